This is an optimization exercise on Yosys and OpenROAD, whose aim is small area, not a production implementation.
RTL that was checked went through simulation tests only; none was proved equivalent to the original.
Order is by start time. A run may have started before the one above it ended, and the first run may already hold edits.
Not every run is shown, and edits may drop behaviour that the tests do not exercise.
No functional check of the RTL was part of runs 4 and 5.

===== flow/config.mk =====
export PLATFORM = sky130hd
export DESIGN_NAME = FM_demodulator
export DESIGN_NICKNAME = FM_demodulator
export VERILOG_FILES = /design/flow/design.v
export SDC_FILE = /design/flow/constraint.sdc
export NUM_CORES = 4
export LEC_CHECK = 0
export ABC_AREA = 1
export CAP_MARGIN = 20
export CORE_MARGIN = 2
export CORE_UTILIZATION = 40
export SLEW_MARGIN = 20

===== flow/constraint.sdc =====
create_clock -name core_clock -period 25.0 [get_ports {clk}]
set_input_delay 5.0000 -clock core_clock [delete_from_list [all_inputs] [get_ports {clk}]]
set_output_delay 5.0000 -clock core_clock [all_outputs]
set_load 0.01 [all_outputs]

===== flow/design.v =====
`timescale 1 ns / 1 ns
module FM_demodulator
          (
           clk,
           reset,
           clk_enable,
           inp_I,
           inp_Q,
           out_fm
          );
  input   clk;
  input   reset;
  input   clk_enable;
  input   signed [38:0] inp_I;
  input   signed [38:0] inp_Q;
  output  [12:0] out_fm;
  reg [38:0] I1;
  reg [38:0] Q1;
  reg [36:8] I2;
  reg [36:7] Q2;
  reg [12:0] out_r;
  always @(posedge clk or posedge reset)
    if (reset) begin
      I1 <= 39'd0;
      Q1 <= 39'd0;
      I2 <= 29'd0;
      Q2 <= 30'd0;
    end else if (clk_enable) begin
      I1 <= inp_I;
      Q1 <= inp_Q;
      I2 <= I1[36:8];
      Q2 <= Q1[36:7];
    end
  wire [29:0] dQ = inp_Q[36:7] - Q2;
  wire [28:0] dI = inp_I[36:8] - I2;
  wire a_one0;
  wire a_two0;
  wire a_neg0;
  wire a_p0_0;
  wire a_p0_1;
  wire a_p0_2;
  wire a_p0_3;
  wire a_p0_4;
  wire a_p0_5;
  wire a_p0_6;
  wire a_p0_7;
  wire a_p0_8;
  wire a_p0_9;
  wire a_p0_10;
  wire a_p0_11;
  wire a_p0_12;
  wire a_p0_13;
  wire a_p0_14;
  wire a_p0_15;
  wire a_p0_16;
  wire a_p0_17;
  wire a_p0_18;
  wire a_p0_19;
  wire a_p0_20;
  wire a_p0_21;
  wire a_p0_22;
  wire a_p0_23;
  wire a_p0_24;
  wire a_p0_25;
  wire a_p0_26;
  wire a_p0_27;
  wire a_p0_28;
  wire a_p0_29;
  wire a_p0_30;
  wire a_one1;
  wire a_two1;
  wire a_neg1;
  wire a_p1_0;
  wire a_p1_1;
  wire a_p1_2;
  wire a_p1_3;
  wire a_p1_4;
  wire a_p1_5;
  wire a_p1_6;
  wire a_p1_7;
  wire a_p1_8;
  wire a_p1_9;
  wire a_p1_10;
  wire a_p1_11;
  wire a_p1_12;
  wire a_p1_13;
  wire a_p1_14;
  wire a_p1_15;
  wire a_p1_16;
  wire a_p1_17;
  wire a_p1_18;
  wire a_p1_19;
  wire a_p1_20;
  wire a_p1_21;
  wire a_p1_22;
  wire a_p1_23;
  wire a_p1_24;
  wire a_p1_25;
  wire a_p1_26;
  wire a_p1_27;
  wire a_p1_28;
  wire a_p1_29;
  wire a_p1_30;
  wire a_one2;
  wire a_two2;
  wire a_neg2;
  wire a_p2_0;
  wire a_p2_1;
  wire a_p2_2;
  wire a_p2_3;
  wire a_p2_4;
  wire a_p2_5;
  wire a_p2_6;
  wire a_p2_7;
  wire a_p2_8;
  wire a_p2_9;
  wire a_p2_10;
  wire a_p2_11;
  wire a_p2_12;
  wire a_p2_13;
  wire a_p2_14;
  wire a_p2_15;
  wire a_p2_16;
  wire a_p2_17;
  wire a_p2_18;
  wire a_p2_19;
  wire a_p2_20;
  wire a_p2_21;
  wire a_p2_22;
  wire a_p2_23;
  wire a_p2_24;
  wire a_p2_25;
  wire a_p2_26;
  wire a_p2_27;
  wire a_p2_28;
  wire a_p2_29;
  wire a_p2_30;
  wire a_one3;
  wire a_two3;
  wire a_neg3;
  wire a_p3_0;
  wire a_p3_1;
  wire a_p3_2;
  wire a_p3_3;
  wire a_p3_4;
  wire a_p3_5;
  wire a_p3_6;
  wire a_p3_7;
  wire a_p3_8;
  wire a_p3_9;
  wire a_p3_10;
  wire a_p3_11;
  wire a_p3_12;
  wire a_p3_13;
  wire a_p3_14;
  wire a_p3_15;
  wire a_p3_16;
  wire a_p3_17;
  wire a_p3_18;
  wire a_p3_19;
  wire a_p3_20;
  wire a_p3_21;
  wire a_p3_22;
  wire a_p3_23;
  wire a_p3_24;
  wire a_p3_25;
  wire a_p3_26;
  wire a_p3_27;
  wire a_p3_28;
  wire a_p3_29;
  wire a_p3_30;
  wire a_one4;
  wire a_two4;
  wire a_neg4;
  wire a_p4_0;
  wire a_p4_1;
  wire a_p4_2;
  wire a_p4_3;
  wire a_p4_4;
  wire a_p4_5;
  wire a_p4_6;
  wire a_p4_7;
  wire a_p4_8;
  wire a_p4_9;
  wire a_p4_10;
  wire a_p4_11;
  wire a_p4_12;
  wire a_p4_13;
  wire a_p4_14;
  wire a_p4_15;
  wire a_p4_16;
  wire a_p4_17;
  wire a_p4_18;
  wire a_p4_19;
  wire a_p4_20;
  wire a_p4_21;
  wire a_p4_22;
  wire a_p4_23;
  wire a_p4_24;
  wire a_p4_25;
  wire a_p4_26;
  wire a_p4_27;
  wire a_p4_28;
  wire a_p4_29;
  wire a_p4_30;
  wire a_one5;
  wire a_two5;
  wire a_neg5;
  wire a_p5_0;
  wire a_p5_1;
  wire a_p5_2;
  wire a_p5_3;
  wire a_p5_4;
  wire a_p5_5;
  wire a_p5_6;
  wire a_p5_7;
  wire a_p5_8;
  wire a_p5_9;
  wire a_p5_10;
  wire a_p5_11;
  wire a_p5_12;
  wire a_p5_13;
  wire a_p5_14;
  wire a_p5_15;
  wire a_p5_16;
  wire a_p5_17;
  wire a_p5_18;
  wire a_p5_19;
  wire a_p5_20;
  wire a_p5_21;
  wire a_p5_22;
  wire a_p5_23;
  wire a_p5_24;
  wire a_p5_25;
  wire a_p5_26;
  wire a_p5_27;
  wire a_p5_28;
  wire a_p5_29;
  wire a_p5_30;
  wire a_one6;
  wire a_two6;
  wire a_neg6;
  wire a_p6_0;
  wire a_p6_1;
  wire a_p6_2;
  wire a_p6_3;
  wire a_p6_4;
  wire a_p6_5;
  wire a_p6_6;
  wire a_p6_7;
  wire a_p6_8;
  wire a_p6_9;
  wire a_p6_10;
  wire a_p6_11;
  wire a_p6_12;
  wire a_p6_13;
  wire a_p6_14;
  wire a_p6_15;
  wire a_p6_16;
  wire a_p6_17;
  wire a_p6_18;
  wire a_p6_19;
  wire a_p6_20;
  wire a_p6_21;
  wire a_p6_22;
  wire a_p6_23;
  wire a_p6_24;
  wire a_p6_25;
  wire a_p6_26;
  wire a_p6_27;
  wire a_p6_28;
  wire a_p6_29;
  wire a_p6_30;
  wire a_one7;
  wire a_two7;
  wire a_neg7;
  wire a_p7_0;
  wire a_p7_1;
  wire a_p7_2;
  wire a_p7_3;
  wire a_p7_4;
  wire a_p7_5;
  wire a_p7_6;
  wire a_p7_7;
  wire a_p7_8;
  wire a_p7_9;
  wire a_p7_10;
  wire a_p7_11;
  wire a_p7_12;
  wire a_p7_13;
  wire a_p7_14;
  wire a_p7_15;
  wire a_p7_16;
  wire a_p7_17;
  wire a_p7_18;
  wire a_p7_19;
  wire a_p7_20;
  wire a_p7_21;
  wire a_p7_22;
  wire a_p7_23;
  wire a_p7_24;
  wire a_p7_25;
  wire a_p7_26;
  wire a_p7_27;
  wire a_p7_28;
  wire a_p7_29;
  wire a_p7_30;
  wire a_one8;
  wire a_two8;
  wire a_neg8;
  wire a_p8_0;
  wire a_p8_1;
  wire a_p8_2;
  wire a_p8_3;
  wire a_p8_4;
  wire a_p8_5;
  wire a_p8_6;
  wire a_p8_7;
  wire a_p8_8;
  wire a_p8_9;
  wire a_p8_10;
  wire a_p8_11;
  wire a_p8_12;
  wire a_p8_13;
  wire a_p8_14;
  wire a_p8_15;
  wire a_p8_16;
  wire a_p8_17;
  wire a_p8_18;
  wire a_p8_19;
  wire a_p8_20;
  wire a_p8_21;
  wire a_p8_22;
  wire a_p8_23;
  wire a_p8_24;
  wire a_p8_25;
  wire a_p8_26;
  wire a_p8_27;
  wire a_p8_28;
  wire a_p8_29;
  wire a_p8_30;
  wire a_one9;
  wire a_two9;
  wire a_neg9;
  wire a_p9_0;
  wire a_p9_1;
  wire a_p9_2;
  wire a_p9_3;
  wire a_p9_4;
  wire a_p9_5;
  wire a_p9_6;
  wire a_p9_7;
  wire a_p9_8;
  wire a_p9_9;
  wire a_p9_10;
  wire a_p9_11;
  wire a_p9_12;
  wire a_p9_13;
  wire a_p9_14;
  wire a_p9_15;
  wire a_p9_16;
  wire a_p9_17;
  wire a_p9_18;
  wire a_p9_19;
  wire a_p9_20;
  wire a_p9_21;
  wire a_p9_22;
  wire a_p9_23;
  wire a_p9_24;
  wire a_p9_25;
  wire a_p9_26;
  wire a_p9_27;
  wire a_p9_28;
  wire a_p9_29;
  wire a_p9_30;
  wire a_one10;
  wire a_two10;
  wire a_neg10;
  wire a_p10_0;
  wire a_p10_1;
  wire a_p10_2;
  wire a_p10_3;
  wire a_p10_4;
  wire a_p10_5;
  wire a_p10_6;
  wire a_p10_7;
  wire a_p10_8;
  wire a_p10_9;
  wire a_p10_10;
  wire a_p10_11;
  wire a_p10_12;
  wire a_p10_13;
  wire a_p10_14;
  wire a_p10_15;
  wire a_p10_16;
  wire a_p10_17;
  wire a_p10_18;
  wire a_p10_19;
  wire a_p10_20;
  wire a_p10_21;
  wire a_p10_22;
  wire a_p10_23;
  wire a_p10_24;
  wire a_p10_25;
  wire a_p10_26;
  wire a_p10_27;
  wire a_p10_28;
  wire a_p10_29;
  wire a_p10_30;
  wire a_one11;
  wire a_two11;
  wire a_neg11;
  wire a_p11_0;
  wire a_p11_1;
  wire a_p11_2;
  wire a_p11_3;
  wire a_p11_4;
  wire a_p11_5;
  wire a_p11_6;
  wire a_p11_7;
  wire a_p11_8;
  wire a_p11_9;
  wire a_p11_10;
  wire a_p11_11;
  wire a_p11_12;
  wire a_p11_13;
  wire a_p11_14;
  wire a_p11_15;
  wire a_p11_16;
  wire a_p11_17;
  wire a_p11_18;
  wire a_p11_19;
  wire a_p11_20;
  wire a_p11_21;
  wire a_p11_22;
  wire a_p11_23;
  wire a_p11_24;
  wire a_p11_25;
  wire a_p11_26;
  wire a_p11_27;
  wire a_p11_28;
  wire a_p11_29;
  wire a_p11_30;
  wire a_one12;
  wire a_two12;
  wire a_neg12;
  wire a_p12_0;
  wire a_p12_1;
  wire a_p12_2;
  wire a_p12_3;
  wire a_p12_4;
  wire a_p12_5;
  wire a_p12_6;
  wire a_p12_7;
  wire a_p12_8;
  wire a_p12_9;
  wire a_p12_10;
  wire a_p12_11;
  wire a_p12_12;
  wire a_p12_13;
  wire a_p12_14;
  wire a_p12_15;
  wire a_p12_16;
  wire a_p12_17;
  wire a_p12_18;
  wire a_p12_19;
  wire a_p12_20;
  wire a_p12_21;
  wire a_p12_22;
  wire a_p12_23;
  wire a_p12_24;
  wire a_p12_25;
  wire a_p12_26;
  wire a_p12_27;
  wire a_p12_28;
  wire a_p12_29;
  wire a_p12_30;
  wire a_one13;
  wire a_two13;
  wire a_neg13;
  wire a_p13_0;
  wire a_p13_1;
  wire a_p13_2;
  wire a_p13_3;
  wire a_p13_4;
  wire a_p13_5;
  wire a_p13_6;
  wire a_p13_7;
  wire a_p13_8;
  wire a_p13_9;
  wire a_p13_10;
  wire a_p13_11;
  wire a_p13_12;
  wire a_p13_13;
  wire a_p13_14;
  wire a_p13_15;
  wire a_p13_16;
  wire a_p13_17;
  wire a_p13_18;
  wire a_p13_19;
  wire a_p13_20;
  wire a_p13_21;
  wire a_p13_22;
  wire a_p13_23;
  wire a_p13_24;
  wire a_p13_25;
  wire a_p13_26;
  wire a_p13_27;
  wire a_p13_28;
  wire a_p13_29;
  wire a_p13_30;
  wire a_one14;
  wire a_two14;
  wire a_neg14;
  wire a_p14_0;
  wire a_p14_1;
  wire a_p14_2;
  wire a_p14_3;
  wire a_p14_4;
  wire a_p14_5;
  wire a_p14_6;
  wire a_p14_7;
  wire a_p14_8;
  wire a_p14_9;
  wire a_p14_10;
  wire a_p14_11;
  wire a_p14_12;
  wire a_p14_13;
  wire a_p14_14;
  wire a_p14_15;
  wire a_p14_16;
  wire a_p14_17;
  wire a_p14_18;
  wire a_p14_19;
  wire a_p14_20;
  wire a_p14_21;
  wire a_p14_22;
  wire a_p14_23;
  wire a_p14_24;
  wire a_p14_25;
  wire a_p14_26;
  wire a_p14_27;
  wire a_p14_28;
  wire a_p14_29;
  wire a_p14_30;
  wire a_one15;
  wire a_two15;
  wire a_neg15;
  wire a_p15_0;
  wire a_p15_1;
  wire a_p15_2;
  wire a_p15_3;
  wire a_p15_4;
  wire a_p15_5;
  wire a_p15_6;
  wire a_p15_7;
  wire a_p15_8;
  wire a_p15_9;
  wire a_p15_10;
  wire a_p15_11;
  wire a_p15_12;
  wire a_p15_13;
  wire a_p15_14;
  wire a_p15_15;
  wire a_p15_16;
  wire a_p15_17;
  wire a_p15_18;
  wire a_p15_19;
  wire a_p15_20;
  wire a_p15_21;
  wire a_p15_22;
  wire a_p15_23;
  wire a_p15_24;
  wire a_p15_25;
  wire a_p15_26;
  wire a_p15_27;
  wire a_p15_28;
  wire a_p15_29;
  wire a_p15_30;
  wire a_one16;
  wire a_two16;
  wire a_neg16;
  wire a_p16_0;
  wire a_p16_1;
  wire a_p16_2;
  wire a_p16_3;
  wire a_p16_4;
  wire a_p16_5;
  wire a_p16_6;
  wire a_p16_7;
  wire a_p16_8;
  wire a_p16_9;
  wire a_p16_10;
  wire a_p16_11;
  wire a_p16_12;
  wire a_p16_13;
  wire a_p16_14;
  wire a_p16_15;
  wire a_p16_16;
  wire a_p16_17;
  wire a_p16_18;
  wire a_p16_19;
  wire a_p16_20;
  wire a_p16_21;
  wire a_p16_22;
  wire a_p16_23;
  wire a_p16_24;
  wire a_p16_25;
  wire a_p16_26;
  wire a_p16_27;
  wire a_p16_28;
  wire a_p16_29;
  wire a_p16_30;
  wire a_one17;
  wire a_two17;
  wire a_neg17;
  wire a_p17_0;
  wire a_p17_1;
  wire a_p17_2;
  wire a_p17_3;
  wire a_p17_4;
  wire a_p17_5;
  wire a_p17_6;
  wire a_p17_7;
  wire a_p17_8;
  wire a_p17_9;
  wire a_p17_10;
  wire a_p17_11;
  wire a_p17_12;
  wire a_p17_13;
  wire a_p17_14;
  wire a_p17_15;
  wire a_p17_16;
  wire a_p17_17;
  wire a_p17_18;
  wire a_p17_19;
  wire a_p17_20;
  wire a_p17_21;
  wire a_p17_22;
  wire a_p17_23;
  wire a_p17_24;
  wire a_p17_25;
  wire a_p17_26;
  wire a_p17_27;
  wire a_p17_28;
  wire a_p17_29;
  wire a_p17_30;
  wire a_one18;
  wire a_two18;
  wire a_neg18;
  wire a_p18_0;
  wire a_p18_1;
  wire a_p18_2;
  wire a_p18_3;
  wire a_p18_4;
  wire a_p18_5;
  wire a_p18_6;
  wire a_p18_7;
  wire a_p18_8;
  wire a_p18_9;
  wire a_p18_10;
  wire a_p18_11;
  wire a_p18_12;
  wire a_p18_13;
  wire a_p18_14;
  wire a_p18_15;
  wire a_p18_16;
  wire a_p18_17;
  wire a_p18_18;
  wire a_p18_19;
  wire a_p18_20;
  wire a_p18_21;
  wire a_p18_22;
  wire a_p18_23;
  wire a_p18_24;
  wire a_p18_25;
  wire a_p18_26;
  wire a_p18_27;
  wire a_p18_28;
  wire a_p18_29;
  wire a_one19;
  wire a_two19;
  wire a_neg19;
  wire a_p19_0;
  wire a_p19_1;
  wire a_p19_2;
  wire a_p19_3;
  wire a_p19_4;
  wire a_p19_5;
  wire a_p19_6;
  wire a_p19_7;
  wire a_p19_8;
  wire a_p19_9;
  wire a_p19_10;
  wire a_p19_11;
  wire a_p19_12;
  wire a_p19_13;
  wire a_p19_14;
  wire a_p19_15;
  wire a_p19_16;
  wire a_p19_17;
  wire a_p19_18;
  wire a_p19_19;
  wire a_p19_20;
  wire a_p19_21;
  wire a_p19_22;
  wire a_p19_23;
  wire a_p19_24;
  wire a_p19_25;
  wire a_p19_26;
  wire a_p19_27;
  wire b_one0;
  wire b_two0;
  wire b_neg0;
  wire b_p0_0;
  wire b_p0_1;
  wire b_p0_2;
  wire b_p0_3;
  wire b_p0_4;
  wire b_p0_5;
  wire b_p0_6;
  wire b_p0_7;
  wire b_p0_8;
  wire b_p0_9;
  wire b_p0_10;
  wire b_p0_11;
  wire b_p0_12;
  wire b_p0_13;
  wire b_p0_14;
  wire b_p0_15;
  wire b_p0_16;
  wire b_p0_17;
  wire b_p0_18;
  wire b_p0_19;
  wire b_p0_20;
  wire b_p0_21;
  wire b_p0_22;
  wire b_p0_23;
  wire b_p0_24;
  wire b_p0_25;
  wire b_p0_26;
  wire b_p0_27;
  wire b_p0_28;
  wire b_p0_29;
  wire b_one1;
  wire b_two1;
  wire b_neg1;
  wire b_p1_0;
  wire b_p1_1;
  wire b_p1_2;
  wire b_p1_3;
  wire b_p1_4;
  wire b_p1_5;
  wire b_p1_6;
  wire b_p1_7;
  wire b_p1_8;
  wire b_p1_9;
  wire b_p1_10;
  wire b_p1_11;
  wire b_p1_12;
  wire b_p1_13;
  wire b_p1_14;
  wire b_p1_15;
  wire b_p1_16;
  wire b_p1_17;
  wire b_p1_18;
  wire b_p1_19;
  wire b_p1_20;
  wire b_p1_21;
  wire b_p1_22;
  wire b_p1_23;
  wire b_p1_24;
  wire b_p1_25;
  wire b_p1_26;
  wire b_p1_27;
  wire b_p1_28;
  wire b_p1_29;
  wire b_one2;
  wire b_two2;
  wire b_neg2;
  wire b_p2_0;
  wire b_p2_1;
  wire b_p2_2;
  wire b_p2_3;
  wire b_p2_4;
  wire b_p2_5;
  wire b_p2_6;
  wire b_p2_7;
  wire b_p2_8;
  wire b_p2_9;
  wire b_p2_10;
  wire b_p2_11;
  wire b_p2_12;
  wire b_p2_13;
  wire b_p2_14;
  wire b_p2_15;
  wire b_p2_16;
  wire b_p2_17;
  wire b_p2_18;
  wire b_p2_19;
  wire b_p2_20;
  wire b_p2_21;
  wire b_p2_22;
  wire b_p2_23;
  wire b_p2_24;
  wire b_p2_25;
  wire b_p2_26;
  wire b_p2_27;
  wire b_p2_28;
  wire b_p2_29;
  wire b_one3;
  wire b_two3;
  wire b_neg3;
  wire b_p3_0;
  wire b_p3_1;
  wire b_p3_2;
  wire b_p3_3;
  wire b_p3_4;
  wire b_p3_5;
  wire b_p3_6;
  wire b_p3_7;
  wire b_p3_8;
  wire b_p3_9;
  wire b_p3_10;
  wire b_p3_11;
  wire b_p3_12;
  wire b_p3_13;
  wire b_p3_14;
  wire b_p3_15;
  wire b_p3_16;
  wire b_p3_17;
  wire b_p3_18;
  wire b_p3_19;
  wire b_p3_20;
  wire b_p3_21;
  wire b_p3_22;
  wire b_p3_23;
  wire b_p3_24;
  wire b_p3_25;
  wire b_p3_26;
  wire b_p3_27;
  wire b_p3_28;
  wire b_p3_29;
  wire b_one4;
  wire b_two4;
  wire b_neg4;
  wire b_p4_0;
  wire b_p4_1;
  wire b_p4_2;
  wire b_p4_3;
  wire b_p4_4;
  wire b_p4_5;
  wire b_p4_6;
  wire b_p4_7;
  wire b_p4_8;
  wire b_p4_9;
  wire b_p4_10;
  wire b_p4_11;
  wire b_p4_12;
  wire b_p4_13;
  wire b_p4_14;
  wire b_p4_15;
  wire b_p4_16;
  wire b_p4_17;
  wire b_p4_18;
  wire b_p4_19;
  wire b_p4_20;
  wire b_p4_21;
  wire b_p4_22;
  wire b_p4_23;
  wire b_p4_24;
  wire b_p4_25;
  wire b_p4_26;
  wire b_p4_27;
  wire b_p4_28;
  wire b_p4_29;
  wire b_one5;
  wire b_two5;
  wire b_neg5;
  wire b_p5_0;
  wire b_p5_1;
  wire b_p5_2;
  wire b_p5_3;
  wire b_p5_4;
  wire b_p5_5;
  wire b_p5_6;
  wire b_p5_7;
  wire b_p5_8;
  wire b_p5_9;
  wire b_p5_10;
  wire b_p5_11;
  wire b_p5_12;
  wire b_p5_13;
  wire b_p5_14;
  wire b_p5_15;
  wire b_p5_16;
  wire b_p5_17;
  wire b_p5_18;
  wire b_p5_19;
  wire b_p5_20;
  wire b_p5_21;
  wire b_p5_22;
  wire b_p5_23;
  wire b_p5_24;
  wire b_p5_25;
  wire b_p5_26;
  wire b_p5_27;
  wire b_p5_28;
  wire b_p5_29;
  wire b_one6;
  wire b_two6;
  wire b_neg6;
  wire b_p6_0;
  wire b_p6_1;
  wire b_p6_2;
  wire b_p6_3;
  wire b_p6_4;
  wire b_p6_5;
  wire b_p6_6;
  wire b_p6_7;
  wire b_p6_8;
  wire b_p6_9;
  wire b_p6_10;
  wire b_p6_11;
  wire b_p6_12;
  wire b_p6_13;
  wire b_p6_14;
  wire b_p6_15;
  wire b_p6_16;
  wire b_p6_17;
  wire b_p6_18;
  wire b_p6_19;
  wire b_p6_20;
  wire b_p6_21;
  wire b_p6_22;
  wire b_p6_23;
  wire b_p6_24;
  wire b_p6_25;
  wire b_p6_26;
  wire b_p6_27;
  wire b_p6_28;
  wire b_p6_29;
  wire b_one7;
  wire b_two7;
  wire b_neg7;
  wire b_p7_0;
  wire b_p7_1;
  wire b_p7_2;
  wire b_p7_3;
  wire b_p7_4;
  wire b_p7_5;
  wire b_p7_6;
  wire b_p7_7;
  wire b_p7_8;
  wire b_p7_9;
  wire b_p7_10;
  wire b_p7_11;
  wire b_p7_12;
  wire b_p7_13;
  wire b_p7_14;
  wire b_p7_15;
  wire b_p7_16;
  wire b_p7_17;
  wire b_p7_18;
  wire b_p7_19;
  wire b_p7_20;
  wire b_p7_21;
  wire b_p7_22;
  wire b_p7_23;
  wire b_p7_24;
  wire b_p7_25;
  wire b_p7_26;
  wire b_p7_27;
  wire b_p7_28;
  wire b_p7_29;
  wire b_one8;
  wire b_two8;
  wire b_neg8;
  wire b_p8_0;
  wire b_p8_1;
  wire b_p8_2;
  wire b_p8_3;
  wire b_p8_4;
  wire b_p8_5;
  wire b_p8_6;
  wire b_p8_7;
  wire b_p8_8;
  wire b_p8_9;
  wire b_p8_10;
  wire b_p8_11;
  wire b_p8_12;
  wire b_p8_13;
  wire b_p8_14;
  wire b_p8_15;
  wire b_p8_16;
  wire b_p8_17;
  wire b_p8_18;
  wire b_p8_19;
  wire b_p8_20;
  wire b_p8_21;
  wire b_p8_22;
  wire b_p8_23;
  wire b_p8_24;
  wire b_p8_25;
  wire b_p8_26;
  wire b_p8_27;
  wire b_p8_28;
  wire b_p8_29;
  wire b_one9;
  wire b_two9;
  wire b_neg9;
  wire b_p9_0;
  wire b_p9_1;
  wire b_p9_2;
  wire b_p9_3;
  wire b_p9_4;
  wire b_p9_5;
  wire b_p9_6;
  wire b_p9_7;
  wire b_p9_8;
  wire b_p9_9;
  wire b_p9_10;
  wire b_p9_11;
  wire b_p9_12;
  wire b_p9_13;
  wire b_p9_14;
  wire b_p9_15;
  wire b_p9_16;
  wire b_p9_17;
  wire b_p9_18;
  wire b_p9_19;
  wire b_p9_20;
  wire b_p9_21;
  wire b_p9_22;
  wire b_p9_23;
  wire b_p9_24;
  wire b_p9_25;
  wire b_p9_26;
  wire b_p9_27;
  wire b_p9_28;
  wire b_p9_29;
  wire b_one10;
  wire b_two10;
  wire b_neg10;
  wire b_p10_0;
  wire b_p10_1;
  wire b_p10_2;
  wire b_p10_3;
  wire b_p10_4;
  wire b_p10_5;
  wire b_p10_6;
  wire b_p10_7;
  wire b_p10_8;
  wire b_p10_9;
  wire b_p10_10;
  wire b_p10_11;
  wire b_p10_12;
  wire b_p10_13;
  wire b_p10_14;
  wire b_p10_15;
  wire b_p10_16;
  wire b_p10_17;
  wire b_p10_18;
  wire b_p10_19;
  wire b_p10_20;
  wire b_p10_21;
  wire b_p10_22;
  wire b_p10_23;
  wire b_p10_24;
  wire b_p10_25;
  wire b_p10_26;
  wire b_p10_27;
  wire b_p10_28;
  wire b_p10_29;
  wire b_one11;
  wire b_two11;
  wire b_neg11;
  wire b_p11_0;
  wire b_p11_1;
  wire b_p11_2;
  wire b_p11_3;
  wire b_p11_4;
  wire b_p11_5;
  wire b_p11_6;
  wire b_p11_7;
  wire b_p11_8;
  wire b_p11_9;
  wire b_p11_10;
  wire b_p11_11;
  wire b_p11_12;
  wire b_p11_13;
  wire b_p11_14;
  wire b_p11_15;
  wire b_p11_16;
  wire b_p11_17;
  wire b_p11_18;
  wire b_p11_19;
  wire b_p11_20;
  wire b_p11_21;
  wire b_p11_22;
  wire b_p11_23;
  wire b_p11_24;
  wire b_p11_25;
  wire b_p11_26;
  wire b_p11_27;
  wire b_p11_28;
  wire b_p11_29;
  wire b_one12;
  wire b_two12;
  wire b_neg12;
  wire b_p12_0;
  wire b_p12_1;
  wire b_p12_2;
  wire b_p12_3;
  wire b_p12_4;
  wire b_p12_5;
  wire b_p12_6;
  wire b_p12_7;
  wire b_p12_8;
  wire b_p12_9;
  wire b_p12_10;
  wire b_p12_11;
  wire b_p12_12;
  wire b_p12_13;
  wire b_p12_14;
  wire b_p12_15;
  wire b_p12_16;
  wire b_p12_17;
  wire b_p12_18;
  wire b_p12_19;
  wire b_p12_20;
  wire b_p12_21;
  wire b_p12_22;
  wire b_p12_23;
  wire b_p12_24;
  wire b_p12_25;
  wire b_p12_26;
  wire b_p12_27;
  wire b_p12_28;
  wire b_p12_29;
  wire b_one13;
  wire b_two13;
  wire b_neg13;
  wire b_p13_0;
  wire b_p13_1;
  wire b_p13_2;
  wire b_p13_3;
  wire b_p13_4;
  wire b_p13_5;
  wire b_p13_6;
  wire b_p13_7;
  wire b_p13_8;
  wire b_p13_9;
  wire b_p13_10;
  wire b_p13_11;
  wire b_p13_12;
  wire b_p13_13;
  wire b_p13_14;
  wire b_p13_15;
  wire b_p13_16;
  wire b_p13_17;
  wire b_p13_18;
  wire b_p13_19;
  wire b_p13_20;
  wire b_p13_21;
  wire b_p13_22;
  wire b_p13_23;
  wire b_p13_24;
  wire b_p13_25;
  wire b_p13_26;
  wire b_p13_27;
  wire b_p13_28;
  wire b_p13_29;
  wire b_one14;
  wire b_two14;
  wire b_neg14;
  wire b_p14_0;
  wire b_p14_1;
  wire b_p14_2;
  wire b_p14_3;
  wire b_p14_4;
  wire b_p14_5;
  wire b_p14_6;
  wire b_p14_7;
  wire b_p14_8;
  wire b_p14_9;
  wire b_p14_10;
  wire b_p14_11;
  wire b_p14_12;
  wire b_p14_13;
  wire b_p14_14;
  wire b_p14_15;
  wire b_p14_16;
  wire b_p14_17;
  wire b_p14_18;
  wire b_p14_19;
  wire b_p14_20;
  wire b_p14_21;
  wire b_p14_22;
  wire b_p14_23;
  wire b_p14_24;
  wire b_p14_25;
  wire b_p14_26;
  wire b_p14_27;
  wire b_p14_28;
  wire b_p14_29;
  wire b_one15;
  wire b_two15;
  wire b_neg15;
  wire b_p15_0;
  wire b_p15_1;
  wire b_p15_2;
  wire b_p15_3;
  wire b_p15_4;
  wire b_p15_5;
  wire b_p15_6;
  wire b_p15_7;
  wire b_p15_8;
  wire b_p15_9;
  wire b_p15_10;
  wire b_p15_11;
  wire b_p15_12;
  wire b_p15_13;
  wire b_p15_14;
  wire b_p15_15;
  wire b_p15_16;
  wire b_p15_17;
  wire b_p15_18;
  wire b_p15_19;
  wire b_p15_20;
  wire b_p15_21;
  wire b_p15_22;
  wire b_p15_23;
  wire b_p15_24;
  wire b_p15_25;
  wire b_p15_26;
  wire b_p15_27;
  wire b_p15_28;
  wire b_p15_29;
  wire b_one16;
  wire b_two16;
  wire b_neg16;
  wire b_p16_0;
  wire b_p16_1;
  wire b_p16_2;
  wire b_p16_3;
  wire b_p16_4;
  wire b_p16_5;
  wire b_p16_6;
  wire b_p16_7;
  wire b_p16_8;
  wire b_p16_9;
  wire b_p16_10;
  wire b_p16_11;
  wire b_p16_12;
  wire b_p16_13;
  wire b_p16_14;
  wire b_p16_15;
  wire b_p16_16;
  wire b_p16_17;
  wire b_p16_18;
  wire b_p16_19;
  wire b_p16_20;
  wire b_p16_21;
  wire b_p16_22;
  wire b_p16_23;
  wire b_p16_24;
  wire b_p16_25;
  wire b_p16_26;
  wire b_p16_27;
  wire b_p16_28;
  wire b_p16_29;
  wire b_one17;
  wire b_two17;
  wire b_neg17;
  wire b_p17_0;
  wire b_p17_1;
  wire b_p17_2;
  wire b_p17_3;
  wire b_p17_4;
  wire b_p17_5;
  wire b_p17_6;
  wire b_p17_7;
  wire b_p17_8;
  wire b_p17_9;
  wire b_p17_10;
  wire b_p17_11;
  wire b_p17_12;
  wire b_p17_13;
  wire b_p17_14;
  wire b_p17_15;
  wire b_p17_16;
  wire b_p17_17;
  wire b_p17_18;
  wire b_p17_19;
  wire b_p17_20;
  wire b_p17_21;
  wire b_p17_22;
  wire b_p17_23;
  wire b_p17_24;
  wire b_p17_25;
  wire b_p17_26;
  wire b_p17_27;
  wire b_p17_28;
  wire b_p17_29;
  wire b_one18;
  wire b_two18;
  wire b_neg18;
  wire b_p18_0;
  wire b_p18_1;
  wire b_p18_2;
  wire b_p18_3;
  wire b_p18_4;
  wire b_p18_5;
  wire b_p18_6;
  wire b_p18_7;
  wire b_p18_8;
  wire b_p18_9;
  wire b_p18_10;
  wire b_p18_11;
  wire b_p18_12;
  wire b_p18_13;
  wire b_p18_14;
  wire b_p18_15;
  wire b_p18_16;
  wire b_p18_17;
  wire b_p18_18;
  wire b_p18_19;
  wire b_p18_20;
  wire b_p18_21;
  wire b_p18_22;
  wire b_p18_23;
  wire b_p18_24;
  wire b_p18_25;
  wire b_p18_26;
  wire b_p18_27;
  wire b_p18_28;
  wire b_one19;
  wire b_two19;
  wire b_neg19;
  wire b_p19_0;
  wire b_p19_1;
  wire b_p19_2;
  wire b_p19_3;
  wire b_p19_4;
  wire b_p19_5;
  wire b_p19_6;
  wire b_p19_7;
  wire b_p19_8;
  wire b_p19_9;
  wire b_p19_10;
  wire b_p19_11;
  wire b_p19_12;
  wire b_p19_13;
  wire b_p19_14;
  wire b_p19_15;
  wire b_p19_16;
  wire b_p19_17;
  wire b_p19_18;
  wire b_p19_19;
  wire b_p19_20;
  wire b_p19_21;
  wire b_p19_22;
  wire b_p19_23;
  wire b_p19_24;
  wire b_p19_25;
  wire b_p19_26;
  wire x3;
  wire s1;
  wire c2;
  wire x6;
  wire s4;
  wire c5;
  wire x9;
  wire s7;
  wire c8;
  wire x12;
  wire s10;
  wire c11;
  wire x15;
  wire s13;
  wire c14;
  wire x18;
  wire s16;
  wire c17;
  wire x21;
  wire s19;
  wire c20;
  wire x24;
  wire s22;
  wire c23;
  wire x27;
  wire s25;
  wire c26;
  wire x30;
  wire s28;
  wire c29;
  wire x33;
  wire s31;
  wire c32;
  wire x36;
  wire s34;
  wire c35;
  wire x39;
  wire s37;
  wire c38;
  wire x42;
  wire s40;
  wire c41;
  wire x45;
  wire s43;
  wire c44;
  wire x48;
  wire s46;
  wire c47;
  wire x51;
  wire s49;
  wire c50;
  wire x54;
  wire s52;
  wire c53;
  wire x57;
  wire s55;
  wire c56;
  wire x60;
  wire s58;
  wire c59;
  wire x63;
  wire s61;
  wire c62;
  wire x66;
  wire s64;
  wire c65;
  wire x69;
  wire s67;
  wire c68;
  wire x72;
  wire s70;
  wire c71;
  wire x75;
  wire s73;
  wire c74;
  wire x78;
  wire s76;
  wire c77;
  wire x81;
  wire s79;
  wire c80;
  wire x84;
  wire s82;
  wire c83;
  wire x87;
  wire s85;
  wire c86;
  wire x90;
  wire s88;
  wire c89;
  wire x93;
  wire s91;
  wire c92;
  wire x96;
  wire s94;
  wire c95;
  wire x99;
  wire s97;
  wire c98;
  wire x102;
  wire s100;
  wire c101;
  wire x105;
  wire s103;
  wire c104;
  wire x108;
  wire s106;
  wire c107;
  wire x111;
  wire s109;
  wire c110;
  wire x114;
  wire s112;
  wire c113;
  wire x117;
  wire s115;
  wire c116;
  wire x120;
  wire s118;
  wire c119;
  wire x123;
  wire s121;
  wire c122;
  wire x126;
  wire s124;
  wire c125;
  wire x129;
  wire s127;
  wire c128;
  wire x132;
  wire s130;
  wire c131;
  wire x135;
  wire s133;
  wire c134;
  wire x138;
  wire s136;
  wire c137;
  wire x141;
  wire s139;
  wire c140;
  wire x144;
  wire s142;
  wire c143;
  wire x147;
  wire s145;
  wire c146;
  wire x150;
  wire s148;
  wire c149;
  wire x153;
  wire s151;
  wire c152;
  wire x156;
  wire s154;
  wire c155;
  wire x159;
  wire s157;
  wire c158;
  wire x162;
  wire s160;
  wire c161;
  wire x165;
  wire s163;
  wire c164;
  wire x168;
  wire s166;
  wire c167;
  wire x171;
  wire s169;
  wire c170;
  wire x174;
  wire s172;
  wire c173;
  wire x177;
  wire s175;
  wire c176;
  wire x180;
  wire s178;
  wire c179;
  wire x183;
  wire s181;
  wire c182;
  wire x186;
  wire s184;
  wire c185;
  wire x189;
  wire s187;
  wire c188;
  wire x192;
  wire s190;
  wire c191;
  wire x195;
  wire s193;
  wire c194;
  wire x198;
  wire s196;
  wire c197;
  wire x201;
  wire s199;
  wire c200;
  wire x204;
  wire s202;
  wire c203;
  wire x207;
  wire s205;
  wire c206;
  wire x210;
  wire s208;
  wire c209;
  wire x213;
  wire s211;
  wire c212;
  wire x216;
  wire s214;
  wire c215;
  wire x219;
  wire s217;
  wire c218;
  wire x222;
  wire s220;
  wire c221;
  wire x225;
  wire s223;
  wire c224;
  wire x228;
  wire s226;
  wire c227;
  wire x231;
  wire s229;
  wire c230;
  wire x234;
  wire s232;
  wire c233;
  wire x237;
  wire s235;
  wire c236;
  wire x240;
  wire s238;
  wire c239;
  wire x243;
  wire s241;
  wire c242;
  wire x246;
  wire s244;
  wire c245;
  wire x249;
  wire s247;
  wire c248;
  wire x252;
  wire s250;
  wire c251;
  wire x255;
  wire s253;
  wire c254;
  wire x258;
  wire s256;
  wire c257;
  wire x261;
  wire s259;
  wire c260;
  wire x264;
  wire s262;
  wire c263;
  wire x267;
  wire s265;
  wire c266;
  wire x270;
  wire s268;
  wire c269;
  wire x273;
  wire s271;
  wire c272;
  wire x276;
  wire s274;
  wire c275;
  wire x279;
  wire s277;
  wire c278;
  wire x282;
  wire s280;
  wire c281;
  wire x285;
  wire s283;
  wire c284;
  wire x288;
  wire s286;
  wire c287;
  wire x291;
  wire s289;
  wire c290;
  wire x294;
  wire s292;
  wire c293;
  wire x297;
  wire s295;
  wire c296;
  wire x300;
  wire s298;
  wire c299;
  wire x303;
  wire s301;
  wire c302;
  wire x306;
  wire s304;
  wire c305;
  wire x309;
  wire s307;
  wire c308;
  wire x312;
  wire s310;
  wire c311;
  wire x315;
  wire s313;
  wire c314;
  wire x318;
  wire s316;
  wire c317;
  wire x321;
  wire s319;
  wire c320;
  wire x324;
  wire s322;
  wire c323;
  wire x327;
  wire s325;
  wire c326;
  wire x330;
  wire s328;
  wire c329;
  wire x333;
  wire s331;
  wire c332;
  wire x336;
  wire s334;
  wire c335;
  wire x339;
  wire s337;
  wire c338;
  wire x342;
  wire s340;
  wire c341;
  wire x345;
  wire s343;
  wire c344;
  wire x348;
  wire s346;
  wire c347;
  wire x351;
  wire s349;
  wire c350;
  wire x354;
  wire s352;
  wire c353;
  wire x357;
  wire s355;
  wire c356;
  wire x360;
  wire s358;
  wire c359;
  wire x363;
  wire s361;
  wire c362;
  wire x366;
  wire s364;
  wire c365;
  wire x369;
  wire s367;
  wire c368;
  wire x372;
  wire s370;
  wire c371;
  wire x375;
  wire s373;
  wire c374;
  wire x378;
  wire s376;
  wire c377;
  wire x381;
  wire s379;
  wire c380;
  wire x384;
  wire s382;
  wire c383;
  wire x387;
  wire s385;
  wire c386;
  wire x390;
  wire s388;
  wire c389;
  wire x393;
  wire s391;
  wire c392;
  wire x396;
  wire s394;
  wire c395;
  wire x399;
  wire s397;
  wire c398;
  wire x402;
  wire s400;
  wire c401;
  wire x405;
  wire s403;
  wire c404;
  wire x408;
  wire s406;
  wire c407;
  wire x411;
  wire s409;
  wire c410;
  wire x414;
  wire s412;
  wire c413;
  wire x417;
  wire s415;
  wire c416;
  wire x420;
  wire s418;
  wire c419;
  wire x423;
  wire s421;
  wire c422;
  wire x426;
  wire s424;
  wire c425;
  wire x429;
  wire s427;
  wire c428;
  wire x432;
  wire s430;
  wire c431;
  wire x435;
  wire s433;
  wire c434;
  wire x438;
  wire s436;
  wire c437;
  wire x441;
  wire s439;
  wire c440;
  wire x444;
  wire s442;
  wire c443;
  wire x447;
  wire s445;
  wire c446;
  wire x450;
  wire s448;
  wire c449;
  wire x453;
  wire s451;
  wire c452;
  wire x456;
  wire s454;
  wire c455;
  wire x459;
  wire s457;
  wire c458;
  wire x462;
  wire s460;
  wire c461;
  wire x465;
  wire s463;
  wire c464;
  wire x468;
  wire s466;
  wire c467;
  wire x471;
  wire s469;
  wire c470;
  wire x474;
  wire s472;
  wire c473;
  wire x477;
  wire s475;
  wire c476;
  wire x480;
  wire s478;
  wire c479;
  wire x483;
  wire s481;
  wire c482;
  wire x486;
  wire s484;
  wire c485;
  wire x489;
  wire s487;
  wire c488;
  wire x492;
  wire s490;
  wire c491;
  wire x495;
  wire s493;
  wire c494;
  wire x498;
  wire s496;
  wire c497;
  wire x501;
  wire s499;
  wire c500;
  wire x504;
  wire s502;
  wire c503;
  wire x507;
  wire s505;
  wire c506;
  wire x510;
  wire s508;
  wire c509;
  wire x513;
  wire s511;
  wire c512;
  wire x516;
  wire s514;
  wire c515;
  wire x519;
  wire s517;
  wire c518;
  wire x522;
  wire s520;
  wire c521;
  wire x525;
  wire s523;
  wire c524;
  wire x528;
  wire s526;
  wire c527;
  wire x531;
  wire s529;
  wire c530;
  wire x534;
  wire s532;
  wire c533;
  wire x537;
  wire s535;
  wire c536;
  wire x540;
  wire s538;
  wire c539;
  wire x543;
  wire s541;
  wire c542;
  wire x546;
  wire s544;
  wire c545;
  wire x549;
  wire s547;
  wire c548;
  wire x552;
  wire s550;
  wire c551;
  wire x555;
  wire s553;
  wire c554;
  wire x558;
  wire s556;
  wire c557;
  wire x561;
  wire s559;
  wire c560;
  wire x564;
  wire s562;
  wire c563;
  wire x567;
  wire s565;
  wire c566;
  wire x570;
  wire s568;
  wire c569;
  wire x573;
  wire s571;
  wire c572;
  wire x576;
  wire s574;
  wire c575;
  wire x579;
  wire s577;
  wire c578;
  wire x582;
  wire s580;
  wire c581;
  wire x585;
  wire s583;
  wire c584;
  wire x588;
  wire s586;
  wire c587;
  wire x591;
  wire s589;
  wire c590;
  wire x594;
  wire s592;
  wire c593;
  wire x597;
  wire s595;
  wire c596;
  wire x600;
  wire s598;
  wire c599;
  wire x603;
  wire s601;
  wire c602;
  wire x606;
  wire s604;
  wire c605;
  wire x609;
  wire s607;
  wire c608;
  wire x612;
  wire s610;
  wire c611;
  wire x615;
  wire s613;
  wire c614;
  wire x618;
  wire s616;
  wire c617;
  wire x621;
  wire s619;
  wire c620;
  wire x624;
  wire s622;
  wire c623;
  wire x627;
  wire s625;
  wire c626;
  wire x630;
  wire s628;
  wire c629;
  wire x633;
  wire s631;
  wire c632;
  wire x636;
  wire s634;
  wire c635;
  wire x639;
  wire s637;
  wire c638;
  wire x642;
  wire s640;
  wire c641;
  wire x645;
  wire s643;
  wire c644;
  wire x648;
  wire s646;
  wire c647;
  wire x651;
  wire s649;
  wire c650;
  wire x654;
  wire s652;
  wire c653;
  wire x657;
  wire s655;
  wire c656;
  wire x660;
  wire s658;
  wire c659;
  wire x663;
  wire s661;
  wire c662;
  wire x666;
  wire s664;
  wire c665;
  wire x669;
  wire s667;
  wire c668;
  wire x672;
  wire s670;
  wire c671;
  wire x675;
  wire s673;
  wire c674;
  wire x678;
  wire s676;
  wire c677;
  wire x681;
  wire s679;
  wire c680;
  wire x684;
  wire s682;
  wire c683;
  wire x687;
  wire s685;
  wire c686;
  wire x690;
  wire s688;
  wire c689;
  wire x693;
  wire s691;
  wire c692;
  wire x696;
  wire s694;
  wire c695;
  wire x699;
  wire s697;
  wire c698;
  wire x702;
  wire s700;
  wire c701;
  wire x705;
  wire s703;
  wire c704;
  wire x708;
  wire s706;
  wire c707;
  wire x711;
  wire s709;
  wire c710;
  wire x714;
  wire s712;
  wire c713;
  wire x717;
  wire s715;
  wire c716;
  wire x720;
  wire s718;
  wire c719;
  wire x723;
  wire s721;
  wire c722;
  wire x726;
  wire s724;
  wire c725;
  wire x729;
  wire s727;
  wire c728;
  wire x732;
  wire s730;
  wire c731;
  wire x735;
  wire s733;
  wire c734;
  wire x738;
  wire s736;
  wire c737;
  wire x741;
  wire s739;
  wire c740;
  wire x744;
  wire s742;
  wire c743;
  wire x747;
  wire s745;
  wire c746;
  wire x750;
  wire s748;
  wire c749;
  wire x753;
  wire s751;
  wire c752;
  wire x756;
  wire s754;
  wire c755;
  wire x759;
  wire s757;
  wire c758;
  wire x762;
  wire s760;
  wire c761;
  wire x765;
  wire s763;
  wire c764;
  wire x768;
  wire s766;
  wire c767;
  wire x771;
  wire s769;
  wire c770;
  wire x774;
  wire s772;
  wire c773;
  wire x777;
  wire s775;
  wire c776;
  wire x780;
  wire s778;
  wire c779;
  wire x783;
  wire s781;
  wire c782;
  wire x786;
  wire s784;
  wire c785;
  wire x789;
  wire s787;
  wire c788;
  wire x792;
  wire s790;
  wire c791;
  wire x795;
  wire s793;
  wire c794;
  wire x798;
  wire s796;
  wire c797;
  wire x801;
  wire s799;
  wire c800;
  wire x804;
  wire s802;
  wire c803;
  wire x807;
  wire s805;
  wire c806;
  wire x810;
  wire s808;
  wire c809;
  wire x813;
  wire s811;
  wire c812;
  wire x816;
  wire s814;
  wire c815;
  wire x819;
  wire s817;
  wire c818;
  wire x822;
  wire s820;
  wire c821;
  wire x825;
  wire s823;
  wire c824;
  wire x828;
  wire s826;
  wire c827;
  wire x831;
  wire s829;
  wire c830;
  wire x834;
  wire s832;
  wire c833;
  wire x837;
  wire s835;
  wire c836;
  wire x840;
  wire s838;
  wire c839;
  wire x843;
  wire s841;
  wire c842;
  wire x846;
  wire s844;
  wire c845;
  wire x849;
  wire s847;
  wire c848;
  wire x852;
  wire s850;
  wire c851;
  wire x855;
  wire s853;
  wire c854;
  wire x858;
  wire s856;
  wire c857;
  wire x861;
  wire s859;
  wire c860;
  wire x864;
  wire s862;
  wire c863;
  wire x867;
  wire s865;
  wire c866;
  wire x870;
  wire s868;
  wire c869;
  wire x873;
  wire s871;
  wire c872;
  wire x876;
  wire s874;
  wire c875;
  wire x879;
  wire s877;
  wire c878;
  wire x882;
  wire s880;
  wire c881;
  wire x885;
  wire s883;
  wire c884;
  wire x888;
  wire s886;
  wire c887;
  wire x891;
  wire s889;
  wire c890;
  wire x894;
  wire s892;
  wire c893;
  wire x897;
  wire s895;
  wire c896;
  wire x900;
  wire s898;
  wire c899;
  wire c901;
  wire c902;
  wire c903;
  wire c904;
  wire c905;
  wire c906;
  wire c907;
  wire c908;
  wire c909;
  wire c910;
  wire c911;
  wire c912;
  wire c913;
  wire c914;
  wire c915;
  wire c916;
  wire c917;
  wire c918;
  wire c919;
  wire c920;
  wire c921;
  wire c922;
  wire c923;
  wire c924;
  wire c925;
  wire c926;
  wire c927;
  wire c928;
  wire c929;
  wire c930;
  wire c931;
  wire c932;
  wire c933;
  wire c934;
  wire c935;
  wire c936;
  wire x939;
  wire s937;
  wire c938;
  wire x942;
  wire s940;
  wire c941;
  wire x945;
  wire s943;
  wire c944;
  wire x948;
  wire s946;
  wire c947;
  wire x951;
  wire s949;
  wire c950;
  wire x954;
  wire s952;
  wire c953;
  wire x957;
  wire s955;
  wire c956;
  wire x960;
  wire s958;
  wire c959;
  wire x963;
  wire s961;
  wire c962;
  wire x966;
  wire s964;
  wire c965;
  wire x969;
  wire s967;
  wire c968;
  wire x972;
  wire s970;
  wire c971;
  wire x975;
  wire s973;
  wire c974;
  wire x978;
  wire s976;
  wire c977;
  wire x981;
  wire s979;
  wire c980;
  wire x984;
  wire s982;
  wire c983;
  wire x987;
  wire s985;
  wire c986;
  wire x990;
  wire s988;
  wire c989;
  wire x993;
  wire s991;
  wire c992;
  wire x996;
  wire s994;
  wire c995;
  wire x999;
  wire s997;
  wire c998;
  wire x1002;
  wire s1000;
  wire c1001;
  wire x1005;
  wire s1003;
  wire c1004;
  wire x1008;
  wire s1006;
  wire c1007;
  wire x1011;
  wire s1009;
  wire c1010;
  wire x1014;
  wire s1012;
  wire c1013;
  wire x1017;
  wire s1015;
  wire c1016;
  wire x1020;
  wire s1018;
  wire c1019;
  wire x1023;
  wire s1021;
  wire c1022;
  wire x1026;
  wire s1024;
  wire c1025;
  wire x1029;
  wire s1027;
  wire c1028;
  wire x1032;
  wire s1030;
  wire c1031;
  wire x1035;
  wire s1033;
  wire c1034;
  wire x1038;
  wire s1036;
  wire c1037;
  wire x1041;
  wire s1039;
  wire c1040;
  wire x1044;
  wire s1042;
  wire c1043;
  wire x1047;
  wire s1045;
  wire c1046;
  wire x1050;
  wire s1048;
  wire c1049;
  wire x1053;
  wire s1051;
  wire c1052;
  wire x1056;
  wire s1054;
  wire c1055;
  wire x1059;
  wire s1057;
  wire c1058;
  wire x1062;
  wire s1060;
  wire c1061;
  wire x1065;
  wire s1063;
  wire c1064;
  wire x1068;
  wire s1066;
  wire c1067;
  wire x1071;
  wire s1069;
  wire c1070;
  wire x1074;
  wire s1072;
  wire c1073;
  wire x1077;
  wire s1075;
  wire c1076;
  wire x1080;
  wire s1078;
  wire c1079;
  wire x1083;
  wire s1081;
  wire c1082;
  wire x1086;
  wire s1084;
  wire c1085;
  wire x1089;
  wire s1087;
  wire c1088;
  wire x1092;
  wire s1090;
  wire c1091;
  wire x1095;
  wire s1093;
  wire c1094;
  wire x1098;
  wire s1096;
  wire c1097;
  wire x1101;
  wire s1099;
  wire c1100;
  wire x1104;
  wire s1102;
  wire c1103;
  wire x1107;
  wire s1105;
  wire c1106;
  wire x1110;
  wire s1108;
  wire c1109;
  wire x1113;
  wire s1111;
  wire c1112;
  wire x1116;
  wire s1114;
  wire c1115;
  wire x1119;
  wire s1117;
  wire c1118;
  wire x1122;
  wire s1120;
  wire c1121;
  wire x1125;
  wire s1123;
  wire c1124;
  wire x1128;
  wire s1126;
  wire c1127;
  wire x1131;
  wire s1129;
  wire c1130;
  wire x1134;
  wire s1132;
  wire c1133;
  wire x1137;
  wire s1135;
  wire c1136;
  wire x1140;
  wire s1138;
  wire c1139;
  wire x1143;
  wire s1141;
  wire c1142;
  wire x1146;
  wire s1144;
  wire c1145;
  wire x1149;
  wire s1147;
  wire c1148;
  wire x1152;
  wire s1150;
  wire c1151;
  wire x1155;
  wire s1153;
  wire c1154;
  wire x1158;
  wire s1156;
  wire c1157;
  wire x1161;
  wire s1159;
  wire c1160;
  wire x1164;
  wire s1162;
  wire c1163;
  wire x1167;
  wire s1165;
  wire c1166;
  wire x1170;
  wire s1168;
  wire c1169;
  wire x1173;
  wire s1171;
  wire c1172;
  wire x1176;
  wire s1174;
  wire c1175;
  wire x1179;
  wire s1177;
  wire c1178;
  wire x1182;
  wire s1180;
  wire c1181;
  wire x1185;
  wire s1183;
  wire c1184;
  wire x1188;
  wire s1186;
  wire c1187;
  wire x1191;
  wire s1189;
  wire c1190;
  wire x1194;
  wire s1192;
  wire c1193;
  wire x1197;
  wire s1195;
  wire c1196;
  wire x1200;
  wire s1198;
  wire c1199;
  wire x1203;
  wire s1201;
  wire c1202;
  wire x1206;
  wire s1204;
  wire c1205;
  wire x1209;
  wire s1207;
  wire c1208;
  wire x1212;
  wire s1210;
  wire c1211;
  wire x1215;
  wire s1213;
  wire c1214;
  wire x1218;
  wire s1216;
  wire c1217;
  wire x1221;
  wire s1219;
  wire c1220;
  wire x1224;
  wire s1222;
  wire c1223;
  wire x1227;
  wire s1225;
  wire c1226;
  wire x1230;
  wire s1228;
  wire c1229;
  wire x1233;
  wire s1231;
  wire c1232;
  wire x1236;
  wire s1234;
  wire c1235;
  wire x1239;
  wire s1237;
  wire c1238;
  wire x1242;
  wire s1240;
  wire c1241;
  wire x1245;
  wire s1243;
  wire c1244;
  wire x1248;
  wire s1246;
  wire c1247;
  wire x1251;
  wire s1249;
  wire c1250;
  wire x1254;
  wire s1252;
  wire c1253;
  wire x1257;
  wire s1255;
  wire c1256;
  wire x1260;
  wire s1258;
  wire c1259;
  wire x1263;
  wire s1261;
  wire c1262;
  wire x1266;
  wire s1264;
  wire c1265;
  wire x1269;
  wire s1267;
  wire c1268;
  wire x1272;
  wire s1270;
  wire c1271;
  wire x1275;
  wire s1273;
  wire c1274;
  wire x1278;
  wire s1276;
  wire c1277;
  wire x1281;
  wire s1279;
  wire c1280;
  wire x1284;
  wire s1282;
  wire c1283;
  wire x1287;
  wire s1285;
  wire c1286;
  wire x1290;
  wire s1288;
  wire c1289;
  wire x1293;
  wire s1291;
  wire c1292;
  wire x1296;
  wire s1294;
  wire c1295;
  wire x1299;
  wire s1297;
  wire c1298;
  wire x1302;
  wire s1300;
  wire c1301;
  wire x1305;
  wire s1303;
  wire c1304;
  wire x1308;
  wire s1306;
  wire c1307;
  wire x1311;
  wire s1309;
  wire c1310;
  wire x1314;
  wire s1312;
  wire c1313;
  wire x1317;
  wire s1315;
  wire c1316;
  wire x1320;
  wire s1318;
  wire c1319;
  wire x1323;
  wire s1321;
  wire c1322;
  wire x1326;
  wire s1324;
  wire c1325;
  wire x1329;
  wire s1327;
  wire c1328;
  wire x1332;
  wire s1330;
  wire c1331;
  wire x1335;
  wire s1333;
  wire c1334;
  wire x1338;
  wire s1336;
  wire c1337;
  wire x1341;
  wire s1339;
  wire c1340;
  wire x1344;
  wire s1342;
  wire c1343;
  wire x1347;
  wire s1345;
  wire c1346;
  wire x1350;
  wire s1348;
  wire c1349;
  wire x1353;
  wire s1351;
  wire c1352;
  wire x1356;
  wire s1354;
  wire c1355;
  wire x1359;
  wire s1357;
  wire c1358;
  wire x1362;
  wire s1360;
  wire c1361;
  wire x1365;
  wire s1363;
  wire c1364;
  wire x1368;
  wire s1366;
  wire c1367;
  wire x1371;
  wire s1369;
  wire c1370;
  wire x1374;
  wire s1372;
  wire c1373;
  wire x1377;
  wire s1375;
  wire c1376;
  wire x1380;
  wire s1378;
  wire c1379;
  wire x1383;
  wire s1381;
  wire c1382;
  wire x1386;
  wire s1384;
  wire c1385;
  wire x1389;
  wire s1387;
  wire c1388;
  wire x1392;
  wire s1390;
  wire c1391;
  wire x1395;
  wire s1393;
  wire c1394;
  wire x1398;
  wire s1396;
  wire c1397;
  wire x1401;
  wire s1399;
  wire c1400;
  wire x1404;
  wire s1402;
  wire c1403;
  wire x1407;
  wire s1405;
  wire c1406;
  wire x1410;
  wire s1408;
  wire c1409;
  wire x1413;
  wire s1411;
  wire c1412;
  wire x1416;
  wire s1414;
  wire c1415;
  wire x1419;
  wire s1417;
  wire c1418;
  wire x1422;
  wire s1420;
  wire c1421;
  wire x1425;
  wire s1423;
  wire c1424;
  wire x1428;
  wire s1426;
  wire c1427;
  wire x1431;
  wire s1429;
  wire c1430;
  wire x1434;
  wire s1432;
  wire c1433;
  wire x1437;
  wire s1435;
  wire c1436;
  wire x1440;
  wire s1438;
  wire c1439;
  wire x1443;
  wire s1441;
  wire c1442;
  wire x1446;
  wire s1444;
  wire c1445;
  wire x1449;
  wire s1447;
  wire c1448;
  wire x1452;
  wire s1450;
  wire c1451;
  wire x1455;
  wire s1453;
  wire c1454;
  wire x1458;
  wire s1456;
  wire c1457;
  wire x1461;
  wire s1459;
  wire c1460;
  wire x1464;
  wire s1462;
  wire c1463;
  wire x1467;
  wire s1465;
  wire c1466;
  wire x1470;
  wire s1468;
  wire c1469;
  wire x1473;
  wire s1471;
  wire c1472;
  wire x1476;
  wire s1474;
  wire c1475;
  wire x1479;
  wire s1477;
  wire c1478;
  wire x1482;
  wire s1480;
  wire c1481;
  wire x1485;
  wire s1483;
  wire c1484;
  wire x1488;
  wire s1486;
  wire c1487;
  wire x1491;
  wire s1489;
  wire c1490;
  wire x1494;
  wire s1492;
  wire c1493;
  wire x1497;
  wire s1495;
  wire c1496;
  wire x1500;
  wire s1498;
  wire c1499;
  wire x1503;
  wire s1501;
  wire c1502;
  wire x1506;
  wire s1504;
  wire c1505;
  wire x1509;
  wire s1507;
  wire c1508;
  wire x1512;
  wire s1510;
  wire c1511;
  wire x1515;
  wire s1513;
  wire c1514;
  wire x1518;
  wire s1516;
  wire c1517;
  wire x1521;
  wire s1519;
  wire c1520;
  wire x1524;
  wire s1522;
  wire c1523;
  wire x1527;
  wire s1525;
  wire c1526;
  wire x1530;
  wire s1528;
  wire c1529;
  wire x1533;
  wire s1531;
  wire c1532;
  wire x1536;
  wire s1534;
  wire c1535;
  wire x1539;
  wire s1537;
  wire c1538;
  wire x1542;
  wire s1540;
  wire c1541;
  wire x1545;
  wire s1543;
  wire c1544;
  wire x1548;
  wire s1546;
  wire c1547;
  wire x1551;
  wire s1549;
  wire c1550;
  wire x1554;
  wire s1552;
  wire c1553;
  wire x1557;
  wire s1555;
  wire c1556;
  wire x1560;
  wire s1558;
  wire c1559;
  wire x1563;
  wire s1561;
  wire c1562;
  wire x1566;
  wire s1564;
  wire c1565;
  wire x1569;
  wire s1567;
  wire c1568;
  wire x1572;
  wire s1570;
  wire c1571;
  wire x1575;
  wire s1573;
  wire c1574;
  wire x1578;
  wire s1576;
  wire c1577;
  wire x1581;
  wire s1579;
  wire c1580;
  wire x1584;
  wire s1582;
  wire c1583;
  wire x1587;
  wire s1585;
  wire c1586;
  wire x1590;
  wire s1588;
  wire c1589;
  wire x1593;
  wire s1591;
  wire c1592;
  wire x1596;
  wire s1594;
  wire c1595;
  wire x1599;
  wire s1597;
  wire c1598;
  wire x1602;
  wire s1600;
  wire c1601;
  wire x1605;
  wire s1603;
  wire c1604;
  wire x1608;
  wire s1606;
  wire c1607;
  wire x1611;
  wire s1609;
  wire c1610;
  wire x1614;
  wire s1612;
  wire c1613;
  wire x1617;
  wire s1615;
  wire c1616;
  wire x1620;
  wire s1618;
  wire c1619;
  wire x1623;
  wire s1621;
  wire c1622;
  wire x1626;
  wire s1624;
  wire c1625;
  wire x1629;
  wire s1627;
  wire c1628;
  wire x1632;
  wire s1630;
  wire c1631;
  wire x1635;
  wire s1633;
  wire c1634;
  wire x1638;
  wire s1636;
  wire c1637;
  wire x1641;
  wire s1639;
  wire c1640;
  wire x1644;
  wire s1642;
  wire c1643;
  wire x1647;
  wire s1645;
  wire c1646;
  wire x1650;
  wire s1648;
  wire c1649;
  wire x1653;
  wire s1651;
  wire c1652;
  wire x1656;
  wire s1654;
  wire c1655;
  wire x1659;
  wire s1657;
  wire c1658;
  wire x1662;
  wire s1660;
  wire c1661;
  wire x1665;
  wire s1663;
  wire c1664;
  wire x1668;
  wire s1666;
  wire c1667;
  wire x1671;
  wire s1669;
  wire c1670;
  wire x1674;
  wire s1672;
  wire c1673;
  wire x1677;
  wire s1675;
  wire c1676;
  wire x1680;
  wire s1678;
  wire c1679;
  wire x1683;
  wire s1681;
  wire c1682;
  wire x1686;
  wire s1684;
  wire c1685;
  wire x1689;
  wire s1687;
  wire c1688;
  wire x1692;
  wire s1690;
  wire c1691;
  wire x1695;
  wire s1693;
  wire c1694;
  wire x1698;
  wire s1696;
  wire c1697;
  wire x1701;
  wire s1699;
  wire c1700;
  wire x1704;
  wire s1702;
  wire c1703;
  wire x1707;
  wire s1705;
  wire c1706;
  wire x1710;
  wire s1708;
  wire c1709;
  wire x1713;
  wire s1711;
  wire c1712;
  wire x1716;
  wire s1714;
  wire c1715;
  wire x1719;
  wire s1717;
  wire c1718;
  wire x1722;
  wire s1720;
  wire c1721;
  wire x1725;
  wire s1723;
  wire c1724;
  wire x1728;
  wire s1726;
  wire c1727;
  wire x1731;
  wire s1729;
  wire c1730;
  wire x1734;
  wire s1732;
  wire c1733;
  wire x1737;
  wire s1735;
  wire c1736;
  wire x1740;
  wire s1738;
  wire c1739;
  wire x1743;
  wire s1741;
  wire c1742;
  wire x1746;
  wire s1744;
  wire c1745;
  wire x1749;
  wire s1747;
  wire c1748;
  wire x1752;
  wire s1750;
  wire c1751;
  wire x1755;
  wire s1753;
  wire c1754;
  wire x1758;
  wire s1756;
  wire c1757;
  wire x1761;
  wire s1759;
  wire c1760;
  wire x1764;
  wire s1762;
  wire c1763;
  wire x1767;
  wire s1765;
  wire c1766;
  wire x1770;
  wire s1768;
  wire c1769;
  wire x1773;
  wire s1771;
  wire c1772;
  wire x1776;
  wire s1774;
  wire c1775;
  wire x1779;
  wire s1777;
  wire c1778;
  wire x1782;
  wire s1780;
  wire c1781;
  wire x1785;
  wire s1783;
  wire c1784;
  wire c1786;
  wire c1787;
  wire c1788;
  wire c1789;
  wire c1790;
  wire c1791;
  wire c1792;
  wire c1793;
  wire c1794;
  wire c1795;
  wire c1796;
  wire c1797;
  wire c1798;
  wire c1799;
  wire c1800;
  wire c1801;
  wire c1802;
  wire c1803;
  wire c1804;
  wire c1805;
  wire c1806;
  wire c1807;
  wire c1808;
  wire c1809;
  wire c1810;
  wire c1811;
  wire c1812;
  wire c1813;
  wire c1814;
  wire c1815;
  wire c1816;
  wire c1817;
  wire c1818;
  wire c1819;
  wire c1820;
  wire x1823;
  wire s1821;
  wire c1822;
  wire x1826;
  wire s1824;
  wire c1825;
  wire x1829;
  wire s1827;
  wire c1828;
  wire x1832;
  wire s1830;
  wire c1831;
  wire x1835;
  wire s1833;
  wire c1834;
  wire x1838;
  wire s1836;
  wire c1837;
  wire x1841;
  wire s1839;
  wire c1840;
  wire x1844;
  wire s1842;
  wire c1843;
  wire x1847;
  wire s1845;
  wire c1846;
  wire x1850;
  wire s1848;
  wire c1849;
  wire x1853;
  wire s1851;
  wire c1852;
  wire x1856;
  wire s1854;
  wire c1855;
  wire x1859;
  wire s1857;
  wire c1858;
  wire x1862;
  wire s1860;
  wire c1861;
  wire x1865;
  wire s1863;
  wire c1864;
  wire x1868;
  wire s1866;
  wire c1867;
  wire x1871;
  wire s1869;
  wire c1870;
  wire x1874;
  wire s1872;
  wire c1873;
  wire x1877;
  wire s1875;
  wire c1876;
  wire x1880;
  wire s1878;
  wire c1879;
  wire x1883;
  wire s1881;
  wire c1882;
  wire x1886;
  wire s1884;
  wire c1885;
  wire x1889;
  wire s1887;
  wire c1888;
  wire x1892;
  wire s1890;
  wire c1891;
  wire x1895;
  wire s1893;
  wire c1894;
  wire x1898;
  wire s1896;
  wire c1897;
  wire x1901;
  wire s1899;
  wire c1900;
  wire x1904;
  wire s1902;
  wire c1903;
  wire x1907;
  wire s1905;
  wire c1906;
  wire x1910;
  wire s1908;
  wire c1909;
  wire x1913;
  wire s1911;
  wire c1912;
  wire x1916;
  wire s1914;
  wire c1915;
  wire x1919;
  wire s1917;
  wire c1918;
  wire x1922;
  wire s1920;
  wire c1921;
  wire x1925;
  wire s1923;
  wire c1924;
  wire x1928;
  wire s1926;
  wire c1927;
  wire x1931;
  wire s1929;
  wire c1930;
  wire x1934;
  wire s1932;
  wire c1933;
  wire x1937;
  wire s1935;
  wire c1936;
  wire x1940;
  wire s1938;
  wire c1939;
  wire x1943;
  wire s1941;
  wire c1942;
  wire x1946;
  wire s1944;
  wire c1945;
  wire x1949;
  wire s1947;
  wire c1948;
  wire x1952;
  wire s1950;
  wire c1951;
  wire x1955;
  wire s1953;
  wire c1954;
  wire x1958;
  wire s1956;
  wire c1957;
  wire x1961;
  wire s1959;
  wire c1960;
  wire x1964;
  wire s1962;
  wire c1963;
  wire x1967;
  wire s1965;
  wire c1966;
  wire x1970;
  wire s1968;
  wire c1969;
  wire x1973;
  wire s1971;
  wire c1972;
  wire x1976;
  wire s1974;
  wire c1975;
  wire x1979;
  wire s1977;
  wire c1978;
  wire x1982;
  wire s1980;
  wire c1981;
  wire x1985;
  wire s1983;
  wire c1984;
  wire x1988;
  wire s1986;
  wire c1987;
  wire x1991;
  wire s1989;
  wire c1990;
  wire x1994;
  wire s1992;
  wire c1993;
  wire x1997;
  wire s1995;
  wire c1996;
  wire x2000;
  wire s1998;
  wire c1999;
  wire x2003;
  wire s2001;
  wire c2002;
  wire x2006;
  wire s2004;
  wire c2005;
  wire x2009;
  wire s2007;
  wire c2008;
  wire x2012;
  wire s2010;
  wire c2011;
  wire x2015;
  wire s2013;
  wire c2014;
  wire x2018;
  wire s2016;
  wire c2017;
  wire x2021;
  wire s2019;
  wire c2020;
  wire x2024;
  wire s2022;
  wire c2023;
  wire x2027;
  wire s2025;
  wire c2026;
  wire x2030;
  wire s2028;
  wire c2029;
  wire x2033;
  wire s2031;
  wire c2032;
  wire x2036;
  wire s2034;
  wire c2035;
  wire x2039;
  wire s2037;
  wire c2038;
  wire x2042;
  wire s2040;
  wire c2041;
  wire x2045;
  wire s2043;
  wire c2044;
  wire x2048;
  wire s2046;
  wire c2047;
  wire x2051;
  wire s2049;
  wire c2050;
  wire x2054;
  wire s2052;
  wire c2053;
  wire x2057;
  wire s2055;
  wire c2056;
  wire x2060;
  wire s2058;
  wire c2059;
  wire x2063;
  wire s2061;
  wire c2062;
  wire x2066;
  wire s2064;
  wire c2065;
  wire x2069;
  wire s2067;
  wire c2068;
  wire x2072;
  wire s2070;
  wire c2071;
  wire x2075;
  wire s2073;
  wire c2074;
  wire x2078;
  wire s2076;
  wire c2077;
  wire x2081;
  wire s2079;
  wire c2080;
  wire x2084;
  wire s2082;
  wire c2083;
  wire x2087;
  wire s2085;
  wire c2086;
  wire x2090;
  wire s2088;
  wire c2089;
  wire x2093;
  wire s2091;
  wire c2092;
  wire x2096;
  wire s2094;
  wire c2095;
  wire x2099;
  wire s2097;
  wire c2098;
  wire x2102;
  wire s2100;
  wire c2101;
  wire x2105;
  wire s2103;
  wire c2104;
  wire x2108;
  wire s2106;
  wire c2107;
  wire x2111;
  wire s2109;
  wire c2110;
  wire x2114;
  wire s2112;
  wire c2113;
  wire x2117;
  wire s2115;
  wire c2116;
  wire x2120;
  wire s2118;
  wire c2119;
  wire x2123;
  wire s2121;
  wire c2122;
  wire x2126;
  wire s2124;
  wire c2125;
  wire x2129;
  wire s2127;
  wire c2128;
  wire x2132;
  wire s2130;
  wire c2131;
  wire x2135;
  wire s2133;
  wire c2134;
  wire x2138;
  wire s2136;
  wire c2137;
  wire x2141;
  wire s2139;
  wire c2140;
  wire x2144;
  wire s2142;
  wire c2143;
  wire x2147;
  wire s2145;
  wire c2146;
  wire x2150;
  wire s2148;
  wire c2149;
  wire x2153;
  wire s2151;
  wire c2152;
  wire x2156;
  wire s2154;
  wire c2155;
  wire x2159;
  wire s2157;
  wire c2158;
  wire x2162;
  wire s2160;
  wire c2161;
  wire x2165;
  wire s2163;
  wire c2164;
  wire x2168;
  wire s2166;
  wire c2167;
  wire x2171;
  wire s2169;
  wire c2170;
  wire x2174;
  wire s2172;
  wire c2173;
  wire x2177;
  wire s2175;
  wire c2176;
  wire x2180;
  wire s2178;
  wire c2179;
  wire x2183;
  wire s2181;
  wire c2182;
  wire x2186;
  wire s2184;
  wire c2185;
  wire x2189;
  wire s2187;
  wire c2188;
  wire x2192;
  wire s2190;
  wire c2191;
  wire x2195;
  wire s2193;
  wire c2194;
  wire x2198;
  wire s2196;
  wire c2197;
  wire x2201;
  wire s2199;
  wire c2200;
  wire x2204;
  wire s2202;
  wire c2203;
  wire x2207;
  wire s2205;
  wire c2206;
  wire x2210;
  wire s2208;
  wire c2209;
  wire x2213;
  wire s2211;
  wire c2212;
  wire x2216;
  wire s2214;
  wire c2215;
  wire x2219;
  wire s2217;
  wire c2218;
  wire x2222;
  wire s2220;
  wire c2221;
  wire x2225;
  wire s2223;
  wire c2224;
  wire x2228;
  wire s2226;
  wire c2227;
  wire x2231;
  wire s2229;
  wire c2230;
  wire x2234;
  wire s2232;
  wire c2233;
  wire x2237;
  wire s2235;
  wire c2236;
  wire x2240;
  wire s2238;
  wire c2239;
  wire x2243;
  wire s2241;
  wire c2242;
  wire x2246;
  wire s2244;
  wire c2245;
  wire x2249;
  wire s2247;
  wire c2248;
  wire x2252;
  wire s2250;
  wire c2251;
  wire x2255;
  wire s2253;
  wire c2254;
  wire x2258;
  wire s2256;
  wire c2257;
  wire x2261;
  wire s2259;
  wire c2260;
  wire x2264;
  wire s2262;
  wire c2263;
  wire x2267;
  wire s2265;
  wire c2266;
  wire x2270;
  wire s2268;
  wire c2269;
  wire x2273;
  wire s2271;
  wire c2272;
  wire x2276;
  wire s2274;
  wire c2275;
  wire x2279;
  wire s2277;
  wire c2278;
  wire x2282;
  wire s2280;
  wire c2281;
  wire x2285;
  wire s2283;
  wire c2284;
  wire x2288;
  wire s2286;
  wire c2287;
  wire x2291;
  wire s2289;
  wire c2290;
  wire x2294;
  wire s2292;
  wire c2293;
  wire x2297;
  wire s2295;
  wire c2296;
  wire x2300;
  wire s2298;
  wire c2299;
  wire x2303;
  wire s2301;
  wire c2302;
  wire x2306;
  wire s2304;
  wire c2305;
  wire x2309;
  wire s2307;
  wire c2308;
  wire x2312;
  wire s2310;
  wire c2311;
  wire x2315;
  wire s2313;
  wire c2314;
  wire x2318;
  wire s2316;
  wire c2317;
  wire x2321;
  wire s2319;
  wire c2320;
  wire x2324;
  wire s2322;
  wire c2323;
  wire x2327;
  wire s2325;
  wire c2326;
  wire x2330;
  wire s2328;
  wire c2329;
  wire x2333;
  wire s2331;
  wire c2332;
  wire x2336;
  wire s2334;
  wire c2335;
  wire x2339;
  wire s2337;
  wire c2338;
  wire x2342;
  wire s2340;
  wire c2341;
  wire x2345;
  wire s2343;
  wire c2344;
  wire x2348;
  wire s2346;
  wire c2347;
  wire x2351;
  wire s2349;
  wire c2350;
  wire x2354;
  wire s2352;
  wire c2353;
  wire x2357;
  wire s2355;
  wire c2356;
  wire x2360;
  wire s2358;
  wire c2359;
  wire x2363;
  wire s2361;
  wire c2362;
  wire x2366;
  wire s2364;
  wire c2365;
  wire x2369;
  wire s2367;
  wire c2368;
  wire x2372;
  wire s2370;
  wire c2371;
  wire x2375;
  wire s2373;
  wire c2374;
  wire x2378;
  wire s2376;
  wire c2377;
  wire x2381;
  wire s2379;
  wire c2380;
  wire x2384;
  wire s2382;
  wire c2383;
  wire x2387;
  wire s2385;
  wire c2386;
  wire x2390;
  wire s2388;
  wire c2389;
  wire x2393;
  wire s2391;
  wire c2392;
  wire x2396;
  wire s2394;
  wire c2395;
  wire x2399;
  wire s2397;
  wire c2398;
  wire x2402;
  wire s2400;
  wire c2401;
  wire x2405;
  wire s2403;
  wire c2404;
  wire x2408;
  wire s2406;
  wire c2407;
  wire x2411;
  wire s2409;
  wire c2410;
  wire x2414;
  wire s2412;
  wire c2413;
  wire x2417;
  wire s2415;
  wire c2416;
  wire x2420;
  wire s2418;
  wire c2419;
  wire x2423;
  wire s2421;
  wire c2422;
  wire x2426;
  wire s2424;
  wire c2425;
  wire x2429;
  wire s2427;
  wire c2428;
  wire x2432;
  wire s2430;
  wire c2431;
  wire x2435;
  wire s2433;
  wire c2434;
  wire x2438;
  wire s2436;
  wire c2437;
  wire x2441;
  wire s2439;
  wire c2440;
  wire x2444;
  wire s2442;
  wire c2443;
  wire x2447;
  wire s2445;
  wire c2446;
  wire x2450;
  wire s2448;
  wire c2449;
  wire x2453;
  wire s2451;
  wire c2452;
  wire x2456;
  wire s2454;
  wire c2455;
  wire x2459;
  wire s2457;
  wire c2458;
  wire x2462;
  wire s2460;
  wire c2461;
  wire x2465;
  wire s2463;
  wire c2464;
  wire x2468;
  wire s2466;
  wire c2467;
  wire x2471;
  wire s2469;
  wire c2470;
  wire x2474;
  wire s2472;
  wire c2473;
  wire x2477;
  wire s2475;
  wire c2476;
  wire x2480;
  wire s2478;
  wire c2479;
  wire x2483;
  wire s2481;
  wire c2482;
  wire x2486;
  wire s2484;
  wire c2485;
  wire x2489;
  wire s2487;
  wire c2488;
  wire x2492;
  wire s2490;
  wire c2491;
  wire x2495;
  wire s2493;
  wire c2494;
  wire x2498;
  wire s2496;
  wire c2497;
  wire x2501;
  wire s2499;
  wire c2500;
  wire x2504;
  wire s2502;
  wire c2503;
  wire x2507;
  wire s2505;
  wire c2506;
  wire x2510;
  wire s2508;
  wire c2509;
  wire x2513;
  wire s2511;
  wire c2512;
  wire x2516;
  wire s2514;
  wire c2515;
  wire x2519;
  wire s2517;
  wire c2518;
  wire x2522;
  wire s2520;
  wire c2521;
  wire x2525;
  wire s2523;
  wire c2524;
  wire x2528;
  wire s2526;
  wire c2527;
  wire x2531;
  wire s2529;
  wire c2530;
  wire x2534;
  wire s2532;
  wire c2533;
  wire x2537;
  wire s2535;
  wire c2536;
  wire x2540;
  wire s2538;
  wire c2539;
  wire x2543;
  wire s2541;
  wire c2542;
  wire x2546;
  wire s2544;
  wire c2545;
  wire x2549;
  wire s2547;
  wire c2548;
  wire x2552;
  wire s2550;
  wire c2551;
  wire x2555;
  wire s2553;
  wire c2554;
  wire x2558;
  wire s2556;
  wire c2557;
  wire x2561;
  wire s2559;
  wire c2560;
  wire x2564;
  wire s2562;
  wire c2563;
  wire x2567;
  wire s2565;
  wire c2566;
  wire x2570;
  wire s2568;
  wire c2569;
  wire x2573;
  wire s2571;
  wire c2572;
  wire x2576;
  wire s2574;
  wire c2575;
  wire x2579;
  wire s2577;
  wire c2578;
  wire x2582;
  wire s2580;
  wire c2581;
  wire x2585;
  wire s2583;
  wire c2584;
  wire x2588;
  wire s2586;
  wire c2587;
  wire x2591;
  wire s2589;
  wire c2590;
  wire x2594;
  wire s2592;
  wire c2593;
  wire x2597;
  wire s2595;
  wire c2596;
  wire x2600;
  wire s2598;
  wire c2599;
  wire x2603;
  wire s2601;
  wire c2602;
  wire x2606;
  wire s2604;
  wire c2605;
  wire x2609;
  wire s2607;
  wire c2608;
  wire x2612;
  wire s2610;
  wire c2611;
  wire x2615;
  wire s2613;
  wire c2614;
  wire x2618;
  wire s2616;
  wire c2617;
  wire x2621;
  wire s2619;
  wire c2620;
  wire x2624;
  wire s2622;
  wire c2623;
  wire x2627;
  wire s2625;
  wire c2626;
  wire x2630;
  wire s2628;
  wire c2629;
  wire x2633;
  wire s2631;
  wire c2632;
  wire x2636;
  wire s2634;
  wire c2635;
  wire x2639;
  wire s2637;
  wire c2638;
  wire x2642;
  wire s2640;
  wire c2641;
  wire x2645;
  wire s2643;
  wire c2644;
  wire x2648;
  wire s2646;
  wire c2647;
  wire x2651;
  wire s2649;
  wire c2650;
  wire x2654;
  wire s2652;
  wire c2653;
  wire x2657;
  wire s2655;
  wire c2656;
  wire x2660;
  wire s2658;
  wire c2659;
  wire x2663;
  wire s2661;
  wire c2662;
  wire x2666;
  wire s2664;
  wire c2665;
  wire x2669;
  wire s2667;
  wire c2668;
  wire x2672;
  wire s2670;
  wire c2671;
  wire x2675;
  wire s2673;
  wire c2674;
  wire x2678;
  wire s2676;
  wire c2677;
  wire x2681;
  wire s2679;
  wire c2680;
  wire x2684;
  wire s2682;
  wire c2683;
  wire x2687;
  wire s2685;
  wire c2686;
  wire x2690;
  wire s2688;
  wire c2689;
  wire x2693;
  wire s2691;
  wire c2692;
  wire x2696;
  wire s2694;
  wire c2695;
  wire x2699;
  wire s2697;
  wire c2698;
  wire x2702;
  wire s2700;
  wire c2701;
  wire x2705;
  wire s2703;
  wire c2704;
  wire x2708;
  wire s2706;
  wire c2707;
  wire x2711;
  wire s2709;
  wire c2710;
  wire x2714;
  wire s2712;
  wire c2713;
  wire x2717;
  wire s2715;
  wire c2716;
  wire x2720;
  wire s2718;
  wire c2719;
  wire x2723;
  wire s2721;
  wire c2722;
  wire x2726;
  wire s2724;
  wire c2725;
  wire x2729;
  wire s2727;
  wire c2728;
  wire x2732;
  wire s2730;
  wire c2731;
  wire x2735;
  wire s2733;
  wire c2734;
  wire x2738;
  wire s2736;
  wire c2737;
  wire x2741;
  wire s2739;
  wire c2740;
  wire x2744;
  wire s2742;
  wire c2743;
  wire x2747;
  wire s2745;
  wire c2746;
  wire x2750;
  wire s2748;
  wire c2749;
  wire x2753;
  wire s2751;
  wire c2752;
  wire x2756;
  wire s2754;
  wire c2755;
  wire x2759;
  wire s2757;
  wire c2758;
  wire x2762;
  wire s2760;
  wire c2761;
  wire x2765;
  wire s2763;
  wire c2764;
  wire x2768;
  wire s2766;
  wire c2767;
  wire x2771;
  wire s2769;
  wire c2770;
  wire x2774;
  wire s2772;
  wire c2773;
  wire x2777;
  wire s2775;
  wire c2776;
  wire x2780;
  wire s2778;
  wire c2779;
  wire x2783;
  wire s2781;
  wire c2782;
  wire x2786;
  wire s2784;
  wire c2785;
  wire x2789;
  wire s2787;
  wire c2788;
  wire x2792;
  wire s2790;
  wire c2791;
  wire x2795;
  wire s2793;
  wire c2794;
  wire x2798;
  wire s2796;
  wire c2797;
  wire x2801;
  wire s2799;
  wire c2800;
  wire x2804;
  wire s2802;
  wire c2803;
  wire x2807;
  wire s2805;
  wire c2806;
  wire x2810;
  wire s2808;
  wire c2809;
  wire x2813;
  wire s2811;
  wire c2812;
  wire x2816;
  wire s2814;
  wire c2815;
  wire x2819;
  wire s2817;
  wire c2818;
  wire x2822;
  wire s2820;
  wire c2821;
  wire x2825;
  wire s2823;
  wire c2824;
  wire x2828;
  wire s2826;
  wire c2827;
  wire x2831;
  wire s2829;
  wire c2830;
  wire x2834;
  wire s2832;
  wire c2833;
  wire x2837;
  wire s2835;
  wire c2836;
  wire x2840;
  wire s2838;
  wire c2839;
  wire x2843;
  wire s2841;
  wire c2842;
  wire x2846;
  wire s2844;
  wire c2845;
  wire x2849;
  wire s2847;
  wire c2848;
  wire x2852;
  wire s2850;
  wire c2851;
  wire x2855;
  wire s2853;
  wire c2854;
  wire x2858;
  wire s2856;
  wire c2857;
  wire x2861;
  wire s2859;
  wire c2860;
  wire x2864;
  wire s2862;
  wire c2863;
  wire x2867;
  wire s2865;
  wire c2866;
  wire x2870;
  wire s2868;
  wire c2869;
  wire x2873;
  wire s2871;
  wire c2872;
  wire x2876;
  wire s2874;
  wire c2875;
  wire x2879;
  wire s2877;
  wire c2878;
  wire x2882;
  wire s2880;
  wire c2881;
  wire x2885;
  wire s2883;
  wire c2884;
  wire x2888;
  wire s2886;
  wire c2887;
  wire x2891;
  wire s2889;
  wire c2890;
  wire x2894;
  wire s2892;
  wire c2893;
  wire x2897;
  wire s2895;
  wire c2896;
  wire x2900;
  wire s2898;
  wire c2899;
  wire x2903;
  wire s2901;
  wire c2902;
  wire x2906;
  wire s2904;
  wire c2905;
  wire x2909;
  wire s2907;
  wire c2908;
  wire x2912;
  wire s2910;
  wire c2911;
  wire x2915;
  wire s2913;
  wire c2914;
  wire x2918;
  wire s2916;
  wire c2917;
  wire x2921;
  wire s2919;
  wire c2920;
  wire x2924;
  wire s2922;
  wire c2923;
  wire x2927;
  wire s2925;
  wire c2926;
  wire x2930;
  wire s2928;
  wire c2929;
  wire x2933;
  wire s2931;
  wire c2932;
  wire x2936;
  wire s2934;
  wire c2935;
  wire x2939;
  wire s2937;
  wire c2938;
  wire x2942;
  wire s2940;
  wire c2941;
  wire x2945;
  wire s2943;
  wire c2944;
  wire x2948;
  wire s2946;
  wire c2947;
  wire x2951;
  wire s2949;
  wire c2950;
  wire x2954;
  wire s2952;
  wire c2953;
  wire x2957;
  wire s2955;
  wire c2956;
  wire x2960;
  wire s2958;
  wire c2959;
  wire x2963;
  wire s2961;
  wire c2962;
  wire x2966;
  wire s2964;
  wire c2965;
  wire x2969;
  wire s2967;
  wire c2968;
  wire x2972;
  wire s2970;
  wire c2971;
  wire x2975;
  wire s2973;
  wire c2974;
  wire x2978;
  wire s2976;
  wire c2977;
  wire x2981;
  wire s2979;
  wire c2980;
  wire x2984;
  wire s2982;
  wire c2983;
  wire x2987;
  wire s2985;
  wire c2986;
  wire x2990;
  wire s2988;
  wire c2989;
  wire x2993;
  wire s2991;
  wire c2992;
  wire x2996;
  wire s2994;
  wire c2995;
  wire x2999;
  wire s2997;
  wire c2998;
  wire x3002;
  wire s3000;
  wire c3001;
  wire x3005;
  wire s3003;
  wire c3004;
  wire x3008;
  wire s3006;
  wire c3007;
  wire x3011;
  wire s3009;
  wire c3010;
  wire x3014;
  wire s3012;
  wire c3013;
  wire x3017;
  wire s3015;
  wire c3016;
  wire x3020;
  wire s3018;
  wire c3019;
  wire x3023;
  wire s3021;
  wire c3022;
  wire x3026;
  wire s3024;
  wire c3025;
  wire x3029;
  wire s3027;
  wire c3028;
  wire x3032;
  wire s3030;
  wire c3031;
  wire x3035;
  wire s3033;
  wire c3034;
  wire x3038;
  wire s3036;
  wire c3037;
  wire x3041;
  wire s3039;
  wire c3040;
  wire x3044;
  wire s3042;
  wire c3043;
  wire x3047;
  wire s3045;
  wire c3046;
  wire x3050;
  wire s3048;
  wire c3049;
  wire x3053;
  wire s3051;
  wire c3052;
  wire x3056;
  wire s3054;
  wire c3055;
  wire x3059;
  wire s3057;
  wire c3058;
  wire x3062;
  wire s3060;
  wire c3061;
  wire x3065;
  wire s3063;
  wire c3064;
  wire x3068;
  wire s3066;
  wire c3067;
  wire x3071;
  wire s3069;
  wire c3070;
  wire x3074;
  wire s3072;
  wire c3073;
  wire x3077;
  wire s3075;
  wire c3076;
  wire x3080;
  wire s3078;
  wire c3079;
  wire x3083;
  wire s3081;
  wire c3082;
  wire x3086;
  wire s3084;
  wire c3085;
  wire x3089;
  wire s3087;
  wire c3088;
  wire x3092;
  wire s3090;
  wire c3091;
  wire x3095;
  wire s3093;
  wire c3094;
  wire x3098;
  wire s3096;
  wire c3097;
  wire x3101;
  wire s3099;
  wire c3100;
  wire x3104;
  wire s3102;
  wire c3103;
  wire x3107;
  wire s3105;
  wire c3106;
  wire x3110;
  wire s3108;
  wire c3109;
  wire x3113;
  wire s3111;
  wire c3112;
  wire x3116;
  wire s3114;
  wire c3115;
  wire x3119;
  wire s3117;
  wire c3118;
  wire x3122;
  wire s3120;
  wire c3121;
  wire x3125;
  wire s3123;
  wire c3124;
  wire x3128;
  wire s3126;
  wire c3127;
  wire x3131;
  wire s3129;
  wire c3130;
  wire x3134;
  wire s3132;
  wire c3133;
  wire x3137;
  wire s3135;
  wire c3136;
  wire x3140;
  wire s3138;
  wire c3139;
  wire x3143;
  wire s3141;
  wire c3142;
  wire x3146;
  wire s3144;
  wire c3145;
  wire x3149;
  wire s3147;
  wire c3148;
  wire x3152;
  wire s3150;
  wire c3151;
  wire x3155;
  wire s3153;
  wire c3154;
  wire x3158;
  wire s3156;
  wire c3157;
  wire x3161;
  wire s3159;
  wire c3160;
  wire x3164;
  wire s3162;
  wire c3163;
  wire x3167;
  wire s3165;
  wire c3166;
  wire x3170;
  wire s3168;
  wire c3169;
  wire x3173;
  wire s3171;
  wire c3172;
  wire x3176;
  wire s3174;
  wire c3175;
  wire x3179;
  wire s3177;
  wire c3178;
  wire x3182;
  wire s3180;
  wire c3181;
  wire x3185;
  wire s3183;
  wire c3184;
  wire x3188;
  wire s3186;
  wire c3187;
  wire x3191;
  wire s3189;
  wire c3190;
  wire x3194;
  wire s3192;
  wire c3193;
  wire x3197;
  wire s3195;
  wire c3196;
  wire x3200;
  wire s3198;
  wire c3199;
  wire x3203;
  wire s3201;
  wire c3202;
  wire x3206;
  wire s3204;
  wire c3205;
  wire x3209;
  wire s3207;
  wire c3208;
  wire x3212;
  wire s3210;
  wire c3211;
  wire x3215;
  wire s3213;
  wire c3214;
  wire x3218;
  wire s3216;
  wire c3217;
  wire x3221;
  wire s3219;
  wire c3220;
  wire x3224;
  wire s3222;
  wire c3223;
  wire x3227;
  wire s3225;
  wire c3226;
  wire x3230;
  wire s3228;
  wire c3229;
  wire x3233;
  wire s3231;
  wire c3232;
  wire x3236;
  wire s3234;
  wire c3235;
  wire x3239;
  wire s3237;
  wire c3238;
  wire x3242;
  wire s3240;
  wire c3241;
  wire x3245;
  wire s3243;
  wire c3244;
  wire x3248;
  wire s3246;
  wire c3247;
  wire x3251;
  wire s3249;
  wire c3250;
  wire x3254;
  wire s3252;
  wire c3253;
  wire x3257;
  wire s3255;
  wire c3256;
  wire x3260;
  wire s3258;
  wire c3259;
  wire x3263;
  wire s3261;
  wire c3262;
  wire x3266;
  wire s3264;
  wire c3265;
  wire x3269;
  wire s3267;
  wire c3268;
  wire x3272;
  wire s3270;
  wire c3271;
  wire x3275;
  wire s3273;
  wire c3274;
  wire x3278;
  wire s3276;
  wire c3277;
  wire x3281;
  wire s3279;
  wire c3280;
  wire x3284;
  wire s3282;
  wire c3283;
  wire x3287;
  wire s3285;
  wire c3286;
  wire x3290;
  wire s3288;
  wire c3289;
  wire x3293;
  wire s3291;
  wire c3292;
  wire x3296;
  wire s3294;
  wire c3295;
  wire x3299;
  wire s3297;
  wire c3298;
  wire x3302;
  wire s3300;
  wire c3301;
  wire x3305;
  wire s3303;
  wire c3304;
  wire x3308;
  wire s3306;
  wire c3307;
  wire x3311;
  wire s3309;
  wire c3310;
  wire x3314;
  wire s3312;
  wire c3313;
  wire x3317;
  wire s3315;
  wire c3316;
  wire x3320;
  wire s3318;
  wire c3319;
  wire x3323;
  wire s3321;
  wire c3322;
  wire x3326;
  wire s3324;
  wire c3325;
  wire x3329;
  wire s3327;
  wire c3328;
  wire x3332;
  wire s3330;
  wire c3331;
  wire x3335;
  wire s3333;
  wire c3334;
  wire x3338;
  wire s3336;
  wire c3337;
  wire x3341;
  wire s3339;
  wire c3340;
  wire x3344;
  wire s3342;
  wire c3343;
  wire x3347;
  wire s3345;
  wire c3346;
  wire x3350;
  wire s3348;
  wire c3349;
  wire x3353;
  wire s3351;
  wire c3352;
  wire x3356;
  wire s3354;
  wire c3355;
  wire x3359;
  wire s3357;
  wire c3358;
  wire x3362;
  wire s3360;
  wire c3361;
  wire x3365;
  wire s3363;
  wire c3364;
  wire x3368;
  wire s3366;
  wire c3367;
  wire x3371;
  wire s3369;
  wire c3370;
  wire x3374;
  wire s3372;
  wire c3373;
  wire x3377;
  wire s3375;
  wire c3376;
  wire x3380;
  wire s3378;
  wire c3379;
  wire x3383;
  wire s3381;
  wire c3382;
  wire x3386;
  wire s3384;
  wire c3385;
  wire x3389;
  wire s3387;
  wire c3388;
  wire x3392;
  wire s3390;
  wire c3391;
  wire x3395;
  wire s3393;
  wire c3394;
  wire x3398;
  wire s3396;
  wire c3397;
  wire x3401;
  wire s3399;
  wire c3400;
  wire x3404;
  wire s3402;
  wire c3403;
  wire x3407;
  wire s3405;
  wire c3406;
  wire x3410;
  wire s3408;
  wire c3409;
  wire x3413;
  wire s3411;
  wire c3412;
  wire x3416;
  wire s3414;
  wire c3415;
  wire x3419;
  wire s3417;
  wire c3418;
  wire x3422;
  wire s3420;
  wire c3421;
  wire x3425;
  wire s3423;
  wire c3424;
  wire x3428;
  wire s3426;
  wire c3427;
  wire x3431;
  wire s3429;
  wire c3430;
  wire x3434;
  wire s3432;
  wire c3433;
  wire x3437;
  wire s3435;
  wire c3436;
  wire x3440;
  wire s3438;
  wire c3439;
  wire x3443;
  wire s3441;
  wire c3442;
  wire x3446;
  wire s3444;
  wire c3445;
  wire x3449;
  wire s3447;
  wire c3448;
  wire x3452;
  wire s3450;
  wire c3451;
  wire x3455;
  wire s3453;
  wire c3454;
  wire x3458;
  wire s3456;
  wire c3457;
  wire x3461;
  wire s3459;
  wire c3460;
  wire x3464;
  wire s3462;
  wire c3463;
  wire x3467;
  wire s3465;
  wire c3466;
  wire x3470;
  wire s3468;
  wire c3469;
  wire x3473;
  wire s3471;
  wire c3472;
  wire x3476;
  wire s3474;
  wire c3475;
  wire x3479;
  wire s3477;
  wire c3478;
  wire x3482;
  wire s3480;
  wire c3481;
  wire x3485;
  wire s3483;
  wire c3484;
  wire x3488;
  wire s3486;
  wire c3487;
  wire x3491;
  wire s3489;
  wire c3490;
  wire x3494;
  wire s3492;
  wire c3493;
  wire x3497;
  wire s3495;
  wire c3496;
  wire x3500;
  wire s3498;
  wire c3499;
  wire x3503;
  wire s3501;
  wire c3502;
  wire x3506;
  wire s3504;
  wire c3505;
  wire x3509;
  wire s3507;
  wire c3508;
  wire x3512;
  wire s3510;
  wire c3511;
  wire x3515;
  wire s3513;
  wire c3514;
  wire x3518;
  wire s3516;
  wire c3517;
  wire s3519;
  wire c3520;
  wire x3523;
  wire s3521;
  wire c3522;
  wire s3524;
  wire c3525;
  wire x3528;
  wire s3526;
  wire c3527;
  wire s3529;
  wire c3530;
  wire x3533;
  wire s3531;
  wire c3532;
  wire s3534;
  wire c3535;
  wire x3538;
  wire s3536;
  wire c3537;
  wire s3539;
  wire c3540;
  wire x3543;
  wire s3541;
  wire c3542;
  wire s3544;
  wire c3545;
  wire x3548;
  wire s3546;
  wire c3547;
  wire s3549;
  wire c3550;
  wire x3553;
  wire s3551;
  wire c3552;
  wire s3554;
  wire c3555;
  wire x3558;
  wire s3556;
  wire c3557;
  wire s3559;
  wire c3560;
  wire x3563;
  wire s3561;
  wire c3562;
  wire s3564;
  wire c3565;
  wire x3568;
  wire s3566;
  wire c3567;
  wire s3569;
  wire c3570;
  wire x3573;
  wire s3571;
  wire c3572;
  wire s3574;
  wire c3575;
  wire x3578;
  wire s3576;
  wire c3577;
  wire s3579;
  wire c3580;
  wire x3583;
  wire s3581;
  wire c3582;
  wire s3584;
  wire c3585;
  wire x3588;
  wire s3586;
  wire c3587;
  assign a_one0 = I1[0] ^ 1'b0;
  assign a_two0 = (I1[1] & ~I1[0] & ~1'b0) | (~I1[1] & I1[0] & 1'b0);
  assign a_neg0 = I1[1];
  assign a_p0_0 = ((a_one0 & dQ[0]) | (a_two0 & 1'b0)) ^ a_neg0;
  assign a_p0_1 = ((a_one0 & dQ[1]) | (a_two0 & dQ[0])) ^ a_neg0;
  assign a_p0_2 = ((a_one0 & dQ[2]) | (a_two0 & dQ[1])) ^ a_neg0;
  assign a_p0_3 = ((a_one0 & dQ[3]) | (a_two0 & dQ[2])) ^ a_neg0;
  assign a_p0_4 = ((a_one0 & dQ[4]) | (a_two0 & dQ[3])) ^ a_neg0;
  assign a_p0_5 = ((a_one0 & dQ[5]) | (a_two0 & dQ[4])) ^ a_neg0;
  assign a_p0_6 = ((a_one0 & dQ[6]) | (a_two0 & dQ[5])) ^ a_neg0;
  assign a_p0_7 = ((a_one0 & dQ[7]) | (a_two0 & dQ[6])) ^ a_neg0;
  assign a_p0_8 = ((a_one0 & dQ[8]) | (a_two0 & dQ[7])) ^ a_neg0;
  assign a_p0_9 = ((a_one0 & dQ[9]) | (a_two0 & dQ[8])) ^ a_neg0;
  assign a_p0_10 = ((a_one0 & dQ[10]) | (a_two0 & dQ[9])) ^ a_neg0;
  assign a_p0_11 = ((a_one0 & dQ[11]) | (a_two0 & dQ[10])) ^ a_neg0;
  assign a_p0_12 = ((a_one0 & dQ[12]) | (a_two0 & dQ[11])) ^ a_neg0;
  assign a_p0_13 = ((a_one0 & dQ[13]) | (a_two0 & dQ[12])) ^ a_neg0;
  assign a_p0_14 = ((a_one0 & dQ[14]) | (a_two0 & dQ[13])) ^ a_neg0;
  assign a_p0_15 = ((a_one0 & dQ[15]) | (a_two0 & dQ[14])) ^ a_neg0;
  assign a_p0_16 = ((a_one0 & dQ[16]) | (a_two0 & dQ[15])) ^ a_neg0;
  assign a_p0_17 = ((a_one0 & dQ[17]) | (a_two0 & dQ[16])) ^ a_neg0;
  assign a_p0_18 = ((a_one0 & dQ[18]) | (a_two0 & dQ[17])) ^ a_neg0;
  assign a_p0_19 = ((a_one0 & dQ[19]) | (a_two0 & dQ[18])) ^ a_neg0;
  assign a_p0_20 = ((a_one0 & dQ[20]) | (a_two0 & dQ[19])) ^ a_neg0;
  assign a_p0_21 = ((a_one0 & dQ[21]) | (a_two0 & dQ[20])) ^ a_neg0;
  assign a_p0_22 = ((a_one0 & dQ[22]) | (a_two0 & dQ[21])) ^ a_neg0;
  assign a_p0_23 = ((a_one0 & dQ[23]) | (a_two0 & dQ[22])) ^ a_neg0;
  assign a_p0_24 = ((a_one0 & dQ[24]) | (a_two0 & dQ[23])) ^ a_neg0;
  assign a_p0_25 = ((a_one0 & dQ[25]) | (a_two0 & dQ[24])) ^ a_neg0;
  assign a_p0_26 = ((a_one0 & dQ[26]) | (a_two0 & dQ[25])) ^ a_neg0;
  assign a_p0_27 = ((a_one0 & dQ[27]) | (a_two0 & dQ[26])) ^ a_neg0;
  assign a_p0_28 = ((a_one0 & dQ[28]) | (a_two0 & dQ[27])) ^ a_neg0;
  assign a_p0_29 = ((a_one0 & dQ[29]) | (a_two0 & dQ[28])) ^ a_neg0;
  assign a_p0_30 = ~(((a_one0 & dQ[29]) | (a_two0 & dQ[29])) ^ a_neg0);
  assign a_one1 = I1[2] ^ I1[1];
  assign a_two1 = (I1[3] & ~I1[2] & ~I1[1]) | (~I1[3] & I1[2] & I1[1]);
  assign a_neg1 = I1[3];
  assign a_p1_0 = ((a_one1 & dQ[0]) | (a_two1 & 1'b0)) ^ a_neg1;
  assign a_p1_1 = ((a_one1 & dQ[1]) | (a_two1 & dQ[0])) ^ a_neg1;
  assign a_p1_2 = ((a_one1 & dQ[2]) | (a_two1 & dQ[1])) ^ a_neg1;
  assign a_p1_3 = ((a_one1 & dQ[3]) | (a_two1 & dQ[2])) ^ a_neg1;
  assign a_p1_4 = ((a_one1 & dQ[4]) | (a_two1 & dQ[3])) ^ a_neg1;
  assign a_p1_5 = ((a_one1 & dQ[5]) | (a_two1 & dQ[4])) ^ a_neg1;
  assign a_p1_6 = ((a_one1 & dQ[6]) | (a_two1 & dQ[5])) ^ a_neg1;
  assign a_p1_7 = ((a_one1 & dQ[7]) | (a_two1 & dQ[6])) ^ a_neg1;
  assign a_p1_8 = ((a_one1 & dQ[8]) | (a_two1 & dQ[7])) ^ a_neg1;
  assign a_p1_9 = ((a_one1 & dQ[9]) | (a_two1 & dQ[8])) ^ a_neg1;
  assign a_p1_10 = ((a_one1 & dQ[10]) | (a_two1 & dQ[9])) ^ a_neg1;
  assign a_p1_11 = ((a_one1 & dQ[11]) | (a_two1 & dQ[10])) ^ a_neg1;
  assign a_p1_12 = ((a_one1 & dQ[12]) | (a_two1 & dQ[11])) ^ a_neg1;
  assign a_p1_13 = ((a_one1 & dQ[13]) | (a_two1 & dQ[12])) ^ a_neg1;
  assign a_p1_14 = ((a_one1 & dQ[14]) | (a_two1 & dQ[13])) ^ a_neg1;
  assign a_p1_15 = ((a_one1 & dQ[15]) | (a_two1 & dQ[14])) ^ a_neg1;
  assign a_p1_16 = ((a_one1 & dQ[16]) | (a_two1 & dQ[15])) ^ a_neg1;
  assign a_p1_17 = ((a_one1 & dQ[17]) | (a_two1 & dQ[16])) ^ a_neg1;
  assign a_p1_18 = ((a_one1 & dQ[18]) | (a_two1 & dQ[17])) ^ a_neg1;
  assign a_p1_19 = ((a_one1 & dQ[19]) | (a_two1 & dQ[18])) ^ a_neg1;
  assign a_p1_20 = ((a_one1 & dQ[20]) | (a_two1 & dQ[19])) ^ a_neg1;
  assign a_p1_21 = ((a_one1 & dQ[21]) | (a_two1 & dQ[20])) ^ a_neg1;
  assign a_p1_22 = ((a_one1 & dQ[22]) | (a_two1 & dQ[21])) ^ a_neg1;
  assign a_p1_23 = ((a_one1 & dQ[23]) | (a_two1 & dQ[22])) ^ a_neg1;
  assign a_p1_24 = ((a_one1 & dQ[24]) | (a_two1 & dQ[23])) ^ a_neg1;
  assign a_p1_25 = ((a_one1 & dQ[25]) | (a_two1 & dQ[24])) ^ a_neg1;
  assign a_p1_26 = ((a_one1 & dQ[26]) | (a_two1 & dQ[25])) ^ a_neg1;
  assign a_p1_27 = ((a_one1 & dQ[27]) | (a_two1 & dQ[26])) ^ a_neg1;
  assign a_p1_28 = ((a_one1 & dQ[28]) | (a_two1 & dQ[27])) ^ a_neg1;
  assign a_p1_29 = ((a_one1 & dQ[29]) | (a_two1 & dQ[28])) ^ a_neg1;
  assign a_p1_30 = ~(((a_one1 & dQ[29]) | (a_two1 & dQ[29])) ^ a_neg1);
  assign a_one2 = I1[4] ^ I1[3];
  assign a_two2 = (I1[5] & ~I1[4] & ~I1[3]) | (~I1[5] & I1[4] & I1[3]);
  assign a_neg2 = I1[5];
  assign a_p2_0 = ((a_one2 & dQ[0]) | (a_two2 & 1'b0)) ^ a_neg2;
  assign a_p2_1 = ((a_one2 & dQ[1]) | (a_two2 & dQ[0])) ^ a_neg2;
  assign a_p2_2 = ((a_one2 & dQ[2]) | (a_two2 & dQ[1])) ^ a_neg2;
  assign a_p2_3 = ((a_one2 & dQ[3]) | (a_two2 & dQ[2])) ^ a_neg2;
  assign a_p2_4 = ((a_one2 & dQ[4]) | (a_two2 & dQ[3])) ^ a_neg2;
  assign a_p2_5 = ((a_one2 & dQ[5]) | (a_two2 & dQ[4])) ^ a_neg2;
  assign a_p2_6 = ((a_one2 & dQ[6]) | (a_two2 & dQ[5])) ^ a_neg2;
  assign a_p2_7 = ((a_one2 & dQ[7]) | (a_two2 & dQ[6])) ^ a_neg2;
  assign a_p2_8 = ((a_one2 & dQ[8]) | (a_two2 & dQ[7])) ^ a_neg2;
  assign a_p2_9 = ((a_one2 & dQ[9]) | (a_two2 & dQ[8])) ^ a_neg2;
  assign a_p2_10 = ((a_one2 & dQ[10]) | (a_two2 & dQ[9])) ^ a_neg2;
  assign a_p2_11 = ((a_one2 & dQ[11]) | (a_two2 & dQ[10])) ^ a_neg2;
  assign a_p2_12 = ((a_one2 & dQ[12]) | (a_two2 & dQ[11])) ^ a_neg2;
  assign a_p2_13 = ((a_one2 & dQ[13]) | (a_two2 & dQ[12])) ^ a_neg2;
  assign a_p2_14 = ((a_one2 & dQ[14]) | (a_two2 & dQ[13])) ^ a_neg2;
  assign a_p2_15 = ((a_one2 & dQ[15]) | (a_two2 & dQ[14])) ^ a_neg2;
  assign a_p2_16 = ((a_one2 & dQ[16]) | (a_two2 & dQ[15])) ^ a_neg2;
  assign a_p2_17 = ((a_one2 & dQ[17]) | (a_two2 & dQ[16])) ^ a_neg2;
  assign a_p2_18 = ((a_one2 & dQ[18]) | (a_two2 & dQ[17])) ^ a_neg2;
  assign a_p2_19 = ((a_one2 & dQ[19]) | (a_two2 & dQ[18])) ^ a_neg2;
  assign a_p2_20 = ((a_one2 & dQ[20]) | (a_two2 & dQ[19])) ^ a_neg2;
  assign a_p2_21 = ((a_one2 & dQ[21]) | (a_two2 & dQ[20])) ^ a_neg2;
  assign a_p2_22 = ((a_one2 & dQ[22]) | (a_two2 & dQ[21])) ^ a_neg2;
  assign a_p2_23 = ((a_one2 & dQ[23]) | (a_two2 & dQ[22])) ^ a_neg2;
  assign a_p2_24 = ((a_one2 & dQ[24]) | (a_two2 & dQ[23])) ^ a_neg2;
  assign a_p2_25 = ((a_one2 & dQ[25]) | (a_two2 & dQ[24])) ^ a_neg2;
  assign a_p2_26 = ((a_one2 & dQ[26]) | (a_two2 & dQ[25])) ^ a_neg2;
  assign a_p2_27 = ((a_one2 & dQ[27]) | (a_two2 & dQ[26])) ^ a_neg2;
  assign a_p2_28 = ((a_one2 & dQ[28]) | (a_two2 & dQ[27])) ^ a_neg2;
  assign a_p2_29 = ((a_one2 & dQ[29]) | (a_two2 & dQ[28])) ^ a_neg2;
  assign a_p2_30 = ~(((a_one2 & dQ[29]) | (a_two2 & dQ[29])) ^ a_neg2);
  assign a_one3 = I1[6] ^ I1[5];
  assign a_two3 = (I1[7] & ~I1[6] & ~I1[5]) | (~I1[7] & I1[6] & I1[5]);
  assign a_neg3 = I1[7];
  assign a_p3_0 = ((a_one3 & dQ[0]) | (a_two3 & 1'b0)) ^ a_neg3;
  assign a_p3_1 = ((a_one3 & dQ[1]) | (a_two3 & dQ[0])) ^ a_neg3;
  assign a_p3_2 = ((a_one3 & dQ[2]) | (a_two3 & dQ[1])) ^ a_neg3;
  assign a_p3_3 = ((a_one3 & dQ[3]) | (a_two3 & dQ[2])) ^ a_neg3;
  assign a_p3_4 = ((a_one3 & dQ[4]) | (a_two3 & dQ[3])) ^ a_neg3;
  assign a_p3_5 = ((a_one3 & dQ[5]) | (a_two3 & dQ[4])) ^ a_neg3;
  assign a_p3_6 = ((a_one3 & dQ[6]) | (a_two3 & dQ[5])) ^ a_neg3;
  assign a_p3_7 = ((a_one3 & dQ[7]) | (a_two3 & dQ[6])) ^ a_neg3;
  assign a_p3_8 = ((a_one3 & dQ[8]) | (a_two3 & dQ[7])) ^ a_neg3;
  assign a_p3_9 = ((a_one3 & dQ[9]) | (a_two3 & dQ[8])) ^ a_neg3;
  assign a_p3_10 = ((a_one3 & dQ[10]) | (a_two3 & dQ[9])) ^ a_neg3;
  assign a_p3_11 = ((a_one3 & dQ[11]) | (a_two3 & dQ[10])) ^ a_neg3;
  assign a_p3_12 = ((a_one3 & dQ[12]) | (a_two3 & dQ[11])) ^ a_neg3;
  assign a_p3_13 = ((a_one3 & dQ[13]) | (a_two3 & dQ[12])) ^ a_neg3;
  assign a_p3_14 = ((a_one3 & dQ[14]) | (a_two3 & dQ[13])) ^ a_neg3;
  assign a_p3_15 = ((a_one3 & dQ[15]) | (a_two3 & dQ[14])) ^ a_neg3;
  assign a_p3_16 = ((a_one3 & dQ[16]) | (a_two3 & dQ[15])) ^ a_neg3;
  assign a_p3_17 = ((a_one3 & dQ[17]) | (a_two3 & dQ[16])) ^ a_neg3;
  assign a_p3_18 = ((a_one3 & dQ[18]) | (a_two3 & dQ[17])) ^ a_neg3;
  assign a_p3_19 = ((a_one3 & dQ[19]) | (a_two3 & dQ[18])) ^ a_neg3;
  assign a_p3_20 = ((a_one3 & dQ[20]) | (a_two3 & dQ[19])) ^ a_neg3;
  assign a_p3_21 = ((a_one3 & dQ[21]) | (a_two3 & dQ[20])) ^ a_neg3;
  assign a_p3_22 = ((a_one3 & dQ[22]) | (a_two3 & dQ[21])) ^ a_neg3;
  assign a_p3_23 = ((a_one3 & dQ[23]) | (a_two3 & dQ[22])) ^ a_neg3;
  assign a_p3_24 = ((a_one3 & dQ[24]) | (a_two3 & dQ[23])) ^ a_neg3;
  assign a_p3_25 = ((a_one3 & dQ[25]) | (a_two3 & dQ[24])) ^ a_neg3;
  assign a_p3_26 = ((a_one3 & dQ[26]) | (a_two3 & dQ[25])) ^ a_neg3;
  assign a_p3_27 = ((a_one3 & dQ[27]) | (a_two3 & dQ[26])) ^ a_neg3;
  assign a_p3_28 = ((a_one3 & dQ[28]) | (a_two3 & dQ[27])) ^ a_neg3;
  assign a_p3_29 = ((a_one3 & dQ[29]) | (a_two3 & dQ[28])) ^ a_neg3;
  assign a_p3_30 = ~(((a_one3 & dQ[29]) | (a_two3 & dQ[29])) ^ a_neg3);
  assign a_one4 = I1[8] ^ I1[7];
  assign a_two4 = (I1[9] & ~I1[8] & ~I1[7]) | (~I1[9] & I1[8] & I1[7]);
  assign a_neg4 = I1[9];
  assign a_p4_0 = ((a_one4 & dQ[0]) | (a_two4 & 1'b0)) ^ a_neg4;
  assign a_p4_1 = ((a_one4 & dQ[1]) | (a_two4 & dQ[0])) ^ a_neg4;
  assign a_p4_2 = ((a_one4 & dQ[2]) | (a_two4 & dQ[1])) ^ a_neg4;
  assign a_p4_3 = ((a_one4 & dQ[3]) | (a_two4 & dQ[2])) ^ a_neg4;
  assign a_p4_4 = ((a_one4 & dQ[4]) | (a_two4 & dQ[3])) ^ a_neg4;
  assign a_p4_5 = ((a_one4 & dQ[5]) | (a_two4 & dQ[4])) ^ a_neg4;
  assign a_p4_6 = ((a_one4 & dQ[6]) | (a_two4 & dQ[5])) ^ a_neg4;
  assign a_p4_7 = ((a_one4 & dQ[7]) | (a_two4 & dQ[6])) ^ a_neg4;
  assign a_p4_8 = ((a_one4 & dQ[8]) | (a_two4 & dQ[7])) ^ a_neg4;
  assign a_p4_9 = ((a_one4 & dQ[9]) | (a_two4 & dQ[8])) ^ a_neg4;
  assign a_p4_10 = ((a_one4 & dQ[10]) | (a_two4 & dQ[9])) ^ a_neg4;
  assign a_p4_11 = ((a_one4 & dQ[11]) | (a_two4 & dQ[10])) ^ a_neg4;
  assign a_p4_12 = ((a_one4 & dQ[12]) | (a_two4 & dQ[11])) ^ a_neg4;
  assign a_p4_13 = ((a_one4 & dQ[13]) | (a_two4 & dQ[12])) ^ a_neg4;
  assign a_p4_14 = ((a_one4 & dQ[14]) | (a_two4 & dQ[13])) ^ a_neg4;
  assign a_p4_15 = ((a_one4 & dQ[15]) | (a_two4 & dQ[14])) ^ a_neg4;
  assign a_p4_16 = ((a_one4 & dQ[16]) | (a_two4 & dQ[15])) ^ a_neg4;
  assign a_p4_17 = ((a_one4 & dQ[17]) | (a_two4 & dQ[16])) ^ a_neg4;
  assign a_p4_18 = ((a_one4 & dQ[18]) | (a_two4 & dQ[17])) ^ a_neg4;
  assign a_p4_19 = ((a_one4 & dQ[19]) | (a_two4 & dQ[18])) ^ a_neg4;
  assign a_p4_20 = ((a_one4 & dQ[20]) | (a_two4 & dQ[19])) ^ a_neg4;
  assign a_p4_21 = ((a_one4 & dQ[21]) | (a_two4 & dQ[20])) ^ a_neg4;
  assign a_p4_22 = ((a_one4 & dQ[22]) | (a_two4 & dQ[21])) ^ a_neg4;
  assign a_p4_23 = ((a_one4 & dQ[23]) | (a_two4 & dQ[22])) ^ a_neg4;
  assign a_p4_24 = ((a_one4 & dQ[24]) | (a_two4 & dQ[23])) ^ a_neg4;
  assign a_p4_25 = ((a_one4 & dQ[25]) | (a_two4 & dQ[24])) ^ a_neg4;
  assign a_p4_26 = ((a_one4 & dQ[26]) | (a_two4 & dQ[25])) ^ a_neg4;
  assign a_p4_27 = ((a_one4 & dQ[27]) | (a_two4 & dQ[26])) ^ a_neg4;
  assign a_p4_28 = ((a_one4 & dQ[28]) | (a_two4 & dQ[27])) ^ a_neg4;
  assign a_p4_29 = ((a_one4 & dQ[29]) | (a_two4 & dQ[28])) ^ a_neg4;
  assign a_p4_30 = ~(((a_one4 & dQ[29]) | (a_two4 & dQ[29])) ^ a_neg4);
  assign a_one5 = I1[10] ^ I1[9];
  assign a_two5 = (I1[11] & ~I1[10] & ~I1[9]) | (~I1[11] & I1[10] & I1[9]);
  assign a_neg5 = I1[11];
  assign a_p5_0 = ((a_one5 & dQ[0]) | (a_two5 & 1'b0)) ^ a_neg5;
  assign a_p5_1 = ((a_one5 & dQ[1]) | (a_two5 & dQ[0])) ^ a_neg5;
  assign a_p5_2 = ((a_one5 & dQ[2]) | (a_two5 & dQ[1])) ^ a_neg5;
  assign a_p5_3 = ((a_one5 & dQ[3]) | (a_two5 & dQ[2])) ^ a_neg5;
  assign a_p5_4 = ((a_one5 & dQ[4]) | (a_two5 & dQ[3])) ^ a_neg5;
  assign a_p5_5 = ((a_one5 & dQ[5]) | (a_two5 & dQ[4])) ^ a_neg5;
  assign a_p5_6 = ((a_one5 & dQ[6]) | (a_two5 & dQ[5])) ^ a_neg5;
  assign a_p5_7 = ((a_one5 & dQ[7]) | (a_two5 & dQ[6])) ^ a_neg5;
  assign a_p5_8 = ((a_one5 & dQ[8]) | (a_two5 & dQ[7])) ^ a_neg5;
  assign a_p5_9 = ((a_one5 & dQ[9]) | (a_two5 & dQ[8])) ^ a_neg5;
  assign a_p5_10 = ((a_one5 & dQ[10]) | (a_two5 & dQ[9])) ^ a_neg5;
  assign a_p5_11 = ((a_one5 & dQ[11]) | (a_two5 & dQ[10])) ^ a_neg5;
  assign a_p5_12 = ((a_one5 & dQ[12]) | (a_two5 & dQ[11])) ^ a_neg5;
  assign a_p5_13 = ((a_one5 & dQ[13]) | (a_two5 & dQ[12])) ^ a_neg5;
  assign a_p5_14 = ((a_one5 & dQ[14]) | (a_two5 & dQ[13])) ^ a_neg5;
  assign a_p5_15 = ((a_one5 & dQ[15]) | (a_two5 & dQ[14])) ^ a_neg5;
  assign a_p5_16 = ((a_one5 & dQ[16]) | (a_two5 & dQ[15])) ^ a_neg5;
  assign a_p5_17 = ((a_one5 & dQ[17]) | (a_two5 & dQ[16])) ^ a_neg5;
  assign a_p5_18 = ((a_one5 & dQ[18]) | (a_two5 & dQ[17])) ^ a_neg5;
  assign a_p5_19 = ((a_one5 & dQ[19]) | (a_two5 & dQ[18])) ^ a_neg5;
  assign a_p5_20 = ((a_one5 & dQ[20]) | (a_two5 & dQ[19])) ^ a_neg5;
  assign a_p5_21 = ((a_one5 & dQ[21]) | (a_two5 & dQ[20])) ^ a_neg5;
  assign a_p5_22 = ((a_one5 & dQ[22]) | (a_two5 & dQ[21])) ^ a_neg5;
  assign a_p5_23 = ((a_one5 & dQ[23]) | (a_two5 & dQ[22])) ^ a_neg5;
  assign a_p5_24 = ((a_one5 & dQ[24]) | (a_two5 & dQ[23])) ^ a_neg5;
  assign a_p5_25 = ((a_one5 & dQ[25]) | (a_two5 & dQ[24])) ^ a_neg5;
  assign a_p5_26 = ((a_one5 & dQ[26]) | (a_two5 & dQ[25])) ^ a_neg5;
  assign a_p5_27 = ((a_one5 & dQ[27]) | (a_two5 & dQ[26])) ^ a_neg5;
  assign a_p5_28 = ((a_one5 & dQ[28]) | (a_two5 & dQ[27])) ^ a_neg5;
  assign a_p5_29 = ((a_one5 & dQ[29]) | (a_two5 & dQ[28])) ^ a_neg5;
  assign a_p5_30 = ~(((a_one5 & dQ[29]) | (a_two5 & dQ[29])) ^ a_neg5);
  assign a_one6 = I1[12] ^ I1[11];
  assign a_two6 = (I1[13] & ~I1[12] & ~I1[11]) | (~I1[13] & I1[12] & I1[11]);
  assign a_neg6 = I1[13];
  assign a_p6_0 = ((a_one6 & dQ[0]) | (a_two6 & 1'b0)) ^ a_neg6;
  assign a_p6_1 = ((a_one6 & dQ[1]) | (a_two6 & dQ[0])) ^ a_neg6;
  assign a_p6_2 = ((a_one6 & dQ[2]) | (a_two6 & dQ[1])) ^ a_neg6;
  assign a_p6_3 = ((a_one6 & dQ[3]) | (a_two6 & dQ[2])) ^ a_neg6;
  assign a_p6_4 = ((a_one6 & dQ[4]) | (a_two6 & dQ[3])) ^ a_neg6;
  assign a_p6_5 = ((a_one6 & dQ[5]) | (a_two6 & dQ[4])) ^ a_neg6;
  assign a_p6_6 = ((a_one6 & dQ[6]) | (a_two6 & dQ[5])) ^ a_neg6;
  assign a_p6_7 = ((a_one6 & dQ[7]) | (a_two6 & dQ[6])) ^ a_neg6;
  assign a_p6_8 = ((a_one6 & dQ[8]) | (a_two6 & dQ[7])) ^ a_neg6;
  assign a_p6_9 = ((a_one6 & dQ[9]) | (a_two6 & dQ[8])) ^ a_neg6;
  assign a_p6_10 = ((a_one6 & dQ[10]) | (a_two6 & dQ[9])) ^ a_neg6;
  assign a_p6_11 = ((a_one6 & dQ[11]) | (a_two6 & dQ[10])) ^ a_neg6;
  assign a_p6_12 = ((a_one6 & dQ[12]) | (a_two6 & dQ[11])) ^ a_neg6;
  assign a_p6_13 = ((a_one6 & dQ[13]) | (a_two6 & dQ[12])) ^ a_neg6;
  assign a_p6_14 = ((a_one6 & dQ[14]) | (a_two6 & dQ[13])) ^ a_neg6;
  assign a_p6_15 = ((a_one6 & dQ[15]) | (a_two6 & dQ[14])) ^ a_neg6;
  assign a_p6_16 = ((a_one6 & dQ[16]) | (a_two6 & dQ[15])) ^ a_neg6;
  assign a_p6_17 = ((a_one6 & dQ[17]) | (a_two6 & dQ[16])) ^ a_neg6;
  assign a_p6_18 = ((a_one6 & dQ[18]) | (a_two6 & dQ[17])) ^ a_neg6;
  assign a_p6_19 = ((a_one6 & dQ[19]) | (a_two6 & dQ[18])) ^ a_neg6;
  assign a_p6_20 = ((a_one6 & dQ[20]) | (a_two6 & dQ[19])) ^ a_neg6;
  assign a_p6_21 = ((a_one6 & dQ[21]) | (a_two6 & dQ[20])) ^ a_neg6;
  assign a_p6_22 = ((a_one6 & dQ[22]) | (a_two6 & dQ[21])) ^ a_neg6;
  assign a_p6_23 = ((a_one6 & dQ[23]) | (a_two6 & dQ[22])) ^ a_neg6;
  assign a_p6_24 = ((a_one6 & dQ[24]) | (a_two6 & dQ[23])) ^ a_neg6;
  assign a_p6_25 = ((a_one6 & dQ[25]) | (a_two6 & dQ[24])) ^ a_neg6;
  assign a_p6_26 = ((a_one6 & dQ[26]) | (a_two6 & dQ[25])) ^ a_neg6;
  assign a_p6_27 = ((a_one6 & dQ[27]) | (a_two6 & dQ[26])) ^ a_neg6;
  assign a_p6_28 = ((a_one6 & dQ[28]) | (a_two6 & dQ[27])) ^ a_neg6;
  assign a_p6_29 = ((a_one6 & dQ[29]) | (a_two6 & dQ[28])) ^ a_neg6;
  assign a_p6_30 = ~(((a_one6 & dQ[29]) | (a_two6 & dQ[29])) ^ a_neg6);
  assign a_one7 = I1[14] ^ I1[13];
  assign a_two7 = (I1[15] & ~I1[14] & ~I1[13]) | (~I1[15] & I1[14] & I1[13]);
  assign a_neg7 = I1[15];
  assign a_p7_0 = ((a_one7 & dQ[0]) | (a_two7 & 1'b0)) ^ a_neg7;
  assign a_p7_1 = ((a_one7 & dQ[1]) | (a_two7 & dQ[0])) ^ a_neg7;
  assign a_p7_2 = ((a_one7 & dQ[2]) | (a_two7 & dQ[1])) ^ a_neg7;
  assign a_p7_3 = ((a_one7 & dQ[3]) | (a_two7 & dQ[2])) ^ a_neg7;
  assign a_p7_4 = ((a_one7 & dQ[4]) | (a_two7 & dQ[3])) ^ a_neg7;
  assign a_p7_5 = ((a_one7 & dQ[5]) | (a_two7 & dQ[4])) ^ a_neg7;
  assign a_p7_6 = ((a_one7 & dQ[6]) | (a_two7 & dQ[5])) ^ a_neg7;
  assign a_p7_7 = ((a_one7 & dQ[7]) | (a_two7 & dQ[6])) ^ a_neg7;
  assign a_p7_8 = ((a_one7 & dQ[8]) | (a_two7 & dQ[7])) ^ a_neg7;
  assign a_p7_9 = ((a_one7 & dQ[9]) | (a_two7 & dQ[8])) ^ a_neg7;
  assign a_p7_10 = ((a_one7 & dQ[10]) | (a_two7 & dQ[9])) ^ a_neg7;
  assign a_p7_11 = ((a_one7 & dQ[11]) | (a_two7 & dQ[10])) ^ a_neg7;
  assign a_p7_12 = ((a_one7 & dQ[12]) | (a_two7 & dQ[11])) ^ a_neg7;
  assign a_p7_13 = ((a_one7 & dQ[13]) | (a_two7 & dQ[12])) ^ a_neg7;
  assign a_p7_14 = ((a_one7 & dQ[14]) | (a_two7 & dQ[13])) ^ a_neg7;
  assign a_p7_15 = ((a_one7 & dQ[15]) | (a_two7 & dQ[14])) ^ a_neg7;
  assign a_p7_16 = ((a_one7 & dQ[16]) | (a_two7 & dQ[15])) ^ a_neg7;
  assign a_p7_17 = ((a_one7 & dQ[17]) | (a_two7 & dQ[16])) ^ a_neg7;
  assign a_p7_18 = ((a_one7 & dQ[18]) | (a_two7 & dQ[17])) ^ a_neg7;
  assign a_p7_19 = ((a_one7 & dQ[19]) | (a_two7 & dQ[18])) ^ a_neg7;
  assign a_p7_20 = ((a_one7 & dQ[20]) | (a_two7 & dQ[19])) ^ a_neg7;
  assign a_p7_21 = ((a_one7 & dQ[21]) | (a_two7 & dQ[20])) ^ a_neg7;
  assign a_p7_22 = ((a_one7 & dQ[22]) | (a_two7 & dQ[21])) ^ a_neg7;
  assign a_p7_23 = ((a_one7 & dQ[23]) | (a_two7 & dQ[22])) ^ a_neg7;
  assign a_p7_24 = ((a_one7 & dQ[24]) | (a_two7 & dQ[23])) ^ a_neg7;
  assign a_p7_25 = ((a_one7 & dQ[25]) | (a_two7 & dQ[24])) ^ a_neg7;
  assign a_p7_26 = ((a_one7 & dQ[26]) | (a_two7 & dQ[25])) ^ a_neg7;
  assign a_p7_27 = ((a_one7 & dQ[27]) | (a_two7 & dQ[26])) ^ a_neg7;
  assign a_p7_28 = ((a_one7 & dQ[28]) | (a_two7 & dQ[27])) ^ a_neg7;
  assign a_p7_29 = ((a_one7 & dQ[29]) | (a_two7 & dQ[28])) ^ a_neg7;
  assign a_p7_30 = ~(((a_one7 & dQ[29]) | (a_two7 & dQ[29])) ^ a_neg7);
  assign a_one8 = I1[16] ^ I1[15];
  assign a_two8 = (I1[17] & ~I1[16] & ~I1[15]) | (~I1[17] & I1[16] & I1[15]);
  assign a_neg8 = I1[17];
  assign a_p8_0 = ((a_one8 & dQ[0]) | (a_two8 & 1'b0)) ^ a_neg8;
  assign a_p8_1 = ((a_one8 & dQ[1]) | (a_two8 & dQ[0])) ^ a_neg8;
  assign a_p8_2 = ((a_one8 & dQ[2]) | (a_two8 & dQ[1])) ^ a_neg8;
  assign a_p8_3 = ((a_one8 & dQ[3]) | (a_two8 & dQ[2])) ^ a_neg8;
  assign a_p8_4 = ((a_one8 & dQ[4]) | (a_two8 & dQ[3])) ^ a_neg8;
  assign a_p8_5 = ((a_one8 & dQ[5]) | (a_two8 & dQ[4])) ^ a_neg8;
  assign a_p8_6 = ((a_one8 & dQ[6]) | (a_two8 & dQ[5])) ^ a_neg8;
  assign a_p8_7 = ((a_one8 & dQ[7]) | (a_two8 & dQ[6])) ^ a_neg8;
  assign a_p8_8 = ((a_one8 & dQ[8]) | (a_two8 & dQ[7])) ^ a_neg8;
  assign a_p8_9 = ((a_one8 & dQ[9]) | (a_two8 & dQ[8])) ^ a_neg8;
  assign a_p8_10 = ((a_one8 & dQ[10]) | (a_two8 & dQ[9])) ^ a_neg8;
  assign a_p8_11 = ((a_one8 & dQ[11]) | (a_two8 & dQ[10])) ^ a_neg8;
  assign a_p8_12 = ((a_one8 & dQ[12]) | (a_two8 & dQ[11])) ^ a_neg8;
  assign a_p8_13 = ((a_one8 & dQ[13]) | (a_two8 & dQ[12])) ^ a_neg8;
  assign a_p8_14 = ((a_one8 & dQ[14]) | (a_two8 & dQ[13])) ^ a_neg8;
  assign a_p8_15 = ((a_one8 & dQ[15]) | (a_two8 & dQ[14])) ^ a_neg8;
  assign a_p8_16 = ((a_one8 & dQ[16]) | (a_two8 & dQ[15])) ^ a_neg8;
  assign a_p8_17 = ((a_one8 & dQ[17]) | (a_two8 & dQ[16])) ^ a_neg8;
  assign a_p8_18 = ((a_one8 & dQ[18]) | (a_two8 & dQ[17])) ^ a_neg8;
  assign a_p8_19 = ((a_one8 & dQ[19]) | (a_two8 & dQ[18])) ^ a_neg8;
  assign a_p8_20 = ((a_one8 & dQ[20]) | (a_two8 & dQ[19])) ^ a_neg8;
  assign a_p8_21 = ((a_one8 & dQ[21]) | (a_two8 & dQ[20])) ^ a_neg8;
  assign a_p8_22 = ((a_one8 & dQ[22]) | (a_two8 & dQ[21])) ^ a_neg8;
  assign a_p8_23 = ((a_one8 & dQ[23]) | (a_two8 & dQ[22])) ^ a_neg8;
  assign a_p8_24 = ((a_one8 & dQ[24]) | (a_two8 & dQ[23])) ^ a_neg8;
  assign a_p8_25 = ((a_one8 & dQ[25]) | (a_two8 & dQ[24])) ^ a_neg8;
  assign a_p8_26 = ((a_one8 & dQ[26]) | (a_two8 & dQ[25])) ^ a_neg8;
  assign a_p8_27 = ((a_one8 & dQ[27]) | (a_two8 & dQ[26])) ^ a_neg8;
  assign a_p8_28 = ((a_one8 & dQ[28]) | (a_two8 & dQ[27])) ^ a_neg8;
  assign a_p8_29 = ((a_one8 & dQ[29]) | (a_two8 & dQ[28])) ^ a_neg8;
  assign a_p8_30 = ~(((a_one8 & dQ[29]) | (a_two8 & dQ[29])) ^ a_neg8);
  assign a_one9 = I1[18] ^ I1[17];
  assign a_two9 = (I1[19] & ~I1[18] & ~I1[17]) | (~I1[19] & I1[18] & I1[17]);
  assign a_neg9 = I1[19];
  assign a_p9_0 = ((a_one9 & dQ[0]) | (a_two9 & 1'b0)) ^ a_neg9;
  assign a_p9_1 = ((a_one9 & dQ[1]) | (a_two9 & dQ[0])) ^ a_neg9;
  assign a_p9_2 = ((a_one9 & dQ[2]) | (a_two9 & dQ[1])) ^ a_neg9;
  assign a_p9_3 = ((a_one9 & dQ[3]) | (a_two9 & dQ[2])) ^ a_neg9;
  assign a_p9_4 = ((a_one9 & dQ[4]) | (a_two9 & dQ[3])) ^ a_neg9;
  assign a_p9_5 = ((a_one9 & dQ[5]) | (a_two9 & dQ[4])) ^ a_neg9;
  assign a_p9_6 = ((a_one9 & dQ[6]) | (a_two9 & dQ[5])) ^ a_neg9;
  assign a_p9_7 = ((a_one9 & dQ[7]) | (a_two9 & dQ[6])) ^ a_neg9;
  assign a_p9_8 = ((a_one9 & dQ[8]) | (a_two9 & dQ[7])) ^ a_neg9;
  assign a_p9_9 = ((a_one9 & dQ[9]) | (a_two9 & dQ[8])) ^ a_neg9;
  assign a_p9_10 = ((a_one9 & dQ[10]) | (a_two9 & dQ[9])) ^ a_neg9;
  assign a_p9_11 = ((a_one9 & dQ[11]) | (a_two9 & dQ[10])) ^ a_neg9;
  assign a_p9_12 = ((a_one9 & dQ[12]) | (a_two9 & dQ[11])) ^ a_neg9;
  assign a_p9_13 = ((a_one9 & dQ[13]) | (a_two9 & dQ[12])) ^ a_neg9;
  assign a_p9_14 = ((a_one9 & dQ[14]) | (a_two9 & dQ[13])) ^ a_neg9;
  assign a_p9_15 = ((a_one9 & dQ[15]) | (a_two9 & dQ[14])) ^ a_neg9;
  assign a_p9_16 = ((a_one9 & dQ[16]) | (a_two9 & dQ[15])) ^ a_neg9;
  assign a_p9_17 = ((a_one9 & dQ[17]) | (a_two9 & dQ[16])) ^ a_neg9;
  assign a_p9_18 = ((a_one9 & dQ[18]) | (a_two9 & dQ[17])) ^ a_neg9;
  assign a_p9_19 = ((a_one9 & dQ[19]) | (a_two9 & dQ[18])) ^ a_neg9;
  assign a_p9_20 = ((a_one9 & dQ[20]) | (a_two9 & dQ[19])) ^ a_neg9;
  assign a_p9_21 = ((a_one9 & dQ[21]) | (a_two9 & dQ[20])) ^ a_neg9;
  assign a_p9_22 = ((a_one9 & dQ[22]) | (a_two9 & dQ[21])) ^ a_neg9;
  assign a_p9_23 = ((a_one9 & dQ[23]) | (a_two9 & dQ[22])) ^ a_neg9;
  assign a_p9_24 = ((a_one9 & dQ[24]) | (a_two9 & dQ[23])) ^ a_neg9;
  assign a_p9_25 = ((a_one9 & dQ[25]) | (a_two9 & dQ[24])) ^ a_neg9;
  assign a_p9_26 = ((a_one9 & dQ[26]) | (a_two9 & dQ[25])) ^ a_neg9;
  assign a_p9_27 = ((a_one9 & dQ[27]) | (a_two9 & dQ[26])) ^ a_neg9;
  assign a_p9_28 = ((a_one9 & dQ[28]) | (a_two9 & dQ[27])) ^ a_neg9;
  assign a_p9_29 = ((a_one9 & dQ[29]) | (a_two9 & dQ[28])) ^ a_neg9;
  assign a_p9_30 = ~(((a_one9 & dQ[29]) | (a_two9 & dQ[29])) ^ a_neg9);
  assign a_one10 = I1[20] ^ I1[19];
  assign a_two10 = (I1[21] & ~I1[20] & ~I1[19]) | (~I1[21] & I1[20] & I1[19]);
  assign a_neg10 = I1[21];
  assign a_p10_0 = ((a_one10 & dQ[0]) | (a_two10 & 1'b0)) ^ a_neg10;
  assign a_p10_1 = ((a_one10 & dQ[1]) | (a_two10 & dQ[0])) ^ a_neg10;
  assign a_p10_2 = ((a_one10 & dQ[2]) | (a_two10 & dQ[1])) ^ a_neg10;
  assign a_p10_3 = ((a_one10 & dQ[3]) | (a_two10 & dQ[2])) ^ a_neg10;
  assign a_p10_4 = ((a_one10 & dQ[4]) | (a_two10 & dQ[3])) ^ a_neg10;
  assign a_p10_5 = ((a_one10 & dQ[5]) | (a_two10 & dQ[4])) ^ a_neg10;
  assign a_p10_6 = ((a_one10 & dQ[6]) | (a_two10 & dQ[5])) ^ a_neg10;
  assign a_p10_7 = ((a_one10 & dQ[7]) | (a_two10 & dQ[6])) ^ a_neg10;
  assign a_p10_8 = ((a_one10 & dQ[8]) | (a_two10 & dQ[7])) ^ a_neg10;
  assign a_p10_9 = ((a_one10 & dQ[9]) | (a_two10 & dQ[8])) ^ a_neg10;
  assign a_p10_10 = ((a_one10 & dQ[10]) | (a_two10 & dQ[9])) ^ a_neg10;
  assign a_p10_11 = ((a_one10 & dQ[11]) | (a_two10 & dQ[10])) ^ a_neg10;
  assign a_p10_12 = ((a_one10 & dQ[12]) | (a_two10 & dQ[11])) ^ a_neg10;
  assign a_p10_13 = ((a_one10 & dQ[13]) | (a_two10 & dQ[12])) ^ a_neg10;
  assign a_p10_14 = ((a_one10 & dQ[14]) | (a_two10 & dQ[13])) ^ a_neg10;
  assign a_p10_15 = ((a_one10 & dQ[15]) | (a_two10 & dQ[14])) ^ a_neg10;
  assign a_p10_16 = ((a_one10 & dQ[16]) | (a_two10 & dQ[15])) ^ a_neg10;
  assign a_p10_17 = ((a_one10 & dQ[17]) | (a_two10 & dQ[16])) ^ a_neg10;
  assign a_p10_18 = ((a_one10 & dQ[18]) | (a_two10 & dQ[17])) ^ a_neg10;
  assign a_p10_19 = ((a_one10 & dQ[19]) | (a_two10 & dQ[18])) ^ a_neg10;
  assign a_p10_20 = ((a_one10 & dQ[20]) | (a_two10 & dQ[19])) ^ a_neg10;
  assign a_p10_21 = ((a_one10 & dQ[21]) | (a_two10 & dQ[20])) ^ a_neg10;
  assign a_p10_22 = ((a_one10 & dQ[22]) | (a_two10 & dQ[21])) ^ a_neg10;
  assign a_p10_23 = ((a_one10 & dQ[23]) | (a_two10 & dQ[22])) ^ a_neg10;
  assign a_p10_24 = ((a_one10 & dQ[24]) | (a_two10 & dQ[23])) ^ a_neg10;
  assign a_p10_25 = ((a_one10 & dQ[25]) | (a_two10 & dQ[24])) ^ a_neg10;
  assign a_p10_26 = ((a_one10 & dQ[26]) | (a_two10 & dQ[25])) ^ a_neg10;
  assign a_p10_27 = ((a_one10 & dQ[27]) | (a_two10 & dQ[26])) ^ a_neg10;
  assign a_p10_28 = ((a_one10 & dQ[28]) | (a_two10 & dQ[27])) ^ a_neg10;
  assign a_p10_29 = ((a_one10 & dQ[29]) | (a_two10 & dQ[28])) ^ a_neg10;
  assign a_p10_30 = ~(((a_one10 & dQ[29]) | (a_two10 & dQ[29])) ^ a_neg10);
  assign a_one11 = I1[22] ^ I1[21];
  assign a_two11 = (I1[23] & ~I1[22] & ~I1[21]) | (~I1[23] & I1[22] & I1[21]);
  assign a_neg11 = I1[23];
  assign a_p11_0 = ((a_one11 & dQ[0]) | (a_two11 & 1'b0)) ^ a_neg11;
  assign a_p11_1 = ((a_one11 & dQ[1]) | (a_two11 & dQ[0])) ^ a_neg11;
  assign a_p11_2 = ((a_one11 & dQ[2]) | (a_two11 & dQ[1])) ^ a_neg11;
  assign a_p11_3 = ((a_one11 & dQ[3]) | (a_two11 & dQ[2])) ^ a_neg11;
  assign a_p11_4 = ((a_one11 & dQ[4]) | (a_two11 & dQ[3])) ^ a_neg11;
  assign a_p11_5 = ((a_one11 & dQ[5]) | (a_two11 & dQ[4])) ^ a_neg11;
  assign a_p11_6 = ((a_one11 & dQ[6]) | (a_two11 & dQ[5])) ^ a_neg11;
  assign a_p11_7 = ((a_one11 & dQ[7]) | (a_two11 & dQ[6])) ^ a_neg11;
  assign a_p11_8 = ((a_one11 & dQ[8]) | (a_two11 & dQ[7])) ^ a_neg11;
  assign a_p11_9 = ((a_one11 & dQ[9]) | (a_two11 & dQ[8])) ^ a_neg11;
  assign a_p11_10 = ((a_one11 & dQ[10]) | (a_two11 & dQ[9])) ^ a_neg11;
  assign a_p11_11 = ((a_one11 & dQ[11]) | (a_two11 & dQ[10])) ^ a_neg11;
  assign a_p11_12 = ((a_one11 & dQ[12]) | (a_two11 & dQ[11])) ^ a_neg11;
  assign a_p11_13 = ((a_one11 & dQ[13]) | (a_two11 & dQ[12])) ^ a_neg11;
  assign a_p11_14 = ((a_one11 & dQ[14]) | (a_two11 & dQ[13])) ^ a_neg11;
  assign a_p11_15 = ((a_one11 & dQ[15]) | (a_two11 & dQ[14])) ^ a_neg11;
  assign a_p11_16 = ((a_one11 & dQ[16]) | (a_two11 & dQ[15])) ^ a_neg11;
  assign a_p11_17 = ((a_one11 & dQ[17]) | (a_two11 & dQ[16])) ^ a_neg11;
  assign a_p11_18 = ((a_one11 & dQ[18]) | (a_two11 & dQ[17])) ^ a_neg11;
  assign a_p11_19 = ((a_one11 & dQ[19]) | (a_two11 & dQ[18])) ^ a_neg11;
  assign a_p11_20 = ((a_one11 & dQ[20]) | (a_two11 & dQ[19])) ^ a_neg11;
  assign a_p11_21 = ((a_one11 & dQ[21]) | (a_two11 & dQ[20])) ^ a_neg11;
  assign a_p11_22 = ((a_one11 & dQ[22]) | (a_two11 & dQ[21])) ^ a_neg11;
  assign a_p11_23 = ((a_one11 & dQ[23]) | (a_two11 & dQ[22])) ^ a_neg11;
  assign a_p11_24 = ((a_one11 & dQ[24]) | (a_two11 & dQ[23])) ^ a_neg11;
  assign a_p11_25 = ((a_one11 & dQ[25]) | (a_two11 & dQ[24])) ^ a_neg11;
  assign a_p11_26 = ((a_one11 & dQ[26]) | (a_two11 & dQ[25])) ^ a_neg11;
  assign a_p11_27 = ((a_one11 & dQ[27]) | (a_two11 & dQ[26])) ^ a_neg11;
  assign a_p11_28 = ((a_one11 & dQ[28]) | (a_two11 & dQ[27])) ^ a_neg11;
  assign a_p11_29 = ((a_one11 & dQ[29]) | (a_two11 & dQ[28])) ^ a_neg11;
  assign a_p11_30 = ~(((a_one11 & dQ[29]) | (a_two11 & dQ[29])) ^ a_neg11);
  assign a_one12 = I1[24] ^ I1[23];
  assign a_two12 = (I1[25] & ~I1[24] & ~I1[23]) | (~I1[25] & I1[24] & I1[23]);
  assign a_neg12 = I1[25];
  assign a_p12_0 = ((a_one12 & dQ[0]) | (a_two12 & 1'b0)) ^ a_neg12;
  assign a_p12_1 = ((a_one12 & dQ[1]) | (a_two12 & dQ[0])) ^ a_neg12;
  assign a_p12_2 = ((a_one12 & dQ[2]) | (a_two12 & dQ[1])) ^ a_neg12;
  assign a_p12_3 = ((a_one12 & dQ[3]) | (a_two12 & dQ[2])) ^ a_neg12;
  assign a_p12_4 = ((a_one12 & dQ[4]) | (a_two12 & dQ[3])) ^ a_neg12;
  assign a_p12_5 = ((a_one12 & dQ[5]) | (a_two12 & dQ[4])) ^ a_neg12;
  assign a_p12_6 = ((a_one12 & dQ[6]) | (a_two12 & dQ[5])) ^ a_neg12;
  assign a_p12_7 = ((a_one12 & dQ[7]) | (a_two12 & dQ[6])) ^ a_neg12;
  assign a_p12_8 = ((a_one12 & dQ[8]) | (a_two12 & dQ[7])) ^ a_neg12;
  assign a_p12_9 = ((a_one12 & dQ[9]) | (a_two12 & dQ[8])) ^ a_neg12;
  assign a_p12_10 = ((a_one12 & dQ[10]) | (a_two12 & dQ[9])) ^ a_neg12;
  assign a_p12_11 = ((a_one12 & dQ[11]) | (a_two12 & dQ[10])) ^ a_neg12;
  assign a_p12_12 = ((a_one12 & dQ[12]) | (a_two12 & dQ[11])) ^ a_neg12;
  assign a_p12_13 = ((a_one12 & dQ[13]) | (a_two12 & dQ[12])) ^ a_neg12;
  assign a_p12_14 = ((a_one12 & dQ[14]) | (a_two12 & dQ[13])) ^ a_neg12;
  assign a_p12_15 = ((a_one12 & dQ[15]) | (a_two12 & dQ[14])) ^ a_neg12;
  assign a_p12_16 = ((a_one12 & dQ[16]) | (a_two12 & dQ[15])) ^ a_neg12;
  assign a_p12_17 = ((a_one12 & dQ[17]) | (a_two12 & dQ[16])) ^ a_neg12;
  assign a_p12_18 = ((a_one12 & dQ[18]) | (a_two12 & dQ[17])) ^ a_neg12;
  assign a_p12_19 = ((a_one12 & dQ[19]) | (a_two12 & dQ[18])) ^ a_neg12;
  assign a_p12_20 = ((a_one12 & dQ[20]) | (a_two12 & dQ[19])) ^ a_neg12;
  assign a_p12_21 = ((a_one12 & dQ[21]) | (a_two12 & dQ[20])) ^ a_neg12;
  assign a_p12_22 = ((a_one12 & dQ[22]) | (a_two12 & dQ[21])) ^ a_neg12;
  assign a_p12_23 = ((a_one12 & dQ[23]) | (a_two12 & dQ[22])) ^ a_neg12;
  assign a_p12_24 = ((a_one12 & dQ[24]) | (a_two12 & dQ[23])) ^ a_neg12;
  assign a_p12_25 = ((a_one12 & dQ[25]) | (a_two12 & dQ[24])) ^ a_neg12;
  assign a_p12_26 = ((a_one12 & dQ[26]) | (a_two12 & dQ[25])) ^ a_neg12;
  assign a_p12_27 = ((a_one12 & dQ[27]) | (a_two12 & dQ[26])) ^ a_neg12;
  assign a_p12_28 = ((a_one12 & dQ[28]) | (a_two12 & dQ[27])) ^ a_neg12;
  assign a_p12_29 = ((a_one12 & dQ[29]) | (a_two12 & dQ[28])) ^ a_neg12;
  assign a_p12_30 = ~(((a_one12 & dQ[29]) | (a_two12 & dQ[29])) ^ a_neg12);
  assign a_one13 = I1[26] ^ I1[25];
  assign a_two13 = (I1[27] & ~I1[26] & ~I1[25]) | (~I1[27] & I1[26] & I1[25]);
  assign a_neg13 = I1[27];
  assign a_p13_0 = ((a_one13 & dQ[0]) | (a_two13 & 1'b0)) ^ a_neg13;
  assign a_p13_1 = ((a_one13 & dQ[1]) | (a_two13 & dQ[0])) ^ a_neg13;
  assign a_p13_2 = ((a_one13 & dQ[2]) | (a_two13 & dQ[1])) ^ a_neg13;
  assign a_p13_3 = ((a_one13 & dQ[3]) | (a_two13 & dQ[2])) ^ a_neg13;
  assign a_p13_4 = ((a_one13 & dQ[4]) | (a_two13 & dQ[3])) ^ a_neg13;
  assign a_p13_5 = ((a_one13 & dQ[5]) | (a_two13 & dQ[4])) ^ a_neg13;
  assign a_p13_6 = ((a_one13 & dQ[6]) | (a_two13 & dQ[5])) ^ a_neg13;
  assign a_p13_7 = ((a_one13 & dQ[7]) | (a_two13 & dQ[6])) ^ a_neg13;
  assign a_p13_8 = ((a_one13 & dQ[8]) | (a_two13 & dQ[7])) ^ a_neg13;
  assign a_p13_9 = ((a_one13 & dQ[9]) | (a_two13 & dQ[8])) ^ a_neg13;
  assign a_p13_10 = ((a_one13 & dQ[10]) | (a_two13 & dQ[9])) ^ a_neg13;
  assign a_p13_11 = ((a_one13 & dQ[11]) | (a_two13 & dQ[10])) ^ a_neg13;
  assign a_p13_12 = ((a_one13 & dQ[12]) | (a_two13 & dQ[11])) ^ a_neg13;
  assign a_p13_13 = ((a_one13 & dQ[13]) | (a_two13 & dQ[12])) ^ a_neg13;
  assign a_p13_14 = ((a_one13 & dQ[14]) | (a_two13 & dQ[13])) ^ a_neg13;
  assign a_p13_15 = ((a_one13 & dQ[15]) | (a_two13 & dQ[14])) ^ a_neg13;
  assign a_p13_16 = ((a_one13 & dQ[16]) | (a_two13 & dQ[15])) ^ a_neg13;
  assign a_p13_17 = ((a_one13 & dQ[17]) | (a_two13 & dQ[16])) ^ a_neg13;
  assign a_p13_18 = ((a_one13 & dQ[18]) | (a_two13 & dQ[17])) ^ a_neg13;
  assign a_p13_19 = ((a_one13 & dQ[19]) | (a_two13 & dQ[18])) ^ a_neg13;
  assign a_p13_20 = ((a_one13 & dQ[20]) | (a_two13 & dQ[19])) ^ a_neg13;
  assign a_p13_21 = ((a_one13 & dQ[21]) | (a_two13 & dQ[20])) ^ a_neg13;
  assign a_p13_22 = ((a_one13 & dQ[22]) | (a_two13 & dQ[21])) ^ a_neg13;
  assign a_p13_23 = ((a_one13 & dQ[23]) | (a_two13 & dQ[22])) ^ a_neg13;
  assign a_p13_24 = ((a_one13 & dQ[24]) | (a_two13 & dQ[23])) ^ a_neg13;
  assign a_p13_25 = ((a_one13 & dQ[25]) | (a_two13 & dQ[24])) ^ a_neg13;
  assign a_p13_26 = ((a_one13 & dQ[26]) | (a_two13 & dQ[25])) ^ a_neg13;
  assign a_p13_27 = ((a_one13 & dQ[27]) | (a_two13 & dQ[26])) ^ a_neg13;
  assign a_p13_28 = ((a_one13 & dQ[28]) | (a_two13 & dQ[27])) ^ a_neg13;
  assign a_p13_29 = ((a_one13 & dQ[29]) | (a_two13 & dQ[28])) ^ a_neg13;
  assign a_p13_30 = ~(((a_one13 & dQ[29]) | (a_two13 & dQ[29])) ^ a_neg13);
  assign a_one14 = I1[28] ^ I1[27];
  assign a_two14 = (I1[29] & ~I1[28] & ~I1[27]) | (~I1[29] & I1[28] & I1[27]);
  assign a_neg14 = I1[29];
  assign a_p14_0 = ((a_one14 & dQ[0]) | (a_two14 & 1'b0)) ^ a_neg14;
  assign a_p14_1 = ((a_one14 & dQ[1]) | (a_two14 & dQ[0])) ^ a_neg14;
  assign a_p14_2 = ((a_one14 & dQ[2]) | (a_two14 & dQ[1])) ^ a_neg14;
  assign a_p14_3 = ((a_one14 & dQ[3]) | (a_two14 & dQ[2])) ^ a_neg14;
  assign a_p14_4 = ((a_one14 & dQ[4]) | (a_two14 & dQ[3])) ^ a_neg14;
  assign a_p14_5 = ((a_one14 & dQ[5]) | (a_two14 & dQ[4])) ^ a_neg14;
  assign a_p14_6 = ((a_one14 & dQ[6]) | (a_two14 & dQ[5])) ^ a_neg14;
  assign a_p14_7 = ((a_one14 & dQ[7]) | (a_two14 & dQ[6])) ^ a_neg14;
  assign a_p14_8 = ((a_one14 & dQ[8]) | (a_two14 & dQ[7])) ^ a_neg14;
  assign a_p14_9 = ((a_one14 & dQ[9]) | (a_two14 & dQ[8])) ^ a_neg14;
  assign a_p14_10 = ((a_one14 & dQ[10]) | (a_two14 & dQ[9])) ^ a_neg14;
  assign a_p14_11 = ((a_one14 & dQ[11]) | (a_two14 & dQ[10])) ^ a_neg14;
  assign a_p14_12 = ((a_one14 & dQ[12]) | (a_two14 & dQ[11])) ^ a_neg14;
  assign a_p14_13 = ((a_one14 & dQ[13]) | (a_two14 & dQ[12])) ^ a_neg14;
  assign a_p14_14 = ((a_one14 & dQ[14]) | (a_two14 & dQ[13])) ^ a_neg14;
  assign a_p14_15 = ((a_one14 & dQ[15]) | (a_two14 & dQ[14])) ^ a_neg14;
  assign a_p14_16 = ((a_one14 & dQ[16]) | (a_two14 & dQ[15])) ^ a_neg14;
  assign a_p14_17 = ((a_one14 & dQ[17]) | (a_two14 & dQ[16])) ^ a_neg14;
  assign a_p14_18 = ((a_one14 & dQ[18]) | (a_two14 & dQ[17])) ^ a_neg14;
  assign a_p14_19 = ((a_one14 & dQ[19]) | (a_two14 & dQ[18])) ^ a_neg14;
  assign a_p14_20 = ((a_one14 & dQ[20]) | (a_two14 & dQ[19])) ^ a_neg14;
  assign a_p14_21 = ((a_one14 & dQ[21]) | (a_two14 & dQ[20])) ^ a_neg14;
  assign a_p14_22 = ((a_one14 & dQ[22]) | (a_two14 & dQ[21])) ^ a_neg14;
  assign a_p14_23 = ((a_one14 & dQ[23]) | (a_two14 & dQ[22])) ^ a_neg14;
  assign a_p14_24 = ((a_one14 & dQ[24]) | (a_two14 & dQ[23])) ^ a_neg14;
  assign a_p14_25 = ((a_one14 & dQ[25]) | (a_two14 & dQ[24])) ^ a_neg14;
  assign a_p14_26 = ((a_one14 & dQ[26]) | (a_two14 & dQ[25])) ^ a_neg14;
  assign a_p14_27 = ((a_one14 & dQ[27]) | (a_two14 & dQ[26])) ^ a_neg14;
  assign a_p14_28 = ((a_one14 & dQ[28]) | (a_two14 & dQ[27])) ^ a_neg14;
  assign a_p14_29 = ((a_one14 & dQ[29]) | (a_two14 & dQ[28])) ^ a_neg14;
  assign a_p14_30 = ~(((a_one14 & dQ[29]) | (a_two14 & dQ[29])) ^ a_neg14);
  assign a_one15 = I1[30] ^ I1[29];
  assign a_two15 = (I1[31] & ~I1[30] & ~I1[29]) | (~I1[31] & I1[30] & I1[29]);
  assign a_neg15 = I1[31];
  assign a_p15_0 = ((a_one15 & dQ[0]) | (a_two15 & 1'b0)) ^ a_neg15;
  assign a_p15_1 = ((a_one15 & dQ[1]) | (a_two15 & dQ[0])) ^ a_neg15;
  assign a_p15_2 = ((a_one15 & dQ[2]) | (a_two15 & dQ[1])) ^ a_neg15;
  assign a_p15_3 = ((a_one15 & dQ[3]) | (a_two15 & dQ[2])) ^ a_neg15;
  assign a_p15_4 = ((a_one15 & dQ[4]) | (a_two15 & dQ[3])) ^ a_neg15;
  assign a_p15_5 = ((a_one15 & dQ[5]) | (a_two15 & dQ[4])) ^ a_neg15;
  assign a_p15_6 = ((a_one15 & dQ[6]) | (a_two15 & dQ[5])) ^ a_neg15;
  assign a_p15_7 = ((a_one15 & dQ[7]) | (a_two15 & dQ[6])) ^ a_neg15;
  assign a_p15_8 = ((a_one15 & dQ[8]) | (a_two15 & dQ[7])) ^ a_neg15;
  assign a_p15_9 = ((a_one15 & dQ[9]) | (a_two15 & dQ[8])) ^ a_neg15;
  assign a_p15_10 = ((a_one15 & dQ[10]) | (a_two15 & dQ[9])) ^ a_neg15;
  assign a_p15_11 = ((a_one15 & dQ[11]) | (a_two15 & dQ[10])) ^ a_neg15;
  assign a_p15_12 = ((a_one15 & dQ[12]) | (a_two15 & dQ[11])) ^ a_neg15;
  assign a_p15_13 = ((a_one15 & dQ[13]) | (a_two15 & dQ[12])) ^ a_neg15;
  assign a_p15_14 = ((a_one15 & dQ[14]) | (a_two15 & dQ[13])) ^ a_neg15;
  assign a_p15_15 = ((a_one15 & dQ[15]) | (a_two15 & dQ[14])) ^ a_neg15;
  assign a_p15_16 = ((a_one15 & dQ[16]) | (a_two15 & dQ[15])) ^ a_neg15;
  assign a_p15_17 = ((a_one15 & dQ[17]) | (a_two15 & dQ[16])) ^ a_neg15;
  assign a_p15_18 = ((a_one15 & dQ[18]) | (a_two15 & dQ[17])) ^ a_neg15;
  assign a_p15_19 = ((a_one15 & dQ[19]) | (a_two15 & dQ[18])) ^ a_neg15;
  assign a_p15_20 = ((a_one15 & dQ[20]) | (a_two15 & dQ[19])) ^ a_neg15;
  assign a_p15_21 = ((a_one15 & dQ[21]) | (a_two15 & dQ[20])) ^ a_neg15;
  assign a_p15_22 = ((a_one15 & dQ[22]) | (a_two15 & dQ[21])) ^ a_neg15;
  assign a_p15_23 = ((a_one15 & dQ[23]) | (a_two15 & dQ[22])) ^ a_neg15;
  assign a_p15_24 = ((a_one15 & dQ[24]) | (a_two15 & dQ[23])) ^ a_neg15;
  assign a_p15_25 = ((a_one15 & dQ[25]) | (a_two15 & dQ[24])) ^ a_neg15;
  assign a_p15_26 = ((a_one15 & dQ[26]) | (a_two15 & dQ[25])) ^ a_neg15;
  assign a_p15_27 = ((a_one15 & dQ[27]) | (a_two15 & dQ[26])) ^ a_neg15;
  assign a_p15_28 = ((a_one15 & dQ[28]) | (a_two15 & dQ[27])) ^ a_neg15;
  assign a_p15_29 = ((a_one15 & dQ[29]) | (a_two15 & dQ[28])) ^ a_neg15;
  assign a_p15_30 = ~(((a_one15 & dQ[29]) | (a_two15 & dQ[29])) ^ a_neg15);
  assign a_one16 = I1[32] ^ I1[31];
  assign a_two16 = (I1[33] & ~I1[32] & ~I1[31]) | (~I1[33] & I1[32] & I1[31]);
  assign a_neg16 = I1[33];
  assign a_p16_0 = ((a_one16 & dQ[0]) | (a_two16 & 1'b0)) ^ a_neg16;
  assign a_p16_1 = ((a_one16 & dQ[1]) | (a_two16 & dQ[0])) ^ a_neg16;
  assign a_p16_2 = ((a_one16 & dQ[2]) | (a_two16 & dQ[1])) ^ a_neg16;
  assign a_p16_3 = ((a_one16 & dQ[3]) | (a_two16 & dQ[2])) ^ a_neg16;
  assign a_p16_4 = ((a_one16 & dQ[4]) | (a_two16 & dQ[3])) ^ a_neg16;
  assign a_p16_5 = ((a_one16 & dQ[5]) | (a_two16 & dQ[4])) ^ a_neg16;
  assign a_p16_6 = ((a_one16 & dQ[6]) | (a_two16 & dQ[5])) ^ a_neg16;
  assign a_p16_7 = ((a_one16 & dQ[7]) | (a_two16 & dQ[6])) ^ a_neg16;
  assign a_p16_8 = ((a_one16 & dQ[8]) | (a_two16 & dQ[7])) ^ a_neg16;
  assign a_p16_9 = ((a_one16 & dQ[9]) | (a_two16 & dQ[8])) ^ a_neg16;
  assign a_p16_10 = ((a_one16 & dQ[10]) | (a_two16 & dQ[9])) ^ a_neg16;
  assign a_p16_11 = ((a_one16 & dQ[11]) | (a_two16 & dQ[10])) ^ a_neg16;
  assign a_p16_12 = ((a_one16 & dQ[12]) | (a_two16 & dQ[11])) ^ a_neg16;
  assign a_p16_13 = ((a_one16 & dQ[13]) | (a_two16 & dQ[12])) ^ a_neg16;
  assign a_p16_14 = ((a_one16 & dQ[14]) | (a_two16 & dQ[13])) ^ a_neg16;
  assign a_p16_15 = ((a_one16 & dQ[15]) | (a_two16 & dQ[14])) ^ a_neg16;
  assign a_p16_16 = ((a_one16 & dQ[16]) | (a_two16 & dQ[15])) ^ a_neg16;
  assign a_p16_17 = ((a_one16 & dQ[17]) | (a_two16 & dQ[16])) ^ a_neg16;
  assign a_p16_18 = ((a_one16 & dQ[18]) | (a_two16 & dQ[17])) ^ a_neg16;
  assign a_p16_19 = ((a_one16 & dQ[19]) | (a_two16 & dQ[18])) ^ a_neg16;
  assign a_p16_20 = ((a_one16 & dQ[20]) | (a_two16 & dQ[19])) ^ a_neg16;
  assign a_p16_21 = ((a_one16 & dQ[21]) | (a_two16 & dQ[20])) ^ a_neg16;
  assign a_p16_22 = ((a_one16 & dQ[22]) | (a_two16 & dQ[21])) ^ a_neg16;
  assign a_p16_23 = ((a_one16 & dQ[23]) | (a_two16 & dQ[22])) ^ a_neg16;
  assign a_p16_24 = ((a_one16 & dQ[24]) | (a_two16 & dQ[23])) ^ a_neg16;
  assign a_p16_25 = ((a_one16 & dQ[25]) | (a_two16 & dQ[24])) ^ a_neg16;
  assign a_p16_26 = ((a_one16 & dQ[26]) | (a_two16 & dQ[25])) ^ a_neg16;
  assign a_p16_27 = ((a_one16 & dQ[27]) | (a_two16 & dQ[26])) ^ a_neg16;
  assign a_p16_28 = ((a_one16 & dQ[28]) | (a_two16 & dQ[27])) ^ a_neg16;
  assign a_p16_29 = ((a_one16 & dQ[29]) | (a_two16 & dQ[28])) ^ a_neg16;
  assign a_p16_30 = ~(((a_one16 & dQ[29]) | (a_two16 & dQ[29])) ^ a_neg16);
  assign a_one17 = I1[34] ^ I1[33];
  assign a_two17 = (I1[35] & ~I1[34] & ~I1[33]) | (~I1[35] & I1[34] & I1[33]);
  assign a_neg17 = I1[35];
  assign a_p17_0 = ((a_one17 & dQ[0]) | (a_two17 & 1'b0)) ^ a_neg17;
  assign a_p17_1 = ((a_one17 & dQ[1]) | (a_two17 & dQ[0])) ^ a_neg17;
  assign a_p17_2 = ((a_one17 & dQ[2]) | (a_two17 & dQ[1])) ^ a_neg17;
  assign a_p17_3 = ((a_one17 & dQ[3]) | (a_two17 & dQ[2])) ^ a_neg17;
  assign a_p17_4 = ((a_one17 & dQ[4]) | (a_two17 & dQ[3])) ^ a_neg17;
  assign a_p17_5 = ((a_one17 & dQ[5]) | (a_two17 & dQ[4])) ^ a_neg17;
  assign a_p17_6 = ((a_one17 & dQ[6]) | (a_two17 & dQ[5])) ^ a_neg17;
  assign a_p17_7 = ((a_one17 & dQ[7]) | (a_two17 & dQ[6])) ^ a_neg17;
  assign a_p17_8 = ((a_one17 & dQ[8]) | (a_two17 & dQ[7])) ^ a_neg17;
  assign a_p17_9 = ((a_one17 & dQ[9]) | (a_two17 & dQ[8])) ^ a_neg17;
  assign a_p17_10 = ((a_one17 & dQ[10]) | (a_two17 & dQ[9])) ^ a_neg17;
  assign a_p17_11 = ((a_one17 & dQ[11]) | (a_two17 & dQ[10])) ^ a_neg17;
  assign a_p17_12 = ((a_one17 & dQ[12]) | (a_two17 & dQ[11])) ^ a_neg17;
  assign a_p17_13 = ((a_one17 & dQ[13]) | (a_two17 & dQ[12])) ^ a_neg17;
  assign a_p17_14 = ((a_one17 & dQ[14]) | (a_two17 & dQ[13])) ^ a_neg17;
  assign a_p17_15 = ((a_one17 & dQ[15]) | (a_two17 & dQ[14])) ^ a_neg17;
  assign a_p17_16 = ((a_one17 & dQ[16]) | (a_two17 & dQ[15])) ^ a_neg17;
  assign a_p17_17 = ((a_one17 & dQ[17]) | (a_two17 & dQ[16])) ^ a_neg17;
  assign a_p17_18 = ((a_one17 & dQ[18]) | (a_two17 & dQ[17])) ^ a_neg17;
  assign a_p17_19 = ((a_one17 & dQ[19]) | (a_two17 & dQ[18])) ^ a_neg17;
  assign a_p17_20 = ((a_one17 & dQ[20]) | (a_two17 & dQ[19])) ^ a_neg17;
  assign a_p17_21 = ((a_one17 & dQ[21]) | (a_two17 & dQ[20])) ^ a_neg17;
  assign a_p17_22 = ((a_one17 & dQ[22]) | (a_two17 & dQ[21])) ^ a_neg17;
  assign a_p17_23 = ((a_one17 & dQ[23]) | (a_two17 & dQ[22])) ^ a_neg17;
  assign a_p17_24 = ((a_one17 & dQ[24]) | (a_two17 & dQ[23])) ^ a_neg17;
  assign a_p17_25 = ((a_one17 & dQ[25]) | (a_two17 & dQ[24])) ^ a_neg17;
  assign a_p17_26 = ((a_one17 & dQ[26]) | (a_two17 & dQ[25])) ^ a_neg17;
  assign a_p17_27 = ((a_one17 & dQ[27]) | (a_two17 & dQ[26])) ^ a_neg17;
  assign a_p17_28 = ((a_one17 & dQ[28]) | (a_two17 & dQ[27])) ^ a_neg17;
  assign a_p17_29 = ((a_one17 & dQ[29]) | (a_two17 & dQ[28])) ^ a_neg17;
  assign a_p17_30 = ~(((a_one17 & dQ[29]) | (a_two17 & dQ[29])) ^ a_neg17);
  assign a_one18 = I1[36] ^ I1[35];
  assign a_two18 = (I1[37] & ~I1[36] & ~I1[35]) | (~I1[37] & I1[36] & I1[35]);
  assign a_neg18 = I1[37];
  assign a_p18_0 = ((a_one18 & dQ[0]) | (a_two18 & 1'b0)) ^ a_neg18;
  assign a_p18_1 = ((a_one18 & dQ[1]) | (a_two18 & dQ[0])) ^ a_neg18;
  assign a_p18_2 = ((a_one18 & dQ[2]) | (a_two18 & dQ[1])) ^ a_neg18;
  assign a_p18_3 = ((a_one18 & dQ[3]) | (a_two18 & dQ[2])) ^ a_neg18;
  assign a_p18_4 = ((a_one18 & dQ[4]) | (a_two18 & dQ[3])) ^ a_neg18;
  assign a_p18_5 = ((a_one18 & dQ[5]) | (a_two18 & dQ[4])) ^ a_neg18;
  assign a_p18_6 = ((a_one18 & dQ[6]) | (a_two18 & dQ[5])) ^ a_neg18;
  assign a_p18_7 = ((a_one18 & dQ[7]) | (a_two18 & dQ[6])) ^ a_neg18;
  assign a_p18_8 = ((a_one18 & dQ[8]) | (a_two18 & dQ[7])) ^ a_neg18;
  assign a_p18_9 = ((a_one18 & dQ[9]) | (a_two18 & dQ[8])) ^ a_neg18;
  assign a_p18_10 = ((a_one18 & dQ[10]) | (a_two18 & dQ[9])) ^ a_neg18;
  assign a_p18_11 = ((a_one18 & dQ[11]) | (a_two18 & dQ[10])) ^ a_neg18;
  assign a_p18_12 = ((a_one18 & dQ[12]) | (a_two18 & dQ[11])) ^ a_neg18;
  assign a_p18_13 = ((a_one18 & dQ[13]) | (a_two18 & dQ[12])) ^ a_neg18;
  assign a_p18_14 = ((a_one18 & dQ[14]) | (a_two18 & dQ[13])) ^ a_neg18;
  assign a_p18_15 = ((a_one18 & dQ[15]) | (a_two18 & dQ[14])) ^ a_neg18;
  assign a_p18_16 = ((a_one18 & dQ[16]) | (a_two18 & dQ[15])) ^ a_neg18;
  assign a_p18_17 = ((a_one18 & dQ[17]) | (a_two18 & dQ[16])) ^ a_neg18;
  assign a_p18_18 = ((a_one18 & dQ[18]) | (a_two18 & dQ[17])) ^ a_neg18;
  assign a_p18_19 = ((a_one18 & dQ[19]) | (a_two18 & dQ[18])) ^ a_neg18;
  assign a_p18_20 = ((a_one18 & dQ[20]) | (a_two18 & dQ[19])) ^ a_neg18;
  assign a_p18_21 = ((a_one18 & dQ[21]) | (a_two18 & dQ[20])) ^ a_neg18;
  assign a_p18_22 = ((a_one18 & dQ[22]) | (a_two18 & dQ[21])) ^ a_neg18;
  assign a_p18_23 = ((a_one18 & dQ[23]) | (a_two18 & dQ[22])) ^ a_neg18;
  assign a_p18_24 = ((a_one18 & dQ[24]) | (a_two18 & dQ[23])) ^ a_neg18;
  assign a_p18_25 = ((a_one18 & dQ[25]) | (a_two18 & dQ[24])) ^ a_neg18;
  assign a_p18_26 = ((a_one18 & dQ[26]) | (a_two18 & dQ[25])) ^ a_neg18;
  assign a_p18_27 = ((a_one18 & dQ[27]) | (a_two18 & dQ[26])) ^ a_neg18;
  assign a_p18_28 = ((a_one18 & dQ[28]) | (a_two18 & dQ[27])) ^ a_neg18;
  assign a_p18_29 = ((a_one18 & dQ[29]) | (a_two18 & dQ[28])) ^ a_neg18;
  assign a_one19 = I1[38] ^ I1[37];
  assign a_two19 = (I1[38] & ~I1[38] & ~I1[37]) | (~I1[38] & I1[38] & I1[37]);
  assign a_neg19 = I1[38];
  assign a_p19_0 = ((a_one19 & dQ[0]) | (a_two19 & 1'b0)) ^ a_neg19;
  assign a_p19_1 = ((a_one19 & dQ[1]) | (a_two19 & dQ[0])) ^ a_neg19;
  assign a_p19_2 = ((a_one19 & dQ[2]) | (a_two19 & dQ[1])) ^ a_neg19;
  assign a_p19_3 = ((a_one19 & dQ[3]) | (a_two19 & dQ[2])) ^ a_neg19;
  assign a_p19_4 = ((a_one19 & dQ[4]) | (a_two19 & dQ[3])) ^ a_neg19;
  assign a_p19_5 = ((a_one19 & dQ[5]) | (a_two19 & dQ[4])) ^ a_neg19;
  assign a_p19_6 = ((a_one19 & dQ[6]) | (a_two19 & dQ[5])) ^ a_neg19;
  assign a_p19_7 = ((a_one19 & dQ[7]) | (a_two19 & dQ[6])) ^ a_neg19;
  assign a_p19_8 = ((a_one19 & dQ[8]) | (a_two19 & dQ[7])) ^ a_neg19;
  assign a_p19_9 = ((a_one19 & dQ[9]) | (a_two19 & dQ[8])) ^ a_neg19;
  assign a_p19_10 = ((a_one19 & dQ[10]) | (a_two19 & dQ[9])) ^ a_neg19;
  assign a_p19_11 = ((a_one19 & dQ[11]) | (a_two19 & dQ[10])) ^ a_neg19;
  assign a_p19_12 = ((a_one19 & dQ[12]) | (a_two19 & dQ[11])) ^ a_neg19;
  assign a_p19_13 = ((a_one19 & dQ[13]) | (a_two19 & dQ[12])) ^ a_neg19;
  assign a_p19_14 = ((a_one19 & dQ[14]) | (a_two19 & dQ[13])) ^ a_neg19;
  assign a_p19_15 = ((a_one19 & dQ[15]) | (a_two19 & dQ[14])) ^ a_neg19;
  assign a_p19_16 = ((a_one19 & dQ[16]) | (a_two19 & dQ[15])) ^ a_neg19;
  assign a_p19_17 = ((a_one19 & dQ[17]) | (a_two19 & dQ[16])) ^ a_neg19;
  assign a_p19_18 = ((a_one19 & dQ[18]) | (a_two19 & dQ[17])) ^ a_neg19;
  assign a_p19_19 = ((a_one19 & dQ[19]) | (a_two19 & dQ[18])) ^ a_neg19;
  assign a_p19_20 = ((a_one19 & dQ[20]) | (a_two19 & dQ[19])) ^ a_neg19;
  assign a_p19_21 = ((a_one19 & dQ[21]) | (a_two19 & dQ[20])) ^ a_neg19;
  assign a_p19_22 = ((a_one19 & dQ[22]) | (a_two19 & dQ[21])) ^ a_neg19;
  assign a_p19_23 = ((a_one19 & dQ[23]) | (a_two19 & dQ[22])) ^ a_neg19;
  assign a_p19_24 = ((a_one19 & dQ[24]) | (a_two19 & dQ[23])) ^ a_neg19;
  assign a_p19_25 = ((a_one19 & dQ[25]) | (a_two19 & dQ[24])) ^ a_neg19;
  assign a_p19_26 = ((a_one19 & dQ[26]) | (a_two19 & dQ[25])) ^ a_neg19;
  assign a_p19_27 = ((a_one19 & dQ[27]) | (a_two19 & dQ[26])) ^ a_neg19;
  assign b_one0 = Q1[0] ^ 1'b0;
  assign b_two0 = (Q1[1] & ~Q1[0] & ~1'b0) | (~Q1[1] & Q1[0] & 1'b0);
  assign b_neg0 = ~Q1[1];
  assign b_p0_0 = ((b_one0 & dI[0]) | (b_two0 & 1'b0)) ^ b_neg0;
  assign b_p0_1 = ((b_one0 & dI[1]) | (b_two0 & dI[0])) ^ b_neg0;
  assign b_p0_2 = ((b_one0 & dI[2]) | (b_two0 & dI[1])) ^ b_neg0;
  assign b_p0_3 = ((b_one0 & dI[3]) | (b_two0 & dI[2])) ^ b_neg0;
  assign b_p0_4 = ((b_one0 & dI[4]) | (b_two0 & dI[3])) ^ b_neg0;
  assign b_p0_5 = ((b_one0 & dI[5]) | (b_two0 & dI[4])) ^ b_neg0;
  assign b_p0_6 = ((b_one0 & dI[6]) | (b_two0 & dI[5])) ^ b_neg0;
  assign b_p0_7 = ((b_one0 & dI[7]) | (b_two0 & dI[6])) ^ b_neg0;
  assign b_p0_8 = ((b_one0 & dI[8]) | (b_two0 & dI[7])) ^ b_neg0;
  assign b_p0_9 = ((b_one0 & dI[9]) | (b_two0 & dI[8])) ^ b_neg0;
  assign b_p0_10 = ((b_one0 & dI[10]) | (b_two0 & dI[9])) ^ b_neg0;
  assign b_p0_11 = ((b_one0 & dI[11]) | (b_two0 & dI[10])) ^ b_neg0;
  assign b_p0_12 = ((b_one0 & dI[12]) | (b_two0 & dI[11])) ^ b_neg0;
  assign b_p0_13 = ((b_one0 & dI[13]) | (b_two0 & dI[12])) ^ b_neg0;
  assign b_p0_14 = ((b_one0 & dI[14]) | (b_two0 & dI[13])) ^ b_neg0;
  assign b_p0_15 = ((b_one0 & dI[15]) | (b_two0 & dI[14])) ^ b_neg0;
  assign b_p0_16 = ((b_one0 & dI[16]) | (b_two0 & dI[15])) ^ b_neg0;
  assign b_p0_17 = ((b_one0 & dI[17]) | (b_two0 & dI[16])) ^ b_neg0;
  assign b_p0_18 = ((b_one0 & dI[18]) | (b_two0 & dI[17])) ^ b_neg0;
  assign b_p0_19 = ((b_one0 & dI[19]) | (b_two0 & dI[18])) ^ b_neg0;
  assign b_p0_20 = ((b_one0 & dI[20]) | (b_two0 & dI[19])) ^ b_neg0;
  assign b_p0_21 = ((b_one0 & dI[21]) | (b_two0 & dI[20])) ^ b_neg0;
  assign b_p0_22 = ((b_one0 & dI[22]) | (b_two0 & dI[21])) ^ b_neg0;
  assign b_p0_23 = ((b_one0 & dI[23]) | (b_two0 & dI[22])) ^ b_neg0;
  assign b_p0_24 = ((b_one0 & dI[24]) | (b_two0 & dI[23])) ^ b_neg0;
  assign b_p0_25 = ((b_one0 & dI[25]) | (b_two0 & dI[24])) ^ b_neg0;
  assign b_p0_26 = ((b_one0 & dI[26]) | (b_two0 & dI[25])) ^ b_neg0;
  assign b_p0_27 = ((b_one0 & dI[27]) | (b_two0 & dI[26])) ^ b_neg0;
  assign b_p0_28 = ((b_one0 & dI[28]) | (b_two0 & dI[27])) ^ b_neg0;
  assign b_p0_29 = ~(((b_one0 & dI[28]) | (b_two0 & dI[28])) ^ b_neg0);
  assign b_one1 = Q1[2] ^ Q1[1];
  assign b_two1 = (Q1[3] & ~Q1[2] & ~Q1[1]) | (~Q1[3] & Q1[2] & Q1[1]);
  assign b_neg1 = ~Q1[3];
  assign b_p1_0 = ((b_one1 & dI[0]) | (b_two1 & 1'b0)) ^ b_neg1;
  assign b_p1_1 = ((b_one1 & dI[1]) | (b_two1 & dI[0])) ^ b_neg1;
  assign b_p1_2 = ((b_one1 & dI[2]) | (b_two1 & dI[1])) ^ b_neg1;
  assign b_p1_3 = ((b_one1 & dI[3]) | (b_two1 & dI[2])) ^ b_neg1;
  assign b_p1_4 = ((b_one1 & dI[4]) | (b_two1 & dI[3])) ^ b_neg1;
  assign b_p1_5 = ((b_one1 & dI[5]) | (b_two1 & dI[4])) ^ b_neg1;
  assign b_p1_6 = ((b_one1 & dI[6]) | (b_two1 & dI[5])) ^ b_neg1;
  assign b_p1_7 = ((b_one1 & dI[7]) | (b_two1 & dI[6])) ^ b_neg1;
  assign b_p1_8 = ((b_one1 & dI[8]) | (b_two1 & dI[7])) ^ b_neg1;
  assign b_p1_9 = ((b_one1 & dI[9]) | (b_two1 & dI[8])) ^ b_neg1;
  assign b_p1_10 = ((b_one1 & dI[10]) | (b_two1 & dI[9])) ^ b_neg1;
  assign b_p1_11 = ((b_one1 & dI[11]) | (b_two1 & dI[10])) ^ b_neg1;
  assign b_p1_12 = ((b_one1 & dI[12]) | (b_two1 & dI[11])) ^ b_neg1;
  assign b_p1_13 = ((b_one1 & dI[13]) | (b_two1 & dI[12])) ^ b_neg1;
  assign b_p1_14 = ((b_one1 & dI[14]) | (b_two1 & dI[13])) ^ b_neg1;
  assign b_p1_15 = ((b_one1 & dI[15]) | (b_two1 & dI[14])) ^ b_neg1;
  assign b_p1_16 = ((b_one1 & dI[16]) | (b_two1 & dI[15])) ^ b_neg1;
  assign b_p1_17 = ((b_one1 & dI[17]) | (b_two1 & dI[16])) ^ b_neg1;
  assign b_p1_18 = ((b_one1 & dI[18]) | (b_two1 & dI[17])) ^ b_neg1;
  assign b_p1_19 = ((b_one1 & dI[19]) | (b_two1 & dI[18])) ^ b_neg1;
  assign b_p1_20 = ((b_one1 & dI[20]) | (b_two1 & dI[19])) ^ b_neg1;
  assign b_p1_21 = ((b_one1 & dI[21]) | (b_two1 & dI[20])) ^ b_neg1;
  assign b_p1_22 = ((b_one1 & dI[22]) | (b_two1 & dI[21])) ^ b_neg1;
  assign b_p1_23 = ((b_one1 & dI[23]) | (b_two1 & dI[22])) ^ b_neg1;
  assign b_p1_24 = ((b_one1 & dI[24]) | (b_two1 & dI[23])) ^ b_neg1;
  assign b_p1_25 = ((b_one1 & dI[25]) | (b_two1 & dI[24])) ^ b_neg1;
  assign b_p1_26 = ((b_one1 & dI[26]) | (b_two1 & dI[25])) ^ b_neg1;
  assign b_p1_27 = ((b_one1 & dI[27]) | (b_two1 & dI[26])) ^ b_neg1;
  assign b_p1_28 = ((b_one1 & dI[28]) | (b_two1 & dI[27])) ^ b_neg1;
  assign b_p1_29 = ~(((b_one1 & dI[28]) | (b_two1 & dI[28])) ^ b_neg1);
  assign b_one2 = Q1[4] ^ Q1[3];
  assign b_two2 = (Q1[5] & ~Q1[4] & ~Q1[3]) | (~Q1[5] & Q1[4] & Q1[3]);
  assign b_neg2 = ~Q1[5];
  assign b_p2_0 = ((b_one2 & dI[0]) | (b_two2 & 1'b0)) ^ b_neg2;
  assign b_p2_1 = ((b_one2 & dI[1]) | (b_two2 & dI[0])) ^ b_neg2;
  assign b_p2_2 = ((b_one2 & dI[2]) | (b_two2 & dI[1])) ^ b_neg2;
  assign b_p2_3 = ((b_one2 & dI[3]) | (b_two2 & dI[2])) ^ b_neg2;
  assign b_p2_4 = ((b_one2 & dI[4]) | (b_two2 & dI[3])) ^ b_neg2;
  assign b_p2_5 = ((b_one2 & dI[5]) | (b_two2 & dI[4])) ^ b_neg2;
  assign b_p2_6 = ((b_one2 & dI[6]) | (b_two2 & dI[5])) ^ b_neg2;
  assign b_p2_7 = ((b_one2 & dI[7]) | (b_two2 & dI[6])) ^ b_neg2;
  assign b_p2_8 = ((b_one2 & dI[8]) | (b_two2 & dI[7])) ^ b_neg2;
  assign b_p2_9 = ((b_one2 & dI[9]) | (b_two2 & dI[8])) ^ b_neg2;
  assign b_p2_10 = ((b_one2 & dI[10]) | (b_two2 & dI[9])) ^ b_neg2;
  assign b_p2_11 = ((b_one2 & dI[11]) | (b_two2 & dI[10])) ^ b_neg2;
  assign b_p2_12 = ((b_one2 & dI[12]) | (b_two2 & dI[11])) ^ b_neg2;
  assign b_p2_13 = ((b_one2 & dI[13]) | (b_two2 & dI[12])) ^ b_neg2;
  assign b_p2_14 = ((b_one2 & dI[14]) | (b_two2 & dI[13])) ^ b_neg2;
  assign b_p2_15 = ((b_one2 & dI[15]) | (b_two2 & dI[14])) ^ b_neg2;
  assign b_p2_16 = ((b_one2 & dI[16]) | (b_two2 & dI[15])) ^ b_neg2;
  assign b_p2_17 = ((b_one2 & dI[17]) | (b_two2 & dI[16])) ^ b_neg2;
  assign b_p2_18 = ((b_one2 & dI[18]) | (b_two2 & dI[17])) ^ b_neg2;
  assign b_p2_19 = ((b_one2 & dI[19]) | (b_two2 & dI[18])) ^ b_neg2;
  assign b_p2_20 = ((b_one2 & dI[20]) | (b_two2 & dI[19])) ^ b_neg2;
  assign b_p2_21 = ((b_one2 & dI[21]) | (b_two2 & dI[20])) ^ b_neg2;
  assign b_p2_22 = ((b_one2 & dI[22]) | (b_two2 & dI[21])) ^ b_neg2;
  assign b_p2_23 = ((b_one2 & dI[23]) | (b_two2 & dI[22])) ^ b_neg2;
  assign b_p2_24 = ((b_one2 & dI[24]) | (b_two2 & dI[23])) ^ b_neg2;
  assign b_p2_25 = ((b_one2 & dI[25]) | (b_two2 & dI[24])) ^ b_neg2;
  assign b_p2_26 = ((b_one2 & dI[26]) | (b_two2 & dI[25])) ^ b_neg2;
  assign b_p2_27 = ((b_one2 & dI[27]) | (b_two2 & dI[26])) ^ b_neg2;
  assign b_p2_28 = ((b_one2 & dI[28]) | (b_two2 & dI[27])) ^ b_neg2;
  assign b_p2_29 = ~(((b_one2 & dI[28]) | (b_two2 & dI[28])) ^ b_neg2);
  assign b_one3 = Q1[6] ^ Q1[5];
  assign b_two3 = (Q1[7] & ~Q1[6] & ~Q1[5]) | (~Q1[7] & Q1[6] & Q1[5]);
  assign b_neg3 = ~Q1[7];
  assign b_p3_0 = ((b_one3 & dI[0]) | (b_two3 & 1'b0)) ^ b_neg3;
  assign b_p3_1 = ((b_one3 & dI[1]) | (b_two3 & dI[0])) ^ b_neg3;
  assign b_p3_2 = ((b_one3 & dI[2]) | (b_two3 & dI[1])) ^ b_neg3;
  assign b_p3_3 = ((b_one3 & dI[3]) | (b_two3 & dI[2])) ^ b_neg3;
  assign b_p3_4 = ((b_one3 & dI[4]) | (b_two3 & dI[3])) ^ b_neg3;
  assign b_p3_5 = ((b_one3 & dI[5]) | (b_two3 & dI[4])) ^ b_neg3;
  assign b_p3_6 = ((b_one3 & dI[6]) | (b_two3 & dI[5])) ^ b_neg3;
  assign b_p3_7 = ((b_one3 & dI[7]) | (b_two3 & dI[6])) ^ b_neg3;
  assign b_p3_8 = ((b_one3 & dI[8]) | (b_two3 & dI[7])) ^ b_neg3;
  assign b_p3_9 = ((b_one3 & dI[9]) | (b_two3 & dI[8])) ^ b_neg3;
  assign b_p3_10 = ((b_one3 & dI[10]) | (b_two3 & dI[9])) ^ b_neg3;
  assign b_p3_11 = ((b_one3 & dI[11]) | (b_two3 & dI[10])) ^ b_neg3;
  assign b_p3_12 = ((b_one3 & dI[12]) | (b_two3 & dI[11])) ^ b_neg3;
  assign b_p3_13 = ((b_one3 & dI[13]) | (b_two3 & dI[12])) ^ b_neg3;
  assign b_p3_14 = ((b_one3 & dI[14]) | (b_two3 & dI[13])) ^ b_neg3;
  assign b_p3_15 = ((b_one3 & dI[15]) | (b_two3 & dI[14])) ^ b_neg3;
  assign b_p3_16 = ((b_one3 & dI[16]) | (b_two3 & dI[15])) ^ b_neg3;
  assign b_p3_17 = ((b_one3 & dI[17]) | (b_two3 & dI[16])) ^ b_neg3;
  assign b_p3_18 = ((b_one3 & dI[18]) | (b_two3 & dI[17])) ^ b_neg3;
  assign b_p3_19 = ((b_one3 & dI[19]) | (b_two3 & dI[18])) ^ b_neg3;
  assign b_p3_20 = ((b_one3 & dI[20]) | (b_two3 & dI[19])) ^ b_neg3;
  assign b_p3_21 = ((b_one3 & dI[21]) | (b_two3 & dI[20])) ^ b_neg3;
  assign b_p3_22 = ((b_one3 & dI[22]) | (b_two3 & dI[21])) ^ b_neg3;
  assign b_p3_23 = ((b_one3 & dI[23]) | (b_two3 & dI[22])) ^ b_neg3;
  assign b_p3_24 = ((b_one3 & dI[24]) | (b_two3 & dI[23])) ^ b_neg3;
  assign b_p3_25 = ((b_one3 & dI[25]) | (b_two3 & dI[24])) ^ b_neg3;
  assign b_p3_26 = ((b_one3 & dI[26]) | (b_two3 & dI[25])) ^ b_neg3;
  assign b_p3_27 = ((b_one3 & dI[27]) | (b_two3 & dI[26])) ^ b_neg3;
  assign b_p3_28 = ((b_one3 & dI[28]) | (b_two3 & dI[27])) ^ b_neg3;
  assign b_p3_29 = ~(((b_one3 & dI[28]) | (b_two3 & dI[28])) ^ b_neg3);
  assign b_one4 = Q1[8] ^ Q1[7];
  assign b_two4 = (Q1[9] & ~Q1[8] & ~Q1[7]) | (~Q1[9] & Q1[8] & Q1[7]);
  assign b_neg4 = ~Q1[9];
  assign b_p4_0 = ((b_one4 & dI[0]) | (b_two4 & 1'b0)) ^ b_neg4;
  assign b_p4_1 = ((b_one4 & dI[1]) | (b_two4 & dI[0])) ^ b_neg4;
  assign b_p4_2 = ((b_one4 & dI[2]) | (b_two4 & dI[1])) ^ b_neg4;
  assign b_p4_3 = ((b_one4 & dI[3]) | (b_two4 & dI[2])) ^ b_neg4;
  assign b_p4_4 = ((b_one4 & dI[4]) | (b_two4 & dI[3])) ^ b_neg4;
  assign b_p4_5 = ((b_one4 & dI[5]) | (b_two4 & dI[4])) ^ b_neg4;
  assign b_p4_6 = ((b_one4 & dI[6]) | (b_two4 & dI[5])) ^ b_neg4;
  assign b_p4_7 = ((b_one4 & dI[7]) | (b_two4 & dI[6])) ^ b_neg4;
  assign b_p4_8 = ((b_one4 & dI[8]) | (b_two4 & dI[7])) ^ b_neg4;
  assign b_p4_9 = ((b_one4 & dI[9]) | (b_two4 & dI[8])) ^ b_neg4;
  assign b_p4_10 = ((b_one4 & dI[10]) | (b_two4 & dI[9])) ^ b_neg4;
  assign b_p4_11 = ((b_one4 & dI[11]) | (b_two4 & dI[10])) ^ b_neg4;
  assign b_p4_12 = ((b_one4 & dI[12]) | (b_two4 & dI[11])) ^ b_neg4;
  assign b_p4_13 = ((b_one4 & dI[13]) | (b_two4 & dI[12])) ^ b_neg4;
  assign b_p4_14 = ((b_one4 & dI[14]) | (b_two4 & dI[13])) ^ b_neg4;
  assign b_p4_15 = ((b_one4 & dI[15]) | (b_two4 & dI[14])) ^ b_neg4;
  assign b_p4_16 = ((b_one4 & dI[16]) | (b_two4 & dI[15])) ^ b_neg4;
  assign b_p4_17 = ((b_one4 & dI[17]) | (b_two4 & dI[16])) ^ b_neg4;
  assign b_p4_18 = ((b_one4 & dI[18]) | (b_two4 & dI[17])) ^ b_neg4;
  assign b_p4_19 = ((b_one4 & dI[19]) | (b_two4 & dI[18])) ^ b_neg4;
  assign b_p4_20 = ((b_one4 & dI[20]) | (b_two4 & dI[19])) ^ b_neg4;
  assign b_p4_21 = ((b_one4 & dI[21]) | (b_two4 & dI[20])) ^ b_neg4;
  assign b_p4_22 = ((b_one4 & dI[22]) | (b_two4 & dI[21])) ^ b_neg4;
  assign b_p4_23 = ((b_one4 & dI[23]) | (b_two4 & dI[22])) ^ b_neg4;
  assign b_p4_24 = ((b_one4 & dI[24]) | (b_two4 & dI[23])) ^ b_neg4;
  assign b_p4_25 = ((b_one4 & dI[25]) | (b_two4 & dI[24])) ^ b_neg4;
  assign b_p4_26 = ((b_one4 & dI[26]) | (b_two4 & dI[25])) ^ b_neg4;
  assign b_p4_27 = ((b_one4 & dI[27]) | (b_two4 & dI[26])) ^ b_neg4;
  assign b_p4_28 = ((b_one4 & dI[28]) | (b_two4 & dI[27])) ^ b_neg4;
  assign b_p4_29 = ~(((b_one4 & dI[28]) | (b_two4 & dI[28])) ^ b_neg4);
  assign b_one5 = Q1[10] ^ Q1[9];
  assign b_two5 = (Q1[11] & ~Q1[10] & ~Q1[9]) | (~Q1[11] & Q1[10] & Q1[9]);
  assign b_neg5 = ~Q1[11];
  assign b_p5_0 = ((b_one5 & dI[0]) | (b_two5 & 1'b0)) ^ b_neg5;
  assign b_p5_1 = ((b_one5 & dI[1]) | (b_two5 & dI[0])) ^ b_neg5;
  assign b_p5_2 = ((b_one5 & dI[2]) | (b_two5 & dI[1])) ^ b_neg5;
  assign b_p5_3 = ((b_one5 & dI[3]) | (b_two5 & dI[2])) ^ b_neg5;
  assign b_p5_4 = ((b_one5 & dI[4]) | (b_two5 & dI[3])) ^ b_neg5;
  assign b_p5_5 = ((b_one5 & dI[5]) | (b_two5 & dI[4])) ^ b_neg5;
  assign b_p5_6 = ((b_one5 & dI[6]) | (b_two5 & dI[5])) ^ b_neg5;
  assign b_p5_7 = ((b_one5 & dI[7]) | (b_two5 & dI[6])) ^ b_neg5;
  assign b_p5_8 = ((b_one5 & dI[8]) | (b_two5 & dI[7])) ^ b_neg5;
  assign b_p5_9 = ((b_one5 & dI[9]) | (b_two5 & dI[8])) ^ b_neg5;
  assign b_p5_10 = ((b_one5 & dI[10]) | (b_two5 & dI[9])) ^ b_neg5;
  assign b_p5_11 = ((b_one5 & dI[11]) | (b_two5 & dI[10])) ^ b_neg5;
  assign b_p5_12 = ((b_one5 & dI[12]) | (b_two5 & dI[11])) ^ b_neg5;
  assign b_p5_13 = ((b_one5 & dI[13]) | (b_two5 & dI[12])) ^ b_neg5;
  assign b_p5_14 = ((b_one5 & dI[14]) | (b_two5 & dI[13])) ^ b_neg5;
  assign b_p5_15 = ((b_one5 & dI[15]) | (b_two5 & dI[14])) ^ b_neg5;
  assign b_p5_16 = ((b_one5 & dI[16]) | (b_two5 & dI[15])) ^ b_neg5;
  assign b_p5_17 = ((b_one5 & dI[17]) | (b_two5 & dI[16])) ^ b_neg5;
  assign b_p5_18 = ((b_one5 & dI[18]) | (b_two5 & dI[17])) ^ b_neg5;
  assign b_p5_19 = ((b_one5 & dI[19]) | (b_two5 & dI[18])) ^ b_neg5;
  assign b_p5_20 = ((b_one5 & dI[20]) | (b_two5 & dI[19])) ^ b_neg5;
  assign b_p5_21 = ((b_one5 & dI[21]) | (b_two5 & dI[20])) ^ b_neg5;
  assign b_p5_22 = ((b_one5 & dI[22]) | (b_two5 & dI[21])) ^ b_neg5;
  assign b_p5_23 = ((b_one5 & dI[23]) | (b_two5 & dI[22])) ^ b_neg5;
  assign b_p5_24 = ((b_one5 & dI[24]) | (b_two5 & dI[23])) ^ b_neg5;
  assign b_p5_25 = ((b_one5 & dI[25]) | (b_two5 & dI[24])) ^ b_neg5;
  assign b_p5_26 = ((b_one5 & dI[26]) | (b_two5 & dI[25])) ^ b_neg5;
  assign b_p5_27 = ((b_one5 & dI[27]) | (b_two5 & dI[26])) ^ b_neg5;
  assign b_p5_28 = ((b_one5 & dI[28]) | (b_two5 & dI[27])) ^ b_neg5;
  assign b_p5_29 = ~(((b_one5 & dI[28]) | (b_two5 & dI[28])) ^ b_neg5);
  assign b_one6 = Q1[12] ^ Q1[11];
  assign b_two6 = (Q1[13] & ~Q1[12] & ~Q1[11]) | (~Q1[13] & Q1[12] & Q1[11]);
  assign b_neg6 = ~Q1[13];
  assign b_p6_0 = ((b_one6 & dI[0]) | (b_two6 & 1'b0)) ^ b_neg6;
  assign b_p6_1 = ((b_one6 & dI[1]) | (b_two6 & dI[0])) ^ b_neg6;
  assign b_p6_2 = ((b_one6 & dI[2]) | (b_two6 & dI[1])) ^ b_neg6;
  assign b_p6_3 = ((b_one6 & dI[3]) | (b_two6 & dI[2])) ^ b_neg6;
  assign b_p6_4 = ((b_one6 & dI[4]) | (b_two6 & dI[3])) ^ b_neg6;
  assign b_p6_5 = ((b_one6 & dI[5]) | (b_two6 & dI[4])) ^ b_neg6;
  assign b_p6_6 = ((b_one6 & dI[6]) | (b_two6 & dI[5])) ^ b_neg6;
  assign b_p6_7 = ((b_one6 & dI[7]) | (b_two6 & dI[6])) ^ b_neg6;
  assign b_p6_8 = ((b_one6 & dI[8]) | (b_two6 & dI[7])) ^ b_neg6;
  assign b_p6_9 = ((b_one6 & dI[9]) | (b_two6 & dI[8])) ^ b_neg6;
  assign b_p6_10 = ((b_one6 & dI[10]) | (b_two6 & dI[9])) ^ b_neg6;
  assign b_p6_11 = ((b_one6 & dI[11]) | (b_two6 & dI[10])) ^ b_neg6;
  assign b_p6_12 = ((b_one6 & dI[12]) | (b_two6 & dI[11])) ^ b_neg6;
  assign b_p6_13 = ((b_one6 & dI[13]) | (b_two6 & dI[12])) ^ b_neg6;
  assign b_p6_14 = ((b_one6 & dI[14]) | (b_two6 & dI[13])) ^ b_neg6;
  assign b_p6_15 = ((b_one6 & dI[15]) | (b_two6 & dI[14])) ^ b_neg6;
  assign b_p6_16 = ((b_one6 & dI[16]) | (b_two6 & dI[15])) ^ b_neg6;
  assign b_p6_17 = ((b_one6 & dI[17]) | (b_two6 & dI[16])) ^ b_neg6;
  assign b_p6_18 = ((b_one6 & dI[18]) | (b_two6 & dI[17])) ^ b_neg6;
  assign b_p6_19 = ((b_one6 & dI[19]) | (b_two6 & dI[18])) ^ b_neg6;
  assign b_p6_20 = ((b_one6 & dI[20]) | (b_two6 & dI[19])) ^ b_neg6;
  assign b_p6_21 = ((b_one6 & dI[21]) | (b_two6 & dI[20])) ^ b_neg6;
  assign b_p6_22 = ((b_one6 & dI[22]) | (b_two6 & dI[21])) ^ b_neg6;
  assign b_p6_23 = ((b_one6 & dI[23]) | (b_two6 & dI[22])) ^ b_neg6;
  assign b_p6_24 = ((b_one6 & dI[24]) | (b_two6 & dI[23])) ^ b_neg6;
  assign b_p6_25 = ((b_one6 & dI[25]) | (b_two6 & dI[24])) ^ b_neg6;
  assign b_p6_26 = ((b_one6 & dI[26]) | (b_two6 & dI[25])) ^ b_neg6;
  assign b_p6_27 = ((b_one6 & dI[27]) | (b_two6 & dI[26])) ^ b_neg6;
  assign b_p6_28 = ((b_one6 & dI[28]) | (b_two6 & dI[27])) ^ b_neg6;
  assign b_p6_29 = ~(((b_one6 & dI[28]) | (b_two6 & dI[28])) ^ b_neg6);
  assign b_one7 = Q1[14] ^ Q1[13];
  assign b_two7 = (Q1[15] & ~Q1[14] & ~Q1[13]) | (~Q1[15] & Q1[14] & Q1[13]);
  assign b_neg7 = ~Q1[15];
  assign b_p7_0 = ((b_one7 & dI[0]) | (b_two7 & 1'b0)) ^ b_neg7;
  assign b_p7_1 = ((b_one7 & dI[1]) | (b_two7 & dI[0])) ^ b_neg7;
  assign b_p7_2 = ((b_one7 & dI[2]) | (b_two7 & dI[1])) ^ b_neg7;
  assign b_p7_3 = ((b_one7 & dI[3]) | (b_two7 & dI[2])) ^ b_neg7;
  assign b_p7_4 = ((b_one7 & dI[4]) | (b_two7 & dI[3])) ^ b_neg7;
  assign b_p7_5 = ((b_one7 & dI[5]) | (b_two7 & dI[4])) ^ b_neg7;
  assign b_p7_6 = ((b_one7 & dI[6]) | (b_two7 & dI[5])) ^ b_neg7;
  assign b_p7_7 = ((b_one7 & dI[7]) | (b_two7 & dI[6])) ^ b_neg7;
  assign b_p7_8 = ((b_one7 & dI[8]) | (b_two7 & dI[7])) ^ b_neg7;
  assign b_p7_9 = ((b_one7 & dI[9]) | (b_two7 & dI[8])) ^ b_neg7;
  assign b_p7_10 = ((b_one7 & dI[10]) | (b_two7 & dI[9])) ^ b_neg7;
  assign b_p7_11 = ((b_one7 & dI[11]) | (b_two7 & dI[10])) ^ b_neg7;
  assign b_p7_12 = ((b_one7 & dI[12]) | (b_two7 & dI[11])) ^ b_neg7;
  assign b_p7_13 = ((b_one7 & dI[13]) | (b_two7 & dI[12])) ^ b_neg7;
  assign b_p7_14 = ((b_one7 & dI[14]) | (b_two7 & dI[13])) ^ b_neg7;
  assign b_p7_15 = ((b_one7 & dI[15]) | (b_two7 & dI[14])) ^ b_neg7;
  assign b_p7_16 = ((b_one7 & dI[16]) | (b_two7 & dI[15])) ^ b_neg7;
  assign b_p7_17 = ((b_one7 & dI[17]) | (b_two7 & dI[16])) ^ b_neg7;
  assign b_p7_18 = ((b_one7 & dI[18]) | (b_two7 & dI[17])) ^ b_neg7;
  assign b_p7_19 = ((b_one7 & dI[19]) | (b_two7 & dI[18])) ^ b_neg7;
  assign b_p7_20 = ((b_one7 & dI[20]) | (b_two7 & dI[19])) ^ b_neg7;
  assign b_p7_21 = ((b_one7 & dI[21]) | (b_two7 & dI[20])) ^ b_neg7;
  assign b_p7_22 = ((b_one7 & dI[22]) | (b_two7 & dI[21])) ^ b_neg7;
  assign b_p7_23 = ((b_one7 & dI[23]) | (b_two7 & dI[22])) ^ b_neg7;
  assign b_p7_24 = ((b_one7 & dI[24]) | (b_two7 & dI[23])) ^ b_neg7;
  assign b_p7_25 = ((b_one7 & dI[25]) | (b_two7 & dI[24])) ^ b_neg7;
  assign b_p7_26 = ((b_one7 & dI[26]) | (b_two7 & dI[25])) ^ b_neg7;
  assign b_p7_27 = ((b_one7 & dI[27]) | (b_two7 & dI[26])) ^ b_neg7;
  assign b_p7_28 = ((b_one7 & dI[28]) | (b_two7 & dI[27])) ^ b_neg7;
  assign b_p7_29 = ~(((b_one7 & dI[28]) | (b_two7 & dI[28])) ^ b_neg7);
  assign b_one8 = Q1[16] ^ Q1[15];
  assign b_two8 = (Q1[17] & ~Q1[16] & ~Q1[15]) | (~Q1[17] & Q1[16] & Q1[15]);
  assign b_neg8 = ~Q1[17];
  assign b_p8_0 = ((b_one8 & dI[0]) | (b_two8 & 1'b0)) ^ b_neg8;
  assign b_p8_1 = ((b_one8 & dI[1]) | (b_two8 & dI[0])) ^ b_neg8;
  assign b_p8_2 = ((b_one8 & dI[2]) | (b_two8 & dI[1])) ^ b_neg8;
  assign b_p8_3 = ((b_one8 & dI[3]) | (b_two8 & dI[2])) ^ b_neg8;
  assign b_p8_4 = ((b_one8 & dI[4]) | (b_two8 & dI[3])) ^ b_neg8;
  assign b_p8_5 = ((b_one8 & dI[5]) | (b_two8 & dI[4])) ^ b_neg8;
  assign b_p8_6 = ((b_one8 & dI[6]) | (b_two8 & dI[5])) ^ b_neg8;
  assign b_p8_7 = ((b_one8 & dI[7]) | (b_two8 & dI[6])) ^ b_neg8;
  assign b_p8_8 = ((b_one8 & dI[8]) | (b_two8 & dI[7])) ^ b_neg8;
  assign b_p8_9 = ((b_one8 & dI[9]) | (b_two8 & dI[8])) ^ b_neg8;
  assign b_p8_10 = ((b_one8 & dI[10]) | (b_two8 & dI[9])) ^ b_neg8;
  assign b_p8_11 = ((b_one8 & dI[11]) | (b_two8 & dI[10])) ^ b_neg8;
  assign b_p8_12 = ((b_one8 & dI[12]) | (b_two8 & dI[11])) ^ b_neg8;
  assign b_p8_13 = ((b_one8 & dI[13]) | (b_two8 & dI[12])) ^ b_neg8;
  assign b_p8_14 = ((b_one8 & dI[14]) | (b_two8 & dI[13])) ^ b_neg8;
  assign b_p8_15 = ((b_one8 & dI[15]) | (b_two8 & dI[14])) ^ b_neg8;
  assign b_p8_16 = ((b_one8 & dI[16]) | (b_two8 & dI[15])) ^ b_neg8;
  assign b_p8_17 = ((b_one8 & dI[17]) | (b_two8 & dI[16])) ^ b_neg8;
  assign b_p8_18 = ((b_one8 & dI[18]) | (b_two8 & dI[17])) ^ b_neg8;
  assign b_p8_19 = ((b_one8 & dI[19]) | (b_two8 & dI[18])) ^ b_neg8;
  assign b_p8_20 = ((b_one8 & dI[20]) | (b_two8 & dI[19])) ^ b_neg8;
  assign b_p8_21 = ((b_one8 & dI[21]) | (b_two8 & dI[20])) ^ b_neg8;
  assign b_p8_22 = ((b_one8 & dI[22]) | (b_two8 & dI[21])) ^ b_neg8;
  assign b_p8_23 = ((b_one8 & dI[23]) | (b_two8 & dI[22])) ^ b_neg8;
  assign b_p8_24 = ((b_one8 & dI[24]) | (b_two8 & dI[23])) ^ b_neg8;
  assign b_p8_25 = ((b_one8 & dI[25]) | (b_two8 & dI[24])) ^ b_neg8;
  assign b_p8_26 = ((b_one8 & dI[26]) | (b_two8 & dI[25])) ^ b_neg8;
  assign b_p8_27 = ((b_one8 & dI[27]) | (b_two8 & dI[26])) ^ b_neg8;
  assign b_p8_28 = ((b_one8 & dI[28]) | (b_two8 & dI[27])) ^ b_neg8;
  assign b_p8_29 = ~(((b_one8 & dI[28]) | (b_two8 & dI[28])) ^ b_neg8);
  assign b_one9 = Q1[18] ^ Q1[17];
  assign b_two9 = (Q1[19] & ~Q1[18] & ~Q1[17]) | (~Q1[19] & Q1[18] & Q1[17]);
  assign b_neg9 = ~Q1[19];
  assign b_p9_0 = ((b_one9 & dI[0]) | (b_two9 & 1'b0)) ^ b_neg9;
  assign b_p9_1 = ((b_one9 & dI[1]) | (b_two9 & dI[0])) ^ b_neg9;
  assign b_p9_2 = ((b_one9 & dI[2]) | (b_two9 & dI[1])) ^ b_neg9;
  assign b_p9_3 = ((b_one9 & dI[3]) | (b_two9 & dI[2])) ^ b_neg9;
  assign b_p9_4 = ((b_one9 & dI[4]) | (b_two9 & dI[3])) ^ b_neg9;
  assign b_p9_5 = ((b_one9 & dI[5]) | (b_two9 & dI[4])) ^ b_neg9;
  assign b_p9_6 = ((b_one9 & dI[6]) | (b_two9 & dI[5])) ^ b_neg9;
  assign b_p9_7 = ((b_one9 & dI[7]) | (b_two9 & dI[6])) ^ b_neg9;
  assign b_p9_8 = ((b_one9 & dI[8]) | (b_two9 & dI[7])) ^ b_neg9;
  assign b_p9_9 = ((b_one9 & dI[9]) | (b_two9 & dI[8])) ^ b_neg9;
  assign b_p9_10 = ((b_one9 & dI[10]) | (b_two9 & dI[9])) ^ b_neg9;
  assign b_p9_11 = ((b_one9 & dI[11]) | (b_two9 & dI[10])) ^ b_neg9;
  assign b_p9_12 = ((b_one9 & dI[12]) | (b_two9 & dI[11])) ^ b_neg9;
  assign b_p9_13 = ((b_one9 & dI[13]) | (b_two9 & dI[12])) ^ b_neg9;
  assign b_p9_14 = ((b_one9 & dI[14]) | (b_two9 & dI[13])) ^ b_neg9;
  assign b_p9_15 = ((b_one9 & dI[15]) | (b_two9 & dI[14])) ^ b_neg9;
  assign b_p9_16 = ((b_one9 & dI[16]) | (b_two9 & dI[15])) ^ b_neg9;
  assign b_p9_17 = ((b_one9 & dI[17]) | (b_two9 & dI[16])) ^ b_neg9;
  assign b_p9_18 = ((b_one9 & dI[18]) | (b_two9 & dI[17])) ^ b_neg9;
  assign b_p9_19 = ((b_one9 & dI[19]) | (b_two9 & dI[18])) ^ b_neg9;
  assign b_p9_20 = ((b_one9 & dI[20]) | (b_two9 & dI[19])) ^ b_neg9;
  assign b_p9_21 = ((b_one9 & dI[21]) | (b_two9 & dI[20])) ^ b_neg9;
  assign b_p9_22 = ((b_one9 & dI[22]) | (b_two9 & dI[21])) ^ b_neg9;
  assign b_p9_23 = ((b_one9 & dI[23]) | (b_two9 & dI[22])) ^ b_neg9;
  assign b_p9_24 = ((b_one9 & dI[24]) | (b_two9 & dI[23])) ^ b_neg9;
  assign b_p9_25 = ((b_one9 & dI[25]) | (b_two9 & dI[24])) ^ b_neg9;
  assign b_p9_26 = ((b_one9 & dI[26]) | (b_two9 & dI[25])) ^ b_neg9;
  assign b_p9_27 = ((b_one9 & dI[27]) | (b_two9 & dI[26])) ^ b_neg9;
  assign b_p9_28 = ((b_one9 & dI[28]) | (b_two9 & dI[27])) ^ b_neg9;
  assign b_p9_29 = ~(((b_one9 & dI[28]) | (b_two9 & dI[28])) ^ b_neg9);
  assign b_one10 = Q1[20] ^ Q1[19];
  assign b_two10 = (Q1[21] & ~Q1[20] & ~Q1[19]) | (~Q1[21] & Q1[20] & Q1[19]);
  assign b_neg10 = ~Q1[21];
  assign b_p10_0 = ((b_one10 & dI[0]) | (b_two10 & 1'b0)) ^ b_neg10;
  assign b_p10_1 = ((b_one10 & dI[1]) | (b_two10 & dI[0])) ^ b_neg10;
  assign b_p10_2 = ((b_one10 & dI[2]) | (b_two10 & dI[1])) ^ b_neg10;
  assign b_p10_3 = ((b_one10 & dI[3]) | (b_two10 & dI[2])) ^ b_neg10;
  assign b_p10_4 = ((b_one10 & dI[4]) | (b_two10 & dI[3])) ^ b_neg10;
  assign b_p10_5 = ((b_one10 & dI[5]) | (b_two10 & dI[4])) ^ b_neg10;
  assign b_p10_6 = ((b_one10 & dI[6]) | (b_two10 & dI[5])) ^ b_neg10;
  assign b_p10_7 = ((b_one10 & dI[7]) | (b_two10 & dI[6])) ^ b_neg10;
  assign b_p10_8 = ((b_one10 & dI[8]) | (b_two10 & dI[7])) ^ b_neg10;
  assign b_p10_9 = ((b_one10 & dI[9]) | (b_two10 & dI[8])) ^ b_neg10;
  assign b_p10_10 = ((b_one10 & dI[10]) | (b_two10 & dI[9])) ^ b_neg10;
  assign b_p10_11 = ((b_one10 & dI[11]) | (b_two10 & dI[10])) ^ b_neg10;
  assign b_p10_12 = ((b_one10 & dI[12]) | (b_two10 & dI[11])) ^ b_neg10;
  assign b_p10_13 = ((b_one10 & dI[13]) | (b_two10 & dI[12])) ^ b_neg10;
  assign b_p10_14 = ((b_one10 & dI[14]) | (b_two10 & dI[13])) ^ b_neg10;
  assign b_p10_15 = ((b_one10 & dI[15]) | (b_two10 & dI[14])) ^ b_neg10;
  assign b_p10_16 = ((b_one10 & dI[16]) | (b_two10 & dI[15])) ^ b_neg10;
  assign b_p10_17 = ((b_one10 & dI[17]) | (b_two10 & dI[16])) ^ b_neg10;
  assign b_p10_18 = ((b_one10 & dI[18]) | (b_two10 & dI[17])) ^ b_neg10;
  assign b_p10_19 = ((b_one10 & dI[19]) | (b_two10 & dI[18])) ^ b_neg10;
  assign b_p10_20 = ((b_one10 & dI[20]) | (b_two10 & dI[19])) ^ b_neg10;
  assign b_p10_21 = ((b_one10 & dI[21]) | (b_two10 & dI[20])) ^ b_neg10;
  assign b_p10_22 = ((b_one10 & dI[22]) | (b_two10 & dI[21])) ^ b_neg10;
  assign b_p10_23 = ((b_one10 & dI[23]) | (b_two10 & dI[22])) ^ b_neg10;
  assign b_p10_24 = ((b_one10 & dI[24]) | (b_two10 & dI[23])) ^ b_neg10;
  assign b_p10_25 = ((b_one10 & dI[25]) | (b_two10 & dI[24])) ^ b_neg10;
  assign b_p10_26 = ((b_one10 & dI[26]) | (b_two10 & dI[25])) ^ b_neg10;
  assign b_p10_27 = ((b_one10 & dI[27]) | (b_two10 & dI[26])) ^ b_neg10;
  assign b_p10_28 = ((b_one10 & dI[28]) | (b_two10 & dI[27])) ^ b_neg10;
  assign b_p10_29 = ~(((b_one10 & dI[28]) | (b_two10 & dI[28])) ^ b_neg10);
  assign b_one11 = Q1[22] ^ Q1[21];
  assign b_two11 = (Q1[23] & ~Q1[22] & ~Q1[21]) | (~Q1[23] & Q1[22] & Q1[21]);
  assign b_neg11 = ~Q1[23];
  assign b_p11_0 = ((b_one11 & dI[0]) | (b_two11 & 1'b0)) ^ b_neg11;
  assign b_p11_1 = ((b_one11 & dI[1]) | (b_two11 & dI[0])) ^ b_neg11;
  assign b_p11_2 = ((b_one11 & dI[2]) | (b_two11 & dI[1])) ^ b_neg11;
  assign b_p11_3 = ((b_one11 & dI[3]) | (b_two11 & dI[2])) ^ b_neg11;
  assign b_p11_4 = ((b_one11 & dI[4]) | (b_two11 & dI[3])) ^ b_neg11;
  assign b_p11_5 = ((b_one11 & dI[5]) | (b_two11 & dI[4])) ^ b_neg11;
  assign b_p11_6 = ((b_one11 & dI[6]) | (b_two11 & dI[5])) ^ b_neg11;
  assign b_p11_7 = ((b_one11 & dI[7]) | (b_two11 & dI[6])) ^ b_neg11;
  assign b_p11_8 = ((b_one11 & dI[8]) | (b_two11 & dI[7])) ^ b_neg11;
  assign b_p11_9 = ((b_one11 & dI[9]) | (b_two11 & dI[8])) ^ b_neg11;
  assign b_p11_10 = ((b_one11 & dI[10]) | (b_two11 & dI[9])) ^ b_neg11;
  assign b_p11_11 = ((b_one11 & dI[11]) | (b_two11 & dI[10])) ^ b_neg11;
  assign b_p11_12 = ((b_one11 & dI[12]) | (b_two11 & dI[11])) ^ b_neg11;
  assign b_p11_13 = ((b_one11 & dI[13]) | (b_two11 & dI[12])) ^ b_neg11;
  assign b_p11_14 = ((b_one11 & dI[14]) | (b_two11 & dI[13])) ^ b_neg11;
  assign b_p11_15 = ((b_one11 & dI[15]) | (b_two11 & dI[14])) ^ b_neg11;
  assign b_p11_16 = ((b_one11 & dI[16]) | (b_two11 & dI[15])) ^ b_neg11;
  assign b_p11_17 = ((b_one11 & dI[17]) | (b_two11 & dI[16])) ^ b_neg11;
  assign b_p11_18 = ((b_one11 & dI[18]) | (b_two11 & dI[17])) ^ b_neg11;
  assign b_p11_19 = ((b_one11 & dI[19]) | (b_two11 & dI[18])) ^ b_neg11;
  assign b_p11_20 = ((b_one11 & dI[20]) | (b_two11 & dI[19])) ^ b_neg11;
  assign b_p11_21 = ((b_one11 & dI[21]) | (b_two11 & dI[20])) ^ b_neg11;
  assign b_p11_22 = ((b_one11 & dI[22]) | (b_two11 & dI[21])) ^ b_neg11;
  assign b_p11_23 = ((b_one11 & dI[23]) | (b_two11 & dI[22])) ^ b_neg11;
  assign b_p11_24 = ((b_one11 & dI[24]) | (b_two11 & dI[23])) ^ b_neg11;
  assign b_p11_25 = ((b_one11 & dI[25]) | (b_two11 & dI[24])) ^ b_neg11;
  assign b_p11_26 = ((b_one11 & dI[26]) | (b_two11 & dI[25])) ^ b_neg11;
  assign b_p11_27 = ((b_one11 & dI[27]) | (b_two11 & dI[26])) ^ b_neg11;
  assign b_p11_28 = ((b_one11 & dI[28]) | (b_two11 & dI[27])) ^ b_neg11;
  assign b_p11_29 = ~(((b_one11 & dI[28]) | (b_two11 & dI[28])) ^ b_neg11);
  assign b_one12 = Q1[24] ^ Q1[23];
  assign b_two12 = (Q1[25] & ~Q1[24] & ~Q1[23]) | (~Q1[25] & Q1[24] & Q1[23]);
  assign b_neg12 = ~Q1[25];
  assign b_p12_0 = ((b_one12 & dI[0]) | (b_two12 & 1'b0)) ^ b_neg12;
  assign b_p12_1 = ((b_one12 & dI[1]) | (b_two12 & dI[0])) ^ b_neg12;
  assign b_p12_2 = ((b_one12 & dI[2]) | (b_two12 & dI[1])) ^ b_neg12;
  assign b_p12_3 = ((b_one12 & dI[3]) | (b_two12 & dI[2])) ^ b_neg12;
  assign b_p12_4 = ((b_one12 & dI[4]) | (b_two12 & dI[3])) ^ b_neg12;
  assign b_p12_5 = ((b_one12 & dI[5]) | (b_two12 & dI[4])) ^ b_neg12;
  assign b_p12_6 = ((b_one12 & dI[6]) | (b_two12 & dI[5])) ^ b_neg12;
  assign b_p12_7 = ((b_one12 & dI[7]) | (b_two12 & dI[6])) ^ b_neg12;
  assign b_p12_8 = ((b_one12 & dI[8]) | (b_two12 & dI[7])) ^ b_neg12;
  assign b_p12_9 = ((b_one12 & dI[9]) | (b_two12 & dI[8])) ^ b_neg12;
  assign b_p12_10 = ((b_one12 & dI[10]) | (b_two12 & dI[9])) ^ b_neg12;
  assign b_p12_11 = ((b_one12 & dI[11]) | (b_two12 & dI[10])) ^ b_neg12;
  assign b_p12_12 = ((b_one12 & dI[12]) | (b_two12 & dI[11])) ^ b_neg12;
  assign b_p12_13 = ((b_one12 & dI[13]) | (b_two12 & dI[12])) ^ b_neg12;
  assign b_p12_14 = ((b_one12 & dI[14]) | (b_two12 & dI[13])) ^ b_neg12;
  assign b_p12_15 = ((b_one12 & dI[15]) | (b_two12 & dI[14])) ^ b_neg12;
  assign b_p12_16 = ((b_one12 & dI[16]) | (b_two12 & dI[15])) ^ b_neg12;
  assign b_p12_17 = ((b_one12 & dI[17]) | (b_two12 & dI[16])) ^ b_neg12;
  assign b_p12_18 = ((b_one12 & dI[18]) | (b_two12 & dI[17])) ^ b_neg12;
  assign b_p12_19 = ((b_one12 & dI[19]) | (b_two12 & dI[18])) ^ b_neg12;
  assign b_p12_20 = ((b_one12 & dI[20]) | (b_two12 & dI[19])) ^ b_neg12;
  assign b_p12_21 = ((b_one12 & dI[21]) | (b_two12 & dI[20])) ^ b_neg12;
  assign b_p12_22 = ((b_one12 & dI[22]) | (b_two12 & dI[21])) ^ b_neg12;
  assign b_p12_23 = ((b_one12 & dI[23]) | (b_two12 & dI[22])) ^ b_neg12;
  assign b_p12_24 = ((b_one12 & dI[24]) | (b_two12 & dI[23])) ^ b_neg12;
  assign b_p12_25 = ((b_one12 & dI[25]) | (b_two12 & dI[24])) ^ b_neg12;
  assign b_p12_26 = ((b_one12 & dI[26]) | (b_two12 & dI[25])) ^ b_neg12;
  assign b_p12_27 = ((b_one12 & dI[27]) | (b_two12 & dI[26])) ^ b_neg12;
  assign b_p12_28 = ((b_one12 & dI[28]) | (b_two12 & dI[27])) ^ b_neg12;
  assign b_p12_29 = ~(((b_one12 & dI[28]) | (b_two12 & dI[28])) ^ b_neg12);
  assign b_one13 = Q1[26] ^ Q1[25];
  assign b_two13 = (Q1[27] & ~Q1[26] & ~Q1[25]) | (~Q1[27] & Q1[26] & Q1[25]);
  assign b_neg13 = ~Q1[27];
  assign b_p13_0 = ((b_one13 & dI[0]) | (b_two13 & 1'b0)) ^ b_neg13;
  assign b_p13_1 = ((b_one13 & dI[1]) | (b_two13 & dI[0])) ^ b_neg13;
  assign b_p13_2 = ((b_one13 & dI[2]) | (b_two13 & dI[1])) ^ b_neg13;
  assign b_p13_3 = ((b_one13 & dI[3]) | (b_two13 & dI[2])) ^ b_neg13;
  assign b_p13_4 = ((b_one13 & dI[4]) | (b_two13 & dI[3])) ^ b_neg13;
  assign b_p13_5 = ((b_one13 & dI[5]) | (b_two13 & dI[4])) ^ b_neg13;
  assign b_p13_6 = ((b_one13 & dI[6]) | (b_two13 & dI[5])) ^ b_neg13;
  assign b_p13_7 = ((b_one13 & dI[7]) | (b_two13 & dI[6])) ^ b_neg13;
  assign b_p13_8 = ((b_one13 & dI[8]) | (b_two13 & dI[7])) ^ b_neg13;
  assign b_p13_9 = ((b_one13 & dI[9]) | (b_two13 & dI[8])) ^ b_neg13;
  assign b_p13_10 = ((b_one13 & dI[10]) | (b_two13 & dI[9])) ^ b_neg13;
  assign b_p13_11 = ((b_one13 & dI[11]) | (b_two13 & dI[10])) ^ b_neg13;
  assign b_p13_12 = ((b_one13 & dI[12]) | (b_two13 & dI[11])) ^ b_neg13;
  assign b_p13_13 = ((b_one13 & dI[13]) | (b_two13 & dI[12])) ^ b_neg13;
  assign b_p13_14 = ((b_one13 & dI[14]) | (b_two13 & dI[13])) ^ b_neg13;
  assign b_p13_15 = ((b_one13 & dI[15]) | (b_two13 & dI[14])) ^ b_neg13;
  assign b_p13_16 = ((b_one13 & dI[16]) | (b_two13 & dI[15])) ^ b_neg13;
  assign b_p13_17 = ((b_one13 & dI[17]) | (b_two13 & dI[16])) ^ b_neg13;
  assign b_p13_18 = ((b_one13 & dI[18]) | (b_two13 & dI[17])) ^ b_neg13;
  assign b_p13_19 = ((b_one13 & dI[19]) | (b_two13 & dI[18])) ^ b_neg13;
  assign b_p13_20 = ((b_one13 & dI[20]) | (b_two13 & dI[19])) ^ b_neg13;
  assign b_p13_21 = ((b_one13 & dI[21]) | (b_two13 & dI[20])) ^ b_neg13;
  assign b_p13_22 = ((b_one13 & dI[22]) | (b_two13 & dI[21])) ^ b_neg13;
  assign b_p13_23 = ((b_one13 & dI[23]) | (b_two13 & dI[22])) ^ b_neg13;
  assign b_p13_24 = ((b_one13 & dI[24]) | (b_two13 & dI[23])) ^ b_neg13;
  assign b_p13_25 = ((b_one13 & dI[25]) | (b_two13 & dI[24])) ^ b_neg13;
  assign b_p13_26 = ((b_one13 & dI[26]) | (b_two13 & dI[25])) ^ b_neg13;
  assign b_p13_27 = ((b_one13 & dI[27]) | (b_two13 & dI[26])) ^ b_neg13;
  assign b_p13_28 = ((b_one13 & dI[28]) | (b_two13 & dI[27])) ^ b_neg13;
  assign b_p13_29 = ~(((b_one13 & dI[28]) | (b_two13 & dI[28])) ^ b_neg13);
  assign b_one14 = Q1[28] ^ Q1[27];
  assign b_two14 = (Q1[29] & ~Q1[28] & ~Q1[27]) | (~Q1[29] & Q1[28] & Q1[27]);
  assign b_neg14 = ~Q1[29];
  assign b_p14_0 = ((b_one14 & dI[0]) | (b_two14 & 1'b0)) ^ b_neg14;
  assign b_p14_1 = ((b_one14 & dI[1]) | (b_two14 & dI[0])) ^ b_neg14;
  assign b_p14_2 = ((b_one14 & dI[2]) | (b_two14 & dI[1])) ^ b_neg14;
  assign b_p14_3 = ((b_one14 & dI[3]) | (b_two14 & dI[2])) ^ b_neg14;
  assign b_p14_4 = ((b_one14 & dI[4]) | (b_two14 & dI[3])) ^ b_neg14;
  assign b_p14_5 = ((b_one14 & dI[5]) | (b_two14 & dI[4])) ^ b_neg14;
  assign b_p14_6 = ((b_one14 & dI[6]) | (b_two14 & dI[5])) ^ b_neg14;
  assign b_p14_7 = ((b_one14 & dI[7]) | (b_two14 & dI[6])) ^ b_neg14;
  assign b_p14_8 = ((b_one14 & dI[8]) | (b_two14 & dI[7])) ^ b_neg14;
  assign b_p14_9 = ((b_one14 & dI[9]) | (b_two14 & dI[8])) ^ b_neg14;
  assign b_p14_10 = ((b_one14 & dI[10]) | (b_two14 & dI[9])) ^ b_neg14;
  assign b_p14_11 = ((b_one14 & dI[11]) | (b_two14 & dI[10])) ^ b_neg14;
  assign b_p14_12 = ((b_one14 & dI[12]) | (b_two14 & dI[11])) ^ b_neg14;
  assign b_p14_13 = ((b_one14 & dI[13]) | (b_two14 & dI[12])) ^ b_neg14;
  assign b_p14_14 = ((b_one14 & dI[14]) | (b_two14 & dI[13])) ^ b_neg14;
  assign b_p14_15 = ((b_one14 & dI[15]) | (b_two14 & dI[14])) ^ b_neg14;
  assign b_p14_16 = ((b_one14 & dI[16]) | (b_two14 & dI[15])) ^ b_neg14;
  assign b_p14_17 = ((b_one14 & dI[17]) | (b_two14 & dI[16])) ^ b_neg14;
  assign b_p14_18 = ((b_one14 & dI[18]) | (b_two14 & dI[17])) ^ b_neg14;
  assign b_p14_19 = ((b_one14 & dI[19]) | (b_two14 & dI[18])) ^ b_neg14;
  assign b_p14_20 = ((b_one14 & dI[20]) | (b_two14 & dI[19])) ^ b_neg14;
  assign b_p14_21 = ((b_one14 & dI[21]) | (b_two14 & dI[20])) ^ b_neg14;
  assign b_p14_22 = ((b_one14 & dI[22]) | (b_two14 & dI[21])) ^ b_neg14;
  assign b_p14_23 = ((b_one14 & dI[23]) | (b_two14 & dI[22])) ^ b_neg14;
  assign b_p14_24 = ((b_one14 & dI[24]) | (b_two14 & dI[23])) ^ b_neg14;
  assign b_p14_25 = ((b_one14 & dI[25]) | (b_two14 & dI[24])) ^ b_neg14;
  assign b_p14_26 = ((b_one14 & dI[26]) | (b_two14 & dI[25])) ^ b_neg14;
  assign b_p14_27 = ((b_one14 & dI[27]) | (b_two14 & dI[26])) ^ b_neg14;
  assign b_p14_28 = ((b_one14 & dI[28]) | (b_two14 & dI[27])) ^ b_neg14;
  assign b_p14_29 = ~(((b_one14 & dI[28]) | (b_two14 & dI[28])) ^ b_neg14);
  assign b_one15 = Q1[30] ^ Q1[29];
  assign b_two15 = (Q1[31] & ~Q1[30] & ~Q1[29]) | (~Q1[31] & Q1[30] & Q1[29]);
  assign b_neg15 = ~Q1[31];
  assign b_p15_0 = ((b_one15 & dI[0]) | (b_two15 & 1'b0)) ^ b_neg15;
  assign b_p15_1 = ((b_one15 & dI[1]) | (b_two15 & dI[0])) ^ b_neg15;
  assign b_p15_2 = ((b_one15 & dI[2]) | (b_two15 & dI[1])) ^ b_neg15;
  assign b_p15_3 = ((b_one15 & dI[3]) | (b_two15 & dI[2])) ^ b_neg15;
  assign b_p15_4 = ((b_one15 & dI[4]) | (b_two15 & dI[3])) ^ b_neg15;
  assign b_p15_5 = ((b_one15 & dI[5]) | (b_two15 & dI[4])) ^ b_neg15;
  assign b_p15_6 = ((b_one15 & dI[6]) | (b_two15 & dI[5])) ^ b_neg15;
  assign b_p15_7 = ((b_one15 & dI[7]) | (b_two15 & dI[6])) ^ b_neg15;
  assign b_p15_8 = ((b_one15 & dI[8]) | (b_two15 & dI[7])) ^ b_neg15;
  assign b_p15_9 = ((b_one15 & dI[9]) | (b_two15 & dI[8])) ^ b_neg15;
  assign b_p15_10 = ((b_one15 & dI[10]) | (b_two15 & dI[9])) ^ b_neg15;
  assign b_p15_11 = ((b_one15 & dI[11]) | (b_two15 & dI[10])) ^ b_neg15;
  assign b_p15_12 = ((b_one15 & dI[12]) | (b_two15 & dI[11])) ^ b_neg15;
  assign b_p15_13 = ((b_one15 & dI[13]) | (b_two15 & dI[12])) ^ b_neg15;
  assign b_p15_14 = ((b_one15 & dI[14]) | (b_two15 & dI[13])) ^ b_neg15;
  assign b_p15_15 = ((b_one15 & dI[15]) | (b_two15 & dI[14])) ^ b_neg15;
  assign b_p15_16 = ((b_one15 & dI[16]) | (b_two15 & dI[15])) ^ b_neg15;
  assign b_p15_17 = ((b_one15 & dI[17]) | (b_two15 & dI[16])) ^ b_neg15;
  assign b_p15_18 = ((b_one15 & dI[18]) | (b_two15 & dI[17])) ^ b_neg15;
  assign b_p15_19 = ((b_one15 & dI[19]) | (b_two15 & dI[18])) ^ b_neg15;
  assign b_p15_20 = ((b_one15 & dI[20]) | (b_two15 & dI[19])) ^ b_neg15;
  assign b_p15_21 = ((b_one15 & dI[21]) | (b_two15 & dI[20])) ^ b_neg15;
  assign b_p15_22 = ((b_one15 & dI[22]) | (b_two15 & dI[21])) ^ b_neg15;
  assign b_p15_23 = ((b_one15 & dI[23]) | (b_two15 & dI[22])) ^ b_neg15;
  assign b_p15_24 = ((b_one15 & dI[24]) | (b_two15 & dI[23])) ^ b_neg15;
  assign b_p15_25 = ((b_one15 & dI[25]) | (b_two15 & dI[24])) ^ b_neg15;
  assign b_p15_26 = ((b_one15 & dI[26]) | (b_two15 & dI[25])) ^ b_neg15;
  assign b_p15_27 = ((b_one15 & dI[27]) | (b_two15 & dI[26])) ^ b_neg15;
  assign b_p15_28 = ((b_one15 & dI[28]) | (b_two15 & dI[27])) ^ b_neg15;
  assign b_p15_29 = ~(((b_one15 & dI[28]) | (b_two15 & dI[28])) ^ b_neg15);
  assign b_one16 = Q1[32] ^ Q1[31];
  assign b_two16 = (Q1[33] & ~Q1[32] & ~Q1[31]) | (~Q1[33] & Q1[32] & Q1[31]);
  assign b_neg16 = ~Q1[33];
  assign b_p16_0 = ((b_one16 & dI[0]) | (b_two16 & 1'b0)) ^ b_neg16;
  assign b_p16_1 = ((b_one16 & dI[1]) | (b_two16 & dI[0])) ^ b_neg16;
  assign b_p16_2 = ((b_one16 & dI[2]) | (b_two16 & dI[1])) ^ b_neg16;
  assign b_p16_3 = ((b_one16 & dI[3]) | (b_two16 & dI[2])) ^ b_neg16;
  assign b_p16_4 = ((b_one16 & dI[4]) | (b_two16 & dI[3])) ^ b_neg16;
  assign b_p16_5 = ((b_one16 & dI[5]) | (b_two16 & dI[4])) ^ b_neg16;
  assign b_p16_6 = ((b_one16 & dI[6]) | (b_two16 & dI[5])) ^ b_neg16;
  assign b_p16_7 = ((b_one16 & dI[7]) | (b_two16 & dI[6])) ^ b_neg16;
  assign b_p16_8 = ((b_one16 & dI[8]) | (b_two16 & dI[7])) ^ b_neg16;
  assign b_p16_9 = ((b_one16 & dI[9]) | (b_two16 & dI[8])) ^ b_neg16;
  assign b_p16_10 = ((b_one16 & dI[10]) | (b_two16 & dI[9])) ^ b_neg16;
  assign b_p16_11 = ((b_one16 & dI[11]) | (b_two16 & dI[10])) ^ b_neg16;
  assign b_p16_12 = ((b_one16 & dI[12]) | (b_two16 & dI[11])) ^ b_neg16;
  assign b_p16_13 = ((b_one16 & dI[13]) | (b_two16 & dI[12])) ^ b_neg16;
  assign b_p16_14 = ((b_one16 & dI[14]) | (b_two16 & dI[13])) ^ b_neg16;
  assign b_p16_15 = ((b_one16 & dI[15]) | (b_two16 & dI[14])) ^ b_neg16;
  assign b_p16_16 = ((b_one16 & dI[16]) | (b_two16 & dI[15])) ^ b_neg16;
  assign b_p16_17 = ((b_one16 & dI[17]) | (b_two16 & dI[16])) ^ b_neg16;
  assign b_p16_18 = ((b_one16 & dI[18]) | (b_two16 & dI[17])) ^ b_neg16;
  assign b_p16_19 = ((b_one16 & dI[19]) | (b_two16 & dI[18])) ^ b_neg16;
  assign b_p16_20 = ((b_one16 & dI[20]) | (b_two16 & dI[19])) ^ b_neg16;
  assign b_p16_21 = ((b_one16 & dI[21]) | (b_two16 & dI[20])) ^ b_neg16;
  assign b_p16_22 = ((b_one16 & dI[22]) | (b_two16 & dI[21])) ^ b_neg16;
  assign b_p16_23 = ((b_one16 & dI[23]) | (b_two16 & dI[22])) ^ b_neg16;
  assign b_p16_24 = ((b_one16 & dI[24]) | (b_two16 & dI[23])) ^ b_neg16;
  assign b_p16_25 = ((b_one16 & dI[25]) | (b_two16 & dI[24])) ^ b_neg16;
  assign b_p16_26 = ((b_one16 & dI[26]) | (b_two16 & dI[25])) ^ b_neg16;
  assign b_p16_27 = ((b_one16 & dI[27]) | (b_two16 & dI[26])) ^ b_neg16;
  assign b_p16_28 = ((b_one16 & dI[28]) | (b_two16 & dI[27])) ^ b_neg16;
  assign b_p16_29 = ~(((b_one16 & dI[28]) | (b_two16 & dI[28])) ^ b_neg16);
  assign b_one17 = Q1[34] ^ Q1[33];
  assign b_two17 = (Q1[35] & ~Q1[34] & ~Q1[33]) | (~Q1[35] & Q1[34] & Q1[33]);
  assign b_neg17 = ~Q1[35];
  assign b_p17_0 = ((b_one17 & dI[0]) | (b_two17 & 1'b0)) ^ b_neg17;
  assign b_p17_1 = ((b_one17 & dI[1]) | (b_two17 & dI[0])) ^ b_neg17;
  assign b_p17_2 = ((b_one17 & dI[2]) | (b_two17 & dI[1])) ^ b_neg17;
  assign b_p17_3 = ((b_one17 & dI[3]) | (b_two17 & dI[2])) ^ b_neg17;
  assign b_p17_4 = ((b_one17 & dI[4]) | (b_two17 & dI[3])) ^ b_neg17;
  assign b_p17_5 = ((b_one17 & dI[5]) | (b_two17 & dI[4])) ^ b_neg17;
  assign b_p17_6 = ((b_one17 & dI[6]) | (b_two17 & dI[5])) ^ b_neg17;
  assign b_p17_7 = ((b_one17 & dI[7]) | (b_two17 & dI[6])) ^ b_neg17;
  assign b_p17_8 = ((b_one17 & dI[8]) | (b_two17 & dI[7])) ^ b_neg17;
  assign b_p17_9 = ((b_one17 & dI[9]) | (b_two17 & dI[8])) ^ b_neg17;
  assign b_p17_10 = ((b_one17 & dI[10]) | (b_two17 & dI[9])) ^ b_neg17;
  assign b_p17_11 = ((b_one17 & dI[11]) | (b_two17 & dI[10])) ^ b_neg17;
  assign b_p17_12 = ((b_one17 & dI[12]) | (b_two17 & dI[11])) ^ b_neg17;
  assign b_p17_13 = ((b_one17 & dI[13]) | (b_two17 & dI[12])) ^ b_neg17;
  assign b_p17_14 = ((b_one17 & dI[14]) | (b_two17 & dI[13])) ^ b_neg17;
  assign b_p17_15 = ((b_one17 & dI[15]) | (b_two17 & dI[14])) ^ b_neg17;
  assign b_p17_16 = ((b_one17 & dI[16]) | (b_two17 & dI[15])) ^ b_neg17;
  assign b_p17_17 = ((b_one17 & dI[17]) | (b_two17 & dI[16])) ^ b_neg17;
  assign b_p17_18 = ((b_one17 & dI[18]) | (b_two17 & dI[17])) ^ b_neg17;
  assign b_p17_19 = ((b_one17 & dI[19]) | (b_two17 & dI[18])) ^ b_neg17;
  assign b_p17_20 = ((b_one17 & dI[20]) | (b_two17 & dI[19])) ^ b_neg17;
  assign b_p17_21 = ((b_one17 & dI[21]) | (b_two17 & dI[20])) ^ b_neg17;
  assign b_p17_22 = ((b_one17 & dI[22]) | (b_two17 & dI[21])) ^ b_neg17;
  assign b_p17_23 = ((b_one17 & dI[23]) | (b_two17 & dI[22])) ^ b_neg17;
  assign b_p17_24 = ((b_one17 & dI[24]) | (b_two17 & dI[23])) ^ b_neg17;
  assign b_p17_25 = ((b_one17 & dI[25]) | (b_two17 & dI[24])) ^ b_neg17;
  assign b_p17_26 = ((b_one17 & dI[26]) | (b_two17 & dI[25])) ^ b_neg17;
  assign b_p17_27 = ((b_one17 & dI[27]) | (b_two17 & dI[26])) ^ b_neg17;
  assign b_p17_28 = ((b_one17 & dI[28]) | (b_two17 & dI[27])) ^ b_neg17;
  assign b_p17_29 = ~(((b_one17 & dI[28]) | (b_two17 & dI[28])) ^ b_neg17);
  assign b_one18 = Q1[36] ^ Q1[35];
  assign b_two18 = (Q1[37] & ~Q1[36] & ~Q1[35]) | (~Q1[37] & Q1[36] & Q1[35]);
  assign b_neg18 = ~Q1[37];
  assign b_p18_0 = ((b_one18 & dI[0]) | (b_two18 & 1'b0)) ^ b_neg18;
  assign b_p18_1 = ((b_one18 & dI[1]) | (b_two18 & dI[0])) ^ b_neg18;
  assign b_p18_2 = ((b_one18 & dI[2]) | (b_two18 & dI[1])) ^ b_neg18;
  assign b_p18_3 = ((b_one18 & dI[3]) | (b_two18 & dI[2])) ^ b_neg18;
  assign b_p18_4 = ((b_one18 & dI[4]) | (b_two18 & dI[3])) ^ b_neg18;
  assign b_p18_5 = ((b_one18 & dI[5]) | (b_two18 & dI[4])) ^ b_neg18;
  assign b_p18_6 = ((b_one18 & dI[6]) | (b_two18 & dI[5])) ^ b_neg18;
  assign b_p18_7 = ((b_one18 & dI[7]) | (b_two18 & dI[6])) ^ b_neg18;
  assign b_p18_8 = ((b_one18 & dI[8]) | (b_two18 & dI[7])) ^ b_neg18;
  assign b_p18_9 = ((b_one18 & dI[9]) | (b_two18 & dI[8])) ^ b_neg18;
  assign b_p18_10 = ((b_one18 & dI[10]) | (b_two18 & dI[9])) ^ b_neg18;
  assign b_p18_11 = ((b_one18 & dI[11]) | (b_two18 & dI[10])) ^ b_neg18;
  assign b_p18_12 = ((b_one18 & dI[12]) | (b_two18 & dI[11])) ^ b_neg18;
  assign b_p18_13 = ((b_one18 & dI[13]) | (b_two18 & dI[12])) ^ b_neg18;
  assign b_p18_14 = ((b_one18 & dI[14]) | (b_two18 & dI[13])) ^ b_neg18;
  assign b_p18_15 = ((b_one18 & dI[15]) | (b_two18 & dI[14])) ^ b_neg18;
  assign b_p18_16 = ((b_one18 & dI[16]) | (b_two18 & dI[15])) ^ b_neg18;
  assign b_p18_17 = ((b_one18 & dI[17]) | (b_two18 & dI[16])) ^ b_neg18;
  assign b_p18_18 = ((b_one18 & dI[18]) | (b_two18 & dI[17])) ^ b_neg18;
  assign b_p18_19 = ((b_one18 & dI[19]) | (b_two18 & dI[18])) ^ b_neg18;
  assign b_p18_20 = ((b_one18 & dI[20]) | (b_two18 & dI[19])) ^ b_neg18;
  assign b_p18_21 = ((b_one18 & dI[21]) | (b_two18 & dI[20])) ^ b_neg18;
  assign b_p18_22 = ((b_one18 & dI[22]) | (b_two18 & dI[21])) ^ b_neg18;
  assign b_p18_23 = ((b_one18 & dI[23]) | (b_two18 & dI[22])) ^ b_neg18;
  assign b_p18_24 = ((b_one18 & dI[24]) | (b_two18 & dI[23])) ^ b_neg18;
  assign b_p18_25 = ((b_one18 & dI[25]) | (b_two18 & dI[24])) ^ b_neg18;
  assign b_p18_26 = ((b_one18 & dI[26]) | (b_two18 & dI[25])) ^ b_neg18;
  assign b_p18_27 = ((b_one18 & dI[27]) | (b_two18 & dI[26])) ^ b_neg18;
  assign b_p18_28 = ((b_one18 & dI[28]) | (b_two18 & dI[27])) ^ b_neg18;
  assign b_one19 = Q1[38] ^ Q1[37];
  assign b_two19 = (Q1[38] & ~Q1[38] & ~Q1[37]) | (~Q1[38] & Q1[38] & Q1[37]);
  assign b_neg19 = ~Q1[38];
  assign b_p19_0 = ((b_one19 & dI[0]) | (b_two19 & 1'b0)) ^ b_neg19;
  assign b_p19_1 = ((b_one19 & dI[1]) | (b_two19 & dI[0])) ^ b_neg19;
  assign b_p19_2 = ((b_one19 & dI[2]) | (b_two19 & dI[1])) ^ b_neg19;
  assign b_p19_3 = ((b_one19 & dI[3]) | (b_two19 & dI[2])) ^ b_neg19;
  assign b_p19_4 = ((b_one19 & dI[4]) | (b_two19 & dI[3])) ^ b_neg19;
  assign b_p19_5 = ((b_one19 & dI[5]) | (b_two19 & dI[4])) ^ b_neg19;
  assign b_p19_6 = ((b_one19 & dI[6]) | (b_two19 & dI[5])) ^ b_neg19;
  assign b_p19_7 = ((b_one19 & dI[7]) | (b_two19 & dI[6])) ^ b_neg19;
  assign b_p19_8 = ((b_one19 & dI[8]) | (b_two19 & dI[7])) ^ b_neg19;
  assign b_p19_9 = ((b_one19 & dI[9]) | (b_two19 & dI[8])) ^ b_neg19;
  assign b_p19_10 = ((b_one19 & dI[10]) | (b_two19 & dI[9])) ^ b_neg19;
  assign b_p19_11 = ((b_one19 & dI[11]) | (b_two19 & dI[10])) ^ b_neg19;
  assign b_p19_12 = ((b_one19 & dI[12]) | (b_two19 & dI[11])) ^ b_neg19;
  assign b_p19_13 = ((b_one19 & dI[13]) | (b_two19 & dI[12])) ^ b_neg19;
  assign b_p19_14 = ((b_one19 & dI[14]) | (b_two19 & dI[13])) ^ b_neg19;
  assign b_p19_15 = ((b_one19 & dI[15]) | (b_two19 & dI[14])) ^ b_neg19;
  assign b_p19_16 = ((b_one19 & dI[16]) | (b_two19 & dI[15])) ^ b_neg19;
  assign b_p19_17 = ((b_one19 & dI[17]) | (b_two19 & dI[16])) ^ b_neg19;
  assign b_p19_18 = ((b_one19 & dI[18]) | (b_two19 & dI[17])) ^ b_neg19;
  assign b_p19_19 = ((b_one19 & dI[19]) | (b_two19 & dI[18])) ^ b_neg19;
  assign b_p19_20 = ((b_one19 & dI[20]) | (b_two19 & dI[19])) ^ b_neg19;
  assign b_p19_21 = ((b_one19 & dI[21]) | (b_two19 & dI[20])) ^ b_neg19;
  assign b_p19_22 = ((b_one19 & dI[22]) | (b_two19 & dI[21])) ^ b_neg19;
  assign b_p19_23 = ((b_one19 & dI[23]) | (b_two19 & dI[22])) ^ b_neg19;
  assign b_p19_24 = ((b_one19 & dI[24]) | (b_two19 & dI[23])) ^ b_neg19;
  assign b_p19_25 = ((b_one19 & dI[25]) | (b_two19 & dI[24])) ^ b_neg19;
  assign b_p19_26 = ((b_one19 & dI[26]) | (b_two19 & dI[25])) ^ b_neg19;
  assign x3 = a_neg1 ^ a_p0_2;
  assign s1 = x3 ^ a_p1_0;
  assign c2 = (a_neg1 & a_p0_2) | (x3 & a_p1_0);
  assign x6 = a_p0_3 ^ a_p1_1;
  assign s4 = x6 ^ c2;
  assign c5 = (a_p0_3 & a_p1_1) | (x6 & c2);
  assign x9 = a_neg2 ^ a_p0_4;
  assign s7 = x9 ^ a_p1_2;
  assign c8 = (a_neg2 & a_p0_4) | (x9 & a_p1_2);
  assign x12 = a_p2_0 ^ s7;
  assign s10 = x12 ^ c5;
  assign c11 = (a_p2_0 & s7) | (x12 & c5);
  assign x15 = a_p0_5 ^ a_p1_3;
  assign s13 = x15 ^ a_p2_1;
  assign c14 = (a_p0_5 & a_p1_3) | (x15 & a_p2_1);
  assign x18 = c8 ^ s13;
  assign s16 = x18 ^ c11;
  assign c17 = (c8 & s13) | (x18 & c11);
  assign x21 = a_neg3 ^ a_p0_6;
  assign s19 = x21 ^ a_p1_4;
  assign c20 = (a_neg3 & a_p0_6) | (x21 & a_p1_4);
  assign x24 = a_p2_2 ^ a_p3_0;
  assign s22 = x24 ^ c14;
  assign c23 = (a_p2_2 & a_p3_0) | (x24 & c14);
  assign x27 = s19 ^ s22;
  assign s25 = x27 ^ c17;
  assign c26 = (s19 & s22) | (x27 & c17);
  assign x30 = a_p0_7 ^ a_p1_5;
  assign s28 = x30 ^ a_p2_3;
  assign c29 = (a_p0_7 & a_p1_5) | (x30 & a_p2_3);
  assign x33 = a_p3_1 ^ c20;
  assign s31 = x33 ^ s28;
  assign c32 = (a_p3_1 & c20) | (x33 & s28);
  assign x36 = c23 ^ s31;
  assign s34 = x36 ^ c26;
  assign c35 = (c23 & s31) | (x36 & c26);
  assign x39 = a_neg4 ^ a_p0_8;
  assign s37 = x39 ^ a_p1_6;
  assign c38 = (a_neg4 & a_p0_8) | (x39 & a_p1_6);
  assign x42 = a_p2_4 ^ a_p3_2;
  assign s40 = x42 ^ a_p4_0;
  assign c41 = (a_p2_4 & a_p3_2) | (x42 & a_p4_0);
  assign x45 = c29 ^ s37;
  assign s43 = x45 ^ s40;
  assign c44 = (c29 & s37) | (x45 & s40);
  assign x48 = c32 ^ s43;
  assign s46 = x48 ^ c35;
  assign c47 = (c32 & s43) | (x48 & c35);
  assign x51 = a_p0_9 ^ a_p1_7;
  assign s49 = x51 ^ a_p2_5;
  assign c50 = (a_p0_9 & a_p1_7) | (x51 & a_p2_5);
  assign x54 = a_p3_3 ^ a_p4_1;
  assign s52 = x54 ^ c38;
  assign c53 = (a_p3_3 & a_p4_1) | (x54 & c38);
  assign x57 = c41 ^ s49;
  assign s55 = x57 ^ c44;
  assign c56 = (c41 & s49) | (x57 & c44);
  assign x60 = s52 ^ s55;
  assign s58 = x60 ^ c47;
  assign c59 = (s52 & s55) | (x60 & c47);
  assign x63 = a_neg5 ^ a_p0_10;
  assign s61 = x63 ^ a_p1_8;
  assign c62 = (a_neg5 & a_p0_10) | (x63 & a_p1_8);
  assign x66 = a_p2_6 ^ a_p3_4;
  assign s64 = x66 ^ a_p4_2;
  assign c65 = (a_p2_6 & a_p3_4) | (x66 & a_p4_2);
  assign x69 = a_p5_0 ^ c50;
  assign s67 = x69 ^ s61;
  assign c68 = (a_p5_0 & c50) | (x69 & s61);
  assign x72 = s64 ^ c53;
  assign s70 = x72 ^ s67;
  assign c71 = (s64 & c53) | (x72 & s67);
  assign x75 = c56 ^ s70;
  assign s73 = x75 ^ c59;
  assign c74 = (c56 & s70) | (x75 & c59);
  assign x78 = a_p0_11 ^ a_p1_9;
  assign s76 = x78 ^ a_p2_7;
  assign c77 = (a_p0_11 & a_p1_9) | (x78 & a_p2_7);
  assign x81 = a_p3_5 ^ a_p4_3;
  assign s79 = x81 ^ a_p5_1;
  assign c80 = (a_p3_5 & a_p4_3) | (x81 & a_p5_1);
  assign x84 = c62 ^ c65;
  assign s82 = x84 ^ s76;
  assign c83 = (c62 & c65) | (x84 & s76);
  assign x87 = s79 ^ c68;
  assign s85 = x87 ^ s82;
  assign c86 = (s79 & c68) | (x87 & s82);
  assign x90 = c71 ^ s85;
  assign s88 = x90 ^ c74;
  assign c89 = (c71 & s85) | (x90 & c74);
  assign x93 = a_neg6 ^ a_p0_12;
  assign s91 = x93 ^ a_p1_10;
  assign c92 = (a_neg6 & a_p0_12) | (x93 & a_p1_10);
  assign x96 = a_p2_8 ^ a_p3_6;
  assign s94 = x96 ^ a_p4_4;
  assign c95 = (a_p2_8 & a_p3_6) | (x96 & a_p4_4);
  assign x99 = a_p5_2 ^ a_p6_0;
  assign s97 = x99 ^ c77;
  assign c98 = (a_p5_2 & a_p6_0) | (x99 & c77);
  assign x102 = c80 ^ s91;
  assign s100 = x102 ^ s94;
  assign c101 = (c80 & s91) | (x102 & s94);
  assign x105 = c83 ^ s97;
  assign s103 = x105 ^ s100;
  assign c104 = (c83 & s97) | (x105 & s100);
  assign x108 = c86 ^ s103;
  assign s106 = x108 ^ c89;
  assign c107 = (c86 & s103) | (x108 & c89);
  assign x111 = a_p0_13 ^ a_p1_11;
  assign s109 = x111 ^ a_p2_9;
  assign c110 = (a_p0_13 & a_p1_11) | (x111 & a_p2_9);
  assign x114 = a_p3_7 ^ a_p4_5;
  assign s112 = x114 ^ a_p5_3;
  assign c113 = (a_p3_7 & a_p4_5) | (x114 & a_p5_3);
  assign x117 = a_p6_1 ^ c92;
  assign s115 = x117 ^ c95;
  assign c116 = (a_p6_1 & c92) | (x117 & c95);
  assign x120 = s109 ^ s112;
  assign s118 = x120 ^ c98;
  assign c119 = (s109 & s112) | (x120 & c98);
  assign x123 = c101 ^ s115;
  assign s121 = x123 ^ s118;
  assign c122 = (c101 & s115) | (x123 & s118);
  assign x126 = c104 ^ s121;
  assign s124 = x126 ^ c107;
  assign c125 = (c104 & s121) | (x126 & c107);
  assign x129 = a_neg7 ^ a_p0_14;
  assign s127 = x129 ^ a_p1_12;
  assign c128 = (a_neg7 & a_p0_14) | (x129 & a_p1_12);
  assign x132 = a_p2_10 ^ a_p3_8;
  assign s130 = x132 ^ a_p4_6;
  assign c131 = (a_p2_10 & a_p3_8) | (x132 & a_p4_6);
  assign x135 = a_p5_4 ^ a_p6_2;
  assign s133 = x135 ^ a_p7_0;
  assign c134 = (a_p5_4 & a_p6_2) | (x135 & a_p7_0);
  assign x138 = c110 ^ c113;
  assign s136 = x138 ^ s127;
  assign c137 = (c110 & c113) | (x138 & s127);
  assign x141 = s130 ^ s133;
  assign s139 = x141 ^ c116;
  assign c140 = (s130 & s133) | (x141 & c116);
  assign x144 = s136 ^ c119;
  assign s142 = x144 ^ s139;
  assign c143 = (s136 & c119) | (x144 & s139);
  assign x147 = c122 ^ s142;
  assign s145 = x147 ^ c125;
  assign c146 = (c122 & s142) | (x147 & c125);
  assign x150 = a_p0_15 ^ a_p1_13;
  assign s148 = x150 ^ a_p2_11;
  assign c149 = (a_p0_15 & a_p1_13) | (x150 & a_p2_11);
  assign x153 = a_p3_9 ^ a_p4_7;
  assign s151 = x153 ^ a_p5_5;
  assign c152 = (a_p3_9 & a_p4_7) | (x153 & a_p5_5);
  assign x156 = a_p6_3 ^ a_p7_1;
  assign s154 = x156 ^ c128;
  assign c155 = (a_p6_3 & a_p7_1) | (x156 & c128);
  assign x159 = c131 ^ c134;
  assign s157 = x159 ^ s148;
  assign c158 = (c131 & c134) | (x159 & s148);
  assign x162 = s151 ^ c137;
  assign s160 = x162 ^ s154;
  assign c161 = (s151 & c137) | (x162 & s154);
  assign x165 = s157 ^ c140;
  assign s163 = x165 ^ s160;
  assign c164 = (s157 & c140) | (x165 & s160);
  assign x168 = c143 ^ s163;
  assign s166 = x168 ^ c146;
  assign c167 = (c143 & s163) | (x168 & c146);
  assign x171 = a_neg8 ^ a_p0_16;
  assign s169 = x171 ^ a_p1_14;
  assign c170 = (a_neg8 & a_p0_16) | (x171 & a_p1_14);
  assign x174 = a_p2_12 ^ a_p3_10;
  assign s172 = x174 ^ a_p4_8;
  assign c173 = (a_p2_12 & a_p3_10) | (x174 & a_p4_8);
  assign x177 = a_p5_6 ^ a_p6_4;
  assign s175 = x177 ^ a_p7_2;
  assign c176 = (a_p5_6 & a_p6_4) | (x177 & a_p7_2);
  assign x180 = a_p8_0 ^ c149;
  assign s178 = x180 ^ c152;
  assign c179 = (a_p8_0 & c149) | (x180 & c152);
  assign x183 = s169 ^ s172;
  assign s181 = x183 ^ s175;
  assign c182 = (s169 & s172) | (x183 & s175);
  assign x186 = c155 ^ c158;
  assign s184 = x186 ^ s178;
  assign c185 = (c155 & c158) | (x186 & s178);
  assign x189 = s181 ^ c161;
  assign s187 = x189 ^ s184;
  assign c188 = (s181 & c161) | (x189 & s184);
  assign x192 = c164 ^ s187;
  assign s190 = x192 ^ c167;
  assign c191 = (c164 & s187) | (x192 & c167);
  assign x195 = a_p0_17 ^ a_p1_15;
  assign s193 = x195 ^ a_p2_13;
  assign c194 = (a_p0_17 & a_p1_15) | (x195 & a_p2_13);
  assign x198 = a_p3_11 ^ a_p4_9;
  assign s196 = x198 ^ a_p5_7;
  assign c197 = (a_p3_11 & a_p4_9) | (x198 & a_p5_7);
  assign x201 = a_p6_5 ^ a_p7_3;
  assign s199 = x201 ^ a_p8_1;
  assign c200 = (a_p6_5 & a_p7_3) | (x201 & a_p8_1);
  assign x204 = c170 ^ c173;
  assign s202 = x204 ^ c176;
  assign c203 = (c170 & c173) | (x204 & c176);
  assign x207 = s193 ^ s196;
  assign s205 = x207 ^ s199;
  assign c206 = (s193 & s196) | (x207 & s199);
  assign x210 = c179 ^ c182;
  assign s208 = x210 ^ s202;
  assign c209 = (c179 & c182) | (x210 & s202);
  assign x213 = s205 ^ c185;
  assign s211 = x213 ^ s208;
  assign c212 = (s205 & c185) | (x213 & s208);
  assign x216 = c188 ^ s211;
  assign s214 = x216 ^ c191;
  assign c215 = (c188 & s211) | (x216 & c191);
  assign x219 = a_neg9 ^ a_p0_18;
  assign s217 = x219 ^ a_p1_16;
  assign c218 = (a_neg9 & a_p0_18) | (x219 & a_p1_16);
  assign x222 = a_p2_14 ^ a_p3_12;
  assign s220 = x222 ^ a_p4_10;
  assign c221 = (a_p2_14 & a_p3_12) | (x222 & a_p4_10);
  assign x225 = a_p5_8 ^ a_p6_6;
  assign s223 = x225 ^ a_p7_4;
  assign c224 = (a_p5_8 & a_p6_6) | (x225 & a_p7_4);
  assign x228 = a_p8_2 ^ a_p9_0;
  assign s226 = x228 ^ c194;
  assign c227 = (a_p8_2 & a_p9_0) | (x228 & c194);
  assign x231 = c197 ^ c200;
  assign s229 = x231 ^ s217;
  assign c230 = (c197 & c200) | (x231 & s217);
  assign x234 = s220 ^ s223;
  assign s232 = x234 ^ c203;
  assign c233 = (s220 & s223) | (x234 & c203);
  assign x237 = c206 ^ s226;
  assign s235 = x237 ^ s229;
  assign c236 = (c206 & s226) | (x237 & s229);
  assign x240 = c209 ^ s232;
  assign s238 = x240 ^ s235;
  assign c239 = (c209 & s232) | (x240 & s235);
  assign x243 = c212 ^ s238;
  assign s241 = x243 ^ c215;
  assign c242 = (c212 & s238) | (x243 & c215);
  assign x246 = a_p0_19 ^ a_p1_17;
  assign s244 = x246 ^ a_p2_15;
  assign c245 = (a_p0_19 & a_p1_17) | (x246 & a_p2_15);
  assign x249 = a_p3_13 ^ a_p4_11;
  assign s247 = x249 ^ a_p5_9;
  assign c248 = (a_p3_13 & a_p4_11) | (x249 & a_p5_9);
  assign x252 = a_p6_7 ^ a_p7_5;
  assign s250 = x252 ^ a_p8_3;
  assign c251 = (a_p6_7 & a_p7_5) | (x252 & a_p8_3);
  assign x255 = a_p9_1 ^ c218;
  assign s253 = x255 ^ c221;
  assign c254 = (a_p9_1 & c218) | (x255 & c221);
  assign x258 = c224 ^ s244;
  assign s256 = x258 ^ s247;
  assign c257 = (c224 & s244) | (x258 & s247);
  assign x261 = s250 ^ c227;
  assign s259 = x261 ^ c230;
  assign c260 = (s250 & c227) | (x261 & c230);
  assign x264 = s253 ^ s256;
  assign s262 = x264 ^ c233;
  assign c263 = (s253 & s256) | (x264 & c233);
  assign x267 = s259 ^ c236;
  assign s265 = x267 ^ s262;
  assign c266 = (s259 & c236) | (x267 & s262);
  assign x270 = c239 ^ s265;
  assign s268 = x270 ^ c242;
  assign c269 = (c239 & s265) | (x270 & c242);
  assign x273 = a_neg10 ^ a_p0_20;
  assign s271 = x273 ^ a_p1_18;
  assign c272 = (a_neg10 & a_p0_20) | (x273 & a_p1_18);
  assign x276 = a_p2_16 ^ a_p3_14;
  assign s274 = x276 ^ a_p4_12;
  assign c275 = (a_p2_16 & a_p3_14) | (x276 & a_p4_12);
  assign x279 = a_p5_10 ^ a_p6_8;
  assign s277 = x279 ^ a_p7_6;
  assign c278 = (a_p5_10 & a_p6_8) | (x279 & a_p7_6);
  assign x282 = a_p8_4 ^ a_p9_2;
  assign s280 = x282 ^ a_p10_0;
  assign c281 = (a_p8_4 & a_p9_2) | (x282 & a_p10_0);
  assign x285 = c245 ^ c248;
  assign s283 = x285 ^ c251;
  assign c284 = (c245 & c248) | (x285 & c251);
  assign x288 = s271 ^ s274;
  assign s286 = x288 ^ s277;
  assign c287 = (s271 & s274) | (x288 & s277);
  assign x291 = s280 ^ c254;
  assign s289 = x291 ^ c257;
  assign c290 = (s280 & c254) | (x291 & c257);
  assign x294 = s283 ^ s286;
  assign s292 = x294 ^ c260;
  assign c293 = (s283 & s286) | (x294 & c260);
  assign x297 = s289 ^ c263;
  assign s295 = x297 ^ s292;
  assign c296 = (s289 & c263) | (x297 & s292);
  assign x300 = c266 ^ s295;
  assign s298 = x300 ^ c269;
  assign c299 = (c266 & s295) | (x300 & c269);
  assign x303 = a_p0_21 ^ a_p1_19;
  assign s301 = x303 ^ a_p2_17;
  assign c302 = (a_p0_21 & a_p1_19) | (x303 & a_p2_17);
  assign x306 = a_p3_15 ^ a_p4_13;
  assign s304 = x306 ^ a_p5_11;
  assign c305 = (a_p3_15 & a_p4_13) | (x306 & a_p5_11);
  assign x309 = a_p6_9 ^ a_p7_7;
  assign s307 = x309 ^ a_p8_5;
  assign c308 = (a_p6_9 & a_p7_7) | (x309 & a_p8_5);
  assign x312 = a_p9_3 ^ a_p10_1;
  assign s310 = x312 ^ c272;
  assign c311 = (a_p9_3 & a_p10_1) | (x312 & c272);
  assign x315 = c275 ^ c278;
  assign s313 = x315 ^ c281;
  assign c314 = (c275 & c278) | (x315 & c281);
  assign x318 = s301 ^ s304;
  assign s316 = x318 ^ s307;
  assign c317 = (s301 & s304) | (x318 & s307);
  assign x321 = c284 ^ c287;
  assign s319 = x321 ^ s310;
  assign c320 = (c284 & c287) | (x321 & s310);
  assign x324 = s313 ^ s316;
  assign s322 = x324 ^ c290;
  assign c323 = (s313 & s316) | (x324 & c290);
  assign x327 = s319 ^ c293;
  assign s325 = x327 ^ s322;
  assign c326 = (s319 & c293) | (x327 & s322);
  assign x330 = c296 ^ s325;
  assign s328 = x330 ^ c299;
  assign c329 = (c296 & s325) | (x330 & c299);
  assign x333 = a_neg11 ^ a_p0_22;
  assign s331 = x333 ^ a_p1_20;
  assign c332 = (a_neg11 & a_p0_22) | (x333 & a_p1_20);
  assign x336 = a_p2_18 ^ a_p3_16;
  assign s334 = x336 ^ a_p4_14;
  assign c335 = (a_p2_18 & a_p3_16) | (x336 & a_p4_14);
  assign x339 = a_p5_12 ^ a_p6_10;
  assign s337 = x339 ^ a_p7_8;
  assign c338 = (a_p5_12 & a_p6_10) | (x339 & a_p7_8);
  assign x342 = a_p8_6 ^ a_p9_4;
  assign s340 = x342 ^ a_p10_2;
  assign c341 = (a_p8_6 & a_p9_4) | (x342 & a_p10_2);
  assign x345 = a_p11_0 ^ c302;
  assign s343 = x345 ^ c305;
  assign c344 = (a_p11_0 & c302) | (x345 & c305);
  assign x348 = c308 ^ s331;
  assign s346 = x348 ^ s334;
  assign c347 = (c308 & s331) | (x348 & s334);
  assign x351 = s337 ^ s340;
  assign s349 = x351 ^ c311;
  assign c350 = (s337 & s340) | (x351 & c311);
  assign x354 = c314 ^ c317;
  assign s352 = x354 ^ s343;
  assign c353 = (c314 & c317) | (x354 & s343);
  assign x357 = s346 ^ c320;
  assign s355 = x357 ^ s349;
  assign c356 = (s346 & c320) | (x357 & s349);
  assign x360 = s352 ^ c323;
  assign s358 = x360 ^ s355;
  assign c359 = (s352 & c323) | (x360 & s355);
  assign x363 = c326 ^ s358;
  assign s361 = x363 ^ c329;
  assign c362 = (c326 & s358) | (x363 & c329);
  assign x366 = a_p0_23 ^ a_p1_21;
  assign s364 = x366 ^ a_p2_19;
  assign c365 = (a_p0_23 & a_p1_21) | (x366 & a_p2_19);
  assign x369 = a_p3_17 ^ a_p4_15;
  assign s367 = x369 ^ a_p5_13;
  assign c368 = (a_p3_17 & a_p4_15) | (x369 & a_p5_13);
  assign x372 = a_p6_11 ^ a_p7_9;
  assign s370 = x372 ^ a_p8_7;
  assign c371 = (a_p6_11 & a_p7_9) | (x372 & a_p8_7);
  assign x375 = a_p9_5 ^ a_p10_3;
  assign s373 = x375 ^ a_p11_1;
  assign c374 = (a_p9_5 & a_p10_3) | (x375 & a_p11_1);
  assign x378 = c332 ^ c335;
  assign s376 = x378 ^ c338;
  assign c377 = (c332 & c335) | (x378 & c338);
  assign x381 = c341 ^ s364;
  assign s379 = x381 ^ s367;
  assign c380 = (c341 & s364) | (x381 & s367);
  assign x384 = s370 ^ s373;
  assign s382 = x384 ^ c344;
  assign c383 = (s370 & s373) | (x384 & c344);
  assign x387 = c347 ^ s376;
  assign s385 = x387 ^ s379;
  assign c386 = (c347 & s376) | (x387 & s379);
  assign x390 = c350 ^ c353;
  assign s388 = x390 ^ s382;
  assign c389 = (c350 & c353) | (x390 & s382);
  assign x393 = s385 ^ c356;
  assign s391 = x393 ^ s388;
  assign c392 = (s385 & c356) | (x393 & s388);
  assign x396 = c359 ^ s391;
  assign s394 = x396 ^ c362;
  assign c395 = (c359 & s391) | (x396 & c362);
  assign x399 = a_neg12 ^ a_p0_24;
  assign s397 = x399 ^ a_p1_22;
  assign c398 = (a_neg12 & a_p0_24) | (x399 & a_p1_22);
  assign x402 = a_p2_20 ^ a_p3_18;
  assign s400 = x402 ^ a_p4_16;
  assign c401 = (a_p2_20 & a_p3_18) | (x402 & a_p4_16);
  assign x405 = a_p5_14 ^ a_p6_12;
  assign s403 = x405 ^ a_p7_10;
  assign c404 = (a_p5_14 & a_p6_12) | (x405 & a_p7_10);
  assign x408 = a_p8_8 ^ a_p9_6;
  assign s406 = x408 ^ a_p10_4;
  assign c407 = (a_p8_8 & a_p9_6) | (x408 & a_p10_4);
  assign x411 = a_p11_2 ^ a_p12_0;
  assign s409 = x411 ^ c365;
  assign c410 = (a_p11_2 & a_p12_0) | (x411 & c365);
  assign x414 = c368 ^ c371;
  assign s412 = x414 ^ c374;
  assign c413 = (c368 & c371) | (x414 & c374);
  assign x417 = s397 ^ s400;
  assign s415 = x417 ^ s403;
  assign c416 = (s397 & s400) | (x417 & s403);
  assign x420 = s406 ^ c377;
  assign s418 = x420 ^ c380;
  assign c419 = (s406 & c377) | (x420 & c380);
  assign x423 = s409 ^ s412;
  assign s421 = x423 ^ s415;
  assign c422 = (s409 & s412) | (x423 & s415);
  assign x426 = c383 ^ s418;
  assign s424 = x426 ^ c386;
  assign c425 = (c383 & s418) | (x426 & c386);
  assign x429 = s421 ^ c389;
  assign s427 = x429 ^ s424;
  assign c428 = (s421 & c389) | (x429 & s424);
  assign x432 = c392 ^ s427;
  assign s430 = x432 ^ c395;
  assign c431 = (c392 & s427) | (x432 & c395);
  assign x435 = a_p0_25 ^ a_p1_23;
  assign s433 = x435 ^ a_p2_21;
  assign c434 = (a_p0_25 & a_p1_23) | (x435 & a_p2_21);
  assign x438 = a_p3_19 ^ a_p4_17;
  assign s436 = x438 ^ a_p5_15;
  assign c437 = (a_p3_19 & a_p4_17) | (x438 & a_p5_15);
  assign x441 = a_p6_13 ^ a_p7_11;
  assign s439 = x441 ^ a_p8_9;
  assign c440 = (a_p6_13 & a_p7_11) | (x441 & a_p8_9);
  assign x444 = a_p9_7 ^ a_p10_5;
  assign s442 = x444 ^ a_p11_3;
  assign c443 = (a_p9_7 & a_p10_5) | (x444 & a_p11_3);
  assign x447 = a_p12_1 ^ c398;
  assign s445 = x447 ^ c401;
  assign c446 = (a_p12_1 & c398) | (x447 & c401);
  assign x450 = c404 ^ c407;
  assign s448 = x450 ^ s433;
  assign c449 = (c404 & c407) | (x450 & s433);
  assign x453 = s436 ^ s439;
  assign s451 = x453 ^ s442;
  assign c452 = (s436 & s439) | (x453 & s442);
  assign x456 = c410 ^ c413;
  assign s454 = x456 ^ c416;
  assign c455 = (c410 & c413) | (x456 & c416);
  assign x459 = s445 ^ s448;
  assign s457 = x459 ^ s451;
  assign c458 = (s445 & s448) | (x459 & s451);
  assign x462 = c419 ^ s454;
  assign s460 = x462 ^ c422;
  assign c461 = (c419 & s454) | (x462 & c422);
  assign x465 = s457 ^ c425;
  assign s463 = x465 ^ s460;
  assign c464 = (s457 & c425) | (x465 & s460);
  assign x468 = c428 ^ s463;
  assign s466 = x468 ^ c431;
  assign c467 = (c428 & s463) | (x468 & c431);
  assign x471 = a_neg13 ^ a_p0_26;
  assign s469 = x471 ^ a_p1_24;
  assign c470 = (a_neg13 & a_p0_26) | (x471 & a_p1_24);
  assign x474 = a_p2_22 ^ a_p3_20;
  assign s472 = x474 ^ a_p4_18;
  assign c473 = (a_p2_22 & a_p3_20) | (x474 & a_p4_18);
  assign x477 = a_p5_16 ^ a_p6_14;
  assign s475 = x477 ^ a_p7_12;
  assign c476 = (a_p5_16 & a_p6_14) | (x477 & a_p7_12);
  assign x480 = a_p8_10 ^ a_p9_8;
  assign s478 = x480 ^ a_p10_6;
  assign c479 = (a_p8_10 & a_p9_8) | (x480 & a_p10_6);
  assign x483 = a_p11_4 ^ a_p12_2;
  assign s481 = x483 ^ a_p13_0;
  assign c482 = (a_p11_4 & a_p12_2) | (x483 & a_p13_0);
  assign x486 = c434 ^ c437;
  assign s484 = x486 ^ c440;
  assign c485 = (c434 & c437) | (x486 & c440);
  assign x489 = c443 ^ s469;
  assign s487 = x489 ^ s472;
  assign c488 = (c443 & s469) | (x489 & s472);
  assign x492 = s475 ^ s478;
  assign s490 = x492 ^ s481;
  assign c491 = (s475 & s478) | (x492 & s481);
  assign x495 = c446 ^ c449;
  assign s493 = x495 ^ c452;
  assign c494 = (c446 & c449) | (x495 & c452);
  assign x498 = s484 ^ s487;
  assign s496 = x498 ^ s490;
  assign c497 = (s484 & s487) | (x498 & s490);
  assign x501 = c455 ^ s493;
  assign s499 = x501 ^ c458;
  assign c500 = (c455 & s493) | (x501 & c458);
  assign x504 = s496 ^ c461;
  assign s502 = x504 ^ s499;
  assign c503 = (s496 & c461) | (x504 & s499);
  assign x507 = c464 ^ s502;
  assign s505 = x507 ^ c467;
  assign c506 = (c464 & s502) | (x507 & c467);
  assign x510 = a_p0_27 ^ a_p1_25;
  assign s508 = x510 ^ a_p2_23;
  assign c509 = (a_p0_27 & a_p1_25) | (x510 & a_p2_23);
  assign x513 = a_p3_21 ^ a_p4_19;
  assign s511 = x513 ^ a_p5_17;
  assign c512 = (a_p3_21 & a_p4_19) | (x513 & a_p5_17);
  assign x516 = a_p6_15 ^ a_p7_13;
  assign s514 = x516 ^ a_p8_11;
  assign c515 = (a_p6_15 & a_p7_13) | (x516 & a_p8_11);
  assign x519 = a_p9_9 ^ a_p10_7;
  assign s517 = x519 ^ a_p11_5;
  assign c518 = (a_p9_9 & a_p10_7) | (x519 & a_p11_5);
  assign x522 = a_p12_3 ^ a_p13_1;
  assign s520 = x522 ^ c470;
  assign c521 = (a_p12_3 & a_p13_1) | (x522 & c470);
  assign x525 = c473 ^ c476;
  assign s523 = x525 ^ c479;
  assign c524 = (c473 & c476) | (x525 & c479);
  assign x528 = c482 ^ s508;
  assign s526 = x528 ^ s511;
  assign c527 = (c482 & s508) | (x528 & s511);
  assign x531 = s514 ^ s517;
  assign s529 = x531 ^ c485;
  assign c530 = (s514 & s517) | (x531 & c485);
  assign x534 = c488 ^ c491;
  assign s532 = x534 ^ s520;
  assign c533 = (c488 & c491) | (x534 & s520);
  assign x537 = s523 ^ s526;
  assign s535 = x537 ^ c494;
  assign c536 = (s523 & s526) | (x537 & c494);
  assign x540 = s529 ^ s532;
  assign s538 = x540 ^ c497;
  assign c539 = (s529 & s532) | (x540 & c497);
  assign x543 = s535 ^ c500;
  assign s541 = x543 ^ s538;
  assign c542 = (s535 & c500) | (x543 & s538);
  assign x546 = c503 ^ s541;
  assign s544 = x546 ^ c506;
  assign c545 = (c503 & s541) | (x546 & c506);
  assign x549 = a_neg14 ^ a_p0_28;
  assign s547 = x549 ^ a_p1_26;
  assign c548 = (a_neg14 & a_p0_28) | (x549 & a_p1_26);
  assign x552 = a_p2_24 ^ a_p3_22;
  assign s550 = x552 ^ a_p4_20;
  assign c551 = (a_p2_24 & a_p3_22) | (x552 & a_p4_20);
  assign x555 = a_p5_18 ^ a_p6_16;
  assign s553 = x555 ^ a_p7_14;
  assign c554 = (a_p5_18 & a_p6_16) | (x555 & a_p7_14);
  assign x558 = a_p8_12 ^ a_p9_10;
  assign s556 = x558 ^ a_p10_8;
  assign c557 = (a_p8_12 & a_p9_10) | (x558 & a_p10_8);
  assign x561 = a_p11_6 ^ a_p12_4;
  assign s559 = x561 ^ a_p13_2;
  assign c560 = (a_p11_6 & a_p12_4) | (x561 & a_p13_2);
  assign x564 = a_p14_0 ^ c509;
  assign s562 = x564 ^ c512;
  assign c563 = (a_p14_0 & c509) | (x564 & c512);
  assign x567 = c515 ^ c518;
  assign s565 = x567 ^ s547;
  assign c566 = (c515 & c518) | (x567 & s547);
  assign x570 = s550 ^ s553;
  assign s568 = x570 ^ s556;
  assign c569 = (s550 & s553) | (x570 & s556);
  assign x573 = s559 ^ c521;
  assign s571 = x573 ^ c524;
  assign c572 = (s559 & c521) | (x573 & c524);
  assign x576 = c527 ^ s562;
  assign s574 = x576 ^ s565;
  assign c575 = (c527 & s562) | (x576 & s565);
  assign x579 = s568 ^ c530;
  assign s577 = x579 ^ c533;
  assign c578 = (s568 & c530) | (x579 & c533);
  assign x582 = s571 ^ s574;
  assign s580 = x582 ^ c536;
  assign c581 = (s571 & s574) | (x582 & c536);
  assign x585 = s577 ^ c539;
  assign s583 = x585 ^ s580;
  assign c584 = (s577 & c539) | (x585 & s580);
  assign x588 = c542 ^ s583;
  assign s586 = x588 ^ c545;
  assign c587 = (c542 & s583) | (x588 & c545);
  assign x591 = a_p0_29 ^ a_p1_27;
  assign s589 = x591 ^ a_p2_25;
  assign c590 = (a_p0_29 & a_p1_27) | (x591 & a_p2_25);
  assign x594 = a_p3_23 ^ a_p4_21;
  assign s592 = x594 ^ a_p5_19;
  assign c593 = (a_p3_23 & a_p4_21) | (x594 & a_p5_19);
  assign x597 = a_p6_17 ^ a_p7_15;
  assign s595 = x597 ^ a_p8_13;
  assign c596 = (a_p6_17 & a_p7_15) | (x597 & a_p8_13);
  assign x600 = a_p9_11 ^ a_p10_9;
  assign s598 = x600 ^ a_p11_7;
  assign c599 = (a_p9_11 & a_p10_9) | (x600 & a_p11_7);
  assign x603 = a_p12_5 ^ a_p13_3;
  assign s601 = x603 ^ a_p14_1;
  assign c602 = (a_p12_5 & a_p13_3) | (x603 & a_p14_1);
  assign x606 = c548 ^ c551;
  assign s604 = x606 ^ c554;
  assign c605 = (c548 & c551) | (x606 & c554);
  assign x609 = c557 ^ c560;
  assign s607 = x609 ^ s589;
  assign c608 = (c557 & c560) | (x609 & s589);
  assign x612 = s592 ^ s595;
  assign s610 = x612 ^ s598;
  assign c611 = (s592 & s595) | (x612 & s598);
  assign x615 = s601 ^ c563;
  assign s613 = x615 ^ c566;
  assign c614 = (s601 & c563) | (x615 & c566);
  assign x618 = c569 ^ s604;
  assign s616 = x618 ^ s607;
  assign c617 = (c569 & s604) | (x618 & s607);
  assign x621 = s610 ^ c572;
  assign s619 = x621 ^ s613;
  assign c620 = (s610 & c572) | (x621 & s613);
  assign x624 = c575 ^ s616;
  assign s622 = x624 ^ c578;
  assign c623 = (c575 & s616) | (x624 & c578);
  assign x627 = s619 ^ c581;
  assign s625 = x627 ^ s622;
  assign c626 = (s619 & c581) | (x627 & s622);
  assign x630 = c584 ^ s625;
  assign s628 = x630 ^ c587;
  assign c629 = (c584 & s625) | (x630 & c587);
  assign x633 = 1'b1 ^ a_neg15;
  assign s631 = x633 ^ a_p0_30;
  assign c632 = (1'b1 & a_neg15) | (x633 & a_p0_30);
  assign x636 = a_p1_28 ^ a_p2_26;
  assign s634 = x636 ^ a_p3_24;
  assign c635 = (a_p1_28 & a_p2_26) | (x636 & a_p3_24);
  assign x639 = a_p4_22 ^ a_p5_20;
  assign s637 = x639 ^ a_p6_18;
  assign c638 = (a_p4_22 & a_p5_20) | (x639 & a_p6_18);
  assign x642 = a_p7_16 ^ a_p8_14;
  assign s640 = x642 ^ a_p9_12;
  assign c641 = (a_p7_16 & a_p8_14) | (x642 & a_p9_12);
  assign x645 = a_p10_10 ^ a_p11_8;
  assign s643 = x645 ^ a_p12_6;
  assign c644 = (a_p10_10 & a_p11_8) | (x645 & a_p12_6);
  assign x648 = a_p13_4 ^ a_p14_2;
  assign s646 = x648 ^ a_p15_0;
  assign c647 = (a_p13_4 & a_p14_2) | (x648 & a_p15_0);
  assign x651 = c590 ^ c593;
  assign s649 = x651 ^ c596;
  assign c650 = (c590 & c593) | (x651 & c596);
  assign x654 = c599 ^ c602;
  assign s652 = x654 ^ s631;
  assign c653 = (c599 & c602) | (x654 & s631);
  assign x657 = s634 ^ s637;
  assign s655 = x657 ^ s640;
  assign c656 = (s634 & s637) | (x657 & s640);
  assign x660 = s643 ^ s646;
  assign s658 = x660 ^ c605;
  assign c659 = (s643 & s646) | (x660 & c605);
  assign x663 = c608 ^ c611;
  assign s661 = x663 ^ s649;
  assign c662 = (c608 & c611) | (x663 & s649);
  assign x666 = s652 ^ s655;
  assign s664 = x666 ^ c614;
  assign c665 = (s652 & s655) | (x666 & c614);
  assign x669 = s658 ^ s661;
  assign s667 = x669 ^ c617;
  assign c668 = (s658 & s661) | (x669 & c617);
  assign x672 = c620 ^ s664;
  assign s670 = x672 ^ s667;
  assign c671 = (c620 & s664) | (x672 & s667);
  assign x675 = c623 ^ s670;
  assign s673 = x675 ^ c626;
  assign c674 = (c623 & s670) | (x675 & c626);
  assign x678 = 1'b1 ^ a_p1_29;
  assign s676 = x678 ^ a_p2_27;
  assign c677 = (1'b1 & a_p1_29) | (x678 & a_p2_27);
  assign x681 = a_p3_25 ^ a_p4_23;
  assign s679 = x681 ^ a_p5_21;
  assign c680 = (a_p3_25 & a_p4_23) | (x681 & a_p5_21);
  assign x684 = a_p6_19 ^ a_p7_17;
  assign s682 = x684 ^ a_p8_15;
  assign c683 = (a_p6_19 & a_p7_17) | (x684 & a_p8_15);
  assign x687 = a_p9_13 ^ a_p10_11;
  assign s685 = x687 ^ a_p11_9;
  assign c686 = (a_p9_13 & a_p10_11) | (x687 & a_p11_9);
  assign x690 = a_p12_7 ^ a_p13_5;
  assign s688 = x690 ^ a_p14_3;
  assign c689 = (a_p12_7 & a_p13_5) | (x690 & a_p14_3);
  assign x693 = a_p15_1 ^ c632;
  assign s691 = x693 ^ c635;
  assign c692 = (a_p15_1 & c632) | (x693 & c635);
  assign x696 = c638 ^ c641;
  assign s694 = x696 ^ c644;
  assign c695 = (c638 & c641) | (x696 & c644);
  assign x699 = c647 ^ s676;
  assign s697 = x699 ^ s679;
  assign c698 = (c647 & s676) | (x699 & s679);
  assign x702 = s682 ^ s685;
  assign s700 = x702 ^ s688;
  assign c701 = (s682 & s685) | (x702 & s688);
  assign x705 = c650 ^ c653;
  assign s703 = x705 ^ c656;
  assign c704 = (c650 & c653) | (x705 & c656);
  assign x708 = s691 ^ s694;
  assign s706 = x708 ^ s697;
  assign c707 = (s691 & s694) | (x708 & s697);
  assign x711 = s700 ^ c659;
  assign s709 = x711 ^ c662;
  assign c710 = (s700 & c659) | (x711 & c662);
  assign x714 = s703 ^ s706;
  assign s712 = x714 ^ c665;
  assign c713 = (s703 & s706) | (x714 & c665);
  assign x717 = s709 ^ c668;
  assign s715 = x717 ^ s712;
  assign c716 = (s709 & c668) | (x717 & s712);
  assign x720 = c671 ^ s715;
  assign s718 = x720 ^ c674;
  assign c719 = (c671 & s715) | (x720 & c674);
  assign x723 = a_neg16 ^ a_p1_30;
  assign s721 = x723 ^ a_p2_28;
  assign c722 = (a_neg16 & a_p1_30) | (x723 & a_p2_28);
  assign x726 = a_p3_26 ^ a_p4_24;
  assign s724 = x726 ^ a_p5_22;
  assign c725 = (a_p3_26 & a_p4_24) | (x726 & a_p5_22);
  assign x729 = a_p6_20 ^ a_p7_18;
  assign s727 = x729 ^ a_p8_16;
  assign c728 = (a_p6_20 & a_p7_18) | (x729 & a_p8_16);
  assign x732 = a_p9_14 ^ a_p10_12;
  assign s730 = x732 ^ a_p11_10;
  assign c731 = (a_p9_14 & a_p10_12) | (x732 & a_p11_10);
  assign x735 = a_p12_8 ^ a_p13_6;
  assign s733 = x735 ^ a_p14_4;
  assign c734 = (a_p12_8 & a_p13_6) | (x735 & a_p14_4);
  assign x738 = a_p15_2 ^ a_p16_0;
  assign s736 = x738 ^ c677;
  assign c737 = (a_p15_2 & a_p16_0) | (x738 & c677);
  assign x741 = c680 ^ c683;
  assign s739 = x741 ^ c686;
  assign c740 = (c680 & c683) | (x741 & c686);
  assign x744 = c689 ^ s721;
  assign s742 = x744 ^ s724;
  assign c743 = (c689 & s721) | (x744 & s724);
  assign x747 = s727 ^ s730;
  assign s745 = x747 ^ s733;
  assign c746 = (s727 & s730) | (x747 & s733);
  assign x750 = c692 ^ c695;
  assign s748 = x750 ^ c698;
  assign c749 = (c692 & c695) | (x750 & c698);
  assign x753 = c701 ^ s736;
  assign s751 = x753 ^ s739;
  assign c752 = (c701 & s736) | (x753 & s739);
  assign x756 = s742 ^ s745;
  assign s754 = x756 ^ c704;
  assign c755 = (s742 & s745) | (x756 & c704);
  assign x759 = s748 ^ s751;
  assign s757 = x759 ^ c707;
  assign c758 = (s748 & s751) | (x759 & c707);
  assign x762 = c710 ^ s754;
  assign s760 = x762 ^ s757;
  assign c761 = (c710 & s754) | (x762 & s757);
  assign x765 = c713 ^ s760;
  assign s763 = x765 ^ c716;
  assign c764 = (c713 & s760) | (x765 & c716);
  assign x768 = 1'b1 ^ a_p2_29;
  assign s766 = x768 ^ a_p3_27;
  assign c767 = (1'b1 & a_p2_29) | (x768 & a_p3_27);
  assign x771 = a_p4_25 ^ a_p5_23;
  assign s769 = x771 ^ a_p6_21;
  assign c770 = (a_p4_25 & a_p5_23) | (x771 & a_p6_21);
  assign x774 = a_p7_19 ^ a_p8_17;
  assign s772 = x774 ^ a_p9_15;
  assign c773 = (a_p7_19 & a_p8_17) | (x774 & a_p9_15);
  assign x777 = a_p10_13 ^ a_p11_11;
  assign s775 = x777 ^ a_p12_9;
  assign c776 = (a_p10_13 & a_p11_11) | (x777 & a_p12_9);
  assign x780 = a_p13_7 ^ a_p14_5;
  assign s778 = x780 ^ a_p15_3;
  assign c779 = (a_p13_7 & a_p14_5) | (x780 & a_p15_3);
  assign x783 = a_p16_1 ^ c722;
  assign s781 = x783 ^ c725;
  assign c782 = (a_p16_1 & c722) | (x783 & c725);
  assign x786 = c728 ^ c731;
  assign s784 = x786 ^ c734;
  assign c785 = (c728 & c731) | (x786 & c734);
  assign x789 = s766 ^ s769;
  assign s787 = x789 ^ s772;
  assign c788 = (s766 & s769) | (x789 & s772);
  assign x792 = s775 ^ s778;
  assign s790 = x792 ^ c737;
  assign c791 = (s775 & s778) | (x792 & c737);
  assign x795 = c740 ^ c743;
  assign s793 = x795 ^ c746;
  assign c794 = (c740 & c743) | (x795 & c746);
  assign x798 = s781 ^ s784;
  assign s796 = x798 ^ s787;
  assign c797 = (s781 & s784) | (x798 & s787);
  assign x801 = c749 ^ c752;
  assign s799 = x801 ^ s790;
  assign c800 = (c749 & c752) | (x801 & s790);
  assign x804 = s793 ^ s796;
  assign s802 = x804 ^ c755;
  assign c803 = (s793 & s796) | (x804 & c755);
  assign x807 = s799 ^ c758;
  assign s805 = x807 ^ s802;
  assign c806 = (s799 & c758) | (x807 & s802);
  assign x810 = c761 ^ s805;
  assign s808 = x810 ^ c764;
  assign c809 = (c761 & s805) | (x810 & c764);
  assign x813 = a_neg17 ^ a_p2_30;
  assign s811 = x813 ^ a_p3_28;
  assign c812 = (a_neg17 & a_p2_30) | (x813 & a_p3_28);
  assign x816 = a_p4_26 ^ a_p5_24;
  assign s814 = x816 ^ a_p6_22;
  assign c815 = (a_p4_26 & a_p5_24) | (x816 & a_p6_22);
  assign x819 = a_p7_20 ^ a_p8_18;
  assign s817 = x819 ^ a_p9_16;
  assign c818 = (a_p7_20 & a_p8_18) | (x819 & a_p9_16);
  assign x822 = a_p10_14 ^ a_p11_12;
  assign s820 = x822 ^ a_p12_10;
  assign c821 = (a_p10_14 & a_p11_12) | (x822 & a_p12_10);
  assign x825 = a_p13_8 ^ a_p14_6;
  assign s823 = x825 ^ a_p15_4;
  assign c824 = (a_p13_8 & a_p14_6) | (x825 & a_p15_4);
  assign x828 = a_p16_2 ^ a_p17_0;
  assign s826 = x828 ^ c767;
  assign c827 = (a_p16_2 & a_p17_0) | (x828 & c767);
  assign x831 = c770 ^ c773;
  assign s829 = x831 ^ c776;
  assign c830 = (c770 & c773) | (x831 & c776);
  assign x834 = c779 ^ s811;
  assign s832 = x834 ^ s814;
  assign c833 = (c779 & s811) | (x834 & s814);
  assign x837 = s817 ^ s820;
  assign s835 = x837 ^ s823;
  assign c836 = (s817 & s820) | (x837 & s823);
  assign x840 = c782 ^ c785;
  assign s838 = x840 ^ c788;
  assign c839 = (c782 & c785) | (x840 & c788);
  assign x843 = s826 ^ s829;
  assign s841 = x843 ^ s832;
  assign c842 = (s826 & s829) | (x843 & s832);
  assign x846 = s835 ^ c791;
  assign s844 = x846 ^ c794;
  assign c845 = (s835 & c791) | (x846 & c794);
  assign x849 = s838 ^ c797;
  assign s847 = x849 ^ s841;
  assign c848 = (s838 & c797) | (x849 & s841);
  assign x852 = c800 ^ s844;
  assign s850 = x852 ^ s847;
  assign c851 = (c800 & s844) | (x852 & s847);
  assign x855 = c803 ^ s850;
  assign s853 = x855 ^ c806;
  assign c854 = (c803 & s850) | (x855 & c806);
  assign x858 = 1'b1 ^ a_p3_29;
  assign s856 = x858 ^ a_p4_27;
  assign c857 = (1'b1 & a_p3_29) | (x858 & a_p4_27);
  assign x861 = a_p5_25 ^ a_p6_23;
  assign s859 = x861 ^ a_p7_21;
  assign c860 = (a_p5_25 & a_p6_23) | (x861 & a_p7_21);
  assign x864 = a_p8_19 ^ a_p9_17;
  assign s862 = x864 ^ a_p10_15;
  assign c863 = (a_p8_19 & a_p9_17) | (x864 & a_p10_15);
  assign x867 = a_p11_13 ^ a_p12_11;
  assign s865 = x867 ^ a_p13_9;
  assign c866 = (a_p11_13 & a_p12_11) | (x867 & a_p13_9);
  assign x870 = a_p14_7 ^ a_p15_5;
  assign s868 = x870 ^ a_p16_3;
  assign c869 = (a_p14_7 & a_p15_5) | (x870 & a_p16_3);
  assign x873 = a_p17_1 ^ c812;
  assign s871 = x873 ^ c815;
  assign c872 = (a_p17_1 & c812) | (x873 & c815);
  assign x876 = c818 ^ c821;
  assign s874 = x876 ^ c824;
  assign c875 = (c818 & c821) | (x876 & c824);
  assign x879 = s856 ^ s859;
  assign s877 = x879 ^ s862;
  assign c878 = (s856 & s859) | (x879 & s862);
  assign x882 = s865 ^ s868;
  assign s880 = x882 ^ c827;
  assign c881 = (s865 & s868) | (x882 & c827);
  assign x885 = c830 ^ c833;
  assign s883 = x885 ^ c836;
  assign c884 = (c830 & c833) | (x885 & c836);
  assign x888 = s871 ^ s874;
  assign s886 = x888 ^ s877;
  assign c887 = (s871 & s874) | (x888 & s877);
  assign x891 = c839 ^ s880;
  assign s889 = x891 ^ s883;
  assign c890 = (c839 & s880) | (x891 & s883);
  assign x894 = c842 ^ s886;
  assign s892 = x894 ^ c845;
  assign c893 = (c842 & s886) | (x894 & c845);
  assign x897 = s889 ^ c848;
  assign s895 = x897 ^ s892;
  assign c896 = (s889 & c848) | (x897 & s892);
  assign x900 = c851 ^ s895;
  assign s898 = x900 ^ c854;
  assign c899 = (c851 & s895) | (x900 & c854);
  assign c901 = a_neg0 & a_p0_0;
  assign c902 = a_p0_1 & c901;
  assign c903 = s1 & c902;
  assign c904 = s4 & c903;
  assign c905 = s10 & c904;
  assign c906 = s16 & c905;
  assign c907 = s25 & c906;
  assign c908 = s34 & c907;
  assign c909 = s46 & c908;
  assign c910 = s58 & c909;
  assign c911 = s73 & c910;
  assign c912 = s88 & c911;
  assign c913 = s106 & c912;
  assign c914 = s124 & c913;
  assign c915 = s145 & c914;
  assign c916 = s166 & c915;
  assign c917 = s190 & c916;
  assign c918 = s214 & c917;
  assign c919 = s241 & c918;
  assign c920 = s268 & c919;
  assign c921 = s298 & c920;
  assign c922 = s328 & c921;
  assign c923 = s361 & c922;
  assign c924 = s394 & c923;
  assign c925 = s430 & c924;
  assign c926 = s466 & c925;
  assign c927 = s505 & c926;
  assign c928 = s544 & c927;
  assign c929 = s586 & c928;
  assign c930 = s628 & c929;
  assign c931 = (s673 & c629) | (s673 & c930) | (c629 & c930);
  assign c932 = s718 & c931;
  assign c933 = (s763 & c719) | (s763 & c932) | (c719 & c932);
  assign c934 = s808 & c933;
  assign c935 = (s853 & c809) | (s853 & c934) | (c809 & c934);
  assign c936 = s898 & c935;
  assign x939 = 1'b1 ^ b_neg1;
  assign s937 = x939 ^ b_p0_2;
  assign c938 = (1'b1 & b_neg1) | (x939 & b_p0_2);
  assign x942 = 1'b1 ^ b_p0_3;
  assign s940 = x942 ^ b_p1_1;
  assign c941 = (1'b1 & b_p0_3) | (x942 & b_p1_1);
  assign x945 = 1'b1 ^ b_neg2;
  assign s943 = x945 ^ b_p0_4;
  assign c944 = (1'b1 & b_neg2) | (x945 & b_p0_4);
  assign x948 = b_p1_2 ^ b_p2_0;
  assign s946 = x948 ^ c941;
  assign c947 = (b_p1_2 & b_p2_0) | (x948 & c941);
  assign x951 = 1'b1 ^ b_p0_5;
  assign s949 = x951 ^ b_p1_3;
  assign c950 = (1'b1 & b_p0_5) | (x951 & b_p1_3);
  assign x954 = b_p2_1 ^ c944;
  assign s952 = x954 ^ s949;
  assign c953 = (b_p2_1 & c944) | (x954 & s949);
  assign x957 = 1'b1 ^ b_neg3;
  assign s955 = x957 ^ b_p0_6;
  assign c956 = (1'b1 & b_neg3) | (x957 & b_p0_6);
  assign x960 = b_p1_4 ^ b_p2_2;
  assign s958 = x960 ^ b_p3_0;
  assign c959 = (b_p1_4 & b_p2_2) | (x960 & b_p3_0);
  assign x963 = c950 ^ s955;
  assign s961 = x963 ^ s958;
  assign c962 = (c950 & s955) | (x963 & s958);
  assign x966 = 1'b1 ^ b_p0_7;
  assign s964 = x966 ^ b_p1_5;
  assign c965 = (1'b1 & b_p0_7) | (x966 & b_p1_5);
  assign x969 = b_p2_3 ^ b_p3_1;
  assign s967 = x969 ^ c956;
  assign c968 = (b_p2_3 & b_p3_1) | (x969 & c956);
  assign x972 = c959 ^ s964;
  assign s970 = x972 ^ c962;
  assign c971 = (c959 & s964) | (x972 & c962);
  assign x975 = 1'b1 ^ b_neg4;
  assign s973 = x975 ^ b_p0_8;
  assign c974 = (1'b1 & b_neg4) | (x975 & b_p0_8);
  assign x978 = b_p1_6 ^ b_p2_4;
  assign s976 = x978 ^ b_p3_2;
  assign c977 = (b_p1_6 & b_p2_4) | (x978 & b_p3_2);
  assign x981 = b_p4_0 ^ c965;
  assign s979 = x981 ^ s973;
  assign c980 = (b_p4_0 & c965) | (x981 & s973);
  assign x984 = s976 ^ c968;
  assign s982 = x984 ^ s979;
  assign c983 = (s976 & c968) | (x984 & s979);
  assign x987 = 1'b1 ^ b_p0_9;
  assign s985 = x987 ^ b_p1_7;
  assign c986 = (1'b1 & b_p0_9) | (x987 & b_p1_7);
  assign x990 = b_p2_5 ^ b_p3_3;
  assign s988 = x990 ^ b_p4_1;
  assign c989 = (b_p2_5 & b_p3_3) | (x990 & b_p4_1);
  assign x993 = c974 ^ c977;
  assign s991 = x993 ^ s985;
  assign c992 = (c974 & c977) | (x993 & s985);
  assign x996 = s988 ^ c980;
  assign s994 = x996 ^ s991;
  assign c995 = (s988 & c980) | (x996 & s991);
  assign x999 = 1'b1 ^ b_neg5;
  assign s997 = x999 ^ b_p0_10;
  assign c998 = (1'b1 & b_neg5) | (x999 & b_p0_10);
  assign x1002 = b_p1_8 ^ b_p2_6;
  assign s1000 = x1002 ^ b_p3_4;
  assign c1001 = (b_p1_8 & b_p2_6) | (x1002 & b_p3_4);
  assign x1005 = b_p4_2 ^ b_p5_0;
  assign s1003 = x1005 ^ c986;
  assign c1004 = (b_p4_2 & b_p5_0) | (x1005 & c986);
  assign x1008 = c989 ^ s997;
  assign s1006 = x1008 ^ s1000;
  assign c1007 = (c989 & s997) | (x1008 & s1000);
  assign x1011 = c992 ^ s1003;
  assign s1009 = x1011 ^ s1006;
  assign c1010 = (c992 & s1003) | (x1011 & s1006);
  assign x1014 = 1'b1 ^ b_p0_11;
  assign s1012 = x1014 ^ b_p1_9;
  assign c1013 = (1'b1 & b_p0_11) | (x1014 & b_p1_9);
  assign x1017 = b_p2_7 ^ b_p3_5;
  assign s1015 = x1017 ^ b_p4_3;
  assign c1016 = (b_p2_7 & b_p3_5) | (x1017 & b_p4_3);
  assign x1020 = b_p5_1 ^ c998;
  assign s1018 = x1020 ^ c1001;
  assign c1019 = (b_p5_1 & c998) | (x1020 & c1001);
  assign x1023 = s1012 ^ s1015;
  assign s1021 = x1023 ^ c1004;
  assign c1022 = (s1012 & s1015) | (x1023 & c1004);
  assign x1026 = c1007 ^ s1018;
  assign s1024 = x1026 ^ s1021;
  assign c1025 = (c1007 & s1018) | (x1026 & s1021);
  assign x1029 = 1'b1 ^ b_neg6;
  assign s1027 = x1029 ^ b_p0_12;
  assign c1028 = (1'b1 & b_neg6) | (x1029 & b_p0_12);
  assign x1032 = b_p1_10 ^ b_p2_8;
  assign s1030 = x1032 ^ b_p3_6;
  assign c1031 = (b_p1_10 & b_p2_8) | (x1032 & b_p3_6);
  assign x1035 = b_p4_4 ^ b_p5_2;
  assign s1033 = x1035 ^ b_p6_0;
  assign c1034 = (b_p4_4 & b_p5_2) | (x1035 & b_p6_0);
  assign x1038 = c1013 ^ c1016;
  assign s1036 = x1038 ^ s1027;
  assign c1037 = (c1013 & c1016) | (x1038 & s1027);
  assign x1041 = s1030 ^ s1033;
  assign s1039 = x1041 ^ c1019;
  assign c1040 = (s1030 & s1033) | (x1041 & c1019);
  assign x1044 = s1036 ^ c1022;
  assign s1042 = x1044 ^ s1039;
  assign c1043 = (s1036 & c1022) | (x1044 & s1039);
  assign x1047 = 1'b1 ^ b_p0_13;
  assign s1045 = x1047 ^ b_p1_11;
  assign c1046 = (1'b1 & b_p0_13) | (x1047 & b_p1_11);
  assign x1050 = b_p2_9 ^ b_p3_7;
  assign s1048 = x1050 ^ b_p4_5;
  assign c1049 = (b_p2_9 & b_p3_7) | (x1050 & b_p4_5);
  assign x1053 = b_p5_3 ^ b_p6_1;
  assign s1051 = x1053 ^ c1028;
  assign c1052 = (b_p5_3 & b_p6_1) | (x1053 & c1028);
  assign x1056 = c1031 ^ c1034;
  assign s1054 = x1056 ^ s1045;
  assign c1055 = (c1031 & c1034) | (x1056 & s1045);
  assign x1059 = s1048 ^ c1037;
  assign s1057 = x1059 ^ s1051;
  assign c1058 = (s1048 & c1037) | (x1059 & s1051);
  assign x1062 = s1054 ^ c1040;
  assign s1060 = x1062 ^ s1057;
  assign c1061 = (s1054 & c1040) | (x1062 & s1057);
  assign x1065 = 1'b1 ^ b_neg7;
  assign s1063 = x1065 ^ b_p0_14;
  assign c1064 = (1'b1 & b_neg7) | (x1065 & b_p0_14);
  assign x1068 = b_p1_12 ^ b_p2_10;
  assign s1066 = x1068 ^ b_p3_8;
  assign c1067 = (b_p1_12 & b_p2_10) | (x1068 & b_p3_8);
  assign x1071 = b_p4_6 ^ b_p5_4;
  assign s1069 = x1071 ^ b_p6_2;
  assign c1070 = (b_p4_6 & b_p5_4) | (x1071 & b_p6_2);
  assign x1074 = b_p7_0 ^ c1046;
  assign s1072 = x1074 ^ c1049;
  assign c1073 = (b_p7_0 & c1046) | (x1074 & c1049);
  assign x1077 = s1063 ^ s1066;
  assign s1075 = x1077 ^ s1069;
  assign c1076 = (s1063 & s1066) | (x1077 & s1069);
  assign x1080 = c1052 ^ c1055;
  assign s1078 = x1080 ^ s1072;
  assign c1079 = (c1052 & c1055) | (x1080 & s1072);
  assign x1083 = s1075 ^ c1058;
  assign s1081 = x1083 ^ s1078;
  assign c1082 = (s1075 & c1058) | (x1083 & s1078);
  assign x1086 = 1'b1 ^ b_p0_15;
  assign s1084 = x1086 ^ b_p1_13;
  assign c1085 = (1'b1 & b_p0_15) | (x1086 & b_p1_13);
  assign x1089 = b_p2_11 ^ b_p3_9;
  assign s1087 = x1089 ^ b_p4_7;
  assign c1088 = (b_p2_11 & b_p3_9) | (x1089 & b_p4_7);
  assign x1092 = b_p5_5 ^ b_p6_3;
  assign s1090 = x1092 ^ b_p7_1;
  assign c1091 = (b_p5_5 & b_p6_3) | (x1092 & b_p7_1);
  assign x1095 = c1064 ^ c1067;
  assign s1093 = x1095 ^ c1070;
  assign c1094 = (c1064 & c1067) | (x1095 & c1070);
  assign x1098 = s1084 ^ s1087;
  assign s1096 = x1098 ^ s1090;
  assign c1097 = (s1084 & s1087) | (x1098 & s1090);
  assign x1101 = c1073 ^ c1076;
  assign s1099 = x1101 ^ s1093;
  assign c1100 = (c1073 & c1076) | (x1101 & s1093);
  assign x1104 = s1096 ^ c1079;
  assign s1102 = x1104 ^ s1099;
  assign c1103 = (s1096 & c1079) | (x1104 & s1099);
  assign x1107 = 1'b1 ^ b_neg8;
  assign s1105 = x1107 ^ b_p0_16;
  assign c1106 = (1'b1 & b_neg8) | (x1107 & b_p0_16);
  assign x1110 = b_p1_14 ^ b_p2_12;
  assign s1108 = x1110 ^ b_p3_10;
  assign c1109 = (b_p1_14 & b_p2_12) | (x1110 & b_p3_10);
  assign x1113 = b_p4_8 ^ b_p5_6;
  assign s1111 = x1113 ^ b_p6_4;
  assign c1112 = (b_p4_8 & b_p5_6) | (x1113 & b_p6_4);
  assign x1116 = b_p7_2 ^ b_p8_0;
  assign s1114 = x1116 ^ c1085;
  assign c1115 = (b_p7_2 & b_p8_0) | (x1116 & c1085);
  assign x1119 = c1088 ^ c1091;
  assign s1117 = x1119 ^ s1105;
  assign c1118 = (c1088 & c1091) | (x1119 & s1105);
  assign x1122 = s1108 ^ s1111;
  assign s1120 = x1122 ^ c1094;
  assign c1121 = (s1108 & s1111) | (x1122 & c1094);
  assign x1125 = c1097 ^ s1114;
  assign s1123 = x1125 ^ s1117;
  assign c1124 = (c1097 & s1114) | (x1125 & s1117);
  assign x1128 = c1100 ^ s1120;
  assign s1126 = x1128 ^ s1123;
  assign c1127 = (c1100 & s1120) | (x1128 & s1123);
  assign x1131 = 1'b1 ^ b_p0_17;
  assign s1129 = x1131 ^ b_p1_15;
  assign c1130 = (1'b1 & b_p0_17) | (x1131 & b_p1_15);
  assign x1134 = b_p2_13 ^ b_p3_11;
  assign s1132 = x1134 ^ b_p4_9;
  assign c1133 = (b_p2_13 & b_p3_11) | (x1134 & b_p4_9);
  assign x1137 = b_p5_7 ^ b_p6_5;
  assign s1135 = x1137 ^ b_p7_3;
  assign c1136 = (b_p5_7 & b_p6_5) | (x1137 & b_p7_3);
  assign x1140 = b_p8_1 ^ c1106;
  assign s1138 = x1140 ^ c1109;
  assign c1139 = (b_p8_1 & c1106) | (x1140 & c1109);
  assign x1143 = c1112 ^ s1129;
  assign s1141 = x1143 ^ s1132;
  assign c1142 = (c1112 & s1129) | (x1143 & s1132);
  assign x1146 = s1135 ^ c1115;
  assign s1144 = x1146 ^ c1118;
  assign c1145 = (s1135 & c1115) | (x1146 & c1118);
  assign x1149 = s1138 ^ s1141;
  assign s1147 = x1149 ^ c1121;
  assign c1148 = (s1138 & s1141) | (x1149 & c1121);
  assign x1152 = s1144 ^ c1124;
  assign s1150 = x1152 ^ s1147;
  assign c1151 = (s1144 & c1124) | (x1152 & s1147);
  assign x1155 = 1'b1 ^ b_neg9;
  assign s1153 = x1155 ^ b_p0_18;
  assign c1154 = (1'b1 & b_neg9) | (x1155 & b_p0_18);
  assign x1158 = b_p1_16 ^ b_p2_14;
  assign s1156 = x1158 ^ b_p3_12;
  assign c1157 = (b_p1_16 & b_p2_14) | (x1158 & b_p3_12);
  assign x1161 = b_p4_10 ^ b_p5_8;
  assign s1159 = x1161 ^ b_p6_6;
  assign c1160 = (b_p4_10 & b_p5_8) | (x1161 & b_p6_6);
  assign x1164 = b_p7_4 ^ b_p8_2;
  assign s1162 = x1164 ^ b_p9_0;
  assign c1163 = (b_p7_4 & b_p8_2) | (x1164 & b_p9_0);
  assign x1167 = c1130 ^ c1133;
  assign s1165 = x1167 ^ c1136;
  assign c1166 = (c1130 & c1133) | (x1167 & c1136);
  assign x1170 = s1153 ^ s1156;
  assign s1168 = x1170 ^ s1159;
  assign c1169 = (s1153 & s1156) | (x1170 & s1159);
  assign x1173 = s1162 ^ c1139;
  assign s1171 = x1173 ^ c1142;
  assign c1172 = (s1162 & c1139) | (x1173 & c1142);
  assign x1176 = s1165 ^ s1168;
  assign s1174 = x1176 ^ c1145;
  assign c1175 = (s1165 & s1168) | (x1176 & c1145);
  assign x1179 = s1171 ^ c1148;
  assign s1177 = x1179 ^ s1174;
  assign c1178 = (s1171 & c1148) | (x1179 & s1174);
  assign x1182 = 1'b1 ^ b_p0_19;
  assign s1180 = x1182 ^ b_p1_17;
  assign c1181 = (1'b1 & b_p0_19) | (x1182 & b_p1_17);
  assign x1185 = b_p2_15 ^ b_p3_13;
  assign s1183 = x1185 ^ b_p4_11;
  assign c1184 = (b_p2_15 & b_p3_13) | (x1185 & b_p4_11);
  assign x1188 = b_p5_9 ^ b_p6_7;
  assign s1186 = x1188 ^ b_p7_5;
  assign c1187 = (b_p5_9 & b_p6_7) | (x1188 & b_p7_5);
  assign x1191 = b_p8_3 ^ b_p9_1;
  assign s1189 = x1191 ^ c1154;
  assign c1190 = (b_p8_3 & b_p9_1) | (x1191 & c1154);
  assign x1194 = c1157 ^ c1160;
  assign s1192 = x1194 ^ c1163;
  assign c1193 = (c1157 & c1160) | (x1194 & c1163);
  assign x1197 = s1180 ^ s1183;
  assign s1195 = x1197 ^ s1186;
  assign c1196 = (s1180 & s1183) | (x1197 & s1186);
  assign x1200 = c1166 ^ c1169;
  assign s1198 = x1200 ^ s1189;
  assign c1199 = (c1166 & c1169) | (x1200 & s1189);
  assign x1203 = s1192 ^ s1195;
  assign s1201 = x1203 ^ c1172;
  assign c1202 = (s1192 & s1195) | (x1203 & c1172);
  assign x1206 = s1198 ^ c1175;
  assign s1204 = x1206 ^ s1201;
  assign c1205 = (s1198 & c1175) | (x1206 & s1201);
  assign x1209 = 1'b1 ^ b_neg10;
  assign s1207 = x1209 ^ b_p0_20;
  assign c1208 = (1'b1 & b_neg10) | (x1209 & b_p0_20);
  assign x1212 = b_p1_18 ^ b_p2_16;
  assign s1210 = x1212 ^ b_p3_14;
  assign c1211 = (b_p1_18 & b_p2_16) | (x1212 & b_p3_14);
  assign x1215 = b_p4_12 ^ b_p5_10;
  assign s1213 = x1215 ^ b_p6_8;
  assign c1214 = (b_p4_12 & b_p5_10) | (x1215 & b_p6_8);
  assign x1218 = b_p7_6 ^ b_p8_4;
  assign s1216 = x1218 ^ b_p9_2;
  assign c1217 = (b_p7_6 & b_p8_4) | (x1218 & b_p9_2);
  assign x1221 = b_p10_0 ^ c1181;
  assign s1219 = x1221 ^ c1184;
  assign c1220 = (b_p10_0 & c1181) | (x1221 & c1184);
  assign x1224 = c1187 ^ s1207;
  assign s1222 = x1224 ^ s1210;
  assign c1223 = (c1187 & s1207) | (x1224 & s1210);
  assign x1227 = s1213 ^ s1216;
  assign s1225 = x1227 ^ c1190;
  assign c1226 = (s1213 & s1216) | (x1227 & c1190);
  assign x1230 = c1193 ^ c1196;
  assign s1228 = x1230 ^ s1219;
  assign c1229 = (c1193 & c1196) | (x1230 & s1219);
  assign x1233 = s1222 ^ c1199;
  assign s1231 = x1233 ^ s1225;
  assign c1232 = (s1222 & c1199) | (x1233 & s1225);
  assign x1236 = s1228 ^ c1202;
  assign s1234 = x1236 ^ s1231;
  assign c1235 = (s1228 & c1202) | (x1236 & s1231);
  assign x1239 = 1'b1 ^ b_p0_21;
  assign s1237 = x1239 ^ b_p1_19;
  assign c1238 = (1'b1 & b_p0_21) | (x1239 & b_p1_19);
  assign x1242 = b_p2_17 ^ b_p3_15;
  assign s1240 = x1242 ^ b_p4_13;
  assign c1241 = (b_p2_17 & b_p3_15) | (x1242 & b_p4_13);
  assign x1245 = b_p5_11 ^ b_p6_9;
  assign s1243 = x1245 ^ b_p7_7;
  assign c1244 = (b_p5_11 & b_p6_9) | (x1245 & b_p7_7);
  assign x1248 = b_p8_5 ^ b_p9_3;
  assign s1246 = x1248 ^ b_p10_1;
  assign c1247 = (b_p8_5 & b_p9_3) | (x1248 & b_p10_1);
  assign x1251 = c1208 ^ c1211;
  assign s1249 = x1251 ^ c1214;
  assign c1250 = (c1208 & c1211) | (x1251 & c1214);
  assign x1254 = c1217 ^ s1237;
  assign s1252 = x1254 ^ s1240;
  assign c1253 = (c1217 & s1237) | (x1254 & s1240);
  assign x1257 = s1243 ^ s1246;
  assign s1255 = x1257 ^ c1220;
  assign c1256 = (s1243 & s1246) | (x1257 & c1220);
  assign x1260 = c1223 ^ s1249;
  assign s1258 = x1260 ^ s1252;
  assign c1259 = (c1223 & s1249) | (x1260 & s1252);
  assign x1263 = c1226 ^ c1229;
  assign s1261 = x1263 ^ s1255;
  assign c1262 = (c1226 & c1229) | (x1263 & s1255);
  assign x1266 = s1258 ^ c1232;
  assign s1264 = x1266 ^ s1261;
  assign c1265 = (s1258 & c1232) | (x1266 & s1261);
  assign x1269 = 1'b1 ^ b_neg11;
  assign s1267 = x1269 ^ b_p0_22;
  assign c1268 = (1'b1 & b_neg11) | (x1269 & b_p0_22);
  assign x1272 = b_p1_20 ^ b_p2_18;
  assign s1270 = x1272 ^ b_p3_16;
  assign c1271 = (b_p1_20 & b_p2_18) | (x1272 & b_p3_16);
  assign x1275 = b_p4_14 ^ b_p5_12;
  assign s1273 = x1275 ^ b_p6_10;
  assign c1274 = (b_p4_14 & b_p5_12) | (x1275 & b_p6_10);
  assign x1278 = b_p7_8 ^ b_p8_6;
  assign s1276 = x1278 ^ b_p9_4;
  assign c1277 = (b_p7_8 & b_p8_6) | (x1278 & b_p9_4);
  assign x1281 = b_p10_2 ^ b_p11_0;
  assign s1279 = x1281 ^ c1238;
  assign c1280 = (b_p10_2 & b_p11_0) | (x1281 & c1238);
  assign x1284 = c1241 ^ c1244;
  assign s1282 = x1284 ^ c1247;
  assign c1283 = (c1241 & c1244) | (x1284 & c1247);
  assign x1287 = s1267 ^ s1270;
  assign s1285 = x1287 ^ s1273;
  assign c1286 = (s1267 & s1270) | (x1287 & s1273);
  assign x1290 = s1276 ^ c1250;
  assign s1288 = x1290 ^ c1253;
  assign c1289 = (s1276 & c1250) | (x1290 & c1253);
  assign x1293 = s1279 ^ s1282;
  assign s1291 = x1293 ^ s1285;
  assign c1292 = (s1279 & s1282) | (x1293 & s1285);
  assign x1296 = c1256 ^ s1288;
  assign s1294 = x1296 ^ c1259;
  assign c1295 = (c1256 & s1288) | (x1296 & c1259);
  assign x1299 = s1291 ^ c1262;
  assign s1297 = x1299 ^ s1294;
  assign c1298 = (s1291 & c1262) | (x1299 & s1294);
  assign x1302 = 1'b1 ^ b_p0_23;
  assign s1300 = x1302 ^ b_p1_21;
  assign c1301 = (1'b1 & b_p0_23) | (x1302 & b_p1_21);
  assign x1305 = b_p2_19 ^ b_p3_17;
  assign s1303 = x1305 ^ b_p4_15;
  assign c1304 = (b_p2_19 & b_p3_17) | (x1305 & b_p4_15);
  assign x1308 = b_p5_13 ^ b_p6_11;
  assign s1306 = x1308 ^ b_p7_9;
  assign c1307 = (b_p5_13 & b_p6_11) | (x1308 & b_p7_9);
  assign x1311 = b_p8_7 ^ b_p9_5;
  assign s1309 = x1311 ^ b_p10_3;
  assign c1310 = (b_p8_7 & b_p9_5) | (x1311 & b_p10_3);
  assign x1314 = b_p11_1 ^ c1268;
  assign s1312 = x1314 ^ c1271;
  assign c1313 = (b_p11_1 & c1268) | (x1314 & c1271);
  assign x1317 = c1274 ^ c1277;
  assign s1315 = x1317 ^ s1300;
  assign c1316 = (c1274 & c1277) | (x1317 & s1300);
  assign x1320 = s1303 ^ s1306;
  assign s1318 = x1320 ^ s1309;
  assign c1319 = (s1303 & s1306) | (x1320 & s1309);
  assign x1323 = c1280 ^ c1283;
  assign s1321 = x1323 ^ c1286;
  assign c1322 = (c1280 & c1283) | (x1323 & c1286);
  assign x1326 = s1312 ^ s1315;
  assign s1324 = x1326 ^ s1318;
  assign c1325 = (s1312 & s1315) | (x1326 & s1318);
  assign x1329 = c1289 ^ s1321;
  assign s1327 = x1329 ^ c1292;
  assign c1328 = (c1289 & s1321) | (x1329 & c1292);
  assign x1332 = s1324 ^ c1295;
  assign s1330 = x1332 ^ s1327;
  assign c1331 = (s1324 & c1295) | (x1332 & s1327);
  assign x1335 = 1'b1 ^ b_neg12;
  assign s1333 = x1335 ^ b_p0_24;
  assign c1334 = (1'b1 & b_neg12) | (x1335 & b_p0_24);
  assign x1338 = b_p1_22 ^ b_p2_20;
  assign s1336 = x1338 ^ b_p3_18;
  assign c1337 = (b_p1_22 & b_p2_20) | (x1338 & b_p3_18);
  assign x1341 = b_p4_16 ^ b_p5_14;
  assign s1339 = x1341 ^ b_p6_12;
  assign c1340 = (b_p4_16 & b_p5_14) | (x1341 & b_p6_12);
  assign x1344 = b_p7_10 ^ b_p8_8;
  assign s1342 = x1344 ^ b_p9_6;
  assign c1343 = (b_p7_10 & b_p8_8) | (x1344 & b_p9_6);
  assign x1347 = b_p10_4 ^ b_p11_2;
  assign s1345 = x1347 ^ b_p12_0;
  assign c1346 = (b_p10_4 & b_p11_2) | (x1347 & b_p12_0);
  assign x1350 = c1301 ^ c1304;
  assign s1348 = x1350 ^ c1307;
  assign c1349 = (c1301 & c1304) | (x1350 & c1307);
  assign x1353 = c1310 ^ s1333;
  assign s1351 = x1353 ^ s1336;
  assign c1352 = (c1310 & s1333) | (x1353 & s1336);
  assign x1356 = s1339 ^ s1342;
  assign s1354 = x1356 ^ s1345;
  assign c1355 = (s1339 & s1342) | (x1356 & s1345);
  assign x1359 = c1313 ^ c1316;
  assign s1357 = x1359 ^ c1319;
  assign c1358 = (c1313 & c1316) | (x1359 & c1319);
  assign x1362 = s1348 ^ s1351;
  assign s1360 = x1362 ^ s1354;
  assign c1361 = (s1348 & s1351) | (x1362 & s1354);
  assign x1365 = c1322 ^ s1357;
  assign s1363 = x1365 ^ c1325;
  assign c1364 = (c1322 & s1357) | (x1365 & c1325);
  assign x1368 = s1360 ^ c1328;
  assign s1366 = x1368 ^ s1363;
  assign c1367 = (s1360 & c1328) | (x1368 & s1363);
  assign x1371 = 1'b1 ^ b_p0_25;
  assign s1369 = x1371 ^ b_p1_23;
  assign c1370 = (1'b1 & b_p0_25) | (x1371 & b_p1_23);
  assign x1374 = b_p2_21 ^ b_p3_19;
  assign s1372 = x1374 ^ b_p4_17;
  assign c1373 = (b_p2_21 & b_p3_19) | (x1374 & b_p4_17);
  assign x1377 = b_p5_15 ^ b_p6_13;
  assign s1375 = x1377 ^ b_p7_11;
  assign c1376 = (b_p5_15 & b_p6_13) | (x1377 & b_p7_11);
  assign x1380 = b_p8_9 ^ b_p9_7;
  assign s1378 = x1380 ^ b_p10_5;
  assign c1379 = (b_p8_9 & b_p9_7) | (x1380 & b_p10_5);
  assign x1383 = b_p11_3 ^ b_p12_1;
  assign s1381 = x1383 ^ c1334;
  assign c1382 = (b_p11_3 & b_p12_1) | (x1383 & c1334);
  assign x1386 = c1337 ^ c1340;
  assign s1384 = x1386 ^ c1343;
  assign c1385 = (c1337 & c1340) | (x1386 & c1343);
  assign x1389 = c1346 ^ s1369;
  assign s1387 = x1389 ^ s1372;
  assign c1388 = (c1346 & s1369) | (x1389 & s1372);
  assign x1392 = s1375 ^ s1378;
  assign s1390 = x1392 ^ c1349;
  assign c1391 = (s1375 & s1378) | (x1392 & c1349);
  assign x1395 = c1352 ^ c1355;
  assign s1393 = x1395 ^ s1381;
  assign c1394 = (c1352 & c1355) | (x1395 & s1381);
  assign x1398 = s1384 ^ s1387;
  assign s1396 = x1398 ^ c1358;
  assign c1397 = (s1384 & s1387) | (x1398 & c1358);
  assign x1401 = s1390 ^ s1393;
  assign s1399 = x1401 ^ c1361;
  assign c1400 = (s1390 & s1393) | (x1401 & c1361);
  assign x1404 = s1396 ^ c1364;
  assign s1402 = x1404 ^ s1399;
  assign c1403 = (s1396 & c1364) | (x1404 & s1399);
  assign x1407 = 1'b1 ^ b_neg13;
  assign s1405 = x1407 ^ b_p0_26;
  assign c1406 = (1'b1 & b_neg13) | (x1407 & b_p0_26);
  assign x1410 = b_p1_24 ^ b_p2_22;
  assign s1408 = x1410 ^ b_p3_20;
  assign c1409 = (b_p1_24 & b_p2_22) | (x1410 & b_p3_20);
  assign x1413 = b_p4_18 ^ b_p5_16;
  assign s1411 = x1413 ^ b_p6_14;
  assign c1412 = (b_p4_18 & b_p5_16) | (x1413 & b_p6_14);
  assign x1416 = b_p7_12 ^ b_p8_10;
  assign s1414 = x1416 ^ b_p9_8;
  assign c1415 = (b_p7_12 & b_p8_10) | (x1416 & b_p9_8);
  assign x1419 = b_p10_6 ^ b_p11_4;
  assign s1417 = x1419 ^ b_p12_2;
  assign c1418 = (b_p10_6 & b_p11_4) | (x1419 & b_p12_2);
  assign x1422 = b_p13_0 ^ c1370;
  assign s1420 = x1422 ^ c1373;
  assign c1421 = (b_p13_0 & c1370) | (x1422 & c1373);
  assign x1425 = c1376 ^ c1379;
  assign s1423 = x1425 ^ s1405;
  assign c1424 = (c1376 & c1379) | (x1425 & s1405);
  assign x1428 = s1408 ^ s1411;
  assign s1426 = x1428 ^ s1414;
  assign c1427 = (s1408 & s1411) | (x1428 & s1414);
  assign x1431 = s1417 ^ c1382;
  assign s1429 = x1431 ^ c1385;
  assign c1430 = (s1417 & c1382) | (x1431 & c1385);
  assign x1434 = c1388 ^ s1420;
  assign s1432 = x1434 ^ s1423;
  assign c1433 = (c1388 & s1420) | (x1434 & s1423);
  assign x1437 = s1426 ^ c1391;
  assign s1435 = x1437 ^ c1394;
  assign c1436 = (s1426 & c1391) | (x1437 & c1394);
  assign x1440 = s1429 ^ s1432;
  assign s1438 = x1440 ^ c1397;
  assign c1439 = (s1429 & s1432) | (x1440 & c1397);
  assign x1443 = s1435 ^ c1400;
  assign s1441 = x1443 ^ s1438;
  assign c1442 = (s1435 & c1400) | (x1443 & s1438);
  assign x1446 = 1'b1 ^ b_p0_27;
  assign s1444 = x1446 ^ b_p1_25;
  assign c1445 = (1'b1 & b_p0_27) | (x1446 & b_p1_25);
  assign x1449 = b_p2_23 ^ b_p3_21;
  assign s1447 = x1449 ^ b_p4_19;
  assign c1448 = (b_p2_23 & b_p3_21) | (x1449 & b_p4_19);
  assign x1452 = b_p5_17 ^ b_p6_15;
  assign s1450 = x1452 ^ b_p7_13;
  assign c1451 = (b_p5_17 & b_p6_15) | (x1452 & b_p7_13);
  assign x1455 = b_p8_11 ^ b_p9_9;
  assign s1453 = x1455 ^ b_p10_7;
  assign c1454 = (b_p8_11 & b_p9_9) | (x1455 & b_p10_7);
  assign x1458 = b_p11_5 ^ b_p12_3;
  assign s1456 = x1458 ^ b_p13_1;
  assign c1457 = (b_p11_5 & b_p12_3) | (x1458 & b_p13_1);
  assign x1461 = c1406 ^ c1409;
  assign s1459 = x1461 ^ c1412;
  assign c1460 = (c1406 & c1409) | (x1461 & c1412);
  assign x1464 = c1415 ^ c1418;
  assign s1462 = x1464 ^ s1444;
  assign c1463 = (c1415 & c1418) | (x1464 & s1444);
  assign x1467 = s1447 ^ s1450;
  assign s1465 = x1467 ^ s1453;
  assign c1466 = (s1447 & s1450) | (x1467 & s1453);
  assign x1470 = s1456 ^ c1421;
  assign s1468 = x1470 ^ c1424;
  assign c1469 = (s1456 & c1421) | (x1470 & c1424);
  assign x1473 = c1427 ^ s1459;
  assign s1471 = x1473 ^ s1462;
  assign c1472 = (c1427 & s1459) | (x1473 & s1462);
  assign x1476 = s1465 ^ c1430;
  assign s1474 = x1476 ^ s1468;
  assign c1475 = (s1465 & c1430) | (x1476 & s1468);
  assign x1479 = c1433 ^ s1471;
  assign s1477 = x1479 ^ c1436;
  assign c1478 = (c1433 & s1471) | (x1479 & c1436);
  assign x1482 = s1474 ^ c1439;
  assign s1480 = x1482 ^ s1477;
  assign c1481 = (s1474 & c1439) | (x1482 & s1477);
  assign x1485 = 1'b1 ^ b_neg14;
  assign s1483 = x1485 ^ b_p0_28;
  assign c1484 = (1'b1 & b_neg14) | (x1485 & b_p0_28);
  assign x1488 = b_p1_26 ^ b_p2_24;
  assign s1486 = x1488 ^ b_p3_22;
  assign c1487 = (b_p1_26 & b_p2_24) | (x1488 & b_p3_22);
  assign x1491 = b_p4_20 ^ b_p5_18;
  assign s1489 = x1491 ^ b_p6_16;
  assign c1490 = (b_p4_20 & b_p5_18) | (x1491 & b_p6_16);
  assign x1494 = b_p7_14 ^ b_p8_12;
  assign s1492 = x1494 ^ b_p9_10;
  assign c1493 = (b_p7_14 & b_p8_12) | (x1494 & b_p9_10);
  assign x1497 = b_p10_8 ^ b_p11_6;
  assign s1495 = x1497 ^ b_p12_4;
  assign c1496 = (b_p10_8 & b_p11_6) | (x1497 & b_p12_4);
  assign x1500 = b_p13_2 ^ b_p14_0;
  assign s1498 = x1500 ^ c1445;
  assign c1499 = (b_p13_2 & b_p14_0) | (x1500 & c1445);
  assign x1503 = c1448 ^ c1451;
  assign s1501 = x1503 ^ c1454;
  assign c1502 = (c1448 & c1451) | (x1503 & c1454);
  assign x1506 = c1457 ^ s1483;
  assign s1504 = x1506 ^ s1486;
  assign c1505 = (c1457 & s1483) | (x1506 & s1486);
  assign x1509 = s1489 ^ s1492;
  assign s1507 = x1509 ^ s1495;
  assign c1508 = (s1489 & s1492) | (x1509 & s1495);
  assign x1512 = c1460 ^ c1463;
  assign s1510 = x1512 ^ c1466;
  assign c1511 = (c1460 & c1463) | (x1512 & c1466);
  assign x1515 = s1498 ^ s1501;
  assign s1513 = x1515 ^ s1504;
  assign c1514 = (s1498 & s1501) | (x1515 & s1504);
  assign x1518 = s1507 ^ c1469;
  assign s1516 = x1518 ^ s1510;
  assign c1517 = (s1507 & c1469) | (x1518 & s1510);
  assign x1521 = c1472 ^ s1513;
  assign s1519 = x1521 ^ c1475;
  assign c1520 = (c1472 & s1513) | (x1521 & c1475);
  assign x1524 = s1516 ^ c1478;
  assign s1522 = x1524 ^ s1519;
  assign c1523 = (s1516 & c1478) | (x1524 & s1519);
  assign x1527 = b_p0_29 ^ b_p1_27;
  assign s1525 = x1527 ^ b_p2_25;
  assign c1526 = (b_p0_29 & b_p1_27) | (x1527 & b_p2_25);
  assign x1530 = b_p3_23 ^ b_p4_21;
  assign s1528 = x1530 ^ b_p5_19;
  assign c1529 = (b_p3_23 & b_p4_21) | (x1530 & b_p5_19);
  assign x1533 = b_p6_17 ^ b_p7_15;
  assign s1531 = x1533 ^ b_p8_13;
  assign c1532 = (b_p6_17 & b_p7_15) | (x1533 & b_p8_13);
  assign x1536 = b_p9_11 ^ b_p10_9;
  assign s1534 = x1536 ^ b_p11_7;
  assign c1535 = (b_p9_11 & b_p10_9) | (x1536 & b_p11_7);
  assign x1539 = b_p12_5 ^ b_p13_3;
  assign s1537 = x1539 ^ b_p14_1;
  assign c1538 = (b_p12_5 & b_p13_3) | (x1539 & b_p14_1);
  assign x1542 = c1484 ^ c1487;
  assign s1540 = x1542 ^ c1490;
  assign c1541 = (c1484 & c1487) | (x1542 & c1490);
  assign x1545 = c1493 ^ c1496;
  assign s1543 = x1545 ^ s1525;
  assign c1544 = (c1493 & c1496) | (x1545 & s1525);
  assign x1548 = s1528 ^ s1531;
  assign s1546 = x1548 ^ s1534;
  assign c1547 = (s1528 & s1531) | (x1548 & s1534);
  assign x1551 = s1537 ^ c1499;
  assign s1549 = x1551 ^ c1502;
  assign c1550 = (s1537 & c1499) | (x1551 & c1502);
  assign x1554 = c1505 ^ c1508;
  assign s1552 = x1554 ^ s1540;
  assign c1553 = (c1505 & c1508) | (x1554 & s1540);
  assign x1557 = s1543 ^ s1546;
  assign s1555 = x1557 ^ c1511;
  assign c1556 = (s1543 & s1546) | (x1557 & c1511);
  assign x1560 = s1549 ^ s1552;
  assign s1558 = x1560 ^ c1514;
  assign c1559 = (s1549 & s1552) | (x1560 & c1514);
  assign x1563 = c1517 ^ s1555;
  assign s1561 = x1563 ^ s1558;
  assign c1562 = (c1517 & s1555) | (x1563 & s1558);
  assign x1566 = c1520 ^ s1561;
  assign s1564 = x1566 ^ c1523;
  assign c1565 = (c1520 & s1561) | (x1566 & c1523);
  assign x1569 = 1'b1 ^ b_neg15;
  assign s1567 = x1569 ^ b_p1_28;
  assign c1568 = (1'b1 & b_neg15) | (x1569 & b_p1_28);
  assign x1572 = b_p2_26 ^ b_p3_24;
  assign s1570 = x1572 ^ b_p4_22;
  assign c1571 = (b_p2_26 & b_p3_24) | (x1572 & b_p4_22);
  assign x1575 = b_p5_20 ^ b_p6_18;
  assign s1573 = x1575 ^ b_p7_16;
  assign c1574 = (b_p5_20 & b_p6_18) | (x1575 & b_p7_16);
  assign x1578 = b_p8_14 ^ b_p9_12;
  assign s1576 = x1578 ^ b_p10_10;
  assign c1577 = (b_p8_14 & b_p9_12) | (x1578 & b_p10_10);
  assign x1581 = b_p11_8 ^ b_p12_6;
  assign s1579 = x1581 ^ b_p13_4;
  assign c1580 = (b_p11_8 & b_p12_6) | (x1581 & b_p13_4);
  assign x1584 = b_p14_2 ^ b_p15_0;
  assign s1582 = x1584 ^ c1526;
  assign c1583 = (b_p14_2 & b_p15_0) | (x1584 & c1526);
  assign x1587 = c1529 ^ c1532;
  assign s1585 = x1587 ^ c1535;
  assign c1586 = (c1529 & c1532) | (x1587 & c1535);
  assign x1590 = c1538 ^ s1567;
  assign s1588 = x1590 ^ s1570;
  assign c1589 = (c1538 & s1567) | (x1590 & s1570);
  assign x1593 = s1573 ^ s1576;
  assign s1591 = x1593 ^ s1579;
  assign c1592 = (s1573 & s1576) | (x1593 & s1579);
  assign x1596 = c1541 ^ c1544;
  assign s1594 = x1596 ^ c1547;
  assign c1595 = (c1541 & c1544) | (x1596 & c1547);
  assign x1599 = s1582 ^ s1585;
  assign s1597 = x1599 ^ s1588;
  assign c1598 = (s1582 & s1585) | (x1599 & s1588);
  assign x1602 = s1591 ^ c1550;
  assign s1600 = x1602 ^ c1553;
  assign c1601 = (s1591 & c1550) | (x1602 & c1553);
  assign x1605 = s1594 ^ s1597;
  assign s1603 = x1605 ^ c1556;
  assign c1604 = (s1594 & s1597) | (x1605 & c1556);
  assign x1608 = s1600 ^ c1559;
  assign s1606 = x1608 ^ s1603;
  assign c1607 = (s1600 & c1559) | (x1608 & s1603);
  assign x1611 = c1562 ^ s1606;
  assign s1609 = x1611 ^ c1565;
  assign c1610 = (c1562 & s1606) | (x1611 & c1565);
  assign x1614 = b_p1_29 ^ b_p2_27;
  assign s1612 = x1614 ^ b_p3_25;
  assign c1613 = (b_p1_29 & b_p2_27) | (x1614 & b_p3_25);
  assign x1617 = b_p4_23 ^ b_p5_21;
  assign s1615 = x1617 ^ b_p6_19;
  assign c1616 = (b_p4_23 & b_p5_21) | (x1617 & b_p6_19);
  assign x1620 = b_p7_17 ^ b_p8_15;
  assign s1618 = x1620 ^ b_p9_13;
  assign c1619 = (b_p7_17 & b_p8_15) | (x1620 & b_p9_13);
  assign x1623 = b_p10_11 ^ b_p11_9;
  assign s1621 = x1623 ^ b_p12_7;
  assign c1622 = (b_p10_11 & b_p11_9) | (x1623 & b_p12_7);
  assign x1626 = b_p13_5 ^ b_p14_3;
  assign s1624 = x1626 ^ b_p15_1;
  assign c1625 = (b_p13_5 & b_p14_3) | (x1626 & b_p15_1);
  assign x1629 = c1568 ^ c1571;
  assign s1627 = x1629 ^ c1574;
  assign c1628 = (c1568 & c1571) | (x1629 & c1574);
  assign x1632 = c1577 ^ c1580;
  assign s1630 = x1632 ^ s1612;
  assign c1631 = (c1577 & c1580) | (x1632 & s1612);
  assign x1635 = s1615 ^ s1618;
  assign s1633 = x1635 ^ s1621;
  assign c1634 = (s1615 & s1618) | (x1635 & s1621);
  assign x1638 = s1624 ^ c1583;
  assign s1636 = x1638 ^ c1586;
  assign c1637 = (s1624 & c1583) | (x1638 & c1586);
  assign x1641 = c1589 ^ c1592;
  assign s1639 = x1641 ^ s1627;
  assign c1640 = (c1589 & c1592) | (x1641 & s1627);
  assign x1644 = s1630 ^ s1633;
  assign s1642 = x1644 ^ c1595;
  assign c1643 = (s1630 & s1633) | (x1644 & c1595);
  assign x1647 = s1636 ^ s1639;
  assign s1645 = x1647 ^ c1598;
  assign c1646 = (s1636 & s1639) | (x1647 & c1598);
  assign x1650 = c1601 ^ s1642;
  assign s1648 = x1650 ^ s1645;
  assign c1649 = (c1601 & s1642) | (x1650 & s1645);
  assign x1653 = c1604 ^ s1648;
  assign s1651 = x1653 ^ c1607;
  assign c1652 = (c1604 & s1648) | (x1653 & c1607);
  assign x1656 = 1'b1 ^ b_neg16;
  assign s1654 = x1656 ^ b_p2_28;
  assign c1655 = (1'b1 & b_neg16) | (x1656 & b_p2_28);
  assign x1659 = b_p3_26 ^ b_p4_24;
  assign s1657 = x1659 ^ b_p5_22;
  assign c1658 = (b_p3_26 & b_p4_24) | (x1659 & b_p5_22);
  assign x1662 = b_p6_20 ^ b_p7_18;
  assign s1660 = x1662 ^ b_p8_16;
  assign c1661 = (b_p6_20 & b_p7_18) | (x1662 & b_p8_16);
  assign x1665 = b_p9_14 ^ b_p10_12;
  assign s1663 = x1665 ^ b_p11_10;
  assign c1664 = (b_p9_14 & b_p10_12) | (x1665 & b_p11_10);
  assign x1668 = b_p12_8 ^ b_p13_6;
  assign s1666 = x1668 ^ b_p14_4;
  assign c1667 = (b_p12_8 & b_p13_6) | (x1668 & b_p14_4);
  assign x1671 = b_p15_2 ^ b_p16_0;
  assign s1669 = x1671 ^ c1613;
  assign c1670 = (b_p15_2 & b_p16_0) | (x1671 & c1613);
  assign x1674 = c1616 ^ c1619;
  assign s1672 = x1674 ^ c1622;
  assign c1673 = (c1616 & c1619) | (x1674 & c1622);
  assign x1677 = c1625 ^ s1654;
  assign s1675 = x1677 ^ s1657;
  assign c1676 = (c1625 & s1654) | (x1677 & s1657);
  assign x1680 = s1660 ^ s1663;
  assign s1678 = x1680 ^ s1666;
  assign c1679 = (s1660 & s1663) | (x1680 & s1666);
  assign x1683 = c1628 ^ c1631;
  assign s1681 = x1683 ^ c1634;
  assign c1682 = (c1628 & c1631) | (x1683 & c1634);
  assign x1686 = s1669 ^ s1672;
  assign s1684 = x1686 ^ s1675;
  assign c1685 = (s1669 & s1672) | (x1686 & s1675);
  assign x1689 = s1678 ^ c1637;
  assign s1687 = x1689 ^ c1640;
  assign c1688 = (s1678 & c1637) | (x1689 & c1640);
  assign x1692 = s1681 ^ s1684;
  assign s1690 = x1692 ^ c1643;
  assign c1691 = (s1681 & s1684) | (x1692 & c1643);
  assign x1695 = s1687 ^ c1646;
  assign s1693 = x1695 ^ s1690;
  assign c1694 = (s1687 & c1646) | (x1695 & s1690);
  assign x1698 = c1649 ^ s1693;
  assign s1696 = x1698 ^ c1652;
  assign c1697 = (c1649 & s1693) | (x1698 & c1652);
  assign x1701 = b_p2_29 ^ b_p3_27;
  assign s1699 = x1701 ^ b_p4_25;
  assign c1700 = (b_p2_29 & b_p3_27) | (x1701 & b_p4_25);
  assign x1704 = b_p5_23 ^ b_p6_21;
  assign s1702 = x1704 ^ b_p7_19;
  assign c1703 = (b_p5_23 & b_p6_21) | (x1704 & b_p7_19);
  assign x1707 = b_p8_17 ^ b_p9_15;
  assign s1705 = x1707 ^ b_p10_13;
  assign c1706 = (b_p8_17 & b_p9_15) | (x1707 & b_p10_13);
  assign x1710 = b_p11_11 ^ b_p12_9;
  assign s1708 = x1710 ^ b_p13_7;
  assign c1709 = (b_p11_11 & b_p12_9) | (x1710 & b_p13_7);
  assign x1713 = b_p14_5 ^ b_p15_3;
  assign s1711 = x1713 ^ b_p16_1;
  assign c1712 = (b_p14_5 & b_p15_3) | (x1713 & b_p16_1);
  assign x1716 = c1655 ^ c1658;
  assign s1714 = x1716 ^ c1661;
  assign c1715 = (c1655 & c1658) | (x1716 & c1661);
  assign x1719 = c1664 ^ c1667;
  assign s1717 = x1719 ^ s1699;
  assign c1718 = (c1664 & c1667) | (x1719 & s1699);
  assign x1722 = s1702 ^ s1705;
  assign s1720 = x1722 ^ s1708;
  assign c1721 = (s1702 & s1705) | (x1722 & s1708);
  assign x1725 = s1711 ^ c1670;
  assign s1723 = x1725 ^ c1673;
  assign c1724 = (s1711 & c1670) | (x1725 & c1673);
  assign x1728 = c1676 ^ c1679;
  assign s1726 = x1728 ^ s1714;
  assign c1727 = (c1676 & c1679) | (x1728 & s1714);
  assign x1731 = s1717 ^ s1720;
  assign s1729 = x1731 ^ c1682;
  assign c1730 = (s1717 & s1720) | (x1731 & c1682);
  assign x1734 = s1723 ^ s1726;
  assign s1732 = x1734 ^ c1685;
  assign c1733 = (s1723 & s1726) | (x1734 & c1685);
  assign x1737 = c1688 ^ s1729;
  assign s1735 = x1737 ^ s1732;
  assign c1736 = (c1688 & s1729) | (x1737 & s1732);
  assign x1740 = c1691 ^ s1735;
  assign s1738 = x1740 ^ c1694;
  assign c1739 = (c1691 & s1735) | (x1740 & c1694);
  assign x1743 = 1'b1 ^ b_neg17;
  assign s1741 = x1743 ^ b_p3_28;
  assign c1742 = (1'b1 & b_neg17) | (x1743 & b_p3_28);
  assign x1746 = b_p4_26 ^ b_p5_24;
  assign s1744 = x1746 ^ b_p6_22;
  assign c1745 = (b_p4_26 & b_p5_24) | (x1746 & b_p6_22);
  assign x1749 = b_p7_20 ^ b_p8_18;
  assign s1747 = x1749 ^ b_p9_16;
  assign c1748 = (b_p7_20 & b_p8_18) | (x1749 & b_p9_16);
  assign x1752 = b_p10_14 ^ b_p11_12;
  assign s1750 = x1752 ^ b_p12_10;
  assign c1751 = (b_p10_14 & b_p11_12) | (x1752 & b_p12_10);
  assign x1755 = b_p13_8 ^ b_p14_6;
  assign s1753 = x1755 ^ b_p15_4;
  assign c1754 = (b_p13_8 & b_p14_6) | (x1755 & b_p15_4);
  assign x1758 = b_p16_2 ^ b_p17_0;
  assign s1756 = x1758 ^ c1700;
  assign c1757 = (b_p16_2 & b_p17_0) | (x1758 & c1700);
  assign x1761 = c1703 ^ c1706;
  assign s1759 = x1761 ^ c1709;
  assign c1760 = (c1703 & c1706) | (x1761 & c1709);
  assign x1764 = c1712 ^ s1741;
  assign s1762 = x1764 ^ s1744;
  assign c1763 = (c1712 & s1741) | (x1764 & s1744);
  assign x1767 = s1747 ^ s1750;
  assign s1765 = x1767 ^ s1753;
  assign c1766 = (s1747 & s1750) | (x1767 & s1753);
  assign x1770 = c1715 ^ c1718;
  assign s1768 = x1770 ^ c1721;
  assign c1769 = (c1715 & c1718) | (x1770 & c1721);
  assign x1773 = s1756 ^ s1759;
  assign s1771 = x1773 ^ s1762;
  assign c1772 = (s1756 & s1759) | (x1773 & s1762);
  assign x1776 = s1765 ^ c1724;
  assign s1774 = x1776 ^ c1727;
  assign c1775 = (s1765 & c1724) | (x1776 & c1727);
  assign x1779 = s1768 ^ s1771;
  assign s1777 = x1779 ^ c1730;
  assign c1778 = (s1768 & s1771) | (x1779 & c1730);
  assign x1782 = s1774 ^ c1733;
  assign s1780 = x1782 ^ s1777;
  assign c1781 = (s1774 & c1733) | (x1782 & s1777);
  assign x1785 = c1736 ^ s1780;
  assign s1783 = x1785 ^ c1739;
  assign c1784 = (c1736 & s1780) | (x1785 & c1739);
  assign c1786 = (1'b1 & b_neg0) | (1'b1 & b_p0_0) | (b_neg0 & b_p0_0);
  assign c1787 = (1'b1 & b_p0_1) | (1'b1 & c1786) | (b_p0_1 & c1786);
  assign c1788 = (b_p1_0 & s937) | (b_p1_0 & c1787) | (s937 & c1787);
  assign c1789 = (c938 & s940) | (c938 & c1788) | (s940 & c1788);
  assign c1790 = (s943 & s946) | (s943 & c1789) | (s946 & c1789);
  assign c1791 = (c947 & s952) | (c947 & c1790) | (s952 & c1790);
  assign c1792 = (c953 & s961) | (c953 & c1791) | (s961 & c1791);
  assign c1793 = (s967 & s970) | (s967 & c1792) | (s970 & c1792);
  assign c1794 = (c971 & s982) | (c971 & c1793) | (s982 & c1793);
  assign c1795 = (c983 & s994) | (c983 & c1794) | (s994 & c1794);
  assign c1796 = (c995 & s1009) | (c995 & c1795) | (s1009 & c1795);
  assign c1797 = (c1010 & s1024) | (c1010 & c1796) | (s1024 & c1796);
  assign c1798 = (c1025 & s1042) | (c1025 & c1797) | (s1042 & c1797);
  assign c1799 = (c1043 & s1060) | (c1043 & c1798) | (s1060 & c1798);
  assign c1800 = (c1061 & s1081) | (c1061 & c1799) | (s1081 & c1799);
  assign c1801 = (c1082 & s1102) | (c1082 & c1800) | (s1102 & c1800);
  assign c1802 = (c1103 & s1126) | (c1103 & c1801) | (s1126 & c1801);
  assign c1803 = (c1127 & s1150) | (c1127 & c1802) | (s1150 & c1802);
  assign c1804 = (c1151 & s1177) | (c1151 & c1803) | (s1177 & c1803);
  assign c1805 = (c1178 & s1204) | (c1178 & c1804) | (s1204 & c1804);
  assign c1806 = (c1205 & s1234) | (c1205 & c1805) | (s1234 & c1805);
  assign c1807 = (c1235 & s1264) | (c1235 & c1806) | (s1264 & c1806);
  assign c1808 = (c1265 & s1297) | (c1265 & c1807) | (s1297 & c1807);
  assign c1809 = (c1298 & s1330) | (c1298 & c1808) | (s1330 & c1808);
  assign c1810 = (c1331 & s1366) | (c1331 & c1809) | (s1366 & c1809);
  assign c1811 = (c1367 & s1402) | (c1367 & c1810) | (s1402 & c1810);
  assign c1812 = (c1403 & s1441) | (c1403 & c1811) | (s1441 & c1811);
  assign c1813 = (c1442 & s1480) | (c1442 & c1812) | (s1480 & c1812);
  assign c1814 = (c1481 & s1522) | (c1481 & c1813) | (s1522 & c1813);
  assign c1815 = s1564 & c1814;
  assign c1816 = s1609 & c1815;
  assign c1817 = (s1651 & c1610) | (s1651 & c1816) | (c1610 & c1816);
  assign c1818 = s1696 & c1817;
  assign c1819 = (s1738 & c1697) | (s1738 & c1818) | (c1697 & c1818);
  assign c1820 = s1783 & c1819;
  assign x1823 = 1'b1 ^ a_neg18;
  assign s1821 = x1823 ^ a_p3_30;
  assign c1822 = (1'b1 & a_neg18) | (x1823 & a_p3_30);
  assign x1826 = a_p4_28 ^ a_p5_26;
  assign s1824 = x1826 ^ a_p6_24;
  assign c1825 = (a_p4_28 & a_p5_26) | (x1826 & a_p6_24);
  assign x1829 = a_p7_22 ^ a_p8_20;
  assign s1827 = x1829 ^ a_p9_18;
  assign c1828 = (a_p7_22 & a_p8_20) | (x1829 & a_p9_18);
  assign x1832 = a_p10_16 ^ a_p11_14;
  assign s1830 = x1832 ^ a_p12_12;
  assign c1831 = (a_p10_16 & a_p11_14) | (x1832 & a_p12_12);
  assign x1835 = a_p13_10 ^ a_p14_8;
  assign s1833 = x1835 ^ a_p15_6;
  assign c1834 = (a_p13_10 & a_p14_8) | (x1835 & a_p15_6);
  assign x1838 = a_p16_4 ^ a_p17_2;
  assign s1836 = x1838 ^ a_p18_0;
  assign c1837 = (a_p16_4 & a_p17_2) | (x1838 & a_p18_0);
  assign x1841 = b_p3_29 ^ b_p4_27;
  assign s1839 = x1841 ^ b_p5_25;
  assign c1840 = (b_p3_29 & b_p4_27) | (x1841 & b_p5_25);
  assign x1844 = b_p6_23 ^ b_p7_21;
  assign s1842 = x1844 ^ b_p8_19;
  assign c1843 = (b_p6_23 & b_p7_21) | (x1844 & b_p8_19);
  assign x1847 = b_p9_17 ^ b_p10_15;
  assign s1845 = x1847 ^ b_p11_13;
  assign c1846 = (b_p9_17 & b_p10_15) | (x1847 & b_p11_13);
  assign x1850 = b_p12_11 ^ b_p13_9;
  assign s1848 = x1850 ^ b_p14_7;
  assign c1849 = (b_p12_11 & b_p13_9) | (x1850 & b_p14_7);
  assign x1853 = b_p15_5 ^ b_p16_3;
  assign s1851 = x1853 ^ b_p17_1;
  assign c1852 = (b_p15_5 & b_p16_3) | (x1853 & b_p17_1);
  assign x1856 = c857 ^ c860;
  assign s1854 = x1856 ^ c863;
  assign c1855 = (c857 & c860) | (x1856 & c863);
  assign x1859 = c866 ^ c869;
  assign s1857 = x1859 ^ c1742;
  assign c1858 = (c866 & c869) | (x1859 & c1742);
  assign x1862 = c1745 ^ c1748;
  assign s1860 = x1862 ^ c1751;
  assign c1861 = (c1745 & c1748) | (x1862 & c1751);
  assign x1865 = c1754 ^ s1821;
  assign s1863 = x1865 ^ s1824;
  assign c1864 = (c1754 & s1821) | (x1865 & s1824);
  assign x1868 = s1827 ^ s1830;
  assign s1866 = x1868 ^ s1833;
  assign c1867 = (s1827 & s1830) | (x1868 & s1833);
  assign x1871 = s1836 ^ s1839;
  assign s1869 = x1871 ^ s1842;
  assign c1870 = (s1836 & s1839) | (x1871 & s1842);
  assign x1874 = s1845 ^ s1848;
  assign s1872 = x1874 ^ s1851;
  assign c1873 = (s1845 & s1848) | (x1874 & s1851);
  assign x1877 = c872 ^ c875;
  assign s1875 = x1877 ^ c1757;
  assign c1876 = (c872 & c875) | (x1877 & c1757);
  assign x1880 = c1760 ^ c878;
  assign s1878 = x1880 ^ c1763;
  assign c1879 = (c1760 & c878) | (x1880 & c1763);
  assign x1883 = c1766 ^ s1854;
  assign s1881 = x1883 ^ s1857;
  assign c1882 = (c1766 & s1854) | (x1883 & s1857);
  assign x1886 = s1860 ^ s1863;
  assign s1884 = x1886 ^ s1866;
  assign c1885 = (s1860 & s1863) | (x1886 & s1866);
  assign x1889 = s1869 ^ s1872;
  assign s1887 = x1889 ^ c881;
  assign c1888 = (s1869 & s1872) | (x1889 & c881);
  assign x1892 = c884 ^ c1769;
  assign s1890 = x1892 ^ s1875;
  assign c1891 = (c884 & c1769) | (x1892 & s1875);
  assign x1895 = s1878 ^ s1881;
  assign s1893 = x1895 ^ c887;
  assign c1894 = (s1878 & s1881) | (x1895 & c887);
  assign x1898 = c1772 ^ s1884;
  assign s1896 = x1898 ^ s1887;
  assign c1897 = (c1772 & s1884) | (x1898 & s1887);
  assign x1901 = c1775 ^ c890;
  assign s1899 = x1901 ^ s1890;
  assign c1900 = (c1775 & c890) | (x1901 & s1890);
  assign x1904 = s1893 ^ c893;
  assign s1902 = x1904 ^ c1778;
  assign c1903 = (s1893 & c893) | (x1904 & c1778);
  assign x1907 = s1896 ^ s1899;
  assign s1905 = x1907 ^ c896;
  assign c1906 = (s1896 & s1899) | (x1907 & c896);
  assign x1910 = c1781 ^ s1902;
  assign s1908 = x1910 ^ s1905;
  assign c1909 = (c1781 & s1902) | (x1910 & s1905);
  assign x1913 = c899 ^ c1784;
  assign s1911 = x1913 ^ s1908;
  assign c1912 = (c899 & c1784) | (x1913 & s1908);
  assign x1916 = b_neg18 ^ a_p4_29;
  assign s1914 = x1916 ^ a_p5_27;
  assign c1915 = (b_neg18 & a_p4_29) | (x1916 & a_p5_27);
  assign x1919 = a_p6_25 ^ a_p7_23;
  assign s1917 = x1919 ^ a_p8_21;
  assign c1918 = (a_p6_25 & a_p7_23) | (x1919 & a_p8_21);
  assign x1922 = a_p9_19 ^ a_p10_17;
  assign s1920 = x1922 ^ a_p11_15;
  assign c1921 = (a_p9_19 & a_p10_17) | (x1922 & a_p11_15);
  assign x1925 = a_p12_13 ^ a_p13_11;
  assign s1923 = x1925 ^ a_p14_9;
  assign c1924 = (a_p12_13 & a_p13_11) | (x1925 & a_p14_9);
  assign x1928 = a_p15_7 ^ a_p16_5;
  assign s1926 = x1928 ^ a_p17_3;
  assign c1927 = (a_p15_7 & a_p16_5) | (x1928 & a_p17_3);
  assign x1931 = a_p18_1 ^ b_p4_28;
  assign s1929 = x1931 ^ b_p5_26;
  assign c1930 = (a_p18_1 & b_p4_28) | (x1931 & b_p5_26);
  assign x1934 = b_p6_24 ^ b_p7_22;
  assign s1932 = x1934 ^ b_p8_20;
  assign c1933 = (b_p6_24 & b_p7_22) | (x1934 & b_p8_20);
  assign x1937 = b_p9_18 ^ b_p10_16;
  assign s1935 = x1937 ^ b_p11_14;
  assign c1936 = (b_p9_18 & b_p10_16) | (x1937 & b_p11_14);
  assign x1940 = b_p12_12 ^ b_p13_10;
  assign s1938 = x1940 ^ b_p14_8;
  assign c1939 = (b_p12_12 & b_p13_10) | (x1940 & b_p14_8);
  assign x1943 = b_p15_6 ^ b_p16_4;
  assign s1941 = x1943 ^ b_p17_2;
  assign c1942 = (b_p15_6 & b_p16_4) | (x1943 & b_p17_2);
  assign x1946 = b_p18_0 ^ c1822;
  assign s1944 = x1946 ^ c1825;
  assign c1945 = (b_p18_0 & c1822) | (x1946 & c1825);
  assign x1949 = c1828 ^ c1831;
  assign s1947 = x1949 ^ c1834;
  assign c1948 = (c1828 & c1831) | (x1949 & c1834);
  assign x1952 = c1837 ^ c1840;
  assign s1950 = x1952 ^ c1843;
  assign c1951 = (c1837 & c1840) | (x1952 & c1843);
  assign x1955 = c1846 ^ c1849;
  assign s1953 = x1955 ^ c1852;
  assign c1954 = (c1846 & c1849) | (x1955 & c1852);
  assign x1958 = s1914 ^ s1917;
  assign s1956 = x1958 ^ s1920;
  assign c1957 = (s1914 & s1917) | (x1958 & s1920);
  assign x1961 = s1923 ^ s1926;
  assign s1959 = x1961 ^ s1929;
  assign c1960 = (s1923 & s1926) | (x1961 & s1929);
  assign x1964 = s1932 ^ s1935;
  assign s1962 = x1964 ^ s1938;
  assign c1963 = (s1932 & s1935) | (x1964 & s1938);
  assign x1967 = s1941 ^ c1855;
  assign s1965 = x1967 ^ c1858;
  assign c1966 = (s1941 & c1855) | (x1967 & c1858);
  assign x1970 = c1861 ^ c1864;
  assign s1968 = x1970 ^ c1867;
  assign c1969 = (c1861 & c1864) | (x1970 & c1867);
  assign x1973 = c1870 ^ c1873;
  assign s1971 = x1973 ^ s1944;
  assign c1972 = (c1870 & c1873) | (x1973 & s1944);
  assign x1976 = s1947 ^ s1950;
  assign s1974 = x1976 ^ s1953;
  assign c1975 = (s1947 & s1950) | (x1976 & s1953);
  assign x1979 = s1956 ^ s1959;
  assign s1977 = x1979 ^ s1962;
  assign c1978 = (s1956 & s1959) | (x1979 & s1962);
  assign x1982 = c1876 ^ c1879;
  assign s1980 = x1982 ^ c1882;
  assign c1981 = (c1876 & c1879) | (x1982 & c1882);
  assign x1985 = s1965 ^ s1968;
  assign s1983 = x1985 ^ s1971;
  assign c1984 = (s1965 & s1968) | (x1985 & s1971);
  assign x1988 = s1974 ^ c1885;
  assign s1986 = x1988 ^ s1977;
  assign c1987 = (s1974 & c1885) | (x1988 & s1977);
  assign x1991 = c1888 ^ c1891;
  assign s1989 = x1991 ^ s1980;
  assign c1990 = (c1888 & c1891) | (x1991 & s1980);
  assign x1994 = c1894 ^ s1983;
  assign s1992 = x1994 ^ s1986;
  assign c1993 = (c1894 & s1983) | (x1994 & s1986);
  assign x1997 = c1897 ^ c1900;
  assign s1995 = x1997 ^ s1989;
  assign c1996 = (c1897 & c1900) | (x1997 & s1989);
  assign x2000 = s1992 ^ c1903;
  assign s1998 = x2000 ^ s1995;
  assign c1999 = (s1992 & c1903) | (x2000 & s1995);
  assign x2003 = c1906 ^ s1998;
  assign s2001 = x2003 ^ c1909;
  assign c2002 = (c1906 & s1998) | (x2003 & c1909);
  assign x2006 = 1'b1 ^ a_neg19;
  assign s2004 = x2006 ^ a_p4_30;
  assign c2005 = (1'b1 & a_neg19) | (x2006 & a_p4_30);
  assign x2009 = a_p5_28 ^ a_p6_26;
  assign s2007 = x2009 ^ a_p7_24;
  assign c2008 = (a_p5_28 & a_p6_26) | (x2009 & a_p7_24);
  assign x2012 = a_p8_22 ^ a_p9_20;
  assign s2010 = x2012 ^ a_p10_18;
  assign c2011 = (a_p8_22 & a_p9_20) | (x2012 & a_p10_18);
  assign x2015 = a_p11_16 ^ a_p12_14;
  assign s2013 = x2015 ^ a_p13_12;
  assign c2014 = (a_p11_16 & a_p12_14) | (x2015 & a_p13_12);
  assign x2018 = a_p14_10 ^ a_p15_8;
  assign s2016 = x2018 ^ a_p16_6;
  assign c2017 = (a_p14_10 & a_p15_8) | (x2018 & a_p16_6);
  assign x2021 = a_p17_4 ^ a_p18_2;
  assign s2019 = x2021 ^ a_p19_0;
  assign c2020 = (a_p17_4 & a_p18_2) | (x2021 & a_p19_0);
  assign x2024 = b_p4_29 ^ b_p5_27;
  assign s2022 = x2024 ^ b_p6_25;
  assign c2023 = (b_p4_29 & b_p5_27) | (x2024 & b_p6_25);
  assign x2027 = b_p7_23 ^ b_p8_21;
  assign s2025 = x2027 ^ b_p9_19;
  assign c2026 = (b_p7_23 & b_p8_21) | (x2027 & b_p9_19);
  assign x2030 = b_p10_17 ^ b_p11_15;
  assign s2028 = x2030 ^ b_p12_13;
  assign c2029 = (b_p10_17 & b_p11_15) | (x2030 & b_p12_13);
  assign x2033 = b_p13_11 ^ b_p14_9;
  assign s2031 = x2033 ^ b_p15_7;
  assign c2032 = (b_p13_11 & b_p14_9) | (x2033 & b_p15_7);
  assign x2036 = b_p16_5 ^ b_p17_3;
  assign s2034 = x2036 ^ b_p18_1;
  assign c2035 = (b_p16_5 & b_p17_3) | (x2036 & b_p18_1);
  assign x2039 = c1915 ^ c1918;
  assign s2037 = x2039 ^ c1921;
  assign c2038 = (c1915 & c1918) | (x2039 & c1921);
  assign x2042 = c1924 ^ c1927;
  assign s2040 = x2042 ^ c1930;
  assign c2041 = (c1924 & c1927) | (x2042 & c1930);
  assign x2045 = c1933 ^ c1936;
  assign s2043 = x2045 ^ c1939;
  assign c2044 = (c1933 & c1936) | (x2045 & c1939);
  assign x2048 = c1942 ^ s2004;
  assign s2046 = x2048 ^ s2007;
  assign c2047 = (c1942 & s2004) | (x2048 & s2007);
  assign x2051 = s2010 ^ s2013;
  assign s2049 = x2051 ^ s2016;
  assign c2050 = (s2010 & s2013) | (x2051 & s2016);
  assign x2054 = s2019 ^ s2022;
  assign s2052 = x2054 ^ s2025;
  assign c2053 = (s2019 & s2022) | (x2054 & s2025);
  assign x2057 = s2028 ^ s2031;
  assign s2055 = x2057 ^ s2034;
  assign c2056 = (s2028 & s2031) | (x2057 & s2034);
  assign x2060 = c1945 ^ c1948;
  assign s2058 = x2060 ^ c1951;
  assign c2059 = (c1945 & c1948) | (x2060 & c1951);
  assign x2063 = c1954 ^ c1957;
  assign s2061 = x2063 ^ c1960;
  assign c2062 = (c1954 & c1957) | (x2063 & c1960);
  assign x2066 = c1963 ^ s2037;
  assign s2064 = x2066 ^ s2040;
  assign c2065 = (c1963 & s2037) | (x2066 & s2040);
  assign x2069 = s2043 ^ s2046;
  assign s2067 = x2069 ^ s2049;
  assign c2068 = (s2043 & s2046) | (x2069 & s2049);
  assign x2072 = s2052 ^ s2055;
  assign s2070 = x2072 ^ c1966;
  assign c2071 = (s2052 & s2055) | (x2072 & c1966);
  assign x2075 = c1969 ^ c1972;
  assign s2073 = x2075 ^ c1975;
  assign c2074 = (c1969 & c1972) | (x2075 & c1975);
  assign x2078 = s2058 ^ s2061;
  assign s2076 = x2078 ^ s2064;
  assign c2077 = (s2058 & s2061) | (x2078 & s2064);
  assign x2081 = c1978 ^ s2067;
  assign s2079 = x2081 ^ s2070;
  assign c2080 = (c1978 & s2067) | (x2081 & s2070);
  assign x2084 = c1981 ^ c1984;
  assign s2082 = x2084 ^ s2073;
  assign c2083 = (c1981 & c1984) | (x2084 & s2073);
  assign x2087 = s2076 ^ c1987;
  assign s2085 = x2087 ^ s2079;
  assign c2086 = (s2076 & c1987) | (x2087 & s2079);
  assign x2090 = c1990 ^ s2082;
  assign s2088 = x2090 ^ c1993;
  assign c2089 = (c1990 & s2082) | (x2090 & c1993);
  assign x2093 = s2085 ^ c1996;
  assign s2091 = x2093 ^ s2088;
  assign c2092 = (s2085 & c1996) | (x2093 & s2088);
  assign x2096 = c1999 ^ s2091;
  assign s2094 = x2096 ^ c2002;
  assign c2095 = (c1999 & s2091) | (x2096 & c2002);
  assign x2099 = b_neg19 ^ a_p5_29;
  assign s2097 = x2099 ^ a_p6_27;
  assign c2098 = (b_neg19 & a_p5_29) | (x2099 & a_p6_27);
  assign x2102 = a_p7_25 ^ a_p8_23;
  assign s2100 = x2102 ^ a_p9_21;
  assign c2101 = (a_p7_25 & a_p8_23) | (x2102 & a_p9_21);
  assign x2105 = a_p10_19 ^ a_p11_17;
  assign s2103 = x2105 ^ a_p12_15;
  assign c2104 = (a_p10_19 & a_p11_17) | (x2105 & a_p12_15);
  assign x2108 = a_p13_13 ^ a_p14_11;
  assign s2106 = x2108 ^ a_p15_9;
  assign c2107 = (a_p13_13 & a_p14_11) | (x2108 & a_p15_9);
  assign x2111 = a_p16_7 ^ a_p17_5;
  assign s2109 = x2111 ^ a_p18_3;
  assign c2110 = (a_p16_7 & a_p17_5) | (x2111 & a_p18_3);
  assign x2114 = a_p19_1 ^ b_p5_28;
  assign s2112 = x2114 ^ b_p6_26;
  assign c2113 = (a_p19_1 & b_p5_28) | (x2114 & b_p6_26);
  assign x2117 = b_p7_24 ^ b_p8_22;
  assign s2115 = x2117 ^ b_p9_20;
  assign c2116 = (b_p7_24 & b_p8_22) | (x2117 & b_p9_20);
  assign x2120 = b_p10_18 ^ b_p11_16;
  assign s2118 = x2120 ^ b_p12_14;
  assign c2119 = (b_p10_18 & b_p11_16) | (x2120 & b_p12_14);
  assign x2123 = b_p13_12 ^ b_p14_10;
  assign s2121 = x2123 ^ b_p15_8;
  assign c2122 = (b_p13_12 & b_p14_10) | (x2123 & b_p15_8);
  assign x2126 = b_p16_6 ^ b_p17_4;
  assign s2124 = x2126 ^ b_p18_2;
  assign c2125 = (b_p16_6 & b_p17_4) | (x2126 & b_p18_2);
  assign x2129 = b_p19_0 ^ c2005;
  assign s2127 = x2129 ^ c2008;
  assign c2128 = (b_p19_0 & c2005) | (x2129 & c2008);
  assign x2132 = c2011 ^ c2014;
  assign s2130 = x2132 ^ c2017;
  assign c2131 = (c2011 & c2014) | (x2132 & c2017);
  assign x2135 = c2020 ^ c2023;
  assign s2133 = x2135 ^ c2026;
  assign c2134 = (c2020 & c2023) | (x2135 & c2026);
  assign x2138 = c2029 ^ c2032;
  assign s2136 = x2138 ^ c2035;
  assign c2137 = (c2029 & c2032) | (x2138 & c2035);
  assign x2141 = s2097 ^ s2100;
  assign s2139 = x2141 ^ s2103;
  assign c2140 = (s2097 & s2100) | (x2141 & s2103);
  assign x2144 = s2106 ^ s2109;
  assign s2142 = x2144 ^ s2112;
  assign c2143 = (s2106 & s2109) | (x2144 & s2112);
  assign x2147 = s2115 ^ s2118;
  assign s2145 = x2147 ^ s2121;
  assign c2146 = (s2115 & s2118) | (x2147 & s2121);
  assign x2150 = s2124 ^ c2038;
  assign s2148 = x2150 ^ c2041;
  assign c2149 = (s2124 & c2038) | (x2150 & c2041);
  assign x2153 = c2044 ^ c2047;
  assign s2151 = x2153 ^ c2050;
  assign c2152 = (c2044 & c2047) | (x2153 & c2050);
  assign x2156 = c2053 ^ c2056;
  assign s2154 = x2156 ^ s2127;
  assign c2155 = (c2053 & c2056) | (x2156 & s2127);
  assign x2159 = s2130 ^ s2133;
  assign s2157 = x2159 ^ s2136;
  assign c2158 = (s2130 & s2133) | (x2159 & s2136);
  assign x2162 = s2139 ^ s2142;
  assign s2160 = x2162 ^ s2145;
  assign c2161 = (s2139 & s2142) | (x2162 & s2145);
  assign x2165 = c2059 ^ c2062;
  assign s2163 = x2165 ^ c2065;
  assign c2164 = (c2059 & c2062) | (x2165 & c2065);
  assign x2168 = s2148 ^ s2151;
  assign s2166 = x2168 ^ s2154;
  assign c2167 = (s2148 & s2151) | (x2168 & s2154);
  assign x2171 = s2157 ^ c2068;
  assign s2169 = x2171 ^ s2160;
  assign c2170 = (s2157 & c2068) | (x2171 & s2160);
  assign x2174 = c2071 ^ c2074;
  assign s2172 = x2174 ^ c2077;
  assign c2173 = (c2071 & c2074) | (x2174 & c2077);
  assign x2177 = s2163 ^ s2166;
  assign s2175 = x2177 ^ s2169;
  assign c2176 = (s2163 & s2166) | (x2177 & s2169);
  assign x2180 = c2080 ^ c2083;
  assign s2178 = x2180 ^ s2172;
  assign c2179 = (c2080 & c2083) | (x2180 & s2172);
  assign x2183 = s2175 ^ c2086;
  assign s2181 = x2183 ^ s2178;
  assign c2182 = (s2175 & c2086) | (x2183 & s2178);
  assign x2186 = c2089 ^ s2181;
  assign s2184 = x2186 ^ c2092;
  assign c2185 = (c2089 & s2181) | (x2186 & c2092);
  assign x2189 = 1'b1 ^ a_p5_30;
  assign s2187 = x2189 ^ a_p6_28;
  assign c2188 = (1'b1 & a_p5_30) | (x2189 & a_p6_28);
  assign x2192 = a_p7_26 ^ a_p8_24;
  assign s2190 = x2192 ^ a_p9_22;
  assign c2191 = (a_p7_26 & a_p8_24) | (x2192 & a_p9_22);
  assign x2195 = a_p10_20 ^ a_p11_18;
  assign s2193 = x2195 ^ a_p12_16;
  assign c2194 = (a_p10_20 & a_p11_18) | (x2195 & a_p12_16);
  assign x2198 = a_p13_14 ^ a_p14_12;
  assign s2196 = x2198 ^ a_p15_10;
  assign c2197 = (a_p13_14 & a_p14_12) | (x2198 & a_p15_10);
  assign x2201 = a_p16_8 ^ a_p17_6;
  assign s2199 = x2201 ^ a_p18_4;
  assign c2200 = (a_p16_8 & a_p17_6) | (x2201 & a_p18_4);
  assign x2204 = a_p19_2 ^ b_p5_29;
  assign s2202 = x2204 ^ b_p6_27;
  assign c2203 = (a_p19_2 & b_p5_29) | (x2204 & b_p6_27);
  assign x2207 = b_p7_25 ^ b_p8_23;
  assign s2205 = x2207 ^ b_p9_21;
  assign c2206 = (b_p7_25 & b_p8_23) | (x2207 & b_p9_21);
  assign x2210 = b_p10_19 ^ b_p11_17;
  assign s2208 = x2210 ^ b_p12_15;
  assign c2209 = (b_p10_19 & b_p11_17) | (x2210 & b_p12_15);
  assign x2213 = b_p13_13 ^ b_p14_11;
  assign s2211 = x2213 ^ b_p15_9;
  assign c2212 = (b_p13_13 & b_p14_11) | (x2213 & b_p15_9);
  assign x2216 = b_p16_7 ^ b_p17_5;
  assign s2214 = x2216 ^ b_p18_3;
  assign c2215 = (b_p16_7 & b_p17_5) | (x2216 & b_p18_3);
  assign x2219 = b_p19_1 ^ c2098;
  assign s2217 = x2219 ^ c2101;
  assign c2218 = (b_p19_1 & c2098) | (x2219 & c2101);
  assign x2222 = c2104 ^ c2107;
  assign s2220 = x2222 ^ c2110;
  assign c2221 = (c2104 & c2107) | (x2222 & c2110);
  assign x2225 = c2113 ^ c2116;
  assign s2223 = x2225 ^ c2119;
  assign c2224 = (c2113 & c2116) | (x2225 & c2119);
  assign x2228 = c2122 ^ c2125;
  assign s2226 = x2228 ^ s2187;
  assign c2227 = (c2122 & c2125) | (x2228 & s2187);
  assign x2231 = s2190 ^ s2193;
  assign s2229 = x2231 ^ s2196;
  assign c2230 = (s2190 & s2193) | (x2231 & s2196);
  assign x2234 = s2199 ^ s2202;
  assign s2232 = x2234 ^ s2205;
  assign c2233 = (s2199 & s2202) | (x2234 & s2205);
  assign x2237 = s2208 ^ s2211;
  assign s2235 = x2237 ^ s2214;
  assign c2236 = (s2208 & s2211) | (x2237 & s2214);
  assign x2240 = c2128 ^ c2131;
  assign s2238 = x2240 ^ c2134;
  assign c2239 = (c2128 & c2131) | (x2240 & c2134);
  assign x2243 = c2137 ^ c2140;
  assign s2241 = x2243 ^ c2143;
  assign c2242 = (c2137 & c2140) | (x2243 & c2143);
  assign x2246 = c2146 ^ s2217;
  assign s2244 = x2246 ^ s2220;
  assign c2245 = (c2146 & s2217) | (x2246 & s2220);
  assign x2249 = s2223 ^ s2226;
  assign s2247 = x2249 ^ s2229;
  assign c2248 = (s2223 & s2226) | (x2249 & s2229);
  assign x2252 = s2232 ^ s2235;
  assign s2250 = x2252 ^ c2149;
  assign c2251 = (s2232 & s2235) | (x2252 & c2149);
  assign x2255 = c2152 ^ c2155;
  assign s2253 = x2255 ^ c2158;
  assign c2254 = (c2152 & c2155) | (x2255 & c2158);
  assign x2258 = s2238 ^ s2241;
  assign s2256 = x2258 ^ s2244;
  assign c2257 = (s2238 & s2241) | (x2258 & s2244);
  assign x2261 = c2161 ^ s2247;
  assign s2259 = x2261 ^ s2250;
  assign c2260 = (c2161 & s2247) | (x2261 & s2250);
  assign x2264 = c2164 ^ c2167;
  assign s2262 = x2264 ^ s2253;
  assign c2263 = (c2164 & c2167) | (x2264 & s2253);
  assign x2267 = s2256 ^ c2170;
  assign s2265 = x2267 ^ s2259;
  assign c2266 = (s2256 & c2170) | (x2267 & s2259);
  assign x2270 = c2173 ^ s2262;
  assign s2268 = x2270 ^ c2176;
  assign c2269 = (c2173 & s2262) | (x2270 & c2176);
  assign x2273 = s2265 ^ c2179;
  assign s2271 = x2273 ^ s2268;
  assign c2272 = (s2265 & c2179) | (x2273 & s2268);
  assign x2276 = c2182 ^ s2271;
  assign s2274 = x2276 ^ c2185;
  assign c2275 = (c2182 & s2271) | (x2276 & c2185);
  assign x2279 = a_p6_29 ^ a_p7_27;
  assign s2277 = x2279 ^ a_p8_25;
  assign c2278 = (a_p6_29 & a_p7_27) | (x2279 & a_p8_25);
  assign x2282 = a_p9_23 ^ a_p10_21;
  assign s2280 = x2282 ^ a_p11_19;
  assign c2281 = (a_p9_23 & a_p10_21) | (x2282 & a_p11_19);
  assign x2285 = a_p12_17 ^ a_p13_15;
  assign s2283 = x2285 ^ a_p14_13;
  assign c2284 = (a_p12_17 & a_p13_15) | (x2285 & a_p14_13);
  assign x2288 = a_p15_11 ^ a_p16_9;
  assign s2286 = x2288 ^ a_p17_7;
  assign c2287 = (a_p15_11 & a_p16_9) | (x2288 & a_p17_7);
  assign x2291 = a_p18_5 ^ a_p19_3;
  assign s2289 = x2291 ^ b_p6_28;
  assign c2290 = (a_p18_5 & a_p19_3) | (x2291 & b_p6_28);
  assign x2294 = b_p7_26 ^ b_p8_24;
  assign s2292 = x2294 ^ b_p9_22;
  assign c2293 = (b_p7_26 & b_p8_24) | (x2294 & b_p9_22);
  assign x2297 = b_p10_20 ^ b_p11_18;
  assign s2295 = x2297 ^ b_p12_16;
  assign c2296 = (b_p10_20 & b_p11_18) | (x2297 & b_p12_16);
  assign x2300 = b_p13_14 ^ b_p14_12;
  assign s2298 = x2300 ^ b_p15_10;
  assign c2299 = (b_p13_14 & b_p14_12) | (x2300 & b_p15_10);
  assign x2303 = b_p16_8 ^ b_p17_6;
  assign s2301 = x2303 ^ b_p18_4;
  assign c2302 = (b_p16_8 & b_p17_6) | (x2303 & b_p18_4);
  assign x2306 = b_p19_2 ^ c2188;
  assign s2304 = x2306 ^ c2191;
  assign c2305 = (b_p19_2 & c2188) | (x2306 & c2191);
  assign x2309 = c2194 ^ c2197;
  assign s2307 = x2309 ^ c2200;
  assign c2308 = (c2194 & c2197) | (x2309 & c2200);
  assign x2312 = c2203 ^ c2206;
  assign s2310 = x2312 ^ c2209;
  assign c2311 = (c2203 & c2206) | (x2312 & c2209);
  assign x2315 = c2212 ^ c2215;
  assign s2313 = x2315 ^ s2277;
  assign c2314 = (c2212 & c2215) | (x2315 & s2277);
  assign x2318 = s2280 ^ s2283;
  assign s2316 = x2318 ^ s2286;
  assign c2317 = (s2280 & s2283) | (x2318 & s2286);
  assign x2321 = s2289 ^ s2292;
  assign s2319 = x2321 ^ s2295;
  assign c2320 = (s2289 & s2292) | (x2321 & s2295);
  assign x2324 = s2298 ^ s2301;
  assign s2322 = x2324 ^ c2218;
  assign c2323 = (s2298 & s2301) | (x2324 & c2218);
  assign x2327 = c2221 ^ c2224;
  assign s2325 = x2327 ^ c2227;
  assign c2326 = (c2221 & c2224) | (x2327 & c2227);
  assign x2330 = c2230 ^ c2233;
  assign s2328 = x2330 ^ c2236;
  assign c2329 = (c2230 & c2233) | (x2330 & c2236);
  assign x2333 = s2304 ^ s2307;
  assign s2331 = x2333 ^ s2310;
  assign c2332 = (s2304 & s2307) | (x2333 & s2310);
  assign x2336 = s2313 ^ s2316;
  assign s2334 = x2336 ^ s2319;
  assign c2335 = (s2313 & s2316) | (x2336 & s2319);
  assign x2339 = c2239 ^ c2242;
  assign s2337 = x2339 ^ c2245;
  assign c2338 = (c2239 & c2242) | (x2339 & c2245);
  assign x2342 = s2322 ^ s2325;
  assign s2340 = x2342 ^ s2328;
  assign c2341 = (s2322 & s2325) | (x2342 & s2328);
  assign x2345 = s2331 ^ c2248;
  assign s2343 = x2345 ^ s2334;
  assign c2344 = (s2331 & c2248) | (x2345 & s2334);
  assign x2348 = c2251 ^ c2254;
  assign s2346 = x2348 ^ c2257;
  assign c2347 = (c2251 & c2254) | (x2348 & c2257);
  assign x2351 = s2337 ^ s2340;
  assign s2349 = x2351 ^ s2343;
  assign c2350 = (s2337 & s2340) | (x2351 & s2343);
  assign x2354 = c2260 ^ c2263;
  assign s2352 = x2354 ^ s2346;
  assign c2353 = (c2260 & c2263) | (x2354 & s2346);
  assign x2357 = s2349 ^ c2266;
  assign s2355 = x2357 ^ s2352;
  assign c2356 = (s2349 & c2266) | (x2357 & s2352);
  assign x2360 = c2269 ^ s2355;
  assign s2358 = x2360 ^ c2272;
  assign c2359 = (c2269 & s2355) | (x2360 & c2272);
  assign x2363 = 1'b1 ^ a_p6_30;
  assign s2361 = x2363 ^ a_p7_28;
  assign c2362 = (1'b1 & a_p6_30) | (x2363 & a_p7_28);
  assign x2366 = a_p8_26 ^ a_p9_24;
  assign s2364 = x2366 ^ a_p10_22;
  assign c2365 = (a_p8_26 & a_p9_24) | (x2366 & a_p10_22);
  assign x2369 = a_p11_20 ^ a_p12_18;
  assign s2367 = x2369 ^ a_p13_16;
  assign c2368 = (a_p11_20 & a_p12_18) | (x2369 & a_p13_16);
  assign x2372 = a_p14_14 ^ a_p15_12;
  assign s2370 = x2372 ^ a_p16_10;
  assign c2371 = (a_p14_14 & a_p15_12) | (x2372 & a_p16_10);
  assign x2375 = a_p17_8 ^ a_p18_6;
  assign s2373 = x2375 ^ a_p19_4;
  assign c2374 = (a_p17_8 & a_p18_6) | (x2375 & a_p19_4);
  assign x2378 = b_p6_29 ^ b_p7_27;
  assign s2376 = x2378 ^ b_p8_25;
  assign c2377 = (b_p6_29 & b_p7_27) | (x2378 & b_p8_25);
  assign x2381 = b_p9_23 ^ b_p10_21;
  assign s2379 = x2381 ^ b_p11_19;
  assign c2380 = (b_p9_23 & b_p10_21) | (x2381 & b_p11_19);
  assign x2384 = b_p12_17 ^ b_p13_15;
  assign s2382 = x2384 ^ b_p14_13;
  assign c2383 = (b_p12_17 & b_p13_15) | (x2384 & b_p14_13);
  assign x2387 = b_p15_11 ^ b_p16_9;
  assign s2385 = x2387 ^ b_p17_7;
  assign c2386 = (b_p15_11 & b_p16_9) | (x2387 & b_p17_7);
  assign x2390 = b_p18_5 ^ b_p19_3;
  assign s2388 = x2390 ^ c2278;
  assign c2389 = (b_p18_5 & b_p19_3) | (x2390 & c2278);
  assign x2393 = c2281 ^ c2284;
  assign s2391 = x2393 ^ c2287;
  assign c2392 = (c2281 & c2284) | (x2393 & c2287);
  assign x2396 = c2290 ^ c2293;
  assign s2394 = x2396 ^ c2296;
  assign c2395 = (c2290 & c2293) | (x2396 & c2296);
  assign x2399 = c2299 ^ c2302;
  assign s2397 = x2399 ^ s2361;
  assign c2398 = (c2299 & c2302) | (x2399 & s2361);
  assign x2402 = s2364 ^ s2367;
  assign s2400 = x2402 ^ s2370;
  assign c2401 = (s2364 & s2367) | (x2402 & s2370);
  assign x2405 = s2373 ^ s2376;
  assign s2403 = x2405 ^ s2379;
  assign c2404 = (s2373 & s2376) | (x2405 & s2379);
  assign x2408 = s2382 ^ s2385;
  assign s2406 = x2408 ^ c2305;
  assign c2407 = (s2382 & s2385) | (x2408 & c2305);
  assign x2411 = c2308 ^ c2311;
  assign s2409 = x2411 ^ c2314;
  assign c2410 = (c2308 & c2311) | (x2411 & c2314);
  assign x2414 = c2317 ^ c2320;
  assign s2412 = x2414 ^ s2388;
  assign c2413 = (c2317 & c2320) | (x2414 & s2388);
  assign x2417 = s2391 ^ s2394;
  assign s2415 = x2417 ^ s2397;
  assign c2416 = (s2391 & s2394) | (x2417 & s2397);
  assign x2420 = s2400 ^ s2403;
  assign s2418 = x2420 ^ c2323;
  assign c2419 = (s2400 & s2403) | (x2420 & c2323);
  assign x2423 = c2326 ^ c2329;
  assign s2421 = x2423 ^ c2332;
  assign c2422 = (c2326 & c2329) | (x2423 & c2332);
  assign x2426 = s2406 ^ s2409;
  assign s2424 = x2426 ^ s2412;
  assign c2425 = (s2406 & s2409) | (x2426 & s2412);
  assign x2429 = c2335 ^ s2415;
  assign s2427 = x2429 ^ s2418;
  assign c2428 = (c2335 & s2415) | (x2429 & s2418);
  assign x2432 = c2338 ^ c2341;
  assign s2430 = x2432 ^ s2421;
  assign c2431 = (c2338 & c2341) | (x2432 & s2421);
  assign x2435 = s2424 ^ c2344;
  assign s2433 = x2435 ^ s2427;
  assign c2434 = (s2424 & c2344) | (x2435 & s2427);
  assign x2438 = c2347 ^ s2430;
  assign s2436 = x2438 ^ c2350;
  assign c2437 = (c2347 & s2430) | (x2438 & c2350);
  assign x2441 = s2433 ^ c2353;
  assign s2439 = x2441 ^ s2436;
  assign c2440 = (s2433 & c2353) | (x2441 & s2436);
  assign x2444 = c2356 ^ s2439;
  assign s2442 = x2444 ^ c2359;
  assign c2443 = (c2356 & s2439) | (x2444 & c2359);
  assign x2447 = a_p7_29 ^ a_p8_27;
  assign s2445 = x2447 ^ a_p9_25;
  assign c2446 = (a_p7_29 & a_p8_27) | (x2447 & a_p9_25);
  assign x2450 = a_p10_23 ^ a_p11_21;
  assign s2448 = x2450 ^ a_p12_19;
  assign c2449 = (a_p10_23 & a_p11_21) | (x2450 & a_p12_19);
  assign x2453 = a_p13_17 ^ a_p14_15;
  assign s2451 = x2453 ^ a_p15_13;
  assign c2452 = (a_p13_17 & a_p14_15) | (x2453 & a_p15_13);
  assign x2456 = a_p16_11 ^ a_p17_9;
  assign s2454 = x2456 ^ a_p18_7;
  assign c2455 = (a_p16_11 & a_p17_9) | (x2456 & a_p18_7);
  assign x2459 = a_p19_5 ^ b_p7_28;
  assign s2457 = x2459 ^ b_p8_26;
  assign c2458 = (a_p19_5 & b_p7_28) | (x2459 & b_p8_26);
  assign x2462 = b_p9_24 ^ b_p10_22;
  assign s2460 = x2462 ^ b_p11_20;
  assign c2461 = (b_p9_24 & b_p10_22) | (x2462 & b_p11_20);
  assign x2465 = b_p12_18 ^ b_p13_16;
  assign s2463 = x2465 ^ b_p14_14;
  assign c2464 = (b_p12_18 & b_p13_16) | (x2465 & b_p14_14);
  assign x2468 = b_p15_12 ^ b_p16_10;
  assign s2466 = x2468 ^ b_p17_8;
  assign c2467 = (b_p15_12 & b_p16_10) | (x2468 & b_p17_8);
  assign x2471 = b_p18_6 ^ b_p19_4;
  assign s2469 = x2471 ^ c2362;
  assign c2470 = (b_p18_6 & b_p19_4) | (x2471 & c2362);
  assign x2474 = c2365 ^ c2368;
  assign s2472 = x2474 ^ c2371;
  assign c2473 = (c2365 & c2368) | (x2474 & c2371);
  assign x2477 = c2374 ^ c2377;
  assign s2475 = x2477 ^ c2380;
  assign c2476 = (c2374 & c2377) | (x2477 & c2380);
  assign x2480 = c2383 ^ c2386;
  assign s2478 = x2480 ^ s2445;
  assign c2479 = (c2383 & c2386) | (x2480 & s2445);
  assign x2483 = s2448 ^ s2451;
  assign s2481 = x2483 ^ s2454;
  assign c2482 = (s2448 & s2451) | (x2483 & s2454);
  assign x2486 = s2457 ^ s2460;
  assign s2484 = x2486 ^ s2463;
  assign c2485 = (s2457 & s2460) | (x2486 & s2463);
  assign x2489 = s2466 ^ c2389;
  assign s2487 = x2489 ^ c2392;
  assign c2488 = (s2466 & c2389) | (x2489 & c2392);
  assign x2492 = c2395 ^ c2398;
  assign s2490 = x2492 ^ c2401;
  assign c2491 = (c2395 & c2398) | (x2492 & c2401);
  assign x2495 = c2404 ^ s2469;
  assign s2493 = x2495 ^ s2472;
  assign c2494 = (c2404 & s2469) | (x2495 & s2472);
  assign x2498 = s2475 ^ s2478;
  assign s2496 = x2498 ^ s2481;
  assign c2497 = (s2475 & s2478) | (x2498 & s2481);
  assign x2501 = s2484 ^ c2407;
  assign s2499 = x2501 ^ c2410;
  assign c2500 = (s2484 & c2407) | (x2501 & c2410);
  assign x2504 = c2413 ^ s2487;
  assign s2502 = x2504 ^ s2490;
  assign c2503 = (c2413 & s2487) | (x2504 & s2490);
  assign x2507 = s2493 ^ c2416;
  assign s2505 = x2507 ^ s2496;
  assign c2506 = (s2493 & c2416) | (x2507 & s2496);
  assign x2510 = c2419 ^ c2422;
  assign s2508 = x2510 ^ c2425;
  assign c2509 = (c2419 & c2422) | (x2510 & c2425);
  assign x2513 = s2499 ^ s2502;
  assign s2511 = x2513 ^ s2505;
  assign c2512 = (s2499 & s2502) | (x2513 & s2505);
  assign x2516 = c2428 ^ c2431;
  assign s2514 = x2516 ^ s2508;
  assign c2515 = (c2428 & c2431) | (x2516 & s2508);
  assign x2519 = s2511 ^ c2434;
  assign s2517 = x2519 ^ s2514;
  assign c2518 = (s2511 & c2434) | (x2519 & s2514);
  assign x2522 = c2437 ^ s2517;
  assign s2520 = x2522 ^ c2440;
  assign c2521 = (c2437 & s2517) | (x2522 & c2440);
  assign x2525 = 1'b1 ^ a_p7_30;
  assign s2523 = x2525 ^ a_p8_28;
  assign c2524 = (1'b1 & a_p7_30) | (x2525 & a_p8_28);
  assign x2528 = a_p9_26 ^ a_p10_24;
  assign s2526 = x2528 ^ a_p11_22;
  assign c2527 = (a_p9_26 & a_p10_24) | (x2528 & a_p11_22);
  assign x2531 = a_p12_20 ^ a_p13_18;
  assign s2529 = x2531 ^ a_p14_16;
  assign c2530 = (a_p12_20 & a_p13_18) | (x2531 & a_p14_16);
  assign x2534 = a_p15_14 ^ a_p16_12;
  assign s2532 = x2534 ^ a_p17_10;
  assign c2533 = (a_p15_14 & a_p16_12) | (x2534 & a_p17_10);
  assign x2537 = a_p18_8 ^ a_p19_6;
  assign s2535 = x2537 ^ b_p7_29;
  assign c2536 = (a_p18_8 & a_p19_6) | (x2537 & b_p7_29);
  assign x2540 = b_p8_27 ^ b_p9_25;
  assign s2538 = x2540 ^ b_p10_23;
  assign c2539 = (b_p8_27 & b_p9_25) | (x2540 & b_p10_23);
  assign x2543 = b_p11_21 ^ b_p12_19;
  assign s2541 = x2543 ^ b_p13_17;
  assign c2542 = (b_p11_21 & b_p12_19) | (x2543 & b_p13_17);
  assign x2546 = b_p14_15 ^ b_p15_13;
  assign s2544 = x2546 ^ b_p16_11;
  assign c2545 = (b_p14_15 & b_p15_13) | (x2546 & b_p16_11);
  assign x2549 = b_p17_9 ^ b_p18_7;
  assign s2547 = x2549 ^ b_p19_5;
  assign c2548 = (b_p17_9 & b_p18_7) | (x2549 & b_p19_5);
  assign x2552 = c2446 ^ c2449;
  assign s2550 = x2552 ^ c2452;
  assign c2551 = (c2446 & c2449) | (x2552 & c2452);
  assign x2555 = c2455 ^ c2458;
  assign s2553 = x2555 ^ c2461;
  assign c2554 = (c2455 & c2458) | (x2555 & c2461);
  assign x2558 = c2464 ^ c2467;
  assign s2556 = x2558 ^ s2523;
  assign c2557 = (c2464 & c2467) | (x2558 & s2523);
  assign x2561 = s2526 ^ s2529;
  assign s2559 = x2561 ^ s2532;
  assign c2560 = (s2526 & s2529) | (x2561 & s2532);
  assign x2564 = s2535 ^ s2538;
  assign s2562 = x2564 ^ s2541;
  assign c2563 = (s2535 & s2538) | (x2564 & s2541);
  assign x2567 = s2544 ^ s2547;
  assign s2565 = x2567 ^ c2470;
  assign c2566 = (s2544 & s2547) | (x2567 & c2470);
  assign x2570 = c2473 ^ c2476;
  assign s2568 = x2570 ^ c2479;
  assign c2569 = (c2473 & c2476) | (x2570 & c2479);
  assign x2573 = c2482 ^ c2485;
  assign s2571 = x2573 ^ s2550;
  assign c2572 = (c2482 & c2485) | (x2573 & s2550);
  assign x2576 = s2553 ^ s2556;
  assign s2574 = x2576 ^ s2559;
  assign c2575 = (s2553 & s2556) | (x2576 & s2559);
  assign x2579 = s2562 ^ c2488;
  assign s2577 = x2579 ^ c2491;
  assign c2578 = (s2562 & c2488) | (x2579 & c2491);
  assign x2582 = c2494 ^ s2565;
  assign s2580 = x2582 ^ s2568;
  assign c2581 = (c2494 & s2565) | (x2582 & s2568);
  assign x2585 = s2571 ^ c2497;
  assign s2583 = x2585 ^ s2574;
  assign c2584 = (s2571 & c2497) | (x2585 & s2574);
  assign x2588 = c2500 ^ c2503;
  assign s2586 = x2588 ^ s2577;
  assign c2587 = (c2500 & c2503) | (x2588 & s2577);
  assign x2591 = s2580 ^ c2506;
  assign s2589 = x2591 ^ s2583;
  assign c2590 = (s2580 & c2506) | (x2591 & s2583);
  assign x2594 = c2509 ^ s2586;
  assign s2592 = x2594 ^ c2512;
  assign c2593 = (c2509 & s2586) | (x2594 & c2512);
  assign x2597 = s2589 ^ c2515;
  assign s2595 = x2597 ^ s2592;
  assign c2596 = (s2589 & c2515) | (x2597 & s2592);
  assign x2600 = c2518 ^ s2595;
  assign s2598 = x2600 ^ c2521;
  assign c2599 = (c2518 & s2595) | (x2600 & c2521);
  assign x2603 = a_p8_29 ^ a_p9_27;
  assign s2601 = x2603 ^ a_p10_25;
  assign c2602 = (a_p8_29 & a_p9_27) | (x2603 & a_p10_25);
  assign x2606 = a_p11_23 ^ a_p12_21;
  assign s2604 = x2606 ^ a_p13_19;
  assign c2605 = (a_p11_23 & a_p12_21) | (x2606 & a_p13_19);
  assign x2609 = a_p14_17 ^ a_p15_15;
  assign s2607 = x2609 ^ a_p16_13;
  assign c2608 = (a_p14_17 & a_p15_15) | (x2609 & a_p16_13);
  assign x2612 = a_p17_11 ^ a_p18_9;
  assign s2610 = x2612 ^ a_p19_7;
  assign c2611 = (a_p17_11 & a_p18_9) | (x2612 & a_p19_7);
  assign x2615 = b_p8_28 ^ b_p9_26;
  assign s2613 = x2615 ^ b_p10_24;
  assign c2614 = (b_p8_28 & b_p9_26) | (x2615 & b_p10_24);
  assign x2618 = b_p11_22 ^ b_p12_20;
  assign s2616 = x2618 ^ b_p13_18;
  assign c2617 = (b_p11_22 & b_p12_20) | (x2618 & b_p13_18);
  assign x2621 = b_p14_16 ^ b_p15_14;
  assign s2619 = x2621 ^ b_p16_12;
  assign c2620 = (b_p14_16 & b_p15_14) | (x2621 & b_p16_12);
  assign x2624 = b_p17_10 ^ b_p18_8;
  assign s2622 = x2624 ^ b_p19_6;
  assign c2623 = (b_p17_10 & b_p18_8) | (x2624 & b_p19_6);
  assign x2627 = c2524 ^ c2527;
  assign s2625 = x2627 ^ c2530;
  assign c2626 = (c2524 & c2527) | (x2627 & c2530);
  assign x2630 = c2533 ^ c2536;
  assign s2628 = x2630 ^ c2539;
  assign c2629 = (c2533 & c2536) | (x2630 & c2539);
  assign x2633 = c2542 ^ c2545;
  assign s2631 = x2633 ^ c2548;
  assign c2632 = (c2542 & c2545) | (x2633 & c2548);
  assign x2636 = s2601 ^ s2604;
  assign s2634 = x2636 ^ s2607;
  assign c2635 = (s2601 & s2604) | (x2636 & s2607);
  assign x2639 = s2610 ^ s2613;
  assign s2637 = x2639 ^ s2616;
  assign c2638 = (s2610 & s2613) | (x2639 & s2616);
  assign x2642 = s2619 ^ s2622;
  assign s2640 = x2642 ^ c2551;
  assign c2641 = (s2619 & s2622) | (x2642 & c2551);
  assign x2645 = c2554 ^ c2557;
  assign s2643 = x2645 ^ c2560;
  assign c2644 = (c2554 & c2557) | (x2645 & c2560);
  assign x2648 = c2563 ^ s2625;
  assign s2646 = x2648 ^ s2628;
  assign c2647 = (c2563 & s2625) | (x2648 & s2628);
  assign x2651 = s2631 ^ s2634;
  assign s2649 = x2651 ^ s2637;
  assign c2650 = (s2631 & s2634) | (x2651 & s2637);
  assign x2654 = c2566 ^ c2569;
  assign s2652 = x2654 ^ c2572;
  assign c2653 = (c2566 & c2569) | (x2654 & c2572);
  assign x2657 = s2640 ^ s2643;
  assign s2655 = x2657 ^ s2646;
  assign c2656 = (s2640 & s2643) | (x2657 & s2646);
  assign x2660 = c2575 ^ s2649;
  assign s2658 = x2660 ^ c2578;
  assign c2659 = (c2575 & s2649) | (x2660 & c2578);
  assign x2663 = c2581 ^ s2652;
  assign s2661 = x2663 ^ s2655;
  assign c2662 = (c2581 & s2652) | (x2663 & s2655);
  assign x2666 = c2584 ^ c2587;
  assign s2664 = x2666 ^ s2658;
  assign c2665 = (c2584 & c2587) | (x2666 & s2658);
  assign x2669 = s2661 ^ c2590;
  assign s2667 = x2669 ^ s2664;
  assign c2668 = (s2661 & c2590) | (x2669 & s2664);
  assign x2672 = c2593 ^ s2667;
  assign s2670 = x2672 ^ c2596;
  assign c2671 = (c2593 & s2667) | (x2672 & c2596);
  assign x2675 = 1'b1 ^ a_p8_30;
  assign s2673 = x2675 ^ a_p9_28;
  assign c2674 = (1'b1 & a_p8_30) | (x2675 & a_p9_28);
  assign x2678 = a_p10_26 ^ a_p11_24;
  assign s2676 = x2678 ^ a_p12_22;
  assign c2677 = (a_p10_26 & a_p11_24) | (x2678 & a_p12_22);
  assign x2681 = a_p13_20 ^ a_p14_18;
  assign s2679 = x2681 ^ a_p15_16;
  assign c2680 = (a_p13_20 & a_p14_18) | (x2681 & a_p15_16);
  assign x2684 = a_p16_14 ^ a_p17_12;
  assign s2682 = x2684 ^ a_p18_10;
  assign c2683 = (a_p16_14 & a_p17_12) | (x2684 & a_p18_10);
  assign x2687 = a_p19_8 ^ b_p8_29;
  assign s2685 = x2687 ^ b_p9_27;
  assign c2686 = (a_p19_8 & b_p8_29) | (x2687 & b_p9_27);
  assign x2690 = b_p10_25 ^ b_p11_23;
  assign s2688 = x2690 ^ b_p12_21;
  assign c2689 = (b_p10_25 & b_p11_23) | (x2690 & b_p12_21);
  assign x2693 = b_p13_19 ^ b_p14_17;
  assign s2691 = x2693 ^ b_p15_15;
  assign c2692 = (b_p13_19 & b_p14_17) | (x2693 & b_p15_15);
  assign x2696 = b_p16_13 ^ b_p17_11;
  assign s2694 = x2696 ^ b_p18_9;
  assign c2695 = (b_p16_13 & b_p17_11) | (x2696 & b_p18_9);
  assign x2699 = b_p19_7 ^ c2602;
  assign s2697 = x2699 ^ c2605;
  assign c2698 = (b_p19_7 & c2602) | (x2699 & c2605);
  assign x2702 = c2608 ^ c2611;
  assign s2700 = x2702 ^ c2614;
  assign c2701 = (c2608 & c2611) | (x2702 & c2614);
  assign x2705 = c2617 ^ c2620;
  assign s2703 = x2705 ^ c2623;
  assign c2704 = (c2617 & c2620) | (x2705 & c2623);
  assign x2708 = s2673 ^ s2676;
  assign s2706 = x2708 ^ s2679;
  assign c2707 = (s2673 & s2676) | (x2708 & s2679);
  assign x2711 = s2682 ^ s2685;
  assign s2709 = x2711 ^ s2688;
  assign c2710 = (s2682 & s2685) | (x2711 & s2688);
  assign x2714 = s2691 ^ s2694;
  assign s2712 = x2714 ^ c2626;
  assign c2713 = (s2691 & s2694) | (x2714 & c2626);
  assign x2717 = c2629 ^ c2632;
  assign s2715 = x2717 ^ c2635;
  assign c2716 = (c2629 & c2632) | (x2717 & c2635);
  assign x2720 = c2638 ^ s2697;
  assign s2718 = x2720 ^ s2700;
  assign c2719 = (c2638 & s2697) | (x2720 & s2700);
  assign x2723 = s2703 ^ s2706;
  assign s2721 = x2723 ^ s2709;
  assign c2722 = (s2703 & s2706) | (x2723 & s2709);
  assign x2726 = c2641 ^ c2644;
  assign s2724 = x2726 ^ c2647;
  assign c2725 = (c2641 & c2644) | (x2726 & c2647);
  assign x2729 = s2712 ^ s2715;
  assign s2727 = x2729 ^ s2718;
  assign c2728 = (s2712 & s2715) | (x2729 & s2718);
  assign x2732 = c2650 ^ s2721;
  assign s2730 = x2732 ^ c2653;
  assign c2731 = (c2650 & s2721) | (x2732 & c2653);
  assign x2735 = c2656 ^ s2724;
  assign s2733 = x2735 ^ s2727;
  assign c2734 = (c2656 & s2724) | (x2735 & s2727);
  assign x2738 = c2659 ^ s2730;
  assign s2736 = x2738 ^ c2662;
  assign c2737 = (c2659 & s2730) | (x2738 & c2662);
  assign x2741 = s2733 ^ c2665;
  assign s2739 = x2741 ^ s2736;
  assign c2740 = (s2733 & c2665) | (x2741 & s2736);
  assign x2744 = c2668 ^ s2739;
  assign s2742 = x2744 ^ c2671;
  assign c2743 = (c2668 & s2739) | (x2744 & c2671);
  assign x2747 = a_p9_29 ^ a_p10_27;
  assign s2745 = x2747 ^ a_p11_25;
  assign c2746 = (a_p9_29 & a_p10_27) | (x2747 & a_p11_25);
  assign x2750 = a_p12_23 ^ a_p13_21;
  assign s2748 = x2750 ^ a_p14_19;
  assign c2749 = (a_p12_23 & a_p13_21) | (x2750 & a_p14_19);
  assign x2753 = a_p15_17 ^ a_p16_15;
  assign s2751 = x2753 ^ a_p17_13;
  assign c2752 = (a_p15_17 & a_p16_15) | (x2753 & a_p17_13);
  assign x2756 = a_p18_11 ^ a_p19_9;
  assign s2754 = x2756 ^ b_p9_28;
  assign c2755 = (a_p18_11 & a_p19_9) | (x2756 & b_p9_28);
  assign x2759 = b_p10_26 ^ b_p11_24;
  assign s2757 = x2759 ^ b_p12_22;
  assign c2758 = (b_p10_26 & b_p11_24) | (x2759 & b_p12_22);
  assign x2762 = b_p13_20 ^ b_p14_18;
  assign s2760 = x2762 ^ b_p15_16;
  assign c2761 = (b_p13_20 & b_p14_18) | (x2762 & b_p15_16);
  assign x2765 = b_p16_14 ^ b_p17_12;
  assign s2763 = x2765 ^ b_p18_10;
  assign c2764 = (b_p16_14 & b_p17_12) | (x2765 & b_p18_10);
  assign x2768 = b_p19_8 ^ c2674;
  assign s2766 = x2768 ^ c2677;
  assign c2767 = (b_p19_8 & c2674) | (x2768 & c2677);
  assign x2771 = c2680 ^ c2683;
  assign s2769 = x2771 ^ c2686;
  assign c2770 = (c2680 & c2683) | (x2771 & c2686);
  assign x2774 = c2689 ^ c2692;
  assign s2772 = x2774 ^ c2695;
  assign c2773 = (c2689 & c2692) | (x2774 & c2695);
  assign x2777 = s2745 ^ s2748;
  assign s2775 = x2777 ^ s2751;
  assign c2776 = (s2745 & s2748) | (x2777 & s2751);
  assign x2780 = s2754 ^ s2757;
  assign s2778 = x2780 ^ s2760;
  assign c2779 = (s2754 & s2757) | (x2780 & s2760);
  assign x2783 = s2763 ^ c2698;
  assign s2781 = x2783 ^ c2701;
  assign c2782 = (s2763 & c2698) | (x2783 & c2701);
  assign x2786 = c2704 ^ c2707;
  assign s2784 = x2786 ^ c2710;
  assign c2785 = (c2704 & c2707) | (x2786 & c2710);
  assign x2789 = s2766 ^ s2769;
  assign s2787 = x2789 ^ s2772;
  assign c2788 = (s2766 & s2769) | (x2789 & s2772);
  assign x2792 = s2775 ^ s2778;
  assign s2790 = x2792 ^ c2713;
  assign c2791 = (s2775 & s2778) | (x2792 & c2713);
  assign x2795 = c2716 ^ c2719;
  assign s2793 = x2795 ^ s2781;
  assign c2794 = (c2716 & c2719) | (x2795 & s2781);
  assign x2798 = s2784 ^ s2787;
  assign s2796 = x2798 ^ c2722;
  assign c2797 = (s2784 & s2787) | (x2798 & c2722);
  assign x2801 = s2790 ^ c2725;
  assign s2799 = x2801 ^ c2728;
  assign c2800 = (s2790 & c2725) | (x2801 & c2728);
  assign x2804 = s2793 ^ s2796;
  assign s2802 = x2804 ^ c2731;
  assign c2803 = (s2793 & s2796) | (x2804 & c2731);
  assign x2807 = c2734 ^ s2799;
  assign s2805 = x2807 ^ s2802;
  assign c2806 = (c2734 & s2799) | (x2807 & s2802);
  assign x2810 = c2737 ^ s2805;
  assign s2808 = x2810 ^ c2740;
  assign c2809 = (c2737 & s2805) | (x2810 & c2740);
  assign x2813 = 1'b1 ^ a_p9_30;
  assign s2811 = x2813 ^ a_p10_28;
  assign c2812 = (1'b1 & a_p9_30) | (x2813 & a_p10_28);
  assign x2816 = a_p11_26 ^ a_p12_24;
  assign s2814 = x2816 ^ a_p13_22;
  assign c2815 = (a_p11_26 & a_p12_24) | (x2816 & a_p13_22);
  assign x2819 = a_p14_20 ^ a_p15_18;
  assign s2817 = x2819 ^ a_p16_16;
  assign c2818 = (a_p14_20 & a_p15_18) | (x2819 & a_p16_16);
  assign x2822 = a_p17_14 ^ a_p18_12;
  assign s2820 = x2822 ^ a_p19_10;
  assign c2821 = (a_p17_14 & a_p18_12) | (x2822 & a_p19_10);
  assign x2825 = b_p9_29 ^ b_p10_27;
  assign s2823 = x2825 ^ b_p11_25;
  assign c2824 = (b_p9_29 & b_p10_27) | (x2825 & b_p11_25);
  assign x2828 = b_p12_23 ^ b_p13_21;
  assign s2826 = x2828 ^ b_p14_19;
  assign c2827 = (b_p12_23 & b_p13_21) | (x2828 & b_p14_19);
  assign x2831 = b_p15_17 ^ b_p16_15;
  assign s2829 = x2831 ^ b_p17_13;
  assign c2830 = (b_p15_17 & b_p16_15) | (x2831 & b_p17_13);
  assign x2834 = b_p18_11 ^ b_p19_9;
  assign s2832 = x2834 ^ c2746;
  assign c2833 = (b_p18_11 & b_p19_9) | (x2834 & c2746);
  assign x2837 = c2749 ^ c2752;
  assign s2835 = x2837 ^ c2755;
  assign c2836 = (c2749 & c2752) | (x2837 & c2755);
  assign x2840 = c2758 ^ c2761;
  assign s2838 = x2840 ^ c2764;
  assign c2839 = (c2758 & c2761) | (x2840 & c2764);
  assign x2843 = s2811 ^ s2814;
  assign s2841 = x2843 ^ s2817;
  assign c2842 = (s2811 & s2814) | (x2843 & s2817);
  assign x2846 = s2820 ^ s2823;
  assign s2844 = x2846 ^ s2826;
  assign c2845 = (s2820 & s2823) | (x2846 & s2826);
  assign x2849 = s2829 ^ c2767;
  assign s2847 = x2849 ^ c2770;
  assign c2848 = (s2829 & c2767) | (x2849 & c2770);
  assign x2852 = c2773 ^ c2776;
  assign s2850 = x2852 ^ c2779;
  assign c2851 = (c2773 & c2776) | (x2852 & c2779);
  assign x2855 = s2832 ^ s2835;
  assign s2853 = x2855 ^ s2838;
  assign c2854 = (s2832 & s2835) | (x2855 & s2838);
  assign x2858 = s2841 ^ s2844;
  assign s2856 = x2858 ^ c2782;
  assign c2857 = (s2841 & s2844) | (x2858 & c2782);
  assign x2861 = c2785 ^ c2788;
  assign s2859 = x2861 ^ s2847;
  assign c2860 = (c2785 & c2788) | (x2861 & s2847);
  assign x2864 = s2850 ^ s2853;
  assign s2862 = x2864 ^ c2791;
  assign c2863 = (s2850 & s2853) | (x2864 & c2791);
  assign x2867 = s2856 ^ c2794;
  assign s2865 = x2867 ^ s2859;
  assign c2866 = (s2856 & c2794) | (x2867 & s2859);
  assign x2870 = c2797 ^ s2862;
  assign s2868 = x2870 ^ c2800;
  assign c2869 = (c2797 & s2862) | (x2870 & c2800);
  assign x2873 = s2865 ^ c2803;
  assign s2871 = x2873 ^ s2868;
  assign c2872 = (s2865 & c2803) | (x2873 & s2868);
  assign x2876 = c2806 ^ s2871;
  assign s2874 = x2876 ^ c2809;
  assign c2875 = (c2806 & s2871) | (x2876 & c2809);
  assign x2879 = a_p10_29 ^ a_p11_27;
  assign s2877 = x2879 ^ a_p12_25;
  assign c2878 = (a_p10_29 & a_p11_27) | (x2879 & a_p12_25);
  assign x2882 = a_p13_23 ^ a_p14_21;
  assign s2880 = x2882 ^ a_p15_19;
  assign c2881 = (a_p13_23 & a_p14_21) | (x2882 & a_p15_19);
  assign x2885 = a_p16_17 ^ a_p17_15;
  assign s2883 = x2885 ^ a_p18_13;
  assign c2884 = (a_p16_17 & a_p17_15) | (x2885 & a_p18_13);
  assign x2888 = a_p19_11 ^ b_p10_28;
  assign s2886 = x2888 ^ b_p11_26;
  assign c2887 = (a_p19_11 & b_p10_28) | (x2888 & b_p11_26);
  assign x2891 = b_p12_24 ^ b_p13_22;
  assign s2889 = x2891 ^ b_p14_20;
  assign c2890 = (b_p12_24 & b_p13_22) | (x2891 & b_p14_20);
  assign x2894 = b_p15_18 ^ b_p16_16;
  assign s2892 = x2894 ^ b_p17_14;
  assign c2893 = (b_p15_18 & b_p16_16) | (x2894 & b_p17_14);
  assign x2897 = b_p18_12 ^ b_p19_10;
  assign s2895 = x2897 ^ c2812;
  assign c2896 = (b_p18_12 & b_p19_10) | (x2897 & c2812);
  assign x2900 = c2815 ^ c2818;
  assign s2898 = x2900 ^ c2821;
  assign c2899 = (c2815 & c2818) | (x2900 & c2821);
  assign x2903 = c2824 ^ c2827;
  assign s2901 = x2903 ^ c2830;
  assign c2902 = (c2824 & c2827) | (x2903 & c2830);
  assign x2906 = s2877 ^ s2880;
  assign s2904 = x2906 ^ s2883;
  assign c2905 = (s2877 & s2880) | (x2906 & s2883);
  assign x2909 = s2886 ^ s2889;
  assign s2907 = x2909 ^ s2892;
  assign c2908 = (s2886 & s2889) | (x2909 & s2892);
  assign x2912 = c2833 ^ c2836;
  assign s2910 = x2912 ^ c2839;
  assign c2911 = (c2833 & c2836) | (x2912 & c2839);
  assign x2915 = c2842 ^ c2845;
  assign s2913 = x2915 ^ s2895;
  assign c2914 = (c2842 & c2845) | (x2915 & s2895);
  assign x2918 = s2898 ^ s2901;
  assign s2916 = x2918 ^ s2904;
  assign c2917 = (s2898 & s2901) | (x2918 & s2904);
  assign x2921 = s2907 ^ c2848;
  assign s2919 = x2921 ^ c2851;
  assign c2920 = (s2907 & c2848) | (x2921 & c2851);
  assign x2924 = c2854 ^ s2910;
  assign s2922 = x2924 ^ s2913;
  assign c2923 = (c2854 & s2910) | (x2924 & s2913);
  assign x2927 = s2916 ^ c2857;
  assign s2925 = x2927 ^ c2860;
  assign c2926 = (s2916 & c2857) | (x2927 & c2860);
  assign x2930 = s2919 ^ s2922;
  assign s2928 = x2930 ^ c2863;
  assign c2929 = (s2919 & s2922) | (x2930 & c2863);
  assign x2933 = c2866 ^ s2925;
  assign s2931 = x2933 ^ s2928;
  assign c2932 = (c2866 & s2925) | (x2933 & s2928);
  assign x2936 = c2869 ^ s2931;
  assign s2934 = x2936 ^ c2872;
  assign c2935 = (c2869 & s2931) | (x2936 & c2872);
  assign x2939 = 1'b1 ^ a_p10_30;
  assign s2937 = x2939 ^ a_p11_28;
  assign c2938 = (1'b1 & a_p10_30) | (x2939 & a_p11_28);
  assign x2942 = a_p12_26 ^ a_p13_24;
  assign s2940 = x2942 ^ a_p14_22;
  assign c2941 = (a_p12_26 & a_p13_24) | (x2942 & a_p14_22);
  assign x2945 = a_p15_20 ^ a_p16_18;
  assign s2943 = x2945 ^ a_p17_16;
  assign c2944 = (a_p15_20 & a_p16_18) | (x2945 & a_p17_16);
  assign x2948 = a_p18_14 ^ a_p19_12;
  assign s2946 = x2948 ^ b_p10_29;
  assign c2947 = (a_p18_14 & a_p19_12) | (x2948 & b_p10_29);
  assign x2951 = b_p11_27 ^ b_p12_25;
  assign s2949 = x2951 ^ b_p13_23;
  assign c2950 = (b_p11_27 & b_p12_25) | (x2951 & b_p13_23);
  assign x2954 = b_p14_21 ^ b_p15_19;
  assign s2952 = x2954 ^ b_p16_17;
  assign c2953 = (b_p14_21 & b_p15_19) | (x2954 & b_p16_17);
  assign x2957 = b_p17_15 ^ b_p18_13;
  assign s2955 = x2957 ^ b_p19_11;
  assign c2956 = (b_p17_15 & b_p18_13) | (x2957 & b_p19_11);
  assign x2960 = c2878 ^ c2881;
  assign s2958 = x2960 ^ c2884;
  assign c2959 = (c2878 & c2881) | (x2960 & c2884);
  assign x2963 = c2887 ^ c2890;
  assign s2961 = x2963 ^ c2893;
  assign c2962 = (c2887 & c2890) | (x2963 & c2893);
  assign x2966 = s2937 ^ s2940;
  assign s2964 = x2966 ^ s2943;
  assign c2965 = (s2937 & s2940) | (x2966 & s2943);
  assign x2969 = s2946 ^ s2949;
  assign s2967 = x2969 ^ s2952;
  assign c2968 = (s2946 & s2949) | (x2969 & s2952);
  assign x2972 = s2955 ^ c2896;
  assign s2970 = x2972 ^ c2899;
  assign c2971 = (s2955 & c2896) | (x2972 & c2899);
  assign x2975 = c2902 ^ c2905;
  assign s2973 = x2975 ^ c2908;
  assign c2974 = (c2902 & c2905) | (x2975 & c2908);
  assign x2978 = s2958 ^ s2961;
  assign s2976 = x2978 ^ s2964;
  assign c2977 = (s2958 & s2961) | (x2978 & s2964);
  assign x2981 = s2967 ^ c2911;
  assign s2979 = x2981 ^ c2914;
  assign c2980 = (s2967 & c2911) | (x2981 & c2914);
  assign x2984 = s2970 ^ s2973;
  assign s2982 = x2984 ^ c2917;
  assign c2983 = (s2970 & s2973) | (x2984 & c2917);
  assign x2987 = s2976 ^ c2920;
  assign s2985 = x2987 ^ c2923;
  assign c2986 = (s2976 & c2920) | (x2987 & c2923);
  assign x2990 = s2979 ^ s2982;
  assign s2988 = x2990 ^ c2926;
  assign c2989 = (s2979 & s2982) | (x2990 & c2926);
  assign x2993 = s2985 ^ c2929;
  assign s2991 = x2993 ^ s2988;
  assign c2992 = (s2985 & c2929) | (x2993 & s2988);
  assign x2996 = c2932 ^ s2991;
  assign s2994 = x2996 ^ c2935;
  assign c2995 = (c2932 & s2991) | (x2996 & c2935);
  assign x2999 = a_p11_29 ^ a_p12_27;
  assign s2997 = x2999 ^ a_p13_25;
  assign c2998 = (a_p11_29 & a_p12_27) | (x2999 & a_p13_25);
  assign x3002 = a_p14_23 ^ a_p15_21;
  assign s3000 = x3002 ^ a_p16_19;
  assign c3001 = (a_p14_23 & a_p15_21) | (x3002 & a_p16_19);
  assign x3005 = a_p17_17 ^ a_p18_15;
  assign s3003 = x3005 ^ a_p19_13;
  assign c3004 = (a_p17_17 & a_p18_15) | (x3005 & a_p19_13);
  assign x3008 = b_p11_28 ^ b_p12_26;
  assign s3006 = x3008 ^ b_p13_24;
  assign c3007 = (b_p11_28 & b_p12_26) | (x3008 & b_p13_24);
  assign x3011 = b_p14_22 ^ b_p15_20;
  assign s3009 = x3011 ^ b_p16_18;
  assign c3010 = (b_p14_22 & b_p15_20) | (x3011 & b_p16_18);
  assign x3014 = b_p17_16 ^ b_p18_14;
  assign s3012 = x3014 ^ b_p19_12;
  assign c3013 = (b_p17_16 & b_p18_14) | (x3014 & b_p19_12);
  assign x3017 = c2938 ^ c2941;
  assign s3015 = x3017 ^ c2944;
  assign c3016 = (c2938 & c2941) | (x3017 & c2944);
  assign x3020 = c2947 ^ c2950;
  assign s3018 = x3020 ^ c2953;
  assign c3019 = (c2947 & c2950) | (x3020 & c2953);
  assign x3023 = c2956 ^ s2997;
  assign s3021 = x3023 ^ s3000;
  assign c3022 = (c2956 & s2997) | (x3023 & s3000);
  assign x3026 = s3003 ^ s3006;
  assign s3024 = x3026 ^ s3009;
  assign c3025 = (s3003 & s3006) | (x3026 & s3009);
  assign x3029 = s3012 ^ c2959;
  assign s3027 = x3029 ^ c2962;
  assign c3028 = (s3012 & c2959) | (x3029 & c2962);
  assign x3032 = c2965 ^ c2968;
  assign s3030 = x3032 ^ s3015;
  assign c3031 = (c2965 & c2968) | (x3032 & s3015);
  assign x3035 = s3018 ^ s3021;
  assign s3033 = x3035 ^ s3024;
  assign c3034 = (s3018 & s3021) | (x3035 & s3024);
  assign x3038 = c2971 ^ c2974;
  assign s3036 = x3038 ^ s3027;
  assign c3037 = (c2971 & c2974) | (x3038 & s3027);
  assign x3041 = s3030 ^ c2977;
  assign s3039 = x3041 ^ s3033;
  assign c3040 = (s3030 & c2977) | (x3041 & s3033);
  assign x3044 = c2980 ^ s3036;
  assign s3042 = x3044 ^ c2983;
  assign c3043 = (c2980 & s3036) | (x3044 & c2983);
  assign x3047 = s3039 ^ c2986;
  assign s3045 = x3047 ^ s3042;
  assign c3046 = (s3039 & c2986) | (x3047 & s3042);
  assign x3050 = c2989 ^ s3045;
  assign s3048 = x3050 ^ c2992;
  assign c3049 = (c2989 & s3045) | (x3050 & c2992);
  assign x3053 = 1'b1 ^ a_p11_30;
  assign s3051 = x3053 ^ a_p12_28;
  assign c3052 = (1'b1 & a_p11_30) | (x3053 & a_p12_28);
  assign x3056 = a_p13_26 ^ a_p14_24;
  assign s3054 = x3056 ^ a_p15_22;
  assign c3055 = (a_p13_26 & a_p14_24) | (x3056 & a_p15_22);
  assign x3059 = a_p16_20 ^ a_p17_18;
  assign s3057 = x3059 ^ a_p18_16;
  assign c3058 = (a_p16_20 & a_p17_18) | (x3059 & a_p18_16);
  assign x3062 = a_p19_14 ^ b_p11_29;
  assign s3060 = x3062 ^ b_p12_27;
  assign c3061 = (a_p19_14 & b_p11_29) | (x3062 & b_p12_27);
  assign x3065 = b_p13_25 ^ b_p14_23;
  assign s3063 = x3065 ^ b_p15_21;
  assign c3064 = (b_p13_25 & b_p14_23) | (x3065 & b_p15_21);
  assign x3068 = b_p16_19 ^ b_p17_17;
  assign s3066 = x3068 ^ b_p18_15;
  assign c3067 = (b_p16_19 & b_p17_17) | (x3068 & b_p18_15);
  assign x3071 = b_p19_13 ^ c2998;
  assign s3069 = x3071 ^ c3001;
  assign c3070 = (b_p19_13 & c2998) | (x3071 & c3001);
  assign x3074 = c3004 ^ c3007;
  assign s3072 = x3074 ^ c3010;
  assign c3073 = (c3004 & c3007) | (x3074 & c3010);
  assign x3077 = c3013 ^ s3051;
  assign s3075 = x3077 ^ s3054;
  assign c3076 = (c3013 & s3051) | (x3077 & s3054);
  assign x3080 = s3057 ^ s3060;
  assign s3078 = x3080 ^ s3063;
  assign c3079 = (s3057 & s3060) | (x3080 & s3063);
  assign x3083 = s3066 ^ c3016;
  assign s3081 = x3083 ^ c3019;
  assign c3082 = (s3066 & c3016) | (x3083 & c3019);
  assign x3086 = c3022 ^ c3025;
  assign s3084 = x3086 ^ s3069;
  assign c3085 = (c3022 & c3025) | (x3086 & s3069);
  assign x3089 = s3072 ^ s3075;
  assign s3087 = x3089 ^ s3078;
  assign c3088 = (s3072 & s3075) | (x3089 & s3078);
  assign x3092 = c3028 ^ c3031;
  assign s3090 = x3092 ^ s3081;
  assign c3091 = (c3028 & c3031) | (x3092 & s3081);
  assign x3095 = s3084 ^ c3034;
  assign s3093 = x3095 ^ s3087;
  assign c3094 = (s3084 & c3034) | (x3095 & s3087);
  assign x3098 = c3037 ^ s3090;
  assign s3096 = x3098 ^ c3040;
  assign c3097 = (c3037 & s3090) | (x3098 & c3040);
  assign x3101 = s3093 ^ c3043;
  assign s3099 = x3101 ^ s3096;
  assign c3100 = (s3093 & c3043) | (x3101 & s3096);
  assign x3104 = c3046 ^ s3099;
  assign s3102 = x3104 ^ c3049;
  assign c3103 = (c3046 & s3099) | (x3104 & c3049);
  assign x3107 = a_p12_29 ^ a_p13_27;
  assign s3105 = x3107 ^ a_p14_25;
  assign c3106 = (a_p12_29 & a_p13_27) | (x3107 & a_p14_25);
  assign x3110 = a_p15_23 ^ a_p16_21;
  assign s3108 = x3110 ^ a_p17_19;
  assign c3109 = (a_p15_23 & a_p16_21) | (x3110 & a_p17_19);
  assign x3113 = a_p18_17 ^ a_p19_15;
  assign s3111 = x3113 ^ b_p12_28;
  assign c3112 = (a_p18_17 & a_p19_15) | (x3113 & b_p12_28);
  assign x3116 = b_p13_26 ^ b_p14_24;
  assign s3114 = x3116 ^ b_p15_22;
  assign c3115 = (b_p13_26 & b_p14_24) | (x3116 & b_p15_22);
  assign x3119 = b_p16_20 ^ b_p17_18;
  assign s3117 = x3119 ^ b_p18_16;
  assign c3118 = (b_p16_20 & b_p17_18) | (x3119 & b_p18_16);
  assign x3122 = b_p19_14 ^ c3052;
  assign s3120 = x3122 ^ c3055;
  assign c3121 = (b_p19_14 & c3052) | (x3122 & c3055);
  assign x3125 = c3058 ^ c3061;
  assign s3123 = x3125 ^ c3064;
  assign c3124 = (c3058 & c3061) | (x3125 & c3064);
  assign x3128 = c3067 ^ s3105;
  assign s3126 = x3128 ^ s3108;
  assign c3127 = (c3067 & s3105) | (x3128 & s3108);
  assign x3131 = s3111 ^ s3114;
  assign s3129 = x3131 ^ s3117;
  assign c3130 = (s3111 & s3114) | (x3131 & s3117);
  assign x3134 = c3070 ^ c3073;
  assign s3132 = x3134 ^ c3076;
  assign c3133 = (c3070 & c3073) | (x3134 & c3076);
  assign x3137 = c3079 ^ s3120;
  assign s3135 = x3137 ^ s3123;
  assign c3136 = (c3079 & s3120) | (x3137 & s3123);
  assign x3140 = s3126 ^ s3129;
  assign s3138 = x3140 ^ c3082;
  assign c3139 = (s3126 & s3129) | (x3140 & c3082);
  assign x3143 = c3085 ^ s3132;
  assign s3141 = x3143 ^ s3135;
  assign c3142 = (c3085 & s3132) | (x3143 & s3135);
  assign x3146 = c3088 ^ s3138;
  assign s3144 = x3146 ^ c3091;
  assign c3145 = (c3088 & s3138) | (x3146 & c3091);
  assign x3149 = s3141 ^ c3094;
  assign s3147 = x3149 ^ s3144;
  assign c3148 = (s3141 & c3094) | (x3149 & s3144);
  assign x3152 = c3097 ^ s3147;
  assign s3150 = x3152 ^ c3100;
  assign c3151 = (c3097 & s3147) | (x3152 & c3100);
  assign x3155 = 1'b1 ^ a_p12_30;
  assign s3153 = x3155 ^ a_p13_28;
  assign c3154 = (1'b1 & a_p12_30) | (x3155 & a_p13_28);
  assign x3158 = a_p14_26 ^ a_p15_24;
  assign s3156 = x3158 ^ a_p16_22;
  assign c3157 = (a_p14_26 & a_p15_24) | (x3158 & a_p16_22);
  assign x3161 = a_p17_20 ^ a_p18_18;
  assign s3159 = x3161 ^ a_p19_16;
  assign c3160 = (a_p17_20 & a_p18_18) | (x3161 & a_p19_16);
  assign x3164 = b_p12_29 ^ b_p13_27;
  assign s3162 = x3164 ^ b_p14_25;
  assign c3163 = (b_p12_29 & b_p13_27) | (x3164 & b_p14_25);
  assign x3167 = b_p15_23 ^ b_p16_21;
  assign s3165 = x3167 ^ b_p17_19;
  assign c3166 = (b_p15_23 & b_p16_21) | (x3167 & b_p17_19);
  assign x3170 = b_p18_17 ^ b_p19_15;
  assign s3168 = x3170 ^ c3106;
  assign c3169 = (b_p18_17 & b_p19_15) | (x3170 & c3106);
  assign x3173 = c3109 ^ c3112;
  assign s3171 = x3173 ^ c3115;
  assign c3172 = (c3109 & c3112) | (x3173 & c3115);
  assign x3176 = c3118 ^ s3153;
  assign s3174 = x3176 ^ s3156;
  assign c3175 = (c3118 & s3153) | (x3176 & s3156);
  assign x3179 = s3159 ^ s3162;
  assign s3177 = x3179 ^ s3165;
  assign c3178 = (s3159 & s3162) | (x3179 & s3165);
  assign x3182 = c3121 ^ c3124;
  assign s3180 = x3182 ^ c3127;
  assign c3181 = (c3121 & c3124) | (x3182 & c3127);
  assign x3185 = c3130 ^ s3168;
  assign s3183 = x3185 ^ s3171;
  assign c3184 = (c3130 & s3168) | (x3185 & s3171);
  assign x3188 = s3174 ^ s3177;
  assign s3186 = x3188 ^ c3133;
  assign c3187 = (s3174 & s3177) | (x3188 & c3133);
  assign x3191 = c3136 ^ s3180;
  assign s3189 = x3191 ^ s3183;
  assign c3190 = (c3136 & s3180) | (x3191 & s3183);
  assign x3194 = c3139 ^ c3142;
  assign s3192 = x3194 ^ s3186;
  assign c3193 = (c3139 & c3142) | (x3194 & s3186);
  assign x3197 = s3189 ^ c3145;
  assign s3195 = x3197 ^ s3192;
  assign c3196 = (s3189 & c3145) | (x3197 & s3192);
  assign x3200 = c3148 ^ s3195;
  assign s3198 = x3200 ^ c3151;
  assign c3199 = (c3148 & s3195) | (x3200 & c3151);
  assign x3203 = a_p13_29 ^ a_p14_27;
  assign s3201 = x3203 ^ a_p15_25;
  assign c3202 = (a_p13_29 & a_p14_27) | (x3203 & a_p15_25);
  assign x3206 = a_p16_23 ^ a_p17_21;
  assign s3204 = x3206 ^ a_p18_19;
  assign c3205 = (a_p16_23 & a_p17_21) | (x3206 & a_p18_19);
  assign x3209 = a_p19_17 ^ b_p13_28;
  assign s3207 = x3209 ^ b_p14_26;
  assign c3208 = (a_p19_17 & b_p13_28) | (x3209 & b_p14_26);
  assign x3212 = b_p15_24 ^ b_p16_22;
  assign s3210 = x3212 ^ b_p17_20;
  assign c3211 = (b_p15_24 & b_p16_22) | (x3212 & b_p17_20);
  assign x3215 = b_p18_18 ^ b_p19_16;
  assign s3213 = x3215 ^ c3154;
  assign c3214 = (b_p18_18 & b_p19_16) | (x3215 & c3154);
  assign x3218 = c3157 ^ c3160;
  assign s3216 = x3218 ^ c3163;
  assign c3217 = (c3157 & c3160) | (x3218 & c3163);
  assign x3221 = c3166 ^ s3201;
  assign s3219 = x3221 ^ s3204;
  assign c3220 = (c3166 & s3201) | (x3221 & s3204);
  assign x3224 = s3207 ^ s3210;
  assign s3222 = x3224 ^ c3169;
  assign c3223 = (s3207 & s3210) | (x3224 & c3169);
  assign x3227 = c3172 ^ c3175;
  assign s3225 = x3227 ^ c3178;
  assign c3226 = (c3172 & c3175) | (x3227 & c3178);
  assign x3230 = s3213 ^ s3216;
  assign s3228 = x3230 ^ s3219;
  assign c3229 = (s3213 & s3216) | (x3230 & s3219);
  assign x3233 = c3181 ^ c3184;
  assign s3231 = x3233 ^ s3222;
  assign c3232 = (c3181 & c3184) | (x3233 & s3222);
  assign x3236 = s3225 ^ s3228;
  assign s3234 = x3236 ^ c3187;
  assign c3235 = (s3225 & s3228) | (x3236 & c3187);
  assign x3239 = c3190 ^ s3231;
  assign s3237 = x3239 ^ c3193;
  assign c3238 = (c3190 & s3231) | (x3239 & c3193);
  assign x3242 = s3234 ^ c3196;
  assign s3240 = x3242 ^ s3237;
  assign c3241 = (s3234 & c3196) | (x3242 & s3237);
  assign x3245 = 1'b1 ^ a_p13_30;
  assign s3243 = x3245 ^ a_p14_28;
  assign c3244 = (1'b1 & a_p13_30) | (x3245 & a_p14_28);
  assign x3248 = a_p15_26 ^ a_p16_24;
  assign s3246 = x3248 ^ a_p17_22;
  assign c3247 = (a_p15_26 & a_p16_24) | (x3248 & a_p17_22);
  assign x3251 = a_p18_20 ^ a_p19_18;
  assign s3249 = x3251 ^ b_p13_29;
  assign c3250 = (a_p18_20 & a_p19_18) | (x3251 & b_p13_29);
  assign x3254 = b_p14_27 ^ b_p15_25;
  assign s3252 = x3254 ^ b_p16_23;
  assign c3253 = (b_p14_27 & b_p15_25) | (x3254 & b_p16_23);
  assign x3257 = b_p17_21 ^ b_p18_19;
  assign s3255 = x3257 ^ b_p19_17;
  assign c3256 = (b_p17_21 & b_p18_19) | (x3257 & b_p19_17);
  assign x3260 = c3202 ^ c3205;
  assign s3258 = x3260 ^ c3208;
  assign c3259 = (c3202 & c3205) | (x3260 & c3208);
  assign x3263 = c3211 ^ s3243;
  assign s3261 = x3263 ^ s3246;
  assign c3262 = (c3211 & s3243) | (x3263 & s3246);
  assign x3266 = s3249 ^ s3252;
  assign s3264 = x3266 ^ s3255;
  assign c3265 = (s3249 & s3252) | (x3266 & s3255);
  assign x3269 = c3214 ^ c3217;
  assign s3267 = x3269 ^ c3220;
  assign c3268 = (c3214 & c3217) | (x3269 & c3220);
  assign x3272 = s3258 ^ s3261;
  assign s3270 = x3272 ^ s3264;
  assign c3271 = (s3258 & s3261) | (x3272 & s3264);
  assign x3275 = c3223 ^ c3226;
  assign s3273 = x3275 ^ s3267;
  assign c3274 = (c3223 & c3226) | (x3275 & s3267);
  assign x3278 = c3229 ^ s3270;
  assign s3276 = x3278 ^ c3232;
  assign c3277 = (c3229 & s3270) | (x3278 & c3232);
  assign x3281 = s3273 ^ c3235;
  assign s3279 = x3281 ^ s3276;
  assign c3280 = (s3273 & c3235) | (x3281 & s3276);
  assign x3284 = c3238 ^ s3279;
  assign s3282 = x3284 ^ c3241;
  assign c3283 = (c3238 & s3279) | (x3284 & c3241);
  assign x3287 = a_p14_29 ^ a_p15_27;
  assign s3285 = x3287 ^ a_p16_25;
  assign c3286 = (a_p14_29 & a_p15_27) | (x3287 & a_p16_25);
  assign x3290 = a_p17_23 ^ a_p18_21;
  assign s3288 = x3290 ^ a_p19_19;
  assign c3289 = (a_p17_23 & a_p18_21) | (x3290 & a_p19_19);
  assign x3293 = b_p14_28 ^ b_p15_26;
  assign s3291 = x3293 ^ b_p16_24;
  assign c3292 = (b_p14_28 & b_p15_26) | (x3293 & b_p16_24);
  assign x3296 = b_p17_22 ^ b_p18_20;
  assign s3294 = x3296 ^ b_p19_18;
  assign c3295 = (b_p17_22 & b_p18_20) | (x3296 & b_p19_18);
  assign x3299 = c3244 ^ c3247;
  assign s3297 = x3299 ^ c3250;
  assign c3298 = (c3244 & c3247) | (x3299 & c3250);
  assign x3302 = c3253 ^ c3256;
  assign s3300 = x3302 ^ s3285;
  assign c3301 = (c3253 & c3256) | (x3302 & s3285);
  assign x3305 = s3288 ^ s3291;
  assign s3303 = x3305 ^ s3294;
  assign c3304 = (s3288 & s3291) | (x3305 & s3294);
  assign x3308 = c3259 ^ c3262;
  assign s3306 = x3308 ^ c3265;
  assign c3307 = (c3259 & c3262) | (x3308 & c3265);
  assign x3311 = s3297 ^ s3300;
  assign s3309 = x3311 ^ s3303;
  assign c3310 = (s3297 & s3300) | (x3311 & s3303);
  assign x3314 = c3268 ^ s3306;
  assign s3312 = x3314 ^ c3271;
  assign c3313 = (c3268 & s3306) | (x3314 & c3271);
  assign x3317 = s3309 ^ c3274;
  assign s3315 = x3317 ^ s3312;
  assign c3316 = (s3309 & c3274) | (x3317 & s3312);
  assign x3320 = c3277 ^ s3315;
  assign s3318 = x3320 ^ c3280;
  assign c3319 = (c3277 & s3315) | (x3320 & c3280);
  assign x3323 = 1'b1 ^ a_p14_30;
  assign s3321 = x3323 ^ a_p15_28;
  assign c3322 = (1'b1 & a_p14_30) | (x3323 & a_p15_28);
  assign x3326 = a_p16_26 ^ a_p17_24;
  assign s3324 = x3326 ^ a_p18_22;
  assign c3325 = (a_p16_26 & a_p17_24) | (x3326 & a_p18_22);
  assign x3329 = a_p19_20 ^ b_p14_29;
  assign s3327 = x3329 ^ b_p15_27;
  assign c3328 = (a_p19_20 & b_p14_29) | (x3329 & b_p15_27);
  assign x3332 = b_p16_25 ^ b_p17_23;
  assign s3330 = x3332 ^ b_p18_21;
  assign c3331 = (b_p16_25 & b_p17_23) | (x3332 & b_p18_21);
  assign x3335 = b_p19_19 ^ c3286;
  assign s3333 = x3335 ^ c3289;
  assign c3334 = (b_p19_19 & c3286) | (x3335 & c3289);
  assign x3338 = c3292 ^ c3295;
  assign s3336 = x3338 ^ s3321;
  assign c3337 = (c3292 & c3295) | (x3338 & s3321);
  assign x3341 = s3324 ^ s3327;
  assign s3339 = x3341 ^ s3330;
  assign c3340 = (s3324 & s3327) | (x3341 & s3330);
  assign x3344 = c3298 ^ c3301;
  assign s3342 = x3344 ^ c3304;
  assign c3343 = (c3298 & c3301) | (x3344 & c3304);
  assign x3347 = s3333 ^ s3336;
  assign s3345 = x3347 ^ s3339;
  assign c3346 = (s3333 & s3336) | (x3347 & s3339);
  assign x3350 = c3307 ^ s3342;
  assign s3348 = x3350 ^ c3310;
  assign c3349 = (c3307 & s3342) | (x3350 & c3310);
  assign x3353 = s3345 ^ c3313;
  assign s3351 = x3353 ^ s3348;
  assign c3352 = (s3345 & c3313) | (x3353 & s3348);
  assign x3356 = c3316 ^ s3351;
  assign s3354 = x3356 ^ c3319;
  assign c3355 = (c3316 & s3351) | (x3356 & c3319);
  assign x3359 = a_p15_29 ^ a_p16_27;
  assign s3357 = x3359 ^ a_p17_25;
  assign c3358 = (a_p15_29 & a_p16_27) | (x3359 & a_p17_25);
  assign x3362 = a_p18_23 ^ a_p19_21;
  assign s3360 = x3362 ^ b_p15_28;
  assign c3361 = (a_p18_23 & a_p19_21) | (x3362 & b_p15_28);
  assign x3365 = b_p16_26 ^ b_p17_24;
  assign s3363 = x3365 ^ b_p18_22;
  assign c3364 = (b_p16_26 & b_p17_24) | (x3365 & b_p18_22);
  assign x3368 = b_p19_20 ^ c3322;
  assign s3366 = x3368 ^ c3325;
  assign c3367 = (b_p19_20 & c3322) | (x3368 & c3325);
  assign x3371 = c3328 ^ c3331;
  assign s3369 = x3371 ^ s3357;
  assign c3370 = (c3328 & c3331) | (x3371 & s3357);
  assign x3374 = s3360 ^ s3363;
  assign s3372 = x3374 ^ c3334;
  assign c3373 = (s3360 & s3363) | (x3374 & c3334);
  assign x3377 = c3337 ^ c3340;
  assign s3375 = x3377 ^ s3366;
  assign c3376 = (c3337 & c3340) | (x3377 & s3366);
  assign x3380 = s3369 ^ c3343;
  assign s3378 = x3380 ^ s3372;
  assign c3379 = (s3369 & c3343) | (x3380 & s3372);
  assign x3383 = s3375 ^ c3346;
  assign s3381 = x3383 ^ s3378;
  assign c3382 = (s3375 & c3346) | (x3383 & s3378);
  assign x3386 = c3349 ^ s3381;
  assign s3384 = x3386 ^ c3352;
  assign c3385 = (c3349 & s3381) | (x3386 & c3352);
  assign x3389 = 1'b1 ^ a_p15_30;
  assign s3387 = x3389 ^ a_p16_28;
  assign c3388 = (1'b1 & a_p15_30) | (x3389 & a_p16_28);
  assign x3392 = a_p17_26 ^ a_p18_24;
  assign s3390 = x3392 ^ a_p19_22;
  assign c3391 = (a_p17_26 & a_p18_24) | (x3392 & a_p19_22);
  assign x3395 = b_p15_29 ^ b_p16_27;
  assign s3393 = x3395 ^ b_p17_25;
  assign c3394 = (b_p15_29 & b_p16_27) | (x3395 & b_p17_25);
  assign x3398 = b_p18_23 ^ b_p19_21;
  assign s3396 = x3398 ^ c3358;
  assign c3397 = (b_p18_23 & b_p19_21) | (x3398 & c3358);
  assign x3401 = c3361 ^ c3364;
  assign s3399 = x3401 ^ s3387;
  assign c3400 = (c3361 & c3364) | (x3401 & s3387);
  assign x3404 = s3390 ^ s3393;
  assign s3402 = x3404 ^ c3367;
  assign c3403 = (s3390 & s3393) | (x3404 & c3367);
  assign x3407 = c3370 ^ s3396;
  assign s3405 = x3407 ^ s3399;
  assign c3406 = (c3370 & s3396) | (x3407 & s3399);
  assign x3410 = c3373 ^ c3376;
  assign s3408 = x3410 ^ s3402;
  assign c3409 = (c3373 & c3376) | (x3410 & s3402);
  assign x3413 = s3405 ^ c3379;
  assign s3411 = x3413 ^ s3408;
  assign c3412 = (s3405 & c3379) | (x3413 & s3408);
  assign x3416 = c3382 ^ s3411;
  assign s3414 = x3416 ^ c3385;
  assign c3415 = (c3382 & s3411) | (x3416 & c3385);
  assign x3419 = a_p16_29 ^ a_p17_27;
  assign s3417 = x3419 ^ a_p18_25;
  assign c3418 = (a_p16_29 & a_p17_27) | (x3419 & a_p18_25);
  assign x3422 = a_p19_23 ^ b_p16_28;
  assign s3420 = x3422 ^ b_p17_26;
  assign c3421 = (a_p19_23 & b_p16_28) | (x3422 & b_p17_26);
  assign x3425 = b_p18_24 ^ b_p19_22;
  assign s3423 = x3425 ^ c3388;
  assign c3424 = (b_p18_24 & b_p19_22) | (x3425 & c3388);
  assign x3428 = c3391 ^ c3394;
  assign s3426 = x3428 ^ s3417;
  assign c3427 = (c3391 & c3394) | (x3428 & s3417);
  assign x3431 = s3420 ^ c3397;
  assign s3429 = x3431 ^ c3400;
  assign c3430 = (s3420 & c3397) | (x3431 & c3400);
  assign x3434 = s3423 ^ s3426;
  assign s3432 = x3434 ^ c3403;
  assign c3433 = (s3423 & s3426) | (x3434 & c3403);
  assign x3437 = s3429 ^ c3406;
  assign s3435 = x3437 ^ s3432;
  assign c3436 = (s3429 & c3406) | (x3437 & s3432);
  assign x3440 = c3409 ^ s3435;
  assign s3438 = x3440 ^ c3412;
  assign c3439 = (c3409 & s3435) | (x3440 & c3412);
  assign x3443 = 1'b1 ^ a_p16_30;
  assign s3441 = x3443 ^ a_p17_28;
  assign c3442 = (1'b1 & a_p16_30) | (x3443 & a_p17_28);
  assign x3446 = a_p18_26 ^ a_p19_24;
  assign s3444 = x3446 ^ b_p16_29;
  assign c3445 = (a_p18_26 & a_p19_24) | (x3446 & b_p16_29);
  assign x3449 = b_p17_27 ^ b_p18_25;
  assign s3447 = x3449 ^ b_p19_23;
  assign c3448 = (b_p17_27 & b_p18_25) | (x3449 & b_p19_23);
  assign x3452 = c3418 ^ c3421;
  assign s3450 = x3452 ^ s3441;
  assign c3451 = (c3418 & c3421) | (x3452 & s3441);
  assign x3455 = s3444 ^ s3447;
  assign s3453 = x3455 ^ c3424;
  assign c3454 = (s3444 & s3447) | (x3455 & c3424);
  assign x3458 = c3427 ^ s3450;
  assign s3456 = x3458 ^ c3430;
  assign c3457 = (c3427 & s3450) | (x3458 & c3430);
  assign x3461 = s3453 ^ c3433;
  assign s3459 = x3461 ^ s3456;
  assign c3460 = (s3453 & c3433) | (x3461 & s3456);
  assign x3464 = c3436 ^ s3459;
  assign s3462 = x3464 ^ c3439;
  assign c3463 = (c3436 & s3459) | (x3464 & c3439);
  assign x3467 = a_p17_29 ^ a_p18_27;
  assign s3465 = x3467 ^ a_p19_25;
  assign c3466 = (a_p17_29 & a_p18_27) | (x3467 & a_p19_25);
  assign x3470 = b_p17_28 ^ b_p18_26;
  assign s3468 = x3470 ^ b_p19_24;
  assign c3469 = (b_p17_28 & b_p18_26) | (x3470 & b_p19_24);
  assign x3473 = c3442 ^ c3445;
  assign s3471 = x3473 ^ c3448;
  assign c3472 = (c3442 & c3445) | (x3473 & c3448);
  assign x3476 = s3465 ^ s3468;
  assign s3474 = x3476 ^ c3451;
  assign c3475 = (s3465 & s3468) | (x3476 & c3451);
  assign x3479 = s3471 ^ c3454;
  assign s3477 = x3479 ^ s3474;
  assign c3478 = (s3471 & c3454) | (x3479 & s3474);
  assign x3482 = c3457 ^ s3477;
  assign s3480 = x3482 ^ c3460;
  assign c3481 = (c3457 & s3477) | (x3482 & c3460);
  assign x3485 = 1'b1 ^ a_p17_30;
  assign s3483 = x3485 ^ a_p18_28;
  assign c3484 = (1'b1 & a_p17_30) | (x3485 & a_p18_28);
  assign x3488 = a_p19_26 ^ b_p17_29;
  assign s3486 = x3488 ^ b_p18_27;
  assign c3487 = (a_p19_26 & b_p17_29) | (x3488 & b_p18_27);
  assign x3491 = b_p19_25 ^ c3466;
  assign s3489 = x3491 ^ c3469;
  assign c3490 = (b_p19_25 & c3466) | (x3491 & c3469);
  assign x3494 = s3483 ^ s3486;
  assign s3492 = x3494 ^ c3472;
  assign c3493 = (s3483 & s3486) | (x3494 & c3472);
  assign x3497 = s3489 ^ c3475;
  assign s3495 = x3497 ^ s3492;
  assign c3496 = (s3489 & c3475) | (x3497 & s3492);
  assign x3500 = c3478 ^ s3495;
  assign s3498 = x3500 ^ c3481;
  assign c3499 = (c3478 & s3495) | (x3500 & c3481);
  assign x3503 = a_p18_29 ^ a_p19_27;
  assign s3501 = x3503 ^ b_p18_28;
  assign c3502 = (a_p18_29 & a_p19_27) | (x3503 & b_p18_28);
  assign x3506 = b_p19_26 ^ c3484;
  assign s3504 = x3506 ^ c3487;
  assign c3505 = (b_p19_26 & c3484) | (x3506 & c3487);
  assign x3509 = s3501 ^ c3490;
  assign s3507 = x3509 ^ s3504;
  assign c3508 = (s3501 & c3490) | (x3509 & s3504);
  assign x3512 = c3493 ^ s3507;
  assign s3510 = x3512 ^ c3496;
  assign c3511 = (c3493 & s3507) | (x3512 & c3496);
  assign x3515 = s1911 ^ c1820;
  assign s3513 = x3515 ^ c936;
  assign c3514 = (s1911 & c1820) | (x3515 & c936);
  assign x3518 = c1912 ^ s2001;
  assign s3516 = x3518 ^ c3514;
  assign c3517 = (c1912 & s2001) | (x3518 & c3514);
  assign s3519 = s2094 ^ c3517;
  assign c3520 = s2094 & c3517;
  assign x3523 = s2184 ^ c2095;
  assign s3521 = x3523 ^ c3520;
  assign c3522 = (s2184 & c2095) | (x3523 & c3520);
  assign s3524 = s2274 ^ c3522;
  assign c3525 = s2274 & c3522;
  assign x3528 = s2358 ^ c2275;
  assign s3526 = x3528 ^ c3525;
  assign c3527 = (s2358 & c2275) | (x3528 & c3525);
  assign s3529 = s2442 ^ c3527;
  assign c3530 = s2442 & c3527;
  assign x3533 = s2520 ^ c2443;
  assign s3531 = x3533 ^ c3530;
  assign c3532 = (s2520 & c2443) | (x3533 & c3530);
  assign s3534 = s2598 ^ c3532;
  assign c3535 = s2598 & c3532;
  assign x3538 = s2670 ^ c2599;
  assign s3536 = x3538 ^ c3535;
  assign c3537 = (s2670 & c2599) | (x3538 & c3535);
  assign s3539 = s2742 ^ c3537;
  assign c3540 = s2742 & c3537;
  assign x3543 = s2808 ^ c2743;
  assign s3541 = x3543 ^ c3540;
  assign c3542 = (s2808 & c2743) | (x3543 & c3540);
  assign s3544 = s2874 ^ c3542;
  assign c3545 = s2874 & c3542;
  assign x3548 = s2934 ^ c2875;
  assign s3546 = x3548 ^ c3545;
  assign c3547 = (s2934 & c2875) | (x3548 & c3545);
  assign s3549 = s2994 ^ c3547;
  assign c3550 = s2994 & c3547;
  assign x3553 = s3048 ^ c2995;
  assign s3551 = x3553 ^ c3550;
  assign c3552 = (s3048 & c2995) | (x3553 & c3550);
  assign s3554 = s3102 ^ c3552;
  assign c3555 = s3102 & c3552;
  assign x3558 = s3150 ^ c3103;
  assign s3556 = x3558 ^ c3555;
  assign c3557 = (s3150 & c3103) | (x3558 & c3555);
  assign s3559 = s3198 ^ c3557;
  assign c3560 = s3198 & c3557;
  assign x3563 = s3240 ^ c3199;
  assign s3561 = x3563 ^ c3560;
  assign c3562 = (s3240 & c3199) | (x3563 & c3560);
  assign s3564 = s3282 ^ c3562;
  assign c3565 = s3282 & c3562;
  assign x3568 = s3318 ^ c3283;
  assign s3566 = x3568 ^ c3565;
  assign c3567 = (s3318 & c3283) | (x3568 & c3565);
  assign s3569 = s3354 ^ c3567;
  assign c3570 = s3354 & c3567;
  assign x3573 = s3384 ^ c3355;
  assign s3571 = x3573 ^ c3570;
  assign c3572 = (s3384 & c3355) | (x3573 & c3570);
  assign s3574 = s3414 ^ c3572;
  assign c3575 = s3414 & c3572;
  assign x3578 = s3438 ^ c3415;
  assign s3576 = x3578 ^ c3575;
  assign c3577 = (s3438 & c3415) | (x3578 & c3575);
  assign s3579 = s3462 ^ c3577;
  assign c3580 = s3462 & c3577;
  assign x3583 = s3480 ^ c3463;
  assign s3581 = x3583 ^ c3580;
  assign c3582 = (s3480 & c3463) | (x3583 & c3580);
  assign s3584 = s3498 ^ c3582;
  assign c3585 = s3498 & c3582;
  assign x3588 = s3510 ^ c3499;
  assign s3586 = x3588 ^ c3585;
  assign c3587 = (s3510 & c3499) | (x3588 & c3585);
  wire [12:0] res = {s3586, s3584, s3581, s3579, s3576, s3574, s3571, s3569, s3566, s3564, s3561, s3559, s3556};
  always @(posedge clk)
    if (clk_enable)
      out_r <= res;
  assign out_fm = out_r;
endmodule   

===== flow/run.sh =====
#!/bin/bash
# synth_recipe.tcl (not shown) runs the flow's synth.tcl, then flattens the netlist and writes it again
# the make line also repeats each setting of config.mk as NAME=value (left out here)
make -C /OpenROAD-flow-scripts/flow DESIGN_CONFIG=/design/flow/config.mk WORK_HOME=/design/flow/orfs CLKGATE_MAP_FILE= SYNTH_SCRIPT=/design/flow/synth_recipe.tcl finish

==> impl_metrics.ini, run 1 <==
[clocking]
clockRootBuffer = clkbuf_16
htree_levels = 4
cts_tree = done
clock_path_buffers = 2
clkSinkCount = 150
cts-resized-gates = 0
cts_buffers = 17
clkTransAtPathRegs_ns = 0.07
clock_latency_ns = 0.50
cts_setup_buffers = 0
cts_hold_buf = 0

[die]
die_w_um = 371
initial_utilization = 0.403
core_area_um2 = 134000
rows = 134
dieArea_um2 = 138000
ios = 94
die_h_um = 371

[worst_hold_path]
whs_path_depth = 2
hp-class = register to register

[global_route]
antenna_found_initial = 7
grt_overflow = 0
grt_pass1_vias = 48300
grt_max_degree = 144
grt_pass1_wl_um = 327000
grt_usage = 0.321

[finish]
syn_to_final_growth_pct = 6.63
drive_gt1_frac = 0.0891
nNetsFinal = 6689

[critical_path]
crit_top_cell = fa_1
crit_fanout = 4
worst-r2r-cell-count = 78
end_kind = register
start_kind = input port
worstSetupPathType = input port to register
slowest_stage = fa_1
critPathArrivalTime_ns = 24.50
required_ns = 25.24
critical-path-max-stage-delay_ns = 0.50

[synthesis]
syn_area_um2 = 53900
synth_cell_types = 56
synth_edf_count = 13
synth.avg_cell_area_um2 = 9.49
yosys.area_share.simple = 0.0409
seq_area_frac_synth = 0.0709
synthArstFlopShare = 0.913
synth_area_leaders = fa_1 41%, xor2_1 19%, o22ai_1 12%
synth.largest_area_cell = fa_1
synth_nets = 6978
synth-seq-cells = 150
synth-compound-area-share = 0.177
synthCells = 5675
synth_mux_area_frac = 0.00669
synthAdderAreaFrac = 0.437
ys.flop_type = dfrtp_1
synth_top_family_by_area = adder cells
yosys_warnings = 1
synth_xor_area_frac = 0.192
synth_top_area_share = 0.409

[timing]
slew_headroom = 0.148
whs_ns = 0.530
finalCritPeriodShare = 0.970
fin_setup_tns_ns = 0
report.final.slew_viol_count = 0
fmax_mhz = 41.2
rsz0062_at_grt = no
layout_min_cycle_time_ns = 24.26
setup-violations-final = 0
worst_clock_skew_ns = 0.0247
final_hold_viol_count = 0
worst_pin_slew_ns = 1.27

[route]
wl_per_cell_um = 30.6
wirelength_um = 220000
drt_iter0_markers = 6012
viasPerCell = 6.45
vias = 46300
firstDrtPassIters = 7
drc = 0
postRouteAntennaNets = 0

[status]
status = timing/DRC/antenna clean

[flow_run]
drv_cap = 0

[placement]
port_buffers = 93
place_congestion = 0.968
dp_hpwl_um = 159000
cells in the mapped netlist (3+ instances only):
master,instances
a21oi_2,3
buf_1,66
clkinv_1,20
a22oi_1,13
clkbuf_1,474
o21a_1,5
o21ai_0,242
buf_6,17
fa_1,1101
edfxtp_1,13
inv_1,369
nor2_1,114
nand3_1,16
dfrtp_1,137
nor4_1,6
a21boi_2,4
nand4_1,7
buf_2,45
or2_2,6
o22ai_2,44
or2_1,4
o211ai_1,20
nand2_2,6
a21oi_1,79
buf_4,3
o21ai_1,22
o21ai_2,8
mux2_2,32
nand2_1,390
inv_2,34
o21ai_4,3
o22ai_1,1044
nor3_1,4
xor2_1,1145
ha_1,121
xnor2_1,32
registers in the layout, indices dropped and copies added (netlist names):
register and count:
out_r 13, Q1 39, Q2 30, I2 29, I1 39
placed cells by master, fill, tap and decap left out, types with 7 or more instances in the layout:
| master | synthesis | layout |
|---|---|---|
| xor2_1 | 1145 | 1131 |
| fa_1 | 1101 | 1101 |
| o22ai_1 | 1044 | 1044 |
| nand2_1 | 390 | 390 |
| inv_1 | 369 | 368 |
| o21ai_0 | 242 | 223 |
| buf_4 | 3 | 203 |
| ha_1 | 121 | 121 |
| dfrtp_1 | 137 | 118 |
| nor2_1 | 114 | 114 |
| clkdlybuf4s50_1 | 0 | 92 |
| a21oi_1 | 79 | 79 |
| o22ai_2 | 44 | 44 |
| inv_2 | 34 | 34 |
| mux2_2 | 32 | 32 |
| o21ai_2 | 8 | 30 |
| xnor2_2 | 1 | 28 |
| clkinv_1 | 20 | 20 |
| o211ai_1 | 20 | 20 |
| dfrtp_2 | 0 | 19 |
| clkbuf_16 | 0 | 18 |
| nand3_1 | 16 | 16 |
| xor2_4 | 1 | 15 |
| a22oi_1 | 13 | 13 |
| edfxtp_1 | 13 | 13 |
| o21ai_4 | 3 | 12 |
| o21ai_1 | 22 | 10 |
| nand4_1 | 7 | 7 |
worst max-delay path, delay by kind of cell:
family	cells	cell delay, ns
buffers and inverters	7	0.89
adders and majority gates	41	15.27
xor gates and xnor gates	3	0.48
AOI/OAI and AO/OA	4	0.74
and+or+nand+nor	28	2.13
routing by layer:
metal | wire [um] | global-route usage | share of wire | up-vias
li1 | - | - | - | 18500
met1 | 78900 | 0.399 | 0.36 | 23300
met2 | 94400 | 0.481 | 0.43 | 3597
met3 | 27800 | 0.0991 | 0.13 | 914
met4 | 18700 | 0.214 | 0.085 | 6
met5 | 38 | 0.00245 | 0.00017 | -
worst paths after layout:
path / startpoint / to / slack (ns)
max: inp_Q[7] / out_r[12] / 0.74
min: Q2[28] / Q2[28] / 0.53
max reg2reg: I1[0] / out_r[12] / 5.35
min reg2reg: Q2[28] / Q2[28] / 0.53
max in group asynchronous: reset / Q1[19] / 18.55
min in group asynchronous: reset / I2[19] / 5.02
cell type report:
cell class	count	area, um2
clock inverters	10	168
well taps	1768	2210
flip-flops and latches	150	3840
fillers	12900	76200
multi-input cells	4497	46700
diodes	6	15.0
clock buffers	22	475
repair buffers	297	2470
inverters	423	1590
stage by stage:
step | cells | util | setup WS [ns] | instance area (um2)
3_5_place_dp | 7134 | 0.425 | 0.490 | 56800
2_1_floorplan | 5675 | - | 2.50 | 53900
5_1_grt | 7167 | 0.430 | 0.0165 | 57400
3_3_place_gp | 7134 | 0.425 | 0.518 | 56800
4_1_cts | 7166 | 0.430 | 0.963 | 57400
6_report | 7173 | 0.430 | 0.743 | 57400
logic make-up (layout without fill, tap and decap cells):
kind of cell | after synthesis | count (layout)
buffers and inverters | 1028 | 752
multiplexers | 32 | 32
AND/OR/NAND/NOR | 556 | 556
other | 0 | 6
XOR/XNOR | 1179 | 1179
AO/OA/AOI/OAI | 1508 | 1508
adder cells (fa/ha/maj) | 1222 | 1222
flip-flops | 150 | 150
Power of run 1 is left out: the tool's default activity adds up to more than one toggle a clock period on the data nets, which glitch-free logic cannot reach.
--- run 2: outline of the changes from run 1 ---
flow/design.v: 9881 -> 10296 lines; modules unchanged: 0
  FM_demodulator: edited, 9880 -> 10295 lines, shown in part
==> module FM_demodulator as of run 2, first 122 of 10295 lines <==
module FM_demodulator
          (
           clk,
           reset,
           clk_enable,
           inp_I,
           inp_Q,
           out_fm
          );
  input   clk;
  input   reset;
  input   clk_enable;
  input   signed [38:0] inp_I;
  input   signed [38:0] inp_Q;
  output  [12:0] out_fm;
  reg [38:0] I1;
  reg [38:0] Q1;
  reg [36:8] I2;
  reg [36:7] Q2;
  reg [12:0] out_r;
  always @(posedge clk or posedge reset)
    if (reset) begin
      I1 <= 39'd0;
      Q1 <= 39'd0;
      I2 <= 29'd0;
      Q2 <= 30'd0;
    end else if (clk_enable) begin
      I1 <= inp_I;
      Q1 <= inp_Q;
      I2 <= I1[36:8];
      Q2 <= Q1[36:7];
    end
  wire [28:0] dI = inp_I[36:8] - I2;
  wire [29:0] eQ = Q2 - inp_Q[36:7];
  wire eQ30 = eQ[29] & (|eQ[28:0]);
  wire s1;
  wire c2;
  wire x5;
  wire s3;
  wire c4;
  wire x8;
  wire s6;
  wire c7;
  wire x11;
  wire s9;
  wire c10;
  wire x14;
  wire s12;
  wire c13;
  wire x17;
  wire s15;
  wire c16;
  wire x20;
  wire s18;
  wire c19;
  wire x23;
  wire s21;
  wire c22;
  wire x26;
  wire s24;
  wire c25;
  wire x29;
  wire s27;
  wire c28;
  wire x32;
  wire s30;
  wire c31;
  wire x35;
  wire s33;
  wire c34;
  wire x38;
  wire s36;
  wire c37;
  wire x41;
  wire s39;
  wire c40;
  wire x44;
  wire s42;
  wire c43;
  wire x47;
  wire s45;
  wire c46;
  wire x50;
  wire s48;
  wire c49;
  wire x53;
  wire s51;
  wire c52;
  wire x56;
  wire s54;
  wire c55;
  wire x59;
  wire s57;
  wire c58;
  wire x62;
  wire s60;
  wire c61;
  wire x65;
  wire s63;
  wire c64;
  wire x68;
  wire s66;
  wire c67;
  wire x71;
  wire s69;
  wire c70;
  wire x74;
  wire s72;
  wire c73;
  wire x77;
  wire s75;
  wire c76;
  wire x80;
  wire s78;
  wire c79;
  wire x83;
  wire s81;
  wire c82;
  wire x86;
  wire s84;
  wire c85;
  wire x89;
--- a/flow/config.mk
+++ b/flow/config.mk
@@ -10,3 +10,4 @@
 export CORE_MARGIN = 2
 export CORE_UTILIZATION = 40
+export GPL_TIMING_DRIVEN = 0
 export SLEW_MARGIN = 20
==> run 2 against run 1 <==
  * Now fails the layout checks on setup timing
  * Flip-flop and latch count unchanged
  * Setup slack got worse by 1.3 ns
  * Synthesized cell count increased by 1.7%
  * Core utilization increased by 1.5 points
==> impl_metrics.ini, run 2 <==
[synthesis]
synth_nets = 7145
synth_area_leaders = fa_1 45%, o221ai_1 18%, nand2_1 10%
synth.cells.most_frequent = 1,408 x nand2_1, 1,167 x fa_1, 1,063 x o221ai_1, 575 x clkbuf_1, 479 x inv_1
synth_top_area_share = 0.453
seq_area_frac_synth = 0.0740
synth.largest_area_cell = fa_1
synthArstFlopShare = 0.913
synth_edf_count = 13
synth_cell_types = 59
yosys_warnings = 1
synth.avg_cell_area_um2 = 8.94
synthCells = 5769
ys.flop_type = dfrtp_1
synthMostInstantiatedCell = nand2_1
syn_area_um2 = 51600
synth-seq-cells = 150

[finish]
final_common_cell = nand2_1
nNetsFinal = 7289
reg_top3 = I1: 39 flops, Q1: 39 flops, Q2: 30 flops
final_cell_mix = 1,400 x nand2_1, 1,086 x fa_1, 1,047 x o221ai_1
drive_gt1_frac = 0.0699
stdcell_count = 7616
syn_to_final_growth_pct = 10.2

[status]
status = finished with violations
so_faults = setup timing

[timing]
slew_headroom = 0.0807
fin_setup_tns_ns = -0.587
fmax_mhz = 39.1
layout_setup_ws_ns = -0.587
final_hold_viol_count = 0
rsz0062_at_grt = yes
whs_ns = 0.538
finalCritPeriodShare = 1.02
setup-violations-final = 1
worst_clock_skew_ns = 0.0409
layout_min_cycle_time_ns = 25.59
report.final.slew_viol_count = 0
worst_pin_slew_ns = 1.38

[critical_path]
slowest_stage = fa_2
critical-path-max-stage-delay_ns = 0.84
worst-r2r-cell-count = 98
end_kind = register
crit_fanout = 11
required_ns = 25.30
critPathArrivalTime_ns = 25.89
crit_top_cell = fa_2
start_kind = register
worstSetupPathType = register to register

[die]
die_h_um = 363
initial_utilization = 0.404
core_area_um2 = 128000
rows = 131
ios = 94
die_w_um = 363
dieArea_um2 = 132000

[route]
wl_per_cell_um = 49.8
drc = 0
wirelength_um = 380000
drt_iter0_markers = 11200
viasPerCell = 7.53
vias = 57400
postRouteAntennaNets = 0
firstDrtPassIters = 10

[placement]
port_buffers = 93
dp_cells = 7535
pre_cts_slack_ns = -4.69
dp_hpwl_um = 308000
place_congestion = 1.12

[global_route]
grt_usage = 0.573
grt_pass1_vias = 55900
grt_pass1_wl_um = 504000
grt_max_degree = 80
grt_overflow = 0
antenna_found_initial = 35

[clocking]
clock_path_buffers = 2
htree_levels = 4
clock_latency_ns = 0.54
cts_buffers = 17
clockRootBuffer = clkbuf_16
cts_tree = done
clkSinkCount = 150
clkTransAtPathRegs_ns = 0.09
cts_hold_buf = 0

[worst_hold_path]
whs_path_depth = 2
hp-class = register to register

[flow_run]
drv_cap = 0
[run 2: timing repair]
action	in CTS	in global routing
pin swaps	50	48
setup endpoints to repair	9	3
gates resized for setup	245	57
setup buffers	21	6
[run 2: cell type report]
type / instances / area, um2
Clock inverter: 15 / 196
Antenna cell: 28 / 70.1
Tap cell: 1662 / 2080
Buffer: 662 / 2930
Fill cell: 12700 / 71000
Clock buffer: 17 / 425
Timing Repair Buffer: 136 / 1370
Sequential cell: 150 / 3820
Multi-Input combinational cell: 4404 / 43800
Inverter: 542 / 2090
[run 2: final timing paths]
| path | start | to | slack [ns] |
|---|---|---|---|
| worst min register to register | Q2[14] | Q2[14] | 0.54 |
| worst max-delay path | Q1[5] | out_r[12] | -0.59 |
| worst min-delay path | Q2[14] | Q2[14] | 0.54 |
| min in group asynchronous | reset | Q2[13] | 4.90 |
| worst max register to register | Q1[5] | out_r[12] | -0.59 |
| max in group asynchronous | reset | Q1[2] | 19.29 |
[run 2: logic make-up after synthesis]
logic type               count (synthesis)  synth area share
AND/OR/NAND/NOR                       1627             0.121
AO/OA/AOI/OAI                         1413             0.220
adder cells (fa/ha/maj)               1295             0.484
buffers and inverters                 1215            0.0885
flip-flops                             150            0.0740
XOR/XNOR                                62            0.0112
multiplexers                             7           0.00136
[run 2: per-stage QoR]
stage / instance area, um2 / util
after global routing: 56800 / 0.444
after floorplan: 51600 / -
after CTS: 56400 / 0.441
after detailed placement: 54900 / 0.429
final: 56800 / 0.445
after global placement: 54600 / 0.427
[run 2: critical path: cells and delay by family (launching register included)]
family                   cells  cell delay, ns
AO/OA/AOI/OAI                3            0.45
XOR/XNOR                     6            1.32
adder cells (fa/ha/maj)     54           19.68
buffers and inverters       15            2.25
flip-flops                   1            0.33
AND/OR/NAND/NOR             20            1.28
[run 2: layer usage]
layer  GRT usage  vias to the layer above  part of all wire
li1            -                    20400                 -
met1       0.684                    29000              0.35
met2       0.743                     6164              0.37
met3       0.341                     1747              0.18
met4       0.418                       52             0.096
met5      0.0664                        -            0.0041
Power of run 2 is left out for the same reason.
==> inputs of run 3 (changes only) <==
--- a/flow/config.mk
+++ b/flow/config.mk
@@ -10,4 +10,3 @@
 export CORE_MARGIN = 2
 export CORE_UTILIZATION = 40
-export GPL_TIMING_DRIVEN = 0
 export SLEW_MARGIN = 20
==> run 3 against run 2 <==
  * The run now finishes clean
  * Via count down 8.7%
  * Critical path depth down 8
  * Die area unchanged
  * Sequential share of layout area about the same
  * Count of clock-buffer cells in the layout up 2
  * Critical endpoint unchanged
  * Highest routed layer unchanged
==> impl_metrics.ini, run 3 <==
[synthesis]
synth_area_leaders = fa_1 45%, o221ai_1 18%, nand2_1 10%
synth.avg_cell_area_um2 = 8.94
seq_area_frac_synth = 0.0740
synth.cells.most_frequent = 1,408 x nand2_1, 1,167 x fa_1, 1,063 x o221ai_1, 575 x clkbuf_1, 479 x inv_1
synth-seq-cells = 150
synthCells = 5769
synth-compound-area-share = 0.220
synthArstFlopShare = 0.913
synth_mux_area_frac = 0.00136
synthAdderAreaFrac = 0.484
synth_xor_area_frac = 0.0112
syn_area_um2 = 51600
synth_nets = 7145
synth_edf_count = 13
synthMostInstantiatedCell = nand2_1
synth.largest_area_cell = fa_1
yosys.area_share.simple = 0.121
synth_top_area_share = 0.453
synth_top_family_by_area = adder cells
yosys_warnings = 1
synth_cell_types = 59
ys.flop_type = dfrtp_1

[finish]
final_util = 0.443
nFillCells = 12300
syn_to_final_growth_pct = 9.68
final_common_cell = nand2_1
drive_gt1_frac = 0.117
reg_top3 = I1: 39 flops, Q1: 39 flops, Q2: 30 flops
nNetsFinal = 7043
final_cell_mix = 1,406 x nand2_1, 1,112 x fa_1, 1,057 x o221ai_1

[critical_path]
reg2reg_from = Q1[0]
r2r_end = out_r[12]
crit_top_cell = fa_2
cp_top_family = adder cells
crit_fanout = 3
worst-r2r-cell-count = 99
worstSetupPathType = input port to register
critPathArrivalTime_ns = 24.92
worst-r2r-setup-slack_ns = 0.37
required_ns = 25.26
cp_num_buf_inv = 5
critical-path-max-stage-delay_ns = 0.50
start_kind = input port
slowest_stage = clkdlybuf4s50_1
end_kind = register

[clocking]
cts_tree = done
clkSinkCount = 150
htree_levels = 4
clock_path_buffers = 2
clockRootBuffer = clkbuf_16
cts_hold_buf = 0
cts_buffers = 17
clkTransAtPathRegs_ns = 0.07
clock_latency_ns = 0.51

[timing]
final_hold_viol_count = 0
rsz0062_at_grt = yes
worst_pin_slew_ns = 1.25
report.final.slew_viol_count = 0
worst_clock_skew_ns = 0.0210
layout_setup_ws_ns = 0.339
fmax_mhz = 40.5
setup-violations-final = 0
finalCritPeriodShare = 0.986
slew_headroom = 0.162
layout_min_cycle_time_ns = 24.66

[global_route]
grt_max_degree = 109
antenna_found_initial = 17
grt_usage = 0.423
grt_pass1_vias = 53100
grt_overflow = 0
grt_pass1_wl_um = 398000

[placement]
pre_cts_slack_ns = -2.26
port_buffers = 93
dp_hpwl_um = 209000
place_congestion = 1.08

[die]
dieArea_um2 = 132000
rows = 131
die_w_um = 363
initial_utilization = 0.404
ios = 94
die_h_um = 363
core_area_um2 = 128000

[status]
status = timing/DRC/antenna clean

[worst_hold_path]
holdPathEnd = I2[33]
whs_path_depth = 2
hold_path_startpoint = I1[33]
hp-class = register to register

[route]
vias = 52400
drc = 0
firstDrtPassIters = 9
postRouteAntennaNets = 0
viasPerCell = 7.13
drt_iter0_markers = 8765
wirelength_um = 279000
wl_per_cell_um = 37.9

[flow_run]
drv_cap = 0
## run 3: cell counts after synthesis
No cell type changed its count.
## run 3: cell type report
class | count | area, um2 | area share
Timing Repair Buffer | 552 | 4420 | 0.0781
Clock buffer | 19 | 464 | 0.00820
Tap cell | 1662 | 2080 | 0.0367
Sequential cell | 150 | 3820 | 0.0675
Multi-Input combinational cell | 4404 | 43600 | 0.770
Antenna cell | 4 | 10.0 | 0.000177
Inverter | 542 | 2040 | 0.0360
Clock inverter | 13 | 195 | 0.00345
## run 3: stage by stage
step	cells	TNS (ns)	instance area (um2)	hold slack, ns
after floorplan	5769	0	51600	0.493
after global placement	7307	-4.67	55600	0.484
after detailed placement	7307	-5.07	55600	0.484
after CTS	7341	0	56500	0.501
after global routing	7342	-0.452	56600	0.542
final	7346	0	56600	0.496
## run 3: how the worst max path moves through the flow
stage                        start   endpoint  slack [ns]  cells after the start
after floorplan           inp_Q[7]  out_r[12]       0.002                     89
after global placement    inp_Q[7]  out_r[12]       -2.16                     90
after detailed placement  inp_Q[7]  out_r[12]       -2.26                     90
after CTS                    Q1[0]  out_r[12]        0.02                     99
after global routing         Q1[0]  out_r[12]       -0.45                     99
final                     inp_Q[7]  out_r[12]        0.34                     90
## run 3: metal layers
metal,wire length (um),vias up,GRT usage
li1,-,19800,-
met1,95200,25700,0.511
met2,109000,5163,0.587
met3,46700,1649,0.204
met4,27200,14,0.299
met5,147,-,0
## run 3: what timing repair did
| item | in CTS | in global routing |
|---|---|---|
| pin swaps | 16 | 24 |
| resized for setup | 57 | 24 |
| endpoints found under the hold margin | 0 | 0 |
| setup buffers | 2 | 1 |
| gates cloned | 0 | 0 |
| setup endpoints to repair | 3 | 1 |
## run 3: worst reg2reg max path, delay by kind of cell, from the launching register on
family,cells,cell delay [ns]
xor gates and xnor gates,6,1.00
DFF,1,0.37
adders and majority gates,58,20.61
buffers and inverters,12,0.75
AOI/OAI and AO/OA,3,0.45
and+or+nand+nor,20,1.19
## run 3: kinds of logic after synthesis
kind of cell	Yosys count
simple gates	1627
compound gates	1413
fa+ha+maj	1295
buf+inv	1215
flops	150
xor+xnor	62
mux	7
Power of run 3 is left out for the same reason.
--- run 4: outline of the changes from run 3 ---
flow/design.v: 10296 -> 9822 lines; modules unchanged: 0
  FM_demodulator: edited, 10295 -> 9821 lines, shown in part
==> module FM_demodulator as of run 4, first 101 of 9821 lines <==
module FM_demodulator
          (
           clk,
           reset,
           clk_enable,
           inp_I,
           inp_Q,
           out_fm
          );
  input   clk;
  input   reset;
  input   clk_enable;
  input   signed [38:0] inp_I;
  input   signed [38:0] inp_Q;
  output  [12:0] out_fm;
  reg [38:0] I1;
  reg [38:0] Q1;
  reg [36:8] I2;
  reg [36:7] Q2;
  reg [12:0] out_r;
  always @(posedge clk or posedge reset)
    if (reset) begin
      I1 <= 39'd0;
      Q1 <= 39'd0;
      I2 <= 29'd0;
      Q2 <= 30'd0;
    end else if (clk_enable) begin
      I1 <= inp_I;
      Q1 <= inp_Q;
      I2 <= I1[36:8];
      Q2 <= Q1[36:7];
    end
  wire [28:0] dI = inp_I[36:8] - I2;
  wire [29:0] eQ = Q2 - inp_Q[36:7];
  wire eQ30 = eQ[29] & (|eQ[28:0]);
  wire a_s1_0;
  wire a_s2_0;
  wire a_s3_0;
  wire a_n0_0;
  wire a_n0_1;
  wire a_n0_2;
  wire a_n0_3;
  wire a_n0_4;
  wire a_n0_5;
  wire a_n0_6;
  wire a_n0_7;
  wire a_n0_8;
  wire a_n0_9;
  wire a_n0_10;
  wire a_n0_11;
  wire a_n0_12;
  wire a_n0_13;
  wire a_n0_14;
  wire a_n0_15;
  wire a_n0_16;
  wire a_n0_17;
  wire a_n0_18;
  wire a_n0_19;
  wire a_n0_20;
  wire a_n0_21;
  wire a_n0_22;
  wire a_n0_23;
  wire a_n0_24;
  wire a_n0_25;
  wire a_n0_26;
  wire a_n0_27;
  wire a_n0_28;
  wire a_n0_29;
  wire a_n0_30;
  wire a_n0_31;
  wire a_n0_32;
  wire a_n0_33;
  wire a_n0_34;
  wire a_n0_35;
  wire a_n0_36;
  wire a_n0_37;
  wire a_n0_38;
  wire a_n0_39;
  wire a_v0_40;
  wire a_s1_1;
  wire a_s2_1;
  wire a_s3_1;
  wire a_n1_0;
  wire a_n1_1;
  wire a_n1_2;
  wire a_n1_3;
  wire a_n1_4;
  wire a_n1_5;
  wire a_n1_6;
  wire a_n1_7;
  wire a_n1_8;
  wire a_n1_9;
  wire a_n1_10;
  wire a_n1_11;
  wire a_n1_12;
  wire a_n1_13;
  wire a_n1_14;
  wire a_n1_15;
  wire a_n1_16;
  wire a_n1_17;
  wire a_n1_18;
==> run 4 against run 3 <==
  * Area after synthesis is 2.1% higher
  * Sequential share of layout area fell by 0.064 points
  * Cell area increased by 0.89%
  * Setup slack improved by 0.34 ns
  * Die area up 2.1%
  * Global-route usage shrank 2.3 points
  * Count of clock-buffer cells in the layout decreased by 2
  * Register-to-register slack gained 3.4 ns
  * Critical path depth increased by 2
  * Highest routed layer unchanged
==> impl_metrics.ini, run 4 <==
[critical_path]
crit_top_cell = fa_2
critPathArrivalTime_ns = 24.61
crit_fanout = 2
worstSetupPathType = input port to register
slowest_stage = fa_2
critical-path-max-stage-delay_ns = 0.48
required_ns = 25.29
end_kind = register
worst-r2r-cell-count = 90
worst-r2r-setup-slack_ns = 3.74
cp.depth = 92
cp_num_buf_inv = 8
start_kind = input port
cp_top_family = adder cells

[clocking]
clock_latency_ns = 0.55
clkTransAtPathRegs_ns = 0.08
cts_hold_buf = 0
htree_levels = 4
clockRootBuffer = clkbuf_16
clkSinkCount = 150
clock_path_buffers = 2
cts_tree = done
cts_buffers = 17

[synthesis]
ys.flop_type = dfrtp_1
syn_area_um2 = 52700
seq_area_frac_synth = 0.0725
synth-seq-cells = 150
synth-compound-area-share = 0.233
synth_cell_types = 54
synth.largest_area_cell = fa_1
synthAdderAreaFrac = 0.464
synth.avg_cell_area_um2 = 8.71
synth_top_family_by_area = adder cells
synth_nets = 7431
yosys_warnings = 1
synth_top_area_share = 0.416
yosys.area_share.simple = 0.125
synthArstFlopShare = 0.913
synthMostInstantiatedCell = nand2_1
synth_edf_count = 13
synth_area_leaders = fa_1 42%, o221ai_1 17%, nand2_1 10%
synthCells = 6052
synth_xor_area_frac = 0.0214
synth_mux_area_frac = 0.000190
synth.cells.most_frequent = 1,463 x nand2_1, 1,095 x fa_1, 1,042 x o221ai_1, 532 x clkbuf_1, 513 x inv_1

[finish]
final_cell_mix = 1,461 x nand2_1, 1,067 x fa_1, 1,040 x o221ai_1
nNetsFinal = 7281
seq_area_um2 = 3820
reg_top3 = I1: 39 flops, Q1: 39 flops, Q2: 30 flops
drive_gt1_frac = 0.0925
nFillCells = 13100
multiInputGateArea_um2 = 44800
syn_to_final_growth_pct = 8.37
fin_area_um2 = 57100
final_common_cell = nand2_1

[worst_hold_path]
hp-class = register to register
whs_path_depth = 2

[global_route]
antenna_found_initial = 12
grt_usage = 0.400
grt_pass1_vias = 53200
grt_overflow = 0
grt_pass1_wl_um = 391000
grt_max_degree = 108

[route]
viasPerCell = 7.00
wl_per_cell_um = 35.7
wirelength_um = 274000
drt_iter0_markers = 9053
drc = 0
firstDrtPassIters = 11
postRouteAntennaNets = 0
vias = 53700

[timing]
layout_setup_ws_ns = 0.678
report.final.slew_viol_count = 0
fin_setup_tns_ns = 0
worst_clock_skew_ns = 0.0255
worst_pin_slew_ns = 1.29
slew_headroom = 0.141
setup-violations-final = 0
layout_min_cycle_time_ns = 24.32
final_hold_viol_count = 0
fmax_mhz = 41.1
finalCritPeriodShare = 0.973

[die]
ios = 94
initial_utilization = 0.402
dieArea_um2 = 135000
rows = 133
die_w_um = 367
die_h_um = 367
core_area_um2 = 131000

[placement]
place_area_um2 = 56300
port_buffers = 93
place_congestion = 1.08
dp_hpwl_um = 203000
pre_cts_slack_ns = -1.65

[flow_run]
drv_cap = 0

[status]
status = timing/DRC/antenna clean
-- run 4: cell count changes after synthesis, sizes merged, moves of 44 or more --
cell | before | now
o21ai | 144 | 213
nand2 | 1423 | 1467
fa | 1167 | 1095
xor2 | 45 | 91
a21oi | 129 | 219
ha | 128 | 203
-- run 4: kinds of logic (layout without fill, tap and decap cells) --
| kind of cell | Yosys count | in the layout |
|---|---|---|
| buf+inv | 1179 | 1042 |
| flops | 150 | 150 |
| xor+xnor | 128 | 128 |
| other cells | 0 | 7 |
| simple gates | 1709 | 1709 |
| fa+ha+maj | 1298 | 1298 |
| mux | 1 | 1 |
| compound gates | 1587 | 1587 |
-- run 4: routing by layer --
layer / up-vias / track usage / share of wire
li1: 20900 / - / -
met1: 26400 / 0.496 / 0.35
met2: 5045 / 0.546 / 0.39
met3: 1399 / 0.208 / 0.17
met4: 24 / 0.244 / 0.082
met5: - / 0.00962 / 0.0012
-- run 4: path summary, 6_finish.rpt --
path / startpoint / endpoint
min in group asynchronous: reset / I2[31]
max in group asynchronous: reset / I1[1]
worst max register to register: I1[2] / out_r[12]
worst min-delay path: I2[35] / I2[35]
worst min register to register: I2[35] / I2[35]
worst max-delay path: inp_Q[7] / out_r[12]
-- run 4: worst min-delay path, delay by kind of cell (launching register included) --
| family | cells | cell delay [ns] |
|---|---|---|
| DFF | 1 | 0.33 |
| buffers and inverters | 1 | 0.05 |
| AOI/OAI and AO/OA | 1 | 0.13 |
-- run 4: stage by stage --
step / hold slack [ns] / instances / util
2_1_floorplan: 0.493 / 6052 / -
3_3_place_gp: 0.513 / 7636 / 0.429
3_5_place_dp: 0.522 / 7636 / 0.429
4_1_cts: 0.537 / 7669 / 0.435
5_1_grt: 0.559 / 7672 / 0.435
6_report: 0.537 / 7677 / 0.435
-- run 4: timing repair --
action / 4_1_cts / 5_1_grt
resized for setup: 31 / 24
setup buffers: 1 / 0
pin swaps: 10 / 10
setup endpoints to repair: 3 / 2
-- run 4: area by class of cell --
class | count | area share
Clock inverter | 15 | 0.00309
Timing Repair Buffer | 439 | 0.0617
Tap cell | 1755 | 0.0385
Multi-Input combinational cell | 4723 | 0.784
Clock buffer | 17 | 0.00745
Sequential cell | 150 | 0.0669
Inverter | 571 | 0.0376
Antenna cell | 7 | 0.000307
Power of run 4 is left out for the same reason.
## Run 5: large edit since run 4, in outline
flow/design.v: 9822 -> 10632 lines; modules unchanged: 0
  FM_demodulator: edited, 9821 -> 10631 lines, shown in part
==> module FM_demodulator, changes in run 5, first 132 of 17303 lines <==
@@ -34,4 +34,207 @@
   wire [29:0] eQ = Q2 - inp_Q[36:7];
   wire eQ30 = eQ[29] & (|eQ[28:0]);
+  wire s1;
+  wire c2;
+  wire x5;
+  wire s3;
+  wire c4;
+  wire x8;
+  wire s6;
+  wire c7;
+  wire x11;
+  wire s9;
+  wire c10;
+  wire x14;
+  wire s12;
+  wire c13;
+  wire x17;
+  wire s15;
+  wire c16;
+  wire x20;
+  wire s18;
+  wire c19;
+  wire x23;
+  wire s21;
+  wire c22;
+  wire x26;
+  wire s24;
+  wire c25;
+  wire x29;
+  wire s27;
+  wire c28;
+  wire x32;
+  wire s30;
+  wire c31;
+  wire x35;
+  wire s33;
+  wire c34;
+  wire x38;
+  wire s36;
+  wire c37;
+  wire x41;
+  wire s39;
+  wire c40;
+  wire x44;
+  wire s42;
+  wire c43;
+  wire x47;
+  wire s45;
+  wire c46;
+  wire x50;
+  wire s48;
+  wire c49;
+  wire x53;
+  wire s51;
+  wire c52;
+  wire x56;
+  wire s54;
+  wire c55;
+  wire x59;
+  wire s57;
+  wire c58;
+  wire x62;
+  wire s60;
+  wire c61;
+  wire t63;
+  wire x66;
+  wire s64;
+  wire c65;
+  wire x69;
+  wire s67;
+  wire c68;
+  wire t70;
+  wire x73;
+  wire s71;
+  wire c72;
+  wire x76;
+  wire s74;
+  wire c75;
+  wire t77;
+  wire x80;
+  wire s78;
+  wire c79;
+  wire x83;
+  wire s81;
+  wire c82;
+  wire t84;
+  wire x87;
+  wire s85;
+  wire c86;
+  wire x90;
+  wire s88;
+  wire c89;
+  wire t91;
+  wire x94;
+  wire s92;
+  wire c93;
+  wire x97;
+  wire s95;
+  wire c96;
+  wire t98;
+  wire x101;
+  wire s99;
+  wire c100;
+  wire x104;
+  wire s102;
+  wire c103;
+  wire t105;
+  wire x108;
+  wire s106;
+  wire c107;
+  wire x111;
+  wire s109;
+  wire c110;
+  wire t112;
+  wire x115;
+  wire s113;
+  wire c114;
+  wire x118;
+  wire s116;
+  wire c117;
+  wire t119;
+  wire x122;
+  wire s120;
+  wire c121;
+  wire x125;
+  wire s123;
+  wire c124;
+  wire t126;
+  wire x129;
+  wire s127;
+  wire c128;
==> run 5 against run 4 <==
  * Via count down 2.1%
  * Die area down 1.7%
  * Sequential share of layout area about the same
  * Critical path type is now register to register
  * Critical endpoint unchanged
==> impl_metrics.ini, run 5 <==
[critical_path]
worst-r2r-cell-count = 97
critPathArrivalTime_ns = 24.67
cp_top_family = adder cells
worstSetupPathType = register to register
slowest_stage = fa_2
crit_fanout = 3
crit_top_cell = fa_2
required_ns = 25.22
cp_num_buf_inv = 9
r2r_end = out_r[12]
worst-r2r-setup-slack_ns = 0.56
end_kind = register
reg2reg_from = I1[1]
critical-path-max-stage-delay_ns = 0.59
start_kind = register

[synthesis]
synth_nets = 7247
syn_area_um2 = 51800
synth.largest_area_cell = fa_1
synthMostInstantiatedCell = nand2_1
ys.flop_type = dfrtp_1
synth.avg_cell_area_um2 = 8.82
synth_top_area_share = 0.451
synth_edf_count = 13
synth-seq-cells = 150
synth_area_leaders = fa_1 45%, o221ai_1 17%, nand2_1 11%
synth.cells.most_frequent = 1,495 x nand2_1, 1,165 x fa_1, 1,021 x o221ai_1, 575 x clkbuf_1, 493 x inv_1
synth_cell_types = 55
synthCells = 5869
yosys_warnings = 1
seq_area_frac_synth = 0.0738
synthArstFlopShare = 0.913

[die]
ios = 94
rows = 131
initial_utilization = 0.404
die_h_um = 364
dieArea_um2 = 132000
core_area_um2 = 128000
die_w_um = 364

[clocking]
cts_buffers = 17
cts_hold_buf = 0
htree_levels = 4
clkTransAtPathRegs_ns = 0.08
clockRootBuffer = clkbuf_16
clock_latency_ns = 0.48
cts_tree = done
clkSinkCount = 150
clock_path_buffers = 2

[route]
vias = 52600
wirelength_um = 283000
drt_iter0_markers = 9004
wl_per_cell_um = 37.6
viasPerCell = 7.00
postRouteAntennaNets = 0
firstDrtPassIters = 10
drc = 0

[global_route]
antenna_found_initial = 9
grt_usage = 0.429
grt_max_degree = 181
grt_pass1_wl_um = 402000
grt_overflow = 0
grt_pass1_vias = 53700

[timing]
layout_setup_ws_ns = 0.557
final_hold_viol_count = 0
worst_clock_skew_ns = 0.0182
finalCritPeriodShare = 0.978
layout_min_cycle_time_ns = 24.44
fmax_mhz = 40.9
rsz0062_at_grt = yes
worst_pin_slew_ns = 1.24
setup-violations-final = 0
slew_headroom = 0.163
report.final.slew_viol_count = 0

[finish]
drive_gt1_frac = 0.115
final_cell_mix = 1,493 x nand2_1, 1,083 x fa_1, 1,013 x o221ai_1
final_common_cell = nand2_1
reg_top3 = I1: 39 flops, Q1: 39 flops, Q2: 30 flops
syn_to_final_growth_pct = 9.74
nNetsFinal = 7142

[placement]
place_congestion = 1.07
dp_hpwl_um = 217000
pre_cts_slack_ns = -2.03
port_buffers = 93

[worst_hold_path]
hold_path_startpoint = I2[15]
holdPathEnd = I2[15]
hp-class = register to register
whs_path_depth = 2

[flow_run]
drv_cap = 0

[status]
status = timing/DRC/antenna clean
run 5: changes by cell type in the layout (fill, tap and decap cells not counted), moves of 21 or more:
cell | previous run | this run
a21oi_1 | 213 | 129
a22oi_1 | 33 | 2
buf_4 | 345 | 431
fa_2 | 28 | 82
ha_1 | 202 | 129
inv_1 | 510 | 489
nand2_1 | 1461 | 1493
o21ai_0 | 176 | 136
o21ai_2 | 24 | 3
o221ai_1 | 1040 | 1013
xor2_1 | 78 | 45
run 5: worst min-delay path, cell delays in order (launching register included):
cell,delay (ns)
dfrtp_1,0.32
inv_1,0.05
o21ai_0,0.12
run 5: cell type report:
class / instances / area, um2
antenna: 7 / 17.5
clock inverter: 14 / 158
sequential: 150 / 3820
inverter: 567 / 2130
timing repair buffer: 529 / 4250
clock buffer: 18 / 450
multi-input combinational: 4499 / 43800
tap: 1729 / 2160
fill: 12500 / 71200
run 5: how the worst max path moves through the flow:
stage	from	to	slack [ns]	depth (start not counted)
floorplan	inp_Q[7]	out_r[12]	0.11	87
global placement	inp_Q[9]	out_r[12]	-1.97	90
detailed placement	inp_Q[8]	out_r[12]	-2.03	90
CTS	Q1[1]	out_r[12]	0.005	98
global route	Q1[1]	out_r[12]	-0.13	98
finish	I1[1]	out_r[12]	0.56	97
run 5: kinds of logic after synthesis:
logic type / Yosys count / share of synthesized area
compound gates: 1386 / 0.212
mux: 6 / 0.00116
buf+inv: 1220 / 0.0888
xor+xnor: 64 / 0.0111
flops: 150 / 0.0738
simple gates: 1746 / 0.130
fa+ha+maj: 1297 / 0.482
run 5: layer usage:
layer | track usage | share of wire
met1 | 0.511 | 0.35
met2 | 0.613 | 0.41
met3 | 0.189 | 0.15
met4 | 0.309 | 0.096
met5 | 0.0182 | 0.0012
run 5: metrics by stage:
step / hold slack [ns] / cell area [um2] / TNS, ns / cells / util
4_1_cts: 0.539 / 56500 / 0 / 7504 / 0.441
3_5_place_dp: 0.523 / 55800 / -4.68 / 7472 / 0.436
5_1_grt: 0.554 / 56800 / -0.128 / 7506 / 0.444
6_report: 0.529 / 56800 / 0 / 7513 / 0.444
3_3_place_gp: 0.511 / 55800 / -4.44 / 7472 / 0.436
2_1_floorplan: 0.493 / 51800 / 0 / 5869 / -
run 5: what timing repair did:
item	in CTS	in global routing
gates resized for setup	42	77
pin swaps	17	33
buffers inserted	0	2
endpoints found under the hold margin	0	0
endpoints found under the setup margin	3	2
Power of run 5 is left out for the same reason.
==> inputs of run 6 (changes only) <==
==> flow/design.v: back to that of run 2 <==
==> flow/flow/run.sh (new file) <==
#!/bin/bash
# The standard layout (standard.sh, all steps), with one change: the
# buffers that placement puts on the input and output ports are buf_1 cells.
set -euo pipefail
export BUFFER_PORTS_ARGS="-buffer_cell sky130_fd_sc_hd__buf_1"
bash standard.sh > "$(pwd)/standard_flow.log" 2>&1
==> flow/standard.sh (new file) <==
#!/bin/bash
# synth_recipe.tcl (not shown) runs the flow's synth.tcl, then flattens the netlist and writes it again
# the make line also repeats each setting of config.mk as NAME=value (left out here)
make -C /OpenROAD-flow-scripts/flow DESIGN_CONFIG=/design/flow/config.mk WORK_HOME=/design/flow/orfs CLKGATE_MAP_FILE= SYNTH_SCRIPT=/design/flow/synth_recipe.tcl "${@:-finish}"
removed: flow/run.sh
==> run 6 against run 5 <==
  * Area after synthesis shrank 0.32%
  * Still clean on timing, DRC and antenna
  * Critical endpoint unchanged
  * Non-clock buffer count shrank 10
  * Cell area is 1.8% lower
  * Synthesized cell count fell by 1.7%
  * Wire length fell by 2.9%
  * Via count decreased by 0.57%
  * Setup slack better by 0.057 ns
  * Global-route usage shrank 1.1 points
  * Die area is 0.32% lower
  * Clock skew rose by 0.0025 ns
==> impl_metrics.ini, run 6 <==
[status]
status = timing/DRC/antenna clean

[die]
initial_utilization = 0.404
die_w_um = 363
rows = 131
dieArea_um2 = 132000
die_h_um = 363
ios = 94
core_area_um2 = 128000

[global_route]
grt_pass1_vias = 52900
grt_max_degree = 225
grt_usage = 0.417
grt_pass1_wl_um = 394000
grt_overflow = 0
antenna_found_initial = 10

[synthesis]
synth.largest_area_cell = fa_1
synthMostInstantiatedCell = nand2_1
syn_area_um2 = 51600
synth.avg_cell_area_um2 = 8.94
synthCells = 5769
synth_nets = 7145
synth_cell_types = 59
synth.cells.most_frequent = 1,408 x nand2_1, 1,167 x fa_1, 1,063 x o221ai_1, 575 x clkbuf_1, 479 x inv_1
seq_area_frac_synth = 0.0740
yosys_warnings = 1
synthArstFlopShare = 0.913
synth_area_leaders = fa_1 45%, o221ai_1 18%, nand2_1 10%
ys.flop_type = dfrtp_1
synth_top_area_share = 0.453
synth-seq-cells = 150
synth_edf_count = 13

[route]
drc = 0
postRouteAntennaNets = 0
viasPerCell = 7.15
drt_iter0_markers = 9158
vias = 52300
wl_per_cell_um = 37.5
wirelength_um = 274000
firstDrtPassIters = 8

[timing]
worst_pin_slew_ns = 1.27
report.final.slew_viol_count = 0
rsz0062_at_grt = yes
whs_ns = 0.537
worst_clock_skew_ns = 0.0207
fmax_mhz = 41.0
slew_headroom = 0.155
layout_min_cycle_time_ns = 24.39
setup-violations-final = 0
final_hold_viol_count = 0
finalCritPeriodShare = 0.975

[finish]
nNetsFinal = 7010
drive_gt1_frac = 0.113
final_cell_mix = 1,407 x nand2_1, 1,103 x fa_1, 1,054 x o221ai_1
fin_area_um2 = 55800
final_common_cell = nand2_1
syn_to_final_growth_pct = 8.09
reg_top3 = I1: 39 flops, Q1: 39 flops, Q2: 30 flops
final_util = 0.436

[critical_path]
reg2reg_from = I1[0]
cp_num_buf_inv = 7
end_kind = register
critical-path-max-stage-delay_ns = 0.48
cp_top_family = adder cells
cp.depth = 89
r2r_end = out_r[12]
crit_top_cell = fa_2
cp-startpoint = inp_Q[7]
worst-r2r-cell-count = 101
critPathArrivalTime_ns = 24.63
crit_fanout = 36
worstSetupPathType = input port to register
start_kind = input port
required_ns = 25.25
endpoint = out_r[12]
slowest_stage = fa_1
worst-r2r-setup-slack_ns = 0.74

[placement]
place_congestion = 1.06
port_buffers = 93
place_area_um2 = 54800
dp_hpwl_um = 203000

[clocking]
clkTransAtPathRegs_ns = 0.08
clockRootBuffer = clkbuf_16
htree_levels = 4
cts_tree = done
clock_latency_ns = 0.50
cts_buffers = 17
cts_hold_buf = 0
clock_path_buffers = 2
clkSinkCount = 150

[flow_run]
drv_cap = 0

[worst_hold_path]
hp-class = register to register
run 6: cell types whose count changed in the layout (fill, tap and decap cells not counted), sizes merged, moves of 6 or more:
cell           change
inv               -19
a21oi              -9
o221ai            +42
clkinv             -6
nand2             -82
o21ai              -6
buf               +82
nand3             -33
clkdlybuf4s50     -90
run 6: per-stage QoR:
| stage | instances | setup WS (ns) | setup TNS (ns) |
|---|---|---|---|
| 2_1_floorplan | 5769 | 0.00236 | 0 |
| 3_3_place_gp | 7276 | -1.79 | -3.16 |
| 3_5_place_dp | 7276 | -1.91 | -3.50 |
| 4_1_cts | 7309 | 0.00379 | 0 |
| 5_1_grt | 7310 | -0.156 | -0.156 |
| 6_report | 7315 | 0.614 | 0 |
run 6: cell families after synthesis:
family          Yosys count  synth area share
flops                   150            0.0740
buf+inv                1215            0.0885
xor+xnor                 62            0.0112
fa+ha+maj              1295             0.484
compound gates         1413             0.220
mux                       7           0.00136
simple gates           1627             0.121
run 6: metal layers:
layer | up-vias | wire length, um | part of all wire | track usage
met3 | 1652 | 47300 | 0.17 | 0.214
met2 | 5295 | 108000 | 0.39 | 0.579
met5 | - | 255 | 0.00093 | 0.00980
met4 | 8 | 24800 | 0.090 | 0.270
li1 | 19800 | - | - | -
met1 | 25600 | 94100 | 0.34 | 0.505
run 6: layout make-up:
| type | instances | area (um2) |
|---|---|---|
| diodes | 6 | 15.0 |
| clock buffers | 19 | 464 |
| clock inverters | 13 | 150 |
| fillers | 12500 | 72100 |
| inverters | 542 | 2040 |
| multi-input cells | 4404 | 43600 |
| flip-flops and latches | 150 | 3820 |
| well taps | 1662 | 2080 |
| repair buffers | 519 | 3600 |
run 6: how the worst min path moves through the flow:
stage | to | cells past startpoint | startpoint
2_1_floorplan | Q2[10] | 2 | Q2[10]
3_3_place_gp | I2[13] | 2 | I2[13]
3_5_place_dp | I2[14] | 2 | I2[14]
4_1_cts | I2[14] | 2 | I2[14]
5_1_grt | Q2[12] | 2 | Q2[12]
6_report | I2[35] | 2 | I2[35]
run 6: worst min-delay path, delay by kind of cell, from the launching register on:
family          cells  cell delay [ns]
compound gates      1             0.07
buf+inv             1             0.07
flops               1             0.36
run 6: repair_timing:
item,in CTS,in global routing
setup buffers,1,0
pin swaps,9,23
setup endpoints to repair,3,2
gates resized for setup,40,53
Power of run 6 is left out for the same reason.

## static timing again, ports no longer ideal
The results above use ideal ports. As a check the final layouts listed here were re-extracted and re-timed, cells and wires unchanged. Step 1 assumes that a clkbuf_16 drives the clock port and a buf_2 every other input. Step 2, shift: input delay + t, output delay - t, t = (earliest + latest rising clock arrival at the registers) / 2. This alone moves slack from input paths to output paths. Three values: ideal ports, drivers, drivers and shift; two values: the first two.
run	t (ns)	setup WS [ns]	worst setup path at the end	worst data-port slew with drivers (ns)	pins driven straight from the clock port
run 1	0.538	0.743 / 0.771 / 0.232	input to register	0.09	1
run 2	0.605	-0.587 / -0.587 / -1.061	input to register	0.11	1
run 3	0.574	0.339 / 0.369 / -0.186	input to register	0.09	1
run 4	0.603	0.678 / 0.703 / 0.100	input to register	0.08	1
run 5	0.531	0.557 / 0.557 / 0.123	input to register	0.08	1
run 6	0.575	0.614 / 0.672 / 0.098	input to register	0.07	1
Met with ideal ports but missed after step 2: setup timing in run 3. For run 4, which loses most, drivers alone change the setup slack by +0.025 ns; drivers and shift together by -0.578 ns.
